From an optimization exercise on the open Yosys and OpenROAD flow, aimed at small area; shortcuts taken in it are not production practice.
At most, simulation tests tie the RTL to the original design; equivalence was not proved.
Order is by start time. A run may have started before the one above it ended, and the first run may already hold edits.
Some runs may be left out. An edit can pass the tests and still lose a function that they never use.
Function not checked in runs 1, 12 and 13: the RTL went through the layout flow alone.

==> design.v <==
`timescale 1ns / 1ps
module mux2_5(
    input [4:0]         d0,
    input [4:0]         d1,
    input               sel,
    output reg [4:0]    y
    );
    always@(*) 
    begin
        case(sel)
            1'b0: y <= d0;
            1'b1: y <= d1;
        endcase
    end
endmodule
module mux2_32(
    input [31:0]        d0,
    input [31:0]        d1,
    input               sel,
    output reg [31:0]   y
    );
    always@(*) 
    begin
        case(sel)
            1'b0: y <= d0;
            1'b1: y <= d1;
        endcase
    end
endmodule
module mux4_32(
    input   [31:0]      d0,
    input   [31:0]      d1,
    input   [31:0]      d2,
    input   [31:0]      d3,
    input   [1:0]       sel,
    output reg [31:0]   y
    );
    always@(*) 
    begin
        case(sel)
            2'b00:      y <= d0;
            2'b01:      y <= d1;
            2'b10:      y <= d2;
            2'b11:      y <= d3;
        endcase
   end
endmodule
module mux8_32(
    input   [31:0]      d0,
    input   [31:0]      d1,
    input   [31:0]      d2,
    input   [31:0]      d3,
    input   [31:0]      d4,
    input   [31:0]      d5,
    input   [31:0]      d6,
    input   [31:0]      d7,
    input   [2:0]       sel,
    output reg [31:0]   y
    ); 
    always@(*) 
    begin
        case(sel)
            3'b000:     y <= d0;
            3'b001:     y <= d1;
            3'b010:     y <= d2;
            3'b011:     y <= d3;
            3'b100:     y <= d4;
            3'b101:     y <= d5;
            3'b110:     y <= d6;
            3'b111:     y <= d7;
        endcase
    end
endmodule
`timescale 1ns / 1ps
module alu (
    input [31:0]    a,    
    input [31:0]    b, 
    input [3:0]     aluc,
    output [31:0]   y,
    output          zero,
    output          carry, 
    output          negative, 
    output          overflow
    );
    wire signed [31:0] signedA, signedB;
    reg [32:0] ans;
    assign signedA = a;
    assign signedB = b;
    always@(*) 
    begin
        case(aluc)
            4'b0000: ans = a + b;
            4'b0010: ans = signedA + signedB;
            4'b0001: ans = a - b;
            4'b0011: ans = signedA - signedB;
            4'b0100: ans = a & b;
            4'b0101: ans = a | b;
            4'b0110: ans = a ^ b;
            4'b0111: ans = ~(a | b);
            4'b1000: ans = { b[15:0], 16'b0 };
            4'b1001: ans = { b[15:0], 16'b0 };
            4'b1011: ans = (signedA < signedB);
            4'b1010: ans = (a < b);
            4'b1100:
            begin
                if(a == 0) 
                    { ans[31:0], ans[32] } = { signedB, 1'b0 };
                else
                    { ans[31:0], ans[32] } = signedB >>> (a - 1);
            end
            4'b1110: ans = b << a;
            4'b1111: ans = b << a;
            4'b1101:
            begin
                if(a == 0) 
                    { ans[31:0], ans[32] } = { b, 1'b0 };
                else
                    { ans[31:0], ans[32] } = b >> (a - 1);
            end
        endcase
    end
    assign y        = ans[31:0];
    assign zero     = (ans == 32'b0) ? 1'b1 : 1'b0;
    assign carry    = ans[32];
    assign overflow = ans[32] ^ ans[31];
    assign negative = ans[31];
endmodule
`timescale 1ns / 1ps
module mult(  
    input           in_rst,
    input           in_ena,     
    input           in_sign, 
    input [31:0]    in_a,
    input [31:0]    in_b,
    output [31:0]   out_hi,
    output [31:0]   out_lo
    );
    reg [31:0] a_tmp;
    reg [31:0] b_tmp;
    reg [63:0] ans_tmp;
    reg [63:0] ans;
    reg neg;
    integer i;
    always@(*) 
    begin
        ans     = 64'b0;
        ans_tmp = 64'b0;
        neg     = 1'b0;
        a_tmp   = in_a;
        b_tmp   = in_b;
        if(in_sign) 
        begin
            neg = in_a[31] ^ in_b[31];
            if(in_a[31]) 
                a_tmp = (in_a ^ 32'hffffffff) + 32'd1;
            if(in_b[31]) 
                b_tmp = (in_b ^ 32'hffffffff) + 32'd1;
        end
        for(i = 0; i < 32; i = i + 1) 
        begin
            ans_tmp = b_tmp[i] ? ({ 32'b0, a_tmp } << i) : 64'b0;
            ans     = ans + ans_tmp;       
        end
        if(neg) 
            ans = (ans ^ 64'hffffffffffffffff) + 64'd1;
    end
	assign out_lo = in_ena ? ans[31:0]  : 32'b0;
    assign out_hi = in_ena ? ans[63:32] : 32'b0;
endmodule
`timescale 1ns / 1ps
module div(
    input           in_rst,
    input           in_ena,
    input           in_sign,
    input [31:0]    in_a,
    input [31:0]    in_b,
    output [31:0]   out_q,
    output [31:0]   out_r
    );
    reg neg;
    reg div_neg;
    reg [63:0] dividend_tmp;
    reg [63:0] divisor_tmp;
    integer i;
    always@(*) 
    begin
        neg          = 1'b0;
        div_neg      = 1'b0;
        dividend_tmp = { 32'b0, in_a };
        divisor_tmp  = { in_b, 32'b0 };
        if(in_sign) 
        begin
            neg     = in_a[31] ^ in_b[31];
            div_neg = in_a[31];
            if(in_a[31]) 
                dividend_tmp = { 32'b0, (in_a ^ 32'hffffffff) + 32'd1 };
            if(in_b[31]) 
                divisor_tmp = { (in_b ^ 32'hffffffff) + 32'd1, 32'b0 };
        end
        for(i = 0; i < 32; i = i + 1) 
        begin
            dividend_tmp = dividend_tmp << 1;
            if(dividend_tmp >= divisor_tmp) 
            begin
                dividend_tmp = dividend_tmp - divisor_tmp;
                dividend_tmp = dividend_tmp + 1;
            end
        end
        if(div_neg) 
        begin
            dividend_tmp = dividend_tmp ^ 64'hffffffff00000000;
            dividend_tmp = dividend_tmp + 64'h0000000100000000;
        end          
        if(neg) 
        begin
            dividend_tmp = dividend_tmp ^ 64'h00000000ffffffff;
            dividend_tmp = dividend_tmp + 64'h0000000000000001;
            if(dividend_tmp[31:0] == 32'b0) 
                dividend_tmp = dividend_tmp - 64'h0000000100000000;
        end
    end
	assign out_q = in_ena ? dividend_tmp[31:0] : 32'b0;
    assign out_r = in_ena ? dividend_tmp[63:32]: 32'b0;
endmodule
`timescale 1ns / 1ps
module clz_counter(
    input [31:0] 		in_data,
    input 				in_ena,
    output reg [31:0] 	out_cnt
);
	always@(*) 
	begin
		if(1'b1) 
		begin
			casex(in_data)
				32'b1xxxxxxx_xxxxxxxx_xxxxxxxx_xxxxxxxx : out_cnt <= 32'd0;
				32'b01xxxxxx_xxxxxxxx_xxxxxxxx_xxxxxxxx : out_cnt <= 32'd1;
				32'b001xxxxx_xxxxxxxx_xxxxxxxx_xxxxxxxx : out_cnt <= 32'd2;
				32'b0001xxxx_xxxxxxxx_xxxxxxxx_xxxxxxxx : out_cnt <= 32'd3;
				32'b00001xxx_xxxxxxxx_xxxxxxxx_xxxxxxxx : out_cnt <= 32'd4;
				32'b000001xx_xxxxxxxx_xxxxxxxx_xxxxxxxx : out_cnt <= 32'd5;
				32'b0000001x_xxxxxxxx_xxxxxxxx_xxxxxxxx : out_cnt <= 32'd6;
				32'b00000001_xxxxxxxx_xxxxxxxx_xxxxxxxx : out_cnt <= 32'd7;
				32'b00000000_1xxxxxxx_xxxxxxxx_xxxxxxxx : out_cnt <= 32'd8;
				32'b00000000_01xxxxxx_xxxxxxxx_xxxxxxxx : out_cnt <= 32'd9;
				32'b00000000_001xxxxx_xxxxxxxx_xxxxxxxx : out_cnt <= 32'd10;
				32'b00000000_0001xxxx_xxxxxxxx_xxxxxxxx : out_cnt <= 32'd11;
				32'b00000000_00001xxx_xxxxxxxx_xxxxxxxx : out_cnt <= 32'd12;
				32'b00000000_000001xx_xxxxxxxx_xxxxxxxx : out_cnt <= 32'd13;
				32'b00000000_0000001x_xxxxxxxx_xxxxxxxx : out_cnt <= 32'd14;
				32'b00000000_00000001_xxxxxxxx_xxxxxxxx : out_cnt <= 32'd15;
				32'b00000000_00000000_1xxxxxxx_xxxxxxxx : out_cnt <= 32'd16;
				32'b00000000_00000000_01xxxxxx_xxxxxxxx : out_cnt <= 32'd17;
				32'b00000000_00000000_001xxxxx_xxxxxxxx : out_cnt <= 32'd18;
				32'b00000000_00000000_0001xxxx_xxxxxxxx : out_cnt <= 32'd19;
				32'b00000000_00000000_00001xxx_xxxxxxxx : out_cnt <= 32'd20;
				32'b00000000_00000000_000001xx_xxxxxxxx : out_cnt <= 32'd21;
				32'b00000000_00000000_0000001x_xxxxxxxx : out_cnt <= 32'd22;
				32'b00000000_00000000_00000001_xxxxxxxx : out_cnt <= 32'd23;
				32'b00000000_00000000_00000000_1xxxxxxx : out_cnt <= 32'd24;
				32'b00000000_00000000_00000000_01xxxxxx : out_cnt <= 32'd25;
				32'b00000000_00000000_00000000_001xxxxx : out_cnt <= 32'd26;
				32'b00000000_00000000_00000000_0001xxxx : out_cnt <= 32'd27;
				32'b00000000_00000000_00000000_00001xxx : out_cnt <= 32'd28;
				32'b00000000_00000000_00000000_000001xx : out_cnt <= 32'd29;
				32'b00000000_00000000_00000000_0000001x : out_cnt <= 32'd30;
				32'b00000000_00000000_00000000_00000001 : out_cnt <= 32'd31;
				32'b00000000_00000000_00000000_00000000 : out_cnt <= 32'd32;
				default:								  out_cnt <= 32'b0;
			endcase
		end
    end
endmodule
`timescale 1ns / 1ps
`timescale 1ns / 1ps
module compare(
    input 			in_clk,
    input 			in_rst,
    input 	[31:0] 	in_a, 
    input 	[31:0] 	in_b,
    input 	[5:0] 	in_op,
    input 	[5:0] 	in_func,
    input 			in_exception,
    output reg 		out_branch 
    );
	always@(*) 
	begin
	    if(in_rst)
	        out_branch <= 1'b0;
		else if(in_op == 6'b000100) 
			out_branch <= (in_a == in_b);
	    else if(in_op == 6'b000101) 
			out_branch <= (in_a != in_b);
		else if(in_op == 6'b000001) 
			out_branch <= ($signed(in_a) >= 0);
	    else if(in_op == 6'b000010)
			out_branch <= 1'b1;
	    else if(in_op == 6'b000000 && in_func == 6'b001000)
            out_branch <= 1'b1;
	    else if(in_op == 6'b000011)
	        out_branch <= 1'b1;
        else if(in_op == 6'b000000 && in_func == 6'b001001)
            out_branch <= 1'b1;
		else if(in_op == 6'b000000 && in_func == 6'b110100)
			out_branch <= (in_a == in_b);
        else if(in_exception)
            out_branch <= 1'b1;
        else
            out_branch <= 1'b0;
	end
endmodule
`timescale 1ns / 1ps
module controller (
    input           in_branch,
    input [31:0]    in_status,
    input [31:0]    in_instr,
    output [2:0]    out_pc_sel,
    output          out_immed_sign,
    output          out_ext5_sel,
    output          out_rs_rena,
    output          out_rt_rena,
    output          out_alu_a_sel,
    output [1:0]    out_alu_b_sel,
    output [3:0]    out_aluc,
    output          out_mul_ena,
    output          out_div_ena,
    output          out_clz_ena,
    output          out_mul_sign,
    output          out_div_sign,
    output          out_cutter_sign,
    output          out_cutter_addr_sel,
    output [2:0]    out_cutter_sel,
    output          out_dmem_ena,
    output          out_dmem_wena,
    output [1:0]    out_dmem_wsel,
    output [1:0]    out_dmem_rsel,
    output          out_eret,
    output [4:0]    out_cause,
    output          out_exception,
    output [4:0]    out_cp0_addr,
    output          out_mfc0,
    output          out_mtc0,
    output          out_hi_wena,
    output          out_lo_wena,
    output          out_rd_wena,
    output [1:0]    out_hi_sel,
    output [1:0]    out_lo_sel,
    output [2:0]    out_rd_sel,
    output [4:0]    out_rdc
    );
    wire [5:0] op   = in_instr[31:26];
    wire [5:0] func = in_instr[5:0];
    wire Addi       = (op == 6'b001000);
    wire Addiu      = (op == 6'b001001);
    wire Andi       = (op == 6'b001100);
    wire Ori        = (op == 6'b001101);
    wire Sltiu      = (op == 6'b001011);
    wire Lui        = (op == 6'b001111);
    wire Xori       = (op == 6'b001110);
    wire Slti       = (op == 6'b001010);
    wire Addu       = (op == 6'b000000 && func == 6'b100001);
    wire And        = (op == 6'b000000 && func == 6'b100100);
    wire Beq        = (op == 6'b000100);
    wire Bne        = (op == 6'b000101);
    wire J          = (op == 6'b000010);
    wire Jal        = (op == 6'b000011);
    wire Jr         = (op == 6'b000000 && func == 6'b001000);
    wire Lw         = (op == 6'b100011);
    wire Xor        = (op == 6'b000000 && func == 6'b100110);
    wire Nor        = (op == 6'b000000 && func == 6'b100111);
    wire Or         = (op == 6'b000000 && func == 6'b100101);
    wire Sll        = (op == 6'b000000 && func == 6'b000000);
    wire Sllv       = (op == 6'b000000 && func == 6'b000100);
    wire Sltu       = (op == 6'b000000 && func == 6'b101011);
    wire Sra        = (op == 6'b000000 && func == 6'b000011);
    wire Srl        = (op == 6'b000000 && func == 6'b000010);
    wire Subu       = (op == 6'b000000 && func == 6'b100011);
    wire Sw         = (op == 6'b101011);
    wire Add        = (op == 6'b000000 && func == 6'b100000);
    wire Sub        = (op == 6'b000000 && func == 6'b100010);
    wire Slt        = (op == 6'b000000 && func == 6'b101010);
    wire Srlv       = (op == 6'b000000 && func == 6'b000110);
    wire Srav       = (op == 6'b000000 && func == 6'b000111);
    wire Clz        = (op == 6'b011100 && func == 6'b100000);
    wire Divu       = (op == 6'b000000 && func == 6'b011011);
    wire Eret       = (op == 6'b010000 && func == 6'b011000);
    wire Jalr       = (op == 6'b000000 && func == 6'b001001);
    wire Lb         = (op == 6'b100000);
    wire Lbu        = (op == 6'b100100);
    wire Lhu        = (op == 6'b100101);
    wire Sb         = (op == 6'b101000);
    wire Sh         = (op == 6'b101001);
    wire Lh         = (op == 6'b100001);
    wire Mfc0       = (in_instr[31:21] == 11'b01000000000 && in_instr[10:3] == 8'b0);
    wire Mfhi       = (op == 6'b000000 && func == 6'b010000);
    wire Mflo       = (op == 6'b000000 && func == 6'b010010);
    wire Mtc0       = (in_instr[31:21] == 11'b01000000100 && in_instr[10:3] == 8'b0);
	wire Mthi       = (op == 6'b000000 && func == 6'b010001);
	wire Mtlo       = (op == 6'b000000 && func == 6'b010011);
    wire Mul        = (op == 6'b011100 && func == 6'b000010);
	wire Multu      = (op == 6'b000000 && func == 6'b011001);
	wire Syscall    = (op == 6'b000000 && func == 6'b001100);
	wire Div        = (op == 6'b000000 && func == 6'b011010);
	wire Teq        = (op == 6'b000000 && func == 6'b110100);
    wire Bgez       = (op == 6'b000001);
    wire Break      = (op == 6'b000000 && func == 6'b001101);
    assign out_pc_sel[2] = (Beq & in_branch) | (Bne & in_branch) | (Bgez & in_branch) | Eret;
    assign out_pc_sel[1] = ~(J | Jr | Jal | Jalr | (Beq & in_branch) | (Bne & in_branch) | (Bgez & in_branch) | Eret);
    assign out_pc_sel[0] = Eret | out_exception | Jr | Jalr;
    assign out_ext5_sel     = Sllv | Srav | Srlv;
    assign out_immed_sign   = Addi | Addiu | Sltiu | Slti;
    assign out_aluc[3]      = Lui | Srl | Slt | Sltu | Sllv | Srlv | Srav | Sra | Slti | Sltiu | Sll;
    assign out_aluc[2]      = And | Or | Xor | Nor | Sll | Srl | Sra | Sllv | Srlv | Srav | Andi | Ori | Xori;
    assign out_aluc[1]      = Add | Sub | Xor | Nor | Slt | Sltu | Sll | Sllv | Addi | Xori | Beq | Bne | Slti | Sltiu | Bgez | Teq;
    assign out_aluc[0]      = Subu | Sub | Or | Nor | Slt | Sllv | Srlv | Sll | Srl | Slti | Ori | Beq | Bne | Bgez | Teq;
    assign out_alu_a_sel    = ~(Sll | Srl | Sra | Div | Divu | Mul | Multu | J | Jr | Jal | Jalr | Mfc0 | Mtc0 | Mfhi | Mflo | Mthi | Mtlo | Clz | Eret | Syscall | Break);
    assign out_alu_b_sel[1] = Bgez;
    assign out_alu_b_sel[0] = Addi | Addiu | Andi | Ori | Xori | Slti | Sltiu | Lb | Lbu | Lh | Lhu | Lw | Sb | Sh | Sw | Lui;
    assign out_mul_ena   = Mul | Multu;
    assign out_div_ena   = Div | Divu;
    assign out_mul_sign  = Mul;
    assign out_div_sign  = Div;
    assign out_clz_ena   = Clz;
    assign out_dmem_ena     = Lw | Sw | Lh | Sh | Lb | Sb | Lhu | Lbu;
    assign out_dmem_wena    = Sw | Sh | Sb;
    assign out_dmem_wsel[1] = Sh | Sb;
    assign out_dmem_wsel[0] = Sw | Sb;
    assign out_dmem_rsel[1] = Lh | Lb | Lhu | Lbu;
    assign out_dmem_rsel[0] = Lw | Lb | Lbu;     
    assign out_cutter_sign  = Lh | Lb;
    assign out_cutter_addr_sel  = ~(Sb | Sh | Sw);
    assign out_cutter_sel[2]    = Sh;
    assign out_cutter_sel[1]    = Lb | Lbu | Sb;
    assign out_cutter_sel[0]    = Lh | Lhu | Sb;
    assign out_rs_rena   = Addi | Addiu | Andi | Ori | Sltiu | Xori | Slti | Addu | And | Beq | Bne | Jr | Lw | Xor | Nor | Or | Sllv | Sltu | Subu | Sw | Add | Sub | Slt | Srlv | Srav | Clz | Divu | Jalr | Lb | Lbu | Lhu | Sb | Sh | Lh | Mul | Multu | Teq | Div;
    assign out_rt_rena   = Addu | And | Beq | Bne | Xor | Nor | Or | Sll | Sllv | Sltu | Sra | Srl | Subu | Sw | Add | Sub | Slt | Srlv | Srav | Divu | Sb | Sh | Mtc0 | Mul | Multu | Teq | Div;
    assign out_rd_wena   = Addi | Addiu | Andi | Ori | Sltiu | Lui | Xori | Slti | Addu | And | Xor | Nor | Or | Sll | Sllv | Sltu | Sra | Srl | Subu | Add | Sub | Slt | Srlv | Srav | Lb | Lbu | Lh | Lhu | Lw | Mfc0 | Clz | Jal | Jalr | Mfhi | Mflo | Mul;
    assign out_rdc = (Add | Addu | Sub | Subu | And | Or | Xor | Nor | Slt | Sltu | Sll | Srl | Sra | Sllv | Srlv | Srav | Clz | Jalr | Mfhi | Mflo | Mul) ? 
                   in_instr[15:11] : (( Addi | Addiu | Andi | Ori | Xori | Lb | Lbu | Lh | Lhu | Lw | Slti | Sltiu | Lui | Mfc0) ? 
                   in_instr[20:16] : (Jal ? 5'd31 : 5'b0));
    assign out_rd_sel[2] = ~(Beq | Bne | Bgez | Div | Divu | Sb | Multu | Sh | Sw | J | Jr | Jal | Jalr | Mfc0 | Mtc0 | Mflo | Mthi | Mtlo | Clz | Eret | Syscall | Teq | Break);
    assign out_rd_sel[1] = Mul | Mfc0 | Mtc0 | Clz | Mfhi;
    assign out_rd_sel[0] = ~(Beq | Bne | Bgez | Div | Divu | Multu | Lb | Lbu | Lh | Lhu | Lw | Sb | Sh | Sw | J | Mtc0 | Mfhi | Mflo | Mthi | Mtlo | Clz | Eret | Syscall | Teq | Break);
    assign out_hi_wena   = Mul | Multu | Div | Divu | Mthi;
    assign out_hi_sel[1] = Mthi;
    assign out_hi_sel[0] = Mul | Multu;
    assign out_lo_wena   = Mul | Multu | Div | Divu | Mtlo; 
    assign out_lo_sel[1] = Mtlo;
    assign out_lo_sel[0] = Mul | Multu;
    assign out_mfc0  = Mfc0;
    assign out_mtc0  = Mtc0;
    assign out_cause        = Break ? 5'b01001 : (Syscall ? 5'b01000 : (Teq ? 5'b01101 : 5'b0));
    assign out_eret         = Eret; 
    assign out_cp0_addr     = in_instr[15:11];
    assign out_exception    = in_status[0] && ((Syscall && in_status[1]) || (Break && in_status[2]) || (Teq && in_status[3]));
endmodule
`timescale 1ns / 1ps
module cp0(
    input           in_clk,
    input           in_rst,
    input           in_mfc0,
    input           in_mtc0,
    input   [31:0]  in_pc,
    input   [4:0]   in_rdc,
    input   [31:0]  in_wdata,
    input           in_exception,
    input           in_eret,
    input   [4:0]   in_cause,
    output  [31:0]  out_rdata,
    output  [31:0]  out_status,
    output  [31:0]  out_eaddr
);
    reg [31:0] array_reg [31:0];
    integer i;
    always@(posedge in_clk or posedge in_rst)
    begin
        if(in_rst)
        begin
            for(i = 0; i < 32; i = i + 1)
                array_reg[i] <= 32'b0;
        end
        else if(in_mtc0)
        begin
            array_reg[in_rdc] <= in_wdata;
        end
        else if(in_exception)
        begin
            array_reg[12] <= { array_reg[12][26:0], 5'b0 };
            array_reg[13]  <= { 25'd0, in_cause, 2'd0 };
            array_reg[14]    <= in_pc;
        end
        else if(in_eret)
        begin
            array_reg[12] <= { 5'b0, array_reg[12][31:5] };
        end    
    end
    assign out_status  = array_reg[12];
    assign out_eaddr   = in_eret ? array_reg[14] : 32'h00400004;  
    assign out_rdata   = in_mfc0 ? array_reg[in_rdc] : 32'b0;
endmodule
`timescale 1ns / 1ps
module forwarding(
    input               in_clk,
    input               in_rst,
    input [5:0]         in_op,
    input [5:0]         in_func,
    input               in_rs_rena,
    input               in_rt_rena,
    input [4:0]         in_rsc,
    input [4:0]         in_rtc,
    input [5:0]         in_exe_op,
    input [5:0]         in_exe_func,
    input [31:0]        in_exe_hi_data,
    input [31:0]        in_exe_lo_data,
    input [31:0]        in_exe_rd_data,
    input               in_exe_hi_wena,
    input               in_exe_lo_wena,
    input               in_exe_rd_wena,
    input [4:0]         in_exe_rdc,
    input [31:0]        in_mem_hi_data,
    input [31:0]        in_mem_lo_data,
    input [31:0]        in_mem_rd_data,
    input               in_mem_hi_wena,
    input               in_mem_lo_wena,
    input               in_mem_rd_wena,
    input [4:0]         in_mem_rdc,
    output reg          out_stall,
    output reg          out_forwarding,
    output reg          out_is_rs,
    output reg          out_is_rt,
    output reg [31:0]   out_rs_data,
    output reg [31:0]   out_rt_data,
    output reg [31:0]   out_hi_data,
    output reg [31:0]   out_lo_data
    );
    always@(negedge in_clk or posedge in_rst) 
    begin
        if(in_rst) 
        begin
            out_stall       <= 1'b0;
            out_rs_data     <= 32'b0;
            out_rt_data     <= 32'b0;
            out_hi_data     <= 32'b0;
            out_lo_data     <= 32'b0;
            out_forwarding  <= 1'b0;
            out_is_rs       <= 1'b0;
            out_is_rt       <= 1'b0;
        end 
        else if(out_stall) 
        begin
            out_stall <= 1'b0;
            if(out_is_rs) 
                out_rs_data <= in_mem_rd_data;
            else if(out_is_rt)
                out_rt_data <= in_mem_rd_data;
        end 
        else if(~out_stall) 
        begin
            out_forwarding <= 1'b0;
            out_is_rs <= 1'b0;
            out_is_rt <= 1'b0;
            if(in_op == 6'b000000 && in_func == 6'b010000) 
            begin
                if(in_exe_hi_wena) 
                begin
                    out_hi_data     <= in_exe_hi_data;
                    out_forwarding  <= 1'b1;
                end 
                else if(in_mem_hi_wena) 
                begin
                    out_hi_data     <= in_mem_hi_data;
                    out_forwarding  <= 1'b1;
                end
            end 
            else if(in_op == 6'b000000 && in_func == 6'b010010) 
            begin
                if(in_exe_lo_wena) 
                begin
                    out_lo_data     <= in_exe_lo_data;
                    out_forwarding  <= 1'b1;
                end 
                else if(in_mem_lo_wena) 
                begin
                    out_lo_data     <= in_mem_lo_data;
                    out_forwarding  <= 1'b1;
                end
            end 
            else 
            begin
                if(in_exe_rd_wena && in_rs_rena && in_exe_rdc == in_rsc) 
                begin
                    if(in_exe_op == 6'b100011 || in_exe_op == 6'b100001 || in_exe_op == 6'b100101 || in_exe_op == 6'b100000 || in_exe_op == 6'b100100) 
                    begin
                        out_is_rs       <= 1'b1;
                        out_stall       <= 1'b1;
                        out_forwarding  <= 1'b1;
                    end
                    else 
                    begin
                        out_is_rs       <= 1'b1;
                        out_rs_data     <= in_exe_rd_data;
                        out_forwarding  <= 1'b1;
                    end
                end
                else if(in_mem_rd_wena && in_rs_rena && in_mem_rdc == in_rsc) 
                begin
                    out_is_rs       <= 1'b1;
                    out_rs_data     <= in_mem_rd_data;
                    out_forwarding  <= 1'b1;
                end
                if(in_exe_rd_wena && in_rt_rena && in_exe_rdc == in_rtc) 
                begin
                    if(in_exe_op == 6'b100011 || in_exe_op == 6'b100001 || in_exe_op == 6'b100101 || in_exe_op == 6'b100000 || in_exe_op == 6'b100100) 
                    begin
                        out_is_rt       <= 1'b1;
                        out_stall       <= 1'b1;
                        out_forwarding  <= 1'b1;
                    end 
                    else 
                    begin
                        out_is_rt       <= 1'b1;
                        out_rt_data     <= in_exe_rd_data;
                        out_forwarding  <= 1'b1;
                    end
                end 
                else if(in_mem_rd_wena && in_rt_rena && in_mem_rdc == in_rtc) 
                begin
                    out_is_rt       <= 1'b1;
                    out_rt_data     <= in_mem_rd_data;
                    out_forwarding  <= 1'b1;
                end
            end
        end
	end      
endmodule
`timescale 1ns / 1ps
module regfile(
    input 				in_clk, 
    input 				in_rst, 
    input 				in_rd_wena, 
    input 	[4:0]		in_rs_addr, 
    input 	[4:0]		in_rt_addr, 
    input 				in_rs_ena,
    input 				in_rt_ena,
    input 	[4:0] 		in_rd_addr, 
    input 	[31:0] 		in_rd_data, 
    output reg [31:0] 	out_rs_data, 
    output reg [31:0] 	out_rt_data,
    output [31:0] 		out_reg6,
    output [31:0] 		out_reg7,
    output [31:0] 		out_reg15,
    output [31:0] 		out_reg16
    );
    reg [31:0] array_reg [31:0];
	integer i;
	always@(posedge in_clk or posedge in_rst) 
    begin
        if(in_rst) 
		begin
		    for(i = 0; i < 32; i = i + 1)
                array_reg[i] <= 32'b0;
        end 
		else 
		begin
            if(in_rd_wena && (in_rd_addr != 0))
                array_reg[in_rd_addr] = in_rd_data;
        end
	end
	always@(*) 
	begin
	    if (in_rst) 
			out_rs_data <= 32'b0;
	    else if (in_rs_addr == 5'b0) 
	  		out_rs_data <= 32'b0;
	    else if((in_rs_addr == in_rd_addr) && in_rd_wena && in_rs_ena) 
	  	    out_rs_data <= in_rd_data;
	    else if(in_rs_ena) 
	        out_rs_data <= array_reg[in_rs_addr];
	    else 
	        out_rs_data <= 32'b0;
	end
	always@(*) 
    begin
	    if(in_rst) 
			out_rt_data <= 32'b0;
	    else if(in_rt_addr == 5'b0) 
	  		out_rt_data <= 32'b0;
        else if((in_rt_addr == in_rd_addr) && in_rd_wena && in_rt_ena) 
            out_rt_data <= in_rd_data;
	    else if(in_rt_ena) 
	        out_rt_data <= array_reg[in_rt_addr];
	    else 
	        out_rt_data <= 32'b0;
	end
    assign out_reg6 = array_reg[6];
    assign out_reg7 = array_reg[7];
    assign out_reg15 = array_reg[15];
    assign out_reg16 = array_reg[16];
endmodule
`timescale 1ns / 1ps
`timescale 1ns / 1ps
module register(
    input               in_clk, 
    input               in_rst, 
    input               in_wena, 
    input [31:0]        in_data, 
    output reg [31:0]   out_data 
    );
    always@(negedge in_clk or posedge in_rst)
    begin
        if(in_rst) 
            out_data <= 32'b0;
        else if(in_wena) 
            out_data <= in_data;
    end
endmodule
`timescale 1ns / 1ps
module pc(
    input               in_clk,
    input               in_rst,
    input               in_ena,
    input               in_stall,
    input  [31:0]       in_pc,
    output reg [31:0]   out_pc
    );
    always@(posedge in_clk or posedge in_rst)
    begin
        if(in_rst) 
            out_pc <= 32'h00400000;
        else if(~in_stall) 
        begin
            if(in_ena) 
                out_pc <= in_pc;
        end
    end
endmodule
`timescale 1ns / 1ps
module dmem(
    input               in_clk,
    input               in_ena,
    input               in_wena,
    input [1:0]         in_wsel,
    input [1:0]         in_rsel,
    input [31:0]        in_data,
    input [31:0]        in_addr,
    output reg [31:0]   out_data,
    output              out_mem_en,
    output              out_mem_we,
    output reg [3:0]    out_mem_be,
    output [9:0]        out_mem_addr,
    output reg [31:0]   out_mem_wdata,
    input [31:0]        in_mem_rdata
    );
    wire [9:0] addr_hi = (in_addr - 32'h10010000) >> 2;
    wire [1:0] addr_lo = (in_addr - 32'h10010000) & 2'b11;
    assign out_mem_en   = in_ena;
    assign out_mem_we   = in_ena & in_wena;
    assign out_mem_addr = addr_hi;
    always @(*)
    begin
        out_data = 32'b0;
        if(in_ena && ~in_wena)
        begin
        case(in_rsel)
            2'b01: out_data = in_mem_rdata;
            2'b10:
                case(addr_lo)
                    2'b00:   out_data = { 16'b0, in_mem_rdata[15:0] };
                    2'b10:   out_data = { 16'b0, in_mem_rdata[31:16] };
                    default: out_data = 32'b0;
                endcase
            2'b11:
                case(addr_lo)
                    2'b00:   out_data = { 24'b0, in_mem_rdata[7:0] };
                    2'b01:   out_data = { 24'b0, in_mem_rdata[15:8] };
                    2'b10:   out_data = { 24'b0, in_mem_rdata[23:16] };
                    default: out_data = { 24'b0, in_mem_rdata[31:24] };
                endcase
            default: out_data = 32'b0;
        endcase
        end
    end
    always @(*)
    begin
        out_mem_be    = 4'b0000;
        out_mem_wdata = in_data;
        case(in_wsel)
            2'b01: out_mem_be = 4'b1111;
            2'b10:
            begin
                out_mem_wdata = { in_data[15:0], in_data[15:0] };
                case(addr_lo)
                    2'b00:   out_mem_be = 4'b0011;
                    2'b10:   out_mem_be = 4'b1100;
                    default: out_mem_be = 4'b0000;
                endcase
            end
            2'b11:
            begin
                out_mem_wdata = { 4{ in_data[7:0] } };
                case(addr_lo)
                    2'b00:   out_mem_be = 4'b0001;
                    2'b01:   out_mem_be = 4'b0010;
                    2'b10:   out_mem_be = 4'b0100;
                    default: out_mem_be = 4'b1000;
                endcase
            end
            default: out_mem_be = 4'b0000;
        endcase
    end
endmodule
module cutter(
    input [31:0] 		in,
    input [2:0] 		in_sel,
    input 				in_sign,
    output reg [31:0] 	out
    );
    always@(*) 
	begin
        case(in_sel)
            3'b010: 	out <= { { 24{ in_sign & in[7] } }, in[7:0] };
            3'b011: 	out <= { 24'b0, in[7:0] };
			3'b001: 	out <= { { 16{ in_sign & in[15] } }, in[15:0] };
            3'b100: 	out <= { 16'b0, in[15:0] };
            default: 	out <= in;
        endcase
    end
endmodule
`timescale 1ns / 1ps
module pipe_if(
    input   [31:0]  in_pc,
    input   [2:0]   in_pc_sel,
    input   [31:0]  in_pc_eaddr,
    input   [31:0]  in_pc_baddr,
    input   [31:0]  in_pc_raddr,
    input   [31:0]  in_pc_jaddr,
    output  [31:0]  out_npc,
    output  [31:0]  out_pc4,
    input   [31:0]  in_imem_data,
    output  [31:0]  out_instr 
    );
    assign out_pc4 = in_pc + 32'd4;
    assign out_instr = in_imem_data;
    mux8_32 mux_npc(in_pc_jaddr, in_pc_raddr, out_pc4, 32'h00400004, 
                    in_pc_baddr, in_pc_eaddr, 32'b0, 32'b0, in_pc_sel, out_npc);
endmodule
module pipe_if_id(
    input               in_clk,
    input               in_rst,
    input               in_stall,
    input               in_branch,
    input [31:0]        in_pc4,
    input [31:0]        in_instr,
    output reg [31:0]   out_pc4,
    output reg [31:0]   out_instr 
    );
    always @(posedge in_clk or posedge in_rst)
    begin
		if(in_rst) 
        begin
		    out_pc4   <= 32'b0;
		    out_instr <= 32'b0;       
		end 
        else if(in_branch)
        begin
            out_pc4   <= 32'b0;
            out_instr <= 32'b0;
        end 
        else if(~in_stall) 
        begin
		    out_pc4   <= in_pc4;
		    out_instr <= in_instr;
		end
	end
endmodule
module pipe_id(
	input           in_clk,
    input           in_rst,
    input [31:0]    in_pc4,
    input [31:0]    in_instr,
    input           in_hi_wena,
    input           in_lo_wena,
    input           in_rd_wena,
    input [4:0]     in_rd_waddr,
    input [31:0]    in_hi_data,
    input [31:0]    in_lo_data,
    input [31:0]    in_rd_data,
    input [5:0]     in_ex_op,
    input [5:0]     in_ex_func,
    input [31:0]    in_ex_pc4,
    input [31:0]    in_ex_alu_data,
    input [31:0]    in_ex_mul_hi,
    input [31:0]    in_ex_mul_lo,
    input [31:0]    in_ex_div_r,
    input [31:0]    in_ex_div_q,
    input [31:0]    in_ex_clz_data,
    input [31:0]    in_ex_hi_data,
    input [31:0]    in_ex_lo_data,
    input [31:0]    in_ex_rs_data,
    input           in_ex_hi_wena,
    input           in_ex_lo_wena,
    input           in_ex_rd_wena,
    input [1:0]     in_ex_hi_sel,
    input [1:0]     in_ex_lo_sel,
    input [2:0]     in_ex_rd_sel,
    input [4:0]     in_ex_rd_waddr,
    input [31:0]    in_mem_pc4,
    input [31:0]    in_mem_alu_data,
    input [31:0]    in_mem_mul_hi,
    input [31:0]    in_mem_mul_lo,
    input [31:0]    in_mem_div_q,
    input [31:0]    in_mem_div_r,
    input [31:0]    in_mem_clz_data,
    input [31:0]    in_mem_lo_data,
    input [31:0]    in_mem_hi_data,
    input [31:0]    in_mem_rs_data,
    input [31:0]    in_mem_dmem_data,
    input           in_mem_hi_wena,
    input           in_mem_lo_wena,
    input           in_mem_rd_wena,
    input [1:0]     in_mem_hi_sel,
    input [1:0]     in_mem_lo_sel,
    input [2:0]     in_mem_rd_sel,
    input [4:0]     in_mem_rd_waddr,
    output          out_stall,
    output          out_branch,
    output [5:0]    out_op,
    output [5:0]    out_func,
    output [2:0]    out_pc_sel,
    output [31:0]   our_pc4,
    output [31:0]   out_immed,
    output [31:0]   out_shamt,
    output [31:0]   out_pc_eaddr,
    output [31:0]   out_pc_baddr,
    output [31:0]   out_pc_jaddr,
    output [31:0]   out_pc_raddr,
    output [31:0]   out_rs_data,
    output [31:0]   out_rt_data,
    output [31:0]   out_hi_data,
    output [31:0]   out_lo_data,
    output [31:0]   out_cp0_data,
    output          out_alu_a_sel,
    output [1:0]    out_alu_b_sel,
    output [3:0]    out_aluc,
    output          out_mul_ena,
    output          out_div_ena,
    output          out_clz_ena,
    output          out_mul_sign,
    output          out_div_sign,
    output          out_hi_wena,
    output          out_lo_wena,
    output          out_rd_wena,
    output          out_cutter_sign,
    output          out_cutter_addr_sel,
    output [2:0]    out_cutter_sel,
    output          out_dmem_ena,
    output          out_dmem_wena,
    output [1:0]    out_dmem_wsel,
    output [1:0]    out_dmem_rsel,
    output [1:0]    out_hi_sel,
    output [1:0]    out_lo_sel,
    output [2:0]    out_rd_sel,
    output [4:0]    out_rd_waddr,
    output [31:0]   out_reg6,
    output [31:0] 	out_reg7,
    output [31:0] 	out_reg15,
    output [31:0] 	out_reg16
    );
    wire [5:0] op   = in_instr[31:26];
    wire [5:0] func = in_instr[5:0];
    wire [4:0] rsc  = in_instr[25:21];
    wire [4:0] rtc  = in_instr[20:16];
    wire rs_rena;
    wire rt_rena;
    wire immed_sign;
    wire mfc0;
    wire mtc0;
    wire eret;
    wire [31:0] ex_df_hi_data;
    wire [31:0] ex_df_lo_data;
    wire [31:0] ex_df_rd_data;
    wire [31:0] mem_df_hi_data;
    wire [31:0] mem_df_lo_data;
    wire [31:0] mem_df_rd_data;
    wire        ext5_sel;
    wire [4:0]  ext5_data;
    wire forward;
    wire is_rs, is_rt;
    wire [31:0] hi_df_data;
    wire [31:0] lo_df_data;
    wire [31:0] rs_df_data;
    wire [31:0] rt_df_data;
    wire [31:0] hi_data;
    wire [31:0] lo_data;
    wire [31:0] rs_data;
    wire [31:0] rt_data;
    wire        cp0_exec;
    wire [4:0]  cp0_addr;
    wire [4:0]  cp0_cause;
    wire [31:0] cp0_status;
    assign out_immed    = { { 16{ immed_sign & in_instr[15] } }, in_instr[15:0] };
    assign out_shamt    = { 27'b0, ext5_data };
    assign out_pc_baddr = in_pc4 + { { { 14{ in_instr[15] } }, in_instr[15:0], 2'b00 } };
    assign out_pc_jaddr = { in_pc4[31:28], in_instr[25:0], 2'b00 };
    assign out_pc_raddr = out_rs_data;
    assign out_rs_data  = (forward && is_rs) ? rs_df_data : rs_data;
    assign out_rt_data  = (forward && is_rt) ? rt_df_data : rt_data;
    assign out_hi_data  = forward ? hi_df_data : hi_data;
    assign out_lo_data  = forward ? lo_df_data : lo_data;
    assign our_pc4      = in_pc4;
    assign out_op       = op;
    assign out_func     = func;
    mux2_5 mux_extend5(in_instr[10:6], out_rs_data[4:0], ext5_sel, ext5_data);
    mux4_32 mux_ex_df_hi(in_ex_div_r, in_ex_mul_hi, in_ex_rs_data, 32'b0, in_ex_hi_sel, ex_df_hi_data);
    mux4_32 mux_ex_df_lo(in_ex_div_q, in_ex_mul_lo, in_ex_rs_data, 32'b0, in_ex_lo_sel, ex_df_lo_data);
    mux8_32 mux_ex_df_rd(in_ex_lo_data, in_ex_pc4, in_ex_clz_data, 32'b0, 32'b0, in_ex_alu_data, in_ex_hi_data, in_ex_mul_lo, in_ex_rd_sel, ex_df_rd_data);
    mux4_32 mux_mem_df_hi(in_mem_div_q, in_mem_mul_hi, in_mem_rs_data, 32'b0, in_mem_hi_sel, mem_df_hi_data);
    mux4_32 mux_mem_df_lo(in_mem_div_r, in_mem_mul_lo, in_mem_rs_data, 32'b0, in_mem_lo_sel, mem_df_lo_data);
    mux8_32 mux_mem_df_rd(in_mem_lo_data, in_mem_pc4, in_mem_clz_data, 32'b0, in_mem_dmem_data, in_mem_alu_data, in_mem_hi_data, in_mem_mul_lo, in_mem_rd_sel, mem_df_rd_data);
    regfile regfile_inst(in_clk, in_rst, in_rd_wena, rsc, rtc, rs_rena, rt_rena, in_rd_waddr, in_rd_data, rs_data, rt_data, out_reg6, out_reg7, out_reg15, out_reg16);
    cp0 cp0_inst(in_clk, in_rst, mfc0, mtc0, in_pc4 - 32'd4, cp0_addr, out_rt_data, cp0_exec, eret, cp0_cause, out_cp0_data, cp0_status, out_pc_eaddr);
    register hi_inst(in_clk, in_rst, in_hi_wena, in_hi_data, hi_data);
    register lo_inst(in_clk, in_rst, in_lo_wena, in_lo_data, lo_data);
    forwarding forwarding_inst(
        .in_clk(in_clk),
        .in_rst(in_rst),
        .in_op(op),
        .in_func(func),
        .in_rs_rena(rs_rena),
        .in_rt_rena(rt_rena),
        .in_rsc(rsc),
        .in_rtc(rtc),
        .in_exe_op(in_ex_op),
        .in_exe_func(in_ex_func),
        .in_exe_hi_data(ex_df_hi_data),
        .in_exe_lo_data(ex_df_lo_data),
        .in_exe_rd_data(ex_df_rd_data),
        .in_exe_hi_wena(in_ex_hi_wena),
        .in_exe_lo_wena(in_ex_lo_wena),
        .in_exe_rd_wena(in_ex_rd_wena),
        .in_exe_rdc(in_ex_rd_waddr),
        .in_mem_hi_data(mem_df_hi_data),
        .in_mem_lo_data(mem_df_lo_data),
        .in_mem_rd_data(mem_df_rd_data),
        .in_mem_hi_wena(in_mem_hi_wena),
        .in_mem_lo_wena(in_mem_lo_wena),
        .in_mem_rd_wena(in_mem_rd_wena),
        .in_mem_rdc(in_mem_rd_waddr),
        .out_stall(out_stall),
        .out_forwarding(forward),
        .out_is_rs(is_rs),
        .out_is_rt(is_rt),
        .out_rs_data(rs_df_data),
        .out_rt_data(rt_df_data),
        .out_hi_data(hi_df_data),
        .out_lo_data(lo_df_data)
        );
    compare compare_inst(in_clk, in_rst, out_rs_data, out_rt_data, op, func, cp0_exec, out_branch);
    controller controller_inst(
        .in_branch(out_branch),
        .in_status(cp0_status),
        .in_instr(in_instr),
        .out_pc_sel(out_pc_sel),
        .out_immed_sign(immed_sign),
        .out_ext5_sel(ext5_sel),
        .out_rs_rena(rs_rena),
        .out_rt_rena(rt_rena),
        .out_alu_a_sel(out_alu_a_sel),
        .out_alu_b_sel(out_alu_b_sel),
        .out_aluc(out_aluc),
        .out_mul_ena(out_mul_ena),
        .out_div_ena(out_div_ena),
        .out_clz_ena(out_clz_ena),
        .out_mul_sign(out_mul_sign),
        .out_div_sign(out_div_sign),
        .out_cutter_sign(out_cutter_sign),
        .out_cutter_addr_sel(out_cutter_addr_sel),
        .out_cutter_sel(out_cutter_sel),
        .out_dmem_ena(out_dmem_ena),
        .out_dmem_wena(out_dmem_wena),
        .out_dmem_wsel(out_dmem_wsel),
        .out_dmem_rsel(out_dmem_rsel),
        .out_eret(eret),
        .out_cause(cp0_cause),
        .out_exception(cp0_exec),
        .out_cp0_addr(cp0_addr),
        .out_mfc0(mfc0),
        .out_mtc0(mtc0),
        .out_hi_wena(out_hi_wena),
        .out_lo_wena(out_lo_wena),
        .out_rd_wena(out_rd_wena),
        .out_hi_sel(out_hi_sel),
        .out_lo_sel(out_lo_sel),
        .out_rd_sel(out_rd_sel),
        .out_rdc(out_rd_waddr)
        );
endmodule
module pipe_id_ex(
    input               in_clk,
    input               in_rst,
    input               in_wena,
    input               in_stall,
    input [5:0]         in_op,
    input [5:0]         in_func,
    input [31:0]        in_pc4,
    input [31:0]        in_immed,
    input [31:0]        in_shamt,
    input [31:0]        in_rs_data,
    input [31:0]        in_rt_data,
    input [31:0]        in_hi_data,
    input [31:0]        in_lo_data,
    input [31:0]        in_cp0_data,
    input               in_alu_a_sel,
    input [1:0]         in_alu_b_sel,
    input [3:0]         in_aluc,
    input               in_mul_ena,
    input               in_clz_ena,
    input               in_div_ena,
    input               in_mul_sign,
    input               in_div_sign,
    input               in_cutter_sign,
    input               in_cutter_addr_sel,
    input [2:0]         in_cutter_sel,
    input               in_dmem_ena,
    input               in_dmem_wena,
    input [1:0]         in_dmem_wsel,
    input [1:0]         in_dmem_rsel,
    input               in_hi_wena,
    input               in_lo_wena,
    input               in_rd_wena,
    input [1:0]         in_hi_sel,
    input [1:0]         in_lo_sel,
    input [2:0]         in_rd_sel,
    input [4:0]         in_rd_waddr,
    output reg [5:0]    out_op,
    output reg [5:0]    out_func,
    output reg [31:0]   out_pc4,
    output reg [31:0]   out_immed,
    output reg [31:0]   out_shamt,
    output reg [31:0]   out_rs_data,
    output reg [31:0]   out_rt_data,
    output reg [31:0]   out_hi_data,
    output reg [31:0]   out_lo_data,
    output reg [31:0]   out_cp0_data,
    output reg          out_alu_a_sel,
    output reg [1:0]    out_alu_b_sel,
    output reg [3:0]    out_aluc,
    output reg          out_clz_ena,
    output reg          out_mul_ena,
    output reg          out_div_ena,
    output reg          out_mul_sign,
    output reg          out_div_sign,
    output reg          out_cutter_sign,
    output reg          out_cutter_addr_sel,
    output reg [2:0]    out_cutter_sel,
    output reg          out_dmem_ena,
    output reg          out_dmem_wena,
    output reg [1:0]    out_dmem_wsel,
    output reg [1:0]    out_dmem_rsel,
    output reg          out_rd_wena,
    output reg          out_hi_wena,
    output reg          out_lo_wena,
    output reg [1:0]    out_hi_sel,
    output reg [1:0]    out_lo_sel,
    output reg [2:0]    out_rd_sel,
    output reg [4:0]    out_rd_waddr
    );
    always @(posedge in_clk or posedge in_rst) 
    begin
        if(in_rst) 
        begin
            out_cutter_sign     <= 1'b0;
            out_cutter_addr_sel <= 1'b0;
            out_cutter_sel      <= 3'b0;
            out_dmem_ena        <= 1'b0;
            out_dmem_wena       <= 1'b0;
            out_dmem_wsel       <= 2'b0;
            out_dmem_rsel       <= 2'b0;
            out_op              <= 6'b0;
            out_func            <= 6'b0;
            out_immed           <= 32'b0;
            out_shamt           <= 32'b0;
            out_pc4             <= 32'b0;
            out_rs_data         <= 32'b0;
            out_rt_data         <= 32'b0;
            out_hi_data         <= 32'b0;
            out_lo_data         <= 32'b0;
            out_cp0_data        <= 32'b0;
            out_alu_a_sel       <= 1'b0;
            out_alu_b_sel       <= 1'b0;
            out_aluc            <= 4'b0;
            out_mul_ena         <= 1'b0;
            out_div_ena         <= 1'b0;
            out_clz_ena         <= 1'b0;
            out_mul_sign        <= 1'b0;
            out_div_sign        <= 1'b0;
            out_hi_wena         <= 1'b0;
            out_lo_wena         <= 1'b0;
            out_rd_wena         <= 1'b0;
            out_hi_sel          <= 2'b0;
            out_lo_sel          <= 2'b0;
            out_rd_sel          <= 3'b0;
            out_rd_waddr        <= 5'b0;
        end
        else if(in_stall) 
        begin
            out_cutter_sign     <= 1'b0;
            out_cutter_addr_sel <= 1'b0;
            out_cutter_sel      <= 3'b0;
            out_dmem_ena        <= 1'b0;
            out_dmem_wena       <= 1'b0;
            out_dmem_wsel       <= 2'b0;
            out_dmem_rsel       <= 2'b0;
            out_op              <= 6'b0;
            out_func            <= 6'b0;
            out_immed           <= 32'b0;
            out_shamt           <= 32'b0;
            out_pc4             <= 32'b0;
            out_rs_data         <= 32'b0;
            out_rt_data         <= 32'b0;
            out_hi_data         <= 32'b0;
            out_lo_data         <= 32'b0;
            out_cp0_data        <= 32'b0;
            out_alu_a_sel       <= 1'b0;
            out_alu_b_sel       <= 1'b0;
            out_aluc            <= 4'b0;
            out_mul_ena         <= 1'b0;
            out_div_ena         <= 1'b0;
            out_clz_ena         <= 1'b0;
            out_mul_sign        <= 1'b0;
            out_div_sign        <= 1'b0;
            out_hi_wena         <= 1'b0;
            out_lo_wena         <= 1'b0;
            out_rd_wena         <= 1'b0;
            out_hi_sel          <= 2'b0;
            out_lo_sel          <= 2'b0;
            out_rd_sel          <= 3'b0;
            out_rd_waddr        <= 5'b0;
        end
        else if(in_wena) 
        begin
            out_op              <= in_op;
            out_func            <= in_func;
            out_immed           <= in_immed;
            out_shamt           <= in_shamt;
            out_pc4             <= in_pc4;
            out_dmem_ena        <= in_dmem_ena;
            out_dmem_wena       <= in_dmem_wena;
            out_dmem_wsel       <= in_dmem_wsel;
            out_dmem_rsel       <= in_dmem_rsel;
            out_alu_a_sel       <= in_alu_a_sel;
            out_alu_b_sel       <= in_alu_b_sel;
            out_aluc            <= in_aluc;
            out_rs_data         <= in_rs_data;
            out_rt_data         <= in_rt_data;
            out_hi_data         <= in_hi_data;
            out_lo_data         <= in_lo_data;
            out_cp0_data        <= in_cp0_data;
            out_cutter_sign     <= in_cutter_sign;
            out_cutter_addr_sel <= in_cutter_addr_sel;
            out_cutter_sel      <= in_cutter_sel;
            out_mul_ena         <= in_mul_ena;
            out_div_ena         <= in_div_ena;
            out_clz_ena         <= in_clz_ena;
            out_mul_sign        <= in_mul_sign;
            out_div_sign        <= in_div_sign;
            out_hi_wena         <= in_hi_wena;
            out_lo_wena         <= in_lo_wena;
            out_rd_wena         <= in_rd_wena;
            out_hi_sel          <= in_hi_sel;
            out_lo_sel          <= in_lo_sel;
            out_rd_sel          <= in_rd_sel;
            out_rd_waddr        <= in_rd_waddr;
        end
    end 
endmodule
module pipe_ex(
    input           in_rst,
    input [31:0]    in_pc4,
    input [31:0]    in_immed,
    input [31:0]    in_shamt,
    input [31:0]    in_rs_data,
    input [31:0]    in_rt_data,
    input [31:0]    in_hi_data,
    input [31:0]    in_lo_data,
    input [31:0]    in_cp0_data,
    input           in_alu_a_sel,
    input [1:0]     in_alu_b_sel,
    input [3:0]     in_aluc,
    input           in_mul_ena,
    input           in_div_ena,
    input           in_clz_ena,
    input           in_mul_sign,
    input           in_div_sign,
    input           in_cutter_sign,
    input           in_cutter_addr_sel,
    input [2:0]     in_cutter_sel,
    input           in_dmem_ena,
    input           in_dmem_wena,
    input [1:0]     in_dmem_wsel,
    input [1:0]     in_dmem_rsel,
    input           in_rd_wena,
    input           in_hi_wena,
    input           in_lo_wena,
    input [1:0]     in_hi_sel,
    input [1:0]     in_lo_sel,
    input [2:0]     in_rd_sel,
    input [4:0]     in_rd_waddr,
    output [31:0]   out_pc4,
    output [31:0]   out_mul_hi,
    output [31:0]   out_mul_lo,
    output [31:0]   out_div_r,
    output [31:0]   out_div_q,
    output [31:0]   out_rs_data,
    output [31:0]   out_rt_data,
    output [31:0]   out_hi_data,
    output [31:0]   out_lo_data,
    output [31:0]   out_cp0_data,
    output [31:0]   out_clz_data,
    output [31:0]   out_alu_data,
    output          out_cutter_sign,
    output          out_cutter_addr_sel,
    output [2:0]    out_cutter_sel,
    output          out_dmem_ena,
    output          out_dmem_wena,
    output [1:0]    out_dmem_wsel,
    output [1:0]    out_dmem_rsel,
    output          out_hi_wena,
    output          out_lo_wena,
    output          out_rd_wena,
    output [1:0]    out_hi_sel,
    output [1:0]    out_lo_sel,
    output [2:0]    out_rd_sel,
    output [4:0]    out_rd_waddr
);
    wire [31:0] alu_a;
    wire [31:0] alu_b;
    wire zero, carry, negative, overdlow;
    assign out_pc4              = in_pc4;
    assign out_cutter_sign      = in_cutter_sign;
    assign out_cutter_addr_sel  = in_cutter_addr_sel;
    assign out_cutter_sel       = in_cutter_sel;
    assign out_dmem_ena         = in_dmem_ena;
    assign out_dmem_wena        = in_dmem_wena;
    assign out_dmem_rsel        = in_dmem_rsel;
    assign out_dmem_wsel        = in_dmem_wsel;
    assign out_rs_data          = in_rs_data;
    assign out_rt_data          = in_rt_data;
    assign out_hi_data          = in_hi_data;
    assign out_lo_data          = in_lo_data;
    assign out_cp0_data         = in_cp0_data;
    assign out_rd_wena          = in_rd_wena;
    assign out_hi_wena          = in_hi_wena;
    assign out_lo_wena          = in_lo_wena;
    assign out_hi_sel           = in_hi_sel;
    assign out_lo_sel           = in_lo_sel;
    assign out_rd_sel           = in_rd_sel;
    assign out_rd_waddr         = in_rd_waddr;
    mux2_32 mux_alu_a(in_shamt, in_rs_data, in_alu_a_sel, alu_a);
    mux4_32 mux_alu_b(in_rt_data, in_immed, 32'b0, 32'b0, in_alu_b_sel, alu_b);
    alu alu_inst(alu_a, alu_b, in_aluc, out_alu_data, zero, carry, negative, overdlow);
    mult mult_inst(in_rst, in_mul_ena, in_mul_sign, in_rs_data, in_rt_data, out_mul_hi, out_mul_lo);
    div div_inst(in_rst, in_div_ena, in_div_sign, in_rs_data, in_rt_data, out_div_q, out_div_r);
    clz_counter clz_counter_inst(in_rs_data, in_clz_ena, out_clz_data);
endmodule
module pipe_ex_mem(
    input               in_clk,
    input               in_rst,
    input               in_wena,
    input [31:0]        in_pc4,
    input [31:0]        in_rs_data,
    input [31:0]        in_rt_data,
    input [31:0]        in_hi_data,
    input [31:0]        in_lo_data,
    input [31:0]        in_cp0_data,
    input [31:0]        in_alu_data,
    input [31:0]        in_mul_hi,
    input [31:0]        in_mul_lo,
    input [31:0]        in_div_r,
    input [31:0]        in_div_q,
    input [31:0]        in_clz_data,
    input               in_cutter_sign,
    input [2:0]         in_cutter_sel,
    input               in_cutter_addr_sel,
    input               in_dmem_ena,
    input               in_dmem_wena,
    input [1:0]         in_dmem_wsel,
    input [1:0]         in_dmem_rsel,
    input               in_hi_wena,
    input               in_lo_wena,
    input               in_rd_wena,
    input [1:0]         in_hi_sel,
    input [1:0]         in_lo_sel,
    input [2:0]         in_rd_sel,
    input [4:0]         in_rd_waddr,
    output reg [31:0]   out_pc4,
    output reg [31:0]   out_rs_data,
    output reg [31:0]   out_rt_data,
    output reg [31:0]   out_hi_data,
    output reg [31:0]   out_lo_data,
    output reg [31:0]   out_cp0_data,
    output reg [31:0]   out_alu_data,
    output reg [31:0]   out_mul_hi,
    output reg [31:0]   out_mul_lo,
    output reg [31:0]   out_div_r,
    output reg [31:0]   out_div_q,
    output reg [31:0]   out_clz_data,
    output reg          out_cutter_sign,
    output reg          out_cutter_addr_sel,
    output reg [2:0]    out_cutter_sel,
    output reg          out_dmem_ena,
    output reg          out_dmem_wena,
    output reg [1:0]    out_dmem_wsel,
    output reg [1:0]    out_dmem_rsel,
    output reg          out_rd_wena,
    output reg          out_hi_wena,
    output reg          out_lo_wena,
    output reg [1:0]    out_hi_sel,
    output reg [1:0]    out_lo_sel,
    output reg [2:0]    out_rd_sel,
    output reg [4:0]    out_rd_waddr
);
always @(posedge in_clk or posedge in_rst) 
begin
    if(in_rst) 
    begin
        out_pc4             <= 32'b0;
        out_rs_data         <= 32'b0;
        out_rt_data         <= 32'b0;
        out_alu_data        <= 32'b0;
        out_mul_hi          <= 32'b0;
        out_mul_lo          <= 32'b0;
        out_div_r           <= 32'b0;
        out_div_q           <= 32'b0;
        out_clz_data        <= 32'b0;
        out_hi_data         <= 32'b0;
        out_lo_data         <= 32'b0;
        out_cp0_data        <= 32'b0;
        out_rd_waddr        <= 5'b0;
        out_cutter_sign     <= 1'b0;
        out_cutter_addr_sel <= 1'b0;
        out_cutter_sel      <= 3'b0;
        out_dmem_ena        <= 1'b0;
        out_dmem_wena       <= 1'b0;
        out_dmem_wsel       <= 1'b0;
        out_dmem_rsel       <= 1'b0;
        out_hi_wena         <= 1'b0;
        out_lo_wena         <= 1'b0;
        out_rd_wena         <= 1'b0;
        out_hi_sel          <= 2'b0;
        out_lo_sel          <= 2'b0;
        out_rd_sel          <= 3'b0;
    end 
    else if(in_wena) 
    begin
        out_mul_hi          <= in_mul_hi;
        out_mul_lo          <= in_mul_lo;
        out_div_r           <= in_div_r;
        out_div_q           <= in_div_q;
        out_clz_data        <= in_clz_data;
        out_alu_data        <= in_alu_data;
        out_pc4             <= in_pc4;
        out_rs_data         <= in_rs_data;
        out_rt_data         <= in_rt_data;
        out_hi_data         <= in_hi_data;
        out_lo_data         <= in_lo_data;
        out_cp0_data        <= in_cp0_data;
        out_cutter_sign     <= in_cutter_sign;
        out_cutter_addr_sel <= in_cutter_addr_sel;
        out_cutter_sel      <= in_cutter_sel;
        out_dmem_ena        <= in_dmem_ena;
        out_dmem_wena       <= in_dmem_wena;
        out_dmem_wsel       <= in_dmem_wsel;
        out_dmem_rsel       <= in_dmem_rsel;
        out_hi_wena         <= in_hi_wena;
        out_lo_wena         <= in_lo_wena;
        out_rd_wena         <= in_rd_wena;
        out_hi_sel          <= in_hi_sel;
        out_lo_sel          <= in_lo_sel;
        out_rd_sel          <= in_rd_sel;
        out_rd_waddr        <= in_rd_waddr;
    end
end
endmodule
module pipe_mem(
    input           in_clk,
    input [31:0]    in_pc4,
    input [31:0]    in_rs_data,
    input [31:0]    in_rt_data,
    input [31:0]    in_hi_data,
    input [31:0]    in_lo_data,
    input [31:0]    in_cp0_data,
    input [31:0]    in_alu_data,
    input [31:0]    in_mul_hi,
    input [31:0]    in_mul_lo,
    input [31:0]    in_div_r,
    input [31:0]    in_div_q,
    input [31:0]    in_clz_data,
    input           in_cutter_sign,
    input           in_cutter_addr_sel,
    input [2:0]     in_cutter_sel,
    input [1:0]     in_dmem_wsel,
    input [1:0]     in_dmem_rsel,
    input           in_dmem_ena,
    input           in_dmem_wena,
    input           in_hi_wena,
    input           in_lo_wena,
    input           in_rd_wena,
    input [1:0]     in_hi_sel,
    input [1:0]     in_lo_sel,
    input [2:0]     in_rd_sel,
    input [4:0]     in_rd_waddr,
    output [31:0]   our_pc4,
    output [31:0]   out_rs_data,
    output [31:0]   out_hi_data,
    output [31:0]   out_lo_data,
    output [31:0]   out_cp0_data,
    output [31:0]   out_alu_data,
    output [31:0]   out_mul_hi,
    output [31:0]   out_mul_lo,
    output [31:0]   out_div_r,
    output [31:0]   out_div_q,
    output [31:0]   out_clz_data,
    output [31:0]   out_dmem_data,
    output          out_hi_wena,
    output          out_lo_wena,
    output          out_rd_wena,
    output [1:0]    out_hi_sel,
    output [1:0]    out_lo_sel,
    output [2:0]    out_rd_sel,
    output [4:0]    out_rd_waddr,
    output          out_mem_en,
    output          out_mem_we,
    output [3:0]    out_mem_be,
    output [9:0]    out_mem_addr,
    output [31:0]   out_mem_wdata,
    input  [31:0]   in_mem_rdata
    );
    wire [31:0] in_cutter;
	wire [31:0] dmem_data_temp;
    assign our_pc4      = in_pc4;
	assign out_mul_hi   = in_mul_hi;
    assign out_mul_lo   = in_mul_lo;
    assign out_div_q    = in_div_q;
    assign out_div_r    = in_div_r;
    assign out_clz_data = in_clz_data;
    assign out_alu_data = in_alu_data;
    assign out_rs_data  = in_rs_data;
    assign out_hi_data  = in_hi_data;
    assign out_lo_data  = in_lo_data;
    assign out_cp0_data = in_cp0_data;
    assign out_hi_wena  = in_hi_wena;
    assign out_lo_wena  = in_lo_wena;
    assign out_rd_wena  = in_rd_wena;
    assign out_hi_sel   = in_hi_sel;
    assign out_lo_sel   = in_lo_sel;
    assign out_rd_sel   = in_rd_sel;
    assign out_rd_waddr = in_rd_waddr;
    mux2_32 mux_cutter(in_rt_data, dmem_data_temp, in_cutter_addr_sel, in_cutter);
    cutter cutter_inst(in_cutter, in_cutter_sel, in_cutter_sign, out_dmem_data);
    dmem dmem_inst(in_clk, in_dmem_ena, in_dmem_wena, in_dmem_wsel, in_dmem_rsel, 
                    out_dmem_data, in_alu_data, dmem_data_temp,
                    out_mem_en, out_mem_we, out_mem_be, out_mem_addr, out_mem_wdata, in_mem_rdata);
endmodule
module pipe_mem_wb(
    input               in_clk,
    input               in_rst,
    input               in_wena,
    input [31:0]        in_pc4,
    input [31:0]        in_rs_data,
    input [31:0]        in_hi_data,
    input [31:0]        in_lo_data,
    input [31:0]        in_cp0_data,
    input [31:0]        in_alu_data,
    input [31:0]        in_mul_hi,
    input [31:0]        in_mul_lo,
    input [31:0]        in_div_r,
    input [31:0]        in_div_q,
    input [31:0]        in_clz_data,
    input [31:0]        in_dmem_data,
    input               in_hi_wena,
    input               in_lo_wena,
    input               in_rd_wena,
    input [1:0]         in_hi_sel,
    input [1:0]         in_lo_sel,
    input [2:0]         in_rd_sel,
    input [4:0]         in_rd_waddr,
    output reg [31:0]   out_pc4,
    output reg [31:0]   out_rs_data,
    output reg [31:0]   out_hi_data,
    output reg [31:0]   out_lo_data,
    output reg [31:0]   out_cp0_data,
    output reg [31:0]   out_alu_data,
    output reg [31:0]   out_mul_hi,
    output reg [31:0]   out_mul_lo,
    output reg [31:0]   out_div_r,
    output reg [31:0]   out_div_q,
    output reg [31:0]   out_clz_data,
    output reg [31:0]   out_dmem_data,
    output reg          out_hi_wena,
    output reg          out_lo_wena,
    output reg          out_rd_wena,
    output reg [1:0]    out_hi_sel,
    output reg [1:0]    out_lo_sel,
    output reg [2:0]    out_rd_sel,
    output reg [4:0]    out_rd_waddr
    );
    always @(posedge in_clk or posedge in_rst) 
    begin
        if(in_rst)
        begin
            out_pc4         <= 32'b0;
            out_rs_data     <= 32'b0;
            out_hi_data     <= 32'b0;
            out_lo_data     <= 32'b0;
            out_cp0_data    <= 32'b0;
            out_alu_data    <= 32'b0;
            out_mul_hi      <= 32'b0;
            out_mul_lo      <= 32'b0;
            out_div_r       <= 32'b0;
            out_div_q       <= 32'b0;
            out_clz_data    <= 32'b0;
            out_dmem_data   <= 32'b0;
            out_rd_wena     <= 1'b0;
            out_hi_wena     <= 1'b0;
            out_lo_wena     <= 1'b0;
            out_hi_sel      <= 2'b0;
            out_lo_sel      <= 2'b0;
            out_rd_sel      <= 3'b0;
            out_rd_waddr    <= 5'b0;
        end
        else if(in_wena)
        begin
            out_pc4         <= in_pc4;		    
            out_rs_data     <= in_rs_data;
            out_hi_data     <= in_hi_data;
            out_lo_data     <= in_lo_data;
            out_cp0_data    <= in_cp0_data;
            out_alu_data    <= in_alu_data;
            out_mul_hi      <= in_mul_hi;			
            out_mul_lo      <= in_mul_lo;
            out_div_r       <= in_div_r;			
            out_div_q       <= in_div_q;
            out_clz_data    <= in_clz_data;
            out_dmem_data   <= in_dmem_data;
            out_rd_wena     <= in_rd_wena;
            out_hi_wena     <= in_hi_wena;
            out_lo_wena     <= in_lo_wena;
            out_hi_sel      <= in_hi_sel;
            out_lo_sel      <= in_lo_sel;
            out_rd_sel      <= in_rd_sel;
            out_rd_waddr    <= in_rd_waddr;
        end
    end 
endmodule
module pipe_wb(
    input [31:0]    in_pc4,
    input [31:0]    in_rs_data,
    input [31:0]    in_hi_data,
    input [31:0]    in_lo_data,
    input [31:0]    in_cp0_data,
    input [31:0]    in_alu_data,
    input [31:0]    in_mul_hi,
    input [31:0]    in_mul_lo,
    input [31:0]    in_div_r,
    input [31:0]    in_div_q,
    input [31:0]    in_clz_data,
    input [31:0]    in_dmem_data,
    input           in_hi_wena,
    input           in_lo_wena,
    input           in_rd_wena,
    input [1:0]     in_hi_sel,
    input [1:0]     in_lo_sel,
    input [2:0]     in_rd_sel,
    input [4:0]     in_rd_waddr,
    output          out_hi_wena,
    output          out_lo_wena,
    output          out_rd_wena,
    output [4:0]    out_rd_waddr,
    output [31:0]   out_hi_data,
    output [31:0]   out_lo_data,
    output [31:0]   out_rd_data
    );
    assign out_hi_wena   = in_hi_wena;
    assign out_lo_wena   = in_lo_wena;
	assign out_rd_wena   = in_rd_wena;
	assign out_rd_waddr  = in_rd_waddr;
    mux4_32 mux_hi(in_div_r, in_mul_hi, in_rs_data, 32'b0, in_hi_sel, out_hi_data);
    mux4_32 mux_lo(in_div_q, in_mul_lo, in_rs_data, 32'b0, in_lo_sel, out_lo_data);
    mux8_32 mux_rd(in_lo_data, in_pc4, in_clz_data, in_cp0_data, 
                    in_dmem_data, in_alu_data, in_hi_data, in_mul_lo, 
                    in_rd_sel, out_rd_data);
endmodule
`timescale 1ns / 1ps
module cpu(
    input           clk,
    input           rst,
    output [31:0]   pc,
    input  [31:0]   imem_data,
    output          dmem_en,
    output          dmem_we,
    output [3:0]    dmem_be,
    output [9:0]    dmem_addr,
    output [31:0]   dmem_wdata,
    input  [31:0]   dmem_rdata,
    output [31:0] 	out_reg6,
    output [31:0] 	out_reg7,
    output [31:0] 	out_reg15,
    output [31:0] 	out_reg16
);
    wire        ena = 1'b1;
    wire [31:0] instr;
    wire pc_ena;
    wire id_ex_reg_wena;
    wire ex_mem_reg_wena;
    wire mem_wb_reg_wena;
    wire stall;
    wire branch;
    wire [31:0] if_out_npc; 
    wire [31:0] if_out_pc4;
    wire [31:0] id_in_pc4;
    wire [31:0] id_in_instr;
    wire [2:0]  id_out_pc_sel;
    wire [5:0]  id_out_op;
    wire [5:0]  id_out_func;
    wire [31:0] id_out_immed;
    wire [31:0] id_out_shamt;
    wire [31:0] id_out_pc4;
    wire [31:0] id_out_eaddr;
    wire [31:0] id_out_baddr;
    wire [31:0] id_out_jaddr;
    wire [31:0] id_out_raddr;
    wire [31:0] id_out_rs_data;  
    wire [31:0] id_out_rt_data;
    wire [31:0] id_out_hi_data;
    wire [31:0] id_out_lo_data;
    wire [31:0] id_out_cp0_data;
    wire        id_out_alu_a_sel;
    wire [1:0]  id_out_alu_b_sel;
    wire [3:0]  id_out_aluc;
    wire        id_out_mul_ena;
    wire        id_out_div_ena;
    wire        id_out_clz_ena;
    wire        id_out_mul_sign;
    wire        id_out_div_sign;
    wire        id_out_cutter_sign;
    wire        id_out_cutter_addr_sel;
    wire [2:0]  id_out_cutter_sel;
    wire        id_out_dmem_ena;
    wire        id_out_dmem_wena;
    wire [1:0]  id_out_dmem_wsel;
    wire [1:0]  id_out_dmem_rsel;
    wire        id_out_hi_wena;
    wire        id_out_lo_wena;
    wire        id_out_rd_wena;
    wire [1:0]  id_out_hi_sel;
    wire [1:0]  id_out_lo_sel;
    wire [2:0]  id_out_rd_sel;
    wire [4:0]  id_out_rd_waddr;
    wire [5:0]  ex_in_op;
    wire [5:0]  ex_in_func;
    wire [31:0] ex_in_pc4;
    wire [31:0] ex_in_immed;
    wire [31:0] ex_in_shamt;
    wire [31:0] ex_in_rs_data;
    wire [31:0] ex_in_rt_data;
    wire [31:0] ex_in_hi_data;
    wire [31:0] ex_in_lo_data;
    wire [31:0] ex_in_cp0_data;
    wire        ex_in_alu_a_sel;
    wire [1:0]  ex_in_alu_b_sel;
    wire [3:0]  ex_in_aluc;
    wire        ex_in_mul_ena;
    wire        ex_in_div_ena;
    wire        ex_in_clz_ena;
    wire        ex_in_mul_sign;
    wire        ex_in_div_sign;
    wire        ex_in_cutter_sign;
    wire        ex_in_cutter_addr_sel;
    wire [2:0]  ex_in_cutter_sel;
    wire        ex_in_dmem_ena;
    wire        ex_in_dmem_wena;
    wire [1:0]  ex_in_dmem_wsel;
    wire [1:0]  ex_in_dmem_rsel;
    wire        ex_in_hi_wena;
    wire        ex_in_lo_wena;
    wire        ex_in_rd_wena;
    wire [1:0]  ex_in_hi_sel;
    wire [1:0]  ex_in_lo_sel;
    wire [2:0]  ex_in_rd_sel;
    wire [4:0]  ex_in_rd_waddr;
    wire [31:0] ex_out_pc4;
    wire [31:0] ex_out_rs_data;
    wire [31:0] ex_out_rt_data;
    wire [31:0] ex_out_hi_data;
    wire [31:0] ex_out_lo_data;
    wire [31:0] ex_out_cp0_data;
    wire [31:0] ex_out_alu_data;
    wire [31:0] ex_out_mul_hi;
    wire [31:0] ex_out_mul_lo;
    wire [31:0] ex_out_div_r;
    wire [31:0] ex_out_div_q;
    wire [31:0] ex_out_clz_data;
    wire        ex_out_cutter_sign;
    wire        ex_out_cutter_addr_sel;
    wire [2:0]  ex_out_cutter_sel;
    wire        ex_out_dmem_ena;
    wire        ex_out_dmem_wena;
    wire [1:0]  ex_out_dmem_wsel;
    wire [1:0]  ex_out_dmem_rsel;
    wire        ex_out_hi_wena;
    wire        ex_out_lo_wena;
    wire        ex_out_rd_wena;
    wire [1:0]  ex_out_hi_sel;
    wire [1:0]  ex_out_lo_sel;
    wire [2:0]  ex_out_rd_sel;
    wire [4:0]  ex_out_rd_waddr;
    wire [31:0] mem_in_pc4;
    wire [31:0] mem_in_rs_data;
    wire [31:0] mem_in_rt_data;
    wire [31:0] mem_in_hi_data;
    wire [31:0] mem_in_lo_data;
    wire [31:0] mem_in_cp0_data;
    wire [31:0] mem_in_alu_data;
    wire [31:0] mem_in_mul_hi;
    wire [31:0] mem_in_mul_lo;  
    wire [31:0] mem_in_div_r;
    wire [31:0] mem_in_div_q;
    wire [31:0] mem_in_clz_data;
    wire        mem_in_cutter_sign;
    wire        mem_in_cutter_addr_sel;
    wire [2:0]  mem_in_cutter_sel;
    wire        mem_in_dmem_ena;
    wire        mem_in_dmem_wena;
    wire [1:0]  mem_in_dmem_wsel;
    wire [1:0]  mem_in_dmem_rsel;
    wire        mem_in_hi_wena;
    wire        mem_in_lo_wena;
    wire        mem_in_rd_wena;
    wire [1:0]  mem_in_hi_sel;
    wire [1:0]  mem_in_lo_sel;
    wire [2:0]  mem_in_rd_sel;
    wire [4:0]  mem_in_rd_waddr;
    wire [31:0] mem_out_pc4;
    wire [31:0] mem_out_rs_data;
    wire [31:0] mem_out_hi_data;
    wire [31:0] mem_out_lo_data;
    wire [31:0] mem_out_cp0_data;
    wire [31:0] mem_out_alu_data;
    wire [31:0] mem_out_mul_hi;
    wire [31:0] mem_out_mul_lo;
    wire [31:0] mem_out_div_r;
    wire [31:0] mem_out_div_q;
    wire [31:0] mem_out_clz_data;
    wire [31:0] mem_out_dmem_data;
    wire        mem_out_hi_wena;
    wire        mem_out_lo_wena;
    wire        mem_out_rd_wena;       
    wire [1:0]  mem_out_hi_sel;
    wire [1:0]  mem_out_lo_sel;
    wire [2:0]  mem_out_rd_sel;
    wire [4:0]  mem_out_rd_waddr;
    wire [31:0] wb_in_pc4;
    wire [31:0] wb_in_rs_data;
    wire [31:0] wb_in_hi_data;
    wire [31:0] wb_in_lo_data;
    wire [31:0] wb_in_cp0_data;
    wire [31:0] wb_in_alu_data;
    wire [31:0] wb_in_mul_hi;
    wire [31:0] wb_in_mul_lo;
    wire [31:0] wb_in_div_r;
    wire [31:0] wb_in_div_q;
    wire [31:0] wb_in_clz_data;
    wire [31:0] wb_in_dmem_data;
    wire        wb_in_hi_wena;
    wire        wb_in_lo_wena;
    wire        wb_in_rd_wena;
    wire [1:0]  wb_in_hi_sel;
    wire [1:0]  wb_in_lo_sel;
    wire [2:0]  wb_in_rd_sel;
    wire [4:0]  wb_in_rd_waddr;
    wire        wb_out_hi_wena;
    wire        wb_out_lo_wena;
    wire        wb_out_rd_wena;
    wire [31:0] wb_out_hi_data;
    wire [31:0] wb_out_lo_data;
    wire [31:0] wb_out_rd_data;
    wire [4:0]  wb_out_rd_waddr;
    assign pc_ena           = ena;
    assign id_ex_reg_wena   = ena;
    assign ex_mem_reg_wena  = ena;
    assign mem_wb_reg_wena  = ena;
	pc pc_inst(
	    .in_clk(clk),
        .in_rst(rst),
        .in_ena(pc_ena),
        .in_stall(stall),
        .in_pc(if_out_npc),
        .out_pc(pc)
    );
    pipe_if pipe_if_inst(
        .in_pc(pc),
        .in_pc_sel(id_out_pc_sel),
        .in_pc_eaddr(id_out_eaddr),
        .in_pc_baddr(id_out_baddr),
        .in_pc_raddr(id_out_raddr),
        .in_pc_jaddr(id_out_jaddr),
        .out_npc(if_out_npc),
        .out_pc4(if_out_pc4),
        .in_imem_data(imem_data),
        .out_instr(instr)
    );
    pipe_if_id pipe_if_id_inst(
        .in_clk(clk),
        .in_rst(rst),
        .in_stall(stall),
        .in_branch(branch),
        .in_pc4(if_out_pc4),
        .in_instr(instr),
        .out_pc4(id_in_pc4),
        .out_instr(id_in_instr)
    );
    pipe_id pipe_id_inst(
        .in_clk(clk),
        .in_rst(rst),
        .in_pc4(id_in_pc4),
        .in_instr(id_in_instr),
        .in_hi_wena(wb_out_hi_wena),
        .in_lo_wena(wb_out_lo_wena),
        .in_rd_wena(wb_out_rd_wena),
        .in_rd_waddr(wb_out_rd_waddr),
        .in_hi_data(wb_out_hi_data),
        .in_lo_data(wb_out_lo_data),
        .in_rd_data(wb_out_rd_data),
        .in_ex_op(ex_in_op),
        .in_ex_func(ex_in_func),
        .in_ex_pc4(ex_out_pc4),
        .in_ex_alu_data(ex_out_alu_data),
        .in_ex_mul_hi(ex_out_mul_hi),
        .in_ex_mul_lo(ex_out_mul_lo),
        .in_ex_div_r(ex_out_div_r),
        .in_ex_div_q(ex_out_div_q),
        .in_ex_clz_data(ex_out_clz_data),
        .in_ex_hi_data(ex_out_hi_data),
        .in_ex_lo_data(ex_out_lo_data),
        .in_ex_rs_data(ex_out_rs_data),
        .in_ex_hi_wena(ex_out_hi_wena),
        .in_ex_lo_wena(ex_out_lo_wena),
        .in_ex_rd_wena(ex_out_rd_wena),
        .in_ex_hi_sel(ex_out_hi_sel),
        .in_ex_lo_sel(ex_out_lo_sel),
        .in_ex_rd_sel(ex_out_rd_sel),
        .in_ex_rd_waddr(ex_out_rd_waddr),
        .in_mem_pc4(mem_out_pc4),
        .in_mem_alu_data(mem_out_alu_data),
        .in_mem_mul_hi(mem_out_mul_hi),
        .in_mem_mul_lo(mem_out_mul_lo),
        .in_mem_div_q(mem_out_div_r),
        .in_mem_div_r(mem_out_div_q),
        .in_mem_clz_data(mem_out_clz_data),
        .in_mem_lo_data(mem_out_lo_data),
        .in_mem_hi_data(mem_out_hi_data),
        .in_mem_rs_data(mem_out_rs_data),
        .in_mem_dmem_data(mem_out_dmem_data),
        .in_mem_hi_wena(mem_out_hi_wena),
        .in_mem_lo_wena(mem_out_lo_wena),
        .in_mem_rd_wena(mem_out_rd_wena),
        .in_mem_hi_sel(mem_out_hi_sel),
        .in_mem_lo_sel(mem_out_lo_sel),
        .in_mem_rd_sel(mem_out_rd_sel),
        .in_mem_rd_waddr(mem_out_rd_waddr),
        .out_stall(stall),
        .out_branch(branch),
        .out_op(id_out_op),
        .out_func(id_out_func),
        .out_pc_sel(id_out_pc_sel),
        .our_pc4(id_out_pc4),
        .out_immed(id_out_immed),
        .out_shamt(id_out_shamt),
        .out_pc_eaddr(id_out_eaddr),
        .out_pc_baddr(id_out_baddr),
        .out_pc_jaddr(id_out_jaddr),
        .out_pc_raddr(id_out_raddr),
        .out_rs_data(id_out_rs_data),
        .out_rt_data(id_out_rt_data),
        .out_hi_data(id_out_hi_data),
        .out_lo_data(id_out_lo_data),
        .out_cp0_data(id_out_cp0_data),
        .out_alu_a_sel(id_out_alu_a_sel),
        .out_alu_b_sel(id_out_alu_b_sel),
        .out_aluc(id_out_aluc),
        .out_mul_ena(id_out_mul_ena),
        .out_div_ena(id_out_div_ena),
        .out_clz_ena(id_out_clz_ena),
        .out_mul_sign(id_out_mul_sign),
        .out_div_sign(id_out_div_sign),
        .out_hi_wena(id_out_hi_wena),
        .out_lo_wena(id_out_lo_wena),
        .out_rd_wena(id_out_rd_wena),
        .out_cutter_sign(id_out_cutter_sign),
        .out_cutter_addr_sel(id_out_cutter_addr_sel),
        .out_cutter_sel(id_out_cutter_sel),
        .out_dmem_ena(id_out_dmem_ena),
        .out_dmem_wena(id_out_dmem_wena),
        .out_dmem_wsel(id_out_dmem_wsel),
        .out_dmem_rsel(id_out_dmem_rsel),
        .out_hi_sel(id_out_hi_sel),
        .out_lo_sel(id_out_lo_sel),
        .out_rd_sel(id_out_rd_sel),
        .out_rd_waddr(id_out_rd_waddr),
        .out_reg6(out_reg6),
        .out_reg7(out_reg7), 
        .out_reg15(out_reg15), 
        .out_reg16(out_reg16)
    );
    pipe_id_ex pipe_id_ex_inst(
        .in_clk(clk),
        .in_rst(rst),
        .in_wena(id_ex_reg_wena),
        .in_stall(stall),
        .in_op(id_out_op),
        .in_func(id_out_func),
        .in_pc4(id_out_pc4),
        .in_immed(id_out_immed),
        .in_shamt(id_out_shamt),
        .in_rs_data(id_out_rs_data),
        .in_rt_data(id_out_rt_data),
        .in_hi_data(id_out_hi_data),
        .in_lo_data(id_out_lo_data),
        .in_cp0_data(id_out_cp0_data),
        .in_alu_a_sel(id_out_alu_a_sel),
        .in_alu_b_sel(id_out_alu_b_sel),
        .in_aluc(id_out_aluc),
        .in_mul_ena(id_out_mul_ena),
        .in_clz_ena(id_out_clz_ena),
        .in_div_ena(id_out_div_ena),
        .in_mul_sign(id_out_mul_sign),
        .in_div_sign(id_out_div_sign),
        .in_cutter_sign(id_out_cutter_sign),
        .in_cutter_addr_sel(id_out_cutter_addr_sel),
        .in_cutter_sel(id_out_cutter_sel),
        .in_dmem_ena(id_out_dmem_ena),
        .in_dmem_wena(id_out_dmem_wena),
        .in_dmem_wsel(id_out_dmem_wsel),
        .in_dmem_rsel(id_out_dmem_rsel),
        .in_hi_wena(id_out_hi_wena),
        .in_lo_wena(id_out_lo_wena),
        .in_rd_wena(id_out_rd_wena),
        .in_hi_sel(id_out_hi_sel),
        .in_lo_sel(id_out_lo_sel),
        .in_rd_sel(id_out_rd_sel),
        .in_rd_waddr(id_out_rd_waddr),
        .out_op(ex_in_op),
        .out_func(ex_in_func),
        .out_pc4(ex_in_pc4),
        .out_immed(ex_in_immed),
        .out_shamt(ex_in_shamt),
        .out_rs_data(ex_in_rs_data),
        .out_rt_data(ex_in_rt_data),
        .out_hi_data(ex_in_hi_data),
        .out_lo_data(ex_in_lo_data),
        .out_cp0_data(ex_in_cp0_data),
        .out_alu_a_sel(ex_in_alu_a_sel),
        .out_alu_b_sel(ex_in_alu_b_sel),
        .out_aluc(ex_in_aluc),
        .out_clz_ena(ex_in_clz_ena),
        .out_mul_ena(ex_in_mul_ena),
        .out_div_ena(ex_in_div_ena),
        .out_mul_sign(ex_in_mul_sign),
        .out_div_sign(ex_in_div_sign),
        .out_cutter_sign(ex_in_cutter_sign),
        .out_cutter_addr_sel(ex_in_cutter_addr_sel),
        .out_cutter_sel(ex_in_cutter_sel),
        .out_dmem_ena(ex_in_dmem_ena),
        .out_dmem_wena(ex_in_dmem_wena),
        .out_dmem_wsel(ex_in_dmem_wsel),
        .out_dmem_rsel(ex_in_dmem_rsel),
        .out_rd_wena(ex_in_rd_wena),
        .out_hi_wena(ex_in_hi_wena),
        .out_lo_wena(ex_in_lo_wena),
        .out_hi_sel(ex_in_hi_sel),
        .out_lo_sel(ex_in_lo_sel),
        .out_rd_sel(ex_in_rd_sel),
        .out_rd_waddr(ex_in_rd_waddr)
    );
    pipe_ex pipe_ex_inst(
        .in_rst(rst),
        .in_pc4(ex_in_pc4),
        .in_immed(ex_in_immed),
        .in_shamt(ex_in_shamt),
        .in_rs_data(ex_in_rs_data),
        .in_rt_data(ex_in_rt_data),
        .in_hi_data(ex_in_hi_data),
        .in_lo_data(ex_in_lo_data),
        .in_cp0_data(ex_in_cp0_data),
        .in_alu_a_sel(ex_in_alu_a_sel),
        .in_alu_b_sel(ex_in_alu_b_sel),
        .in_aluc(ex_in_aluc),
        .in_mul_ena(ex_in_mul_ena),
        .in_div_ena(ex_in_div_ena),
        .in_clz_ena(ex_in_clz_ena),
        .in_mul_sign(ex_in_mul_sign),
        .in_div_sign(ex_in_div_sign),
        .in_cutter_sign(ex_in_cutter_sign),
        .in_cutter_addr_sel(ex_in_cutter_addr_sel),
        .in_cutter_sel(ex_in_cutter_sel),
        .in_dmem_ena(ex_in_dmem_ena),
        .in_dmem_wena(ex_in_dmem_wena),
        .in_dmem_wsel(ex_in_dmem_wsel),
        .in_dmem_rsel(ex_in_dmem_rsel),
        .in_rd_wena(ex_in_rd_wena),
        .in_hi_wena(ex_in_hi_wena),
        .in_lo_wena(ex_in_lo_wena),
        .in_hi_sel(ex_in_hi_sel),
        .in_lo_sel(ex_in_lo_sel),
        .in_rd_sel(ex_in_rd_sel),
        .in_rd_waddr(ex_in_rd_waddr),
        .out_pc4(ex_out_pc4),
        .out_mul_hi(ex_out_mul_hi),
        .out_mul_lo(ex_out_mul_lo),
        .out_div_r(ex_out_div_r),
        .out_div_q(ex_out_div_q),
        .out_rs_data(ex_out_rs_data),
        .out_rt_data(ex_out_rt_data),
        .out_hi_data(ex_out_hi_data),
        .out_lo_data(ex_out_lo_data),
        .out_cp0_data(ex_out_cp0_data),
        .out_clz_data(ex_out_clz_data),
        .out_alu_data(ex_out_alu_data),
        .out_cutter_sign(ex_out_cutter_sign),
        .out_cutter_addr_sel(ex_out_cutter_addr_sel),
        .out_cutter_sel(ex_out_cutter_sel),
        .out_dmem_ena(ex_out_dmem_ena),
        .out_dmem_wena(ex_out_dmem_wena),
        .out_dmem_wsel(ex_out_dmem_wsel),
        .out_dmem_rsel(ex_out_dmem_rsel),
        .out_hi_wena(ex_out_hi_wena),
        .out_lo_wena(ex_out_lo_wena),
        .out_rd_wena(ex_out_rd_wena),
        .out_hi_sel(ex_out_hi_sel),
        .out_lo_sel(ex_out_lo_sel),
        .out_rd_sel(ex_out_rd_sel),
        .out_rd_waddr(ex_out_rd_waddr)
    );
    pipe_ex_mem pipe_ex_mem_inst(
        .in_clk(clk),
        .in_rst(rst),
        .in_wena(ex_mem_reg_wena),
        .in_pc4(ex_out_pc4),
        .in_rs_data(ex_out_rs_data),
        .in_rt_data(ex_out_rt_data),
        .in_hi_data(ex_out_hi_data),
        .in_lo_data(ex_out_lo_data),
        .in_cp0_data(ex_out_cp0_data),
        .in_alu_data(ex_out_alu_data),
        .in_mul_hi(ex_out_mul_hi),
        .in_mul_lo(ex_out_mul_lo),
        .in_div_r(ex_out_div_r),
        .in_div_q(ex_out_div_q),
        .in_clz_data(ex_out_clz_data),
        .in_cutter_sign(ex_out_cutter_sign),
        .in_cutter_sel(ex_out_cutter_sel),
        .in_cutter_addr_sel(ex_out_cutter_addr_sel),
        .in_dmem_ena(ex_out_dmem_ena),
        .in_dmem_wena(ex_out_dmem_wena),
        .in_dmem_wsel(ex_out_dmem_wsel),
        .in_dmem_rsel(ex_out_dmem_rsel),
        .in_hi_wena(ex_out_hi_wena),
        .in_lo_wena(ex_out_lo_wena),
        .in_rd_wena(ex_out_rd_wena),
        .in_hi_sel(ex_out_hi_sel),
        .in_lo_sel(ex_out_lo_sel),
        .in_rd_sel(ex_out_rd_sel),
        .in_rd_waddr(ex_out_rd_waddr),
        .out_pc4(mem_in_pc4),
        .out_rs_data(mem_in_rs_data),
        .out_rt_data(mem_in_rt_data),
        .out_hi_data(mem_in_hi_data),
        .out_lo_data(mem_in_lo_data),
        .out_cp0_data(mem_in_cp0_data),
        .out_alu_data(mem_in_alu_data),
        .out_mul_hi(mem_in_mul_hi),
        .out_mul_lo(mem_in_mul_lo),
        .out_div_r(mem_in_div_r),
        .out_div_q(mem_in_div_q),
        .out_clz_data(mem_in_clz_data),
        .out_cutter_sign(mem_in_cutter_sign),
        .out_cutter_addr_sel(mem_in_cutter_addr_sel),
        .out_cutter_sel(mem_in_cutter_sel),
        .out_dmem_ena(mem_in_dmem_ena),
        .out_dmem_wena(mem_in_dmem_wena),
        .out_dmem_wsel(mem_in_dmem_wsel),
        .out_dmem_rsel(mem_in_dmem_rsel),
        .out_rd_wena(mem_in_rd_wena),
        .out_hi_wena(mem_in_hi_wena),
        .out_lo_wena(mem_in_lo_wena),
        .out_hi_sel(mem_in_hi_sel),
        .out_lo_sel(mem_in_lo_sel),
        .out_rd_sel(mem_in_rd_sel),
        .out_rd_waddr(mem_in_rd_waddr)
    );
    pipe_mem pipe_mem_inst(
        .in_clk(clk),
        .in_pc4(mem_in_pc4),
        .in_rs_data(mem_in_rs_data),
        .in_rt_data(mem_in_rt_data),
        .in_hi_data(mem_in_hi_data),
        .in_lo_data(mem_in_lo_data),
        .in_cp0_data(mem_in_cp0_data),
        .in_alu_data(mem_in_alu_data),
        .in_mul_hi(mem_in_mul_hi),
        .in_mul_lo(mem_in_mul_lo),
        .in_div_r(mem_in_div_r),
        .in_div_q(mem_in_div_q),
        .in_clz_data(mem_in_clz_data),
        .in_cutter_sign(mem_in_cutter_sign),
        .in_cutter_addr_sel(mem_in_cutter_addr_sel),
        .in_cutter_sel(mem_in_cutter_sel),
        .in_dmem_wsel(mem_in_dmem_wsel),
        .in_dmem_rsel(mem_in_dmem_rsel),
        .in_dmem_ena(mem_in_dmem_ena),
        .in_dmem_wena(mem_in_dmem_wena),
        .in_hi_wena(mem_in_hi_wena),
        .in_lo_wena(mem_in_lo_wena),
        .in_rd_wena(mem_in_rd_wena),
        .in_hi_sel(mem_in_hi_sel),
        .in_lo_sel(mem_in_lo_sel),
        .in_rd_sel(mem_in_rd_sel),
        .in_rd_waddr(mem_in_rd_waddr),
        .our_pc4(mem_out_pc4),
        .out_rs_data(mem_out_rs_data),
        .out_hi_data(mem_out_hi_data),
        .out_lo_data(mem_out_lo_data),
        .out_cp0_data(mem_out_cp0_data),
        .out_alu_data(mem_out_alu_data),
        .out_mul_hi(mem_out_mul_hi),
        .out_mul_lo(mem_out_mul_lo),
        .out_div_r(mem_out_div_r),
        .out_div_q(mem_out_div_q),
        .out_clz_data(mem_out_clz_data),
        .out_dmem_data(mem_out_dmem_data),
        .out_hi_wena(mem_out_hi_wena),
        .out_lo_wena(mem_out_lo_wena),
        .out_rd_wena(mem_out_rd_wena),
        .out_hi_sel(mem_out_hi_sel),
        .out_lo_sel(mem_out_lo_sel),
        .out_rd_sel(mem_out_rd_sel),
        .out_rd_waddr(mem_out_rd_waddr),
        .out_mem_en(dmem_en),
        .out_mem_we(dmem_we),
        .out_mem_be(dmem_be),
        .out_mem_addr(dmem_addr),
        .out_mem_wdata(dmem_wdata),
        .in_mem_rdata(dmem_rdata)
    );
    pipe_mem_wb pipe_mem_wb_inst(
        .in_clk(clk),
        .in_rst(rst),
        .in_wena(mem_wb_reg_wena),
        .in_pc4(mem_out_pc4),
        .in_rs_data(mem_out_rs_data),
        .in_hi_data(mem_out_hi_data),
        .in_lo_data(mem_out_lo_data),
        .in_cp0_data(mem_out_cp0_data),
        .in_alu_data(mem_out_alu_data),
        .in_mul_hi(mem_out_mul_hi),
        .in_mul_lo(mem_out_mul_lo),
        .in_div_r(mem_out_div_r),
        .in_div_q(mem_out_div_q),
        .in_clz_data(mem_out_clz_data),
        .in_dmem_data(mem_out_dmem_data),
        .in_hi_wena(mem_out_hi_wena),
        .in_lo_wena(mem_out_lo_wena),
        .in_rd_wena(mem_out_rd_wena),
        .in_hi_sel(mem_out_hi_sel),
        .in_lo_sel(mem_out_lo_sel),
        .in_rd_sel(mem_out_rd_sel),
        .in_rd_waddr(mem_out_rd_waddr),
        .out_pc4(wb_in_pc4),
        .out_rs_data(wb_in_rs_data),
        .out_hi_data(wb_in_hi_data),
        .out_lo_data(wb_in_lo_data),
        .out_cp0_data(wb_in_cp0_data),
        .out_alu_data(wb_in_alu_data),
        .out_mul_hi(wb_in_mul_hi),
        .out_mul_lo(wb_in_mul_lo),
        .out_div_r(wb_in_div_r),
        .out_div_q(wb_in_div_q),
        .out_clz_data(wb_in_clz_data),
        .out_dmem_data(wb_in_dmem_data),
        .out_hi_wena(wb_in_hi_wena),
        .out_lo_wena(wb_in_lo_wena),
        .out_rd_wena(wb_in_rd_wena),
        .out_hi_sel(wb_in_hi_sel),
        .out_lo_sel(wb_in_lo_sel),
        .out_rd_sel(wb_in_rd_sel),
        .out_rd_waddr(wb_in_rd_waddr)
    );
    pipe_wb pipe_wb_inst(
        .in_pc4(wb_in_pc4),
        .in_rs_data(wb_in_rs_data),
        .in_hi_data(wb_in_hi_data),
        .in_lo_data(wb_in_lo_data),
        .in_cp0_data(wb_in_cp0_data),
        .in_alu_data(wb_in_alu_data),
        .in_mul_hi(wb_in_mul_hi),
        .in_mul_lo(wb_in_mul_lo),
        .in_div_r(wb_in_div_r),
        .in_div_q(wb_in_div_q),
        .in_clz_data(wb_in_clz_data),
        .in_dmem_data(wb_in_dmem_data),
        .in_hi_wena(wb_in_hi_wena),
        .in_lo_wena(wb_in_lo_wena),
        .in_rd_wena(wb_in_rd_wena),
        .in_hi_sel(wb_in_hi_sel),
        .in_lo_sel(wb_in_lo_sel),
        .in_rd_sel(wb_in_rd_sel),
        .in_rd_waddr(wb_in_rd_waddr),
        .out_hi_wena(wb_out_hi_wena),
        .out_lo_wena(wb_out_lo_wena),
        .out_rd_wena(wb_out_rd_wena),
        .out_rd_waddr(wb_out_rd_waddr),
        .out_hi_data(wb_out_hi_data),
        .out_lo_data(wb_out_lo_data),
        .out_rd_data(wb_out_rd_data)
    );
endmodule
==> constraint.sdc <==
create_clock -name core_clock -period 500.0 [get_ports {clk}]
set_input_delay 100.0000 -clock core_clock [delete_from_list [all_inputs] [get_ports {clk}]]
set_output_delay 100.0000 -clock core_clock [all_outputs]
set_load 0.01 [all_outputs]
==> run.sh <==
#!/bin/bash
# synth_recipe.tcl (not shown) runs the flow's synth.tcl, then flattens the netlist and writes it again
# the make line also repeats each setting of config.mk as NAME=value (left out here)
make -C /OpenROAD-flow-scripts/flow DESIGN_CONFIG=/design/flow/config.mk WORK_HOME=/design/flow/orfs CLKGATE_MAP_FILE= SYNTH_SCRIPT=/design/flow/synth_recipe.tcl finish
==> config.mk <==
export PLATFORM = sky130hd
export DESIGN_NAME = cpu
export DESIGN_NICKNAME = cpu
export VERILOG_FILES = /design/flow/design.v
export SDC_FILE = /design/flow/constraint.sdc
export NUM_CORES = 8
export LEC_CHECK = 0
export CAP_MARGIN = 20
export CORE_MARGIN = 2
export CORE_UTILIZATION = 30
export PLACE_DENSITY = 0.4
export SLEW_MARGIN = 20
==> qor.yml, run 1 <==
timing:
  relSlewSlack_pct: 8.43
  setup_viol: 0
  finalSetupTns_ps: 0
  final_hold_viol_count: 0
  report.final.slew_viol_count: 0
  finClkSkew_ps: 223
  rsz0062_at_grt: "false"
  tightest_slew_ps: 1370
detailed_routing:
  route.detailed.drc: 0
  firstDrtPassIters: 9
  ant_nets: 0
  vias: 381000
  first_iter_violations: 49300
  viasPerCell: 6.06
  routed_wl_um: 2220000
  wire_per_inst_um: 35.4
worst_setup_path:
  crit_path_end_kind: "flop"
  cp_num_buf_inv: 65
  critPathTopFamily: "compound AO/OA/AOI/OAI gates"
  rr_startpoint: "pipe_id_ex_inst.out_rs_data[1]$_DFF_PP0_"
  crit_fanout: 62
  cpMostUsedCell: "a21oi_1"
  cp-endpoint: "pipe_id_inst.forwarding_inst.out_hi_data[21]$_DFFE_NP0P_"
  worst_path_max_delay_cell: "o21ai_0"
  cp_slowest_stage_delay_ps: 1210
  cp.arrival_ps: 187090
  reg2reg_depth: 593
  cp.required_ps: 250740
  reg2reg_slack_ps: 63650
  startpoint_type: "flop"
  r2r-end: "pipe_id_inst.forwarding_inst.out_hi_data[21]$_DFFE_NP0P_"
  crit_path_start: "pipe_id_ex_inst.out_rs_data[1]$_DFF_PP0_"
  critPathKind: "flop to flop"
  crit_cells: 593
finish:
  largest_reg_flops: 1024
  drive_gt1_share_pct: 7.27
  multi_input_area_um2: 267000
  synthToLayoutAreaGrowth_pct: 11.5
  nets: 51200
  fillers: 130000
  seqCellArea_um2: 83100
clocking:
  post-cts-setup-buffers: 0
  cts_root_buffer: "clkbuf_16"
  clock_latency_ps: 1100
  cts_sinks: 3318
  cts.reportedPaths.clkPinSlew_ps: 60
  cts_tree: "yes"
  htree_levels: 5
  cts_max_path_buffers: 4
  cts_hold_buffers: 0
  cts_repair_resize_count: 0
  numCtsBuffers: 375
grt:
  grt_use_total_pct: 34.5
  grt_pass1_vias: 359000
  grt-ovfl-total: 0
  antenna_found_initial: 239
  grt_max_degree: 184
  grt_first_pass_wirelength_um: 3020000
yosys:
  ys_types: 124
  ys_warn_count: 22
  synth_nets: 51600
  synth_area_leaders: "dfrtp_1 21%, ha_1 13%, fa_1 7.2%, nand2_1 6.2%, o21ai_0 6.0%"
  synth_async_sr_flop_share_pct: 100
  synth_seq_cells: 3318
  synthesis.instances: 46500
  synth_top_area_share_pct: 21.3
  yosysTopAreaCell: "dfrtp_1"
  synth_edf_count: 0
  ys.flop_type: "dfrtp_1"
  seq_area_frac_synth_pct: 22.6
  yosysMostFrequentCell: "nand2_1"
  avgSynthCellArea_um2: 7.89
  synth_common_cells: "6048 x nand2_1, 4405 x o21ai_0, 3711 x ha_1, 3661 x nor2_1, 3355 x a21oi_1"
  syn_area_um2: 367000
placement:
  routabilityCongestion: 1.02
  portBuffers: 273
  hpwl_um: 1730000
run:
  cap_viol_max_count: 0
run_status:
  status: "timing/DRC/antenna clean"
hold_path:
  whs_path_depth: 0
  hold_end: "pipe_ex_mem_inst.out_cp0_data[22]$_DFF_PP0_"
  worstHoldStart: "pipe_id_ex_inst.out_cp0_data[22]$_DFF_PP0_"
  hold_path_class: "flop to flop"
die:
  die_h_um: 1110
  die_area_um2: 1230000
  initial_utilization_pct: 30.1
  row_count: 406
  core_um2: 1220000
  io_pins: 274
  die_width_um: 1110
==> routing by layer <==
layer / GRT usage (%) / up-vias / share of wire, %
met3: 6.11 / 3578 / 8.4
met1: 48.4 / 192000 / 44
li1: - / 165000 / -
met4: 13.4 / 84 / 4.9
met5: 0 / - / 0.029
met2: 52.7 / 19300 / 43
==> metrics by stage <==
stage	setup slack [ps]	area [um^2]	util, %	hold WS, ps	cells
4_1_cts	68740	409000	33.5	264	62700
2_1_floorplan	58220	367000	-	331	46500
3_3_place_gp	60770	395000	32.4	336	62000
3_5_place_dp	69960	396000	32.4	336	62000
5_1_grt	58850	409000	33.5	293	62700
6_report	63650	409000	33.5	265	62800
==> area by class of cell <==
type	count	share of cell area, %
diodes	72	0.0440
clock buffers	556	2.71
clock inverters	135	0.389
inverters	3229	2.97
multi-input cells	37500	65.3
flip-flops and latches	3318	20.3
well taps	16300	4.99
repair buffers	1650	3.27
==> kinds of logic after synthesis <==
logic type	count (synthesis)	synth area share (%)
xor gates and xnor gates	2061	4.92
AOI/OAI and AO/OA	14900	26.0
muxes	832	2.42
buffers and inverters	5646	5.81
adders and majority gates	5025	19.8
DFF	3318	22.6
and+or+nand+nor	14800	18.4
==> cells in the final DEF (no fill, tap or decap), types with 298 or more instances in the layout <==
cell type and n:
fa_1 1314, a21oi_1 3299, o21ai_0 4341, nand3_1 768
nand2_1 5975, a31oi_1 507, nand4_1 660, o21a_1 445
and3_1 298, nor3_1 708, nand2b_1 444, a22oi_1 663
nor2b_1 494, a211oi_1 367, nor2_1 3547, a21o_1 886
a22o_1 390, xnor2_1 1317, a221oi_1 575, buf_4 1341
or3_1 306, o21bai_1 492, mux2i_1 622, ha_1 3711
dfrtp_1 3098, clkbuf_16 382, xor2_1 629, inv_1 3172
Power of run 1 is not shown: the default activity estimate is doubtful for this run.
==> run 2, diff against run 1 <==
==> design.v (replaced) <==
`timescale 1ns / 1ps
module muldiv(
    input           clk,
    input           rst,
    input           mul,       
    input           sgn,       
    input  [31:0]   a,
    input  [31:0]   b,
    output [31:0]   hi,
    output [31:0]   lo
    );
    reg ph_p, ph_n;
    always @(posedge clk or posedge rst)
        if (rst) ph_p <= 1'b0;
        else     ph_p <= ~ph_p;
    always @(negedge clk or posedge rst)
        if (rst) ph_n <= 1'b0;
        else     ph_n <= ph_p;
    wire ph1 = ph_p ^ ph_n;
    wire na = sgn & a[31];
    wire nb = sgn & b[31];
    wire [31:0] ua, ub;
    cneg32 neg_a(.x(a), .n(na), .ci(1'b0), .y(ua), .any());
    cneg32 neg_b(.x(b), .n(nb), .ci(1'b0), .y(ub), .any());
    wire [31:0] k = mul ? ua : ~ub;
    reg  [31:0] st_w;
    reg  [15:0] st_u0, st_u1;
    wire [31:0] row_in  [0:16];
    wire [15:0] u0, u1;
    assign row_in[0] = ph1 ? 32'b0 : st_w;
    genvar p, j;
    generate
        for (p = 0; p < 16; p = p + 1) begin : g_row
            wire ybit = ph1 ? ua[31 - p] : ua[15 - p];
            wire bbit = ph1 ? ub[31 - p] : ub[15 - p];
            wire g    = ~mul | bbit;
            wire [31:0] y = { row_in[p][30:0], ~mul & ybit };
            wire [32:0] c;
            wire [31:0] s;
            assign c[0] = ~mul;
            for (j = 0; j < 32; j = j + 1) begin : g_cell
                wire x = k[j] & g;
                assign s[j]   = y[j] ^ x ^ c[j];
                assign c[j+1] = (y[j] & x) | (c[j] & (y[j] ^ x));
            end
            wire sel = mul | c[32];
            assign row_in[p+1] = sel ? s : y;
            assign u0[p] = mul ? (row_in[p][31] ^ c[32]) : c[32];
            assign u1[p] = row_in[p][31] & c[32];
        end
    endgenerate
    always @(negedge clk or posedge rst)
        if (rst) begin
            st_w  <= 32'b0;
            st_u0 <= 16'b0;
            st_u1 <= 16'b0;
        end else begin
            st_w  <= row_in[16];
            st_u0 <= u0;
            st_u1 <= u1;
        end
    wire [31:0] U0 = { st_u0[0],  st_u0[1],  st_u0[2],  st_u0[3],  st_u0[4],  st_u0[5],
                       st_u0[6],  st_u0[7],  st_u0[8],  st_u0[9],  st_u0[10], st_u0[11],
                       st_u0[12], st_u0[13], st_u0[14], st_u0[15],
                       u0[0],  u0[1],  u0[2],  u0[3],  u0[4],  u0[5],  u0[6],  u0[7],
                       u0[8],  u0[9],  u0[10], u0[11], u0[12], u0[13], u0[14], u0[15] };
    wire [31:0] U1 = { st_u1[0],  st_u1[1],  st_u1[2],  st_u1[3],  st_u1[4],  st_u1[5],
                       st_u1[6],  st_u1[7],  st_u1[8],  st_u1[9],  st_u1[10], st_u1[11],
                       st_u1[12], st_u1[13], st_u1[14], st_u1[15],
                       u1[0],  u1[1],  u1[2],  u1[3],  u1[4],  u1[5],  u1[6],  u1[7],
                       u1[8],  u1[9],  u1[10], u1[11], u1[12], u1[13], u1[14], u1[15] };
    wire [31:0] w = row_in[16];
    wire [31:0] mh;
    wire [32:0] hc;
    assign hc[0] = 1'b0;
    generate
        for (j = 0; j < 32; j = j + 1) begin : g_hadd
            wire u1s = (j == 0) ? 1'b0 : U1[j-1];
            assign mh[j]   = U0[j] ^ u1s ^ hc[j];
            assign hc[j+1] = (U0[j] & u1s) | (hc[j] & (U0[j] ^ u1s));
        end
    endgenerate
    wire [31:0] hi_u = mul ? mh : w;
    wire [31:0] lo_u = mul ? w : U0;
    wire n_lo = sgn & (a[31] ^ b[31]);
    wire n_hi = mul ? n_lo : na;
    wire lo_any;
    cneg32 neg_lo(.x(lo_u), .n(n_lo), .ci(1'b0), .y(lo), .any(lo_any));
    cneg32 neg_hi(.x(hi_u), .n(n_hi), .ci(mul & lo_any), .y(hi), .any());
endmodule
module cneg32(
    input  [31:0] x,
    input         n,
    input         ci,
    output [31:0] y,
    output        any
    );
    wire [32:0] o;
    assign o[0] = ci;
    genvar j;
    generate
        for (j = 0; j < 32; j = j + 1) begin : g
            assign y[j]   = x[j] ^ (n & o[j]);
            assign o[j+1] = o[j] | x[j];
        end
    endgenerate
    assign any = o[32];
endmodule
`timescale 1ns / 1ps
module cpu(
    input           clk,
    input           rst,
    output [31:0]   pc,
    input  [31:0]   imem_data,
    output          dmem_en,
    output          dmem_we,
    output [3:0]    dmem_be,
    output [9:0]    dmem_addr,
    output [31:0]   dmem_wdata,
    input  [31:0]   dmem_rdata,
    output [31:0]   out_reg6,
    output [31:0]   out_reg7,
    output [31:0]   out_reg15,
    output [31:0]   out_reg16
);
    localparam F_ADD = 5'd0, F_SUB = 5'd1, F_AND = 5'd2, F_OR = 5'd3, F_XOR = 5'd4,
               F_NOR = 5'd5, F_LUI = 5'd6, F_SLT = 5'd7, F_SLTU = 5'd8, F_SLL = 5'd9,
               F_SRL = 5'd10, F_SRA = 5'd11, F_P = 5'd12, F_HI = 5'd13, F_LO = 5'd14,
               F_CLZ = 5'd15, F_MUL = 5'd16;
    localparam H_MUL = 2'd0, H_DIV = 2'd1, H_RS = 2'd2;
    localparam S_W = 2'd0, S_H = 2'd1, S_B = 2'd2;
    reg  [31:0] pc_r;
    reg  [31:0] id_instr;
    reg  [31:0] id_pc4;
    reg         f_stall, f_is_rs, f_is_rt;
    reg  [31:0] f_rs, f_rt;
    wire        n_stall, n_is_rs, n_is_rt;
    wire [31:0] n_rs, n_rt;
    reg  [31:0] e_a, e_b, e_p;
    reg  [4:0]  e_fn;
    reg         e_hw, e_lw, e_sgn;
    reg  [1:0]  e_hsrc;
    reg         e_men, e_mwe, e_msg;
    reg  [1:0]  e_msz;
    reg         e_wena, e_mfc0;
    reg  [4:0]  e_rdc;
    reg  [31:0] m_val;
    reg  [11:0] m_addr;
    reg         m_en, m_we, m_sg;
    reg  [1:0]  m_sz;
    reg         m_wena, m_mfc0;
    reg  [4:0]  m_rdc;
    reg  [31:0] w_val;
    reg         w_wena;
    reg  [4:0]  w_rdc;
    reg  [31:0] hi_r, lo_r;
    wire        stall = n_stall;
    wire [31:0] ins = id_instr;
    wire [5:0]  op  = ins[31:26];
    wire [5:0]  fn  = ins[5:0];
    wire [4:0]  rsc = ins[25:21];
    wire [4:0]  rtc = ins[20:16];
    wire [4:0]  rdf = ins[15:11];
    wire        opR = (op == 6'b000000);
    wire d_addi    = (op == 6'b001000);
    wire d_addiu   = (op == 6'b001001);
    wire d_andi    = (op == 6'b001100);
    wire d_ori     = (op == 6'b001101);
    wire d_sltiu   = (op == 6'b001011);
    wire d_lui     = (op == 6'b001111);
    wire d_xori    = (op == 6'b001110);
    wire d_slti    = (op == 6'b001010);
    wire d_beq     = (op == 6'b000100);
    wire d_bne     = (op == 6'b000101);
    wire d_j       = (op == 6'b000010);
    wire d_jal     = (op == 6'b000011);
    wire d_bgez    = (op == 6'b000001);
    wire d_lw      = (op == 6'b100011);
    wire d_lh      = (op == 6'b100001);
    wire d_lhu     = (op == 6'b100101);
    wire d_lb      = (op == 6'b100000);
    wire d_lbu     = (op == 6'b100100);
    wire d_sw      = (op == 6'b101011);
    wire d_sh      = (op == 6'b101001);
    wire d_sb      = (op == 6'b101000);
    wire d_addu    = opR & (fn == 6'b100001);
    wire d_and     = opR & (fn == 6'b100100);
    wire d_jr      = opR & (fn == 6'b001000);
    wire d_xor     = opR & (fn == 6'b100110);
    wire d_nor     = opR & (fn == 6'b100111);
    wire d_or      = opR & (fn == 6'b100101);
    wire d_sll     = opR & (fn == 6'b000000);
    wire d_sllv    = opR & (fn == 6'b000100);
    wire d_sltu    = opR & (fn == 6'b101011);
    wire d_sra     = opR & (fn == 6'b000011);
    wire d_srl     = opR & (fn == 6'b000010);
    wire d_subu    = opR & (fn == 6'b100011);
    wire d_add     = opR & (fn == 6'b100000);
    wire d_sub     = opR & (fn == 6'b100010);
    wire d_slt     = opR & (fn == 6'b101010);
    wire d_srlv    = opR & (fn == 6'b000110);
    wire d_srav    = opR & (fn == 6'b000111);
    wire d_divu    = opR & (fn == 6'b011011);
    wire d_jalr    = opR & (fn == 6'b001001);
    wire d_mfhi    = opR & (fn == 6'b010000);
    wire d_mflo    = opR & (fn == 6'b010010);
    wire d_mthi    = opR & (fn == 6'b010001);
    wire d_mtlo    = opR & (fn == 6'b010011);
    wire d_multu   = opR & (fn == 6'b011001);
    wire d_syscall = opR & (fn == 6'b001100);
    wire d_div     = opR & (fn == 6'b011010);
    wire d_teq     = opR & (fn == 6'b110100);
    wire d_break   = opR & (fn == 6'b001101);
    wire d_clz     = (op == 6'b011100) & (fn == 6'b100000);
    wire d_mul     = (op == 6'b011100) & (fn == 6'b000010);
    wire d_eret    = (op == 6'b010000) & (fn == 6'b011000);
    wire d_mfc0    = (ins[31:21] == 11'b01000000000) & (ins[10:3] == 8'b0);
    wire d_mtc0    = (ins[31:21] == 11'b01000000100) & (ins[10:3] == 8'b0);
    wire d_load  = d_lw | d_lh | d_lhu | d_lb | d_lbu;
    wire d_store = d_sw | d_sh | d_sb;
    wire rs_rena = d_addi | d_addiu | d_andi | d_ori | d_sltiu | d_xori | d_slti | d_addu |
                   d_and | d_beq | d_bne | d_jr | d_xor | d_nor | d_or | d_sllv | d_sltu |
                   d_subu | d_add | d_sub | d_slt | d_srlv | d_srav | d_clz | d_divu |
                   d_jalr | d_load | d_store | d_mul | d_multu | d_teq | d_div;
    wire rt_rena = d_addu | d_and | d_beq | d_bne | d_xor | d_nor | d_or | d_sll | d_sllv |
                   d_sltu | d_sra | d_srl | d_subu | d_add | d_sub | d_slt | d_srlv |
                   d_srav | d_divu | d_store | d_mtc0 | d_mul | d_multu | d_teq | d_div;
    wire grp_r   = d_add | d_addu | d_sub | d_subu | d_and | d_or | d_xor | d_nor | d_slt |
                   d_sltu | d_sll | d_srl | d_sra | d_sllv | d_srlv | d_srav | d_clz |
                   d_jalr | d_mfhi | d_mflo | d_mul;
    wire grp_i   = d_addi | d_addiu | d_andi | d_ori | d_xori | d_load | d_slti | d_sltiu |
                   d_lui | d_mfc0;
    wire rd_wena = grp_r | grp_i | d_jal;
    wire [4:0] rd_addr = grp_i ? rtc : (d_jal ? 5'd31 : rdf);
    wire b_imm    = d_addi | d_addiu | d_andi | d_ori | d_xori | d_slti | d_sltiu | d_load |
                    d_store | d_lui;
    wire imm_sign = d_addi | d_addiu | d_sltiu | d_slti;
    wire [31:0] imm = { {16{imm_sign & ins[15]}}, ins[15:0] };
    reg [4:0] d_fn;
    always @(*) begin
        if (d_sub | d_subu)              d_fn = F_SUB;
        else if (d_and | d_andi)         d_fn = F_AND;
        else if (d_or | d_ori)           d_fn = F_OR;
        else if (d_xor | d_xori)         d_fn = F_XOR;
        else if (d_nor)                  d_fn = F_NOR;
        else if (d_lui)                  d_fn = F_LUI;
        else if (d_slt | d_slti)         d_fn = F_SLT;
        else if (d_sltu | d_sltiu)       d_fn = F_SLTU;
        else if (d_sll | d_sllv)         d_fn = F_SLL;
        else if (d_srl | d_srlv)         d_fn = F_SRL;
        else if (d_sra | d_srav)         d_fn = F_SRA;
        else if (d_jal | d_jalr | d_mfc0 | d_store) d_fn = F_P;
        else if (d_mfhi)                 d_fn = F_HI;
        else if (d_mflo)                 d_fn = F_LO;
        else if (d_clz)                  d_fn = F_CLZ;
        else if (d_mul)                  d_fn = F_MUL;
        else                             d_fn = F_ADD;
    end
    wire [1023:0] gflat;
    wire [31:0]   gvalid;
    assign gflat[31:0] = 32'b0;
    assign gvalid[0]   = 1'b0;
    wire wb_we = w_wena & (w_rdc != 5'd0);
    genvar gi;
    generate
        for (gi = 1; gi < 32; gi = gi + 1) begin : g_gpr
            reg [31:0] q;
            wire we = wb_we & (w_rdc == gi);
            if (gi == 6 || gi == 7 || gi == 15 || gi == 16) begin : g_rst
                always @(posedge clk or posedge rst)
                    if (rst)     q <= 32'b0;
                    else if (we) q <= w_val;
                assign gvalid[gi] = 1'b1;
            end else begin : g_val
                reg v;
                always @(posedge clk)
                    if (we) q <= w_val;
                always @(posedge clk or posedge rst)
                    if (rst)     v <= 1'b0;
                    else if (we) v <= 1'b1;
                assign gvalid[gi] = v;
            end
            assign gflat[gi*32 +: 32] = q;
        end
    endgenerate
    assign out_reg6  = g_gpr[6].q;
    assign out_reg7  = g_gpr[7].q;
    assign out_reg15 = g_gpr[15].q;
    assign out_reg16 = g_gpr[16].q;
    wire [31:0] rf_rs_q = gflat[rsc*32 +: 32] & {32{gvalid[rsc]}};
    wire [31:0] rf_rt_q = gflat[rtc*32 +: 32] & {32{gvalid[rtc]}};
    wire        byp_rs  = w_wena & (w_rdc == rsc);
    wire        byp_rt  = w_wena & (w_rdc == rtc);
    wire [31:0] rf_rs = (rs_rena & (rsc != 5'd0)) ? (byp_rs ? w_val : rf_rs_q) : 32'b0;
    wire [31:0] rf_rt = (rt_rena & (rtc != 5'd0)) ? (byp_rt ? w_val : rf_rt_q) : 32'b0;
    wire [31:0] rs_v = n_is_rs ? n_rs : rf_rs;
    wire [31:0] rt_v = n_is_rt ? n_rt : rf_rt;
    wire [1023:0] cflat;
    wire [31:0]   cvalid;
    wire [31:0]   status;
    wire [31:0]   epc;
    wire exc = status[0] & ((d_syscall & status[1]) | (d_break & status[2]) | (d_teq & status[3]));
    wire [4:0] cause = d_break ? 5'b01001 : (d_syscall ? 5'b01000 : (d_teq ? 5'b01101 : 5'b0));
    wire [31:0] epc_in;
    dec30 epc_dec(.x(id_pc4[31:2]), .y(epc_in[31:2]));
    assign epc_in[1:0] = id_pc4[1:0];
    generate
        for (gi = 0; gi < 32; gi = gi + 1) begin : g_c0
            reg [31:0] q;
            wire wsel = d_mtc0 & (rdf == gi);
            if (gi == 12) begin : g_st
                always @(posedge clk or posedge rst)
                    if (rst)         q <= 32'b0;
                    else if (wsel)   q <= rt_v;
                    else if (d_mtc0) q <= q;
                    else if (exc)    q <= { q[26:0], 5'b0 };
                    else if (d_eret) q <= { 5'b0, q[31:5] };
                assign cvalid[gi] = 1'b1;
            end else if (gi == 13) begin : g_ca
                always @(posedge clk or posedge rst)
                    if (rst)                  q <= 32'b0;
                    else if (wsel)            q <= rt_v;
                    else if (~d_mtc0 & exc)   q <= { 25'd0, cause, 2'd0 };
                assign cvalid[gi] = 1'b1;
            end else if (gi == 14) begin : g_epc
                always @(posedge clk or posedge rst)
                    if (rst)                  q <= 32'b0;
                    else if (wsel)            q <= rt_v;
                    else if (~d_mtc0 & exc)   q <= epc_in;
                assign cvalid[gi] = 1'b1;
            end else begin : g_val
                reg v;
                always @(posedge clk)
                    if (wsel) q <= rt_v;
                always @(posedge clk or posedge rst)
                    if (rst)       v <= 1'b0;
                    else if (wsel) v <= 1'b1;
                assign cvalid[gi] = v;
            end
            assign cflat[gi*32 +: 32] = q;
        end
    endgenerate
    assign status = g_c0[12].q;
    assign epc    = g_c0[14].q;
    wire [31:0] c0_rd = cflat[rdf*32 +: 32] & {32{cvalid[rdf]}};
    wire eq = (rs_v == rt_v);
    wire branch = (d_beq & eq) | (d_bne & ~eq) | (d_bgez & ~rs_v[31]) | d_j | d_jr | d_jal |
                  d_jalr | (d_teq & eq) | (~d_teq & exc);
    wire btaken = (d_beq | d_bne | d_bgez) & branch;
    wire [31:0] pc4_if, baddr;
    inc30 pc_inc(.x(pc_r[31:2]), .y(pc4_if[31:2]));
    assign pc4_if[1:0] = pc_r[1:0];
    wire [1:0] baddr_hi_unused;
    add32 br_add(.a({ 2'b0, id_pc4[31:2] }), .b({ {16{ins[15]}}, ins[15:0] }), .ci(1'b0),
                 .s({ baddr_hi_unused, baddr[31:2] }), .co());
    assign baddr[1:0] = id_pc4[1:0];
    wire [31:0] jaddr  = { id_pc4[31:28], ins[25:0], 2'b00 };
    wire [31:0] npc = d_eret          ? epc :
                      btaken          ? baddr :
                      (d_j | d_jal)   ? jaddr :
                      (d_jr | d_jalr) ? rs_v :
                      exc             ? 32'h00400004 : pc4_if;
    assign pc = pc_r;
    always @(posedge clk or posedge rst)
        if (rst)         pc_r <= 32'h00400000;
        else if (~stall) pc_r <= npc;
    always @(posedge clk or posedge rst)
        if (rst)         id_instr <= 32'b0;
        else if (branch) id_instr <= 32'b0;
        else if (~stall) id_instr <= imem_data;
    always @(posedge clk)
        if (~stall) id_pc4 <= pc4_if;
    wire e_load = e_men & ~e_mwe;
    always @(posedge clk or posedge rst)
        if (rst) begin
            e_wena <= 1'b0; e_men <= 1'b0; e_hw <= 1'b0; e_lw <= 1'b0;
        end else if (stall) begin
            e_wena <= 1'b0; e_men <= 1'b0; e_hw <= 1'b0; e_lw <= 1'b0;
        end else begin
            e_wena <= rd_wena;
            e_men  <= d_load | d_store;
            e_hw   <= d_mul | d_multu | d_div | d_divu | d_mthi;
            e_lw   <= d_mul | d_multu | d_div | d_divu | d_mtlo;
        end
    always @(posedge clk) begin
        e_a    <= (d_sll | d_srl | d_sra) ? { 27'b0, ins[10:6] } : rs_v;
        e_b    <= b_imm ? imm : rt_v;
        e_p    <= (d_jal | d_jalr) ? id_pc4 : (d_mfc0 ? c0_rd : rt_v);
        e_fn   <= d_fn;
        e_sgn  <= d_mul | d_div;
        e_hsrc <= (d_div | d_divu) ? H_DIV : ((d_mthi | d_mtlo) ? H_RS : H_MUL);
        e_mwe  <= d_store;
        e_msz  <= (d_lh | d_lhu | d_sh) ? S_H : ((d_lb | d_lbu | d_sb) ? S_B : S_W);
        e_msg  <= d_lh | d_lb;
        e_rdc  <= rd_addr;
        e_mfc0 <= d_mfc0;
    end
    wire [31:0] A = e_a;
    wire [31:0] B = e_b;
    wire        sub = (e_fn == F_SUB) | (e_fn == F_SLT) | (e_fn == F_SLTU);
    wire [32:0] sum;
    add32 alu_add(.a(A), .b(B ^ {32{sub}}), .ci(sub), .s(sum[31:0]), .co(sum[32]));
    wire        lt_u = ~sum[32];
    wire        lt_s = (A[31] ^ B[31]) ? A[31] : sum[31];
    function [31:0] rev32(input [31:0] x);
        integer k;
        for (k = 0; k < 32; k = k + 1) rev32[k] = x[31 - k];
    endfunction
    wire        sh_left = (e_fn == F_SLL);
    wire        sh_fill = (e_fn == F_SRA) & B[31];
    wire        sh_big  = |A[31:5];
    wire [31:0] sh_in   = sh_left ? rev32(B) : B;
    wire [63:0] sh_ext  = { {32{sh_fill}}, sh_in } >> A[4:0];
    wire [31:0] sh_r    = sh_big ? {32{sh_fill}} : sh_ext[31:0];
    wire [31:0] sh_out  = sh_left ? rev32(sh_r) : sh_r;
    reg [5:0] clz;
    integer ci;
    always @(*) begin
        clz = 6'd32;
        for (ci = 0; ci < 32; ci = ci + 1)
            if (A[ci]) clz = 6'd31 - ci[5:0];
    end
    wire [31:0] md_hi, md_lo;
    muldiv muldiv_inst(
        .clk(clk), .rst(rst), .mul(e_hsrc == H_MUL), .sgn(e_sgn),
        .a(A), .b(B), .hi(md_hi), .lo(md_lo));
    reg [31:0] ex_val;
    always @(*) begin
        case (e_fn)
            F_ADD:   ex_val = sum[31:0];
            F_SUB:   ex_val = sum[31:0];
            F_AND:   ex_val = A & B;
            F_OR:    ex_val = A | B;
            F_XOR:   ex_val = A ^ B;
            F_NOR:   ex_val = ~(A | B);
            F_LUI:   ex_val = { B[15:0], 16'b0 };
            F_SLT:   ex_val = { 31'b0, lt_s };
            F_SLTU:  ex_val = { 31'b0, lt_u };
            F_SLL:   ex_val = sh_out;
            F_SRL:   ex_val = sh_out;
            F_SRA:   ex_val = sh_out;
            F_P:     ex_val = e_p;
            F_HI:    ex_val = hi_r;
            F_LO:    ex_val = lo_r;
            F_CLZ:   ex_val = { 26'b0, clz };
            F_MUL:   ex_val = md_lo;
            default: ex_val = sum[31:0];
        endcase
    end
    wire [31:0] ex_fwd = e_mfc0 ? 32'b0 : ex_val;
    always @(posedge clk or posedge rst)
        if (rst) begin
            hi_r <= 32'b0;
            lo_r <= 32'b0;
        end else begin
            if (e_hw) hi_r <= (e_hsrc == H_RS) ? A : md_hi;
            if (e_lw) lo_r <= (e_hsrc == H_RS) ? A : md_lo;
        end
    always @(posedge clk or posedge rst)
        if (rst) begin
            m_en   <= 1'b0;
            m_wena <= 1'b0;
        end else begin
            m_en   <= e_men;
            m_wena <= e_wena;
        end
    always @(posedge clk) begin
        m_val  <= ex_val;
        m_addr <= sum[11:0];
        m_we   <= e_mwe;
        m_sz   <= e_msz;
        m_sg   <= e_msg;
        m_rdc  <= e_rdc;
        m_mfc0 <= e_mfc0;
    end
    wire [1:0] alo = m_addr[1:0];
    assign dmem_en   = m_en;
    assign dmem_we   = m_we;
    assign dmem_addr = m_addr[11:2];
    assign dmem_be   = (m_sz == S_W) ? 4'b1111 :
                       (m_sz == S_H) ? ((alo == 2'b00) ? 4'b0011 : ((alo == 2'b10) ? 4'b1100 : 4'b0000)) :
                       (4'b0001 << alo);
    assign dmem_wdata = (m_sz == S_W) ? m_val :
                        (m_sz == S_H) ? { m_val[15:0], m_val[15:0] } : {4{m_val[7:0]}};
    reg [31:0] ld;
    always @(*) begin
        case (m_sz)
            S_H: begin
                case (alo)
                    2'b00:   ld = { {16{m_sg & dmem_rdata[15]}}, dmem_rdata[15:0] };
                    2'b10:   ld = { {16{m_sg & dmem_rdata[31]}}, dmem_rdata[31:16] };
                    default: ld = 32'b0;
                endcase
            end
            S_B: begin
                case (alo)
                    2'b00:   ld = { {24{m_sg & dmem_rdata[7]}},  dmem_rdata[7:0] };
                    2'b01:   ld = { {24{m_sg & dmem_rdata[15]}}, dmem_rdata[15:8] };
                    2'b10:   ld = { {24{m_sg & dmem_rdata[23]}}, dmem_rdata[23:16] };
                    default: ld = { {24{m_sg & dmem_rdata[31]}}, dmem_rdata[31:24] };
                endcase
            end
            default: ld = dmem_rdata;
        endcase
    end
    wire        m_load  = m_en & ~m_we;
    wire [31:0] wb_in   = m_load ? ld : m_val;
    wire [31:0] mem_fwd = m_mfc0 ? 32'b0 : wb_in;
    always @(posedge clk or posedge rst)
        if (rst) w_wena <= 1'b0;
        else     w_wena <= m_wena;
    always @(posedge clk) begin
        w_val <= wb_in;
        w_rdc <= m_rdc;
    end
    wire ex_hit_rs  = e_wena & rs_rena & (e_rdc == rsc);
    wire ex_hit_rt  = e_wena & rt_rena & (e_rdc == rtc);
    wire mem_hit_rs = m_wena & rs_rena & (m_rdc == rsc);
    wire mem_hit_rt = m_wena & rt_rena & (m_rdc == rtc);
    assign n_stall = ~f_stall & (ex_hit_rs | ex_hit_rt) & e_load;
    assign n_is_rs = f_stall ? f_is_rs : (ex_hit_rs | mem_hit_rs);
    assign n_is_rt = f_stall ? f_is_rt : (ex_hit_rt | mem_hit_rt);
    assign n_rs = f_stall ? (f_is_rs ? mem_fwd : f_rs) :
                  ex_hit_rs ? (e_load ? f_rs : ex_fwd) :
                  mem_hit_rs ? mem_fwd : f_rs;
    assign n_rt = f_stall ? ((~f_is_rs & f_is_rt) ? mem_fwd : f_rt) :
                  ex_hit_rt ? (e_load ? f_rt : ex_fwd) :
                  mem_hit_rt ? mem_fwd : f_rt;
    always @(posedge clk or posedge rst)
        if (rst) begin
            f_stall <= 1'b0;
            f_is_rs <= 1'b0;
            f_is_rt <= 1'b0;
            f_rs    <= 32'b0;
            f_rt    <= 32'b0;
        end else begin
            f_stall <= n_stall;
            f_is_rs <= n_is_rs;
            f_is_rt <= n_is_rt;
            f_rs    <= n_rs;
            f_rt    <= n_rt;
        end
endmodule
module add32(
    input  [31:0] a,
    input  [31:0] b,
    input         ci,
    output [31:0] s,
    output        co
    );
    wire [32:0] c;
    assign c[0] = ci;
    genvar j;
    generate
        for (j = 0; j < 32; j = j + 1) begin : g
            assign s[j]   = a[j] ^ b[j] ^ c[j];
            assign c[j+1] = (a[j] & b[j]) | (c[j] & (a[j] ^ b[j]));
        end
    endgenerate
    assign co = c[32];
endmodule
module inc30(
    input  [29:0] x,
    output [29:0] y
    );
    wire [30:0] c;
    assign c[0] = 1'b1;
    genvar j;
    generate
        for (j = 0; j < 30; j = j + 1) begin : g
            assign y[j]   = x[j] ^ c[j];
            assign c[j+1] = x[j] & c[j];
        end
    endgenerate
endmodule
module dec30(
    input  [29:0] x,
    output [29:0] y
    );
    wire [30:0] bw;
    assign bw[0] = 1'b1;
    genvar j;
    generate
        for (j = 0; j < 30; j = j + 1) begin : g
            assign y[j]    = x[j] ^ bw[j];
            assign bw[j+1] = ~x[j] & bw[j];
        end
    endgenerate
endmodule
==> run 2 against run 1 <==
Net effect: still clean; clock skew fell by 100 ps; wire length fell by 66%; worst hold slack improved by 83 ps; die area fell by 59%; utilization rose by 1.3 points; synthesized cell count fell by 74%; count of clock-buffer cells in the layout fell by 115; cell area fell by 57%; via count fell by 70%; critical path type unchanged.
==> qor.yml, run 2 <==
hold_path:
  hold_end: "m_sz[1]$_DFF_P_"
  hold_path_class: "flop to flop"
  whs_path_depth: 0
  worstHoldStart: "e_msz[1]$_SDFF_PP0_"
finish:
  mostFrequentLayoutCell: "edfxtp_1"
  layout_common_cells: "1824 x edfxtp_1, 1096 x nor2_1, 1085 x nand2_1"
  multi_input_area_um2: 75000
  seqCellArea_um2: 72600
  fillers: 49000
  largest_reg_flops: 1024
  nets: 13100
  synthToLayoutAreaGrowth_pct: 15.6
  drive_gt1_share_pct: 22.6
worst_setup_path:
  worst_path_max_delay_cell: "fa_1"
  rr_startpoint: "muldiv_inst.ph_n$_DFF_NP0_"
  reg2reg_slack_ps: 8120
  reg2reg_depth: 620
  cp.required_ps: 500860
  cp_num_buf_inv: 41
  crit_fanout: 31
  crit_cells: 620
  crit_path_start: "muldiv_inst.ph_n$_DFF_NP0_"
  cp-endpoint: "hi_r[31]$_DFFE_PP0P_"
  startpoint_type: "flop"
  cp.arrival_ps: 492730
  cp_slowest_stage_delay_ps: 490
  r2r-end: "hi_r[31]$_DFFE_PP0P_"
  crit_path_end_kind: "flop"
  critPathKind: "flop to flop"
  cpMostUsedCell: "fa_1"
  critPathTopFamily: "adder cells"
detailed_routing:
  first_iter_violations: 13600
  routed_wl_um: 753000
  viasPerCell: 5.89
  firstDrtPassIters: 9
  ant_nets: 0
  route.detailed.drc: 0
  wire_per_inst_um: 39.1
  vias: 114000
run:
  cap_viol_max_count: 0
clocking:
  htree_levels: 5
  cts_sinks: 2576
  clock_latency_ps: 1000
  cts_root_buffer: "clkbuf_16"
  numCtsBuffers: 314
  cts_max_path_buffers: 4
  cts_hold_buffers: 0
  cts.reportedPaths.clkPinSlew_ps: 60
  cts_tree: "yes"
yosys:
  ys_types: 115
  yosysMostFrequentCell: "edfxtp_1"
  synth_common_cells: "1824 x edfxtp_1, 1166 x nor2_1, 1087 x nand2_1, 911 x mux4_2, 648 x a21oi_1"
  synth_area_leaders: "edfxtp_1 36%, mux4_2 14%, dfrtp_1 8.0%, fa_1 7.9%, nor2_1 2.9%"
  seq_area_frac_synth_pct: 47.9
  synth_nets: 12800
  synth_async_sr_flop_share_pct: 21.2
  ys.flop_type: "edfxtp_1"
  synth_top_area_share_pct: 36.2
  yosysTopAreaCell: "edfxtp_1"
  ys_warn_count: 2
  avgSynthCellArea_um2: 12.6
  synthesis.instances: 12000
  syn_area_um2: 151000
  synth_edf_count: 1824
  synth_seq_cells: 2576
timing:
  finalSetupTns_ps: 0
  report.final.slew_viol_count: 0
  finClkSkew_ps: 119
  final_hold_viol_count: 0
  setup_viol: 0
  relSlewSlack_pct: 4.12
  tightest_slew_ps: 1430
grt:
  grt_use_total_pct: 28.9
  grt_first_pass_wirelength_um: 1020000
  grt_pass1_vias: 114000
  grt-ovfl-total: 0
  antenna_found_initial: 77
  grt_max_degree: 117
die:
  initial_utilization_pct: 30.2
  die_h_um: 714
  die_width_um: 714
  row_count: 260
  io_pins: 274
  die_area_um2: 510000
  core_um2: 502000
placement:
  portBuffers: 273
  routabilityCongestion: 1.01
  hpwl_um: 544000
run_status:
  status: "timing/DRC/antenna clean"
[run 2: cell families after synthesis]
group	count (synthesis)	synth area share [%]
DFF	2576	47.9
and+or+nand+nor	3239	9.70
AOI/OAI and AO/OA	2477	11.0
xor gates and xnor gates	212	1.23
buffers and inverters	1310	3.48
adders and majority gates	741	9.10
muxes	1469	17.5
[run 2: timing repair]
action / in CTS / in global routing
buffers inserted: 0 / 22
gates resized for setup: 0 / 75
setup endpoints to repair: 0 / 118
[run 2: per-stage QoR]
step	hold slack [ps]	cell area (um^2)	instances	util (%)	setup WS [ps]
detailed placement	337	164000	18600	32.7	1130
global placement	321	164000	18600	32.7	1740
finish	348	175000	19300	34.9	8120
CTS	350	174000	19200	34.7	422
floorplan	310	151000	12000	-	4240
global route	354	175000	19300	34.8	-27.5
[run 2: layout make-up]
cell class	instances	area share (%)
Multi-Input combinational cell	8138	42.8
Tap cell	6681	4.78
Clock buffer	441	5.00
Clock inverter	134	0.830
Timing Repair Buffer	853	4.08
Antenna cell	77	0.110
Inverter	385	0.840
Sequential cell	2576	41.5
[run 2: metal layers]
metal | track usage [%] | vias up | part of all wire, %
li1 | - | 46000 | -
met1 | 38.8 | 61000 | 42
met2 | 45.1 | 5257 | 45
met3 | 5.30 | 1241 | 7.1
met4 | 13.9 | 20 | 5.8
met5 | 0 | - | 0.019
Power of run 2 is not shown: the default activity estimate is doubtful for this run.
==> run 3, diff against run 2 <==
--- a/design.v
+++ b/design.v
@@ -4,4 +4,6 @@
     input           rst,
+    input           ph1,       
     input           mul,       
-    input           sgn,       
+    input           sga,       
+    input           sgb,       
     input  [31:0]   a,
@@ -11,12 +13,4 @@
     );
-    reg ph_p, ph_n;
-    always @(posedge clk or posedge rst)
-        if (rst) ph_p <= 1'b0;
-        else     ph_p <= ~ph_p;
-    always @(negedge clk or posedge rst)
-        if (rst) ph_n <= 1'b0;
-        else     ph_n <= ph_p;
-    wire ph1 = ph_p ^ ph_n;
-    wire na = sgn & a[31];
-    wire nb = sgn & b[31];
+    wire na = sga & a[31];
+    wire nb = sgb & b[31];
     wire [31:0] ua, ub;
@@ -24,3 +18,3 @@
     cneg32 neg_b(.x(b), .n(nb), .ci(1'b0), .y(ub), .any());
-    wire [31:0] k = mul ? ua : ~ub;
+    wire [31:0] k = ub ^ {32{~mul}};
     reg  [31:0] st_w;
@@ -33,11 +27,10 @@
         for (p = 0; p < 16; p = p + 1) begin : g_row
-            wire ybit = ph1 ? ua[31 - p] : ua[15 - p];
-            wire bbit = ph1 ? ub[31 - p] : ub[15 - p];
-            wire g    = ~mul | bbit;
-            wire [31:0] y = { row_in[p][30:0], ~mul & ybit };
+            localparam POL = p % 2;
+            wire abit = ph1 ? ua[31 - p] : ua[15 - p];
+            wire [31:0] y = { row_in[p][30:0], (~mul & abit) ^ POL[0] };
             wire [32:0] c;
             wire [31:0] s;
-            assign c[0] = ~mul;
+            assign c[0] = ~mul ^ POL[0];
             for (j = 0; j < 32; j = j + 1) begin : g_cell
-                wire x = k[j] & g;
+                wire x = k[j] ^ POL[0];
                 assign s[j]   = y[j] ^ x ^ c[j];
@@ -45,6 +38,8 @@
             end
-            wire sel = mul | c[32];
-            assign row_in[p+1] = sel ? s : y;
-            assign u0[p] = mul ? (row_in[p][31] ^ c[32]) : c[32];
-            assign u1[p] = row_in[p][31] & c[32];
+            wire co   = c[32] ^ POL[0];
+            wire top  = row_in[p][31] ^ POL[0];
+            wire sel  = mul ? abit : co;
+            assign row_in[p+1] = ~(sel ? s : y);
+            assign u0[p] = mul ? (top ^ (sel & co)) : co;
+            assign u1[p] = sel & top & co;
         end
@@ -84,3 +79,3 @@
     wire [31:0] lo_u = mul ? w : U0;
-    wire n_lo = sgn & (a[31] ^ b[31]);
+    wire n_lo = na ^ nb;
     wire n_hi = mul ? n_lo : na;
@@ -126,5 +121,4 @@
     localparam F_ADD = 5'd0, F_SUB = 5'd1, F_AND = 5'd2, F_OR = 5'd3, F_XOR = 5'd4,
-               F_NOR = 5'd5, F_LUI = 5'd6, F_SLT = 5'd7, F_SLTU = 5'd8, F_SLL = 5'd9,
-               F_SRL = 5'd10, F_SRA = 5'd11, F_P = 5'd12, F_HI = 5'd13, F_LO = 5'd14,
-               F_CLZ = 5'd15, F_MUL = 5'd16;
+               F_NOR = 5'd5, F_LUI = 5'd6, F_SLT = 5'd7, F_SLTU = 5'd8, F_MDHI = 5'd9,
+               F_P = 5'd12, F_HI = 5'd13, F_LO = 5'd14, F_CLZ = 5'd15, F_MUL = 5'd16;
     localparam H_MUL = 2'd0, H_DIV = 2'd1, H_RS = 2'd2;
@@ -140,3 +134,3 @@
     reg  [4:0]  e_fn;
-    reg         e_hw, e_lw, e_sgn;
+    reg         e_hw, e_lw, e_sga, e_sgb;
     reg  [1:0]  e_hsrc;
@@ -157,2 +151,10 @@
     wire        stall = n_stall;
+    reg ph_p, ph_n;
+    always @(posedge clk or posedge rst)
+        if (rst) ph_p <= 1'b0;
+        else     ph_p <= ~ph_p;
+    always @(negedge clk or posedge rst)
+        if (rst) ph_n <= 1'b0;
+        else     ph_n <= ph_p;
+    wire ph1 = ph_p ^ ph_n;
     wire [31:0] ins = id_instr;
@@ -238,2 +240,21 @@
     wire [31:0] imm = { {16{imm_sign & ins[15]}}, ins[15:0] };
+    wire d_sh_l   = d_sll | d_sllv;
+    wire d_sh_ra  = d_sra | d_srav;
+    wire d_sh_any = d_sll | d_srl | d_sra | d_sllv | d_srlv | d_srav;
+    wire d_sh_var = d_sllv | d_srlv | d_srav;
+    wire [4:0] sh_k   = d_sh_var ? rs_v[4:0] : ins[10:6];
+    wire       sh_big = d_sh_var & (|rs_v[31:5]);
+    wire [31:0] sh_oh = 32'b1 << sh_k;
+    wire [31:0] sh_ohr;
+    assign sh_ohr[0] = sh_oh[0];
+    genvar si;
+    generate
+        for (si = 1; si < 32; si = si + 1) begin : g_ohr
+            assign sh_ohr[si] = sh_oh[32 - si];
+        end
+    endgenerate
+    wire [31:0] sh_pow = d_sh_l  ? (sh_big ? 32'b0 : sh_oh) :
+                         d_sh_ra ? (sh_big ? 32'b1 : sh_ohr) :
+                                   (sh_big ? 32'b0 : sh_ohr);
+    wire sh_hi = d_sh_any & ~d_sh_l & ((sh_k != 5'd0) | sh_big);
     reg [4:0] d_fn;
@@ -248,5 +269,4 @@
         else if (d_sltu | d_sltiu)       d_fn = F_SLTU;
-        else if (d_sll | d_sllv)         d_fn = F_SLL;
-        else if (d_srl | d_srlv)         d_fn = F_SRL;
-        else if (d_sra | d_srav)         d_fn = F_SRA;
+        else if (sh_hi)                  d_fn = F_MDHI;
+        else if (d_sh_any)               d_fn = F_MUL;
         else if (d_jal | d_jalr | d_mfc0 | d_store) d_fn = F_P;
@@ -289,4 +309,9 @@
     assign out_reg16 = g_gpr[16].q;
-    wire [31:0] rf_rs_q = gflat[rsc*32 +: 32] & {32{gvalid[rsc]}};
-    wire [31:0] rf_rt_q = gflat[rtc*32 +: 32] & {32{gvalid[rtc]}};
+    wire [4:0]  rf_ra = ph1 ? rsc : rtc;
+    wire [31:0] rf_q  = gflat[rf_ra*32 +: 32] & {32{gvalid[rf_ra]}};
+    reg  [31:0] rf_rs_q;
+    always @(negedge clk or posedge rst)
+        if (rst) rf_rs_q <= 32'b0;
+        else     rf_rs_q <= rf_q;
+    wire [31:0] rf_rt_q = rf_q;
     wire        byp_rs  = w_wena & (w_rdc == rsc);
@@ -385,7 +410,8 @@
     always @(posedge clk) begin
-        e_a    <= (d_sll | d_srl | d_sra) ? { 27'b0, ins[10:6] } : rs_v;
-        e_b    <= b_imm ? imm : rt_v;
+        e_a    <= d_sh_any ? rt_v : rs_v;
+        e_b    <= d_sh_any ? sh_pow : (b_imm ? imm : rt_v);
         e_p    <= (d_jal | d_jalr) ? id_pc4 : (d_mfc0 ? c0_rd : rt_v);
         e_fn   <= d_fn;
-        e_sgn  <= d_mul | d_div;
+        e_sga  <= d_mul | d_div | d_sh_ra;
+        e_sgb  <= d_mul | d_div;
         e_hsrc <= (d_div | d_divu) ? H_DIV : ((d_mthi | d_mtlo) ? H_RS : H_MUL);
@@ -404,13 +430,2 @@
     wire        lt_s = (A[31] ^ B[31]) ? A[31] : sum[31];
-    function [31:0] rev32(input [31:0] x);
-        integer k;
-        for (k = 0; k < 32; k = k + 1) rev32[k] = x[31 - k];
-    endfunction
-    wire        sh_left = (e_fn == F_SLL);
-    wire        sh_fill = (e_fn == F_SRA) & B[31];
-    wire        sh_big  = |A[31:5];
-    wire [31:0] sh_in   = sh_left ? rev32(B) : B;
-    wire [63:0] sh_ext  = { {32{sh_fill}}, sh_in } >> A[4:0];
-    wire [31:0] sh_r    = sh_big ? {32{sh_fill}} : sh_ext[31:0];
-    wire [31:0] sh_out  = sh_left ? rev32(sh_r) : sh_r;
     reg [5:0] clz;
@@ -424,3 +439,3 @@
     muldiv muldiv_inst(
-        .clk(clk), .rst(rst), .mul(e_hsrc == H_MUL), .sgn(e_sgn),
+        .clk(clk), .rst(rst), .ph1(ph1), .mul(e_hsrc == H_MUL), .sga(e_sga), .sgb(e_sgb),
         .a(A), .b(B), .hi(md_hi), .lo(md_lo));
@@ -438,8 +453,6 @@
             F_SLTU:  ex_val = { 31'b0, lt_u };
-            F_SLL:   ex_val = sh_out;
-            F_SRL:   ex_val = sh_out;
-            F_SRA:   ex_val = sh_out;
+            F_MDHI:  ex_val = md_hi;
             F_P:     ex_val = e_p;
-            F_HI:    ex_val = hi_r;
-            F_LO:    ex_val = lo_r;
+            F_HI:    ex_val = hi_r & {32{hi_v}};
+            F_LO:    ex_val = lo_r & {32{lo_v}};
             F_CLZ:   ex_val = { 26'b0, clz };
@@ -450,9 +463,14 @@
     wire [31:0] ex_fwd = e_mfc0 ? 32'b0 : ex_val;
+    reg hi_v, lo_v;
+    always @(posedge clk) begin
+        if (e_hw) hi_r <= (e_hsrc == H_RS) ? A : md_hi;
+        if (e_lw) lo_r <= (e_hsrc == H_RS) ? A : md_lo;
+    end
     always @(posedge clk or posedge rst)
         if (rst) begin
-            hi_r <= 32'b0;
-            lo_r <= 32'b0;
+            hi_v <= 1'b0;
+            lo_v <= 1'b0;
         end else begin
-            if (e_hw) hi_r <= (e_hsrc == H_RS) ? A : md_hi;
-            if (e_lw) lo_r <= (e_hsrc == H_RS) ? A : md_lo;
+            if (e_hw) hi_v <= 1'b1;
+            if (e_lw) lo_v <= 1'b1;
         end
--- a/config.mk
+++ b/config.mk
@@ -7,2 +7,3 @@
 export LEC_CHECK = 0
+export ABC_AREA = 1
 export CAP_MARGIN = 20
==> run 3 against run 2 <==
Net effect: now fails the layout checks on capacitance limit, slew limit; critical path depth increased by 294; critical path type unchanged; worst hold slack improved by 2.2 ps; sequential cell count increased by 35; sequential share of layout area increased by 4.6 points; count of clock-buffer cells in the layout increased by 10; clock skew increased by 23 ps.
==> qor.yml, run 3 <==
worst_setup_path:
  crit_fanout: 24
  cp-endpoint: "pc_r[10]$_DFFE_PP0N_"
  cp.required_ps: 500870
  crit_cells: 914
  cp.arrival_ps: 490410
  critPathTopFamily: "adder cells"
  reg2reg_depth: 730
  startpoint_type: "flop"
  cp_num_buf_inv: 113
  rr_startpoint: "ph_n$_DFF_NP0_"
  reg2reg_slack_ps: 10460
  cp_slowest_stage_delay_ps: 480
  cpMostUsedCell: "fa_1"
  crit_path_start: "ph_n$_DFF_NP0_"
  crit_path_end_kind: "flop"
  worst_path_max_delay_cell: "fa_1"
  critPathKind: "flop to flop"
  r2r-end: "pc_r[10]$_DFFE_PP0N_"
timing:
  finClkSkew_ps: 142
  finalWorstSetupSlack_ps: 10460
  tightest_slew_ps: 3460
  report.final.slew_viol_count: 9
  finalSetupTns_ps: 0
  relSlewSlack_pct: -133
  setup_viol: 0
  final_hold_viol_count: 0
yosys:
  synth_edf_count: 1888
  synth_nets: 14800
  avgSynthCellArea_um2: 9.86
  seq_area_frac_synth_pct: 53.5
  yosysMostFrequentCell: "nand2_1"
  synth_common_cells: "3335 x nand2_1, 1888 x edfxtp_1, 1276 x nand3_1, 1043 x inv_1, 796 x o21ai_0"
  ys.flop_type: "edfxtp_1"
  yosysTopAreaCell: "edfxtp_1"
  synth_seq_cells: 2611
  ys_types: 84
  synth_async_sr_flop_share_pct: 19.8
  syn_area_um2: 138000
  ys_warn_count: 2
  synth_top_area_share_pct: 41.1
  synth_area_leaders: "edfxtp_1 41%, nand2_1 9.1%, fa_1 8.3%, dfrtp_1 7.6%, nand3_1 4.6%"
  synthesis.instances: 14000
detailed_routing:
  route.detailed.drc: 0
  wire_per_inst_um: 31.1
  routed_wl_um: 639000
  viasPerCell: 5.38
  firstDrtPassIters: 8
  ant_nets: 0
  vias: 111000
  first_iter_violations: 11900
hold_path:
  hold_end: "m_rdc[4]$_DFF_P_"
  hold_path_class: "flop to flop"
  worstHoldStart: "e_rdc[4]$_DFF_P_"
  whs_path_depth: 0
finish:
  finalNonFillerCells: 20600
  multi_input_area_um2: 57900
  layout_common_cells: "3307 x nand2_1, 1888 x edfxtp_1, 1269 x nand3_1"
  seqCellArea_um2: 73800
  drive_gt1_share_pct: 9.97
  largest_reg_flops: 1024
  synthToLayoutAreaGrowth_pct: 16.0
  fillers: 46700
  nets: 15000
  mostFrequentLayoutCell: "nand2_1"
grt:
  grt_pass1_vias: 107000
  grt_use_total_pct: 26.6
  antenna_found_initial: 67
  grt_max_degree: 152
  grt_first_pass_wirelength_um: 880000
  grt-ovfl-total: 0
die:
  die_width_um: 682
  die_h_um: 682
  core_um2: 457000
  die_area_um2: 465000
  initial_utilization_pct: 30.2
  io_pins: 274
  row_count: 248
clocking:
  cts_hold_buffers: 0
  cts_tree: "yes"
  cts.reportedPaths.clkPinSlew_ps: 60
  htree_levels: 5
  numCtsBuffers: 319
  clock_latency_ps: 990
  cts_max_path_buffers: 4
  cts_sinks: 2611
  cts_root_buffer: "clkbuf_16"
placement:
  routabilityCongestion: 0.974
  dp_cells: 19900
  dp_slack_ps: 730
  hpwl_um: 435000
  portBuffers: 273
run_status:
  status: "failed layout checks"
  violatedChecks: "capacitance limit, slew limit"
run:
  cap_viol_max_count: 4
[run 3: area by class of cell]
cell class / instances / share of cell area [%]
tap: 6125 / 4.79
clock inverter: 125 / 0.866
sequential: 2611 / 46.1
antenna: 21 / 0.0328
clock buffer: 451 / 5.58
multi-input combinational: 9467 / 36.2
inverter: 1108 / 2.64
timing repair buffer: 677 / 3.79
[run 3: cells by family after synthesis]
family	Yosys count	synth area share (%)
XOR/XNOR	164	1.04
AO/OA/AOI/OAI	2653	12.1
buffers and inverters	1917	5.41
adder cells (fa/ha/maj)	709	9.54
multiplexers	2	0.0145
flip-flops	2611	53.5
AND/OR/NAND/NOR	5930	18.4
[run 3: what timing repair did]
item	CTS	global route
gates resized for setup	0	162
setup endpoints to repair	0	1324
buffers inserted	0	31
[run 3: through the flow]
stage | hold WS, ps | area (um^2) | util [%]
CTS | 349 | 159000 | 34.8
floorplan | 310 | 138000 | -
global placement | 342 | 149000 | 32.5
finish | 351 | 160000 | 35.0
detailed placement | 343 | 149000 | 32.5
global route | 362 | 160000 | 35.0
[run 3: routing by layer]
metal / routed length, um / GRT usage [%] / part of all wire (%)
met3: 37300 / 3.00 / 5.8
met5: 72 / 0 / 0.011
met1: 284000 / 37.7 / 44
met2: 292000 / 42.2 / 46
met4: 26400 / 9.31 / 4.1
Power of run 3 is not shown: the default activity estimate is doubtful for this run.
==> run 4, diff against run 3 <==
--- a/design.v
+++ b/design.v
@@ -19,2 +19,10 @@
     wire [31:0] k = ub ^ {32{~mul}};
+    wire [31:0] zb;
+    assign zb[31] = 1'b1;
+    genvar zi;
+    generate
+        for (zi = 30; zi >= 0; zi = zi - 1) begin : g_zb
+            assign zb[zi] = zb[zi+1] & ~ub[zi+1];
+        end
+    endgenerate
     reg  [31:0] st_w;
@@ -40,6 +48,7 @@
             wire top  = row_in[p][31] ^ POL[0];
-            wire sel  = mul ? abit : co;
+            wire q    = ph1 ? (zb[p] & (c[p+1] ^ POL[0])) : (zb[p+16] & (c[p+17] ^ POL[0]));
+            wire sel  = mul ? abit : q;
             assign row_in[p+1] = ~(sel ? s : y);
-            assign u0[p] = mul ? (top ^ (sel & co)) : co;
-            assign u1[p] = sel & top & co;
+            assign u0[p] = mul ? (top ^ (abit & co)) : q;
+            assign u1[p] = abit & top & co;
         end
==> run 4 against run 3 <==
Net effect: now clean on timing, DRC and antenna; synthesized cell count is 1.4% lower; first-iteration DRC count is 1.0% lower; wire length is 0.86% lower; sequential share of layout area is 0.22 points lower; area after synthesis is 2.0% higher; count of clock-buffer cells in the layout is 24 lower; register-to-register slack better by 45000 ps; via count is 1.0% lower; utilization is 0.58 points lower; critical path depth is 284 lower; die area is 2.0% higher.
==> qor.yml, run 4 <==
run_status:
  status: "timing/DRC/antenna clean"
yosys:
  synth_area_leaders: "edfxtp_1 40%, nand2_1 8.5%, fa_1 8.1%, dfrtp_1 7.5%, nand3_1 3.5%"
  seq_area_frac_synth_pct: 52.4
  syn_area_um2: 141000
  synth_seq_cells: 2611
  avgSynthCellArea_um2: 10.2
  yosysTopAreaCell: "edfxtp_1"
  ys_types: 97
  ys.flop_type: "edfxtp_1"
  synthesis.instances: 13800
  synth_edf_count: 1888
  synth_top_area_share_pct: 40.3
  synth_common_cells: "3172 x nand2_1, 1888 x edfxtp_1, 993 x nand3_1, 942 x inv_1, 785 x o21ai_0"
  synth_nets: 14600
  yosysMostFrequentCell: "nand2_1"
  synth_async_sr_flop_share_pct: 19.8
  ys_warn_count: 2
grt:
  grt_pass1_vias: 106000
  grt_use_total_pct: 26.1
  grt_max_degree: 151
  grt-ovfl-total: 0
  antenna_found_initial: 63
  grt_first_pass_wirelength_um: 878000
hold_path:
  hold_path_class: "flop to flop"
  whs_path_depth: 0
  hold_end: "m_rdc[3]$_DFF_P_"
  worstHoldStart: "e_rdc[3]$_DFF_P_"
clocking:
  cts_root_buffer: "clkbuf_16"
  cts_max_path_buffers: 4
  cts_repair_resize_count: 0
  clock_latency_ps: 1000
  cts_sinks: 2611
  cts.reportedPaths.clkPinSlew_ps: 60
  post-cts-setup-buffers: 0
  numCtsBuffers: 309
  cts_tree: "yes"
  htree_levels: 5
  cts_hold_buffers: 0
finish:
  synthToLayoutAreaGrowth_pct: 14.3
  largest_reg_flops: 1024
  fillers: 47500
  mostFrequentLayoutCell: "nand2_1"
  nets: 14700
  drive_gt1_share_pct: 12.0
  layout_common_cells: "3149 x nand2_1, 1888 x edfxtp_1, 990 x nand3_1"
detailed_routing:
  routed_wl_um: 634000
  wire_per_inst_um: 31.1
  vias: 110000
  ant_nets: 0
  first_iter_violations: 11800
  viasPerCell: 5.37
  firstDrtPassIters: 6
  route.detailed.drc: 0
worst_setup_path:
  cp.arrival_ps: 445660
  crit_fanout: 50
  cp_num_buf_inv: 97
  reg2reg_depth: 630
  reg2reg_slack_ps: 55190
  critPathTopFamily: "adder cells"
  worst_path_max_delay_cell: "clkinv_1"
  cpMostUsedCell: "fa_1"
  rr_startpoint: "ph_n$_DFF_NP0_"
  crit_cells: 630
  crit_path_end_kind: "flop"
  cp_slowest_stage_delay_ps: 670
  r2r-end: "pc_r[1]$_DFFE_PP0P_"
  cp-endpoint: "pc_r[1]$_DFFE_PP0P_"
  critPathKind: "flop to flop"
  crit_path_start: "ph_n$_DFF_NP0_"
  startpoint_type: "flop"
  cp.required_ps: 500850
timing:
  relSlewSlack_pct: 10.8
  rsz0062_at_grt: "false"
  setup_viol: 0
  finClkSkew_ps: 127
  finalSetupTns_ps: 0
  final_hold_viol_count: 0
  report.final.slew_viol_count: 0
  tightest_slew_ps: 1320
die:
  core_um2: 467000
  initial_utilization_pct: 30.1
  row_count: 251
  io_pins: 274
  die_h_um: 689
  die_area_um2: 474000
  die_width_um: 689
run:
  cap_viol_max_count: 0
placement:
  routabilityCongestion: 0.962
  portBuffers: 273
  hpwl_um: 440000
-- run 4: changes by cell type in the layout (fill, tap and decap cells not counted), sizes merged, moves of 24 or more --
cell and delta:
or2 -68, o221ai +24, clkbuf -28, nand3 -152, a311o +24, nor2 -66, nand2 -42, inv -104
a21oi +98, nand4 +28, a22oi -26, buf -24, mux2 +40
-- run 4: cell families after synthesis --
| family | count (synthesis) | synth area share, % |
|---|---|---|
| XOR/XNOR | 165 | 1.05 |
| AND/OR/NAND/NOR | 5668 | 18.4 |
| flip-flops | 2611 | 52.4 |
| multiplexers | 44 | 0.365 |
| buffers and inverters | 1818 | 5.70 |
| AO/OA/AOI/OAI | 2772 | 12.7 |
| adder cells (fa/ha/maj) | 709 | 9.36 |
-- run 4: per-layer routing --
layer	global-route usage [%]	vias to the layer above	share of wire [%]
li1	-	48200	-
met1	36.6	56400	44
met2	41.3	4041	46
met3	3.49	854	6.1
met4	9.18	19	4.0
met5	0.388	-	0.058
-- run 4: final cells by class --
type / instances / area (um^2) / share of cell area, %
Inverter: 1005 / 3830 / 2.39
Sequential cell: 2611 / 73800 / 45.9
Tap cell: 6198 / 7750 / 4.82
Clock buffer: 427 / 8670 / 5.39
Multi-Input combinational cell: 9358 / 59800 / 37.2
Clock inverter: 133 / 1250 / 0.777
Antenna cell: 23 / 57.6 / 0.0358
Timing Repair Buffer: 649 / 5650 / 3.52
-- run 4: stage by stage --
stage | utilization, % | hold slack [ps] | area [um^2] | setup slack, ps | cells
floorplan | - | 310 | 141000 | 70950 | 13800
global placement | 32.3 | 322 | 151000 | 55700 | 19800
detailed placement | 32.3 | 333 | 151000 | 54150 | 19800
CTS | 34.4 | 349 | 161000 | 54220 | 20400
global route | 34.4 | 356 | 161000 | 44870 | 20400
finish | 34.4 | 352 | 161000 | 55190 | 20400
Power of run 4 is not shown: the default activity estimate is doubtful for this run.
==> run 5, diff against run 4 <==
--- a/config.mk
+++ b/config.mk
@@ -11,2 +11,4 @@
 export CORE_UTILIZATION = 30
+export CTS_BUF_LIST = sky130_fd_sc_hd__clkbuf_8
+export CTS_CLUSTER_SIZE = 20
 export PLACE_DENSITY = 0.4
==> run 5 against run 4 <==
Net effect: die area is the same; clock skew rose by 110 ps; highest routed layer unchanged; global-route usage about the same; utilization fell by 0.23 points; still clean; sequential share of layout area up 0.30 points; critical path depth unchanged.
==> qor.yml, run 5 <==
placement:
  routabilityCongestion: 0.962
  portBuffers: 273
  hpwl_um: 440000
clocking:
  cts_tree: "yes"
  numCtsBuffers: 455
  cts_sinks: 2611
  cts.reportedPaths.clkPinSlew_ps: 70
  cts_repair_resize_count: 0
  htree_levels: 5
  cts_max_path_buffers: 4
  post-cts-setup-buffers: 0
  cts_hold_buffers: 0
  clock_latency_ps: 1240
  cts_root_buffer: "clkbuf_8"
detailed_routing:
  firstDrtPassIters: 8
  wire_per_inst_um: 30.7
  viasPerCell: 5.33
  first_iter_violations: 11100
  routed_wl_um: 636000
  vias: 110000
  route.detailed.drc: 0
  ant_nets: 0
die:
  die_width_um: 689
  die_h_um: 689
  core_um2: 467000
  initial_utilization_pct: 30.1
  io_pins: 274
  row_count: 251
  die_area_um2: 474000
timing:
  relSlewSlack_pct: 13.6
  finalSetupTns_ps: 0
  final_hold_viol_count: 0
  rsz0062_at_grt: "false"
  tightest_slew_ps: 1280
  setup_viol: 0
  report.final.slew_viol_count: 0
  finClkSkew_ps: 240
grt:
  antenna_found_initial: 60
  grt_first_pass_wirelength_um: 879000
  grt_max_degree: 151
  grt_use_total_pct: 26.1
  grt_pass1_vias: 107000
  grt-ovfl-total: 0
yosys:
  avgSynthCellArea_um2: 10.2
  muxShareOfSynthArea_pct: 0.365
  ys_warn_count: 2
  synthesis.instances: 13800
  syn_area_um2: 141000
  yosysTopAreaCell: "edfxtp_1"
  yosysMostFrequentCell: "nand2_1"
  synth_nets: 14600
  synth_xor_area_share_pct: 1.05
  synth_async_sr_flop_share_pct: 19.8
  synth_area_leaders: "edfxtp_1 40%, nand2_1 8.5%, fa_1 8.1%, dfrtp_1 7.5%, nand3_1 3.5%"
  synth_common_cells: "3172 x nand2_1, 1888 x edfxtp_1, 993 x nand3_1, 942 x inv_1, 785 x o21ai_0"
  synth_compound_area_share_pct: 12.7
  synth_top_family_by_area: "simple AND/OR/NAND/NOR gates"
  synth_seq_cells: 2611
  synth_edf_count: 1888
  ys.flop_type: "edfxtp_1"
  synth-adder-area-share_pct: 9.36
  ys_types: 97
  synth-simple-area-share_pct: 18.4
  synth_top_area_share_pct: 40.3
  seq_area_frac_synth_pct: 52.4
worst_setup_path:
  rr_startpoint: "ph_n$_DFF_NP0_"
  worst_path_max_delay_cell: "clkinv_1"
  crit_path_start: "ph_n$_DFF_NP0_"
  cp.required_ps: 501080
  cp.arrival_ps: 445620
  critPathTopFamily: "adder cells"
  startpoint_type: "flop"
  crit_cells: 630
  crit_fanout: 50
  cp_num_buf_inv: 97
  cp_slowest_stage_delay_ps: 670
  critPathKind: "flop to flop"
  crit_path_end_kind: "flop"
  reg2reg_slack_ps: 55460
  cpMostUsedCell: "fa_1"
  reg2reg_depth: 630
  r2r-end: "pc_r[1]$_DFFE_PP0P_"
  cp-endpoint: "pc_r[1]$_DFFE_PP0P_"
hold_path:
  hold_path_class: "flop to flop"
  hold_end: "m_sz[1]$_DFF_P_"
  worstHoldStart: "e_msz[1]$_SDFF_PP0_"
  whs_path_depth: 0
run:
  cap_viol_max_count: 0
finish:
  drive_gt1_share_pct: 12.6
  nets: 14900
  largest_reg_flops: 1024
  mostFrequentLayoutCell: "nand2_1"
  synthToLayoutAreaGrowth_pct: 13.6
  layout_common_cells: "3149 x nand2_1, 1888 x edfxtp_1, 1148 x inv_1"
run_status:
  status: "timing/DRC/antenna clean"
-- run 5: layout make-up --
cell class	instances	area, um^2
Fill cell	47700	307000
Inverter	1005	3830
Antenna cell	25	62.6
Timing Repair Buffer	650	5670
Clock buffer	507	6980
Tap cell	6198	7750
Multi-Input combinational cell	9358	59800
Sequential cell	2611	73800
Clock inverter	347	1860
-- run 5: kinds of logic (layout without fill, tap and decap cells) --
group,after synthesis,after routing
simple gates,5668,5668
compound gates,2772,2772
flops,2611,2611
buf+inv,1818,2509
fa+ha+maj,709,709
xor+xnor,165,165
mux,44,44
other cells,0,25
-- run 5: metal layers --
layer / up-vias / global-route usage, % / share of wire [%]
li1: 48600 / - / -
met1: 56600 / 36.6 / 44
met2: 4123 / 41.4 / 46
met3: 922 / 3.63 / 6.1
met4: 16 / 9.02 / 3.8
met5: - / 0 / 0.017
-- run 5: metrics by stage --
| stage | hold WS (ps) | util (%) | instance area, um^2 | setup slack [ps] | std cells |
|---|---|---|---|---|---|
| floorplan | 310 | - | 141000 | 70950 | 13800 |
| global placement | 322 | 32.3 | 151000 | 55700 | 19800 |
| detailed placement | 333 | 32.3 | 151000 | 54150 | 19800 |
| CTS | 340 | 34.2 | 160000 | 54370 | 20700 |
| global route | 351 | 34.2 | 160000 | 44960 | 20700 |
| finish | 349 | 34.2 | 160000 | 55460 | 20700 |
Power of run 5 is not shown: the default activity estimate is doubtful for this run.
==> run 6, diff against run 5 <==
--- a/design.v
+++ b/design.v
@@ -450,2 +450,11 @@
         .a(A), .b(B), .hi(md_hi), .lo(md_lo));
+    wire [3:0] lg_tt = (e_fn == F_AND) ? 4'b1000 :
+                       (e_fn == F_OR)  ? 4'b1110 :
+                       (e_fn == F_XOR) ? 4'b0110 : 4'b0001;
+    wire [31:0] lg;
+    generate
+        for (si = 0; si < 32; si = si + 1) begin : g_lg
+            assign lg[si] = lg_tt[{ A[si], B[si] }];
+        end
+    endgenerate
     reg [31:0] ex_val;
@@ -455,6 +464,6 @@
             F_SUB:   ex_val = sum[31:0];
-            F_AND:   ex_val = A & B;
-            F_OR:    ex_val = A | B;
-            F_XOR:   ex_val = A ^ B;
-            F_NOR:   ex_val = ~(A | B);
+            F_AND:   ex_val = lg;
+            F_OR:    ex_val = lg;
+            F_XOR:   ex_val = lg;
+            F_NOR:   ex_val = lg;
             F_LUI:   ex_val = { B[15:0], 16'b0 };
==> flow/run.sh (new file) <==
#!/bin/bash
# Standard layout with two knobs changed: ports are buffered with the
# smallest buffer, and clock tree synthesis uses mid-size clock buffers
# without dummy loads.
set -euo pipefail
bash standard.sh \
  "BUFFER_PORTS_ARGS=-buffer_cell sky130_fd_sc_hd__buf_1" \
  "CTS_ARGS=-sink_clustering_enable -repair_clock_nets -dont_use_dummy_load -buf_list sky130_fd_sc_hd__clkbuf_8 -sink_clustering_size 20" \
  finish > flow_make.log 2>&1
==> standard.sh (new file) <==
#!/bin/bash
# synth_recipe.tcl (not shown) runs the flow's synth.tcl, then flattens the netlist and writes it again
# the make line also repeats each setting of config.mk as NAME=value (left out here)
make -C /OpenROAD-flow-scripts/flow DESIGN_CONFIG=/design/flow/config.mk WORK_HOME=/design/flow/orfs CLKGATE_MAP_FILE= SYNTH_SCRIPT=/design/flow/synth_recipe.tcl "${@:-finish}"
--- a/config.mk
+++ b/config.mk
@@ -8,8 +8,6 @@
 export ABC_AREA = 1
-export CAP_MARGIN = 20
+export CAP_MARGIN = 40
 export CORE_MARGIN = 2
 export CORE_UTILIZATION = 30
-export CTS_BUF_LIST = sky130_fd_sc_hd__clkbuf_8
-export CTS_CLUSTER_SIZE = 20
 export PLACE_DENSITY = 0.4
-export SLEW_MARGIN = 20
+export SLEW_MARGIN = 40
removed: run.sh
==> run 6 against run 5 <==
Net effect: register-to-register slack improved by 3300 ps; wire length is 0.84% higher; sequential cell count unchanged; critical path type unchanged; largest cell class unchanged.
==> qor.yml, run 6 <==
run_status:
  status: "timing/DRC/antenna clean"
worst_setup_path:
  r2r-end: "pc_r[0]$_DFFE_PP0P_"
  cp_slowest_stage_delay_ps: 590
  cpMostUsedCell: "fa_1"
  startpoint_type: "flop"
  crit_cells: 622
  crit_fanout: 50
  cp.arrival_ps: 442260
  worst_path_max_delay_cell: "nand2_2"
  critPathKind: "flop to flop"
  crit_path_start: "ph_n$_DFF_NP0_"
  cp_num_buf_inv: 89
  critPathTopFamily: "adder cells"
  cp.required_ps: 501050
  crit_path_end_kind: "flop"
  reg2reg_slack_ps: 58790
  rr_startpoint: "ph_n$_DFF_NP0_"
  reg2reg_depth: 622
  cp-endpoint: "pc_r[0]$_DFFE_PP0P_"
yosys:
  syn_area_um2: 138000
  yosysMostFrequentCell: "nand2_1"
  ys_types: 80
  avgSynthCellArea_um2: 9.99
  ys_warn_count: 2
  synth_async_sr_flop_share_pct: 19.8
  yosysTopAreaCell: "edfxtp_1"
  synth_common_cells: "3368 x nand2_1, 1888 x edfxtp_1, 1083 x nand3_1, 958 x inv_1, 774 x o21ai_0"
  synth_seq_cells: 2611
  synth_area_leaders: "edfxtp_1 41%, nand2_1 9.2%, fa_1 8.3%, dfrtp_1 7.6%, nand3_1 3.9%"
  synth_top_area_share_pct: 41.2
  synth_edf_count: 1888
  synth_nets: 14500
  synthesis.instances: 13800
  ys.flop_type: "edfxtp_1"
  seq_area_frac_synth_pct: 53.6
clocking:
  cts_root_buffer: "clkbuf_8"
  clock_latency_ps: 1190
  numCtsBuffers: 461
  cts_tree: "yes"
  cts_hold_buffers: 0
  post-cts-setup-buffers: 0
  cts_repair_resize_count: 0
  cts.reportedPaths.clkPinSlew_ps: 50
  cts_max_path_buffers: 4
  cts_sinks: 2611
  htree_levels: 5
timing:
  setup_viol: 0
  finalSetupTns_ps: 0
  rsz0062_at_grt: "false"
  final_hold_viol_count: 0
  finClkSkew_ps: 299
  report.final.slew_viol_count: 0
  hold_ws_ps: 355
  tightest_slew_ps: 997
  relSlewSlack_pct: 32.8
die:
  die_width_um: 681
  row_count: 248
  core_um2: 456000
  die_h_um: 681
  initial_utilization_pct: 30.1
  die_area_um2: 464000
  io_pins: 274
grt:
  busiest_layer: "met2"
  grt_max_degree: 129
  grt_use_met2_pct: 41.5
  use_met1_pct: 38.0
  grt_use_total_pct: 27.0
  antenna_found_initial: 57
  grt-ovfl-total: 0
  grt_pass1_vias: 106000
  grt_first_pass_wirelength_um: 885000
  gr-usage-met3_pct: 4.76
finish:
  mostFrequentLayoutCell: "nand2_1"
  multi_input_area_um2: 57700
  layout_common_cells: "3343 x nand2_1, 1888 x edfxtp_1, 1080 x nand3_1"
  fin_util_pct: 33.7
  nets: 14800
  synthToLayoutAreaGrowth_pct: 11.8
  seqCellArea_um2: 73800
  drive_gt1_share_pct: 10.6
  fillers: 46700
  largest_reg_flops: 1024
detailed_routing:
  viasPerCell: 5.42
  first_iter_violations: 11800
  ant_nets: 0
  route.detailed.drc: 0
  wire_per_inst_um: 31.7
  vias: 110000
  firstDrtPassIters: 7
  routed_wl_um: 641000
hold_path:
  whs_path_depth: 0
  hold_end: "m_sz[1]$_DFF_P_"
  hold_path_class: "flop to flop"
  worstHoldStart: "e_msz[1]$_SDFF_PP0_"
run:
  cap_viol_max_count: 0
placement:
  portBuffers: 273
  routabilityCongestion: 0.968
  hpwl_um: 442000
## run 6: stage by stage
step	instance area (um^2)	setup WS, ps	cells
after floorplan	138000	70550	13800
after global placement	147000	58680	19700
after detailed placement	147000	57350	19800
after CTS	154000	57670	20200
after global routing	154000	49400	20200
final	154000	58790	20200
## run 6: layout make-up
type,instances,area share (%)
Clock buffer,461,4.12
Timing Repair Buffer,680,2.88
Multi-Input combinational cell,9319,37.5
Sequential cell,2611,48.0
Tap cell,6125,4.98
Antenna cell,23,0.0374
Inverter,1023,2.53
## run 6: layer usage
layer,up-vias,part of all wire [%]
met4,30,4.2
met5,-,0.034
met3,1002,7.2
met1,56000,44
met2,4513,44
li1,48100,-
## run 6: logic make-up (layout without fill, tap and decap cells)
logic type | count (synthesis) | count (layout) | synth area share (%)
simple gates | 5755 | 5755 | 18.2
flops | 2611 | 2611 | 53.6
buf+inv | 1840 | 2164 | 5.36
fa+ha+maj | 645 | 645 | 8.98
compound gates | 2705 | 2705 | 12.3
other cells | 0 | 23 | 0
mux | 47 | 47 | 0.379
xor+xnor | 167 | 167 | 1.07
Power of run 6 is not shown: the default activity estimate is doubtful for this run.
==> run 7, diff against run 6 <==
--- a/config.mk
+++ b/config.mk
@@ -10,4 +10,4 @@
 export CORE_MARGIN = 2
-export CORE_UTILIZATION = 30
-export PLACE_DENSITY = 0.4
+export CORE_UTILIZATION = 55
+export PLACE_DENSITY = 0.65
 export SLEW_MARGIN = 40
==> run 7 against run 6 <==
Net effect: still clean on timing, DRC and antenna; cell area fell by 2.9%; sequential cell count did not move; register-to-register slack got worse by 3200 ps; utilization rose by 26 points; global-route usage rose by 16 points; count of clock-buffer cells in the layout fell by 24; setup slack got worse by 3200 ps; via count rose by 3.8%; wire length fell by 14%; non-clock buffer count fell by 67.
==> qor.yml, run 7 <==
yosys:
  syn_area_um2: 138000
  synth_nets: 14500
  synth_common_cells: "3368 x nand2_1, 1888 x edfxtp_1, 1083 x nand3_1, 958 x inv_1, 774 x o21ai_0"
  synth_area_leaders: "edfxtp_1 41%, nand2_1 9.2%, fa_1 8.3%, dfrtp_1 7.6%, nand3_1 3.9%"
  synth_top_area_share_pct: 41.2
  avgSynthCellArea_um2: 9.99
  synthesis.instances: 13800
  yosysMostFrequentCell: "nand2_1"
  yosysTopAreaCell: "edfxtp_1"
  synth_seq_cells: 2611
  ys_types: 80
  ys.flop_type: "edfxtp_1"
  ys_warn_count: 2
  seq_area_frac_synth_pct: 53.6
  synth_edf_count: 1888
  synth_async_sr_flop_share_pct: 19.8
clocking:
  cts_tree: "yes"
  htree_levels: 5
  cts_sinks: 2611
  cts_root_buffer: "clkbuf_8"
  post-cts-setup-buffers: 0
  cts.reportedPaths.clkPinSlew_ps: 60
  cts_hold_buffers: 0
  cts_max_path_buffers: 4
  cts_repair_resize_count: 0
  clock_latency_ps: 1210
  numCtsBuffers: 437
hold_path:
  whs_path_depth: 0
  worstHoldStart: "e_wena$_DFF_PP0_"
  hold_path_class: "flop to flop"
  hold_end: "m_wena$_DFF_PP0_"
die:
  die_area_um2: 254000
  die_width_um: 504
  core_um2: 249000
  die_h_um: 504
  row_count: 183
  initial_utilization_pct: 55.3
  io_pins: 274
detailed_routing:
  firstDrtPassIters: 6
  ant_nets: 0
  route.detailed.drc: 0
  first_iter_violations: 17700
  vias: 114000
  routed_wl_um: 551000
  wire_per_inst_um: 31.8
  viasPerCell: 6.56
worst_setup_path:
  reg2reg_slack_ps: 55570
  critPathTopFamily: "adder cells"
  cp.required_ps: 500920
  cp-endpoint: "pc_r[0]$_DFFE_PP0P_"
  rr_startpoint: "ph_n$_DFF_NP0_"
  crit_path_end_kind: "flop"
  r2r-end: "pc_r[0]$_DFFE_PP0P_"
  cpMostUsedCell: "fa_1"
  cp.arrival_ps: 445350
  critPathKind: "flop to flop"
  crit_cells: 630
  startpoint_type: "flop"
  cp_num_buf_inv: 93
  crit_path_start: "ph_n$_DFF_NP0_"
  cp_slowest_stage_delay_ps: 760
  worst_path_max_delay_cell: "nand3_4"
  reg2reg_depth: 630
  crit_fanout: 49
placement:
  routabilityCongestion: 1.06
  hpwl_um: 377000
  dp_cells: 16900
  dp_slack_ps: 55610
  portBuffers: 273
finish:
  layout_common_cells: "3352 x nand2_1, 1888 x edfxtp_1, 1082 x nand3_1"
  mostFrequentLayoutCell: "nand2_1"
  nets: 14700
  largest_reg_flops: 1024
  drive_gt1_share_pct: 9.96
  finalNonFillerCells: 17400
  synthToLayoutAreaGrowth_pct: 8.58
timing:
  finalSetupTns_ps: 0
  tightest_slew_ps: 1080
  report.final.slew_viol_count: 0
  final_hold_viol_count: 0
  relSlewSlack_pct: 28.3
  finClkSkew_ps: 283
  setup_viol: 0
  rsz0062_at_grt: "false"
  finalWorstSetupSlack_ps: 55570
grt:
  grt_use_total_pct: 42.5
  grt_first_pass_wirelength_um: 780000
  antenna_found_initial: 45
  grt_max_degree: 179
  grt-ovfl-total: 0
  grt_pass1_vias: 108000
run:
  cap_viol_max_count: 0
run_status:
  status: "timing/DRC/antenna clean"
==> run 7: cell type report <==
type,count,area (um^2)
diodes,20,50.0
clock buffers,437,6010
fillers,21000,99300
inverters,1023,3890
multi-input cells,9319,57600
flip-flops and latches,2611,73800
well taps,3330,4170
repair buffers,613,3860
==> run 7: metrics by stage <==
step / hold WS (ps) / instance area, um^2 / utilization (%)
finish: 381 / 149000 / 60.1
detailed placement: 365 / 143000 / 57.5
CTS: 378 / 149000 / 59.9
global placement: 366 / 143000 / 57.4
global route: 394 / 149000 / 60.1
floorplan: 310 / 138000 / -
==> run 7: cell families after synthesis <==
logic type / synth area share [%]
simple gates: 18.2
compound gates: 12.3
flops: 53.6
buf+inv: 5.36
fa+ha+maj: 8.98
xor+xnor: 1.07
mux: 0.379
==> run 7: layer usage <==
layer  track usage (%)  up-vias  share of wire, %
met2              61.4     8222                43
met3              12.7     1508                13
met1              58.6    56200                38
li1                  -    47900                 -
met4              21.2       16               5.9
met5                 0        -             0.019
Power of run 7 is not shown: the default activity estimate is doubtful for this run.
==> run 8, diff against run 7 <==
==> flow/run.sh (replaced) <==
#!/bin/bash
# Standard layout with two knobs changed: ports are buffered with the
# smallest buffer, and clock tree synthesis clusters more flip-flops per
# leaf buffer and inserts no dummy loads.
set -euo pipefail
bash standard.sh \
  "BUFFER_PORTS_ARGS=-buffer_cell sky130_fd_sc_hd__buf_1" \
  "CTS_ARGS=-sink_clustering_enable -repair_clock_nets -dont_use_dummy_load -buf_list sky130_fd_sc_hd__clkbuf_16 -sink_clustering_size 25 -sink_clustering_max_diameter 90" \
  finish > flow_make.log 2>&1
==> run 8 against run 7 <==
Net effect: still clean on timing, DRC and antenna; utilization decreased by 0.97 points; global-route usage is 0.36 points lower; cell area is 1.6% lower; largest cell class unchanged.
==> qor.yml, run 8 <==
finish:
  mostFrequentLayoutCell: "nand2_1"
  fillers: 21100
  drive_gt1_share_pct: 8.02
  synthToLayoutAreaGrowth_pct: 6.82
  multi_input_area_um2: 57600
  layout_common_cells: "3352 x nand2_1, 1888 x edfxtp_1, 1082 x nand3_1"
  largest_reg_flops: 1024
  nets: 14400
  seqCellArea_um2: 73800
timing:
  relSlewSlack_pct: 27.4
  finClkSkew_ps: 177
  final_hold_viol_count: 0
  finalSetupTns_ps: 0
  tightest_slew_ps: 1090
  report.final.slew_viol_count: 0
  rsz0062_at_grt: "false"
  setup_viol: 0
  finalWorstSetupSlack_ps: 55590
  hold_ws_ps: 389
detailed_routing:
  routed_wl_um: 547000
  first_iter_violations: 18200
  wire_per_inst_um: 32.1
  viasPerCell: 6.57
  top_layer: "met5"
  drt-met1-wl_um: 207000
  routed-wl-met2_um: 235000
  vias: 112000
  route.detailed.drc: 0
  firstDrtPassIters: 9
  routed-wl-met3_um: 72500
  ant_nets: 0
clocking:
  clock_latency_ps: 880
  cts_sinks: 2611
  cts_root_buffer: "clkbuf_16"
  htree_levels: 4
  cts_max_path_buffers: 3
  numCtsBuffers: 141
  cts.reportedPaths.clkPinSlew_ps: 100
  cts_repair_resize_count: 0
  cts_hold_buffers: 0
  post-cts-setup-buffers: 0
  cts_tree: "yes"
yosys:
  ys_types: 80
  muxShareOfSynthArea_pct: 0.379
  synth_common_cells: "3368 x nand2_1, 1888 x edfxtp_1, 1083 x nand3_1, 958 x inv_1, 774 x o21ai_0"
  yosysTopAreaCell: "edfxtp_1"
  synth_top_family_by_area: "simple AND/OR/NAND/NOR gates"
  synth_top_area_share_pct: 41.2
  synth_seq_cells: 2611
  synth_xor_area_share_pct: 1.07
  synthesis.instances: 13800
  synth_edf_count: 1888
  synth_compound_area_share_pct: 12.3
  syn_area_um2: 138000
  yosysMostFrequentCell: "nand2_1"
  synth-simple-area-share_pct: 18.2
  seq_area_frac_synth_pct: 53.6
  avgSynthCellArea_um2: 9.99
  ys.flop_type: "edfxtp_1"
  synth_nets: 14500
  synth_async_sr_flop_share_pct: 19.8
  ys_warn_count: 2
  synth_area_leaders: "edfxtp_1 41%, nand2_1 9.2%, fa_1 8.3%, dfrtp_1 7.6%, nand3_1 3.9%"
  synth-adder-area-share_pct: 8.98
hold_path:
  hold_path_class: "flop to flop"
  whs_path_depth: 0
  worstHoldStart: "e_mfc0$_DFF_P_"
  hold_end: "m_mfc0$_DFF_P_"
grt:
  antenna_found_initial: 37
  grt_pass1_vias: 106000
  grt-ovfl-total: 0
  grt_first_pass_wirelength_um: 773000
  grt_use_total_pct: 42.2
  grt_max_degree: 179
worst_setup_path:
  cp-endpoint: "pc_r[0]$_DFFE_PP0P_"
  critPathTopFamily: "adder cells"
  cp_slowest_stage_delay_ps: 750
  crit_path_end_kind: "flop"
  cp.arrival_ps: 445110
  r2r-end: "pc_r[0]$_DFFE_PP0P_"
  cpMostUsedCell: "fa_1"
  rr_startpoint: "ph_n$_DFF_NP0_"
  crit_fanout: 49
  critPathKind: "flop to flop"
  worst_path_max_delay_cell: "nand3_4"
  crit_cells: 630
  startpoint_type: "flop"
  cp_num_buf_inv: 93
  reg2reg_slack_ps: 55590
  cp.required_ps: 500710
  crit_path_start: "ph_n$_DFF_NP0_"
  reg2reg_depth: 630
placement:
  portBuffers: 273
  routabilityCongestion: 1.06
  hpwl_um: 377000
  dp_slack_ps: 55610
die:
  die_width_um: 504
  die_area_um2: 254000
  die_h_um: 504
  row_count: 183
  core_um2: 249000
  initial_utilization_pct: 55.3
  io_pins: 274
run:
  cap_viol_max_count: 0
run_status:
  status: "timing/DRC/antenna clean"
[run 8: cell count changes in the layout (fill, tap and decap cells not counted), moves of 2 or more]
cell	previous run	this run
clkbuf_16	0	141
buf_12	9	12
clkbuf_8	437	0
buf_6	15	13
[run 8: kinds of logic after synthesis]
logic type	Yosys count
flops	2611
mux	47
buf+inv	1840
simple gates	5755
fa+ha+maj	645
xor+xnor	167
compound gates	2705
[run 8: metrics by stage]
| stage | cells | util (%) | cell area [um^2] |
|---|---|---|---|
| after floorplan | 13800 | - | 138000 |
| after global placement | 16900 | 57.4 | 143000 |
| after detailed placement | 16900 | 57.5 | 143000 |
| after CTS | 17000 | 58.9 | 147000 |
| after global routing | 17000 | 59.1 | 147000 |
| final | 17100 | 59.1 | 147000 |
[run 8: routing by layer]
| metal | vias to the layer above | track usage, % |
|---|---|---|
| li1 | 47400 | - |
| met1 | 55700 | 58.4 |
| met2 | 7686 | 61.3 |
| met3 | 1359 | 11.9 |
| met4 | 18 | 20.4 |
| met5 | - | 0 |
[run 8: final cells by class]
type | instances | area share [%]
Inverter | 1023 | 2.64
Sequential cell | 2611 | 50.2
Timing Repair Buffer | 616 | 2.68
Multi-Input combinational cell | 9319 | 39.2
Antenna cell | 21 | 0.0358
Tap cell | 3330 | 2.84
Clock buffer | 141 | 2.40
Power of run 8 is not shown: the default activity estimate is doubtful for this run.
==> run 9, diff against run 8 <==
--- a/flow/run.sh
+++ b/flow/run.sh
@@ -7,3 +7,3 @@
   "BUFFER_PORTS_ARGS=-buffer_cell sky130_fd_sc_hd__buf_1" \
-  "CTS_ARGS=-sink_clustering_enable -repair_clock_nets -dont_use_dummy_load -buf_list sky130_fd_sc_hd__clkbuf_16 -sink_clustering_size 25 -sink_clustering_max_diameter 90" \
+  "CTS_ARGS=-sink_clustering_enable -repair_clock_nets -dont_use_dummy_load -buf_list sky130_fd_sc_hd__clkbuf_8 -sink_clustering_size 12 -sink_clustering_max_diameter 100" \
   finish > flow_make.log 2>&1
==> run 9 against run 8 <==
Net effect: area after synthesis unchanged; non-clock buffer count decreased by 2; utilization fell by 0.12 points; synthesized cell count stayed put; wire length is 0.24% higher; cell area decreased by 0.21%; sequential share of layout area increased by 0.10 points; largest cell class unchanged; worst hold slack improved by 2.3 ps; die area unchanged; register-to-register slack gained 230 ps; highest routed layer unchanged.
==> qor.yml, run 9 <==
worst_setup_path:
  crit_path_start: "ph_n$_DFF_NP0_"
  critPathKind: "flop to flop"
  startpoint_type: "flop"
  rr_startpoint: "ph_n$_DFF_NP0_"
  cpMostUsedCell: "fa_1"
  crit_cells: 630
  crit_path_end_kind: "flop"
  critPathTopFamily: "adder cells"
  cp.required_ps: 500900
  cp-endpoint: "pc_r[0]$_DFFE_PP0P_"
  reg2reg_slack_ps: 55820
  cp_slowest_stage_delay_ps: 760
  worst_path_max_delay_cell: "nand3_4"
  reg2reg_depth: 630
  cp.arrival_ps: 445080
  r2r-end: "pc_r[0]$_DFFE_PP0P_"
  crit_fanout: 49
  cp_num_buf_inv: 93
placement:
  dp_slack_ps: 55610
  hpwl_um: 377000
  routabilityCongestion: 1.06
  portBuffers: 273
die:
  initial_utilization_pct: 55.3
  io_pins: 274
  core_um2: 249000
  die_h_um: 504
  die_width_um: 504
  row_count: 183
  die_area_um2: 254000
yosys:
  synth_top_area_share_pct: 41.2
  yosysTopAreaCell: "edfxtp_1"
  seq_area_frac_synth_pct: 53.6
  ys_types: 80
  synth_area_leaders: "edfxtp_1 41%, nand2_1 9.2%, fa_1 8.3%, dfrtp_1 7.6%, nand3_1 3.9%"
  synth_edf_count: 1888
  synth_async_sr_flop_share_pct: 19.8
  synth_seq_cells: 2611
  ys.flop_type: "edfxtp_1"
  synth_nets: 14500
  synthesis.instances: 13800
  yosysMostFrequentCell: "nand2_1"
  ys_warn_count: 2
  avgSynthCellArea_um2: 9.99
  synth_common_cells: "3368 x nand2_1, 1888 x edfxtp_1, 1083 x nand3_1, 958 x inv_1, 774 x o21ai_0"
  syn_area_um2: 138000
run:
  cap_viol_max_count: 0
clocking:
  clock_latency_ps: 1130
  htree_levels: 4
  cts_sinks: 2611
  cts_max_path_buffers: 3
  cts_hold_buffers: 0
  numCtsBuffers: 237
  post-cts-setup-buffers: 0
  cts_root_buffer: "clkbuf_8"
  cts.reportedPaths.clkPinSlew_ps: 80
  cts_tree: "yes"
  cts_repair_resize_count: 0
grt:
  grt_max_degree: 179
  grt_pass1_vias: 106000
  grt_use_total_pct: 42.3
  grt_first_pass_wirelength_um: 776000
  antenna_found_initial: 39
  grt-ovfl-total: 0
detailed_routing:
  viasPerCell: 6.57
  routed_wl_um: 549000
  routed-wl-met2_um: 234000
  first_iter_violations: 17600
  routed-wl-met3_um: 74100
  vias: 113000
  drt-met1-wl_um: 207000
  top_layer: "met5"
  firstDrtPassIters: 9
  route.detailed.drc: 0
  ant_nets: 0
  wire_per_inst_um: 32.0
timing:
  report.final.slew_viol_count: 0
  finClkSkew_ps: 335
  setup_viol: 0
  relSlewSlack_pct: 29.6
  finalWorstSetupSlack_ps: 55820
  tightest_slew_ps: 1050
  final_hold_viol_count: 0
  rsz0062_at_grt: "false"
  finalSetupTns_ps: 0
finish:
  largest_reg_flops: 1024
  layout_common_cells: "3352 x nand2_1, 1888 x edfxtp_1, 1082 x nand3_1"
  drive_gt1_share_pct: 8.65
  synthToLayoutAreaGrowth_pct: 6.60
  nets: 14500
  fillers: 21200
  mostFrequentLayoutCell: "nand2_1"
hold_path:
  hold_path_class: "flop to flop"
  whs_path_depth: 0
  hold_end: "m_wena$_DFF_PP0_"
  worstHoldStart: "e_wena$_DFF_PP0_"
run_status:
  status: "timing/DRC/antenna clean"
-- run 9: cell counts after synthesis --
Identical to the previous run, type by type.
-- run 9: cells by family after synthesis --
group | after synthesis | synth area share, %
XOR/XNOR | 167 | 1.07
multiplexers | 47 | 0.379
AND/OR/NAND/NOR | 5755 | 18.2
buffers and inverters | 1840 | 5.36
flip-flops | 2611 | 53.6
adder cells (fa/ha/maj) | 645 | 8.98
AO/OA/AOI/OAI | 2705 | 12.3
-- run 9: area by class of cell --
type                            count  area, um^2  area share (%)
Clock buffer                      237        3260            2.22
Multi-Input combinational cell   9319       57600            39.3
Antenna cell                       21        52.6          0.0358
Sequential cell                  2611       73800            50.3
Tap cell                         3330        4170            2.84
Timing Repair Buffer              614        3900            2.66
Inverter                         1023        3890            2.65
-- run 9: routing by layer --
layer | GRT usage [%] | vias to the layer above
met3 | 12.4 | 1475
met4 | 20.9 | 20
met1 | 58.4 | 55800
met5 | 0.469 | -
met2 | 61.1 | 7846
li1 | - | 47500
-- run 9: through the flow --
| stage | instance area (um^2) | util [%] | hold WS, ps | cells |
|---|---|---|---|---|
| after detailed placement | 143000 | 57.5 | 365 | 16900 |
| after global placement | 143000 | 57.4 | 366 | 16900 |
| after floorplan | 138000 | - | 310 | 13800 |
| final | 147000 | 59.0 | 391 | 17200 |
| after global routing | 147000 | 59.0 | 406 | 17100 |
| after CTS | 146000 | 58.8 | 392 | 17100 |
Power of run 9 is not shown: the default activity estimate is doubtful for this run.
==> run 10, diff against run 9 <==
==> flow/run.sh (replaced) <==
#!/bin/bash
# 1. the standard synthesis, unchanged.
# 2. Area-oriented re-mapping of its combinational gates (flow/remap.tcl);
#    registers, adder cells and tie cells are untouched.
# 3. the standard layout of that netlist, with ports buffered by the
#    smallest buffer and a clock tree with larger leaf clusters and no
#    dummy loads.
# Each tool's output goes to a log file of its own in this folder.
set -euo pipefail
W=$PWD
bash standard.sh synth > log_1_synth.log 2>&1
R=orfs/results/$FLOW_PLATFORM/cpu/base
cp $R/1_2_yosys.v standard_synth.v
mv orfs orfs_synth
YOSYS=$(command -v yosys || echo $FLOW_HOME/../tools/install/yosys/bin/yosys)
REMAP_LIB=$FLOW_HOME/platforms/$FLOW_PLATFORM/lib/sky130_fd_sc_hd__tt_025C_1v80.lib \
REMAP_IN=$W/standard_synth.v REMAP_OUT=$W/remapped.v REMAP_TOP=$FLOW_TOP \
REMAP_SCRIPT=$W/flow/remap.abc REMAP_DIR=$W \
  $YOSYS -c flow/remap.tcl > log_2_remap.log 2>&1
bash standard.sh \
  "SYNTH_NETLIST_FILES=$W/remapped.v" \
  "BUFFER_PORTS_ARGS=-buffer_cell sky130_fd_sc_hd__buf_1" \
  "CTS_ARGS=-sink_clustering_enable -repair_clock_nets -dont_use_dummy_load -buf_list sky130_fd_sc_hd__clkbuf_8 -sink_clustering_size 12 -sink_clustering_max_diameter 100" \
  finish > log_3_layout.log 2>&1
==> flow/remap.abc (new file) <==
strash
dch -f
amap -F 4 -A 10 -m
topo
==> flow/remap.tcl (new file) <==
# Re-map the combinational logic of the standard synthesis with an
# area-oriented ABC script.  Flip-flops, adder cells and tie cells are kept
# as they are (same instances, names and cell types); only the gates between
# them are unmapped to plain logic and mapped again.
yosys -import
set lib $::env(REMAP_LIB)
set dir $::env(REMAP_DIR)
set keep {sky130_fd_sc_hd__df* sky130_fd_sc_hd__edf* sky130_fd_sc_hd__sdf* sky130_fd_sc_hd__sedf*
          sky130_fd_sc_hd__dlx* sky130_fd_sc_hd__dlr* sky130_fd_sc_hd__dlclkp* sky130_fd_sc_hd__sdlclkp*
          sky130_fd_sc_hd__fa_* sky130_fd_sc_hd__fah* sky130_fd_sc_hd__ha_* sky130_fd_sc_hd__conb_*}
set dont_use {}
foreach p {sky130_fd_sc_hd__probe_p_8 sky130_fd_sc_hd__probec_p_8 sky130_fd_sc_hd__lpflow_*
           sky130_fd_sc_hd__clk* sky130_fd_sc_hd__dly* sky130_fd_sc_hd__buf_*} {
  lappend dont_use -dont_use $p
}

# every cell as its function; the kept ones as black boxes
read_liberty -ignore_miss_func $lib
foreach p $keep { setattr -mod -set blackbox 1 $p }
read_verilog $::env(REMAP_IN)
hierarchy -top $::env(REMAP_TOP)
tee -o $dir/remap_before.txt stat -liberty $lib
flatten
opt -purge
abc -liberty $lib {*}$dont_use -script $::env(REMAP_SCRIPT) -D 500000
opt_clean -purge
setundef -zero
hilomap -singleton -hicell sky130_fd_sc_hd__conb_1 HI -locell sky130_fd_sc_hd__conb_1 LO
insbuf -buf sky130_fd_sc_hd__buf_1 A X
splitnets
opt_clean -purge
# cell definitions for the checks below (flatten dropped the unused ones)
read_liberty -lib -overwrite $lib
tee -o $dir/remap_after.txt stat -liberty $lib
check -assert
write_verilog -noattr -nohex -nodec $::env(REMAP_OUT)
==> run 10 against run 9 <==
Net effect: still clean on timing, DRC and antenna; global-route usage up 2.2 points; cell count fell by 20%; via count shrank 10%; cell area is 6.1% lower; sequential cell count unchanged; wire length fell by 5.2%; critical path depth rose by 2; utilization increased by 1.7 points; first-iteration DRC count down 4.2%.
==> qor.yml, run 10 <==
yosys:
  avgSynthCellArea_um2: 12.6
  synthesis.instances: 9943
  synth_nets: 10700
  syn_area_um2: 125000
  ys_warn_count: 0
worst_setup_path:
  cpMostUsedCell: "fa_1"
  rr_startpoint: "ph_n$_DFF_NP0_"
  cp_num_buf_inv: 78
  critPathKind: "flop to flop"
  cp.arrival_ps: 449940
  reg2reg_depth: 632
  cp_slowest_stage_delay_ps: 680
  startpoint_type: "flop"
  critPathTopFamily: "adder cells"
  crit_cells: 632
  cp.required_ps: 500930
  cp-endpoint: "id_instr[15]$_DFFE_PP0P_"
  crit_fanout: 45
  crit_path_end_kind: "flop"
  crit_path_start: "ph_n$_DFF_NP0_"
  r2r-end: "id_instr[15]$_DFFE_PP0P_"
  worst_path_max_delay_cell: "o21ai_0"
  reg2reg_slack_ps: 50990
run_status:
  status: "timing/DRC/antenna clean"
timing:
  finalSetupTns_ps: 0
  setup_viol: 0
  relSlewSlack_pct: 29.6
  final_hold_viol_count: 0
  finClkSkew_ps: 285
  tightest_slew_ps: 1040
  rsz0062_at_grt: "false"
  report.final.slew_viol_count: 0
finish:
  largest_reg_flops: 1024
  synthToLayoutAreaGrowth_pct: 9.77
  finalNonFillerCells: 13700
  nets: 11400
  drive_gt1_share_pct: 8.19
  layout_common_cells: "1888 x edfxtp_1, 903 x inv_1, 756 x o22ai_1"
  fillers: 18100
  mostFrequentLayoutCell: "edfxtp_1"
die:
  row_count: 175
  die_width_um: 482
  initial_utilization_pct: 55.3
  die_h_um: 482
  die_area_um2: 232000
  core_um2: 227000
  io_pins: 274
grt:
  grt_pass1_vias: 96400
  grt_first_pass_wirelength_um: 731000
  grt_use_total_pct: 44.5
  antenna_found_initial: 40
  grt_max_degree: 144
  grt-ovfl-total: 0
clocking:
  clock_latency_ps: 1120
  cts.reportedPaths.clkPinSlew_ps: 80
  cts_root_buffer: "clkbuf_8"
  cts_max_path_buffers: 3
  cts_sinks: 2611
  cts_tree: "yes"
  cts_repair_resize_count: 0
  htree_levels: 4
  cts_hold_buffers: 0
  post-cts-setup-buffers: 0
  numCtsBuffers: 238
placement:
  portBuffers: 273
  hpwl_um: 351000
  dp_cells: 13500
  routabilityCongestion: 1.06
detailed_routing:
  viasPerCell: 7.35
  firstDrtPassIters: 10
  ant_nets: 0
  routed_wl_um: 520000
  vias: 101000
  route.detailed.drc: 0
  first_iter_violations: 16900
  wire_per_inst_um: 37.9
hold_path:
  worstHoldStart: "e_msz[0]$_SDFF_PP1_"
  whs_path_depth: 0
  hold_path_class: "flop to flop"
  hold_end: "m_sz[0]$_DFF_P_"
run:
  cap_viol_max_count: 0
run 10: area by class of cell:
cell class	count	area (um^2)	area share [%]
Sequential cell	2611	73800	53.6
Multi-Input combinational cell	6233	48800	35.4
Timing Repair Buffer	687	4510	3.28
Tap cell	3009	3760	2.73
Inverter	931	3520	2.55
Clock buffer	238	3280	2.38
Antenna cell	22	55.1	0.0400
run 10: metrics by stage:
stage,utilization (%),hold WS (ps),instance area [um^2],worst slack [ps]
floorplan,-,310,125000,50210
global placement,58.9,314,134000,53320
detailed placement,59.1,324,134000,51400
CTS,60.6,342,138000,51250
global route,60.6,356,138000,40770
finish,60.7,341,138000,50990
run 10: per-layer routing:
metal | vias up | part of all wire, % | global-route usage, %
met5 | - | 0.048 | 0
met4 | 28 | 7.7 | 27.8
li1 | 40700 | - | -
met1 | 50500 | 35 | 57.1
met2 | 7959 | 44 | 66.5
met3 | 1751 | 13 | 12.9
Power of run 10 is not shown: the default activity estimate is doubtful for this run.
==> run 11, diff against run 10 <==
--- a/config.mk
+++ b/config.mk
@@ -8,6 +8,7 @@
 export ABC_AREA = 1
-export CAP_MARGIN = 40
+export CAP_MARGIN = 25
 export CORE_MARGIN = 2
 export CORE_UTILIZATION = 55
+export GPL_TIMING_DRIVEN = 0
 export PLACE_DENSITY = 0.65
-export SLEW_MARGIN = 40
+export SLEW_MARGIN = 25
==> run 11 against run 10 <==
Net effect: sequential cell count stayed put; worst hold slack better by 42 ps; cell area increased by 4.4%; critical path depth shrank 10; first-iteration DRC count is 10% lower; synthesized cell count did not move; highest routed layer unchanged.
==> qor.yml, run 11 <==
timing:
  report.final.slew_viol_count: 0
  rsz0062_at_grt: "false"
  final_hold_viol_count: 0
  finClkSkew_ps: 269
  setup_viol: 0
  finalSetupTns_ps: 0
  relSlewSlack_pct: 13.0
  tightest_slew_ps: 1310
placement:
  hpwl_um: 356000
  routabilityCongestion: 0.994
  portBuffers: 273
yosys:
  synthesis.instances: 9943
  avgSynthCellArea_um2: 12.6
  ys_warn_count: 0
  synth_nets: 10700
  syn_area_um2: 125000
finish:
  mostFrequentLayoutCell: "edfxtp_1"
  synthToLayoutAreaGrowth_pct: 14.7
  fillers: 17100
  largest_reg_flops: 1024
  fin_util_pct: 63.4
  drive_gt1_share_pct: 8.98
  layout_common_cells: "1888 x edfxtp_1, 872 x inv_1, 758 x o22ai_1"
  nets: 11600
clocking:
  cts_root_buffer: "clkbuf_8"
  numCtsBuffers: 238
  cts_max_path_buffers: 3
  cts.reportedPaths.clkPinSlew_ps: 80
  clock_latency_ps: 1120
  post-cts-setup-buffers: 0
  cts_sinks: 2611
  htree_levels: 4
  cts_repair_resize_count: 0
  cts_tree: "yes"
  cts_hold_buffers: 0
run:
  cap_viol_max_count: 0
grt:
  grt_first_pass_wirelength_um: 705000
  antenna_found_initial: 36
  grt-ovfl-total: 0
  grt_use_total_pct: 42.4
  grt_max_degree: 95
  grt_pass1_vias: 95700
detailed_routing:
  wire_per_inst_um: 35.7
  routed_wl_um: 495000
  ant_nets: 0
  route.detailed.drc: 0
  vias: 100000
  first_iter_violations: 15200
  viasPerCell: 7.22
  firstDrtPassIters: 9
worst_setup_path:
  crit_cells: 622
  rr_startpoint: "ph_n$_DFF_NP0_"
  cpMostUsedCell: "fa_1"
  r2r-end: "id_instr[24]$_DFFE_PP0P_"
  reg2reg_slack_ps: 36220
  critPathKind: "flop to flop"
  reg2reg_depth: 622
  crit_path_end_kind: "flop"
  cp-endpoint: "id_instr[24]$_DFFE_PP0P_"
  cp.arrival_ps: 464690
  critPathTopFamily: "adder cells"
  crit_fanout: 66
  cp_num_buf_inv: 75
  cp_slowest_stage_delay_ps: 1030
  startpoint_type: "flop"
  cp.required_ps: 500910
  crit_path_start: "ph_n$_DFF_NP0_"
  worst_path_max_delay_cell: "clkinv_1"
die:
  die_h_um: 482
  initial_utilization_pct: 55.3
  io_pins: 274
  core_um2: 227000
  row_count: 175
  die_width_um: 482
  die_area_um2: 232000
hold_path:
  whs_path_depth: 0
  hold_end: "m_rdc[3]$_DFF_P_"
  hold_path_class: "flop to flop"
  worstHoldStart: "e_rdc[3]$_DFF_P_"
run_status:
  status: "timing/DRC/antenna clean"
run 11: changes by cell type in the layout (fill, tap and decap cells not counted), sizes merged:
cell | before | now
clkbuf | 240 | 238
buf | 685 | 852
clkinv | 4 | 2
inv | 927 | 929
diode | 22 | 15
run 11: through the flow:
| step | cell area [um^2] | std cells | worst slack [ps] | hold slack (ps) |
|---|---|---|---|---|
| after global routing | 144000 | 13900 | 28300 | 393 |
| after detailed placement | 140000 | 13600 | 37460 | 367 |
| after CTS | 144000 | 13900 | 37010 | 380 |
| after global placement | 130000 | 13200 | -9540 | 356 |
| final | 144000 | 13900 | 36220 | 383 |
| after floorplan | 125000 | 9943 | 50210 | 310 |
run 11: cell type report:
type / count / area (um^2) / share of cell area [%]
timing repair buffer: 684 / 9620 / 6.69
clock buffer: 238 / 3280 / 2.28
tap: 3009 / 3760 / 2.62
multi-input combinational: 6233 / 49100 / 34.2
antenna: 15 / 37.5 / 0.0261
sequential: 2611 / 73800 / 51.3
buffer: 168 / 631 / 0.438
inverter: 931 / 3570 / 2.48
run 11: layer usage:
| layer | part of all wire, % | track usage [%] | wire (um) |
|---|---|---|---|
| met2 | 44 | 63.4 | 219000 |
| met1 | 37 | 57.0 | 181000 |
| met3 | 12 | 9.40 | 57900 |
| met5 | 0.020 | 0 | 99 |
| met4 | 7.4 | 25.7 | 36600 |
Power of run 11 is not shown: the default activity estimate is doubtful for this run.
==> run 12, diff against run 11 <==
--- a/design.v
+++ b/design.v
@@ -425,3 +425,3 @@
         e_sgb  <= d_mul | d_div;
-        e_hsrc <= (d_div | d_divu) ? H_DIV : ((d_mthi | d_mtlo) ? H_RS : H_MUL);
+        e_hsrc <= (d_div | d_divu) ? H_DIV : H_MUL;
         e_mwe  <= d_store;
@@ -483,4 +483,4 @@
     always @(posedge clk) begin
-        if (e_hw) hi_r <= (e_hsrc == H_RS) ? A : md_hi;
-        if (e_lw) lo_r <= (e_hsrc == H_RS) ? A : md_lo;
+        if (e_hw) hi_r <= md_hi;
+        if (e_lw) lo_r <= md_lo;
     end
--- a/config.mk
+++ b/config.mk
@@ -11,3 +11,2 @@
 export CORE_UTILIZATION = 55
-export GPL_TIMING_DRIVEN = 0
 export PLACE_DENSITY = 0.65
==> run 12 against run 11 <==
Net effect: sequential share of layout area grew 2.7 points; highest routed layer unchanged; setup slack gained 7200 ps; cell count shrank 1.4%; global-route usage grew 0.58 points; critical endpoint is now pc_r[31]$_DFFE_PP0N_; area after synthesis shrank 0.48%; synthesized cell count is essentially flat; die area shrank 0.48%; clock skew grew 25 ps; first-iteration DRC count grew 9.4%.
==> qor.yml, run 12 <==
clocking:
  htree_levels: 4
  cts_max_path_buffers: 3
  numCtsBuffers: 238
  post-cts-setup-buffers: 0
  cts_tree: "yes"
  cts.reportedPaths.clkPinSlew_ps: 90
  cts_sinks: 2610
  clock_latency_ps: 1100
  cts_hold_buffers: 0
  cts_repair_resize_count: 0
  cts_root_buffer: "clkbuf_8"
grt:
  grt_use_total_pct: 43.0
  grt_max_degree: 158
  grt_pass1_vias: 94700
  grt_first_pass_wirelength_um: 709000
  grt-ovfl-total: 0
  antenna_found_initial: 36
hold_path:
  whs_path_depth: 0
  worstHoldStart: "e_rdc[3]$_DFF_P_"
  hold_end: "m_rdc[3]$_DFF_P_"
  hold_path_class: "flop to flop"
yosys:
  avgSynthCellArea_um2: 12.6
  synth_nets: 10700
  syn_area_um2: 125000
  ys_warn_count: 0
  synthesis.instances: 9941
worst_setup_path:
  cpMostUsedCell: "fa_1"
  crit_cells: 604
  cp.required_ps: 500930
  cp-endpoint: "pc_r[31]$_DFFE_PP0N_"
  r2r-end: "pc_r[31]$_DFFE_PP0N_"
  critPathKind: "flop to flop"
  cp.arrival_ps: 457480
  cp_slowest_stage_delay_ps: 750
  cp_num_buf_inv: 56
  startpoint_type: "flop"
  critPathTopFamily: "adder cells"
  rr_startpoint: "ph_n$_DFF_NP0_"
  worst_path_max_delay_cell: "inv_1"
  reg2reg_depth: 604
  crit_path_end_kind: "flop"
  crit_path_start: "ph_n$_DFF_NP0_"
  crit_fanout: 47
  reg2reg_slack_ps: 43450
timing:
  relSlewSlack_pct: 13.2
  report.final.slew_viol_count: 0
  final_hold_viol_count: 0
  setup_viol: 0
  tightest_slew_ps: 1300
  rsz0062_at_grt: "false"
  finalSetupTns_ps: 0
  finClkSkew_ps: 294
finish:
  drive_gt1_share_pct: 7.79
  largest_reg_flops: 1024
  synthToLayoutAreaGrowth_pct: 9.42
  fin_util_pct: 60.6
  nets: 11400
  layout_common_cells: "1888 x edfxtp_1, 860 x o22ai_1, 842 x inv_1"
  fillers: 18000
  mostFrequentLayoutCell: "edfxtp_1"
detailed_routing:
  firstDrtPassIters: 10
  vias: 100000
  route.detailed.drc: 0
  wire_per_inst_um: 36.7
  viasPerCell: 7.30
  routed_wl_um: 503000
  ant_nets: 0
  first_iter_violations: 16600
placement:
  portBuffers: 273
  routabilityCongestion: 1.05
  hpwl_um: 341000
die:
  io_pins: 274
  row_count: 174
  die_h_um: 480
  initial_utilization_pct: 55.4
  die_area_um2: 231000
  core_um2: 225000
  die_width_um: 480
run_status:
  status: "timing/DRC/antenna clean"
run:
  cap_viol_max_count: 0
## run 12: stage by stage
stage	cells	setup slack, ps	hold WS, ps	instance area [um^2]
floorplan	9941	42370	310	125000
global placement	13400	46710	339	133000
detailed placement	13400	43840	349	133000
CTS	13700	43400	357	136000
global route	13700	34010	362	137000
finish	13700	43450	348	137000
## run 12: per-layer routing
layer | up-vias | GRT usage, % | share of wire [%]
met5 | - | 0.124 | 0.031
met4 | 24 | 22.2 | 6.2
met3 | 1454 | 13.0 | 14
met2 | 7750 | 61.7 | 43
met1 | 50300 | 59.4 | 37
li1 | 40600 | - | -
## run 12: final cells by class
type	count	area, um^2	share of cell area [%]
flip-flops and latches	2610	73800	54.0
diodes	12	30.0	0.0220
clock buffers	238	3280	2.40
well taps	2992	3740	2.74
multi-input cells	6303	48300	35.3
repair buffers	684	4270	3.12
inverters	860	3260	2.39
Power of run 12 is not shown: the default activity estimate is doubtful for this run.
==> run 13, diff against run 12 <==
--- a/config.mk
+++ b/config.mk
@@ -8,6 +8,6 @@
 export ABC_AREA = 1
-export CAP_MARGIN = 25
+export CAP_MARGIN = 40
 export CORE_MARGIN = 2
-export CORE_UTILIZATION = 55
-export PLACE_DENSITY = 0.65
-export SLEW_MARGIN = 25
+export CORE_UTILIZATION = 65
+export PLACE_DENSITY = 0.75
+export SLEW_MARGIN = 40
==> run 13 against run 12 <==
Net effect: via count is 3.0% higher; die area is 15% lower; sequential share of layout area is 0.23 points higher; setup slack better by 370 ps; cell area is 0.40% lower; register-to-register slack better by 370 ps; critical path depth is 4 higher; sequential cell count stayed put; area after synthesis stayed put; synthesized cell count stayed put; utilization is 11 points higher; critical endpoint is now pc_r[0]$_DFFE_PP0P_.
==> qor.yml, run 13 <==
run_status:
  status: "timing/DRC/antenna clean"
hold_path:
  hold_path_class: "flop to flop"
  worstHoldStart: "e_msz[0]$_SDFF_PP1_"
  whs_path_depth: 0
  hold_end: "m_sz[0]$_DFF_P_"
worst_setup_path:
  startpoint_type: "flop"
  r2r-end: "pc_r[0]$_DFFE_PP0P_"
  reg2reg_depth: 608
  reg2reg_slack_ps: 43820
  cp_slowest_stage_delay_ps: 820
  worst_path_max_delay_cell: "a21oi_1"
  critPathTopFamily: "adder cells"
  cp.required_ps: 500960
  crit_path_end_kind: "flop"
  cpMostUsedCell: "fa_1"
  crit_fanout: 47
  crit_path_start: "ph_n$_DFF_NP0_"
  cp-endpoint: "pc_r[0]$_DFFE_PP0P_"
  crit_cells: 608
  cp_num_buf_inv: 50
  critPathKind: "flop to flop"
  rr_startpoint: "ph_n$_DFF_NP0_"
  cp.arrival_ps: 457130
grt:
  grt_use_total_pct: 50.3
  busiest_layer: "met2"
  use_met1_pct: 64.6
  grt_use_met2_pct: 72.2
  gr-usage-met3_pct: 17.0
  antenna_found_initial: 42
  grt_first_pass_wirelength_um: 707000
  grt_max_degree: 145
  grt-ovfl-total: 0
  grt_pass1_vias: 98900
placement:
  dp_cells: 12900
  portBuffers: 273
  hpwl_um: 333000
  routabilityCongestion: 1.08
  dp_slack_ps: 44190
clocking:
  cts_repair_resize_count: 0
  cts_root_buffer: "clkbuf_8"
  htree_levels: 4
  cts_hold_buffers: 0
  post-cts-setup-buffers: 0
  cts.reportedPaths.clkPinSlew_ps: 90
  clock_latency_ps: 1090
  cts_tree: "yes"
  cts_sinks: 2610
  numCtsBuffers: 238
  cts_max_path_buffers: 3
detailed_routing:
  firstDrtPassIters: 14
  vias: 103000
  routed_wl_um: 498000
  ant_nets: 0
  wire_per_inst_um: 37.8
  viasPerCell: 7.81
  first_iter_violations: 19800
  route.detailed.drc: 0
timing:
  finalWorstSetupSlack_ps: 43820
  finalSetupTns_ps: 0
  final_hold_viol_count: 0
  finClkSkew_ps: 305
  relSlewSlack_pct: 28.9
  tightest_slew_ps: 1050
  report.final.slew_viol_count: 0
  rsz0062_at_grt: "false"
  setup_viol: 0
finish:
  largest_reg_flops: 1024
  finalNonFillerCells: 13200
  nets: 11400
  drive_gt1_share_pct: 7.89
  seqCellArea_um2: 73800
  multi_input_area_um2: 48500
  mostFrequentLayoutCell: "edfxtp_1"
  fillers: 12600
  synthToLayoutAreaGrowth_pct: 8.98
  layout_common_cells: "1888 x edfxtp_1, 851 x o22ai_1, 832 x inv_1"
run:
  cap_viol_max_count: 0
yosys:
  synthesis.instances: 9941
  avgSynthCellArea_um2: 12.6
  syn_area_um2: 125000
  ys_warn_count: 0
  synth_nets: 10700
die:
  die_area_um2: 196000
  io_pins: 274
  die_h_um: 442
  die_width_um: 442
  row_count: 160
  core_um2: 191000
  initial_utilization_pct: 65.5
[run 13: final cells by class]
class | instances | area share [%]
clock buffers | 238 | 2.41
flip-flops and latches | 2610 | 54.2
multi-input cells | 6303 | 35.6
repair buffers | 644 | 2.99
diodes | 23 | 0.0423
inverters | 860 | 2.40
well taps | 2511 | 2.31
[run 13: stage by stage]
stage	hold WS, ps	cell area [um^2]	utilization, %
after floorplan	310	125000	-
after global placement	329	132000	69.4
after detailed placement	329	133000	69.6
after CTS	307	136000	71.3
after global routing	308	136000	71.4
final	313	136000	71.4
[run 13: layer usage]
layer | vias up | part of all wire, %
met5 | - | 0.046
met3 | 2387 | 16
met1 | 49600 | 32
met4 | 38 | 9.2
met2 | 10500 | 43
li1 | 40400 | -
Power of run 13 is not shown: the default activity estimate is doubtful for this run.
==> run 14, diff against run 13 <==
--- a/design.v
+++ b/design.v
@@ -325,8 +325,11 @@
     wire [31:0] rf_rt_q = rf_q;
-    wire        byp_rs  = w_wena & (w_rdc == rsc);
+    wire        byp_rs  = w_wena & (w_rdc == rsc) & (rsc != 5'd0);
     wire        byp_rt  = w_wena & (w_rdc == rtc);
-    wire [31:0] rf_rs = (rs_rena & (rsc != 5'd0)) ? (byp_rs ? w_val : rf_rs_q) : 32'b0;
+    wire [31:0] rf_rs = byp_rs ? w_val : rf_rs_q;
     wire [31:0] rf_rt = (rt_rena & (rtc != 5'd0)) ? (byp_rt ? w_val : rf_rt_q) : 32'b0;
-    wire [31:0] rs_v = n_is_rs ? n_rs : rf_rs;
-    wire [31:0] rt_v = n_is_rt ? n_rt : rf_rt;
+    wire rt_rd = rt_rena & (rtc != 5'd0);
+    wire [31:0] rs_v = (n_rs & {32{n_is_rs}}) | (w_val & {32{~n_is_rs & byp_rs}}) |
+                       (rf_rs_q & {32{~n_is_rs & ~byp_rs}});
+    wire [31:0] rt_v = (n_rt & {32{n_is_rt}}) | (w_val & {32{~n_is_rt & rt_rd & byp_rt}}) |
+                       (rf_rt_q & {32{~n_is_rt & rt_rd & ~byp_rt}});
     wire [1023:0] cflat;
@@ -378,5 +381,5 @@
     assign epc    = g_c0[14].q;
-    wire [31:0] c0_rd = cflat[rdf*32 +: 32] & {32{cvalid[rdf]}};
+    wire [31:0] c0_rd = cflat[rdf*32 +: 32] & {32{cvalid[rdf] & d_mfc0}};
     wire eq = (rs_v == rt_v);
-    wire branch = (d_beq & eq) | (d_bne & ~eq) | (d_bgez & ~rs_v[31]) | d_j | d_jr | d_jal |
+    wire branch = (d_beq & eq) | (d_bne & ~eq) | d_bgez | d_j | d_jr | d_jal |
                   d_jalr | (d_teq & eq) | (~d_teq & exc);
@@ -391,7 +394,11 @@
     wire [31:0] jaddr  = { id_pc4[31:28], ins[25:0], 2'b00 };
-    wire [31:0] npc = d_eret          ? epc :
-                      btaken          ? baddr :
-                      (d_j | d_jal)   ? jaddr :
-                      (d_jr | d_jalr) ? rs_v :
-                      exc             ? 32'h00400004 : pc4_if;
+    wire n_eret = d_eret;
+    wire n_br   = btaken;
+    wire n_j    = d_j | d_jal;
+    wire n_jr   = d_jr | d_jalr;
+    wire n_exc  = exc;
+    wire n_seq  = ~(n_eret | n_br | n_j | n_jr | n_exc);
+    wire [31:0] npc = (epc & {32{n_eret}}) | (baddr & {32{n_br}}) | (jaddr & {32{n_j}}) |
+                      (rs_v & {32{n_jr}}) | ({32{n_exc}} & 32'h00400004) |
+                      (pc4_if & {32{n_seq}});
     assign pc = pc_r;
@@ -419,5 +426,5 @@
     always @(posedge clk) begin
-        e_a    <= d_sh_any ? rt_v : rs_v;
-        e_b    <= d_sh_any ? sh_pow : (b_imm ? imm : rt_v);
-        e_p    <= (d_jal | d_jalr) ? id_pc4 : (d_mfc0 ? c0_rd : rt_v);
+        e_a    <= (rt_v & {32{d_sh_any}}) | (rs_v & {32{~d_sh_any}});
+        e_b    <= (sh_pow & {32{d_sh_any}}) | (imm & {32{b_imm}}) | (rt_v & {32{~d_sh_any & ~b_imm}});
+        e_p    <= ({32{d_jal | d_jalr}} & id_pc4) | c0_rd | rt_v;
         e_fn   <= d_fn;
@@ -459,23 +466,11 @@
     endgenerate
-    reg [31:0] ex_val;
-    always @(*) begin
-        case (e_fn)
-            F_ADD:   ex_val = sum[31:0];
-            F_SUB:   ex_val = sum[31:0];
-            F_AND:   ex_val = lg;
-            F_OR:    ex_val = lg;
-            F_XOR:   ex_val = lg;
-            F_NOR:   ex_val = lg;
-            F_LUI:   ex_val = { B[15:0], 16'b0 };
-            F_SLT:   ex_val = { 31'b0, lt_s };
-            F_SLTU:  ex_val = { 31'b0, lt_u };
-            F_MDHI:  ex_val = md_hi;
-            F_P:     ex_val = e_p;
-            F_HI:    ex_val = hi_r & {32{hi_v}};
-            F_LO:    ex_val = lo_r & {32{lo_v}};
-            F_CLZ:   ex_val = { 26'b0, clz };
-            F_MUL:   ex_val = md_lo;
-            default: ex_val = sum[31:0];
-        endcase
-    end
+    wire f_arith = (e_fn == F_ADD) | (e_fn == F_SUB);
+    wire f_logic = (e_fn == F_AND) | (e_fn == F_OR) | (e_fn == F_XOR) | (e_fn == F_NOR);
+    wire [31:0] ex_val = (sum[31:0] & {32{f_arith}}) | (lg & {32{f_logic}}) |
+                         ({ B[15:0], 16'b0 } & {32{e_fn == F_LUI}}) |
+                         { 31'b0, (lt_s & (e_fn == F_SLT)) | (lt_u & (e_fn == F_SLTU)) } |
+                         (md_hi & {32{e_fn == F_MDHI}}) | (md_lo & {32{e_fn == F_MUL}}) |
+                         (e_p & {32{e_fn == F_P}}) |
+                         (hi_r & {32{hi_v & (e_fn == F_HI)}}) | (lo_r & {32{lo_v & (e_fn == F_LO)}}) |
+                         ({ 26'b0, clz } & {32{e_fn == F_CLZ}});
     wire [31:0] ex_fwd = e_mfc0 ? 32'b0 : ex_val;
@@ -558,8 +553,12 @@
     assign n_is_rt = f_stall ? f_is_rt : (ex_hit_rt | mem_hit_rt);
-    assign n_rs = f_stall ? (f_is_rs ? mem_fwd : f_rs) :
-                  ex_hit_rs ? (e_load ? f_rs : ex_fwd) :
-                  mem_hit_rs ? mem_fwd : f_rs;
-    assign n_rt = f_stall ? ((~f_is_rs & f_is_rt) ? mem_fwd : f_rt) :
-                  ex_hit_rt ? (e_load ? f_rt : ex_fwd) :
-                  mem_hit_rt ? mem_fwd : f_rt;
+    wire rs_mem = f_stall ? f_is_rs : (~ex_hit_rs & mem_hit_rs);
+    wire rs_ex  = ~f_stall & ex_hit_rs & ~e_load;
+    wire rs_old = ~rs_mem & ~rs_ex;
+    wire rt_mem = f_stall ? (~f_is_rs & f_is_rt) : (~ex_hit_rt & mem_hit_rt);
+    wire rt_ex  = ~f_stall & ex_hit_rt & ~e_load;
+    wire rt_old = ~rt_mem & ~rt_ex;
+    assign n_rs = (wb_in  & {32{rs_mem & ~m_mfc0}}) | (ex_val & {32{rs_ex & ~e_mfc0}}) |
+                  (f_rs   & {32{rs_old}});
+    assign n_rt = (wb_in  & {32{rt_mem & ~m_mfc0}}) | (ex_val & {32{rt_ex & ~e_mfc0}}) |
+                  (f_rt   & {32{rt_old}});
     always @(posedge clk or posedge rst)
--- a/flow/run.sh
+++ b/flow/run.sh
@@ -22,2 +22,3 @@
   "BUFFER_PORTS_ARGS=-buffer_cell sky130_fd_sc_hd__buf_1" \
+  "RECOVER_POWER=100" \
   "CTS_ARGS=-sink_clustering_enable -repair_clock_nets -dont_use_dummy_load -buf_list sky130_fd_sc_hd__clkbuf_8 -sink_clustering_size 12 -sink_clustering_max_diameter 100" \
--- a/config.mk
+++ b/config.mk
@@ -8,6 +8,6 @@
 export ABC_AREA = 1
-export CAP_MARGIN = 40
+export CAP_MARGIN = 25
 export CORE_MARGIN = 2
-export CORE_UTILIZATION = 65
-export PLACE_DENSITY = 0.75
-export SLEW_MARGIN = 40
+export CORE_UTILIZATION = 55
+export PLACE_DENSITY = 0.65
+export SLEW_MARGIN = 25
==> run 14 against run 13 <==
Net effect: the layout now fails its checks (capacitance limit, slew limit); non-clock buffer count is 33 higher; setup slack worse by 6400 ps; area after synthesis is 2.2% lower; wire length is 0.44% lower; cell count is 0.37% higher; largest cell class unchanged.
==> qor.yml, run 14 <==
grt:
  antenna_found_initial: 53
  grt_max_degree: 148
  grt_use_total_pct: 43.5
  grt-ovfl-total: 0
  grt_first_pass_wirelength_um: 694000
  grt_pass1_vias: 91800
worst_setup_path:
  cp_slowest_stage_delay_ps: 1400
  reg2reg_depth: 634
  cpMostUsedCell: "fa_1"
  worst_path_max_delay_cell: "clkbuf_1"
  reg2reg_slack_ps: 37460
  critPathTopFamily: "adder cells"
  startpoint_type: "flop"
  r2r-end: "pc_r[6]$_DFFE_PP0N_"
  rr_startpoint: "ph_n$_DFF_NP0_"
  cp_num_buf_inv: 76
  cp-endpoint: "pc_r[6]$_DFFE_PP0N_"
  cp.arrival_ps: 463480
  cp.required_ps: 500930
  crit_path_end_kind: "flop"
  crit_fanout: 49
  crit_path_start: "ph_n$_DFF_NP0_"
  critPathKind: "flop to flop"
  crit_cells: 634
finish:
  largest_reg_flops: 1024
  fillers: 17600
  nets: 11000
  layout_common_cells: "1888 x edfxtp_1, 1114 x o22ai_1, 787 x inv_1"
  synthToLayoutAreaGrowth_pct: 8.68
  drive_gt1_share_pct: 5.67
  mostFrequentLayoutCell: "edfxtp_1"
timing:
  report.final.slew_viol_count: 4614
  setup_viol: 0
  tightest_slew_ps: 6920
  final_hold_viol_count: 0
  hold_ws_ps: 350
  rsz0062_at_grt: "false"
  finClkSkew_ps: 263
  relSlewSlack_pct: -361
  finalSetupTns_ps: 0
  finalWorstSetupSlack_ps: 37460
clocking:
  htree_levels: 4
  cts_root_buffer: "clkbuf_8"
  cts_hold_buffers: 0
  cts_tree: "yes"
  cts_sinks: 2610
  clock_latency_ps: 1080
  cts_max_path_buffers: 3
  cts_repair_resize_count: 0
  post-cts-setup-buffers: 0
  cts.reportedPaths.clkPinSlew_ps: 90
  numCtsBuffers: 238
die:
  io_pins: 274
  die_width_um: 475
  die_h_um: 475
  die_area_um2: 226000
  initial_utilization_pct: 55.5
  core_um2: 220000
  row_count: 172
placement:
  portBuffers: 273
  routabilityCongestion: 1.05
  hpwl_um: 335000
  dp_slack_ps: 48650
hold_path:
  hold_path_class: "flop to flop"
  whs_path_depth: 0
  worstHoldStart: "e_msz[1]$_SDFF_PP0_"
  hold_end: "m_sz[1]$_DFF_P_"
detailed_routing:
  viasPerCell: 7.29
  drt-met1-wl_um: 176000
  vias: 96600
  route.detailed.drc: 0
  routed_wl_um: 496000
  wire_per_inst_um: 37.5
  top_layer: "met5"
  firstDrtPassIters: 13
  first_iter_violations: 16100
  routed-wl-met2_um: 215000
  ant_nets: 0
  routed-wl-met3_um: 67100
yosys:
  ys_warn_count: 0
  synth_nets: 10200
  syn_area_um2: 122000
  avgSynthCellArea_um2: 12.8
  synthesis.instances: 9505
run_status:
  status: "failed layout checks"
  violatedChecks: "capacitance limit, slew limit"
run:
  cap_viol_max_count: 143
run 14: cell types whose count changed in the layout (fill, tap and decap cells not counted), moves of 54 or more:
cell	previous run	this run
buf_4	346	206
a22oi_1	269	117
a22o_1	185	32
nand2_1	559	486
a21oi_1	513	289
a221oi_1	269	108
a221o_1	100	154
nor2_1	644	766
o22ai_1	851	1114
a222oi_1	120	211
clkbuf_1	0	230
run 14: through the flow:
| stage | cell area [um^2] | std cells | util (%) |
|---|---|---|---|
| 2_1_floorplan | 122000 | 9505 | - |
| 3_3_place_gp | 130000 | 13000 | 59.2 |
| 3_5_place_dp | 130000 | 13000 | 59.2 |
| 4_1_cts | 134000 | 13200 | 60.7 |
| 5_1_grt | 133000 | 13200 | 60.3 |
| 6_report | 133000 | 13200 | 60.3 |
run 14: routing by layer:
layer | vias to the layer above | global-route usage (%)
li1 | 38900 | -
met1 | 48500 | 57.9
met2 | 7521 | 63.6
met3 | 1629 | 12.6
met4 | 28 | 25.9
met5 | - | 0
run 14: area by class of cell:
| cell class | instances | area (um^2) | share of cell area (%) |
|---|---|---|---|
| Timing Repair Buffer | 677 | 3440 | 2.60 |
| Multi-Input combinational cell | 5912 | 45300 | 34.2 |
| Sequential cell | 2610 | 73700 | 55.6 |
| Inverter | 815 | 3110 | 2.34 |
| Tap cell | 2958 | 3700 | 2.79 |
| Clock buffer | 238 | 3280 | 2.47 |
| Antenna cell | 28 | 70.1 | 0.0528 |
Power of run 14 is not shown: the default activity estimate is doubtful for this run.
==> run 15, diff against run 14 <==
--- a/flow/run.sh
+++ b/flow/run.sh
@@ -22,3 +22,2 @@
   "BUFFER_PORTS_ARGS=-buffer_cell sky130_fd_sc_hd__buf_1" \
-  "RECOVER_POWER=100" \
   "CTS_ARGS=-sink_clustering_enable -repair_clock_nets -dont_use_dummy_load -buf_list sky130_fd_sc_hd__clkbuf_8 -sink_clustering_size 12 -sink_clustering_max_diameter 100" \
--- a/config.mk
+++ b/config.mk
@@ -10,4 +10,4 @@
 export CORE_MARGIN = 2
-export CORE_UTILIZATION = 55
-export PLACE_DENSITY = 0.65
+export CORE_UTILIZATION = 65
+export PLACE_DENSITY = 0.75
 export SLEW_MARGIN = 25
==> run 15 against run 14 <==
Net effect: the run now finishes clean; global-route usage grew 5.8 points; via count increased by 1.5%; non-clock buffer count decreased by 11; setup slack improved by 10000 ps; area after synthesis did not move; die area fell by 15%; utilization increased by 11 points; first-iteration DRC count up 8.8%; sequential share of layout area is 0.15 points lower; critical path type unchanged.
==> qor.yml, run 15 <==
die:
  core_um2: 187000
  die_h_um: 437
  io_pins: 274
  row_count: 159
  die_area_um2: 191000
  die_width_um: 437
  initial_utilization_pct: 65.2
worst_setup_path:
  critPathTopFamily: "adder cells"
  startpoint_type: "flop"
  cp_slowest_stage_delay_ps: 770
  critPathKind: "flop to flop"
  cp.required_ps: 500980
  crit_cells: 628
  reg2reg_slack_ps: 47850
  reg2reg_depth: 628
  worst_path_max_delay_cell: "inv_1"
  rr_startpoint: "ph_n$_DFF_NP0_"
  crit_path_end_kind: "flop"
  cp_num_buf_inv: 76
  cp.arrival_ps: 453130
  crit_fanout: 50
  cp-endpoint: "pc_r[22]$_DFFE_PP1N_"
  crit_path_start: "ph_n$_DFF_NP0_"
  cpMostUsedCell: "fa_1"
  r2r-end: "pc_r[22]$_DFFE_PP1N_"
detailed_routing:
  first_iter_violations: 17500
  routed_wl_um: 475000
  ant_nets: 0
  firstDrtPassIters: 13
  route.detailed.drc: 0
  wire_per_inst_um: 37.3
  vias: 98000
  viasPerCell: 7.68
yosys:
  synthesis.instances: 9505
  syn_area_um2: 122000
  synth_nets: 10200
  avgSynthCellArea_um2: 12.8
  ys_warn_count: 0
grt:
  antenna_found_initial: 37
  grt_pass1_vias: 94500
  grt-ovfl-total: 0
  grt_first_pass_wirelength_um: 672000
  grt_use_total_pct: 49.3
  grt_max_degree: 166
timing:
  relSlewSlack_pct: 14.4
  finalSetupTns_ps: 0
  rsz0062_at_grt: "false"
  setup_viol: 0
  finalWorstSetupSlack_ps: 47850
  tightest_slew_ps: 1270
  final_hold_viol_count: 0
  report.final.slew_viol_count: 0
  finClkSkew_ps: 292
  hold_ws_ps: 332
clocking:
  cts_sinks: 2610
  cts_repair_resize_count: 0
  post-cts-setup-buffers: 0
  numCtsBuffers: 238
  cts.reportedPaths.clkPinSlew_ps: 90
  cts_root_buffer: "clkbuf_8"
  cts_tree: "yes"
  htree_levels: 4
  cts_max_path_buffers: 3
  cts_hold_buffers: 0
  clock_latency_ps: 1090
finish:
  drive_gt1_share_pct: 7.92
  fin_util_pct: 71.1
  fillers: 12600
  nets: 11000
  largest_reg_flops: 1024
  synthToLayoutAreaGrowth_pct: 8.99
  layout_common_cells: "1888 x edfxtp_1, 1109 x o22ai_1, 783 x inv_1"
  mostFrequentLayoutCell: "edfxtp_1"
hold_path:
  hold_path_class: "flop to flop"
  whs_path_depth: 0
  worstHoldStart: "e_msz[1]$_SDFF_PP0_"
  hold_end: "m_sz[1]$_DFF_P_"
placement:
  dp_slack_ps: 48580
  hpwl_um: 318000
  routabilityCongestion: 1.09
  portBuffers: 273
run_status:
  status: "timing/DRC/antenna clean"
run:
  cap_viol_max_count: 0
==> run 15: changes by cell type in the layout (fill, tap and decap cells not counted), sizes merged <==
cell	delta
buf	+220
clkbuf	-230
inv	+8
clkinv	-5
diode	-10
clkinvlp	-3
clkdlybuf4s25	-1
==> run 15: final cells by class <==
cell class	instances	area, um^2	share of cell area (%)
diodes	18	45.0	0.0338
clock buffers	238	3280	2.46
inverters	815	3120	2.35
multi-input cells	5912	45700	34.3
flip-flops and latches	2610	73700	55.4
well taps	2495	3120	2.35
repair buffers	666	4090	3.07
==> run 15: stage by stage <==
stage / instances / instance area, um^2
after global placement: 12500 / 130000
after floorplan: 9505 / 122000
final: 12800 / 133000
after CTS: 12700 / 133000
after detailed placement: 12500 / 130000
after global routing: 12700 / 133000
==> run 15: routing by layer <==
layer  GRT usage (%)  vias up  share of wire (%)
met4            37.4       34                9.7
met3            16.5     2291                 15
met1            60.3    47700                 31
met5           0.252        -              0.054
li1                -    38900                  -
met2            72.8     9116                 44
Power of run 15 is not shown: the default activity estimate is doubtful for this run.
==> run 16, diff against run 15 <==
--- a/flow/run.sh
+++ b/flow/run.sh
@@ -22,2 +22,4 @@
   "BUFFER_PORTS_ARGS=-buffer_cell sky130_fd_sc_hd__buf_1" \
+  "RECOVER_POWER=100" \
+  "POST_GLOBAL_ROUTE_TCL=$W/flow/post_grt.tcl" \
   "CTS_ARGS=-sink_clustering_enable -repair_clock_nets -dont_use_dummy_load -buf_list sky130_fd_sc_hd__clkbuf_8 -sink_clustering_size 12 -sink_clustering_max_diameter 100" \
==> flow/post_grt.tcl (new file) <==
# After power recovery (which downsizes gates off the critical paths), fix
# the slew and capacitance limits again, then update the routing guides.
global_route -start_incremental
repair_design -slew_margin $::env(SLEW_MARGIN) -cap_margin $::env(CAP_MARGIN) -verbose
detailed_placement
global_route -end_incremental
estimate_parasitics -global_routing
report_check_types -max_slew -max_capacitance -violators
write_guides $::env(RESULTS_DIR)/route.guide
==> run 16 against run 15 <==
Net effect: sequential cell count stayed put; still clean on timing, DRC and antenna; first-iteration DRC count shrank 0.67%; critical path type unchanged; synthesized cell count is the same; utilization is 0.82 points higher; area after synthesis is the same; critical endpoint is now pc_r[25]$_DFFE_PP0N_.
==> qor.yml, run 16 <==
die:
  row_count: 159
  die_width_um: 437
  die_area_um2: 191000
  die_h_um: 437
  io_pins: 274
  core_um2: 187000
  initial_utilization_pct: 65.2
detailed_routing:
  route.detailed.drc: 0
  ant_nets: 0
  first_iter_violations: 17400
  firstDrtPassIters: 14
  wire_per_inst_um: 37.2
  vias: 98900
  routed_wl_um: 479000
  viasPerCell: 7.69
grt:
  gr-usage-met3_pct: 16.5
  use_met1_pct: 60.3
  busiest_layer: "met2"
  grt-ovfl-total: 0
  grt_use_met2_pct: 72.8
  grt_first_pass_wirelength_um: 672000
  grt_pass1_vias: 94500
  grt_max_degree: 166
  antenna_found_initial: 36
  grt_use_total_pct: 49.3
finish:
  finalNonFillerCells: 12900
  layout_common_cells: "1888 x edfxtp_1, 1110 x o22ai_1, 784 x inv_1"
  mostFrequentLayoutCell: "edfxtp_1"
  largest_reg_flops: 1024
  synthToLayoutAreaGrowth_pct: 10.2
  nets: 11100
  fillers: 12400
  drive_gt1_share_pct: 8.16
timing:
  relSlewSlack_pct: 15.6
  tightest_slew_ps: 1270
  setup_viol: 0
  final_hold_viol_count: 0
  report.final.slew_viol_count: 0
  finalWorstSetupSlack_ps: 43520
  finalSetupTns_ps: 0
  finClkSkew_ps: 289
placement:
  routabilityCongestion: 1.09
  hpwl_um: 318000
  portBuffers: 273
  dp_cells: 12500
  dp_slack_ps: 48580
worst_setup_path:
  critPathTopFamily: "adder cells"
  cpMostUsedCell: "fa_1"
  startpoint_type: "flop"
  crit_fanout: 49
  r2r-end: "pc_r[25]$_DFFE_PP0N_"
  worst_path_max_delay_cell: "inv_1"
  cp.arrival_ps: 457470
  reg2reg_slack_ps: 43520
  cp.required_ps: 500990
  cp_num_buf_inv: 77
  crit_path_end_kind: "flop"
  cp-endpoint: "pc_r[25]$_DFFE_PP0N_"
  cp_slowest_stage_delay_ps: 810
  crit_path_start: "ph_n$_DFF_NP0_"
  reg2reg_depth: 629
  rr_startpoint: "ph_n$_DFF_NP0_"
  crit_cells: 629
  critPathKind: "flop to flop"
run_status:
  status: "timing/DRC/antenna clean"
yosys:
  ys_warn_count: 0
  synthesis.instances: 9505
  avgSynthCellArea_um2: 12.8
  syn_area_um2: 122000
  synth_nets: 10200
clocking:
  cts.reportedPaths.clkPinSlew_ps: 90
  cts_tree: "yes"
  cts_sinks: 2610
  numCtsBuffers: 238
  cts_hold_buffers: 0
  post-cts-setup-buffers: 0
  clock_latency_ps: 1090
  cts_root_buffer: "clkbuf_8"
  htree_levels: 4
  cts_repair_resize_count: 0
  cts_max_path_buffers: 3
hold_path:
  hold_end: "m_sz[1]$_DFF_P_"
  worstHoldStart: "e_msz[1]$_SDFF_PP0_"
  whs_path_depth: 0
  hold_path_class: "flop to flop"
run:
  cap_viol_max_count: 0
## run 16: final cells by class
type | count | area (um^2) | share of cell area (%)
flip-flops and latches | 2610 | 73700 | 54.8
multi-input cells | 5912 | 45600 | 33.9
repair buffers | 762 | 5690 | 4.22
clock buffers | 238 | 3280 | 2.43
well taps | 2495 | 3120 | 2.32
inverters | 815 | 3110 | 2.31
diodes | 28 | 70.1 | 0.0521
## run 16: through the flow
| stage | instance area (um^2) | hold slack (ps) | util (%) |
|---|---|---|---|
| 4_1_cts | 133000 | 330 | 71.0 |
| 3_3_place_gp | 130000 | 314 | 69.2 |
| 2_1_floorplan | 122000 | 310 | - |
| 6_report | 135000 | 333 | 71.9 |
| 3_5_place_dp | 130000 | 312 | 69.2 |
## run 16: per-layer routing
metal / vias up / share of wire [%]
met5: - / 0.047
met1: 47900 / 31
met2: 9420 / 44
met3: 2438 / 15
met4: 26 / 9.9
li1: 39100 / -
Power of run 16 is not shown: the default activity estimate is doubtful for this run.
==> run 17, diff against run 16 <==
--- a/flow/run.sh
+++ b/flow/run.sh
@@ -22,5 +22,3 @@
   "BUFFER_PORTS_ARGS=-buffer_cell sky130_fd_sc_hd__buf_1" \
-  "RECOVER_POWER=100" \
-  "POST_GLOBAL_ROUTE_TCL=$W/flow/post_grt.tcl" \
-  "CTS_ARGS=-sink_clustering_enable -repair_clock_nets -dont_use_dummy_load -buf_list sky130_fd_sc_hd__clkbuf_8 -sink_clustering_size 12 -sink_clustering_max_diameter 100" \
+  "CTS_ARGS=-sink_clustering_enable -repair_clock_nets -dont_use_dummy_load -buf_list sky130_fd_sc_hd__clkbuf_8 -sink_clustering_size 16 -sink_clustering_max_diameter 60" \
   finish > log_3_layout.log 2>&1
removed: flow/post_grt.tcl
==> run 17 against run 16 <==
Net effect: count of clock-buffer cells in the layout decreased by 40; synthesized cell count unchanged; setup slack improved by 4200 ps; clock skew decreased by 25 ps; non-clock buffer count decreased by 93; area after synthesis unchanged; critical path type unchanged.
==> qor.yml, run 17 <==
run_status:
  status: "timing/DRC/antenna clean"
worst_setup_path:
  crit_path_end_kind: "flop"
  startpoint_type: "flop"
  cp-endpoint: "pc_r[22]$_DFFE_PP1N_"
  r2r-end: "pc_r[22]$_DFFE_PP1N_"
  rr_startpoint: "ph_n$_DFF_NP0_"
  cp_slowest_stage_delay_ps: 670
  critPathTopFamily: "adder cells"
  crit_path_start: "ph_n$_DFF_NP0_"
  worst_path_max_delay_cell: "inv_1"
  cp.required_ps: 500900
  cp_num_buf_inv: 75
  reg2reg_slack_ps: 47730
  crit_fanout: 50
  cpMostUsedCell: "fa_1"
  critPathKind: "flop to flop"
  reg2reg_depth: 629
  cp.arrival_ps: 453160
  crit_cells: 629
die:
  io_pins: 274
  die_h_um: 437
  row_count: 159
  die_area_um2: 191000
  core_um2: 187000
  die_width_um: 437
  initial_utilization_pct: 65.2
finish:
  multi_input_area_um2: 45700
  fillers: 12700
  seqCellArea_um2: 73700
  largest_reg_flops: 1024
  synthToLayoutAreaGrowth_pct: 8.58
  layout_common_cells: "1888 x edfxtp_1, 1111 x o22ai_1, 784 x inv_1"
  drive_gt1_share_pct: 7.58
  mostFrequentLayoutCell: "edfxtp_1"
  nets: 10900
placement:
  hpwl_um: 318000
  routabilityCongestion: 1.09
  portBuffers: 273
clocking:
  cts_hold_buffers: 0
  cts_repair_resize_count: 0
  cts_max_path_buffers: 3
  cts_sinks: 2610
  cts.reportedPaths.clkPinSlew_ps: 110
  numCtsBuffers: 198
  clock_latency_ps: 1080
  post-cts-setup-buffers: 0
  cts_tree: "yes"
  cts_root_buffer: "clkbuf_8"
  htree_levels: 4
yosys:
  avgSynthCellArea_um2: 12.8
  synth_nets: 10200
  ys_warn_count: 0
  synthesis.instances: 9505
  syn_area_um2: 122000
detailed_routing:
  first_iter_violations: 17400
  wire_per_inst_um: 37.3
  firstDrtPassIters: 13
  ant_nets: 0
  drt-met1-wl_um: 149000
  route.detailed.drc: 0
  routed-wl-met3_um: 70500
  routed_wl_um: 474000
  routed-wl-met2_um: 208000
  top_layer: "met5"
  vias: 97600
  viasPerCell: 7.67
hold_path:
  hold_path_class: "flop to flop"
  worstHoldStart: "e_rdc[4]$_DFF_P_"
  whs_path_depth: 0
  hold_end: "m_rdc[4]$_DFF_P_"
timing:
  relSlewSlack_pct: 16.5
  finClkSkew_ps: 264
  finalSetupTns_ps: 0
  final_hold_viol_count: 0
  rsz0062_at_grt: "false"
  report.final.slew_viol_count: 0
  tightest_slew_ps: 1240
  setup_viol: 0
run:
  cap_viol_max_count: 0
grt:
  grt_use_total_pct: 49.1
  grt_max_degree: 166
  grt_pass1_vias: 93700
  antenna_found_initial: 35
  grt_first_pass_wirelength_um: 669000
  grt-ovfl-total: 0
[run 17: routing by layer]
metal	global-route usage, %	vias to the layer above
li1	-	38800
met2	72.9	9059
met5	0	-
met1	60.6	47500
met4	36.6	16
met3	15.9	2215
[run 17: cell type report]
class / instances / area share [%]
flip-flops and latches: 2610 / 55.6
multi-input cells: 5912 / 34.4
repair buffers: 669 / 3.12
inverters: 815 / 2.35
well taps: 2495 / 2.35
clock buffers: 198 / 2.06
diodes: 19 / 0.0359
[run 17: stage by stage]
step	util, %	cells	area [um^2]	worst slack, ps	hold WS (ps)
after detailed placement	69.2	12500	130000	48580	312
after global routing	70.8	12700	133000	37900	312
final	70.8	12700	133000	47730	293
after floorplan	-	9505	122000	45520	310
after global placement	69.2	12500	130000	52090	314
after CTS	70.7	12700	132000	48290	280
Power of run 17 is not shown: the default activity estimate is doubtful for this run.
==> run 18, diff against run 17 <==
--- a/config.mk
+++ b/config.mk
@@ -8,3 +8,3 @@
 export ABC_AREA = 1
-export CAP_MARGIN = 25
+export CAP_MARGIN = 15
 export CORE_MARGIN = 2
@@ -12,2 +12,2 @@
 export PLACE_DENSITY = 0.75
-export SLEW_MARGIN = 25
+export SLEW_MARGIN = 15
==> run 18 against run 17 <==
Net effect: wire length fell by 0.11%; non-clock buffer count fell by 10; sequential share of layout area rose by 0.055 points; area after synthesis stayed put; register-to-register slack worse by 610 ps; synthesized cell count did not move; via count about the same; cell area shrank 0.10%; sequential cell count unchanged; count of clock-buffer cells in the layout increased by 1; critical path type unchanged.
==> qor.yml, run 18 <==
placement:
  routabilityCongestion: 1.09
  hpwl_um: 318000
  portBuffers: 273
  place_area_um2: 130000
  dp_slack_ps: 48350
yosys:
  synthesis.instances: 9505
  ys_warn_count: 0
  synth_nets: 10200
  avgSynthCellArea_um2: 12.8
  syn_area_um2: 122000
clocking:
  numCtsBuffers: 199
  clock_latency_ps: 1070
  cts.reportedPaths.clkPinSlew_ps: 110
  cts_repair_resize_count: 0
  cts_root_buffer: "clkbuf_8"
  htree_levels: 4
  cts_sinks: 2610
  post-cts-setup-buffers: 0
  cts_tree: "yes"
  cts_max_path_buffers: 3
  cts_hold_buffers: 0
detailed_routing:
  ant_nets: 0
  wire_per_inst_um: 37.2
  viasPerCell: 7.68
  route.detailed.drc: 0
  first_iter_violations: 16800
  vias: 97700
  routed_wl_um: 473000
  firstDrtPassIters: 17
run:
  cap_viol_max_count: 0
grt:
  grt-ovfl-total: 0
  grt_use_total_pct: 49.1
  grt_max_degree: 166
  grt_first_pass_wirelength_um: 669000
  antenna_found_initial: 30
  grt_pass1_vias: 93700
finish:
  layout_common_cells: "1888 x edfxtp_1, 1112 x o22ai_1, 793 x inv_1"
  largest_reg_flops: 1024
  mostFrequentLayoutCell: "edfxtp_1"
  nets: 10900
  drive_gt1_share_pct: 7.37
  fillers: 12700
  synthToLayoutAreaGrowth_pct: 8.47
  fin_util_pct: 70.7
  fin_area_um2: 132000
die:
  io_pins: 274
  row_count: 159
  die_area_um2: 191000
  core_um2: 187000
  die_width_um: 437
  initial_utilization_pct: 65.2
  die_h_um: 437
worst_setup_path:
  cp.required_ps: 500830
  reg2reg_depth: 623
  cp_num_buf_inv: 74
  rr_startpoint: "ph_n$_DFF_NP0_"
  crit_path_end_kind: "flop"
  cp.arrival_ps: 453700
  cp-endpoint: "pc_r[3]$_DFFE_PP0N_"
  reg2reg_slack_ps: 47130
  worst_path_max_delay_cell: "inv_1"
  cpMostUsedCell: "fa_1"
  cp_slowest_stage_delay_ps: 940
  r2r-end: "pc_r[3]$_DFFE_PP0N_"
  critPathKind: "flop to flop"
  critPathTopFamily: "adder cells"
  crit_path_start: "ph_n$_DFF_NP0_"
  crit_cells: 623
  startpoint_type: "flop"
  crit_fanout: 50
timing:
  setup_viol: 0
  finalSetupTns_ps: 0
  rsz0062_at_grt: "false"
  finClkSkew_ps: 254
  report.final.slew_viol_count: 0
  final_hold_viol_count: 0
  tightest_slew_ps: 1320
  finalWorstSetupSlack_ps: 47130
  relSlewSlack_pct: 12.0
hold_path:
  worstHoldStart: "e_rdc[4]$_DFF_P_"
  hold_end: "m_rdc[4]$_DFF_P_"
  hold_path_class: "flop to flop"
  whs_path_depth: 0
run_status:
  status: "timing/DRC/antenna clean"
[run 18: cell count changes in the layout (fill, tap and decap cells not counted), sizes merged]
cell,delta
buf,-7
clkbuf,-2
clkinv,-3
diode,+9
inv,+3
[run 18: through the flow]
stage | hold slack, ps | instances
floorplan | 310 | 9505
global placement | 314 | 12500
detailed placement | 312 | 12500
CTS | 286 | 12700
global route | 313 | 12700
finish | 302 | 12700
[run 18: metal layers]
metal	wire (um)	global-route usage [%]
met5	150	0.151
met4	46700	37.6
met3	70500	16.4
met2	207000	72.2
met1	149000	60.3
[run 18: final cells by class]
cell class,count,area [um^2],area share [%]
diodes,28,70.1,0.0529
clock buffers,199,2740,2.07
inverters,815,3120,2.36
multi-input cells,5912,45600,34.5
flip-flops and latches,2610,73700,55.7
well taps,2495,3120,2.36
repair buffers,659,3990,3.01
Power of run 18 is not shown: the default activity estimate is doubtful for this run.
==> run 19, diff against run 18 <==
--- a/config.mk
+++ b/config.mk
@@ -10,4 +10,4 @@
 export CORE_MARGIN = 2
-export CORE_UTILIZATION = 65
-export PLACE_DENSITY = 0.75
+export CORE_UTILIZATION = 72
+export PLACE_DENSITY = 0.82
 export SLEW_MARGIN = 15
==> run 19 against run 18 <==
Net effect: still clean; wire length grew 1.4%; setup slack lost 1100 ps; first-iteration DRC count grew 28%; clock skew grew 51 ps; non-clock buffer count shrank 20; register-to-register slack lost 1100 ps; count of clock-buffer cells in the layout shrank 6; area after synthesis is the same; worst hold slack gained 36 ps; critical path type unchanged; critical endpoint is now pc_r[28]$_DFFE_PP0N_.
==> qor.yml, run 19 <==
run_status:
  status: "timing/DRC/antenna clean"
worst_setup_path:
  crit_cells: 628
  r2r-end: "pc_r[28]$_DFFE_PP0N_"
  reg2reg_slack_ps: 46020
  reg2reg_depth: 628
  crit_fanout: 50
  crit_path_end_kind: "flop"
  cpMostUsedCell: "fa_1"
  critPathTopFamily: "adder cells"
  rr_startpoint: "ph_n$_DFF_NP0_"
  cp.required_ps: 500940
  critPathKind: "flop to flop"
  cp.arrival_ps: 454920
  cp_slowest_stage_delay_ps: 890
  startpoint_type: "flop"
  cp-endpoint: "pc_r[28]$_DFFE_PP0N_"
  cp_num_buf_inv: 76
  worst_path_max_delay_cell: "inv_1"
  crit_path_start: "ph_n$_DFF_NP0_"
die:
  die_h_um: 416
  row_count: 151
  die_width_um: 416
  die_area_um2: 173000
  io_pins: 274
  initial_utilization_pct: 72.3
  core_um2: 169000
clocking:
  cts.reportedPaths.clkPinSlew_ps: 100
  numCtsBuffers: 193
  htree_levels: 4
  cts_sinks: 2610
  cts_max_path_buffers: 3
  post-cts-setup-buffers: 0
  cts_root_buffer: "clkbuf_8"
  cts_tree: "yes"
  cts_hold_buffers: 0
  cts_repair_resize_count: 0
  clock_latency_ps: 1100
timing:
  setup_viol: 0
  report.final.slew_viol_count: 0
  final_hold_viol_count: 0
  finalSetupTns_ps: 0
  finClkSkew_ps: 305
  relSlewSlack_pct: 5.06
  tightest_slew_ps: 1410
  rsz0062_at_grt: "false"
finish:
  fillers: 9642
  seqCellArea_um2: 73800
  synthToLayoutAreaGrowth_pct: 8.06
  largest_reg_flops: 1024
  mostFrequentLayoutCell: "edfxtp_1"
  layout_common_cells: "1888 x edfxtp_1, 1113 x o22ai_1, 792 x inv_1"
  drive_gt1_share_pct: 7.20
  nets: 10900
  multi_input_area_um2: 45600
detailed_routing:
  routed_wl_um: 480000
  route.detailed.drc: 0
  wire_per_inst_um: 38.7
  first_iter_violations: 21500
  ant_nets: 0
  viasPerCell: 8.17
  firstDrtPassIters: 14
  vias: 101000
yosys:
  syn_area_um2: 122000
  avgSynthCellArea_um2: 12.8
  synth_nets: 10200
  synthesis.instances: 9505
  ys_warn_count: 0
hold_path:
  hold_end: "m_rdc[4]$_DFF_P_"
  whs_path_depth: 0
  worstHoldStart: "e_rdc[4]$_DFF_P_"
  hold_path_class: "flop to flop"
placement:
  routabilityCongestion: 1.12
  portBuffers: 273
  hpwl_um: 315000
grt:
  grt_first_pass_wirelength_um: 681000
  grt-ovfl-total: 0
  antenna_found_initial: 39
  grt_max_degree: 141
  grt_pass1_vias: 97600
  grt_use_total_pct: 55.1
run:
  cap_viol_max_count: 0
run 19: changes by cell type in the layout (fill, tap and decap cells not counted), moves of 3 or more:
cell | previous run | this run
dfxtp_2 | 3 | 7
buf_16 | 0 | 3
buf_4 | 380 | 354
diode_2 | 28 | 20
dfxtp_1 | 201 | 197
clkbuf_8 | 199 | 194
run 19: routing by layer:
| metal | global-route usage, % | routed length, um | vias up |
|---|---|---|---|
| met5 | 0.695 | 460 | - |
| met4 | 46.2 | 54700 | 42 |
| met3 | 23.2 | 84300 | 3234 |
| met2 | 78.4 | 202000 | 11500 |
| met1 | 65.3 | 139000 | 47900 |
| li1 | - | - | 38800 |
run 19: stage by stage:
stage	cells	setup slack, ps	cell area (um^2)	utilization, %	hold slack [ps]
4_1_cts	12400	47180	132000	78.0	342
3_3_place_gp	12200	50890	129000	76.4	322
5_1_grt	12400	36790	132000	78.1	338
2_1_floorplan	9505	45520	122000	-	310
6_report	12400	46020	132000	78.1	338
3_5_place_dp	12200	47300	129000	76.4	350
run 19: layout make-up:
cell class | count | area share (%)
Sequential cell | 2610 | 55.9
Multi-Input combinational cell | 5912 | 34.6
Timing Repair Buffer | 639 | 2.98
Inverter | 815 | 2.37
Tap cell | 2218 | 2.10
Clock buffer | 193 | 2.01
Antenna cell | 20 | 0.0379
Power of run 19 is not shown: the default activity estimate is doubtful for this run.
==> run 20, diff against run 19 <==
--- a/design.v
+++ b/design.v
@@ -10,4 +10,4 @@
     input  [31:0]   b,
-    output [31:0]   hi,
-    output [31:0]   lo
+    output [31:0]   ow,        
+    output [31:0]   oh         
     );
@@ -52,3 +52,3 @@
             assign u0[p] = mul ? (top ^ (abit & co)) : q;
-            assign u1[p] = abit & top & co;
+            assign u1[p] = mul & abit & top & co;
         end
@@ -86,9 +86,7 @@
     endgenerate
-    wire [31:0] hi_u = mul ? mh : w;
-    wire [31:0] lo_u = mul ? w : U0;
-    wire n_lo = na ^ nb;
-    wire n_hi = mul ? n_lo : na;
-    wire lo_any;
-    cneg32 neg_lo(.x(lo_u), .n(n_lo), .ci(1'b0), .y(lo), .any(lo_any));
-    cneg32 neg_hi(.x(hi_u), .n(n_hi), .ci(mul & lo_any), .y(hi), .any());
+    wire n_h = na ^ nb;
+    wire n_w = mul ? n_h : na;
+    wire w_any;
+    cneg32 neg_w(.x(w),  .n(n_w), .ci(1'b0),        .y(ow), .any(w_any));
+    cneg32 neg_h(.x(mh), .n(n_h), .ci(mul & w_any), .y(oh), .any());
 endmodule
@@ -131,3 +129,3 @@
                F_NOR = 5'd5, F_LUI = 5'd6, F_SLT = 5'd7, F_SLTU = 5'd8, F_MDHI = 5'd9,
-               F_P = 5'd12, F_HI = 5'd13, F_LO = 5'd14, F_CLZ = 5'd15, F_MUL = 5'd16;
+               F_A = 5'd12, F_HI = 5'd13, F_LO = 5'd14, F_CLZ = 5'd15, F_MUL = 5'd16;
     localparam H_MUL = 2'd0, H_DIV = 2'd1, H_RS = 2'd2;
@@ -141,3 +139,3 @@
     wire [31:0] n_rs, n_rt;
-    reg  [31:0] e_a, e_b, e_p;
+    reg  [31:0] e_a, e_b;
     reg  [4:0]  e_fn;
@@ -158,3 +156,3 @@
     reg  [4:0]  w_rdc;
-    reg  [31:0] hi_r, lo_r;
+    reg  [31:0] hl_a, hl_b;    
     wire        stall = n_stall;
@@ -280,3 +278,3 @@
         else if (d_sh_any)               d_fn = F_MUL;
-        else if (d_jal | d_jalr | d_mfc0 | d_store) d_fn = F_P;
+        else if (d_jal | d_jalr | d_mfc0 | d_store) d_fn = F_A;
         else if (d_mfhi)                 d_fn = F_HI;
@@ -413,2 +411,7 @@
         if (~stall) id_pc4 <= pc4_if;
+    wire d_mem    = d_load | d_store;
+    wire e_sel_rt = d_sh_any | d_store;
+    wire e_sel_rs = ~(e_sel_rt | d_jal | d_jalr | d_mfc0);
+    wire [11:0] maddr;
+    add12 ma_add(.a(rs_v[11:0]), .b(ins[11:0]), .s(maddr));
     wire e_load = e_men & ~e_mwe;
@@ -426,5 +429,6 @@
     always @(posedge clk) begin
-        e_a    <= (rt_v & {32{d_sh_any}}) | (rs_v & {32{~d_sh_any}});
-        e_b    <= (sh_pow & {32{d_sh_any}}) | (imm & {32{b_imm}}) | (rt_v & {32{~d_sh_any & ~b_imm}});
-        e_p    <= ({32{d_jal | d_jalr}} & id_pc4) | c0_rd | rt_v;
+        e_a    <= (rt_v & {32{e_sel_rt}}) | (rs_v & {32{e_sel_rs}}) |
+                  (id_pc4 & {32{d_jal | d_jalr}}) | c0_rd;
+        e_b    <= (sh_pow & {32{d_sh_any}}) | (imm & {32{b_imm & ~d_mem}}) |
+                  ({ 20'b0, maddr } & {32{d_mem}}) | (rt_v & {32{~d_sh_any & ~b_imm}});
         e_fn   <= d_fn;
@@ -453,6 +457,6 @@
     end
-    wire [31:0] md_hi, md_lo;
+    wire [31:0] md_hi, md_lo;    
     muldiv muldiv_inst(
         .clk(clk), .rst(rst), .ph1(ph1), .mul(e_hsrc == H_MUL), .sga(e_sga), .sgb(e_sgb),
-        .a(A), .b(B), .hi(md_hi), .lo(md_lo));
+        .a(A), .b(B), .oh(md_hi), .ow(md_lo));
     wire [3:0] lg_tt = (e_fn == F_AND) ? 4'b1000 :
@@ -472,4 +476,5 @@
                          (md_hi & {32{e_fn == F_MDHI}}) | (md_lo & {32{e_fn == F_MUL}}) |
-                         (e_p & {32{e_fn == F_P}}) |
-                         (hi_r & {32{hi_v & (e_fn == F_HI)}}) | (lo_r & {32{lo_v & (e_fn == F_LO)}}) |
+                         (A & {32{e_fn == F_A}}) |
+                         (hl_a & {32{((e_fn == F_HI) & hi_v & ~hl_s) | ((e_fn == F_LO) & lo_v & hl_s)}}) |
+                         (hl_b & {32{((e_fn == F_HI) & hi_v & hl_s) | ((e_fn == F_LO) & lo_v & ~hl_s)}}) |
                          ({ 26'b0, clz } & {32{e_fn == F_CLZ}});
@@ -477,5 +482,9 @@
     reg hi_v, lo_v;
+    reg hl_s;
+    wire hl_we_a = (e_hw & ~hl_s) | (e_lw & hl_s);
+    wire hl_we_b = (e_hw & hl_s) | (e_lw & ~hl_s);
     always @(posedge clk) begin
-        if (e_hw) hi_r <= md_hi;
-        if (e_lw) lo_r <= md_lo;
+        if (hl_we_a) hl_a <= md_lo;
+        if (hl_we_b) hl_b <= md_hi;
+        if (e_hw & e_lw) hl_s <= (e_hsrc == H_MUL);
     end
@@ -499,3 +508,3 @@
         m_val  <= ex_val;
-        m_addr <= sum[11:0];
+        m_addr <= B[11:0];
         m_we   <= e_mwe;
@@ -622,2 +631,17 @@
         end
+    endgenerate
+endmodule
+module add12(
+    input  [11:0] a,
+    input  [11:0] b,
+    output [11:0] s
+    );
+    wire [12:0] c;
+    assign c[0] = 1'b0;
+    genvar j;
+    generate
+        for (j = 0; j < 12; j = j + 1) begin : g
+            assign s[j]   = a[j] ^ b[j] ^ c[j];
+            assign c[j+1] = (a[j] & b[j]) | (c[j] & (a[j] ^ b[j]));
+        end
     endgenerate
--- a/config.mk
+++ b/config.mk
@@ -10,4 +10,4 @@
 export CORE_MARGIN = 2
-export CORE_UTILIZATION = 72
-export PLACE_DENSITY = 0.82
+export CORE_UTILIZATION = 65
+export PLACE_DENSITY = 0.75
 export SLEW_MARGIN = 15
==> run 20 against run 19 <==
Net effect: via count down 2.9%; register-to-register slack better by 7000 ps; global-route usage down 6.4 points; non-clock buffer count up 41; clock skew down 60 ps; die area up 10%; first-iteration DRC count down 11%; worst hold slack worse by 30 ps; cell count up 2.8%; utilization down 7.0 points; critical endpoint is now pc_r[4]$_DFFE_PP0N_; largest cell class unchanged.
==> qor.yml, run 20 <==
detailed_routing:
  routed_wl_um: 470000
  ant_nets: 0
  viasPerCell: 7.72
  route.detailed.drc: 0
  vias: 98400
  firstDrtPassIters: 15
  first_iter_violations: 19100
  wire_per_inst_um: 36.9
worst_setup_path:
  cpMostUsedCell: "fa_1"
  cp.arrival_ps: 447880
  r2r-end: "pc_r[4]$_DFFE_PP0N_"
  crit_path_start: "ph_n$_DFF_NP0_"
  critPathKind: "flop to flop"
  startpoint_type: "flop"
  rr_startpoint: "ph_n$_DFF_NP0_"
  critPathTopFamily: "adder cells"
  crit_cells: 608
  crit_path_end_kind: "flop"
  cp-endpoint: "pc_r[4]$_DFFE_PP0N_"
  worst_path_max_delay_cell: "inv_1"
  reg2reg_depth: 608
  cp_num_buf_inv: 72
  reg2reg_slack_ps: 52980
  cp.required_ps: 500860
  cp_slowest_stage_delay_ps: 900
  crit_fanout: 44
grt:
  antenna_found_initial: 31
  grt_pass1_vias: 94600
  grt-ovfl-total: 0
  grt_first_pass_wirelength_um: 668000
  grt_use_total_pct: 48.8
  grt_max_degree: 153
die:
  row_count: 158
  die_width_um: 437
  initial_utilization_pct: 65.5
  die_area_um2: 191000
  core_um2: 186000
  io_pins: 274
  die_h_um: 437
finish:
  layout_common_cells: "1889 x edfxtp_1, 1122 x o22ai_1, 807 x inv_1"
  largest_reg_flops: 1024
  nets: 11000
  mostFrequentLayoutCell: "edfxtp_1"
  fin_util_pct: 71.1
  synthToLayoutAreaGrowth_pct: 8.49
  drive_gt1_share_pct: 7.44
timing:
  final_hold_viol_count: 0
  rsz0062_at_grt: "false"
  setup_viol: 0
  report.final.slew_viol_count: 0
  finClkSkew_ps: 245
  tightest_slew_ps: 1400
  finalSetupTns_ps: 0
  relSlewSlack_pct: 6.69
yosys:
  syn_area_um2: 122000
  synthesis.instances: 9538
  avgSynthCellArea_um2: 12.8
  synth_nets: 10300
  ys_warn_count: 0
clocking:
  cts_sinks: 2579
  cts_tree: "yes"
  cts_repair_resize_count: 0
  htree_levels: 4
  cts_root_buffer: "clkbuf_8"
  post-cts-setup-buffers: 0
  cts_max_path_buffers: 3
  cts_hold_buffers: 0
  numCtsBuffers: 193
  clock_latency_ps: 1110
  cts.reportedPaths.clkPinSlew_ps: 110
placement:
  hpwl_um: 318000
  routabilityCongestion: 1.05
  portBuffers: 273
run:
  cap_viol_max_count: 0
run_status:
  status: "timing/DRC/antenna clean"
hold_path:
  worstHoldStart: "e_msz[0]$_SDFF_PP1_"
  hold_path_class: "flop to flop"
  whs_path_depth: 0
  hold_end: "m_sz[0]$_DFF_P_"
[run 20: cell count changes in the layout (fill, tap and decap cells not counted), sizes merged, moves of 43 or more]
cell and delta:
nor2b +48, nand2 +83, o221ai -75, a221o -71, nand3 +44, nor2 -71
buf +43
[run 20: through the flow]
step                      cells  cell area, um^2  hold WS (ps)  setup slack [ps]
after global routing      12700           132000           332             43530
after CTS                 12700           132000           325             53390
after floorplan            9538           122000           310             54980
after detailed placement  12500           129000           314             53530
final                     12800           132000           308             52980
after global placement    12500           129000           317             57270
[run 20: layer usage]
layer  global-route usage (%)  wire length, um
met1                     60.7           146000
met2                     72.4           208000
met3                     15.4            72800
met4                     35.5            43900
met5                    0.378              145
[run 20: area by class of cell]
type	count	area, um^2
Antenna cell	29	72.6
Clock buffer	193	2660
Fill cell	12400	53800
Inverter	825	3160
Multi-Input combinational cell	5966	45700
Sequential cell	2579	73100
Tap cell	2480	3100
Timing Repair Buffer	680	4210
Power of run 20 is not shown: the default activity estimate is doubtful for this run.
==> run 21, diff against run 20 <==
--- a/config.mk
+++ b/config.mk
@@ -11,2 +11,3 @@
 export CORE_UTILIZATION = 65
+export GPL_ROUTABILITY_DRIVEN = 0
 export PLACE_DENSITY = 0.75
==> run 21 against run 20 <==
Net effect: via count shrank 1.3%; area after synthesis did not move; synthesized cell count did not move; cell area fell by 0.28%; count of clock-buffer cells in the layout decreased by 5; setup slack got worse by 1900 ps; die area is the same; wire length down 6.3%; register-to-register slack got worse by 1900 ps; critical path depth is 11 lower; still clean.
==> qor.yml, run 21 <==
placement:
  dp_slack_ps: 52820
  portBuffers: 273
  hpwl_um: 291000
finish:
  synthToLayoutAreaGrowth_pct: 8.19
  layout_common_cells: "1889 x edfxtp_1, 1122 x o22ai_1, 807 x inv_1"
  mostFrequentLayoutCell: "edfxtp_1"
  nets: 10900
  drive_gt1_share_pct: 7.01
  largest_reg_flops: 1024
grt:
  grt_use_total_pct: 45.8
  antenna_found_initial: 34
  grt_max_degree: 142
  grt_pass1_vias: 93300
  grt-ovfl-total: 0
  grt_first_pass_wirelength_um: 634000
yosys:
  synth_nets: 10300
  ys_warn_count: 0
  synthesis.instances: 9538
  avgSynthCellArea_um2: 12.8
  syn_area_um2: 122000
run:
  cap_viol_max_count: 0
clocking:
  clock_latency_ps: 1090
  cts_sinks: 2579
  cts_hold_buffers: 0
  htree_levels: 4
  cts.reportedPaths.clkPinSlew_ps: 100
  cts_max_path_buffers: 3
  numCtsBuffers: 188
  post-cts-setup-buffers: 0
  cts_repair_resize_count: 0
  cts_root_buffer: "clkbuf_8"
  cts_tree: "yes"
worst_setup_path:
  crit_fanout: 42
  crit_path_start: "ph_n$_DFF_NP0_"
  cp.required_ps: 500870
  crit_path_end_kind: "flop"
  crit_cells: 597
  reg2reg_slack_ps: 51070
  reg2reg_depth: 597
  cpMostUsedCell: "fa_1"
  critPathTopFamily: "adder cells"
  startpoint_type: "flop"
  cp.arrival_ps: 449800
  critPathKind: "flop to flop"
  rr_startpoint: "ph_n$_DFF_NP0_"
  cp_num_buf_inv: 68
  cp_slowest_stage_delay_ps: 960
  worst_path_max_delay_cell: "a222oi_1"
  cp-endpoint: "pc_r[5]$_DFFE_PP0N_"
  r2r-end: "pc_r[5]$_DFFE_PP0N_"
hold_path:
  hold_path_class: "flop to flop"
  whs_path_depth: 0
  worstHoldStart: "e_msg$_DFF_P_"
  hold_end: "m_sg$_DFF_P_"
timing:
  finalSetupTns_ps: 0
  rsz0062_at_grt: "false"
  report.final.slew_viol_count: 0
  final_hold_viol_count: 0
  setup_viol: 0
  relSlewSlack_pct: 10.9
  finClkSkew_ps: 274
  finalWorstSetupSlack_ps: 51070
  tightest_slew_ps: 1330
die:
  die_h_um: 437
  die_area_um2: 191000
  io_pins: 274
  initial_utilization_pct: 65.5
  core_um2: 186000
  die_width_um: 437
  row_count: 158
detailed_routing:
  vias: 97100
  firstDrtPassIters: 17
  viasPerCell: 7.63
  wire_per_inst_um: 34.6
  first_iter_violations: 19200
  route.detailed.drc: 0
  routed_wl_um: 440000
  ant_nets: 0
run_status:
  status: "timing/DRC/antenna clean"
[run 21: cell types whose count changed in the layout (fill, tap and decap cells not counted), moves of 2 or more]
cell / previous run / this run
buf_4: 395 / 356
nor4_1: 37 / 39
buf_2: 2 / 0
nor3_4: 0 / 2
clkbuf_8: 193 / 189
diode_2: 29 / 41
nor3_2: 35 / 31
nor3_1: 92 / 94
clkbuf_4: 0 / 4
[run 21: per-layer routing]
| layer | vias to the layer above | track usage [%] | part of all wire (%) |
|---|---|---|---|
| met1 | 46900 | 58.7 | 32 |
| met4 | 10 | 34.1 | 9.8 |
| met5 | - | 0.302 | 0.025 |
| li1 | 38800 | - | - |
| met2 | 9065 | 63.7 | 42 |
| met3 | 2410 | 17.2 | 16 |
[run 21: final cells by class]
type / count / area (um^2)
Antenna cell: 41 / 103
Clock buffer: 188 / 2590
Fill cell: 12900 / 54100
Inverter: 825 / 3160
Multi-Input combinational cell: 5966 / 45700
Sequential cell: 2579 / 73100
Tap cell: 2480 / 3100
Timing Repair Buffer: 642 / 3900
[run 21: metrics by stage]
stage | hold slack (ps) | cells | util [%] | cell area, um^2
6_report | 323 | 12700 | 70.9 | 132000
5_1_grt | 323 | 12700 | 70.9 | 132000
4_1_cts | 348 | 12700 | 70.8 | 131000
3_5_place_dp | 325 | 12500 | 69.4 | 129000
3_3_place_gp | 318 | 12500 | 69.4 | 129000
2_1_floorplan | 310 | 9538 | - | 122000
Power of run 21 is not shown: the default activity estimate is doubtful for this run.
==> run 22, diff against run 21 <==
--- a/flow/run.sh
+++ b/flow/run.sh
@@ -22,3 +22,3 @@
   "BUFFER_PORTS_ARGS=-buffer_cell sky130_fd_sc_hd__buf_1" \
-  "CTS_ARGS=-sink_clustering_enable -repair_clock_nets -dont_use_dummy_load -buf_list sky130_fd_sc_hd__clkbuf_8 -sink_clustering_size 16 -sink_clustering_max_diameter 60" \
+  "CTS_ARGS=-sink_clustering_enable -repair_clock_nets -dont_use_dummy_load -buf_list sky130_fd_sc_hd__clkbuf_8 -sink_clustering_size 18 -sink_clustering_max_diameter 60" \
   finish > log_3_layout.log 2>&1
--- a/config.mk
+++ b/config.mk
@@ -11,3 +11,2 @@
 export CORE_UTILIZATION = 65
-export GPL_ROUTABILITY_DRIVEN = 0
 export PLACE_DENSITY = 0.75
==> run 22 against run 21 <==
Net effect: still clean; wire length is 6.5% higher; die area stayed put; sequential cell count stayed put; area after synthesis stayed put; register-to-register slack better by 2100 ps; global-route usage is 2.9 points higher; synthesized cell count stayed put; critical endpoint is now pc_r[20]$_DFFE_PP0N_; highest routed layer unchanged.
==> qor.yml, run 22 <==
worst_setup_path:
  crit_path_start: "ph_n$_DFF_NP0_"
  critPathTopFamily: "adder cells"
  reg2reg_depth: 610
  reg2reg_slack_ps: 53120
  cpMostUsedCell: "fa_1"
  cp_slowest_stage_delay_ps: 880
  cp_num_buf_inv: 71
  crit_path_end_kind: "flop"
  rr_startpoint: "ph_n$_DFF_NP0_"
  worst_path_max_delay_cell: "inv_1"
  r2r-end: "pc_r[20]$_DFFE_PP0N_"
  startpoint_type: "flop"
  crit_fanout: 44
  cp-endpoint: "pc_r[20]$_DFFE_PP0N_"
  crit_cells: 610
  critPathKind: "flop to flop"
  cp.required_ps: 500870
  cp.arrival_ps: 447750
finish:
  fin_util_pct: 71.0
  largest_reg_flops: 1024
  nets: 10900
  drive_gt1_share_pct: 7.28
  fin_area_um2: 132000
  synthToLayoutAreaGrowth_pct: 8.32
  layout_common_cells: "1889 x edfxtp_1, 1122 x o22ai_1, 807 x inv_1"
  mostFrequentLayoutCell: "edfxtp_1"
placement:
  routabilityCongestion: 1.05
  dp_slack_ps: 53530
  place_area_um2: 129000
  hpwl_um: 318000
  portBuffers: 273
timing:
  setup_viol: 0
  report.final.slew_viol_count: 0
  final_hold_viol_count: 0
  tightest_slew_ps: 1380
  rsz0062_at_grt: "false"
  finClkSkew_ps: 287
  finalWorstSetupSlack_ps: 53120
  finalSetupTns_ps: 0
  relSlewSlack_pct: 7.57
hold_path:
  worstHoldStart: "e_rdc[4]$_DFF_P_"
  whs_path_depth: 0
  hold_end: "m_rdc[4]$_DFF_P_"
  hold_path_class: "flop to flop"
die:
  die_width_um: 437
  die_area_um2: 191000
  initial_utilization_pct: 65.5
  core_um2: 186000
  row_count: 158
  io_pins: 274
  die_h_um: 437
detailed_routing:
  ant_nets: 0
  routed_wl_um: 469000
  firstDrtPassIters: 23
  route.detailed.drc: 0
  vias: 98300
  wire_per_inst_um: 36.8
  viasPerCell: 7.71
  first_iter_violations: 18700
clocking:
  numCtsBuffers: 176
  cts_hold_buffers: 0
  cts_root_buffer: "clkbuf_8"
  cts.reportedPaths.clkPinSlew_ps: 110
  cts_repair_resize_count: 0
  htree_levels: 4
  clock_latency_ps: 1060
  post-cts-setup-buffers: 0
  cts_max_path_buffers: 3
  cts_tree: "yes"
  cts_sinks: 2579
run_status:
  status: "timing/DRC/antenna clean"
grt:
  grt-ovfl-total: 0
  grt_use_total_pct: 48.7
  grt_pass1_vias: 94400
  grt_max_degree: 153
  grt_first_pass_wirelength_um: 667000
  antenna_found_initial: 36
yosys:
  avgSynthCellArea_um2: 12.8
  syn_area_um2: 122000
  synthesis.instances: 9538
  ys_warn_count: 0
  synth_nets: 10300
run:
  cap_viol_max_count: 0
==> run 22: cell types whose count changed in the layout (fill, tap and decap cells not counted), moves of 2 or more <==
cell	change
buf_4	+39
clkbuf_8	-13
diode_2	-8
clkbuf_4	-4
buf_12	+2
clkbuf_16	+2
nor3_2	+2
nor4_1	-2
==> run 22: routing by layer <==
| layer | vias to the layer above | track usage [%] | wire, um |
|---|---|---|---|
| met3 | 2164 | 15.3 | 73200 |
| met4 | 14 | 35.5 | 43700 |
| met5 | - | 0 | 103 |
| li1 | 38800 | - | - |
| met1 | 47500 | 60.8 | 146000 |
| met2 | 9774 | 72.1 | 206000 |
==> run 22: area by class of cell <==
cell class | instances | area [um^2]
Sequential cell | 2579 | 73100
Tap cell | 2480 | 3100
Antenna cell | 33 | 82.6
Multi-Input combinational cell | 5966 | 45800
Fill cell | 12400 | 54000
Inverter | 825 | 3160
Clock buffer | 176 | 2420
Timing Repair Buffer | 679 | 4210
==> run 22: metrics by stage <==
stage	std cells	hold slack [ps]
2_1_floorplan	9538	310
4_1_cts	12700	333
5_1_grt	12700	346
3_5_place_dp	12500	314
3_3_place_gp	12500	317
6_report	12700	328
Power of run 22 is not shown: the default activity estimate is doubtful for this run.
==> run 23, diff against run 22 <==
--- a/design.v
+++ b/design.v
@@ -253,14 +253,6 @@
     wire       sh_big = d_sh_var & (|rs_v[31:5]);
-    wire [31:0] sh_oh = 32'b1 << sh_k;
-    wire [31:0] sh_ohr;
-    assign sh_ohr[0] = sh_oh[0];
+    wire [4:0]  sh_e  = d_sh_l ? sh_k : (5'd0 - sh_k);
+    wire [31:0] sh_oh = 32'b1 << sh_e;
+    wire [31:0] sh_pow = sh_big ? { 31'b0, d_sh_ra } : sh_oh;
     genvar si;
-    generate
-        for (si = 1; si < 32; si = si + 1) begin : g_ohr
-            assign sh_ohr[si] = sh_oh[32 - si];
-        end
-    endgenerate
-    wire [31:0] sh_pow = d_sh_l  ? (sh_big ? 32'b0 : sh_oh) :
-                         d_sh_ra ? (sh_big ? 32'b1 : sh_ohr) :
-                                   (sh_big ? 32'b0 : sh_ohr);
     wire sh_hi = d_sh_any & ~d_sh_l & ((sh_k != 5'd0) | sh_big);
--- a/flow/run.sh
+++ b/flow/run.sh
@@ -22,3 +22,3 @@
   "BUFFER_PORTS_ARGS=-buffer_cell sky130_fd_sc_hd__buf_1" \
-  "CTS_ARGS=-sink_clustering_enable -repair_clock_nets -dont_use_dummy_load -buf_list sky130_fd_sc_hd__clkbuf_8 -sink_clustering_size 18 -sink_clustering_max_diameter 60" \
+  "CTS_ARGS=-sink_clustering_enable -repair_clock_nets -dont_use_dummy_load -buf_list sky130_fd_sc_hd__clkbuf_8 -sink_clustering_size 16 -sink_clustering_max_diameter 60" \
   finish > log_3_layout.log 2>&1
==> run 23 against run 22 <==
Net effect: still clean; sequential share of layout area is 0.22 points higher; via count is 1.3% lower; count of clock-buffer cells in the layout is 17 higher; non-clock buffer count is 21 lower; utilization is 0.12 points lower; first-iteration DRC count is 4.6% lower; cell area is 0.39% lower; critical path type unchanged; highest routed layer unchanged.
==> qor.yml, run 23 <==
clocking:
  htree_levels: 4
  cts_max_path_buffers: 3
  cts_repair_resize_count: 0
  cts_tree: "yes"
  cts_root_buffer: "clkbuf_8"
  cts.reportedPaths.clkPinSlew_ps: 100
  post-cts-setup-buffers: 0
  clock_latency_ps: 1070
  numCtsBuffers: 193
  cts_sinks: 2579
  cts_hold_buffers: 0
worst_setup_path:
  crit_path_end_kind: "flop"
  cp.required_ps: 500930
  cp.arrival_ps: 450420
  cp-endpoint: "pc_r[1]$_DFFE_PP0N_"
  cp_slowest_stage_delay_ps: 1160
  crit_path_start: "ph_n$_DFF_NP0_"
  crit_cells: 619
  cp_num_buf_inv: 65
  r2r-end: "pc_r[1]$_DFFE_PP0N_"
  startpoint_type: "flop"
  reg2reg_depth: 619
  crit_fanout: 46
  critPathKind: "flop to flop"
  worst_path_max_delay_cell: "inv_1"
  critPathTopFamily: "adder cells"
  reg2reg_slack_ps: 50510
  cpMostUsedCell: "fa_1"
  rr_startpoint: "ph_n$_DFF_NP0_"
detailed_routing:
  wire_per_inst_um: 37.1
  ant_nets: 0
  routed_wl_um: 467000
  first_iter_violations: 17800
  vias: 97000
  viasPerCell: 7.71
  firstDrtPassIters: 14
  route.detailed.drc: 0
placement:
  routabilityCongestion: 1.06
  hpwl_um: 310000
  place_area_um2: 129000
  portBuffers: 273
run_status:
  status: "timing/DRC/antenna clean"
timing:
  final_hold_viol_count: 0
  finClkSkew_ps: 290
  tightest_slew_ps: 1370
  setup_viol: 0
  report.final.slew_viol_count: 0
  relSlewSlack_pct: 7.96
  rsz0062_at_grt: "false"
  finalSetupTns_ps: 0
yosys:
  synthesis.instances: 9401
  avgSynthCellArea_um2: 12.9
  synth_nets: 10100
  ys_warn_count: 0
  syn_area_um2: 121000
finish:
  mostFrequentLayoutCell: "edfxtp_1"
  fin_util_pct: 70.8
  synthToLayoutAreaGrowth_pct: 8.31
  nets: 10800
  largest_reg_flops: 1024
  fin_area_um2: 131000
  drive_gt1_share_pct: 7.40
  fillers: 12700
  layout_common_cells: "1889 x edfxtp_1, 1119 x o22ai_1, 807 x inv_1"
grt:
  grt_first_pass_wirelength_um: 664000
  grt_pass1_vias: 93900
  grt_use_total_pct: 48.8
  antenna_found_initial: 26
  grt-ovfl-total: 0
  grt_max_degree: 140
die:
  core_um2: 185000
  initial_utilization_pct: 65.4
  die_h_um: 436
  io_pins: 274
  row_count: 158
  die_area_um2: 190000
  die_width_um: 436
hold_path:
  worstHoldStart: "e_msz[1]$_SDFF_PP0_"
  whs_path_depth: 0
  hold_end: "m_sz[1]$_DFF_P_"
  hold_path_class: "flop to flop"
run:
  cap_viol_max_count: 0
## run 23: area by class of cell
type	count	area, um^2	share of cell area [%]
flip-flops and latches	2579	73100	55.7
multi-input cells	5827	45300	34.5
well taps	2480	3100	2.36
inverters	827	3170	2.41
clock buffers	193	2660	2.02
repair buffers	658	3940	3.00
diodes	18	45.0	0.0343
## run 23: per-layer routing
| metal | vias up | share of wire (%) | wire, um | track usage [%] |
|---|---|---|---|---|
| met5 | - | 0.030 | 141 | 0 |
| met4 | 20 | 9.6 | 45000 | 36.7 |
| met3 | 2196 | 15 | 70600 | 15.4 |
| met2 | 9096 | 43 | 201000 | 70.4 |
| met1 | 47300 | 32 | 150000 | 62.1 |
| li1 | 38400 | - | - | - |
## run 23: through the flow
| step | instances | setup WS, ps | hold slack, ps |
|---|---|---|---|
| 4_1_cts | 12600 | 51300 | 286 |
| 3_5_place_dp | 12400 | 51330 | 320 |
| 6_report | 12600 | 50510 | 295 |
| 5_1_grt | 12600 | 41320 | 286 |
| 3_3_place_gp | 12400 | 55260 | 319 |
| 2_1_floorplan | 9401 | 56410 | 310 |
Power of run 23 is not shown: the default activity estimate is doubtful for this run.
==> run 24, diff against run 23 <==
--- a/design.v
+++ b/design.v
@@ -15,6 +15,6 @@
     wire nb = sgb & b[31];
-    wire [31:0] ua, ub;
+    wire [31:0] ua;
     cneg32 neg_a(.x(a), .n(na), .ci(1'b0), .y(ua), .any());
-    cneg32 neg_b(.x(b), .n(nb), .ci(1'b0), .y(ub), .any());
-    wire [31:0] k = ub ^ {32{~mul}};
+    wire inv = mul ? nb : ~nb;
+    wire [31:0] k = b ^ {32{inv}};
     wire [31:0] zb;
@@ -24,3 +24,3 @@
         for (zi = 30; zi >= 0; zi = zi - 1) begin : g_zb
-            assign zb[zi] = zb[zi+1] & ~ub[zi+1];
+            assign zb[zi] = zb[zi+1] & k[zi+1];
         end
@@ -40,3 +40,3 @@
             wire [31:0] s;
-            assign c[0] = ~mul ^ POL[0];
+            assign c[0] = inv ^ POL[0];
             for (j = 0; j < 32; j = j + 1) begin : g_cell
--- a/flow/remap.tcl
+++ b/flow/remap.tcl
@@ -11,3 +11,3 @@
 set dont_use {}
-foreach p {sky130_fd_sc_hd__probe_p_8 sky130_fd_sc_hd__probec_p_8 sky130_fd_sc_hd__lpflow_*
+foreach p {sky130_fd_sc_hd__probe_p_8 sky130_fd_sc_hd__probec_p_8 sky130_fd_sc_hd__lpflow_* sky130_fd_sc_hd__*_0
            sky130_fd_sc_hd__clk* sky130_fd_sc_hd__dly* sky130_fd_sc_hd__buf_*} {
==> run 24 against run 23 <==
Net effect: sequential share of layout area is 0.16 points higher; via count is 1.5% lower; utilization hardly changed; still clean on timing, DRC and antenna; global-route usage is 0.77 points lower; sequential cell count stayed put; area after synthesis is 0.43% lower; critical path type unchanged; clock skew is 9.6 ps higher; cell count is 0.99% lower; die area is 0.42% lower; wire length is 2.1% lower.
==> qor.yml, run 24 <==
run_status:
  status: "timing/DRC/antenna clean"
detailed_routing:
  firstDrtPassIters: 17
  routed_wl_um: 457000
  wire_per_inst_um: 36.7
  ant_nets: 0
  vias: 95500
  first_iter_violations: 17600
  viasPerCell: 7.67
  route.detailed.drc: 0
worst_setup_path:
  crit_cells: 617
  reg2reg_depth: 617
  cpMostUsedCell: "fa_1"
  cp_num_buf_inv: 81
  r2r-end: "pc_r[28]$_DFFE_PP0N_"
  crit_fanout: 43
  crit_path_start: "ph_n$_DFF_NP0_"
  cp-endpoint: "pc_r[28]$_DFFE_PP0N_"
  crit_path_end_kind: "flop"
  worst_path_max_delay_cell: "clkinv_1"
  startpoint_type: "flop"
  reg2reg_slack_ps: 49450
  rr_startpoint: "ph_n$_DFF_NP0_"
  critPathKind: "flop to flop"
  cp.arrival_ps: 451440
  critPathTopFamily: "adder cells"
  cp_slowest_stage_delay_ps: 1000
  cp.required_ps: 500890
finish:
  mostFrequentLayoutCell: "edfxtp_1"
  nets: 10700
  largest_reg_flops: 1024
  synthToLayoutAreaGrowth_pct: 8.47
  drive_gt1_share_pct: 7.45
  layout_common_cells: "1889 x edfxtp_1, 1070 x o22ai_1, 826 x inv_1"
yosys:
  syn_area_um2: 121000
  ys_warn_count: 0
  synth_nets: 10000
  avgSynthCellArea_um2: 13.0
  synthesis.instances: 9284
clocking:
  numCtsBuffers: 196
  cts_hold_buffers: 0
  cts_tree: "yes"
  cts_repair_resize_count: 0
  cts_max_path_buffers: 3
  cts_root_buffer: "clkbuf_8"
  cts_sinks: 2579
  htree_levels: 4
  post-cts-setup-buffers: 0
  cts.reportedPaths.clkPinSlew_ps: 100
  clock_latency_ps: 1080
timing:
  finClkSkew_ps: 299
  rsz0062_at_grt: "false"
  relSlewSlack_pct: 7.32
  finalWorstSetupSlack_ps: 49450
  finalSetupTns_ps: 0
  report.final.slew_viol_count: 0
  setup_viol: 0
  tightest_slew_ps: 1390
  final_hold_viol_count: 0
grt:
  grt_first_pass_wirelength_um: 653000
  antenna_found_initial: 25
  grt_pass1_vias: 91500
  grt-ovfl-total: 0
  grt_use_total_pct: 48.0
  grt_max_degree: 173
die:
  row_count: 158
  core_um2: 185000
  initial_utilization_pct: 65.3
  die_h_um: 435
  io_pins: 274
  die_width_um: 435
  die_area_um2: 189000
placement:
  hpwl_um: 302000
  portBuffers: 273
  dp_slack_ps: 50590
  routabilityCongestion: 1.04
hold_path:
  hold_end: "m_sz[0]$_DFF_P_"
  hold_path_class: "flop to flop"
  whs_path_depth: 0
  worstHoldStart: "e_msz[0]$_SDFF_PP1_"
run:
  cap_viol_max_count: 0
## run 24: area by class of cell
cell class | count | area [um^2]
timing repair buffer | 654 | 4050
multi-input combinational | 5689 | 44700
inverter | 848 | 3240
clock buffer | 196 | 2700
antenna | 12 | 30.0
fill | 12800 | 54000
sequential | 2579 | 73100
tap | 2480 | 3100
## run 24: stage by stage
step                hold slack, ps  area [um^2]  utilization (%)  instances
floorplan                      310       121000                -       9284
global placement               337       128000             69.2      12200
detailed placement             339       128000             69.2      12200
CTS                            340       131000             70.7      12400
global route                   332       131000             70.8      12500
finish                         354       131000             70.8      12500
## run 24: layer usage
layer	global-route usage [%]	part of all wire (%)
met1	61.6	32
met2	70.5	43
met3	15.6	15
met4	31.8	8.6
met5	0	0.028
Power of run 24 is not shown: the default activity estimate is doubtful for this run.
==> run 25, diff against run 24 <==
--- a/config.mk
+++ b/config.mk
@@ -8,3 +8,3 @@
 export ABC_AREA = 1
-export CAP_MARGIN = 15
+export CAP_MARGIN = 20
 export CORE_MARGIN = 2
@@ -12,2 +12,2 @@
 export PLACE_DENSITY = 0.75
-export SLEW_MARGIN = 15
+export SLEW_MARGIN = 20
==> run 25 against run 24 <==
Net effect: setup slack better by 820 ps; synthesized cell count stayed put; via count down 0.48%; area after synthesis is the same; critical path depth grew 1; cell count barely moved; count of clock-buffer cells in the layout decreased by 1; global-route usage down 0.20 points; non-clock buffer count rose by 3; largest cell class unchanged; highest routed layer unchanged.
==> qor.yml, run 25 <==
worst_setup_path:
  cp-endpoint: "pc_r[6]$_DFFE_PP0N_"
  cp_num_buf_inv: 81
  cpMostUsedCell: "fa_1"
  cp.arrival_ps: 450640
  rr_startpoint: "ph_n$_DFF_NP0_"
  cp.required_ps: 500910
  critPathKind: "flop to flop"
  reg2reg_depth: 618
  critPathTopFamily: "adder cells"
  startpoint_type: "flop"
  crit_cells: 618
  cp_slowest_stage_delay_ps: 1140
  reg2reg_slack_ps: 50270
  r2r-end: "pc_r[6]$_DFFE_PP0N_"
  crit_fanout: 43
  crit_path_end_kind: "flop"
  crit_path_start: "ph_n$_DFF_NP0_"
  worst_path_max_delay_cell: "clkinv_1"
grt:
  grt_max_degree: 173
  antenna_found_initial: 29
  grt_first_pass_wirelength_um: 651000
  grt-ovfl-total: 0
  grt_pass1_vias: 91300
  grt_use_total_pct: 47.8
hold_path:
  hold_path_class: "flop to flop"
  hold_end: "m_sz[0]$_DFF_P_"
  whs_path_depth: 0
  worstHoldStart: "e_msz[0]$_SDFF_PP1_"
timing:
  finalWorstSetupSlack_ps: 50270
  finClkSkew_ps: 269
  rsz0062_at_grt: "false"
  report.final.slew_viol_count: 0
  tightest_slew_ps: 1270
  finalSetupTns_ps: 0
  setup_viol: 0
  final_hold_viol_count: 0
  relSlewSlack_pct: 15.6
finish:
  drive_gt1_share_pct: 7.53
  layout_common_cells: "1889 x edfxtp_1, 1070 x o22ai_1, 823 x inv_1"
  synthToLayoutAreaGrowth_pct: 8.49
  largest_reg_flops: 1024
  mostFrequentLayoutCell: "edfxtp_1"
  nets: 10700
die:
  initial_utilization_pct: 65.3
  die_width_um: 435
  core_um2: 185000
  row_count: 158
  die_h_um: 435
  die_area_um2: 189000
  io_pins: 274
clocking:
  cts_sinks: 2579
  clock_latency_ps: 1070
  cts.reportedPaths.clkPinSlew_ps: 100
  cts_root_buffer: "clkbuf_8"
  cts_tree: "yes"
  htree_levels: 4
  cts_repair_resize_count: 0
  post-cts-setup-buffers: 0
  cts_max_path_buffers: 3
  cts_hold_buffers: 0
  numCtsBuffers: 195
detailed_routing:
  vias: 95000
  ant_nets: 0
  firstDrtPassIters: 14
  viasPerCell: 7.63
  route.detailed.drc: 0
  first_iter_violations: 17700
  wire_per_inst_um: 36.5
  routed_wl_um: 455000
yosys:
  syn_area_um2: 121000
  ys_warn_count: 0
  synth_nets: 10000
  avgSynthCellArea_um2: 13.0
  synthesis.instances: 9284
placement:
  routabilityCongestion: 1.04
  dp_slack_ps: 50930
  hpwl_um: 302000
  portBuffers: 273
run:
  cap_viol_max_count: 0
run_status:
  status: "timing/DRC/antenna clean"
## run 25: layer usage
layer	GRT usage [%]	up-vias	share of wire, %
li1	-	38000	-
met1	61.1	46500	32
met2	70.0	8556	44
met3	15.6	1975	15
met4	32.7	26	8.8
met5	0	-	0.041
## run 25: area by class of cell
| cell class | count | area [um^2] |
|---|---|---|
| flip-flops and latches | 2579 | 73100 |
| fillers | 12800 | 54000 |
| multi-input cells | 5689 | 44700 |
| repair buffers | 657 | 4080 |
| inverters | 848 | 3240 |
| well taps | 2480 | 3100 |
| clock buffers | 195 | 2680 |
| diodes | 15 | 37.5 |
## run 25: per-stage QoR
| stage | hold slack, ps | instances | util, % | cell area, um^2 |
|---|---|---|---|---|
| after floorplan | 310 | 9284 | - | 121000 |
| final | 348 | 12500 | 70.8 | 131000 |
| after detailed placement | 335 | 12200 | 69.2 | 128000 |
| after CTS | 351 | 12400 | 70.7 | 131000 |
| after global placement | 337 | 12200 | 69.2 | 128000 |
| after global routing | 349 | 12500 | 70.8 | 131000 |
Power of run 25 is not shown: the default activity estimate is doubtful for this run.
==> run 26, diff against run 25 <==
--- a/design.v
+++ b/design.v
@@ -28,3 +28,3 @@
     reg  [31:0] st_w;
-    reg  [15:0] st_u0, st_u1;
+    reg  [15:0] st_h;
     wire [31:0] row_in  [0:16];
@@ -55,22 +55,27 @@
     endgenerate
+    wire [15:0] p0, p1;
+    generate
+        for (j = 0; j < 16; j = j + 1) begin : g_pbits
+            assign p0[j] = u0[15 - j];
+            assign p1[j] = u1[15 - j];
+        end
+    endgenerate
+    wire [15:0] h1;
+    wire [16:0] c1;
+    assign c1[0] = 1'b0;
+    generate
+        for (j = 0; j < 16; j = j + 1) begin : g_h1
+            wire b1 = (j == 0) ? 1'b0 : p1[j-1];
+            assign h1[j]   = p0[j] ^ b1 ^ c1[j];
+            assign c1[j+1] = (p0[j] & b1) | (c1[j] & (p0[j] ^ b1));
+        end
+    endgenerate
     always @(negedge clk or posedge rst)
         if (rst) begin
-            st_w  <= 32'b0;
-            st_u0 <= 16'b0;
-            st_u1 <= 16'b0;
+            st_w <= 32'b0;
+            st_h <= 16'b0;
         end else begin
-            st_w  <= row_in[16];
-            st_u0 <= u0;
-            st_u1 <= u1;
+            st_w <= row_in[16];
+            st_h <= h1;
         end
-    wire [31:0] U0 = { st_u0[0],  st_u0[1],  st_u0[2],  st_u0[3],  st_u0[4],  st_u0[5],
-                       st_u0[6],  st_u0[7],  st_u0[8],  st_u0[9],  st_u0[10], st_u0[11],
-                       st_u0[12], st_u0[13], st_u0[14], st_u0[15],
-                       u0[0],  u0[1],  u0[2],  u0[3],  u0[4],  u0[5],  u0[6],  u0[7],
-                       u0[8],  u0[9],  u0[10], u0[11], u0[12], u0[13], u0[14], u0[15] };
-    wire [31:0] U1 = { st_u1[0],  st_u1[1],  st_u1[2],  st_u1[3],  st_u1[4],  st_u1[5],
-                       st_u1[6],  st_u1[7],  st_u1[8],  st_u1[9],  st_u1[10], st_u1[11],
-                       st_u1[12], st_u1[13], st_u1[14], st_u1[15],
-                       u1[0],  u1[1],  u1[2],  u1[3],  u1[4],  u1[5],  u1[6],  u1[7],
-                       u1[8],  u1[9],  u1[10], u1[11], u1[12], u1[13], u1[14], u1[15] };
     wire [31:0] w = row_in[16];
@@ -81,5 +86,6 @@
         for (j = 0; j < 32; j = j + 1) begin : g_hadd
-            wire u1s = (j == 0) ? 1'b0 : U1[j-1];
-            assign mh[j]   = U0[j] ^ u1s ^ hc[j];
-            assign hc[j+1] = (U0[j] & u1s) | (hc[j] & (U0[j] ^ u1s));
+            wire ha = (j < 16) ? p0[j] : st_h[j-16];
+            wire hb = (j == 0) ? 1'b0 : ((j <= 16) ? p1[j-1] : 1'b0);
+            assign mh[j]   = ha ^ hb ^ hc[j];
+            assign hc[j+1] = (ha & hb) | (hc[j] & (ha ^ hb));
         end
==> run 26 against run 25 <==
Net effect: via count up 0.93%; first-iteration DRC count is 0.36% higher; cell area fell by 0.17%; sequential share of layout area decreased by 0.20 points; utilization is essentially flat; cell count down 0.14%; non-clock buffer count increased by 8; critical path depth shrank 7; synthesized cell count down 0.32%.
==> qor.yml, run 26 <==
run_status:
  status: "timing/DRC/antenna clean"
hold_path:
  whs_path_depth: 0
  hold_end: "m_sg$_DFF_P_"
  hold_path_class: "flop to flop"
  worstHoldStart: "e_msg$_DFF_P_"
finish:
  finalNonFillerCells: 12400
  nets: 10700
  mostFrequentLayoutCell: "edfxtp_1"
  largest_reg_flops: 1024
  drive_gt1_share_pct: 7.59
  synthToLayoutAreaGrowth_pct: 8.52
  layout_common_cells: "1889 x edfxtp_1, 1027 x o22ai_1, 800 x inv_1"
timing:
  finClkSkew_ps: 226
  report.final.slew_viol_count: 0
  finalSetupTns_ps: 0
  hold_ws_ps: 343
  relSlewSlack_pct: 12.8
  rsz0062_at_grt: "false"
  setup_viol: 0
  tightest_slew_ps: 1300
  final_hold_viol_count: 0
worst_setup_path:
  crit_path_end_kind: "flop"
  critPathKind: "flop to flop"
  rr_startpoint: "ph_n$_DFF_NP0_"
  crit_path_start: "ph_n$_DFF_NP0_"
  reg2reg_slack_ps: 55250
  reg2reg_depth: 611
  cpMostUsedCell: "fa_1"
  cp_slowest_stage_delay_ps: 740
  cp.arrival_ps: 445690
  r2r-end: "pc_r[15]$_DFFE_PP0N_"
  cp_num_buf_inv: 79
  worst_path_max_delay_cell: "inv_1"
  critPathTopFamily: "adder cells"
  crit_cells: 611
  cp.required_ps: 500940
  startpoint_type: "flop"
  cp-endpoint: "pc_r[15]$_DFFE_PP0N_"
  crit_fanout: 48
die:
  initial_utilization_pct: 65.2
  io_pins: 274
  core_um2: 185000
  row_count: 158
  die_area_um2: 189000
  die_width_um: 435
  die_h_um: 435
detailed_routing:
  viasPerCell: 7.71
  vias: 95900
  wire_per_inst_um: 37.0
  first_iter_violations: 17800
  firstDrtPassIters: 17
  route.detailed.drc: 0
  ant_nets: 0
  routed_wl_um: 460000
placement:
  hpwl_um: 308000
  routabilityCongestion: 1.08
  dp_cells: 12200
  portBuffers: 273
clocking:
  cts_tree: "yes"
  cts_root_buffer: "clkbuf_8"
  htree_levels: 4
  cts_hold_buffers: 0
  numCtsBuffers: 192
  cts_sinks: 2564
  cts_repair_resize_count: 0
  post-cts-setup-buffers: 0
  clock_latency_ps: 1050
  cts.reportedPaths.clkPinSlew_ps: 90
  cts_max_path_buffers: 3
grt:
  grt_pass1_vias: 91000
  grt_use_total_pct: 48.5
  antenna_found_initial: 31
  grt-ovfl-total: 0
  grt_max_degree: 145
  grt_first_pass_wirelength_um: 650000
yosys:
  ys_warn_count: 0
  synth_nets: 9978
  avgSynthCellArea_um2: 13.0
  synthesis.instances: 9254
  syn_area_um2: 121000
run:
  cap_viol_max_count: 0
==> run 26: metrics by stage <==
| step | area [um^2] | util, % | setup WS [ps] |
|---|---|---|---|
| 6_report | 131000 | 70.8 | 55250 |
| 5_1_grt | 131000 | 70.7 | 46170 |
| 4_1_cts | 131000 | 70.6 | 55540 |
| 3_5_place_dp | 128000 | 69.2 | 55810 |
| 3_3_place_gp | 128000 | 69.2 | 58780 |
| 2_1_floorplan | 121000 | - | 54940 |
==> run 26: per-layer routing <==
metal	GRT usage, %	vias up	share of wire [%]
met2	70.2	8929	43
li1	-	38000	-
met4	35.8	23	9.3
met3	15.8	2084	15
met5	0.692	-	0.047
met1	61.6	46900	32
==> run 26: area by class of cell <==
class                      instances  area, um^2
antenna                           23        57.6
clock buffer                     192        2640
fill                           12500       54000
inverter                         827        3160
multi-input combinational       5695       45000
sequential                      2564       72800
tap                             2480        3100
timing repair buffer             665        4120
Power of run 26 is not shown: the default activity estimate is doubtful for this run.
==> run 27, diff against run 26 <==
--- a/design.v
+++ b/design.v
@@ -140,3 +140,3 @@
     reg  [31:0] id_instr;
-    reg  [31:0] id_pc4;
+    reg  [31:0] id_pc;       
     reg         f_stall, f_is_rs, f_is_rt;
@@ -276,3 +276,3 @@
         else if (d_sh_any)               d_fn = F_MUL;
-        else if (d_jal | d_jalr | d_mfc0 | d_store) d_fn = F_A;
+        else if (d_mfc0 | d_store)       d_fn = F_A;
         else if (d_mfhi)                 d_fn = F_HI;
@@ -336,5 +336,3 @@
     wire [4:0] cause = d_break ? 5'b01001 : (d_syscall ? 5'b01000 : (d_teq ? 5'b01101 : 5'b0));
-    wire [31:0] epc_in;
-    dec30 epc_dec(.x(id_pc4[31:2]), .y(epc_in[31:2]));
-    assign epc_in[1:0] = id_pc4[1:0];
+    wire [31:0] epc_in = id_pc;
     generate
@@ -386,6 +384,7 @@
     wire [1:0] baddr_hi_unused;
-    add32 br_add(.a({ 2'b0, id_pc4[31:2] }), .b({ {16{ins[15]}}, ins[15:0] }), .ci(1'b0),
+    add32 br_add(.a({ 2'b0, id_pc[31:2] }), .b({ {16{ins[15]}}, ins[15:0] }), .ci(1'b1),
                  .s({ baddr_hi_unused, baddr[31:2] }), .co());
-    assign baddr[1:0] = id_pc4[1:0];
-    wire [31:0] jaddr  = { id_pc4[31:28], ins[25:0], 2'b00 };
+    assign baddr[1:0] = id_pc[1:0];
+    wire [3:0] pc4_top = id_pc[31:28] + { 3'b0, &id_pc[27:2] };
+    wire [31:0] jaddr  = { pc4_top, ins[25:0], 2'b00 };
     wire n_eret = d_eret;
@@ -408,3 +407,3 @@
     always @(posedge clk)
-        if (~stall) id_pc4 <= pc4_if;
+        if (~stall) id_pc <= pc_r;
     wire d_mem    = d_load | d_store;
@@ -428,5 +427,6 @@
         e_a    <= (rt_v & {32{e_sel_rt}}) | (rs_v & {32{e_sel_rs}}) |
-                  (id_pc4 & {32{d_jal | d_jalr}}) | c0_rd;
+                  (id_pc & {32{d_jal | d_jalr}}) | c0_rd;
         e_b    <= (sh_pow & {32{d_sh_any}}) | (imm & {32{b_imm & ~d_mem}}) |
-                  ({ 20'b0, maddr } & {32{d_mem}}) | (rt_v & {32{~d_sh_any & ~b_imm}});
+                  ({ 20'b0, maddr } & {32{d_mem}}) | (rt_v & {32{~d_sh_any & ~b_imm}}) |
+                  { 29'b0, d_jal | d_jalr, 2'b0 };
         e_fn   <= d_fn;
@@ -615,16 +615,2 @@
         end
-    endgenerate
-endmodule
-module dec30(
-    input  [29:0] x,
-    output [29:0] y
-    );
-    wire [30:0] bw;
-    assign bw[0] = 1'b1;
-    genvar j;
-    generate
-        for (j = 0; j < 30; j = j + 1) begin : g
-            assign y[j]    = x[j] ^ bw[j];
-            assign bw[j+1] = ~x[j] & bw[j];
-        end
     endgenerate
==> run 27 against run 26 <==
Net effect: via count increased by 0.74%; wire length rose by 3.2%; non-clock buffer count grew 3; global-route usage is 1.6 points higher; synthesized cell count shrank 0.89%; cell count decreased by 0.78%; count of clock-buffer cells in the layout is 1 higher; still clean; worst hold slack improved by 19 ps.
==> qor.yml, run 27 <==
clocking:
  cts_sinks: 2564
  clock_latency_ps: 1080
  cts_hold_buffers: 0
  cts_tree: "yes"
  htree_levels: 4
  cts_max_path_buffers: 3
  numCtsBuffers: 193
  cts_repair_resize_count: 0
  post-cts-setup-buffers: 0
  cts_root_buffer: "clkbuf_8"
  cts.reportedPaths.clkPinSlew_ps: 90
finish:
  multi_input_area_um2: 44400
  layout_common_cells: "1889 x edfxtp_1, 1026 x o22ai_1, 744 x inv_1"
  fin_area_um2: 130000
  synthToLayoutAreaGrowth_pct: 8.60
  mostFrequentLayoutCell: "edfxtp_1"
  fillers: 12000
  largest_reg_flops: 1024
  nets: 10600
  seqCellArea_um2: 72800
  drive_gt1_share_pct: 7.60
yosys:
  ys_warn_count: 0
  avgSynthCellArea_um2: 13.1
  syn_area_um2: 120000
  synthesis.instances: 9172
  synth_nets: 9870
timing:
  finalSetupTns_ps: 0
  rsz0062_at_grt: "false"
  report.final.slew_viol_count: 0
  final_hold_viol_count: 0
  relSlewSlack_pct: 6.66
  setup_viol: 0
  hold_ws_ps: 362
  finClkSkew_ps: 276
  tightest_slew_ps: 1400
detailed_routing:
  viasPerCell: 7.82
  routed_wl_um: 475000
  firstDrtPassIters: 20
  wire_per_inst_um: 38.5
  vias: 96600
  route.detailed.drc: 0
  first_iter_violations: 19700
  ant_nets: 0
run:
  cap_viol_max_count: 0
placement:
  routabilityCongestion: 1.05
  portBuffers: 273
  hpwl_um: 317000
  place_area_um2: 127000
worst_setup_path:
  reg2reg_depth: 607
  crit_path_end_kind: "flop"
  startpoint_type: "flop"
  critPathKind: "flop to flop"
  r2r-end: "pc_r[27]$_DFFE_PP0N_"
  cp_num_buf_inv: 71
  crit_fanout: 52
  rr_startpoint: "ph_n$_DFF_NP0_"
  cp-endpoint: "pc_r[27]$_DFFE_PP0N_"
  crit_path_start: "ph_n$_DFF_NP0_"
  reg2reg_slack_ps: 52970
  cpMostUsedCell: "fa_1"
  critPathTopFamily: "adder cells"
  cp.arrival_ps: 447950
  crit_cells: 607
  cp_slowest_stage_delay_ps: 930
  cp.required_ps: 500910
  worst_path_max_delay_cell: "inv_1"
grt:
  grt_pass1_vias: 91700
  grt_max_degree: 152
  antenna_found_initial: 34
  grt_first_pass_wirelength_um: 665000
  grt-ovfl-total: 0
  grt_use_total_pct: 50.2
die:
  core_um2: 183000
  die_area_um2: 188000
  die_width_um: 433
  initial_utilization_pct: 65.4
  io_pins: 274
  die_h_um: 433
  row_count: 157
hold_path:
  hold_path_class: "flop to flop"
  whs_path_depth: 0
  worstHoldStart: "e_mwe$_DFF_P_"
  hold_end: "m_we$_DFF_P_"
run_status:
  status: "timing/DRC/antenna clean"
==> run 27: cell count changes in the layout (fill, tap and decap cells not counted), moves of 22 or more <==
cell / delta
ha_1: -26
o21a_1: -36
inv_1: -56
a22oi_1: +40
a222oi_1: +60
nor2_1: +49
a221oi_1: +24
nor3_1: -22
o221ai_1: -106
nand3_1: +36
==> run 27: metrics by stage <==
stage	util, %	worst slack, ps	cells
3_3_place_gp	69.4	56920	12100
2_1_floorplan	-	55630	9172
6_report	71.0	52970	12300
3_5_place_dp	69.5	53550	12100
5_1_grt	71.0	43430	12300
4_1_cts	70.9	53410	12300
==> run 27: routing by layer <==
metal | wire [um] | track usage [%] | vias up
met5 | 144 | 0 | -
met4 | 39100 | 31.2 | 22
met3 | 86000 | 21.9 | 2130
met2 | 195000 | 69.6 | 10000
met1 | 154000 | 65.0 | 46600
li1 | - | - | 37800
==> run 27: final cells by class <==
class	instances	share of cell area (%)
Antenna cell	20	0.0385
Timing Repair Buffer	668	3.21
Sequential cell	2564	55.9
Clock buffer	193	2.04
Multi-Input combinational cell	5671	34.1
Inverter	769	2.26
Tap cell	2464	2.37
Power of run 27 is not shown: the default activity estimate is doubtful for this run.
==> run 28, diff against run 27 <==
==> flow/remap.abc (replaced) <==
strash
dc2
dch -f
amap -F 4 -A 10 -m
topo
==> run 28 against run 27 <==
Net effect: critical path depth increased by 3; setup slack better by 2300 ps; sequential cell count stayed put; first-iteration DRC count down 7.4%; register-to-register slack better by 2300 ps; area after synthesis rose by 0.30%; wire length decreased by 1.5%; cell count increased by 1.5%; synthesized cell count increased by 2.3%; critical path type unchanged.
==> qor.yml, run 28 <==
worst_setup_path:
  reg2reg_slack_ps: 55300
  r2r-end: "pc_r[22]$_DFFE_PP1N_"
  crit_cells: 610
  crit_path_start: "ph_n$_DFF_NP0_"
  crit_fanout: 46
  startpoint_type: "flop"
  reg2reg_depth: 610
  worst_path_max_delay_cell: "clkinv_1"
  cpMostUsedCell: "fa_1"
  cp.required_ps: 500900
  cp_num_buf_inv: 86
  critPathKind: "flop to flop"
  cp_slowest_stage_delay_ps: 820
  critPathTopFamily: "adder cells"
  cp.arrival_ps: 445600
  crit_path_end_kind: "flop"
  cp-endpoint: "pc_r[22]$_DFFE_PP1N_"
  rr_startpoint: "ph_n$_DFF_NP0_"
timing:
  finClkSkew_ps: 253
  finalSetupTns_ps: 0
  report.final.slew_viol_count: 0
  setup_viol: 0
  rsz0062_at_grt: "false"
  relSlewSlack_pct: 9.35
  tightest_slew_ps: 1360
  final_hold_viol_count: 0
clocking:
  cts_root_buffer: "clkbuf_8"
  cts_sinks: 2564
  cts.reportedPaths.clkPinSlew_ps: 100
  cts_repair_resize_count: 0
  cts_tree: "yes"
  clock_latency_ps: 1040
  numCtsBuffers: 188
  post-cts-setup-buffers: 0
  cts_max_path_buffers: 3
  htree_levels: 4
  cts_hold_buffers: 0
detailed_routing:
  top_layer: "met5"
  viasPerCell: 7.70
  firstDrtPassIters: 14
  routed-wl-met3_um: 76900
  first_iter_violations: 18300
  drt-met1-wl_um: 147000
  routed-wl-met2_um: 201000
  ant_nets: 0
  routed_wl_um: 468000
  route.detailed.drc: 0
  vias: 96500
  wire_per_inst_um: 37.3
grt:
  grt-ovfl-total: 0
  grt_first_pass_wirelength_um: 663000
  grt_use_total_pct: 49.7
  grt_pass1_vias: 92900
  antenna_found_initial: 30
  grt_max_degree: 143
yosys:
  ys_warn_count: 0
  synth_nets: 10100
  synthesis.instances: 9380
  avgSynthCellArea_um2: 12.8
  syn_area_um2: 120000
finish:
  layout_common_cells: "1889 x edfxtp_1, 1077 x o22ai_1, 886 x inv_1"
  drive_gt1_share_pct: 7.26
  mostFrequentLayoutCell: "edfxtp_1"
  largest_reg_flops: 1024
  nets: 10800
  synthToLayoutAreaGrowth_pct: 8.34
  fin_util_pct: 71.0
die:
  initial_utilization_pct: 65.5
  core_um2: 183000
  die_h_um: 434
  io_pins: 274
  row_count: 157
  die_area_um2: 188000
  die_width_um: 434
hold_path:
  whs_path_depth: 0
  hold_end: "m_sg$_DFF_P_"
  hold_path_class: "flop to flop"
  worstHoldStart: "e_msg$_DFF_P_"
placement:
  routabilityCongestion: 1.04
  hpwl_um: 311000
  portBuffers: 273
run_status:
  status: "timing/DRC/antenna clean"
run:
  cap_viol_max_count: 0
## run 28: changes by cell type in the layout (fill, tap and decap cells not counted), moves of 54 or more
cell / change
o22a_1: -182
a32oi_1: +64
nand2_1: +163
o21ai_1: +145
a221oi_1: -68
o221ai_1: +54
inv_1: +142
## run 28: area by class of cell
type	count	area (um^2)
Fill cell	12400	53200
Inverter	913	3480
Multi-Input combinational cell	5735	44200
Tap cell	2464	3080
Antenna cell	21	52.6
Sequential cell	2564	72800
Clock buffer	188	2590
Timing Repair Buffer	654	3990
## run 28: layer usage
layer | up-vias | track usage (%)
li1 | 38200 | -
met1 | 46900 | 62.1
met2 | 9216 | 71.5
met3 | 2236 | 18.4
met4 | 22 | 36.2
met5 | - | 0
## run 28: per-stage QoR
stage / area (um^2) / std cells / hold WS [ps] / setup slack (ps)
floorplan: 120000 / 9380 / 310 / 53380
global route: 130000 / 12500 / 334 / 45670
finish: 130000 / 12500 / 329 / 55300
detailed placement: 127000 / 12300 / 326 / 55770
CTS: 130000 / 12500 / 333 / 55690
global placement: 127000 / 12300 / 329 / 59420
Power of run 28 is not shown: the default activity estimate is doubtful for this run.
==> run 29, diff against run 28 <==
--- a/design.v
+++ b/design.v
@@ -136,3 +136,3 @@
                F_A = 5'd12, F_HI = 5'd13, F_LO = 5'd14, F_CLZ = 5'd15, F_MUL = 5'd16;
-    localparam H_MUL = 2'd0, H_DIV = 2'd1, H_RS = 2'd2;
+    localparam H_MUL = 2'd0, H_DIV = 2'd1;
     localparam S_W = 2'd0, S_H = 2'd1, S_B = 2'd2;
@@ -323,4 +323,2 @@
     wire        byp_rt  = w_wena & (w_rdc == rtc);
-    wire [31:0] rf_rs = byp_rs ? w_val : rf_rs_q;
-    wire [31:0] rf_rt = (rt_rena & (rtc != 5'd0)) ? (byp_rt ? w_val : rf_rt_q) : 32'b0;
     wire rt_rd = rt_rena & (rtc != 5'd0);
@@ -478,3 +476,2 @@
                          ({ 26'b0, clz } & {32{e_fn == F_CLZ}});
-    wire [31:0] ex_fwd = e_mfc0 ? 32'b0 : ex_val;
     reg hi_v, lo_v;
@@ -545,3 +542,2 @@
     wire [31:0] wb_in   = m_load ? ld : m_val;
-    wire [31:0] mem_fwd = m_mfc0 ? 32'b0 : wb_in;
     always @(posedge clk or posedge rst)
==> flow/remap.abc (replaced) <==
strash
dch -f
amap -F 4 -A 10 -m
topo
==> run 29 against run 28 <==
Net effect: synthesized cell count shrank 2.2%; register-to-register slack lost 2300 ps; utilization is essentially flat; area after synthesis shrank 0.30%; non-clock buffer count grew 14; wire length grew 1.5%; sequential cell count is the same; via count is essentially flat; die area shrank 0.30%; worst hold slack gained 33 ps; cell count shrank 1.5%; critical endpoint is now pc_r[27]$_DFFE_PP0N_.
==> qor.yml, run 29 <==
run_status:
  status: "timing/DRC/antenna clean"
placement:
  routabilityCongestion: 1.05
  place_area_um2: 127000
  portBuffers: 273
  hpwl_um: 317000
hold_path:
  hold_path_class: "flop to flop"
  hold_end: "m_we$_DFF_P_"
  worstHoldStart: "e_mwe$_DFF_P_"
  whs_path_depth: 0
timing:
  report.final.slew_viol_count: 0
  finalSetupTns_ps: 0
  rsz0062_at_grt: "false"
  finClkSkew_ps: 276
  final_hold_viol_count: 0
  hold_ws_ps: 362
  tightest_slew_ps: 1400
  relSlewSlack_pct: 6.66
  setup_viol: 0
detailed_routing:
  viasPerCell: 7.82
  firstDrtPassIters: 20
  first_iter_violations: 19700
  ant_nets: 0
  route.detailed.drc: 0
  routed_wl_um: 475000
  vias: 96600
  wire_per_inst_um: 38.5
worst_setup_path:
  cpMostUsedCell: "fa_1"
  critPathTopFamily: "adder cells"
  startpoint_type: "flop"
  rr_startpoint: "ph_n$_DFF_NP0_"
  r2r-end: "pc_r[27]$_DFFE_PP0N_"
  cp-endpoint: "pc_r[27]$_DFFE_PP0N_"
  cp.required_ps: 500910
  crit_path_start: "ph_n$_DFF_NP0_"
  crit_fanout: 52
  reg2reg_depth: 607
  crit_path_end_kind: "flop"
  crit_cells: 607
  worst_path_max_delay_cell: "inv_1"
  reg2reg_slack_ps: 52970
  cp_slowest_stage_delay_ps: 930
  cp_num_buf_inv: 71
  cp.arrival_ps: 447950
  critPathKind: "flop to flop"
finish:
  largest_reg_flops: 1024
  fin_area_um2: 130000
  layout_common_cells: "1889 x edfxtp_1, 1026 x o22ai_1, 744 x inv_1"
  drive_gt1_share_pct: 7.60
  nets: 10600
  mostFrequentLayoutCell: "edfxtp_1"
  synthToLayoutAreaGrowth_pct: 8.60
  fillers: 12000
clocking:
  clock_latency_ps: 1080
  htree_levels: 4
  cts_max_path_buffers: 3
  cts.reportedPaths.clkPinSlew_ps: 90
  cts_hold_buffers: 0
  cts_repair_resize_count: 0
  cts_sinks: 2564
  cts_root_buffer: "clkbuf_8"
  cts_tree: "yes"
  numCtsBuffers: 193
  post-cts-setup-buffers: 0
die:
  io_pins: 274
  die_width_um: 433
  initial_utilization_pct: 65.4
  row_count: 157
  core_um2: 183000
  die_area_um2: 188000
  die_h_um: 433
grt:
  grt_pass1_vias: 91700
  antenna_found_initial: 34
  grt_first_pass_wirelength_um: 665000
  grt_use_total_pct: 50.2
  grt_max_degree: 152
  grt-ovfl-total: 0
yosys:
  syn_area_um2: 120000
  avgSynthCellArea_um2: 13.1
  synth_nets: 9870
  ys_warn_count: 0
  synthesis.instances: 9172
run:
  cap_viol_max_count: 0
==> run 29: area by class of cell <==
| class | count | area (um^2) | area share [%] |
|---|---|---|---|
| Multi-Input combinational cell | 5671 | 44400 | 34.1 |
| Antenna cell | 20 | 50.0 | 0.0385 |
| Sequential cell | 2564 | 72800 | 55.9 |
| Timing Repair Buffer | 668 | 4180 | 3.21 |
| Tap cell | 2464 | 3080 | 2.37 |
| Inverter | 769 | 2940 | 2.26 |
| Clock buffer | 193 | 2660 | 2.04 |
==> run 29: routing by layer <==
metal,vias up,GRT usage (%),share of wire (%)
met3,2130,21.9,18
met2,10000,69.6,41
met5,-,0,0.030
li1,37800,-,-
met1,46600,65.0,32
met4,22,31.2,8.2
==> run 29: stage by stage <==
step	cells	utilization [%]	setup slack (ps)
after floorplan	9172	-	55630
after global placement	12100	69.4	56920
after detailed placement	12100	69.5	53550
after CTS	12300	70.9	53410
after global routing	12300	71.0	43430
final	12300	71.0	52970
Power of run 29 is not shown: the default activity estimate is doubtful for this run.
